Source: an optimization exercise on an open RTL-to-GDS flow (aim: small area). Production flows keep margins and buffers that such runs may drop.
At most, simulation tests tie the RTL to the original design; equivalence was not proved.
Order is by start time. A run may have started before the one above it ended, and the first run may already hold edits.
Not every run is shown, and edits may drop behaviour that the tests do not exercise.
The RTL of run 11 was laid out without a check of its function.
In runs 9 to 16 the design's own scripts or RTL, not TritonCTS, make the clock network.
The clock port is modelled as an ideal driver, which makes a skipped or thinned clock tree look cheaper than it is; a real chip needs a root buffer or a tree.
No activity file was given, so power comes from the tool's default toggle rates.

<file path="flow/run.sh">
#!/bin/bash
# synth_recipe.tcl (not shown) runs the flow's synth.tcl, then flattens the netlist and writes it again
# the make line also repeats each setting of config.mk as NAME=value (left out here)
make -C /OpenROAD-flow-scripts/flow DESIGN_CONFIG=/design/flow/config.mk WORK_HOME=/design/flow/orfs CLKGATE_MAP_FILE= SYNTH_SCRIPT=/design/flow/synth_recipe.tcl finish
</file>
<file path="flow/config.mk">
export PLATFORM = sky130hd
export DESIGN_NAME = full_traffic_light
export DESIGN_NICKNAME = full_traffic_light
export VERILOG_FILES = /design/flow/design.v
export SDC_FILE = /design/flow/constraint.sdc
export NUM_CORES = 4
export LEC_CHECK = 0
export CAP_MARGIN = 20
export CORE_MARGIN = 2
export CORE_UTILIZATION = 40
export SLEW_MARGIN = 20
</file>
<file path="flow/constraint.sdc">
create_clock -name core_clock -period 10.0 [get_ports {clk_27}]
set_input_delay 2.0000 -clock core_clock [delete_from_list [all_inputs] [get_ports {clk_27}]]
set_output_delay 2.0000 -clock core_clock [all_outputs]
set_load 0.01 [all_outputs]
</file>
<file path="flow/design.v">
module full_traffic_light(
input clk_27,
input reset,
input de_bug,
input left_turn_request,
input [1:0]push_button,
output reg northbound_green, northbound_amber, northbound_red,
output reg southbound_green, southbound_amber, southbound_red,
output reg [1:0] southbound_arrow,
output reg eastbound_green, eastbound_amber, eastbound_red,
output reg westbound_green, westbound_amber, westbound_red,
output reg [4:0] NBnd_D, SBnd_D, EBnd_D, WBnd_D, 
output [6:1] northbound, southbound, eastbound, westbound
);
reg [4:0] WBnd_FD, NBnd_FD, SBnd_FD, EBnd_FD;
reg NBnd_W;
reg SBnd_W;
reg EBnd_W;
reg WBnd_W;
assign northbound = {NBnd_W,NBnd_FD};
assign southbound = {SBnd_W,SBnd_FD};
assign eastbound = {EBnd_W,EBnd_FD};
assign westbound = {WBnd_W,WBnd_FD};
reg clk;
reg entering_state_2s, state_2s, state_2s_d, staying_in_state_2s;
reg entering_state_1w, entering_state_1fd, entering_state_1d, entering_state_1, entering_state_2, entering_state_3, entering_state_4a, entering_state_4w, entering_state_4fd, entering_state_4d, entering_state_4, entering_state_5, entering_state_6;
reg state_1w, state_1fd, state_1d, state_1, state_2, state_3, state_4a, state_4w, state_4fd, state_4d, state_4, state_5, state_6;
reg state_1w_d, state_1fd_d, state_1d_d, state_1_d, state_2_d, state_3_d, state_4a_d, state_4w_d, state_4fd_d, state_4d_d, state_4_d, state_5_d, state_6_d;
reg staying_in_state_1w, staying_in_state_1fd, staying_in_state_1d, staying_in_state_1, staying_in_state_2, staying_in_state_3, staying_in_state_4a, staying_in_state_4w, staying_in_state_4fd, staying_in_state_4d, staying_in_state_4, staying_in_state_5, staying_in_state_6;
reg [5:0] timer;
reg clk0_5;
reg [12:0] counter0_5;
always @ (posedge clk_27 or negedge reset)
if (reset == 1'b0)
	begin
	counter0_5 <= 13'd0;
	clk0_5 <= 1'b0;
	end
else if (counter0_5 < 13'd6750)
	counter0_5 <= counter0_5 + 13'd1;
else
	begin
	counter0_5 <= 13'd0;
	clk0_5 <= ~clk0_5;
	end 
reg clk0_05;
reg [9:0] counter0_05;
always @ (posedge clk_27 or negedge reset)
if (reset == 1'b0)
	begin
	counter0_05 <= 10'd0;
	clk0_05 <= 1'b0;
	end
else if (counter0_05 < 10'd675)
	counter0_05 <= counter0_05 + 10'd1;
else
	begin
	counter0_05 <= 10'd0;
	clk0_05 <= ~clk0_05;
	end 
reg clk1;
reg [13:0] counter;
always @ (posedge clk_27 or negedge reset)
if (reset == 1'b0)
	begin
	counter <= 14'd0;
	clk1 <= 1'b0;
	end
else if (counter < 14'd13500)
	counter <= counter + 14'd1;
else
	begin
	counter <= 14'd0;
	clk1 <= ~clk1;
	end
reg clk_10;
reg [10:0] counter_10;
always @ (posedge clk_27 or negedge reset)
if (reset == 1'b0)
	begin
	counter_10 <= 11'd0;
	clk_10 <= 1'b0;
	end
else if (counter_10 < 11'd1350)
	counter_10 <= counter_10 + 11'd1;
else
	begin
	counter_10 <= 11'd0;
	clk_10 <= ~clk_10;
	end
reg clk_d;
always @ *	
if (de_bug == 1'b1)
	begin
	clk = clk_10;
	clk_d = clk0_05;
	end
else
	begin
	clk = clk1;
	clk_d = clk0_5;
	end
reg clk_q, clk_d_q;
wire clk_tick, clk_d_tick;
always @ (posedge clk_27 or negedge reset)
if (reset == 1'b0)
	begin
	clk_q <= 1'b0;
	clk_d_q <= 1'b0;
	end
else
	begin
	clk_q <= clk;
	clk_d_q <= clk_d;
	end
assign clk_tick = clk & ~clk_q;
assign clk_d_tick = clk_d & ~clk_d_q;
always @ (posedge clk_27 or negedge reset)
if (reset == 1'b0)
	timer <= 6'd60;  
else if (clk_tick == 1'b0)
	timer <= timer;
else if (entering_state_1w == 1'b1)
		timer <= 6'd10;  
else if (entering_state_1fd == 1'b1)
		timer <= 6'd20;  
else if (entering_state_1d == 1'b1)
		timer <= 6'd30;  
else if (entering_state_1 == 1'b1)
	timer <= 6'd60;  
else if (entering_state_2 == 1'b1)
	timer <= 6'd6;  
else if (entering_state_2s == 1'b1)
	timer <= 6'd20;  
else if (entering_state_3 == 1'b1)
	timer <= 6'd2;  
else if (entering_state_4a == 1'b1)
	timer <= 6'd20;  
else if (entering_state_4w == 1'b1)
		timer <= 6'd10;  
else if (entering_state_4fd == 1'b1)
		timer <= 6'd20;  
else if (entering_state_4d == 1'b1)
		timer <= 6'd30;  
else if (entering_state_4 == 1'b1)
	timer <= 6'd60;  
else if (entering_state_5 == 1'b1)
	timer <= 6'd6;  
else if (entering_state_6 == 1'b1)
	timer <= 6'd2;  
else if (timer == 6'd1)
		timer <= timer;
else 
		timer <= timer - 6'd1;
reg walk_request;
always @ (posedge clk_27 or negedge reset)
	if (reset == 1'b0)  
		walk_request <= 1'b0;
	else if ((push_button[1] == 1'b0))
		walk_request <= 1'b1;
	else if (clk_tick == 1'b0)
		walk_request <= walk_request;
	else if ((state_6 == 1'b1)&&(timer == 6'd1)&& (walk_request == 1'b1))
		walk_request <= 1'b0;
	else if ((state_4a == 1'b1)&&(timer == 6'd1)&& (walk_request == 1'b1))
		walk_request <= 1'b0;
	else if ((state_3 == 1'b1)&&(timer == 6'd1)&&(left_turn_request == 1'b1)&&(walk_request == 1'b1))
		walk_request <= 1'b0;
	else
		walk_request <= walk_request;
always @ (posedge clk_27 or negedge reset)
	if (reset == 1'b0)  
		state_1w <= 1'b0;
	else if (clk_tick == 1'b1) state_1w <= state_1w_d;
always @ *
	if( (state_6 == 1'b1) && (walk_request == 1'b1) && (timer == 6'd1) )
		entering_state_1w <= 1'b1;
	else entering_state_1w <= 1'b0;
always @ *
	if( (state_1w == 1'b1) && (timer != 6'd1) )
		staying_in_state_1w <= 1'b1;
	else staying_in_state_1w <= 1'b0;
always @ *
	if( entering_state_1w == 1'b1 )
		state_1w_d <= 1'b1;
	else if ( staying_in_state_1w == 1'b1)
		state_1w_d <= 1'b1;
	else  
		state_1w_d <= 1'b0;
always @ (posedge clk_27 or negedge reset)
	if (reset == 1'b0)  
		state_1fd <= 1'b0;
	else if (clk_tick == 1'b1) state_1fd <= state_1fd_d;
always @ *
	if( (state_1w == 1'b1) && (timer == 6'd1) )
		entering_state_1fd <= 1'b1;
	else entering_state_1fd <= 1'b0;
always @ *
	if( (state_1fd == 1'b1) && (timer != 6'd1) )
		staying_in_state_1fd <= 1'b1;
	else staying_in_state_1fd <= 1'b0;
always @ *
	if( entering_state_1fd == 1'b1 )
		state_1fd_d <= 1'b1;
	else if ( staying_in_state_1fd == 1'b1)
		state_1fd_d <= 1'b1;
	else  
		state_1fd_d <= 1'b0;		
always @ (posedge clk_27 or negedge reset)
	if (reset == 1'b0)  
		state_1d <= 1'b0;
	else if (clk_tick == 1'b1) state_1d <= state_1d_d;
always @ *
	if( (state_1fd == 1'b1) && (timer == 6'd1) )
		entering_state_1d <= 1'b1;
	else entering_state_1d <= 1'b0;
always @ *
	if( (state_1d == 1'b1) && (timer != 6'd1) )
		staying_in_state_1d <= 1'b1;
	else staying_in_state_1d <= 1'b0;
always @ *
	if( entering_state_1d == 1'b1 )
		state_1d_d <= 1'b1;
	else if ( staying_in_state_1d == 1'b1)
		state_1d_d <= 1'b1;
	else  
		state_1d_d <= 1'b0;		
always @ (posedge clk_27 or negedge reset)
	if (reset == 1'b0)  
		state_1 <= 1'b1;
	else if (clk_tick == 1'b1) state_1 <= state_1_d;
always @ *
	if( (((state_6 == 1'b1)&&(walk_request == 1'b0)) && (timer == 6'd1)) )
		entering_state_1 <= 1'b1;
	else entering_state_1 <= 1'b0;
always @ *
	if( (state_1 == 1'b1) && (timer != 6'd1) )
		staying_in_state_1 <= 1'b1;
	else staying_in_state_1 <= 1'b0;
always @ *
	if( entering_state_1 == 1'b1 )
		state_1_d <= 1'b1;
	else if ( staying_in_state_1 == 1'b1)
		state_1_d <= 1'b1;
	else  
		state_1_d <= 1'b0;
always @ (posedge clk_27 or negedge reset)
	if (reset == 1'b0)  
		state_2 <= 1'b0;
	else if (clk_tick == 1'b1) state_2 <= state_2_d;
always @ *
	if( (state_1 == 1'b1) && (timer == 6'd1) )
		entering_state_2 <= 1'b1;	
	else if (((state_1d == 1'b1))  && (timer == 6'd1) )
		entering_state_2 <= 1'b1;
	else entering_state_2 <= 1'b0;
always @ *
	if( (state_2 == 1'b1) && (timer != 6'd1) )
		staying_in_state_2 <= 1'b1;
	else staying_in_state_2 <= 1'b0;
always @ *
	if( entering_state_2 == 1'b1 )
		state_2_d <= 1'b1;
	else if ( staying_in_state_2 == 1'b1)
		state_2_d <= 1'b1;
	else  
		state_2_d <= 1'b0;
always @ (posedge clk_27 or negedge reset)
	if (reset == 1'b0)  
		state_2s <= 1'b0;
	else if (clk_tick == 1'b1) state_2s <= state_2s_d;
always @ *
	if( (state_2 == 1'b1) && (push_button[0] == 1'b0) && (timer == 6'd1) )
		entering_state_2s <= 1'b1;	
	else entering_state_2s <= 1'b0;
always @ *
	if( (state_2s == 1'b1) && (timer != 6'd1) )
		staying_in_state_2s <= 1'b1;
	else staying_in_state_2s <= 1'b0;
always @ *
	if( entering_state_2s == 1'b1 )
		state_2s_d <= 1'b1;
	else if ( staying_in_state_2s == 1'b1)
		state_2s_d <= 1'b1;
	else  
		state_2s_d <= 1'b0;
always @ (posedge clk_27 or negedge reset)
	if (reset == 1'b0)  
		state_3 <= 1'b0;
	else if (clk_tick == 1'b1) state_3 <= state_3_d;
always @ *
	if( (((state_2 == 1'b1)&&(push_button[0] == 1'b1)) || (state_2s == 1'b1)) && (timer == 6'd1) )
		entering_state_3 <= 1'b1;
	else entering_state_3 <= 1'b0;
always @ *
	if( (state_3 == 1'b1) && (timer != 6'd1) )
		staying_in_state_3 <= 1'b1;
	else staying_in_state_3 <= 1'b0;
always @ *
	if( entering_state_3 == 1'b1 )
		state_3_d <= 1'b1;
	else if ( staying_in_state_3 == 1'b1)
		state_3_d <= 1'b1;
	else  
		state_3_d <= 1'b0;		
always @ (posedge clk_27 or negedge reset)
	if (reset == 1'b0)  
		state_4a <= 1'b0;
	else if (clk_tick == 1'b1) state_4a <= state_4a_d;
always @ *
	if( (state_3 == 1'b1) && (left_turn_request == 1'b0) && (timer == 6'd1) )
		entering_state_4a <= 1'b1;
	else entering_state_4a <= 1'b0;
always @ *
	if( (state_4a == 1'b1) && (timer != 6'd1) )
		staying_in_state_4a <= 1'b1;
	else staying_in_state_4a <= 1'b0;
always @ *
	if( entering_state_4a == 1'b1 )
		state_4a_d <= 1'b1;
	else if ( staying_in_state_4a == 1'b1)
		state_4a_d <= 1'b1;
	else  
		state_4a_d <= 1'b0;	
always @ (posedge clk_27 or negedge reset)
	if (reset == 1'b0)  
		state_4w <= 1'b0;
	else if (clk_tick == 1'b1) state_4w <= state_4w_d;
always @ *
	if( (state_3 == 1'b1) && (left_turn_request == 1'b1)&&(walk_request == 1'b1) && (timer == 6'd1))
		entering_state_4w <= 1'b1;	
	else if ((state_4a == 1'b1) && (walk_request == 1'b1) && (timer == 6'd1) )
		entering_state_4w <= 1'b1;
	else entering_state_4w <= 1'b0;
always @ *
	if( (state_4w == 1'b1) && (timer != 6'd1) )
		staying_in_state_4w <= 1'b1;
	else staying_in_state_4w <= 1'b0;
always @ *
	if( entering_state_4w == 1'b1 )
		state_4w_d <= 1'b1;
	else if ( staying_in_state_4w == 1'b1)
		state_4w_d <= 1'b1;
	else  
		state_4w_d <= 1'b0;
always @ (posedge clk_27 or negedge reset)
	if (reset == 1'b0)  
		state_4fd <= 1'b0;
	else if (clk_tick == 1'b1) state_4fd <= state_4fd_d;
always @ *
	if( (state_4w == 1'b1) && (timer == 6'd1) )
		entering_state_4fd <= 1'b1;
	else entering_state_4fd <= 1'b0;
always @ *
	if( (state_4fd == 1'b1) && (timer != 6'd1) )
		staying_in_state_4fd <= 1'b1;
	else staying_in_state_4fd <= 1'b0;
always @ *
	if( entering_state_4fd == 1'b1 )
		state_4fd_d <= 1'b1;
	else if ( staying_in_state_4fd == 1'b1)
		state_4fd_d <= 1'b1;
	else  
		state_4fd_d <= 1'b0;		
always @ (posedge clk_27 or negedge reset)
	if (reset == 1'b0)  
		state_4d <= 1'b0;
	else if (clk_tick == 1'b1) state_4d <= state_4d_d;
always @ *
	if( (state_4fd == 1'b1) && (timer == 6'd1) )
		entering_state_4d <= 1'b1;
	else entering_state_4d <= 1'b0;
always @ *
	if( (state_4d == 1'b1) && (timer != 6'd1) )
		staying_in_state_4d <= 1'b1;
	else staying_in_state_4d <= 1'b0;
always @ *
	if( entering_state_4d == 1'b1 )
		state_4d_d <= 1'b1;
	else if ( staying_in_state_4d == 1'b1)
		state_4d_d <= 1'b1;
	else  
		state_4d_d <= 1'b0;	
always @ (posedge clk_27 or negedge reset)
	if (reset == 1'b0)  
		state_4 <= 1'b0;
	else if (clk_tick == 1'b1) state_4 <= state_4_d;
always @ *
	if ((state_4a == 1'b1)&&(walk_request == 1'b0)&&(timer == 6'd1))
		entering_state_4 <= 1'b1;
	else if (((state_3 == 1'b1)&&(left_turn_request == 1'b1)&&(walk_request == 1'b0)) && (timer == 6'd1))
		entering_state_4 <= 1'b1;	
	else entering_state_4 <= 1'b0;
always @ *
	if( (state_4 == 1'b1) && (timer != 6'd1) )
		staying_in_state_4 <= 1'b1;
	else staying_in_state_4 <= 1'b0;
always @ *
	if( entering_state_4 == 1'b1 )
		state_4_d <= 1'b1;
	else if ( staying_in_state_4 == 1'b1)
		state_4_d <= 1'b1;
	else  
		state_4_d <= 1'b0;
always @ (posedge clk_27 or negedge reset)
	if (reset == 1'b0)  
		state_5 <= 1'b0;
	else if (clk_tick == 1'b1) state_5 <= state_5_d;
always @ *
	if( ((state_4 == 1'b1) || (state_4d ==1'b1)) && (timer == 6'd1) )
		entering_state_5 <= 1'b1;
	else entering_state_5 <= 1'b0;
always @ *
	if( (state_5 == 1'b1) && (timer != 6'd1) )
		staying_in_state_5 <= 1'b1;
	else staying_in_state_5 <= 1'b0;
always @ *
	if( entering_state_5 == 1'b1 )
		state_5_d <= 1'b1;
	else if ( staying_in_state_5 == 1'b1)
		state_5_d <= 1'b1;
	else  
		state_5_d <= 1'b0;	
always @ (posedge clk_27 or negedge reset)
	if (reset == 1'b0)  
		state_6 <= 1'b0;
	else if (clk_tick == 1'b1) state_6 <= state_6_d;
always @ *
	if( (state_5 == 1'b1) && (timer == 6'd1) )
		entering_state_6 <= 1'b1;
	else entering_state_6 <= 1'b0;
always @ *
	if( (state_6 == 1'b1) && (timer != 6'd1) )
		staying_in_state_6 <= 1'b1;
	else staying_in_state_6 <= 1'b0;
always @ *
	if( entering_state_6 == 1'b1 )
		state_6_d <= 1'b1;
	else if ( staying_in_state_6 == 1'b1)
		state_6_d <= 1'b1;
	else  
		state_6_d <= 1'b0;	
always @ (posedge clk_27 or negedge reset)
if (reset == 1'b0)
	eastbound_red <= 1'b1;
else if (clk_d_tick == 1'b1)
if (state_2s == 1'b1)
	eastbound_red <= ~eastbound_red;
else if ((state_3 | state_4 | state_5 | state_6 | state_4a | state_4w | state_4fd | state_4d) == 1'b1) 
		eastbound_red <= 1'b0;
else
		eastbound_red <= 1'b1;
always @ *
if (state_2 == 1'b1)
	eastbound_amber = 1'b0;
else
	eastbound_amber = 1'b1;
always @ *
if ((state_1 | state_1w | state_1fd | state_1d) == 1'b1)
	eastbound_green = 1'b0;
else
	eastbound_green = 1'b1;
always @ (posedge clk_27 or negedge reset)
if (reset == 1'b0)
	northbound_red <= 1'b0;
else if (clk_d_tick == 1'b1)
	if (state_2s == 1'b1)
		northbound_red <= ~northbound_red;
else if ((state_1 | state_2 | state_3 | state_6 | state_4a | state_1w | state_1fd | state_1d) == 1'b1) 
		northbound_red <= 1'b0;
else
		northbound_red <= 1'b1;
always @ *
if (state_5 == 1'b1)
	northbound_amber = 1'b0;
else
	northbound_amber = 1'b1;
always @ *
if ((state_4 | state_4w | state_4fd | state_4d) == 1'b1)
	northbound_green = 1'b0;
else
	northbound_green = 1'b1;		
always @ (posedge clk_27 or negedge reset)
if (reset == 1'b0)
	southbound_red <= 1'b0;
else if (clk_d_tick == 1'b1)
	if (state_2s == 1'b1)
		southbound_red <= ~southbound_red;
else if ((state_1 | state_2 | state_3 | state_6 | state_1w | state_1fd | state_1d) == 1'b1) 
		southbound_red <= 1'b0;  
else
		southbound_red <= 1'b1;  
always @ *
if ((state_5 == 1'b1) | (state_4a == 1'b1))
	southbound_amber = 1'b0;
else
	southbound_amber = 1'b1;
always @ *
if ((state_4 | state_4w | state_4fd | state_4d) == 1'b1)
	southbound_green = 1'b0;
else
	southbound_green = 1'b1;
always @ *
if (state_4a == 1'b1)
	southbound_arrow = 2'b00;
else
	southbound_arrow = 2'b11;
always @ (posedge clk_27 or negedge reset)
if (reset == 1'b0)
	westbound_red <= 1'b1;
else if (clk_d_tick == 1'b1)
	if (state_2s == 1'b1)
		westbound_red <= ~westbound_red;
else if ((state_3 | state_4 | state_5 | state_6 | state_4a | state_4w | state_4fd | state_4d) == 1'b1) 
		westbound_red <= 1'b0;
else
		westbound_red <= 1'b1;
always @ *
if (state_2 == 1'b1)
	westbound_amber = 1'b0;
else
	westbound_amber = 1'b1;
always @ *
if ((state_1 | state_1w | state_1fd | state_1d) == 1'b1)
	westbound_green = 1'b0;
else
	westbound_green = 1'b1;		
always @ *
if (state_1w | state_1fd | state_1d | state_1 | state_2 | state_3 | state_4a | state_4d | state_4 | state_5 | state_6)
	NBnd_D = 5'b00000;
else 
	NBnd_D = 5'b11111;
always @ (posedge clk_27 or negedge reset)
if (reset == 1'b0)
	NBnd_W <= 1'b1;
else if (clk_d_tick == 1'b1)
if (state_4w == 1'b1)
	NBnd_W <= 1'b0;
else
	NBnd_W <= 1'b1;
always @ (posedge clk_27 or negedge reset)
if (reset == 1'b0)
	NBnd_FD <= 5'b00000;
else if (clk_d_tick == 1'b1)
if (state_4w == 1'b1)
	NBnd_FD <= 5'b11111;
else if (state_4fd == 1'b1)
	NBnd_FD <= ~NBnd_FD;	
else 
	NBnd_FD <= 5'b00000;
always @ *
if (state_1w | state_1fd | state_1d | state_1 | state_2 | state_3 | state_4a | state_4d | state_4 | state_5 | state_6)
	SBnd_D = 5'b00000;
else 
	SBnd_D = 5'b11111;
always @ (posedge clk_27 or negedge reset)
if (reset == 1'b0)
	SBnd_W <= 1'b1;
else if (clk_d_tick == 1'b1)
if (state_4w == 1'b1)
	SBnd_W <= 1'b0;
else
	SBnd_W <= 1'b1;
always @ (posedge clk_27 or negedge reset)
if (reset == 1'b0)
	SBnd_FD <= 5'b00000;
else if (clk_d_tick == 1'b1)
if (state_4w == 1'b1)
	SBnd_FD <= 5'b11111;
else if (state_4fd == 1'b1)
	SBnd_FD <= ~SBnd_FD;		
else 
	SBnd_FD <= 5'b00000;
always @ *
if (state_1d | state_1 | state_2 | state_3 | state_4a | state_4w | state_4fd | state_4d | state_4 | state_5 | state_6)
	EBnd_D = 5'b00000;
else 
	EBnd_D = 5'b11111;
always @ (posedge clk_27 or negedge reset)
if (reset == 1'b0)
	EBnd_W <= 1'b1;
else if (clk_d_tick == 1'b1)
if (state_1w == 1'b1)
	EBnd_W <= 1'b0;
else
	EBnd_W <= 1'b1;
always @ (posedge clk_27 or negedge reset)
if (reset == 1'b0)
	EBnd_FD <= 5'b00000;
else if (clk_d_tick == 1'b1)
if (state_1w == 1'b1)
	EBnd_FD <= 5'b11111;
else if (state_1fd == 1'b1)
	EBnd_FD <= ~EBnd_FD;	
else 
	EBnd_FD <= 5'b00000;	
always @ *
if (state_1d | state_1 | state_2 | state_3 | state_4a | state_4w | state_4fd | state_4d | state_4 | state_5 | state_6)
	WBnd_D = 5'b00000;
else 
	WBnd_D = 5'b11111;
always @ (posedge clk_27 or negedge reset)
if (reset == 1'b0)
	WBnd_W <= 1'b1;
else if (clk_d_tick == 1'b1)
if (state_1w == 1'b1)
	WBnd_W <= 1'b0;
else
	WBnd_W <= 1'b1;
always @ (posedge clk_27 or negedge reset)
if (reset == 1'b0)
	WBnd_FD <= 5'b00000;
else if (clk_d_tick == 1'b1)
if (state_1fd == 1'b1)
	WBnd_FD <= ~WBnd_FD;	
else if (state_1w == 1'b1)
	WBnd_FD <= 5'b11111;
else 
	WBnd_FD <= 5'b00000;
endmodule
</file>
==> impl_summary.log, run 1 <==
INFO  metric most_common_library_cell_in_the_layout_ignoring_fill_and_taps = dfrtp_1
INFO  metric endpoint_kind = output port
INFO  metric grt_pass1_wl = 17.0 mm
INFO  metric synth_cells = 544
INFO  metric critical_path_class = register to output port
INFO  metric grt_start_max_net_pins = 63
INFO  metric total_nets_after_synthesis = 556
INFO  metric utilization = 0.477
INFO  metric clock_sink_count = 101
INFO  metric synth_async_sr_flop_share = 1.00
INFO  metric area.growth.synth_to_final = 17.1%
INFO  metric remaining_antenna_violation_count_after_routing = 0
INFO  metric path_clk_slew = 70 ps
INFO  metric max_slew_margin = 0.407
INFO  metric drt_drc_violations_left = 0
INFO  metric placeableCoreArea = 12600 sq um
INFO  metric synth.yosys.seq_area_share = 0.496
INFO  metric max_freq = 0.198 GHz
INFO  metric critical_path_required = 8000 ps
INFO  metric grt_antenna_before_repair = 0
INFO  metric gr-total-overflow = 0
INFO  metric outcome = timing/DRC/antenna clean
INFO  metric drt-initial-drc-count = 209
INFO  metric yosys.area.top_type_share = 0.450
INFO  metric timing_worst_slew_pin_value = 890 ps
INFO  metric worstHoldPathType = register to register
INFO  metric wirelength = 10.3 mm
INFO  metric post_synth_main_area_contributors = dfrtp_1, nor2_1, dfstp_2
INFO  metric dp_hpwl = 7.15 mm
INFO  metric cell_taking_the_most_area_after_synthesis = dfrtp_1
INFO  metric synthDistinctLibCells = 55
INFO  metric placementRows = 41
INFO  metric grt_setup_unrepaired = false
INFO  metric reg2reg_setup_slack = 7520 ps
INFO  metric hold_buffers = 0
INFO  metric synth-edff-count = 0
INFO  metric drv_slew = 0
INFO  metric most-common-layout-cells = dfrtp_1, nor2_1, clkdlybuf4s50_1
INFO  metric drive_above_1_share = 0.0690
INFO  metric layout.nets = 587
INFO  metric skew = 12.2 ps
INFO  metric critical_path_peak_fanout = 16
INFO  metric post_route_cell_area = 5990 sq um
INFO  metric cts-buffers-inserted = 9
INFO  metric maxCapViolCount = 0
INFO  metric pin_count = 64
INFO  metric die-area = 13700 sq um
INFO  metric globalRouteTotalUtil = 0.160
INFO  metric synth-warning-count = 1
INFO  metric grt_pass1_vias = 3493
INFO  metric worst_ep_arrival_time = 3060 ps
INFO  metric routed_wire_length_per_instance = 13.7 um
INFO  metric insertion_delay = 350 ps
INFO  metric detail_route.vias_per_cell = 5.09
INFO  metric port_buffer_count = 63
INFO  metric start_util = 0.407
INFO  metric die_h = 117 um
INFO  metric seqCellArea = 2540 sq um
INFO  metric cts_resized = 0
INFO  metric synth_seq_cells = 101
INFO  metric clock_tree_from_tritoncts = built
INFO  metric post-cts-setup-buffer-count = 0
INFO  metric placement.cell_area = 5710 sq um
INFO  metric die-width = 117 um
INFO  metric num_vias = 3829
INFO  metric dominantRegCellSynth = dfrtp_1
INFO  metric avgSynthCellArea = 9.41 sq um
INFO  metric antenna-diode-count = 0
INFO  metric crit_path_start_kind = register
INFO  metric period_needed = 5060 ps
INFO  metric synthesized_area = 5120 sq um
INFO  metric max-clock-path-buffers = 2
INFO  metric htree_levels = 3
INFO  metric fillers = 1176
INFO  metric total_area_of_multi_input_combinational_cells = 2190 sq um
INFO  metric post-route-period-util = 0.506
INFO  metric drt_pre_antenna_iters = 4
INFO  metric final-hold-violation-count = 0
INFO  metric cts_root_buffer = clkbuf_16
INFO  metric setup_viol = 0
INFO  metric fin_tns_setup = 0 ps
INFO  metric place_congestion = 0.902
-- Yosys cell counts, types with 4 or more instances --
master	instances
buf_4	27
nand2_1	60
mux2i_1	5
nor2_1	68
nor4_1	6
xor2_1	26
a21oi_1	25
dfstp_2	9
o21ai_1	6
a211oi_1	8
and3_1	6
nor3_1	7
a31oi_1	4
ha_1	6
clkbuf_1	16
dfrtp_1	92
nand4_1	9
inv_1	29
o21ai_0	32
nand2b_1	4
a21o_1	9
xnor2_1	15
nor2b_1	9
nand3_1	18
-- logic make-up (layout without fill, tap and decap cells) --
logic type / Yosys count / count (layout) / share of synthesized area
buf+inv: 75 / 111 / 0.0755
fa+ha+maj: 6 / 6 / 0.0147
mux: 7 / 7 / 0.0142
compound gates: 110 / 110 / 0.139
simple gates: 204 / 204 / 0.191
flops: 101 / 101 / 0.496
xor+xnor: 41 / 41 / 0.0702
-- per-stage QoR --
| stage | hold slack, ps | setup WS, ps | std cells |
|---|---|---|---|
| 3_3_place_gp | 438 | 5430 | 736 |
| 3_5_place_dp | 447 | 5300 | 736 |
| 5_1_grt | 479 | 4650 | 752 |
| 2_1_floorplan | 420 | 5820 | 544 |
| 4_1_cts | 446 | 4910 | 752 |
| 6_report | 446 | 4940 | 752 |
-- metal layers --
| layer | track usage | wire, um | vias up |
|---|---|---|---|
| met2 | 0.247 | 4630 | 104 |
| met4 | 0.0471 | 149 | 0 |
| met3 | 0.0494 | 574 | 16 |
| met5 | 0 | 0 | - |
| met1 | 0.217 | 4930 | 1820 |
| li1 | - | - | 1889 |
-- critical path, stage by stage, from the launching register on --
cell	delay (ps)
dfrtp_1	570
nor4_1	780
nand3_1	230
nor2_1	470
clkdlybuf4s50_1	640
-- worst paths after layout --
check                          startpoint                    endpoint  cells after the start
max in group asynchronous           reset                 counter[11]                      2
max                              register                   SBnd_D[0]                      4
min in group asynchronous           reset  asynchronous set/reset pin                      1
min                        counter_10[10]               counter_10[9]                      1
max reg2reg                      timer[1]                    timer[1]                      7
min reg2reg                counter_10[10]               counter_10[9]                      1
-- area by class of cell --
| class | count | area share |
|---|---|---|
| Tap cell | 172 | 0.0359 |
| Sequential cell | 101 | 0.424 |
| Inverter | 29 | 0.0182 |
| Timing Repair Buffer | 66 | 0.109 |
| Multi-Input combinational cell | 368 | 0.366 |
| Clock inverter | 4 | 0.00543 |
| Clock buffer | 12 | 0.0428 |
Power of run 1 is not shown: the default activity estimate is doubtful for this run.
==> inputs of run 2 (changes only) <==
==> flow/design.v (replaced) <==
module full_traffic_light(
input clk_27,
input reset,
input de_bug,
input left_turn_request,
input [1:0]push_button,
output reg northbound_green, northbound_amber, northbound_red,
output reg southbound_green, southbound_amber, southbound_red,
output reg [1:0] southbound_arrow,
output reg eastbound_green, eastbound_amber, eastbound_red,
output reg westbound_green, westbound_amber, westbound_red,
output reg [4:0] NBnd_D, SBnd_D, EBnd_D, WBnd_D,
output [6:1] northbound, southbound, eastbound, westbound
);
localparam [13:0] C1_T = 14'd8524;
localparam [10:0] C10_T = 11'd1555;
localparam [12:0] C05_T = 13'd5772;
localparam [9:0] C005_T = 10'd597;
localparam C1_J = ~C1_T[8];
localparam C10_J = ~C10_T[4];
localparam C05_J = ~C05_T[3];
localparam C005_J = ~C005_T[4];
reg [13:0] c1;
reg clk1;
wire c1_end = (c1 & 14'h3F3F) == (14'd8524 & 14'h3F3F);
always @ (posedge clk_27 or negedge reset)
if (reset == 1'b0) begin
	c1 <= 14'd152;
	clk1 <= 1'b0;
end else begin
	c1 <= {c1[12:9], c1_end ? C1_J : c1[8], c1[7:0], ~(c1[13] ^ c1[0] ^ c1[2] ^ c1[3])};
	clk1 <= clk1 ^ c1_end;
end
reg [10:0] c10;
reg clk_10;
wire c10_end = (c10 & 11'h7B3) == (11'd1555 & 11'h7B3);
always @ (posedge clk_27 or negedge reset)
if (reset == 1'b0) begin
	c10 <= 11'd1030;
	clk_10 <= 1'b0;
end else begin
	c10 <= {c10[9:5], c10_end ? C10_J : c10[4], c10[3:0], ~(c10[10] ^ c10[2])};
	clk_10 <= clk_10 ^ c10_end;
end
reg [12:0] c05;
reg clk0_5;
wire c05_end = (c05 & 13'h0FDF) == (13'd5772 & 13'h0FDF);
always @ (posedge clk_27 or negedge reset)
if (reset == 1'b0) begin
	c05 <= 13'd3336;
	clk0_5 <= 1'b0;
end else begin
	c05 <= {c05[11:4], c05_end ? C05_J : c05[3], c05[2:0], c05[12] ^ c05[3]};
	clk0_5 <= clk0_5 ^ c05_end;
end
reg [9:0] c005;
reg clk0_05;
wire c005_end = (c005 & 10'h0FF) == (10'd597 & 10'h0FF);
always @ (posedge clk_27 or negedge reset)
if (reset == 1'b0) begin
	c005 <= 10'd138;
	clk0_05 <= 1'b0;
end else begin
	c005 <= {c005[8:5], c005_end ? C005_J : c005[4], c005[3:0], c005[9] ^ c005[0]};
	clk0_05 <= clk0_05 ^ c005_end;
end
wire clk = de_bug ? clk_10 : clk1;
wire clk_d = de_bug ? clk0_05 : clk0_5;
reg clk_q, clk_d_q;
always @ (posedge clk_27)
begin
	clk_q <= clk;
	clk_d_q <= clk_d;
end
wire tick = clk & ~clk_q;
wire dtick = clk_d & ~clk_d_q;
reg h, a, b;        
reg wk;             
reg walk_request;
reg [5:0] e;        
wire L60 = ~a & ~b;
wire L6  = ~a &  b;
wire L20 =  a & ~b;
wire L2  =  a &  b;
wire pend = e[0] & (L2 | (L6 & e[2]) | (e[4] & e[1] & (L20 | (L60 & e[5] & e[3]))));
wire adv = tick & pend;
wire enter60 = a & (h | (b & left_turn_request));
always @ (posedge clk_27 or negedge reset)
if (reset == 1'b0) begin
	h <= 1'b0;
	a <= 1'b0;
	b <= 1'b0;
	wk <= 1'b0;
	e <= 6'd0;
end else if (tick == 1'b1) begin
	if (pend == 1'b1) begin
		h <= h ^ (a & b);
		a <= ~a ? b : (b ? ~h & ~left_turn_request : ~h);
		b <= ~a ? (~b | h | push_button[0]) : (~b & ~h);
		wk <= walk_request;
		e <= 6'd0;
	end else
		e <= e + 6'd1;
end
always @ (posedge clk_27 or negedge reset)
if (reset == 1'b0)
	walk_request <= 1'b0;
else if (push_button[1] == 1'b0)
	walk_request <= 1'b1;
else if (adv & enter60)
	walk_request <= 1'b0;
wire ew60 = ~h & L60;             
wire ns60 =  h & L60;             
wire st2s = ~h & L20;
wire w10 = ~(e[5] | e[4] | (e[3] & (e[2] | e[1])));    
wire w30 = ~(e[5] | (e[4] & e[3] & e[2] & e[1]));      
wire ew_walk = ew60 & wk;
wire ns_walk = ns60 & wk;
always @ *
begin
	eastbound_green = ~ew60;
	westbound_green = ~ew60;
	eastbound_amber = ~(~h & L6);
	westbound_amber = ~(~h & L6);
	northbound_green = ~ns60;
	southbound_green = ~ns60;
	northbound_amber = ~(h & L6);
	southbound_amber = ~(h & (a ^ b));
	southbound_arrow = {2{~(h & L20)}};
	NBnd_D = {5{(ns_walk & w30) | st2s}};
	SBnd_D = {5{(ns_walk & w30) | st2s}};
	EBnd_D = {5{(ew_walk & w30) | st2s}};
	WBnd_D = {5{(ew_walk & w30) | st2s}};
end
reg ew_red, n_red, s_red, ns_w, ns_fd, ew_w, ew_fd;
always @ (posedge clk_27 or negedge reset)
if (reset == 1'b0) begin
	ew_red <= 1'b1;
	n_red <= 1'b0;
	s_red <= 1'b0;
	ns_w <= 1'b1;
	ns_fd <= 1'b0;
	ew_w <= 1'b1;
	ew_fd <= 1'b0;
end else if (dtick == 1'b1) begin
	ew_red <= st2s ? ~ew_red : ~h & ~a;
	n_red <= st2s ? ~n_red : h & ~a;
	s_red <= st2s ? ~s_red : h & ~(a & b);
	ns_w <= ~(ns_walk & w10);
	ns_fd <= ns_walk & (w10 | (w30 & ~ns_fd));
	ew_w <= ~(ew_walk & w10);
	ew_fd <= ew_walk & (w10 | (w30 & ~ew_fd));
end
always @ *
begin
	eastbound_red = ew_red;
	westbound_red = ew_red;
	northbound_red = n_red;
	southbound_red = s_red;
end
assign northbound = {ns_w, {5{ns_fd}}};
assign southbound = {ns_w, {5{ns_fd}}};
assign eastbound = {ew_w, {5{ew_fd}}};
assign westbound = {ew_w, {5{ew_fd}}};
endmodule
==> run 2 against run 1 <==
  * Clock skew down 3.7 ps
  * Synthesized cell count down 54%
  * Register-to-register slack better by 370 ps
  * Critical path type unchanged
==> impl_summary.log, run 2 <==
INFO  metric outcome = timing/DRC/antenna clean
INFO  metric die-area = 8200 sq um
INFO  metric grt_pass1_wl = 8.18 mm
INFO  metric gr-total-overflow = 0
INFO  metric max_slew_margin = 0.412
INFO  metric cts_resized = 0
INFO  metric antenna-diode-count = 0
INFO  metric placedCellCount = 365
INFO  metric crit_path_start_kind = register
INFO  metric cellLeakagePower = 1.51 nW
INFO  metric wirelength = 4.82 mm
INFO  metric layout.nets = 289
INFO  metric post-cts-setup-buffer-count = 0
INFO  metric synth_async_sr_flop_share = 0.972
INFO  metric endpoint_kind = output port
INFO  metric synth-edff-count = 0
INFO  metric insertion_delay = 330 ps
INFO  metric grt_start_max_net_pins = 71
INFO  metric cts_root_buffer = clkbuf_8
INFO  metric most_common_library_cell_in_the_layout_ignoring_fill_and_taps = clkdlybuf4s50_1
INFO  metric routed_wire_length_per_instance = 12.6 um
INFO  metric worst_ep_arrival_time = 2760 ps
INFO  metric area.growth.synth_to_final = 18.9%
INFO  metric placementRows = 31
INFO  metric max-clock-path-buffers = 2
INFO  metric grt_pass1_vias = 1679
INFO  metric critical_path_required = 8000 ps
INFO  metric avgSynthCellArea = 11.9 sq um
INFO  metric max_freq = 0.210 GHz
INFO  metric maxCapViolCount = 0
INFO  metric most-common-layout-cells = clkdlybuf4s50_1, dfrtp_1, nand2_1
INFO  metric vdd.ir_drop.worst = 94.2 uV
INFO  metric post-route-period-util = 0.476
INFO  metric yosys.area.top_type_share = 0.451
INFO  metric critical_path.n_buffers_inverters = 2
INFO  metric critical_path_peak_fanout = 10
INFO  metric cts-buffers-inserted = 9
INFO  metric yosysMostFrequentCell = dfrtp_1
INFO  metric critPathMaxStageDelay = 720 ps
INFO  metric layout.cells.non_filler = 381
INFO  metric drv_slew = 0
INFO  metric largest_register_ffs = 14
INFO  metric drive_above_1_share = 0.128
INFO  metric hold_buffers = 0
INFO  metric start_util = 0.413
INFO  metric dp_hpwl = 3.36 mm
INFO  metric die-width = 90.6 um
INFO  metric globalRouteTotalUtil = 0.126
INFO  metric placeableCoreArea = 7250 sq um
INFO  metric largest_register = c1
INFO  metric num_vias = 1759
INFO  metric place_congestion = 0.756
INFO  metric period_needed = 4760 ps
INFO  metric cell_taking_the_most_area_after_synthesis = dfrtp_1
INFO  metric finalWorstSetupSlack = 5240 ps
INFO  metric total_nets_after_synthesis = 264
INFO  metric biggestRegsByFlops = c1: 14 flops, c05: 13 flops, c10: 11 flops
INFO  metric timing.critical_path.cells = inv_1, ha_1, nand3_1, o21ai_0, clkdlybuf4s50_1
INFO  metric grt_antenna_before_repair = 0
INFO  metric clock_sink_count = 72
INFO  metric pin_count = 64
INFO  metric power_density = 140 nW/um^2
INFO  metric synth_cells = 252
INFO  metric fin_tns_setup = 0 ps
INFO  metric critical_path_class = register to output port
INFO  metric grt_setup_unrepaired = false
INFO  metric fillers = 657
INFO  metric die_h = 90.6 um
INFO  metric synth_seq_cells = 72
INFO  metric port_buffer_count = 63
INFO  metric worstHoldPathType = register to register
INFO  metric drt_drc_violations_left = 0
INFO  metric post_synth_main_area_contributors = dfrtp_1, dfstp_2, buf_4
INFO  metric path_delay_family = buffers and inverters
INFO  metric drt_pre_antenna_iters = 4
INFO  metric synthesized_area = 3000 sq um
INFO  metric path_clk_slew = 70 ps
INFO  metric total_area_of_multi_input_combinational_cells = 787 sq um
INFO  metric seqCellArea = 1810 sq um
INFO  metric place_ws = 5570 ps
INFO  metric dominantRegCellSynth = dfrtp_1
INFO  metric clock_tree_from_tritoncts = built
INFO  metric htree_levels = 3
INFO  metric skew = 8.45 ps
INFO  metric synth.yosys.seq_area_share = 0.604
INFO  metric synth-warning-count = 1
INFO  metric drt-initial-drc-count = 67
INFO  metric critPathSlowestCell = o21ai_0
INFO  metric final-hold-violation-count = 0
INFO  metric utilization = 0.492
INFO  metric remaining_antenna_violation_count_after_routing = 0
INFO  metric detail_route.vias_per_cell = 4.62
INFO  metric setup_viol = 0
INFO  metric synthDistinctLibCells = 43
INFO  metric netlist_top_cells_count = dfrtp_1, buf_4, nand2_1
INFO  metric totalPowerFinal = 0.000498 W
INFO  metric timing_worst_slew_pin_value = 872 ps
run 2: changes by cell type after synthesis, sizes merged, moves of 12 or more:
cell	change
a21oi	-19
buf	+18
clkbuf	-14
dfrtp	-38
inv	-20
nand2	-41
nand3	-12
nor2	-55
o21ai	-28
xor2	-24
run 2: worst paths after layout:
check                              from        end  slack, ps  cells past startpoint
worst max-delay path                  a  SBnd_D[2]       5240                      5
worst min-delay path            c005[8]    c005[9]        350                      0
worst max register to register        a         wk       7890                      6
worst min register to register  c005[8]    c005[9]        350                      0
max in group asynchronous         reset       e[3]       7610                      2
min in group asynchronous         reset       e[4]       1850                      2
run 2: routing by layer:
metal	part of all wire	wire [um]	up-vias	global-route usage
met5	0	0	-	0
met4	0.010	49	0	0.0462
met3	0.068	327	5	0.0576
met2	0.45	2180	52	0.187
met1	0.47	2260	851	0.161
li1	-	-	851	-
run 2: power breakdown:
part                       switching (W)  internal, W  leakage, nW
Combinational                 0.00000556   0.00000199        0.555
Sequential     0.00000000000000000000422     0.000291        0.865
Clock                          0.0000963     0.000103       0.0894
run 2: metrics by stage:
step | hold slack (ps) | area, sq um
2_1_floorplan | 331 | 3000
3_3_place_gp | 334 | 3390
3_5_place_dp | 338 | 3390
4_1_cts | 354 | 3570
5_1_grt | 354 | 3570
6_report | 345 | 3570
run 2: kinds of logic after synthesis:
| kind of cell | Yosys count | synth area share |
|---|---|---|
| DFF | 72 | 0.604 |
| xor gates and xnor gates | 13 | 0.0380 |
| adders and majority gates | 6 | 0.0250 |
| buffers and inverters | 59 | 0.133 |
| and+or+nand+nor | 69 | 0.121 |
| AOI/OAI and AO/OA | 29 | 0.0651 |
| muxes | 4 | 0.0138 |
run 2: layout make-up:
type / count / share of cell area
sequential: 72 / 0.508
multi-input combinational: 121 / 0.221
timing repair buffer: 64 / 0.178
clock buffer: 13 / 0.0446
tap: 99 / 0.0347
inverter: 9 / 0.00947
clock inverter: 3 / 0.00491
run 2: worst reg2reg max path: cells and delay by family, from the launching register on:
family                     cells  cell delay (ps)
buffers and inverters          1              180
adders and majority gates      1              250
AOI/OAI and AO/OA              1              330
and+or+nand+nor                2              420
muxes                          1              370
DFF                            1              460
==> inputs of run 3 (changes only) <==
==> flow/flow/run.sh (new file) <==
#!/bin/bash
# Standard layout, with the port buffers made from the smallest buffer cell.
set -euo pipefail
export BUFFER_PORTS_ARGS="-buffer_cell sky130_fd_sc_hd__buf_1"
bash standard.sh > standard.log 2>&1
==> flow/standard.sh (new file) <==
#!/bin/bash
# synth_recipe.tcl (not shown) runs the flow's synth.tcl, then flattens the netlist and writes it again
# the make line also repeats each setting of config.mk as NAME=value (left out here)
make -C /OpenROAD-flow-scripts/flow DESIGN_CONFIG=/design/flow/config.mk WORK_HOME=/design/flow/orfs CLKGATE_MAP_FILE= SYNTH_SCRIPT=/design/flow/synth_recipe.tcl "${@:-finish}"
removed: flow/run.sh
==> run 3 against run 2 <==
  * Still clean on timing, DRC and antenna
  * Clock-buffer cell count is the same
  * Via count shrank 1.0%
  * Core utilization shrank 5.1 points
  * Die area is the same
  * Clock skew is essentially flat
  * Maximum frequency grew 12%
  * Combinational power shrank 13%
  * Global-route usage shrank 0.29 points
  * Non-clock buffer count is the same
  * Largest cell class unchanged
  * Largest power group unchanged
==> impl_summary.log, run 3 <==
INFO  metric outcome = timing/DRC/antenna clean
INFO  metric period_needed = 4230 ps
INFO  metric remaining_antenna_violation_count_after_routing = 0
INFO  metric drive_above_1_share = 0.124
INFO  metric endpoint_kind = output port
INFO  metric start_util = 0.413
INFO  metric cts-buffers-inserted = 9
INFO  metric post-cts-setup-buffer-count = 0
INFO  metric drv_slew = 0
INFO  metric place_congestion = 0.815
INFO  metric clock_tree_from_tritoncts = built
INFO  metric path_clk_slew = 80 ps
INFO  metric worst_ep_arrival_time = 2230 ps
INFO  metric cell_taking_the_most_area_after_synthesis = dfrtp_1
INFO  metric detail_route.vias_per_cell = 4.57
INFO  metric most_common_library_cell_in_the_layout_ignoring_fill_and_taps = buf_1
INFO  metric avgSynthCellArea = 11.9 sq um
INFO  metric fin_tns_setup = 0 ps
INFO  metric maxCapViolCount = 0
INFO  metric max-clock-path-buffers = 2
INFO  metric synth-edff-count = 0
INFO  metric critPathMaxStageDelay = 670 ps
INFO  metric critical_path_class = register to output port
INFO  metric area.growth.synth_to_final = 6.51%
INFO  metric most-common-layout-cells = buf_1, dfrtp_1, nand2_1
INFO  metric globalRouteMet2Util = 0.179
INFO  metric netlist_top_cells_count = dfrtp_1, buf_4, nand2_1
INFO  metric synth_async_sr_flop_share = 0.972
INFO  metric drt_drc_violations_left = 0
INFO  metric skew = 8.69 ps
INFO  metric max_slew_margin = 0.441
INFO  metric synth-warning-count = 1
INFO  metric placedCellCount = 365
INFO  metric hold_buffers = 0
INFO  metric antenna-diode-count = 0
INFO  metric setup_viol = 0
INFO  metric yosysMostFrequentCell = dfrtp_1
INFO  metric synth_seq_cells = 72
INFO  metric drt-initial-drc-count = 30
INFO  metric dominantRegCellSynth = dfrtp_1
INFO  metric die-area = 8200 sq um
INFO  metric grt_antenna_before_repair = 0
INFO  metric placeableCoreArea = 7250 sq um
INFO  metric utilization = 0.440
INFO  metric post-route-period-util = 0.423
INFO  metric top_usage_layer = met2
INFO  metric critical_path_required = 8000 ps
INFO  metric wirelength = 4.56 mm
INFO  metric placementRows = 31
INFO  metric cts_resized = 0
INFO  metric final-hold-violation-count = 0
INFO  metric layout.cells.non_filler = 381
INFO  metric grt_setup_unrepaired = false
INFO  metric gr-total-overflow = 0
INFO  metric die_h = 90.6 um
INFO  metric cts_root_buffer = clkbuf_8
INFO  metric grt_pass1_vias = 1609
INFO  metric worstHoldPathType = register to register
INFO  metric power_density = 163 nW/um^2
INFO  metric synthDistinctLibCells = 43
INFO  metric clock_sink_count = 72
INFO  metric grt_start_max_net_pins = 71
INFO  metric pin_count = 64
INFO  metric timing_worst_slew_pin_value = 838 ps
INFO  metric met1_usage = 0.162
INFO  metric synthesized_area = 3000 sq um
INFO  metric num_vias = 1741
INFO  metric biggestRegsByFlops = c1: 14 flops, c05: 13 flops, c10: 11 flops
INFO  metric dp_hpwl = 3.10 mm
INFO  metric drt_pre_antenna_iters = 4
INFO  metric grt_util_met3 = 0.0501
INFO  metric crit_path_start_kind = register
INFO  metric total_nets_after_synthesis = 264
INFO  metric htree_levels = 3
INFO  metric critPathSlowestCell = o21ai_0
INFO  metric synth.yosys.seq_area_share = 0.604
INFO  metric largest_register_ffs = 14
INFO  metric critical_path_peak_fanout = 10
INFO  metric post_synth_main_area_contributors = dfrtp_1, dfstp_2, buf_4
INFO  metric grt_pass1_wl = 7.78 mm
INFO  metric layout.nets = 289
INFO  metric routed_wire_length_per_instance = 12.0 um
INFO  metric port_buffer_count = 63
INFO  metric yosys.area.top_type_share = 0.451
INFO  metric globalRouteTotalUtil = 0.123
INFO  metric vdd.ir_drop.worst = 91.5 uV
INFO  metric largest_register = c1
INFO  metric cellLeakagePower = 1.37 nW
INFO  metric insertion_delay = 340 ps
INFO  metric die-width = 90.6 um
INFO  metric max_freq = 0.236 GHz
INFO  metric timing.critical_path.cells = inv_1, ha_1, nand3_1, o21ai_0, buf_1
INFO  metric synth_cells = 252
run 3: cell counts after synthesis:
No cell type changed its count.
run 3: stage by stage:
step / power, W / hold WS, ps / cell area, sq um / worst slack, ps
detailed placement: 0.000304 / 336 / 3000 / 6110
global route: 0.000540 / 361 / 3190 / 5530
global placement: 0.000304 / 334 / 3000 / 6200
CTS: 0.000529 / 353 / 3190 / 5730
floorplan: 0.000297 / 331 / 3000 / 6090
finish: 0.000520 / 349 / 3190 / 5770
run 3: report_power, final:
group | leakage (nW) | internal [W] | switching (W)
sequential | 0.865 | 0.000291 | 0.00000000000000000000770
combinational | 0.408 | 0.000000977 | 0.00000559
clock | 0.0936 | 0.000122 | 0.000101
total | 1.37 | 0.000414 | 0.000106
run 3: worst paths after layout:
check                       start         to  slack [ps]  cells past startpoint
max                             a  NBnd_D[2]        5770                      5
min in group asynchronous   reset      c1[0]        1850                      2
min                        c10[6]     c10[7]         350                      0
min reg2reg                c10[6]     c10[7]         350                      0
max in group asynchronous   reset      s_red        7600                      2
max reg2reg                     a         wk        7920                      6
run 3: layout make-up:
cell class	instances	area (sq um)
Sequential cell	72	1810
Timing Repair Buffer	64	245
Fill cell	679	4060
Tap cell	99	124
Inverter	9	33.8
Clock buffer	13	149
Multi-Input combinational cell	121	787
Clock inverter	3	42.5
run 3: cell families (layout without fill, tap and decap cells):
group,after synthesis,count (layout),synth area share
DFF,72,72,0.604
AOI/OAI and AO/OA,29,29,0.0651
muxes,4,4,0.0138
adders and majority gates,6,6,0.0250
xor gates and xnor gates,13,13,0.0380
buffers and inverters,59,89,0.133
and+or+nand+nor,69,69,0.121
run 3: layer usage:
metal	wire length, um	part of all wire
met4	76	0.017
met3	251	0.055
met1	2190	0.48
met5	0	0
met2	2040	0.45
run 3: worst max-delay path, delay by kind of cell, from the launching register on:
kind,cells,cell delay [ps]
AND/OR/NAND/NOR,1,130
buffers and inverters,2,400
flip-flops,1,450
AO/OA/AOI/OAI,1,670
adder cells (fa/ha/maj),1,260
==> inputs of run 4 (changes only) <==
==> flow/flow/run.sh (replaced) <==
#!/bin/bash
# Standard layout, with the port buffers made from the smallest buffer cell
# and a clock tree of small clock buffers without dummy loads.
set -euo pipefail
export BUFFER_PORTS_ARGS="-buffer_cell sky130_fd_sc_hd__buf_1"
export CTS_ARGS="-sink_clustering_enable -repair_clock_nets -buf_list {sky130_fd_sc_hd__clkbuf_2 sky130_fd_sc_hd__clkbuf_4} -sink_clustering_size 30 -sink_clustering_max_diameter 100 -dont_use_dummy_load"
bash standard.sh > standard.log 2>&1
==> run 4 against run 3 <==
  * Still clean
  * Sequential cell count unchanged
  * Routed wire length decreased by 1.5%
  * First-iteration DRC count increased by 43%
  * Hold slack got worse by 3.4 ps
  * Combinational power about the same
  * Die area unchanged
  * Core utilization decreased by 1.7 points
  * Clock-buffer cell count decreased by 4
  * Register-to-register slack got worse by 40 ps
  * Clock skew increased by 12 ps
  * Critical endpoint unchanged
==> impl_summary.log, run 4 <==
INFO  metric drt_drc_violations_left = 0
INFO  metric synthDistinctLibCells = 43
INFO  metric grt_pass1_vias = 1618
INFO  metric drt_pre_antenna_iters = 4
INFO  metric cts-buffers-inserted = 9
INFO  metric worst_r2r_endpoint = wk
INFO  metric most_common_library_cell_in_the_layout_ignoring_fill_and_taps = buf_1
INFO  metric remaining_antenna_violation_count_after_routing = 0
INFO  metric synthesized_area = 3000 sq um
INFO  metric largest_register = c1
INFO  metric pin_count = 64
INFO  metric endpoint_kind = output port
INFO  metric die_h = 90.6 um
INFO  metric drv_slew = 0
INFO  metric placementRows = 31
INFO  metric whs_path_cells = 0
INFO  metric post-cts-setup-buffer-count = 0
INFO  metric reg2reg_setup_slack = 7880 ps
INFO  metric port_buffer_count = 63
INFO  metric synth.yosys.seq_area_share = 0.604
INFO  metric cellLeakagePower = 1.31 nW
INFO  metric grt_antenna_before_repair = 0
INFO  metric insertion_delay = 400 ps
INFO  metric outcome = timing/DRC/antenna clean
INFO  metric start_util = 0.413
INFO  metric layout.cells.non_filler = 374
INFO  metric routed_wire_length_per_instance = 12.0 um
INFO  metric worstHoldPathType = register to register
INFO  metric globalRouteTotalUtil = 0.122
INFO  metric reg2reg_from = a
INFO  metric synth_cells = 252
INFO  metric power_switching = 0.0000884 W
INFO  metric gr-total-overflow = 0
INFO  metric drt-initial-drc-count = 43
INFO  metric dp_hpwl = 3.10 mm
INFO  metric max-clock-path-buffers = 2
INFO  metric timing_worst_slew_pin_value = 844 ps
INFO  metric synth-edff-count = 0
INFO  metric die-width = 90.6 um
INFO  metric num_vias = 1721
INFO  metric skew = 21.1 ps
INFO  metric cts_resized = 0
INFO  metric layout.nets = 289
INFO  metric post_synth_main_area_contributors = dfrtp_1, dfstp_2, buf_4
INFO  metric total_nets_after_synthesis = 264
INFO  metric synth_async_sr_flop_share = 0.972
INFO  metric biggestRegsByFlops = c1: 14 flops, c05: 13 flops, c10: 11 flops
INFO  metric largest_register_ffs = 14
INFO  metric netlist_top_cells_count = dfrtp_1, buf_4, nand2_1
INFO  metric combPwrFrac = 0.016
INFO  metric grt_start_max_net_pins = 71
INFO  metric timing.critical_path.cells = inv_1, ha_1, nand3_1, o21ai_0, buf_1
INFO  metric die-area = 8200 sq um
INFO  metric htree_levels = 3
INFO  metric placedCellCount = 365
INFO  metric critPathMaxStageDelay = 670 ps
INFO  metric period_needed = 4310 ps
INFO  metric clock_sink_count = 72
INFO  metric pwr-share-clk = 0.295
INFO  metric clock_tree_from_tritoncts = built
INFO  metric final-hold-violation-count = 0
INFO  metric synth-warning-count = 1
INFO  metric max_slew_margin = 0.438
INFO  metric cell_taking_the_most_area_after_synthesis = dfrtp_1
INFO  metric critical_path_class = register to output port
INFO  metric cts_root_buffer = clkbuf_4
INFO  metric drive_above_1_share = 0.113
INFO  metric internal_power = 0.000334 W
INFO  metric post-route-period-util = 0.431
INFO  metric hold_buffers = 0
INFO  metric yosysMostFrequentCell = dfrtp_1
INFO  metric worst_ep_arrival_time = 2310 ps
INFO  metric path_clk_slew = 110 ps
INFO  metric area.growth.synth_to_final = 2.38%
INFO  metric crit_path_start_kind = register
INFO  metric wirelength = 4.49 mm
INFO  metric critical_path_required = 8000 ps
INFO  metric placeableCoreArea = 7250 sq um
INFO  metric grt_setup_unrepaired = false
INFO  metric fin_tns_setup = 0 ps
INFO  metric worst-r2r-cell-count = 6
INFO  metric critPathSlowestCell = o21ai_0
INFO  metric avgSynthCellArea = 11.9 sq um
INFO  metric yosys.area.top_type_share = 0.451
INFO  metric detail_route.vias_per_cell = 4.60
INFO  metric critical_path_peak_fanout = 10
INFO  metric power_density = 138 nW/um^2
INFO  metric worstHoldEndpoint = c10[7]
INFO  metric power.share.sequential = 0.689
INFO  metric antenna-diode-count = 0
INFO  metric grt_pass1_wl = 7.73 mm
INFO  metric most-common-layout-cells = buf_1, dfrtp_1, nand2_1
INFO  metric place_congestion = 0.815
INFO  metric setup_viol = 0
INFO  metric synth_seq_cells = 72
INFO  metric vdd.ir_drop.worst = 71.6 uV
INFO  metric dominantRegCellSynth = dfrtp_1
INFO  metric power.share.switching = 0.209
INFO  metric maxCapViolCount = 0
INFO  metric min-delay-start = c10[6]
INFO  metric max_freq = 0.232 GHz
[run 4: power groups by stage]
| stage | combinational [W] | clock [W] | sequential [W] |
|---|---|---|---|
| 2_1_floorplan | 0.000000302 | 0 | 0.000297 |
| 3_3_place_gp | 0.00000707 | 0 | 0.000297 |
| 3_5_place_dp | 0.00000719 | 0 | 0.000297 |
| 4_1_cts | 0.00000721 | 0.000134 | 0.000291 |
| 5_1_grt | 0.00000795 | 0.000144 | 0.000291 |
| 6_report | 0.00000660 | 0.000125 | 0.000291 |
[run 4: cell type report]
cell class	count	area, sq um
sequential	72	1810
clock buffer	9	67.6
tap	99	124
multi-input combinational	121	787
timing repair buffer	64	245
inverter	9	33.8
fill	683	4180
[run 4: cell families after synthesis]
family	after synthesis	share of synthesized area
DFF	72	0.604
and+or+nand+nor	69	0.121
buffers and inverters	59	0.133
AOI/OAI and AO/OA	29	0.0651
xor gates and xnor gates	13	0.0380
adders and majority gates	6	0.0250
muxes	4	0.0138
[run 4: worst max-delay path: cells and delay by family, from the launching register on]
family	cells	cell delay (ps)
flip-flops	1	460
AO/OA/AOI/OAI	1	670
AND/OR/NAND/NOR	1	130
adder cells (fa/ha/maj)	1	260
buffers and inverters	2	400
[run 4: per-stage QoR]
stage	utilization	setup slack (ps)	total power, W	hold WS (ps)	cell area (sq um)
2_1_floorplan	-	6090	0.000297	331	3000
3_3_place_gp	0.414	6200	0.000304	334	3000
3_5_place_dp	0.414	6110	0.000304	336	3000
4_1_cts	0.423	5640	0.000432	355	3070
5_1_grt	0.423	5430	0.000443	360	3070
6_report	0.423	5690	0.000422	345	3070
[run 4: worst max path at each step]
| stage | slack (ps) | startpoint | endpoint | cells after the start |
|---|---|---|---|---|
| finish | 5690 | a | NBnd_D[2] | 5 |
| global route | 5430 | a | NBnd_D[1] | 5 |
| floorplan | 6090 | a | NBnd_D[1] | 5 |
| global placement | 6200 | a | NBnd_D[1] | 5 |
| detailed placement | 6110 | a | NBnd_D[2] | 5 |
| CTS | 5640 | a | NBnd_D[2] | 5 |
[run 4: routing by layer]
metal | part of all wire | vias up | track usage
met2 | 0.45 | 51 | 0.181
met5 | 0 | - | 0
met4 | 0.021 | 0 | 0.0577
met1 | 0.48 | 815 | 0.158
li1 | - | 846 | -
met3 | 0.047 | 9 | 0.0451
==> inputs of run 5 (changes only) <==
==> flow/flow/run.sh (replaced) <==
#!/bin/bash
# Standard layout, with the port buffers made from the smallest buffer cell
# and a clock tree of small clock buffers without dummy loads.
set -euo pipefail
export BUFFER_PORTS_ARGS="-buffer_cell sky130_fd_sc_hd__buf_1"
export CTS_ARGS="-sink_clustering_enable -repair_clock_nets -buf_list {sky130_fd_sc_hd__clkbuf_4 sky130_fd_sc_hd__clkbuf_8} -sink_clustering_size 50 -sink_clustering_max_diameter 200 -dont_use_dummy_load"
bash standard.sh > standard.log 2>&1
==> run 5 against run 4 <==
  * Cell area is 1.8% higher
  * Combinational power hardly changed
  * Core utilization is 0.78 points higher
  * Critical path depth stayed put
  * Area after synthesis stayed put
  * Sequential share of layout area is 1.1 points lower
  * Clock power is 36% higher
  * Final cell count stayed put
  * Critical endpoint unchanged
==> impl_summary.log, run 5 <==
INFO  metric vdd.ir_drop.worst = 83.7 uV
INFO  metric synth.yosys.seq_area_share = 0.604
INFO  metric die-width = 90.6 um
INFO  metric critPathMaxStageDelay = 670 ps
INFO  metric maxCapViolCount = 0
INFO  metric power.share.sequential = 0.623
INFO  metric worstHoldEndpoint = c10[7]
INFO  metric cellLeakagePower = 1.34 nW
INFO  metric timing.critical_path.cells = inv_1, ha_1, nand3_1, o21ai_0, buf_1
INFO  metric synth_cells = 252
INFO  metric critical_path_required = 8000 ps
INFO  metric routed_wire_length_per_instance = 12.1 um
INFO  metric post-route-period-util = 0.423
INFO  metric combPwrFrac = 0.014
INFO  metric min-delay-start = c10[6]
INFO  metric grt_setup_unrepaired = false
INFO  metric synth_async_sr_flop_share = 0.972
INFO  metric layout.nets = 289
INFO  metric start_util = 0.413
INFO  metric clock_tree_from_tritoncts = built
INFO  metric drive_above_1_share = 0.113
INFO  metric grt_start_max_net_pins = 71
INFO  metric max_freq = 0.236 GHz
INFO  metric cts_resized = 0
INFO  metric max-clock-path-buffers = 2
INFO  metric wirelength = 4.53 mm
INFO  metric yosys.area.top_type_share = 0.451
INFO  metric period_needed = 4230 ps
INFO  metric post-cts-setup-buffer-count = 0
INFO  metric final-hold-violation-count = 0
INFO  metric worst_ep_arrival_time = 2230 ps
INFO  metric avgSynthCellArea = 11.9 sq um
INFO  metric dp_hpwl = 3.10 mm
INFO  metric drt_pre_antenna_iters = 4
INFO  metric antenna-diode-count = 0
INFO  metric seqCellArea = 1810 sq um
INFO  metric skew = 12.8 ps
INFO  metric max_slew_margin = 0.439
INFO  metric worst_r2r_endpoint = wk
INFO  metric yosysMostFrequentCell = dfrtp_1
INFO  metric cts-buffers-inserted = 9
INFO  metric cts_root_buffer = clkbuf_8
INFO  metric critPathSlowestCell = o21ai_0
INFO  metric total_nets_after_synthesis = 264
INFO  metric clock_sink_count = 72
INFO  metric reg2reg_from = a
INFO  metric worst-r2r-cell-count = 6
INFO  metric timing_worst_slew_pin_value = 841 ps
INFO  metric synthDistinctLibCells = 43
INFO  metric area.growth.synth_to_final = 4.26%
INFO  metric reg2reg_setup_slack = 7900 ps
INFO  metric synth_seq_cells = 72
INFO  metric outcome = timing/DRC/antenna clean
INFO  metric largest_register = c1
INFO  metric grt_antenna_before_repair = 0
INFO  metric total_area_of_multi_input_combinational_cells = 787 sq um
INFO  metric insertion_delay = 340 ps
INFO  metric hold_buffers = 0
INFO  metric crit_path_start_kind = register
INFO  metric post_synth_main_area_contributors = dfrtp_1, dfstp_2, buf_4
INFO  metric fin_tns_setup = 0 ps
INFO  metric totalPowerFinal = 0.000468 W
INFO  metric die-area = 8200 sq um
INFO  metric placeableCoreArea = 7250 sq um
INFO  metric dominantRegCellSynth = dfrtp_1
INFO  metric grt_pass1_wl = 7.76 mm
INFO  metric cell_taking_the_most_area_after_synthesis = dfrtp_1
INFO  metric place_congestion = 0.815
INFO  metric synthesized_area = 3000 sq um
INFO  metric port_buffer_count = 63
INFO  metric biggestRegsByFlops = c1: 14 flops, c05: 13 flops, c10: 11 flops
INFO  metric critical_path_class = register to output port
INFO  metric synth-warning-count = 1
INFO  metric power.share.switching = 0.203
INFO  metric fillers = 674
INFO  metric placementRows = 31
INFO  metric worstHoldPathType = register to register
INFO  metric whs_path_cells = 0
INFO  metric critical_path_peak_fanout = 10
INFO  metric drt-initial-drc-count = 42
INFO  metric internal_power = 0.000373 W
INFO  metric path_clk_slew = 70 ps
INFO  metric gr-total-overflow = 0
INFO  metric most_common_library_cell_in_the_layout_ignoring_fill_and_taps = buf_1
INFO  metric power_density = 150 nW/um^2
INFO  metric grt_pass1_vias = 1605
INFO  metric drv_slew = 0
INFO  metric power_switching = 0.0000950 W
INFO  metric synth-edff-count = 0
INFO  metric globalRouteTotalUtil = 0.122
INFO  metric remaining_antenna_violation_count_after_routing = 0
INFO  metric setup_viol = 0
INFO  metric drt_drc_violations_left = 0
INFO  metric htree_levels = 3
INFO  metric num_vias = 1713
INFO  metric detail_route.vias_per_cell = 4.58
INFO  metric most-common-layout-cells = buf_1, dfrtp_1, nand2_1
INFO  metric netlist_top_cells_count = dfrtp_1, buf_4, nand2_1
INFO  metric pwr-share-clk = 0.363
INFO  metric largest_register_ffs = 14
INFO  metric endpoint_kind = output port
INFO  metric die_h = 90.6 um
INFO  metric pin_count = 64
-- run 5: cell counts after synthesis --
Identical to the previous run, type by type.
-- run 5: cell type report --
class | instances | area share
clock buffer | 9 | 0.0396
inverter | 9 | 0.0108
multi-input combinational | 121 | 0.252
sequential | 72 | 0.580
tap | 99 | 0.0396
timing repair buffer | 64 | 0.0785
-- run 5: cells by family after synthesis --
kind of cell               count (synthesis)  share of synthesized area
adders and majority gates                  6                     0.0250
AOI/OAI and AO/OA                         29                     0.0651
muxes                                      4                     0.0138
and+or+nand+nor                           69                      0.121
buffers and inverters                     59                      0.133
DFF                                       72                      0.604
xor gates and xnor gates                  13                     0.0380
-- run 5: metal layers --
layer | track usage | part of all wire | vias to the layer above
met5 | 0 | 0 | -
met4 | 0.0500 | 0.014 | 0
met3 | 0.0501 | 0.058 | 6
met2 | 0.180 | 0.45 | 52
met1 | 0.161 | 0.48 | 812
li1 | - | - | 843
-- run 5: critical path, delay by kind of cell (launching register included) --
| kind | cells | cell delay [ps] |
|---|---|---|
| compound gates | 1 | 670 |
| flops | 1 | 450 |
| buf+inv | 2 | 400 |
| fa+ha+maj | 1 | 250 |
| simple gates | 1 | 130 |
-- run 5: power groups by stage --
stage / sequential (W) / combinational [W] / clock [W]
floorplan: 0.000297 / 0.000000302 / 0
global placement: 0.000297 / 0.00000707 / 0
detailed placement: 0.000297 / 0.00000719 / 0
CTS: 0.000291 / 0.00000721 / 0.000178
global route: 0.000291 / 0.00000798 / 0.000188
finish: 0.000291 / 0.00000658 / 0.000170
-- run 5: worst max-delay path by stage --
| stage | from | end | depth (start not counted) |
|---|---|---|---|
| final | a | NBnd_D[2] | 5 |
| after global routing | a | NBnd_D[1] | 5 |
| after floorplan | a | NBnd_D[1] | 5 |
| after detailed placement | a | NBnd_D[2] | 5 |
| after CTS | a | NBnd_D[2] | 5 |
| after global placement | a | NBnd_D[1] | 5 |
-- run 5: stage by stage --
| stage | instances | instance area, sq um | hold slack (ps) | setup WS (ps) | utilization |
|---|---|---|---|---|---|
| floorplan | 252 | 3000 | 331 | 6090 | - |
| global placement | 365 | 3000 | 334 | 6200 | 0.414 |
| detailed placement | 365 | 3000 | 336 | 6110 | 0.414 |
| CTS | 374 | 3130 | 352 | 5730 | 0.431 |
| global route | 374 | 3130 | 360 | 5530 | 0.431 |
| finish | 374 | 3130 | 346 | 5770 | 0.431 |
==> inputs of run 6 (changes only) <==
--- a/flow/design.v
+++ b/flow/design.v
@@ -134,3 +134,5 @@
 end
-reg ew_red, n_red, s_red, ns_w, ns_fd, ew_w, ew_fd;
+reg ew_red, n_red, s_red, wlk, fd, side;
+wire walk = wk & L60;
+wire fd_cur = fd & (side == h);     
 always @ (posedge clk_27 or negedge reset)
@@ -140,6 +142,5 @@
 	s_red <= 1'b0;
-	ns_w <= 1'b1;
-	ns_fd <= 1'b0;
-	ew_w <= 1'b1;
-	ew_fd <= 1'b0;
+	wlk <= 1'b0;
+	fd <= 1'b0;
+	side <= 1'b0;
 end else if (dtick == 1'b1) begin
@@ -148,6 +149,5 @@
 	s_red <= st2s ? ~s_red : h & ~(a & b);
-	ns_w <= ~(ns_walk & w10);
-	ns_fd <= ns_walk & (w10 | (w30 & ~ns_fd));
-	ew_w <= ~(ew_walk & w10);
-	ew_fd <= ew_walk & (w10 | (w30 & ~ew_fd));
+	wlk <= walk & w10;
+	fd <= walk & (w10 | (w30 & ~fd_cur));
+	side <= h;
 end
@@ -160,2 +160,6 @@
 end
+wire ns_w = ~(wlk & side);
+wire ew_w = ~(wlk & ~side);
+wire ns_fd = fd & side;
+wire ew_fd = fd & ~side;
 assign northbound = {ns_w, {5{ns_fd}}};
==> flow/flow/run.sh (replaced) <==
#!/bin/bash
# Standard layout, with the port buffers made from the smallest buffer cell
# and a clock tree of small clock buffers without dummy loads.
set -euo pipefail
export BUFFER_PORTS_ARGS="-buffer_cell sky130_fd_sc_hd__buf_1"
export CTS_ARGS="-sink_clustering_enable -repair_clock_nets -buf_list {sky130_fd_sc_hd__clkbuf_2 sky130_fd_sc_hd__clkbuf_4} -sink_clustering_size 30 -sink_clustering_max_diameter 100 -dont_use_dummy_load"
bash standard.sh > standard.log 2>&1
==> run 6 against run 5 <==
  * Non-clock buffer count increased by 1
  * Via count increased by 1.2%
  * Critical path depth increased by 1
  * Setup slack improved by 120 ps
  * Still clean on timing, DRC and antenna
  * Critical path type unchanged
  * Sequential cell count decreased by 1
  * Maximum frequency increased by 3.0%
==> impl_summary.log, run 6 <==
INFO  metric synth_cells = 253
INFO  metric drt_drc_violations_left = 0
INFO  metric grt_start_max_net_pins = 70
INFO  metric power.share.switching = 0.213
INFO  metric post_route_cell_area = 3050 sq um
INFO  metric detail_route.vias_per_cell = 4.62
INFO  metric internal_power = 0.000330 W
INFO  metric cts-buffers-inserted = 9
INFO  metric gr-total-overflow = 0
INFO  metric synth_async_sr_flop_share = 0.972
INFO  metric yosysMostFrequentCell = dfrtp_1
INFO  metric total_area_of_multi_input_combinational_cells = 787 sq um
INFO  metric fin_tns_setup = 0 ps
INFO  metric path_clk_slew = 110 ps
INFO  metric maxCapViolCount = 0
INFO  metric insertion_delay = 400 ps
INFO  metric layout.cells.non_filler = 375
INFO  metric combPwrFrac = 0.015
INFO  metric synth.yosys.seq_area_share = 0.599
INFO  metric place_ws = 6290 ps
INFO  metric max_slew_margin = 0.450
INFO  metric most_common_library_cell_in_the_layout_ignoring_fill_and_taps = buf_1
INFO  metric die_h = 90.3 um
INFO  metric synthDistinctLibCells = 40
INFO  metric crit_path_start_kind = register
INFO  metric clock_sink_count = 71
INFO  metric largest_register = c1
INFO  metric pin_count = 64
INFO  metric outcome = timing/DRC/antenna clean
INFO  metric fillers = 707
INFO  metric yosys.area.top_type_share = 0.462
INFO  metric avgSynthCellArea = 11.8 sq um
INFO  metric post-route-period-util = 0.411
INFO  metric synth-warning-count = 1
INFO  metric clock_tree_from_tritoncts = built
INFO  metric netlist_top_cells_count = dfrtp_1, buf_4, nand2_1
INFO  metric cts_root_buffer = clkbuf_4
INFO  metric synthesized_area = 2980 sq um
INFO  metric antenna-diode-count = 0
INFO  metric start_util = 0.413
INFO  metric power_density = 137 nW/um^2
INFO  metric pwr-share-clk = 0.300
INFO  metric port_buffer_count = 63
INFO  metric worstHoldPathType = register to register
INFO  metric drv_slew = 0
INFO  metric period_needed = 4110 ps
INFO  metric grt_setup_unrepaired = false
INFO  metric placementRows = 31
INFO  metric post-cts-setup-buffer-count = 0
INFO  metric cts_resized = 0
INFO  metric wirelength = 4.54 mm
INFO  metric final-hold-violation-count = 0
INFO  metric most-common-layout-cells = buf_1, dfrtp_1, nand2_1
INFO  metric hold_buffers = 0
INFO  metric drt-initial-drc-count = 39
INFO  metric area.growth.synth_to_final = 2.52%
INFO  metric grt_pass1_wl = 7.86 mm
INFO  metric htree_levels = 3
INFO  metric die-width = 90.3 um
INFO  metric placement.cell_area = 2990 sq um
INFO  metric drive_above_1_share = 0.109
INFO  metric endpoint_kind = output port
INFO  metric dominantRegCellSynth = dfrtp_1
INFO  metric finalWorstSetupSlack = 5890 ps
INFO  metric cellLeakagePower = 1.32 nW
INFO  metric synth_seq_cells = 71
INFO  metric utilization = 0.423
INFO  metric layout.nets = 290
INFO  metric skew = 27.6 ps
INFO  metric vdd.ir_drop.worst = 85.7 uV
INFO  metric biggestRegsByFlops = c1: 14 flops, c05: 13 flops, c10: 11 flops
INFO  metric remaining_antenna_violation_count_after_routing = 0
INFO  metric power_switching = 0.0000894 W
INFO  metric grt_pass1_vias = 1668
INFO  metric placeableCoreArea = 7210 sq um
INFO  metric drt_pre_antenna_iters = 5
INFO  metric critical_path_peak_fanout = 10
INFO  metric num_vias = 1734
INFO  metric power.share.sequential = 0.685
INFO  metric seqCellArea = 1780 sq um
INFO  metric max-clock-path-buffers = 2
INFO  metric synth-edff-count = 0
INFO  metric cell_taking_the_most_area_after_synthesis = dfrtp_1
INFO  metric worst_ep_arrival_time = 2110 ps
INFO  metric max_freq = 0.243 GHz
INFO  metric globalRouteTotalUtil = 0.122
INFO  metric post_synth_main_area_contributors = dfrtp_1, dfstp_2, buf_4
INFO  metric placedCellCount = 366
INFO  metric critical_path_required = 8000 ps
INFO  metric setup_viol = 0
INFO  metric total_nets_after_synthesis = 265
INFO  metric critical_path_class = register to output port
INFO  metric routed_wire_length_per_instance = 12.1 um
INFO  metric place_congestion = 0.824
INFO  metric die-area = 8150 sq um
INFO  metric grt_antenna_before_repair = 0
INFO  metric largest_register_ffs = 14
INFO  metric timing_worst_slew_pin_value = 826 ps
INFO  metric dp_hpwl = 3.12 mm
==> run 6: cell count changes in the layout (fill, tap and decap cells not counted), sizes merged, moves of 2 or more <==
cell,delta
a22o,-2
dfstp,-2
nor2,-2
nor3,-3
a31oi,+2
==> run 6: cells by family after synthesis <==
group | Yosys count | share of synthesized area
DFF | 71 | 0.599
and+or+nand+nor | 67 | 0.121
buffers and inverters | 61 | 0.137
AOI/OAI and AO/OA | 30 | 0.0618
xor gates and xnor gates | 14 | 0.0412
adders and majority gates | 6 | 0.0252
muxes | 4 | 0.0151
==> run 6: final timing paths <==
path	startpoint	endpoint	slack, ps	cells after the start
worst max-delay path	a	SBnd_D[4]	5890	6
worst max register to register	a	wk	7840	6
worst min register to register	c10[3]	c10[4]	330	0
worst min-delay path	c10[3]	c10[4]	330	0
max in group asynchronous	reset	walk_request	7670	2
min in group asynchronous	reset	c1[2]	1750	2
==> run 6: cell type report <==
type                    instances  area share
well taps                      99      0.0406
repair buffers                 65      0.0828
multi-input cells             121       0.258
inverters                      10      0.0123
flip-flops and latches         71       0.584
clock buffers                   9      0.0221
==> run 6: routing by layer <==
layer,share of wire,wire length [um],GRT usage
met4,0.013,57,0.0423
met5,0,0,0
met3,0.067,302,0.0501
met2,0.44,2010,0.178
met1,0.48,2160,0.164
==> run 6: per-stage QoR <==
step	hold WS (ps)	total power, W
finish	327	0.000419
global route	339	0.000436
CTS	336	0.000427
detailed placement	336	0.000299
global placement	332	0.000299
floorplan	331	0.000293
==> run 6: worst max-delay path: stages, from the launching register on <==
cell,delay [ps]
dfrtp_1,440
inv_1,190
ha_1,310
nand2_1,100
o41ai_1,310
buf_4,220
buf_1,160
==> run 6: power groups by stage <==
stage | logic [W] | clock network (W) | registers, W
finish | 0.00000631 | 0.000126 | 0.000287
global route | 0.00000764 | 0.000142 | 0.000287
detailed placement | 0.00000691 | 0 | 0.000293
floorplan | 0.000000212 | 0 | 0.000293
global placement | 0.00000678 | 0 | 0.000293
CTS | 0.00000691 | 0.000133 | 0.000287
==> inputs of run 7 (changes only) <==
--- a/flow/flow/run.sh
+++ b/flow/flow/run.sh
@@ -1,5 +1,9 @@
 #!/bin/bash
-# Standard layout, with the port buffers made from the smallest buffer cell
-# and a clock tree of small clock buffers without dummy loads.
+# Standard layout, except:
+#  - logic cells are set to their smallest drive strength after floorplan
+#    (flow/downsize.tcl); later repair steps upsize where needed;
+#  - the port buffers are the smallest buffer cell (buf_1);
+#  - the clock tree uses small clock buffers and no dummy loads.
 set -euo pipefail
+export POST_FLOORPLAN_TCL="$(pwd)/flow/downsize.tcl"
 export BUFFER_PORTS_ARGS="-buffer_cell sky130_fd_sc_hd__buf_1"
==> flow/flow/downsize.tcl (new file) <==
# Sourced after floorplan: every logic cell is set to the smallest drive
# strength of its own cell family (same function and pins).  Synthesis
# sizes for loads it cannot see; later resizing (repair_design,
# repair_timing) upsizes again where slew, capacitance or timing need it.
set db [ord::get_db]
set block [ord::get_db_block]
set dont_use $::env(DONT_USE_CELLS)
set families [dict create]
foreach lib [$db getLibs] {
  foreach m [$lib getMasters] {
    set n [$m getName]
    if {[lsearch -exact $dont_use $n] >= 0} { continue }
    if {![regexp {^(sky130_fd_sc_hd__[a-z0-9]+)_([0-9]+)$} $n -> fam drive]} { continue }
    set area [expr {[$m getWidth] * [$m getHeight]}]
    if {![dict exists $families $fam] || $area < [lindex [dict get $families $fam] 1]} {
      dict set families $fam [list $n $area]
    }
  }
}
set count 0
foreach inst [$block getInsts] {
  set m [$inst getMaster]
  set n [$m getName]
  if {![regexp {^(sky130_fd_sc_hd__[a-z0-9]+)_([0-9]+)$} $n -> fam drive]} { continue }
  # registers, clock cells, tie cells and physical cells keep their cell
  if {[regexp {__(df|dl|sdf|edf|clk|conb|tap|fill|decap|diode|probe|lpflow)} $n]} { continue }
  if {![dict exists $families $fam]} { continue }
  set best [lindex [dict get $families $fam] 0]
  set area [expr {[$m getWidth] * [$m getHeight]}]
  if {$best ne $n && [lindex [dict get $families $fam] 1] < $area} {
    replace_cell [$inst getName] $best
    incr count
  }
}
puts "downsize: $count cells set to their smallest drive strength"
==> run 7 against run 6 <==
  * Global-route usage grew 0.31 points
  * Critical endpoint is now NBnd_D[0]
  * Critical path type unchanged
  * Hold slack gained 19 ps
  * Core utilization shrank 0.10 points
  * Maximum frequency shrank 0.96%
  * Cell area shrank 0.25%
  * Sequential share of layout area grew 0.14 points
  * Final cell count is the same
  * Largest power group unchanged
  * Setup slack lost 40 ps
  * Sequential power is essentially flat
  * Non-clock buffer count is the same
  * Combinational power grew 1%
  * First-iteration DRC count grew 51%
  * Still clean on timing, DRC and antenna
==> impl_summary.log, run 7 <==
INFO  metric outcome = timing/DRC/antenna clean
INFO  metric pin_count = 64
INFO  metric totalPowerFinal = 0.000417 W
INFO  metric path_delay_family = buffers and inverters
INFO  metric clock_tree_from_tritoncts = built
INFO  metric power_density = 137 nW/um^2
INFO  metric cts-buffers-inserted = 9
INFO  metric wirelength = 4.58 mm
INFO  metric skew = 27.3 ps
INFO  metric cell_taking_the_most_area_after_synthesis = dfrtp_1
INFO  metric clock_sink_count = 71
INFO  metric cts_resized = 0
INFO  metric max_slew_margin = 0.445
INFO  metric avgSynthCellArea = 11.8 sq um
INFO  metric grt_setup_unrepaired = false
INFO  metric num_vias = 1755
INFO  metric placementRows = 31
INFO  metric largest_register_ffs = 14
INFO  metric crit_path_start_kind = register
INFO  metric layout.nets = 290
INFO  metric synth_top_family_by_area = buffers and inverters
INFO  metric post_route_cell_area = 3050 sq um
INFO  metric synthDistinctLibCells = 40
INFO  metric timing.critical_path.cells = inv_1, ha_1, nand2_1, o41ai_1, buf_4, buf_1
INFO  metric synth.yosys.seq_area_share = 0.599
INFO  metric synth_cells = 253
INFO  metric biggestRegsByFlops = c1: 14 flops, c05: 13 flops, c10: 11 flops
INFO  metric drt-initial-drc-count = 59
INFO  metric synth_adder_area_share = 0.0252
INFO  metric dominantRegCellSynth = dfrtp_1
INFO  metric cts_root_buffer = clkbuf_4
INFO  metric die-width = 90.3 um
INFO  metric placedCellCount = 366
INFO  metric period_needed = 4150 ps
INFO  metric netlist_top_cells_count = dfrtp_1, buf_4, nand2_1
INFO  metric post_synth_main_area_contributors = dfrtp_1, dfstp_2, buf_4
INFO  metric final-hold-violation-count = 0
INFO  metric placeableCoreArea = 7210 sq um
INFO  metric total_nets_after_synthesis = 265
INFO  metric start_util = 0.413
INFO  metric synth_simple_gate_area_frac = 0.121
INFO  metric power.share.sequential = 0.688
INFO  metric post-route-period-util = 0.415
INFO  metric most_common_library_cell_in_the_layout_ignoring_fill_and_taps = buf_1
INFO  metric drv_slew = 0
INFO  metric layout.cells.non_filler = 375
INFO  metric die-area = 8150 sq um
INFO  metric setup_viol = 0
INFO  metric gr-total-overflow = 0
INFO  metric grt_antenna_before_repair = 0
INFO  metric drive_above_1_share = 0.101
INFO  metric yosys.area_share.xor_xnor = 0.0412
INFO  metric globalRouteTotalUtil = 0.125
INFO  metric critical_path_class = register to output port
INFO  metric endpoint_kind = output port
INFO  metric timing_worst_slew_pin_value = 833 ps
INFO  metric critical_path_peak_fanout = 10
INFO  metric drt_drc_violations_left = 0
INFO  metric synthesized_area = 2980 sq um
INFO  metric worst_ep_arrival_time = 2150 ps
INFO  metric place_congestion = 0.859
INFO  metric htree_levels = 3
INFO  metric hold_buffers = 0
INFO  metric critPathMaxStageDelay = 450 ps
INFO  metric insertion_delay = 390 ps
INFO  metric drt_pre_antenna_iters = 4
INFO  metric worstHoldPathType = register to register
INFO  metric critical_path_required = 8000 ps
INFO  metric vdd.ir_drop.worst = 74.9 uV
INFO  metric largest_register = c1
INFO  metric detail_route.vias_per_cell = 4.68
INFO  metric placement.cell_area = 2980 sq um
INFO  metric power_switching = 0.0000875 W
INFO  metric synth-edff-count = 0
INFO  metric area.growth.synth_to_final = 2.27%
INFO  metric routed_wire_length_per_instance = 12.2 um
INFO  metric synth_compound_area_frac = 0.0618
INFO  metric synth-warning-count = 1
INFO  metric critPathSlowestCell = dfrtp_1
INFO  metric yosysMostFrequentCell = dfrtp_1
INFO  metric most-common-layout-cells = buf_1, dfrtp_1, nand2_1
INFO  metric combPwrFrac = 0.015
INFO  metric synth_seq_cells = 71
INFO  metric max_freq = 0.241 GHz
INFO  metric grt_pass1_wl = 7.97 mm
INFO  metric internal_power = 0.000330 W
INFO  metric remaining_antenna_violation_count_after_routing = 0
INFO  metric post_synth_mux_area_share = 0.0151
INFO  metric path_clk_slew = 90 ps
INFO  metric fin_tns_setup = 0 ps
INFO  metric maxCapViolCount = 0
INFO  metric grt_start_max_net_pins = 70
INFO  metric die_h = 90.3 um
INFO  metric pwr-share-clk = 0.297
INFO  metric synth_async_sr_flop_share = 0.972
INFO  metric grt_pass1_vias = 1617
INFO  metric max-clock-path-buffers = 2
INFO  metric antenna-diode-count = 0
INFO  metric cellLeakagePower = 1.32 nW
INFO  metric power.share.switching = 0.210
INFO  metric yosys.area.top_type_share = 0.462
INFO  metric critical_path.n_buffers_inverters = 3
INFO  metric post-cts-setup-buffer-count = 0
INFO  metric port_buffer_count = 63
INFO  metric dp_hpwl = 3.21 mm
-- run 7: cell counts after synthesis --
Identical to the previous run, type by type.
-- run 7: worst reg2reg max path: cells and delay by family, from the launching register on --
kind	cells	cell delay (ps)
AOI/OAI and AO/OA	1	510
DFF	1	450
and+or+nand+nor	2	370
muxes	1	370
adders and majority gates	1	280
buffers and inverters	1	190
-- run 7: power groups by stage --
stage | registers [W] | logic (W) | clock network, W
2_1_floorplan | 0.000293 | 0.000000212 | 0
3_3_place_gp | 0.000293 | 0.00000680 | 0
3_5_place_dp | 0.000293 | 0.00000693 | 0
4_1_cts | 0.000287 | 0.00000695 | 0.000130
5_1_grt | 0.000287 | 0.00000774 | 0.000142
6_report | 0.000287 | 0.00000639 | 0.000124
-- run 7: area by class of cell --
type,instances,area (sq um)
sequential,71,1780
multi-input combinational,121,779
clock buffer,9,67.6
inverter,10,37.5
tap,99,124
fill,694,4170
timing repair buffer,65,253
-- run 7: layer usage --
layer / GRT usage / routed length, um / part of all wire / vias up
li1: - / - / - / 847
met1: 0.171 / 2240 / 0.49 / 820
met2: 0.178 / 1940 / 0.42 / 82
met3: 0.0384 / 319 / 0.070 / 6
met4: 0.0654 / 82 / 0.018 / 0
met5: 0 / 0 / 0 / -
-- run 7: cell families after synthesis --
family / count (synthesis)
flip-flops: 71
AND/OR/NAND/NOR: 67
buffers and inverters: 61
AO/OA/AOI/OAI: 30
XOR/XNOR: 14
adder cells (fa/ha/maj): 6
multiplexers: 4
-- run 7: worst paths after layout --
| kind | end | slack, ps | startpoint | depth (start not counted) |
|---|---|---|---|---|
| worst max-delay path | NBnd_D[0] | 5850 | a | 6 |
| worst max register to register | wk | 7720 | a | 6 |
| min in group asynchronous | c1[0] | 1790 | reset | 2 |
| max in group asynchronous | e[5] | 7640 | reset | 2 |
| worst min register to register | c1[7] | 350 | c1[6] | 0 |
| worst min-delay path | c1[7] | 350 | c1[6] | 0 |
-- run 7: per-stage QoR --
| stage | hold slack (ps) | util | setup slack (ps) |
|---|---|---|---|
| floorplan | 331 | - | 5690 |
| global placement | 333 | 0.413 | 6270 |
| detailed placement | 336 | 0.413 | 6220 |
| CTS | 355 | 0.422 | 5800 |
| global route | 367 | 0.422 | 5650 |
| finish | 346 | 0.422 | 5850 |
==> inputs of run 8 (changes only) <==
==> flow/design.v (replaced) <==
module full_traffic_light(
input clk_27,
input reset,
input de_bug,
input left_turn_request,
input [1:0]push_button,
output northbound_green, northbound_amber, northbound_red,
output southbound_green, southbound_amber, southbound_red,
output [1:0] southbound_arrow,
output eastbound_green, eastbound_amber, eastbound_red,
output westbound_green, westbound_amber, westbound_red,
output [4:0] NBnd_D, SBnd_D, EBnd_D, WBnd_D,
output [6:1] northbound, southbound, eastbound, westbound
);
reg a;
reg b;
reg [9:0] c005;
reg [12:0] c05;
reg [13:0] c1;
reg [10:0] c10;
reg clk0_05;
reg clk0_5;
reg clk1;
reg clk_10;
reg clk_d_q;
reg clk_q;
reg [5:0] e;
reg ew_red;
reg fd;
reg h;
reg n_red;
reg s_red;
reg side;
reg walk_request;
reg wk;
reg wlk;
wire n8;
wire n9;
wire n10;
wire n11;
wire n13;
wire n14;
wire n15;
wire n17;
wire n18;
wire n19;
wire n20;
wire n21;
wire n22;
wire n24;
wire n27;
wire n33;
wire n35;
wire n36;
wire n37;
wire n38;
wire n41;
wire n42;
wire n43;
wire n49;
wire n50;
wire n53;
wire n56;
wire n59;
wire n62;
wire n63;
wire n64;
wire n66;
wire n69;
wire n71;
wire n76;
wire n81;
wire n82;
wire n83;
wire n84;
wire n86;
wire n89;
wire n94;
wire n97;
wire n98;
wire n99;
wire n101;
wire n105;
wire n108;
wire n111;
wire n116;
wire n118;
wire n119;
wire n120;
wire n121;
wire n122;
wire n123;
wire n125;
wire n127;
wire n128;
wire n129;
wire n130;
wire n131;
wire n132;
wire n133;
wire n134;
wire n135;
wire n137;
wire n138;
wire n139;
wire n140;
wire n141;
wire n142;
wire n143;
wire n144;
wire n145;
wire n146;
wire n147;
wire n148;
wire n149;
wire n150;
wire n151;
wire n152;
wire n153;
wire n155;
wire n156;
wire n157;
wire n158;
wire n159;
wire n160;
wire n161;
wire n162;
wire n163;
wire n164;
wire n165;
wire n166;
wire n167;
wire n168;
wire n169;
wire n170;
wire n171;
wire n172;
wire n173;
wire n174;
wire n175;
wire n176;
wire n177;
wire n178;
wire n179;
wire n180;
wire n181;
wire n182;
always @ (posedge clk_27 or negedge reset) if (reset == 1'b0) a <= 1'b0; else a <= n173;
always @ (posedge clk_27 or negedge reset) if (reset == 1'b0) b <= 1'b0; else b <= n150;
always @ (posedge clk_27 or negedge reset) if (reset == 1'b0) c005[0] <= 1'b0; else c005[0] <= n66;
always @ (posedge clk_27 or negedge reset) if (reset == 1'b0) c005[1] <= 1'b1; else c005[1] <= c005[0];
always @ (posedge clk_27 or negedge reset) if (reset == 1'b0) c005[2] <= 1'b0; else c005[2] <= c005[1];
always @ (posedge clk_27 or negedge reset) if (reset == 1'b0) c005[3] <= 1'b1; else c005[3] <= c005[2];
always @ (posedge clk_27 or negedge reset) if (reset == 1'b0) c005[4] <= 1'b0; else c005[4] <= c005[3];
always @ (posedge clk_27 or negedge reset) if (reset == 1'b0) c005[5] <= 1'b0; else c005[5] <= n64;
always @ (posedge clk_27 or negedge reset) if (reset == 1'b0) c005[6] <= 1'b0; else c005[6] <= c005[5];
always @ (posedge clk_27 or negedge reset) if (reset == 1'b0) c005[7] <= 1'b1; else c005[7] <= c005[6];
always @ (posedge clk_27 or negedge reset) if (reset == 1'b0) c005[8] <= 1'b0; else c005[8] <= c005[7];
always @ (posedge clk_27 or negedge reset) if (reset == 1'b0) c005[9] <= 1'b0; else c005[9] <= c005[8];
always @ (posedge clk_27 or negedge reset) if (reset == 1'b0) c05[0] <= 1'b0; else c05[0] <= n86;
always @ (posedge clk_27 or negedge reset) if (reset == 1'b0) c05[1] <= 1'b0; else c05[1] <= c05[0];
always @ (posedge clk_27 or negedge reset) if (reset == 1'b0) c05[2] <= 1'b0; else c05[2] <= c05[1];
always @ (posedge clk_27 or negedge reset) if (reset == 1'b0) c05[3] <= 1'b1; else c05[3] <= c05[2];
always @ (posedge clk_27 or negedge reset) if (reset == 1'b0) c05[4] <= 1'b0; else c05[4] <= n84;
always @ (posedge clk_27 or negedge reset) if (reset == 1'b0) c05[5] <= 1'b0; else c05[5] <= c05[4];
always @ (posedge clk_27 or negedge reset) if (reset == 1'b0) c05[6] <= 1'b0; else c05[6] <= c05[5];
always @ (posedge clk_27 or negedge reset) if (reset == 1'b0) c05[7] <= 1'b0; else c05[7] <= c05[6];
always @ (posedge clk_27 or negedge reset) if (reset == 1'b0) c05[8] <= 1'b1; else c05[8] <= c05[7];
always @ (posedge clk_27 or negedge reset) if (reset == 1'b0) c05[9] <= 1'b0; else c05[9] <= c05[8];
always @ (posedge clk_27 or negedge reset) if (reset == 1'b0) c05[10] <= 1'b1; else c05[10] <= c05[9];
always @ (posedge clk_27 or negedge reset) if (reset == 1'b0) c05[11] <= 1'b1; else c05[11] <= c05[10];
always @ (posedge clk_27 or negedge reset) if (reset == 1'b0) c05[12] <= 1'b0; else c05[12] <= c05[11];
always @ (posedge clk_27 or negedge reset) if (reset == 1'b0) c1[0] <= 1'b0; else c1[0] <= n123;
always @ (posedge clk_27 or negedge reset) if (reset == 1'b0) c1[1] <= 1'b0; else c1[1] <= c1[0];
always @ (posedge clk_27 or negedge reset) if (reset == 1'b0) c1[2] <= 1'b0; else c1[2] <= c1[1];
always @ (posedge clk_27 or negedge reset) if (reset == 1'b0) c1[3] <= 1'b1; else c1[3] <= c1[2];
always @ (posedge clk_27 or negedge reset) if (reset == 1'b0) c1[4] <= 1'b1; else c1[4] <= c1[3];
always @ (posedge clk_27 or negedge reset) if (reset == 1'b0) c1[5] <= 1'b0; else c1[5] <= c1[4];
always @ (posedge clk_27 or negedge reset) if (reset == 1'b0) c1[6] <= 1'b0; else c1[6] <= c1[5];
always @ (posedge clk_27 or negedge reset) if (reset == 1'b0) c1[7] <= 1'b1; else c1[7] <= c1[6];
always @ (posedge clk_27 or negedge reset) if (reset == 1'b0) c1[8] <= 1'b0; else c1[8] <= c1[7];
always @ (posedge clk_27 or negedge reset) if (reset == 1'b0) c1[9] <= 1'b0; else c1[9] <= n120;
always @ (posedge clk_27 or negedge reset) if (reset == 1'b0) c1[10] <= 1'b0; else c1[10] <= c1[9];
always @ (posedge clk_27 or negedge reset) if (reset == 1'b0) c1[11] <= 1'b0; else c1[11] <= c1[10];
always @ (posedge clk_27 or negedge reset) if (reset == 1'b0) c1[12] <= 1'b0; else c1[12] <= c1[11];
always @ (posedge clk_27 or negedge reset) if (reset == 1'b0) c1[13] <= 1'b0; else c1[13] <= c1[12];
always @ (posedge clk_27 or negedge reset) if (reset == 1'b0) c10[0] <= 1'b0; else c10[0] <= n101;
always @ (posedge clk_27 or negedge reset) if (reset == 1'b0) c10[1] <= 1'b1; else c10[1] <= c10[0];
always @ (posedge clk_27 or negedge reset) if (reset == 1'b0) c10[2] <= 1'b1; else c10[2] <= c10[1];
always @ (posedge clk_27 or negedge reset) if (reset == 1'b0) c10[3] <= 1'b0; else c10[3] <= c10[2];
always @ (posedge clk_27 or negedge reset) if (reset == 1'b0) c10[4] <= 1'b0; else c10[4] <= c10[3];
always @ (posedge clk_27 or negedge reset) if (reset == 1'b0) c10[5] <= 1'b0; else c10[5] <= n99;
always @ (posedge clk_27 or negedge reset) if (reset == 1'b0) c10[6] <= 1'b0; else c10[6] <= c10[5];
always @ (posedge clk_27 or negedge reset) if (reset == 1'b0) c10[7] <= 1'b0; else c10[7] <= c10[6];
always @ (posedge clk_27 or negedge reset) if (reset == 1'b0) c10[8] <= 1'b0; else c10[8] <= c10[7];
always @ (posedge clk_27 or negedge reset) if (reset == 1'b0) c10[9] <= 1'b0; else c10[9] <= c10[8];
always @ (posedge clk_27 or negedge reset) if (reset == 1'b0) c10[10] <= 1'b1; else c10[10] <= c10[9];
always @ (posedge clk_27 or negedge reset) if (reset == 1'b0) clk0_05 <= 1'b0; else clk0_05 <= n63;
always @ (posedge clk_27 or negedge reset) if (reset == 1'b0) clk0_5 <= 1'b0; else clk0_5 <= n83;
always @ (posedge clk_27 or negedge reset) if (reset == 1'b0) clk1 <= 1'b0; else clk1 <= n119;
always @ (posedge clk_27 or negedge reset) if (reset == 1'b0) clk_10 <= 1'b0; else clk_10 <= n98;
always @ (posedge clk_27) clk_d_q <= n50;
always @ (posedge clk_27) clk_q <= n41;
always @ (posedge clk_27 or negedge reset) if (reset == 1'b0) e[0] <= 1'b0; else e[0] <= n166;
always @ (posedge clk_27 or negedge reset) if (reset == 1'b0) e[1] <= 1'b0; else e[1] <= n164;
always @ (posedge clk_27 or negedge reset) if (reset == 1'b0) e[2] <= 1'b0; else e[2] <= n162;
always @ (posedge clk_27 or negedge reset) if (reset == 1'b0) e[3] <= 1'b0; else e[3] <= n160;
always @ (posedge clk_27 or negedge reset) if (reset == 1'b0) e[4] <= 1'b0; else e[4] <= n158;
always @ (posedge clk_27 or negedge reset) if (reset == 1'b0) e[5] <= 1'b0; else e[5] <= n135;
always @ (posedge clk_27 or negedge reset) if (reset == 1'b0) ew_red <= 1'b1; else ew_red <= n147;
always @ (posedge clk_27 or negedge reset) if (reset == 1'b0) fd <= 1'b0; else fd <= n182;
always @ (posedge clk_27 or negedge reset) if (reset == 1'b0) h <= 1'b0; else h <= n178;
always @ (posedge clk_27 or negedge reset) if (reset == 1'b0) n_red <= 1'b0; else n_red <= n139;
always @ (posedge clk_27 or negedge reset) if (reset == 1'b0) s_red <= 1'b0; else s_red <= n143;
always @ (posedge clk_27 or negedge reset) if (reset == 1'b0) side <= 1'b0; else side <= n176;
always @ (posedge clk_27 or negedge reset) if (reset == 1'b0) walk_request <= 1'b0; else walk_request <= n156;
always @ (posedge clk_27 or negedge reset) if (reset == 1'b0) wk <= 1'b0; else wk <= n174;
always @ (posedge clk_27 or negedge reset) if (reset == 1'b0) wlk <= 1'b0; else wlk <= n171;
g_clkinv_1 u0 (.A(h), .Y(n24));
g_nor2_1 u1 (.A(b), .B(a), .Y(n27));
g_nand2_1 u2 (.A(n24), .B(n27), .Y(n14));
g_a41oi_1 u3 (.A1(e[1]), .A2(e[4]), .A3(e[2]), .A4(e[3]), .B1(e[5]), .Y(n33));
g_and3_1 u4 (.A(wk), .B(n27), .C(n33), .X(n35));
g_clkinv_1 u5 (.A(n35), .Y(n36));
g_nor2_1 u6 (.A(b), .B(h), .Y(n37));
g_nand2_1 u7 (.A(a), .B(n37), .Y(n38));
g_o21ai_0 u8 (.A1(h), .A2(n36), .B1(n38), .Y(n18));
g_mux2_1 u9 (.A0(clk1), .A1(clk_10), .S(de_bug), .X(n41));
g_nand2_1 u10 (.A(h), .B(n27), .Y(n8));
g_o21ai_0 u11 (.A1(n24), .A2(n36), .B1(n38), .Y(n17));
g_clkinv_1 u12 (.A(b), .Y(n42));
g_nand3_1 u13 (.A(n42), .B(a), .C(h), .Y(n13));
g_nand2_1 u14 (.A(b), .B(a), .Y(n43));
g_nand3b_1 u15 (.A_N(n27), .B(n43), .C(h), .Y(n11));
g_or3_1 u16 (.A(n42), .B(a), .C(n24), .X(n9));
g_or3_1 u17 (.A(n42), .B(a), .C(h), .X(n15));
g_nor2b_1 u18 (.A(side), .B_N(fd), .Y(n21));
g_nand2_1 u19 (.A(side), .B(wlk), .Y(n20));
g_nand2b_1 u20 (.A_N(side), .B(wlk), .Y(n22));
g_and2_0 u21 (.A(fd), .B(side), .X(n19));
g_mux2i_1 u22 (.A0(clk0_5), .A1(clk0_05), .S(de_bug), .Y(n49));
g_clkinv_1 u23 (.A(n49), .Y(n50));
g_nor2_1 u24 (.A(c005[1]), .B(c005[3]), .Y(n53));
g_nand2_1 u25 (.A(c005[0]), .B(c005[2]), .Y(n56));
g_nor3_1 u26 (.A(c005[5]), .B(c005[7]), .C(n56), .Y(n59));
g_nand4_1 u27 (.A(c005[4]), .B(c005[6]), .C(n53), .D(n59), .Y(n62));
g_xnor2_1 u28 (.A(clk0_05), .B(n62), .Y(n63));
g_and2_0 u29 (.A(c005[4]), .B(n62), .X(n64));
g_xor2_1 u30 (.A(c005[0]), .B(c005[9]), .X(n66));
g_nand2_1 u31 (.A(c05[9]), .B(c05[10]), .Y(n69));
g_nor2_1 u32 (.A(c05[11]), .B(n69), .Y(n71));
g_nor4bb_1 u33 (.A(c05[1]), .B(c05[6]), .C_N(c05[7]), .D_N(c05[3]), .Y(n76));
g_nor4b_1 u34 (.A(c05[0]), .B(c05[4]), .C(c05[8]), .D_N(c05[2]), .Y(n81));
g_nand3_1 u35 (.A(n71), .B(n76), .C(n81), .Y(n82));
g_xnor2_1 u36 (.A(clk0_5), .B(n82), .Y(n83));
g_and2_0 u37 (.A(c05[3]), .B(n82), .X(n84));
g_xor2_1 u38 (.A(c05[3]), .B(c05[12]), .X(n86));
g_nand2_1 u39 (.A(c10[10]), .B(c10[9]), .Y(n89));
g_nand4b_1 u40 (.A_N(c10[5]), .B(c10[4]), .C(c10[0]), .D(c10[1]), .Y(n94));
g_or4_1 u41 (.A(c10[8]), .B(c10[7]), .C(n89), .D(n94), .X(n97));
g_xnor2_1 u42 (.A(clk_10), .B(n97), .Y(n98));
g_and2_0 u43 (.A(c10[4]), .B(n97), .X(n99));
g_xnor2_1 u44 (.A(c10[10]), .B(c10[2]), .Y(n101));
g_nor3_1 u45 (.A(c1[11]), .B(c1[10]), .C(c1[12]), .Y(n105));
g_nand2_1 u46 (.A(c1[2]), .B(c1[3]), .Y(n108));
g_nor3_1 u47 (.A(c1[1]), .B(c1[0]), .C(n108), .Y(n111));
g_nor4b_1 u48 (.A(c1[5]), .B(c1[4]), .C(c1[9]), .D_N(c1[8]), .Y(n116));
g_nand4_1 u49 (.A(c1[13]), .B(n105), .C(n111), .D(n116), .Y(n118));
g_xnor2_1 u50 (.A(clk1), .B(n118), .Y(n119));
g_and2_0 u51 (.A(c1[8]), .B(n118), .X(n120));
g_xnor2_1 u52 (.A(c1[2]), .B(c1[3]), .Y(n121));
g_xnor2_1 u53 (.A(c1[0]), .B(c1[13]), .Y(n122));
g_xnor2_1 u54 (.A(n121), .B(n122), .Y(n123));
g_nor2b_1 u55 (.A(clk_q), .B_N(n41), .Y(n125));
g_and3_1 u56 (.A(e[0]), .B(e[1]), .C(n125), .X(n127));
g_and3_1 u57 (.A(e[2]), .B(e[3]), .C(n127), .X(n128));
g_a21oi_1 u58 (.A1(e[4]), .A2(n128), .B1(e[5]), .Y(n129));
g_and2_0 u59 (.A(e[0]), .B(n125), .X(n130));
g_nand2_1 u60 (.A(e[1]), .B(e[4]), .Y(n131));
g_a21oi_1 u61 (.A1(e[5]), .A2(e[3]), .B1(a), .Y(n132));
g_o21ai_0 u62 (.A1(n131), .A2(n132), .B1(n42), .Y(n133));
g_o311a_1 u63 (.A1(n42), .A2(a), .A3(e[2]), .B1(n130), .C1(n133), .X(n134));
g_nor2_1 u64 (.A(n129), .B(n134), .Y(n135));
g_nor2_1 u65 (.A(clk_d_q), .B(n49), .Y(n137));
g_o221ai_1 u66 (.A1(a), .A2(n24), .B1(n38), .B2(n_red), .C1(n137), .Y(n138));
g_o21a_1 u67 (.A1(n_red), .A2(n137), .B1(n138), .X(n139));
g_nor2_1 u68 (.A(s_red), .B(n38), .Y(n140));
g_a21oi_1 u69 (.A1(h), .A2(n43), .B1(n140), .Y(n141));
g_nor2_1 u70 (.A(s_red), .B(n137), .Y(n142));
g_a21oi_1 u71 (.A1(n137), .A2(n141), .B1(n142), .Y(n143));
g_or2_0 u72 (.A(clk_d_q), .B(n49), .X(n144));
g_nor2_1 u73 (.A(h), .B(n144), .Y(n145));
g_o21ai_0 u74 (.A1(b), .A2(ew_red), .B1(a), .Y(n146));
g_a22o_1 u75 (.A1(ew_red), .A2(n144), .B1(n145), .B2(n146), .X(n147));
g_o21ai_0 u76 (.A1(b), .A2(h), .B1(a), .Y(n148));
g_o311ai_0 u77 (.A1(n42), .A2(h), .A3(push_button[0]), .B1(n134), .C1(n148), .Y(n149));
g_o21ai_0 u78 (.A1(n42), .A2(n134), .B1(n149), .Y(n150));
g_nor2_1 u79 (.A(h), .B(left_turn_request), .Y(n151));
g_nor2_1 u80 (.A(n37), .B(n151), .Y(n152));
g_nand3_1 u81 (.A(a), .B(n134), .C(n152), .Y(n153));
g_nand2_1 u82 (.A(walk_request), .B(n153), .Y(n155));
g_nand2_1 u83 (.A(push_button[1]), .B(n155), .Y(n156));
g_nor2_1 u84 (.A(e[4]), .B(n128), .Y(n157));
g_a211oi_1 u85 (.A1(e[4]), .A2(n128), .B1(n134), .C1(n157), .Y(n158));
g_a21oi_1 u86 (.A1(e[2]), .A2(n127), .B1(e[3]), .Y(n159));
g_nor3_1 u87 (.A(n128), .B(n134), .C(n159), .Y(n160));
g_nor2_1 u88 (.A(e[2]), .B(n127), .Y(n161));
g_a211oi_1 u89 (.A1(e[2]), .A2(n127), .B1(n134), .C1(n161), .Y(n162));
g_nor2_1 u90 (.A(e[1]), .B(n130), .Y(n163));
g_nor3_1 u91 (.A(n127), .B(n134), .C(n163), .Y(n164));
g_nor2_1 u92 (.A(e[0]), .B(n125), .Y(n165));
g_nor2_1 u93 (.A(n130), .B(n165), .Y(n166));
g_nand2_1 u94 (.A(wlk), .B(n144), .Y(n167));
g_o21a_1 u95 (.A1(e[1]), .A2(e[2]), .B1(e[3]), .X(n168));
g_nor3_1 u96 (.A(e[4]), .B(e[5]), .C(n168), .Y(n169));
g_nand4_1 u97 (.A(wk), .B(n27), .C(n137), .D(n169), .Y(n170));
g_nand2_1 u98 (.A(n167), .B(n170), .Y(n171));
g_a21oi_1 u99 (.A1(b), .A2(n134), .B1(a), .Y(n172));
g_a31oi_1 u100 (.A1(a), .A2(n134), .A3(n152), .B1(n172), .Y(n173));
g_mux2_1 u101 (.A0(wk), .A1(walk_request), .S(n134), .X(n174));
g_nor2_1 u102 (.A(side), .B(n137), .Y(n175));
g_nor2_1 u103 (.A(n145), .B(n175), .Y(n176));
g_nand3_1 u104 (.A(b), .B(a), .C(n130), .Y(n177));
g_xnor2_1 u105 (.A(h), .B(n177), .Y(n178));
g_mux2i_1 u106 (.A0(n21), .A1(n19), .S(h), .Y(n179));
g_nand3_1 u107 (.A(n35), .B(n137), .C(n179), .Y(n180));
g_nand2_1 u108 (.A(fd), .B(n144), .Y(n181));
g_nand3_1 u109 (.A(n170), .B(n180), .C(n181), .Y(n182));
assign northbound_green = n8;
assign northbound_amber = n9;
assign northbound_red = n_red;
assign southbound_green = n8;
assign southbound_amber = n11;
assign southbound_red = s_red;
assign southbound_arrow[0] = n13;
assign southbound_arrow[1] = n13;
assign eastbound_green = n14;
assign eastbound_amber = n15;
assign eastbound_red = ew_red;
assign westbound_green = n14;
assign westbound_amber = n15;
assign westbound_red = ew_red;
assign NBnd_D[0] = n17;
assign NBnd_D[1] = n17;
assign NBnd_D[2] = n17;
assign NBnd_D[3] = n17;
assign NBnd_D[4] = n17;
assign SBnd_D[0] = n17;
assign SBnd_D[1] = n17;
assign SBnd_D[2] = n17;
assign SBnd_D[3] = n17;
assign SBnd_D[4] = n17;
assign EBnd_D[0] = n18;
assign EBnd_D[1] = n18;
assign EBnd_D[2] = n18;
assign EBnd_D[3] = n18;
assign EBnd_D[4] = n18;
assign WBnd_D[0] = n18;
assign WBnd_D[1] = n18;
assign WBnd_D[2] = n18;
assign WBnd_D[3] = n18;
assign WBnd_D[4] = n18;
assign northbound[1] = n19;
assign northbound[2] = n19;
assign northbound[3] = n19;
assign northbound[4] = n19;
assign northbound[5] = n19;
assign northbound[6] = n20;
assign southbound[1] = n19;
assign southbound[2] = n19;
assign southbound[3] = n19;
assign southbound[4] = n19;
assign southbound[5] = n19;
assign southbound[6] = n20;
assign eastbound[1] = n21;
assign eastbound[2] = n21;
assign eastbound[3] = n21;
assign eastbound[4] = n21;
assign eastbound[5] = n21;
assign eastbound[6] = n22;
assign westbound[1] = n21;
assign westbound[2] = n21;
assign westbound[3] = n21;
assign westbound[4] = n21;
assign westbound[5] = n21;
assign westbound[6] = n22;
endmodule
module g_a211oi_1(input A1, input A2, input B1, input C1, output Y);
assign Y = (~A1&~B1&~C1) | (~A2&~B1&~C1);
endmodule
module g_a21oi_1(input A1, input A2, input B1, output Y);
assign Y = (~A1&~B1) | (~A2&~B1);
endmodule
module g_a22o_1(input A1, input A2, input B1, input B2, output X);
assign X = (B1&B2) | (A1&A2);
endmodule
module g_a31oi_1(input A1, input A2, input A3, input B1, output Y);
assign Y = (~A1&~B1) | (~A2&~B1) | (~A3&~B1);
endmodule
module g_a41oi_1(input A1, input A2, input A3, input A4, input B1, output Y);
assign Y = (~A1&~B1) | (~A2&~B1) | (~A3&~B1) | (~A4&~B1);
endmodule
module g_and2_0(input A, input B, output X);
assign X = (A&B);
endmodule
module g_and3_1(input A, input B, input C, output X);
assign X = (A&B&C);
endmodule
module g_clkinv_1(input A, output Y);
assign Y = (~A);
endmodule
module g_mux2_1(input A0, input A1, input S, output X);
assign X = (A0&~S) | (A1&S);
endmodule
module g_mux2i_1(input A0, input A1, input S, output Y);
assign Y = (~A0&~S) | (~A1&S);
endmodule
module g_nand2_1(input A, input B, output Y);
assign Y = (~A) | (~B);
endmodule
module g_nand2b_1(input A_N, input B, output Y);
assign Y = (A_N) | (~B);
endmodule
module g_nand3_1(input A, input B, input C, output Y);
assign Y = (~A) | (~B) | (~C);
endmodule
module g_nand3b_1(input A_N, input B, input C, output Y);
assign Y = (A_N) | (~B) | (~C);
endmodule
module g_nand4_1(input A, input B, input C, input D, output Y);
assign Y = (~A) | (~B) | (~C) | (~D);
endmodule
module g_nand4b_1(input A_N, input B, input C, input D, output Y);
assign Y = (A_N) | (~B) | (~C) | (~D);
endmodule
module g_nor2_1(input A, input B, output Y);
assign Y = (~A&~B);
endmodule
module g_nor2b_1(input A, input B_N, output Y);
assign Y = (~A&B_N);
endmodule
module g_nor3_1(input A, input B, input C, output Y);
assign Y = (~A&~B&~C);
endmodule
module g_nor4b_1(input A, input B, input C, input D_N, output Y);
assign Y = (~A&~B&~C&D_N);
endmodule
module g_nor4bb_1(input A, input B, input C_N, input D_N, output Y);
assign Y = (~A&~B&C_N&D_N);
endmodule
module g_o21a_1(input A1, input A2, input B1, output X);
assign X = (A1&B1) | (A2&B1);
endmodule
module g_o21ai_0(input A1, input A2, input B1, output Y);
assign Y = (~A1&~A2) | (~B1);
endmodule
module g_o221ai_1(input A1, input A2, input B1, input B2, input C1, output Y);
assign Y = (~B1&~B2) | (~A1&~A2) | (~C1);
endmodule
module g_o311a_1(input A1, input A2, input A3, input B1, input C1, output X);
assign X = (A1&B1&C1) | (A2&B1&C1) | (A3&B1&C1);
endmodule
module g_o311ai_0(input A1, input A2, input A3, input B1, input C1, output Y);
assign Y = (~A1&~A2&~A3) | (~B1) | (~C1);
endmodule
module g_or2_0(input A, input B, output X);
assign X = (A) | (B);
endmodule
module g_or3_1(input A, input B, input C, output X);
assign X = (A) | (B) | (C);
endmodule
module g_or4_1(input A, input B, input C, input D, output X);
assign X = (A) | (B) | (C) | (D);
endmodule
module g_xnor2_1(input A, input B, output Y);
assign Y = (~A&~B) | (A&B);
endmodule
module g_xor2_1(input A, input B, output X);
assign X = (A&~B) | (~A&B);
endmodule
--- a/flow/config.mk
+++ b/flow/config.mk
@@ -11 +11,3 @@
 export SLEW_MARGIN = 20
+export SYNTH_HIERARCHICAL = 1
+export SYNTH_MINIMUM_KEEP_SIZE = 0
==> run 8 against run 7 <==
  * Routed wire length is 8.9% lower
  * Area after synthesis is 2.1% lower
  * Hold slack better by 7.9 ps
  * Die area is 2.0% lower
  * Via count is 7.4% lower
  * Cell area is 5.9% lower
  * Maximum frequency hardly changed
  * Register-to-register slack better by 460 ps
  * First-iteration DRC count is 36% lower
  * Critical path depth is 1 lower
  * Non-clock buffer count is 1 lower
  * Still clean
  * Sequential power hardly changed
==> impl_summary.log, run 8 <==
INFO  metric crit_path_start_kind = register
INFO  metric worstHoldPathType = register to register
INFO  metric placeableCoreArea = 7140 sq um
INFO  metric synth.yosys.seq_area_share = 0.612
INFO  metric netlist_top_cells_count = dfrtp_1, buf_4, nor2_1
INFO  metric critical_path_peak_fanout = 15
INFO  metric synth_seq_cells = 71
INFO  metric largest_register_ffs = 14
INFO  metric cts_root_buffer = clkbuf_4
INFO  metric hold-worst-slack = 354 ps
INFO  metric maxCapViolCount = 0
INFO  metric clock_sink_count = 71
INFO  metric grt_pass1_vias = 1392
INFO  metric total_area_of_multi_input_combinational_cells = 631 sq um
INFO  metric area.growth.synth_to_final = -1.72%
INFO  metric num_vias = 1625
INFO  metric timing_worst_slew_pin_value = 847 ps
INFO  metric timing.critical_path.cells = nor2_1, and3_1, inv_1, o21ai_1, buf_1
INFO  metric yosysMostFrequentCell = dfrtp_1
INFO  metric grt_start_max_net_pins = 70
INFO  metric grt_setup_unrepaired = false
INFO  metric worst_r2r_endpoint = wk
INFO  metric max_freq = 0.241 GHz
INFO  metric biggestRegsByFlops = c1: 14 flops, c05: 13 flops, c10: 11 flops
INFO  metric critical_path_required = 8000 ps
INFO  metric worst_ep_arrival_time = 2150 ps
INFO  metric drive_above_1_share = 0.102
INFO  metric critPathMaxStageDelay = 540 ps
INFO  metric layout.nets = 262
INFO  metric die-area = 7990 sq um
INFO  metric period_needed = 4150 ps
INFO  metric total_nets_after_synthesis = 237
INFO  metric drt_pre_antenna_iters = 4
INFO  metric most_common_library_cell_in_the_layout_ignoring_fill_and_taps = buf_1
INFO  metric insertion_delay = 390 ps
INFO  metric clock_tree_from_tritoncts = built
INFO  metric drv_slew = 0
INFO  metric endpoint_kind = output port
INFO  metric cell_taking_the_most_area_after_synthesis = dfrtp_1
INFO  metric die_h = 89.4 um
INFO  metric cts_resized = 0
INFO  metric skew = 25.2 ps
INFO  metric max-clock-path-buffers = 2
INFO  metric yosys.area.top_type_share = 0.472
INFO  metric vdd.ir_drop.worst = 96.0 uV
INFO  metric most-common-layout-cells = buf_1, dfrtp_1, nor2_1
INFO  metric pin_count = 64
INFO  metric synthesized_area = 2920 sq um
INFO  metric fin_tns_setup = 0 ps
INFO  metric synth_cells = 231
INFO  metric die-width = 89.4 um
INFO  metric worstHoldEndpoint = c10[4]
INFO  metric post_synth_main_area_contributors = dfrtp_1, buf_4, dfstp_2
INFO  metric critical_path_class = register to output port
INFO  metric synth-warning-count = 7
INFO  metric grt_pass1_wl = 6.62 mm
INFO  metric gr-total-overflow = 0
INFO  metric power_density = 146 nW/um^2
INFO  metric dominantRegCellSynth = dfrtp_1
INFO  metric detail_route.vias_per_cell = 4.60
INFO  metric critPathSlowestCell = dfrtp_1
INFO  metric grt_antenna_before_repair = 0
INFO  metric totalPowerFinal = 0.000418 W
INFO  metric synth_async_sr_flop_share = 0.972
INFO  metric worst-r2r-cell-count = 5
INFO  metric avgSynthCellArea = 12.6 sq um
INFO  metric placementRows = 31
INFO  metric final-hold-violation-count = 0
INFO  metric fillers = 687
INFO  metric drt_drc_violations_left = 0
INFO  metric start_util = 0.409
INFO  metric wirelength = 4.17 mm
INFO  metric outcome = timing/DRC/antenna clean
INFO  metric routed_wire_length_per_instance = 11.8 um
INFO  metric post-cts-setup-buffer-count = 0
INFO  metric antenna-diode-count = 0
INFO  metric synthDistinctLibCells = 35
INFO  metric post-route-period-util = 0.415
INFO  metric drt-initial-drc-count = 38
INFO  metric place_congestion = 0.733
INFO  metric largest_register = c1
INFO  metric htree_levels = 3
INFO  metric hold_buffers = 0
INFO  metric synth-edff-count = 0
INFO  metric remaining_antenna_violation_count_after_routing = 0
INFO  metric path_clk_slew = 90 ps
INFO  metric reg2reg_setup_slack = 8180 ps
INFO  metric cts-buffers-inserted = 9
INFO  metric min-delay-start = c10[3]
INFO  metric setup_viol = 0
INFO  metric reg2reg_from = clk_10
INFO  metric whs_path_cells = 0
INFO  metric max_slew_margin = 0.435
INFO  metric seqCellArea = 1780 sq um
INFO  metric globalRouteTotalUtil = 0.114
INFO  metric dp_hpwl = 2.79 mm
INFO  metric cellLeakagePower = 1.24 nW
INFO  metric port_buffer_count = 63
-- run 8: worst max path at each step --
stage,from,to,slack (ps),depth (start not counted)
after detailed placement,a,EBnd_D[0],6230,5
after global routing,a,EBnd_D[4],5460,5
final,a,EBnd_D[0],5850,5
after CTS,a,EBnd_D[0],5780,5
after floorplan,a,NBnd_D[0],6420,5
after global placement,a,EBnd_D[0],6320,5
-- run 8: Yosys stat by module, one instance, submodules excluded, excerpt --
module / times used / flops+latches / area, sq um / cells inside
g_nand3b_1: 1 / 0 / 7.51 / 1
g_xnor2_1: 9 / 0 / 8.76 / 1
g_or4_1: 1 / 0 / 7.51 / 1
g_a41oi_1: 1 / 0 / 16.3 / 1
g_nor2b_1: 2 / 0 / 13.8 / 1
g_or3_1: 2 / 0 / 6.26 / 1
g_a211oi_1: 2 / 0 / 12.5 / 1
g_nand3_1: 6 / 0 / 5.00 / 1
g_xor2_1: 2 / 0 / 8.76 / 1
g_and2_0: 6 / 0 / 6.26 / 1
-- run 8: routing by layer --
metal  wire length, um  global-route usage
met1              2140               0.158
met4                26              0.0326
met3               266              0.0554
met2              1740               0.158
met5                 0                   0
-- run 8: final cells by class --
type	instances	share of cell area
flip-flops and latches	71	0.622
multi-input cells	106	0.220
well taps	99	0.0432
inverters	4	0.00524
repair buffers	64	0.0856
clock buffers	9	0.0236
-- run 8: critical path: cells and delay by family, from the launching register on --
kind                   cells  cell delay, ps
DFF                        1             540
AOI/OAI and AO/OA          1             450
and+or+nand+nor            2             520
buffers and inverters      2             270
-- run 8: logic make-up (layout without fill, tap and decap cells) --
group           count (synthesis)  count (layout)  share of synthesized area
mux                             4               4                     0.0172
simple gates                   69              69                      0.140
xor+xnor                       11              11                     0.0330
buf+inv                        54              77                      0.134
compound gates                 22              22                     0.0644
flops                          71              71                      0.612
-- run 8: power breakdown --
part | switching, W | internal (W)
clock network | 0.0000826 | 0.0000419
logic | 0.00000571 | 0.000000954
registers | 0.00000000000000000000552 | 0.000287
-- run 8: metrics by stage --
stage	std cells	utilization	cell area, sq um	setup slack [ps]
after floorplan	231	-	2920	6420
final	353	0.402	2870	5850
after global placement	344	0.392	2800	6320
after global routing	353	0.402	2870	5460
after CTS	353	0.402	2870	5780
after detailed placement	344	0.392	2800	6230
==> inputs of run 9 (changes only) <==
==> flow/flow/run.sh (replaced) <==
#!/bin/bash
# Standard layout, except:
#  - logic cells are set to their smallest drive strength after floorplan
#    (flow/downsize.tcl); later repair steps upsize where needed;
#  - the port buffers are the smallest buffer cell (buf_1);
#  - the clock tree is a few clock buffers, one per cluster of flip-flops,
#    each driven by the clock port (flow/cts.tcl).
set -euo pipefail
export POST_FLOORPLAN_TCL="$(pwd)/flow/downsize.tcl"
export BUFFER_PORTS_ARGS="-buffer_cell sky130_fd_sc_hd__buf_1"
export PRE_CTS_TCL="$(pwd)/flow/cts.tcl"
export MY_CLOCK_CLUSTERS="${MY_CLOCK_CLUSTERS:-4}"
export MY_CLOCK_BUFFER="${MY_CLOCK_BUFFER:-sky130_fd_sc_hd__clkbuf_8}"
bash standard.sh > standard.log 2>&1
==> flow/flow/cts.tcl (new file) <==
# Replaces clock_tree_synthesis (sourced before CTS): the flip-flops are
# split into MY_CLOCK_CLUSTERS groups by k-means on their placement, and
# each group gets one MY_CLOCK_BUFFER at its centre, driven by the clock
# port.  Every flip-flop clock pin is driven by exactly one buffer.
rename clock_tree_synthesis __orig_clock_tree_synthesis
proc clock_tree_synthesis {args} {
  set k $::env(MY_CLOCK_CLUSTERS)
  set buf $::env(MY_CLOCK_BUFFER)
  set block [ord::get_db_block]
  set dbu [$block getDbUnitsPerMicron]
  set pins [get_pins -of_objects [get_nets clk_27]]
  set pts {}
  foreach p $pins {
    set box [[[sta::sta_to_db_pin $p] getInst] getBBox]
    lappend pts [list $p [expr {([$box xMin] + [$box xMax]) / 2.0 / $dbu}] \
      [expr {([$box yMin] + [$box yMax]) / 2.0 / $dbu}]]
  }
  set n [llength $pts]
  # initial centres: sinks spread along x + y
  set sorted [lsort -real -index 1 [lmap q $pts {list [lindex $q 0] [expr {[lindex $q 1] + [lindex $q 2]}]}]]
  set cx {}
  set cy {}
  for {set c 0} {$c < $k} {incr c} {
    set q [lindex $pts [lsearch -exact -index 0 $pts [lindex [lindex $sorted [expr {int(($c + 0.5) * $n / $k)}]] 0]]]
    lappend cx [lindex $q 1]
    lappend cy [lindex $q 2]
  }
  for {set it 0} {$it < 50} {incr it} {
    set groups [lrepeat $k {}]
    foreach q $pts {
      set best 0
      set bd 1e30
      for {set c 0} {$c < $k} {incr c} {
        set d [expr {abs([lindex $q 1] - [lindex $cx $c]) + abs([lindex $q 2] - [lindex $cy $c])}]
        if {$d < $bd} { set bd $d; set best $c }
      }
      lset groups $best [concat [lindex $groups $best] [list $q]]
    }
    for {set c 0} {$c < $k} {incr c} {
      set g [lindex $groups $c]
      if {[llength $g] == 0} { continue }
      set sx 0.0
      set sy 0.0
      foreach q $g { set sx [expr {$sx + [lindex $q 1]}]; set sy [expr {$sy + [lindex $q 2]}] }
      lset cx $c [expr {$sx / [llength $g]}]
      lset cy $c [expr {$sy / [llength $g]}]
    }
  }
  for {set c 0} {$c < $k} {incr c} {
    set g [lindex $groups $c]
    if {[llength $g] == 0} { continue }
    puts "clock buffer $c: [llength $g] sinks at [lindex $cx $c] [lindex $cy $c]"
    insert_buffer -buffer_cell $buf -net clk_27 -load_pins [lmap q $g {lindex $q 0}] \
      -location [list [lindex $cx $c] [lindex $cy $c]] \
      -buffer_name clkbuf_$c -net_name clknet_$c
  }
  foreach it [[[$block findBTerm clk_27] getNet] getITerms] {
    set inst [$it getInst]
    foreach o [$inst getITerms] {
      if {[$o isOutputSignal]} { [$o getNet] setSigType CLOCK }
    }
  }
  set_propagated_clock [all_clocks]
}
==> run 9 against run 8 <==
  * Core utilization down 0.18 points
  * Global-route usage shrank 1.5 points
  * Critical path depth stayed put
  * Sequential power about the same
  * Final cell count down 1.4%
  * Hold slack better by 3.1 ps
  * Sequential share of layout area up 0.27 points
  * Routed wire length down 3.9%
==> impl_summary.log, run 9 <==
INFO  metric outcome = timing/DRC/antenna clean
INFO  metric place_ws = 6230 ps
INFO  metric most-common-layout-cells = buf_1, dfrtp_1, nor2_1
INFO  metric layout.nets = 257
INFO  metric dominantRegCellSynth = dfrtp_1
INFO  metric die-width = 89.4 um
INFO  metric whs_path_cells = 0
INFO  metric antenna-diode-count = 0
INFO  metric worst-r2r-cell-count = 5
INFO  metric worstHoldPathType = register to register
INFO  metric critical_path_class = register to output port
INFO  metric totalPowerFinal = 0.000397 W
INFO  metric remaining_antenna_violation_count_after_routing = 0
INFO  metric grt_setup_unrepaired = false
INFO  metric wirelength = 4.01 mm
INFO  metric finalWorstSetupSlack = 6050 ps
INFO  metric period_needed = 3950 ps
INFO  metric synth_adder_area_share = 0
INFO  metric detail_route.vias_per_cell = 4.57
INFO  metric pwr-share-clk = 0.260
INFO  metric routed_wire_length_per_instance = 11.5 um
INFO  metric drt-initial-drc-count = 53
INFO  metric placement.cell_area = 2800 sq um
INFO  metric yosysMostFrequentCell = dfrtp_1
INFO  metric die_h = 89.4 um
INFO  metric dp_hpwl = 2.79 mm
INFO  metric area.growth.synth_to_final = -2.14%
INFO  metric endpoint_kind = output port
INFO  metric worst_ep_arrival_time = 1950 ps
INFO  metric start_util = 0.409
INFO  metric combPwrFrac = 0.017
INFO  metric max_freq = 0.253 GHz
INFO  metric setup_viol = 0
INFO  metric pin_count = 64
INFO  metric grt_antenna_before_repair = 0
INFO  metric gr-total-overflow = 0
INFO  metric synth_async_sr_flop_share = 0.972
INFO  metric yosys.area.top_type_share = 0.472
INFO  metric cts_resized = 0
INFO  metric crit_path_start_kind = register
INFO  metric skew = 18.3 ps
INFO  metric placementRows = 31
INFO  metric port_buffer_count = 63
INFO  metric timing_worst_slew_pin_value = 835 ps
INFO  metric post_synth_mux_area_share = 0.0172
INFO  metric synth-warning-count = 7
INFO  metric drive_above_1_share = 0.0843
INFO  metric internal_power = 0.000325 W
INFO  metric path_clk_slew = 110 ps
INFO  metric grt_pass1_wl = 6.36 mm
INFO  metric cell_taking_the_most_area_after_synthesis = dfrtp_1
INFO  metric power_switching = 0.0000716 W
INFO  metric synth_compound_area_frac = 0.0644
INFO  metric largest_register = c1
INFO  metric synth_seq_cells = 71
INFO  metric grt_start_max_net_pins = 70
INFO  metric hold_buffers = 0
INFO  metric avgSynthCellArea = 12.6 sq um
INFO  metric post-cts-setup-buffer-count = 0
INFO  metric synth.yosys.seq_area_share = 0.612
INFO  metric layout.cells.non_filler = 348
INFO  metric final-hold-violation-count = 0
INFO  metric synth-edff-count = 0
INFO  metric synthDistinctLibCells = 35
INFO  metric vdd.ir_drop.worst = 61.7 uV
INFO  metric insertion_delay = 170 ps
INFO  metric synth_top_family_by_area = simple AND/OR/NAND/NOR gates
INFO  metric placedCellCount = 344
INFO  metric drv_slew = 0
INFO  metric synthesized_area = 2920 sq um
INFO  metric yosys.area_share.xor_xnor = 0.0330
INFO  metric placeableCoreArea = 7140 sq um
INFO  metric die-area = 7990 sq um
INFO  metric place_congestion = 0.733
INFO  metric critical_path_required = 8000 ps
INFO  metric most_common_library_cell_in_the_layout_ignoring_fill_and_taps = buf_1
INFO  metric cellLeakagePower = 1.23 nW
INFO  metric critical_path_peak_fanout = 15
INFO  metric biggestRegsByFlops = c1: 14 flops, c05: 13 flops, c10: 11 flops
INFO  metric post_route_cell_area = 2850 sq um
INFO  metric maxCapViolCount = 0
INFO  metric post_synth_main_area_contributors = dfrtp_1, buf_4, dfstp_2
INFO  metric power.share.switching = 0.180
INFO  metric max_slew_margin = 0.443
INFO  metric grt_pass1_vias = 1340
INFO  metric num_vias = 1592
INFO  metric drt_drc_violations_left = 0
INFO  metric drt_pre_antenna_iters = 4
INFO  metric globalRouteTotalUtil = 0.0982
INFO  metric power.share.sequential = 0.723
INFO  metric synth_simple_gate_area_frac = 0.140
INFO  metric power_density = 139 nW/um^2
INFO  metric netlist_top_cells_count = dfrtp_1, buf_4, nor2_1
INFO  metric fin_tns_setup = 0 ps
INFO  metric largest_register_ffs = 14
INFO  metric synth_cells = 231
INFO  metric total_nets_after_synthesis = 237
INFO  metric post-route-period-util = 0.395
[run 9: cell types whose count changed in the layout (fill, tap and decap cells not counted), sizes merged]
cell    before  now
clkbuf      10    5
[run 9: logic make-up after synthesis]
family,after synthesis
xor gates and xnor gates,11
muxes,4
and+or+nand+nor,69
AOI/OAI and AO/OA,22
DFF,71
buffers and inverters,54
[run 9: worst max-delay path, cell delays in order (launching register included)]
cell and delay (ps):
dfrtp_1 540, nor2_1 300, and3_1 230, inv_1 60, o21ai_1 450, buf_1 210
[run 9: metal layers]
metal | track usage | share of wire
met1 | 0.155 | 0.51
met2 | 0.153 | 0.42
met3 | 0.0111 | 0.057
met4 | 0.00814 | 0.0085
met5 | 0 | 0
[run 9: path summary, 6_finish.rpt]
check | start | end | slack [ps]
worst max-delay path | a | EBnd_D[0] | 6050
worst min-delay path | c10[3] | c10[4] | 360
worst max register to register | clk1 | wk | 8180
worst min register to register | c10[3] | c10[4] | 360
max in group asynchronous | reset | c10[0] | 7440
min in group asynchronous | reset | c10[5] | 2020
[run 9: power groups by stage]
| stage | Sequential [W] | Clock [W] | Combinational [W] |
|---|---|---|---|
| global route | 0.000287 | 0.000118 | 0.00000787 |
| detailed placement | 0.000293 | 0 | 0.00000714 |
| global placement | 0.000293 | 0 | 0.00000705 |
| floorplan | 0.000293 | 0 | 0.000000380 |
| finish | 0.000287 | 0.000103 | 0.00000661 |
| CTS | 0.000287 | 0.000107 | 0.00000710 |
[run 9: modules after synthesis, one instance, submodules excluded, excerpt]
module | flops+latches | cells
g_and2_0 | 0 | 1
g_nand3_1 | 0 | 1
g_nor4bb_1 | 0 | 1
g_o311ai_0 | 0 | 1
g_mux2_1 | 0 | 1
g_o21ai_0 | 0 | 1
g_o21a_1 | 0 | 1
g_nor2_1 | 0 | 1
g_a31oi_1 | 0 | 1
full_traffic_light | 71 | 121
g_mux2i_1 | 0 | 1
g_clkinv_1 | 0 | 1
[run 9: metrics by stage]
step | util | hold WS (ps)
4_1_cts | 0.400 | 359
5_1_grt | 0.400 | 371
3_5_place_dp | 0.392 | 338
2_1_floorplan | - | 331
6_report | 0.400 | 357
3_3_place_gp | 0.392 | 332
[run 9: cell type report, without the clock buffers]
type	instances	area, sq um
tap	99	124
inverter	4	15.0
sequential	71	1780
multi-input combinational	106	631
timing repair buffer	64	245
fill	683	4280
==> inputs of run 10 (changes only) <==
==> flow/design.v (replaced) <==
module full_traffic_light(
input clk_27,
input reset,
input de_bug,
input left_turn_request,
input [1:0]push_button,
output northbound_green, northbound_amber, northbound_red,
output southbound_green, southbound_amber, southbound_red,
output [1:0] southbound_arrow,
output eastbound_green, eastbound_amber, eastbound_red,
output westbound_green, westbound_amber, westbound_red,
output [4:0] NBnd_D, SBnd_D, EBnd_D, WBnd_D,
output [6:1] northbound, southbound, eastbound, westbound
);
reg a;
reg b;
reg [9:0] c005;
reg [12:0] c05;
reg [13:0] c1;
reg [10:0] c10;
reg clk0_05;
reg clk0_5;
reg clk1;
reg clk_10;
reg clk_d_q;
reg clk_q;
reg [5:0] e;
reg ew_red;
reg fd;
reg h;
reg n_red;
reg s_red;
reg side;
reg walk_request;
reg wk;
reg wlk;
wire n8;
wire n9;
wire n10;
wire n11;
wire n13;
wire n14;
wire n15;
wire n17;
wire n18;
wire n19;
wire n20;
wire n21;
wire n22;
wire n25;
wire n34;
wire n36;
wire n37;
wire n38;
wire n39;
wire n40;
wire n41;
wire n42;
wire n48;
wire n49;
wire n51;
wire n52;
wire n55;
wire n58;
wire n61;
wire n64;
wire n65;
wire n66;
wire n68;
wire n71;
wire n76;
wire n79;
wire n82;
wire n84;
wire n85;
wire n86;
wire n88;
wire n91;
wire n96;
wire n99;
wire n100;
wire n101;
wire n103;
wire n108;
wire n113;
wire n118;
wire n119;
wire n120;
wire n121;
wire n122;
wire n123;
wire n124;
wire n125;
wire n126;
wire n127;
wire n129;
wire n130;
wire n132;
wire n133;
wire n134;
wire n135;
wire n136;
wire n137;
wire n138;
wire n139;
wire n140;
wire n141;
wire n142;
wire n143;
wire n145;
wire n146;
wire n147;
wire n148;
wire n149;
wire n150;
wire n151;
wire n152;
wire n153;
wire n154;
wire n155;
wire n156;
wire n157;
wire n158;
wire n159;
wire n160;
wire n161;
wire n162;
wire n163;
wire n164;
wire n165;
wire n166;
wire n167;
wire n168;
wire n169;
wire n170;
wire n171;
wire n172;
wire n173;
wire n174;
wire n175;
wire n176;
wire n177;
wire n178;
always @ (posedge clk_27 or negedge reset) if (reset == 1'b0) a <= 1'b0; else a <= n143;
always @ (posedge clk_27 or negedge reset) if (reset == 1'b0) b <= 1'b0; else b <= n176;
always @ (posedge clk_27 or negedge reset) if (reset == 1'b0) c005[0] <= 1'b0; else c005[0] <= n68;
always @ (posedge clk_27 or negedge reset) if (reset == 1'b0) c005[1] <= 1'b1; else c005[1] <= c005[0];
always @ (posedge clk_27 or negedge reset) if (reset == 1'b0) c005[2] <= 1'b0; else c005[2] <= c005[1];
always @ (posedge clk_27 or negedge reset) if (reset == 1'b0) c005[3] <= 1'b1; else c005[3] <= c005[2];
always @ (posedge clk_27 or negedge reset) if (reset == 1'b0) c005[4] <= 1'b0; else c005[4] <= c005[3];
always @ (posedge clk_27 or negedge reset) if (reset == 1'b0) c005[5] <= 1'b0; else c005[5] <= n66;
always @ (posedge clk_27 or negedge reset) if (reset == 1'b0) c005[6] <= 1'b0; else c005[6] <= c005[5];
always @ (posedge clk_27 or negedge reset) if (reset == 1'b0) c005[7] <= 1'b1; else c005[7] <= c005[6];
always @ (posedge clk_27 or negedge reset) if (reset == 1'b0) c005[8] <= 1'b0; else c005[8] <= c005[7];
always @ (posedge clk_27 or negedge reset) if (reset == 1'b0) c005[9] <= 1'b0; else c005[9] <= c005[8];
always @ (posedge clk_27 or negedge reset) if (reset == 1'b0) c05[0] <= 1'b0; else c05[0] <= n88;
always @ (posedge clk_27 or negedge reset) if (reset == 1'b0) c05[1] <= 1'b0; else c05[1] <= c05[0];
always @ (posedge clk_27 or negedge reset) if (reset == 1'b0) c05[2] <= 1'b0; else c05[2] <= c05[1];
always @ (posedge clk_27 or negedge reset) if (reset == 1'b0) c05[3] <= 1'b1; else c05[3] <= c05[2];
always @ (posedge clk_27 or negedge reset) if (reset == 1'b0) c05[4] <= 1'b0; else c05[4] <= n86;
always @ (posedge clk_27 or negedge reset) if (reset == 1'b0) c05[5] <= 1'b0; else c05[5] <= c05[4];
always @ (posedge clk_27 or negedge reset) if (reset == 1'b0) c05[6] <= 1'b0; else c05[6] <= c05[5];
always @ (posedge clk_27 or negedge reset) if (reset == 1'b0) c05[7] <= 1'b0; else c05[7] <= c05[6];
always @ (posedge clk_27 or negedge reset) if (reset == 1'b0) c05[8] <= 1'b1; else c05[8] <= c05[7];
always @ (posedge clk_27 or negedge reset) if (reset == 1'b0) c05[9] <= 1'b0; else c05[9] <= c05[8];
always @ (posedge clk_27 or negedge reset) if (reset == 1'b0) c05[10] <= 1'b1; else c05[10] <= c05[9];
always @ (posedge clk_27 or negedge reset) if (reset == 1'b0) c05[11] <= 1'b1; else c05[11] <= c05[10];
always @ (posedge clk_27 or negedge reset) if (reset == 1'b0) c05[12] <= 1'b0; else c05[12] <= c05[11];
always @ (posedge clk_27 or negedge reset) if (reset == 1'b0) c1[0] <= 1'b0; else c1[0] <= n123;
always @ (posedge clk_27 or negedge reset) if (reset == 1'b0) c1[1] <= 1'b0; else c1[1] <= c1[0];
always @ (posedge clk_27 or negedge reset) if (reset == 1'b0) c1[2] <= 1'b1; else c1[2] <= c1[1];
always @ (posedge clk_27 or negedge reset) if (reset == 1'b0) c1[3] <= 1'b1; else c1[3] <= c1[2];
always @ (posedge clk_27 or negedge reset) if (reset == 1'b0) c1[4] <= 1'b0; else c1[4] <= c1[3];
always @ (posedge clk_27 or negedge reset) if (reset == 1'b0) c1[5] <= 1'b0; else c1[5] <= c1[4];
always @ (posedge clk_27 or negedge reset) if (reset == 1'b0) c1[6] <= 1'b0; else c1[6] <= c1[5];
always @ (posedge clk_27 or negedge reset) if (reset == 1'b0) c1[7] <= 1'b0; else c1[7] <= n121;
always @ (posedge clk_27 or negedge reset) if (reset == 1'b0) c1[8] <= 1'b1; else c1[8] <= c1[7];
always @ (posedge clk_27 or negedge reset) if (reset == 1'b0) c1[9] <= 1'b0; else c1[9] <= c1[8];
always @ (posedge clk_27 or negedge reset) if (reset == 1'b0) c1[10] <= 1'b0; else c1[10] <= c1[9];
always @ (posedge clk_27 or negedge reset) if (reset == 1'b0) c1[11] <= 1'b0; else c1[11] <= c1[10];
always @ (posedge clk_27 or negedge reset) if (reset == 1'b0) c1[12] <= 1'b0; else c1[12] <= c1[11];
always @ (posedge clk_27 or negedge reset) if (reset == 1'b0) c1[13] <= 1'b1; else c1[13] <= c1[12];
always @ (posedge clk_27 or negedge reset) if (reset == 1'b0) c10[0] <= 1'b0; else c10[0] <= n103;
always @ (posedge clk_27 or negedge reset) if (reset == 1'b0) c10[1] <= 1'b1; else c10[1] <= c10[0];
always @ (posedge clk_27 or negedge reset) if (reset == 1'b0) c10[2] <= 1'b1; else c10[2] <= c10[1];
always @ (posedge clk_27 or negedge reset) if (reset == 1'b0) c10[3] <= 1'b0; else c10[3] <= c10[2];
always @ (posedge clk_27 or negedge reset) if (reset == 1'b0) c10[4] <= 1'b0; else c10[4] <= c10[3];
always @ (posedge clk_27 or negedge reset) if (reset == 1'b0) c10[5] <= 1'b0; else c10[5] <= n101;
always @ (posedge clk_27 or negedge reset) if (reset == 1'b0) c10[6] <= 1'b0; else c10[6] <= c10[5];
always @ (posedge clk_27 or negedge reset) if (reset == 1'b0) c10[7] <= 1'b0; else c10[7] <= c10[6];
always @ (posedge clk_27 or negedge reset) if (reset == 1'b0) c10[8] <= 1'b0; else c10[8] <= c10[7];
always @ (posedge clk_27 or negedge reset) if (reset == 1'b0) c10[9] <= 1'b0; else c10[9] <= c10[8];
always @ (posedge clk_27 or negedge reset) if (reset == 1'b0) c10[10] <= 1'b1; else c10[10] <= c10[9];
always @ (posedge clk_27 or negedge reset) if (reset == 1'b0) clk0_05 <= 1'b0; else clk0_05 <= n65;
always @ (posedge clk_27 or negedge reset) if (reset == 1'b0) clk0_5 <= 1'b0; else clk0_5 <= n85;
always @ (posedge clk_27 or negedge reset) if (reset == 1'b0) clk1 <= 1'b0; else clk1 <= n120;
always @ (posedge clk_27 or negedge reset) if (reset == 1'b0) clk_10 <= 1'b0; else clk_10 <= n100;
always @ (posedge clk_27) clk_d_q <= n49;
always @ (posedge clk_27) clk_q <= n25;
always @ (posedge clk_27 or negedge reset) if (reset == 1'b0) e[0] <= 1'b0; else e[0] <= n165;
always @ (posedge clk_27 or negedge reset) if (reset == 1'b0) e[1] <= 1'b0; else e[1] <= n163;
always @ (posedge clk_27 or negedge reset) if (reset == 1'b0) e[2] <= 1'b1; else e[2] <= n161;
always @ (posedge clk_27 or negedge reset) if (reset == 1'b0) e[3] <= 1'b0; else e[3] <= n158;
always @ (posedge clk_27 or negedge reset) if (reset == 1'b0) e[4] <= 1'b0; else e[4] <= n155;
always @ (posedge clk_27 or negedge reset) if (reset == 1'b0) e[5] <= 1'b0; else e[5] <= n138;
always @ (posedge clk_27 or negedge reset) if (reset == 1'b0) ew_red <= 1'b1; else ew_red <= n141;
always @ (posedge clk_27 or negedge reset) if (reset == 1'b0) fd <= 1'b0; else fd <= n174;
always @ (posedge clk_27 or negedge reset) if (reset == 1'b0) h <= 1'b0; else h <= n167;
always @ (posedge clk_27 or negedge reset) if (reset == 1'b0) n_red <= 1'b0; else n_red <= n127;
always @ (posedge clk_27 or negedge reset) if (reset == 1'b0) s_red <= 1'b0; else s_red <= n152;
always @ (posedge clk_27) if (n52) side <= h;
always @ (posedge clk_27 or negedge reset) if (reset == 1'b0) walk_request <= 1'b0; else walk_request <= n178;
always @ (posedge clk_27 or negedge reset) if (reset == 1'b0) wk <= 1'b0; else wk <= n148;
always @ (posedge clk_27 or negedge reset) if (reset == 1'b0) wlk <= 1'b0; else wlk <= n170;
g_mux2_1 u0 (.A0(clk1), .A1(clk_10), .S(de_bug), .X(n25));
g_or3_1 u1 (.A(a), .B(h), .C(b), .X(n14));
g_o41ai_1 u2 (.A1(e[4]), .A2(e[1]), .A3(e[3]), .A4(e[2]), .B1(e[5]), .Y(n34));
g_nand2_1 u3 (.A(wk), .B(n34), .Y(n36));
g_nor2_1 u4 (.A(h), .B(b), .Y(n37));
g_nand2_1 u5 (.A(a), .B(n37), .Y(n38));
g_o31ai_1 u6 (.A1(h), .A2(b), .A3(n36), .B1(n38), .Y(n18));
g_nor2_1 u7 (.A(a), .B(b), .Y(n39));
g_nand2_1 u8 (.A(h), .B(n39), .Y(n8));
g_o21ai_0 u9 (.A1(n36), .A2(n8), .B1(n38), .Y(n17));
g_o21ai_0 u10 (.A1(h), .A2(b), .B1(a), .Y(n40));
g_or2_0 u11 (.A(b), .B(n40), .X(n13));
g_nor2b_1 u12 (.A(a), .B_N(h), .Y(n41));
g_nand2_1 u13 (.A(b), .B(n41), .Y(n9));
g_and2_0 u14 (.A(n13), .B(n9), .X(n11));
g_nor2_1 u15 (.A(a), .B(h), .Y(n42));
g_nand2_1 u16 (.A(b), .B(n42), .Y(n15));
g_nand2_1 u17 (.A(wlk), .B(side), .Y(n20));
g_nor2b_1 u18 (.A(side), .B_N(fd), .Y(n21));
g_and2_0 u19 (.A(side), .B(fd), .X(n19));
g_nand2b_1 u20 (.A_N(side), .B(wlk), .Y(n22));
g_mux2i_1 u21 (.A0(clk0_5), .A1(clk0_05), .S(de_bug), .Y(n48));
g_clkinv_1 u22 (.A(n48), .Y(n49));
g_or2_0 u23 (.A(clk_d_q), .B(n48), .X(n51));
g_clkinv_1 u24 (.A(n51), .Y(n52));
g_nor2_1 u25 (.A(c005[1]), .B(c005[3]), .Y(n55));
g_nand2_1 u26 (.A(c005[0]), .B(c005[2]), .Y(n58));
g_nor3_1 u27 (.A(c005[5]), .B(c005[7]), .C(n58), .Y(n61));
g_nand4_1 u28 (.A(c005[4]), .B(c005[6]), .C(n55), .D(n61), .Y(n64));
g_xnor2_1 u29 (.A(clk0_05), .B(n64), .Y(n65));
g_and2_0 u30 (.A(c005[4]), .B(n64), .X(n66));
g_xor2_1 u31 (.A(c005[0]), .B(c005[9]), .X(n68));
g_nand2_1 u32 (.A(c05[9]), .B(c05[10]), .Y(n71));
g_nor4b_1 u33 (.A(c05[6]), .B(c05[4]), .C(c05[8]), .D_N(c05[7]), .Y(n76));
g_nor2_1 u34 (.A(c05[1]), .B(c05[0]), .Y(n79));
g_nand4_1 u35 (.A(c05[2]), .B(c05[3]), .C(n76), .D(n79), .Y(n82));
g_or3_1 u36 (.A(c05[11]), .B(n71), .C(n82), .X(n84));
g_xnor2_1 u37 (.A(clk0_5), .B(n84), .Y(n85));
g_and2_0 u38 (.A(c05[3]), .B(n84), .X(n86));
g_xor2_1 u39 (.A(c05[3]), .B(c05[12]), .X(n88));
g_nand2_1 u40 (.A(c10[10]), .B(c10[9]), .Y(n91));
g_nand4b_1 u41 (.A_N(c10[5]), .B(c10[4]), .C(c10[0]), .D(c10[1]), .Y(n96));
g_or4_1 u42 (.A(c10[8]), .B(c10[7]), .C(n91), .D(n96), .X(n99));
g_xnor2_1 u43 (.A(clk_10), .B(n99), .Y(n100));
g_and2_0 u44 (.A(c10[4]), .B(n99), .X(n101));
g_xnor2_1 u45 (.A(c10[10]), .B(c10[2]), .Y(n103));
g_nor4b_1 u46 (.A(c1[10]), .B(c1[9]), .C(c1[11]), .D_N(c1[13]), .Y(n108));
g_nor4b_1 u47 (.A(c1[0]), .B(c1[3]), .C(c1[4]), .D_N(c1[6]), .Y(n113));
g_and4b_1 u48 (.A_N(c1[5]), .B(c1[7]), .C(c1[1]), .D(c1[2]), .X(n118));
g_nand3_1 u49 (.A(n108), .B(n113), .C(n118), .Y(n119));
g_xnor2_1 u50 (.A(clk1), .B(n119), .Y(n120));
g_and2_0 u51 (.A(c1[6]), .B(n119), .X(n121));
g_xor2_1 u52 (.A(c1[3]), .B(c1[13]), .X(n122));
g_xnor2_1 u53 (.A(c1[0]), .B(n122), .Y(n123));
g_nor2_1 u54 (.A(n_red), .B(n52), .Y(n124));
g_nor2_1 u55 (.A(n_red), .B(n38), .Y(n125));
g_nor3_1 u56 (.A(n41), .B(n51), .C(n125), .Y(n126));
g_nor2_1 u57 (.A(n124), .B(n126), .Y(n127));
g_nor2b_1 u58 (.A(clk_q), .B_N(n25), .Y(n129));
g_and3_1 u59 (.A(e[1]), .B(e[3]), .C(e[2]), .X(n130));
g_and3_1 u60 (.A(e[0]), .B(n129), .C(n130), .X(n132));
g_and2_0 u61 (.A(e[4]), .B(n132), .X(n133));
g_and3_1 u62 (.A(e[5]), .B(e[4]), .C(n132), .X(n134));
g_nor2_1 u63 (.A(h), .B(left_turn_request), .Y(n135));
g_nor2_1 u64 (.A(n40), .B(n135), .Y(n136));
g_nand2_1 u65 (.A(n134), .B(n136), .Y(n137));
g_o21a_1 u66 (.A1(e[5]), .A2(n133), .B1(n137), .X(n138));
g_o21ai_0 u67 (.A1(a), .A2(h), .B1(n52), .Y(n139));
g_nor3_1 u68 (.A(h), .B(b), .C(ew_red), .Y(n140));
g_o22a_1 u69 (.A1(ew_red), .A2(n52), .B1(n139), .B2(n140), .X(n141));
g_a21oi_1 u70 (.A1(b), .A2(n134), .B1(a), .Y(n142));
g_a21oi_1 u71 (.A1(n134), .A2(n136), .B1(n142), .Y(n143));
g_nand2_1 u72 (.A(walk_request), .B(n134), .Y(n145));
g_nand2_1 u73 (.A(e[5]), .B(n133), .Y(n146));
g_nand2_1 u74 (.A(wk), .B(n146), .Y(n147));
g_nand2_1 u75 (.A(n145), .B(n147), .Y(n148));
g_clkinv_1 u76 (.A(s_red), .Y(n149));
g_nand2_1 u77 (.A(a), .B(b), .Y(n150));
g_o21ai_0 u78 (.A1(h), .A2(n149), .B1(n150), .Y(n151));
g_a22oi_1 u79 (.A1(n149), .A2(n139), .B1(n151), .B2(n52), .Y(n152));
g_nor2_1 u80 (.A(e[4]), .B(n132), .Y(n153));
g_o211ai_1 u81 (.A1(push_button[0]), .A2(n15), .B1(n134), .C1(n40), .Y(n154));
g_o21ai_0 u82 (.A1(n133), .A2(n153), .B1(n154), .Y(n155));
g_and2_0 u83 (.A(e[0]), .B(n129), .X(n156));
g_a31oi_1 u84 (.A1(e[1]), .A2(e[2]), .A3(n156), .B1(e[3]), .Y(n157));
g_o22ai_1 u85 (.A1(n146), .A2(n136), .B1(n157), .B2(n132), .Y(n158));
g_nand2_1 u86 (.A(e[1]), .B(n156), .Y(n159));
g_xor2_1 u87 (.A(e[2]), .B(n159), .X(n160));
g_o21ai_0 u88 (.A1(n39), .A2(n146), .B1(n160), .Y(n161));
g_xnor2_1 u89 (.A(e[1]), .B(n156), .Y(n162));
g_nand2_1 u90 (.A(n154), .B(n162), .Y(n163));
g_nor2_1 u91 (.A(e[0]), .B(n129), .Y(n164));
g_nor2_1 u92 (.A(n156), .B(n164), .Y(n165));
g_nor2_1 u93 (.A(n146), .B(n150), .Y(n166));
g_xor2_1 u94 (.A(h), .B(n166), .X(n167));
g_nand3_1 u95 (.A(wk), .B(n39), .C(n52), .Y(n168));
g_nor4_1 u96 (.A(e[5]), .B(e[4]), .C(n130), .D(n168), .Y(n169));
g_a21o_1 u97 (.A1(wlk), .A2(n51), .B1(n169), .X(n170));
g_mux2i_1 u98 (.A0(n21), .A1(n19), .S(h), .Y(n171));
g_nand2_1 u99 (.A(n34), .B(n171), .Y(n172));
g_a21oi_1 u100 (.A1(fd), .A2(n51), .B1(n169), .Y(n173));
g_o21ai_0 u101 (.A1(n168), .A2(n172), .B1(n173), .Y(n174));
g_nand2_1 u102 (.A(b), .B(n146), .Y(n175));
g_nand2_1 u103 (.A(n154), .B(n175), .Y(n176));
g_nand2_1 u104 (.A(walk_request), .B(n137), .Y(n177));
g_nand2_1 u105 (.A(push_button[1]), .B(n177), .Y(n178));
assign northbound_green = n8;
assign northbound_amber = n9;
assign northbound_red = n_red;
assign southbound_green = n8;
assign southbound_amber = n11;
assign southbound_red = s_red;
assign southbound_arrow[0] = n13;
assign southbound_arrow[1] = n13;
assign eastbound_green = n14;
assign eastbound_amber = n15;
assign eastbound_red = ew_red;
assign westbound_green = n14;
assign westbound_amber = n15;
assign westbound_red = ew_red;
assign NBnd_D[0] = n17;
assign NBnd_D[1] = n17;
assign NBnd_D[2] = n17;
assign NBnd_D[3] = n17;
assign NBnd_D[4] = n17;
assign SBnd_D[0] = n17;
assign SBnd_D[1] = n17;
assign SBnd_D[2] = n17;
assign SBnd_D[3] = n17;
assign SBnd_D[4] = n17;
assign EBnd_D[0] = n18;
assign EBnd_D[1] = n18;
assign EBnd_D[2] = n18;
assign EBnd_D[3] = n18;
assign EBnd_D[4] = n18;
assign WBnd_D[0] = n18;
assign WBnd_D[1] = n18;
assign WBnd_D[2] = n18;
assign WBnd_D[3] = n18;
assign WBnd_D[4] = n18;
assign northbound[1] = n19;
assign northbound[2] = n19;
assign northbound[3] = n19;
assign northbound[4] = n19;
assign northbound[5] = n19;
assign northbound[6] = n20;
assign southbound[1] = n19;
assign southbound[2] = n19;
assign southbound[3] = n19;
assign southbound[4] = n19;
assign southbound[5] = n19;
assign southbound[6] = n20;
assign eastbound[1] = n21;
assign eastbound[2] = n21;
assign eastbound[3] = n21;
assign eastbound[4] = n21;
assign eastbound[5] = n21;
assign eastbound[6] = n22;
assign westbound[1] = n21;
assign westbound[2] = n21;
assign westbound[3] = n21;
assign westbound[4] = n21;
assign westbound[5] = n21;
assign westbound[6] = n22;
endmodule
module g_a21o_1(input A1, input A2, input B1, output X);
assign X = (A1&A2) | (B1);
endmodule
module g_a21oi_1(input A1, input A2, input B1, output Y);
assign Y = (~A1&~B1) | (~A2&~B1);
endmodule
module g_a22oi_1(input A1, input A2, input B1, input B2, output Y);
assign Y = (~A1&~B1) | (~A1&~B2) | (~A2&~B1) | (~A2&~B2);
endmodule
module g_a31oi_1(input A1, input A2, input A3, input B1, output Y);
assign Y = (~A1&~B1) | (~A2&~B1) | (~A3&~B1);
endmodule
module g_and2_0(input A, input B, output X);
assign X = (A&B);
endmodule
module g_and3_1(input A, input B, input C, output X);
assign X = (A&B&C);
endmodule
module g_and4b_1(input A_N, input B, input C, input D, output X);
assign X = (~A_N&B&C&D);
endmodule
module g_clkinv_1(input A, output Y);
assign Y = (~A);
endmodule
module g_mux2_1(input A0, input A1, input S, output X);
assign X = (A0&~S) | (A1&S);
endmodule
module g_mux2i_1(input A0, input A1, input S, output Y);
assign Y = (~A0&~S) | (~A1&S);
endmodule
module g_nand2_1(input A, input B, output Y);
assign Y = (~A) | (~B);
endmodule
module g_nand2b_1(input A_N, input B, output Y);
assign Y = (A_N) | (~B);
endmodule
module g_nand3_1(input A, input B, input C, output Y);
assign Y = (~A) | (~B) | (~C);
endmodule
module g_nand4_1(input A, input B, input C, input D, output Y);
assign Y = (~A) | (~B) | (~C) | (~D);
endmodule
module g_nand4b_1(input A_N, input B, input C, input D, output Y);
assign Y = (A_N) | (~B) | (~C) | (~D);
endmodule
module g_nor2_1(input A, input B, output Y);
assign Y = (~A&~B);
endmodule
module g_nor2b_1(input A, input B_N, output Y);
assign Y = (~A&B_N);
endmodule
module g_nor3_1(input A, input B, input C, output Y);
assign Y = (~A&~B&~C);
endmodule
module g_nor4_1(input A, input B, input C, input D, output Y);
assign Y = (~A&~B&~C&~D);
endmodule
module g_nor4b_1(input A, input B, input C, input D_N, output Y);
assign Y = (~A&~B&~C&D_N);
endmodule
module g_o211ai_1(input A1, input A2, input B1, input C1, output Y);
assign Y = (~A1&~A2) | (~B1) | (~C1);
endmodule
module g_o21a_1(input A1, input A2, input B1, output X);
assign X = (A1&B1) | (A2&B1);
endmodule
module g_o21ai_0(input A1, input A2, input B1, output Y);
assign Y = (~A1&~A2) | (~B1);
endmodule
module g_o22a_1(input A1, input A2, input B1, input B2, output X);
assign X = (A1&B1) | (A2&B1) | (A1&B2) | (A2&B2);
endmodule
module g_o22ai_1(input A1, input A2, input B1, input B2, output Y);
assign Y = (~B1&~B2) | (~A1&~A2);
endmodule
module g_o31ai_1(input A1, input A2, input A3, input B1, output Y);
assign Y = (~A1&~A2&~A3) | (~B1);
endmodule
module g_o41ai_1(input A1, input A2, input A3, input A4, input B1, output Y);
assign Y = (~A1&~A2&~A3&~A4) | (~B1);
endmodule
module g_or2_0(input A, input B, output X);
assign X = (A) | (B);
endmodule
module g_or3_1(input A, input B, input C, output X);
assign X = (A) | (B) | (C);
endmodule
module g_or4_1(input A, input B, input C, input D, output X);
assign X = (A) | (B) | (C) | (D);
endmodule
module g_xnor2_1(input A, input B, output Y);
assign Y = (~A&~B) | (A&B);
endmodule
module g_xor2_1(input A, input B, output X);
assign X = (A&~B) | (~A&B);
endmodule
==> run 10 against run 9 <==
  * Maximum frequency is 6.4% lower
  * Clock skew grew 12 ps
  * Cell area shrank 0.92%
  * Via count is 4.6% lower
  * Critical path depth down 1
  * Register-to-register slack improved by 80 ps
  * First-iteration DRC count increased by 60%
  * Total power is essentially flat
  * Synthesized cell count fell by 1.7%
  * Critical path type unchanged
  * Critical endpoint unchanged
  * Highest routed layer unchanged
==> impl_summary.log, run 10 <==
INFO  metric outcome = timing/DRC/antenna clean
INFO  metric grt_antenna_before_repair = 0
INFO  metric wirelength = 3.88 mm
INFO  metric routed_wire_length_per_instance = 11.4 um
INFO  metric placementRows = 30
INFO  metric cts_resized = 0
INFO  metric pin_count = 64
INFO  metric post-cts-setup-buffer-count = 0
INFO  metric max_slew_margin = 0.377
INFO  metric start_util = 0.420
INFO  metric grt_start_max_net_pins = 69
INFO  metric synth_async_sr_flop_share = 0.958
INFO  metric power.share.sequential = 0.724
INFO  metric die-width = 88.9 um
INFO  metric remaining_antenna_violation_count_after_routing = 0
INFO  metric maxCapViolCount = 0
INFO  metric num_vias = 1518
INFO  metric drt-initial-drc-count = 85
INFO  metric drt_pre_antenna_iters = 4
INFO  metric cell_taking_the_most_area_after_synthesis = dfrtp_1
INFO  metric crit_path_start_kind = register
INFO  metric power_switching = 0.0000714 W
INFO  metric power_density = 140 nW/um^2
INFO  metric most-common-layout-cells = buf_1, dfrtp_1, nand2_1
INFO  metric grt_pass1_wl = 6.30 mm
INFO  metric fillers = 663
INFO  metric netlist_top_cells_count = dfrtp_1, buf_4, nand2_1
INFO  metric place_congestion = 0.741
INFO  metric hold_buffers = 0
INFO  metric layout.nets = 253
INFO  metric synthesized_area = 2880 sq um
INFO  metric worst_ep_arrival_time = 2220 ps
INFO  metric insertion_delay = 170 ps
INFO  metric globalRouteTotalUtil = 0.0977
INFO  metric total_nets_after_synthesis = 233
INFO  metric port_buffer_count = 63
INFO  metric synth-warning-count = 7
INFO  metric timing_worst_slew_pin_value = 926 ps
INFO  metric synth_cells = 227
INFO  metric cellLeakagePower = 1.25 nW
INFO  metric synth_seq_cells = 71
INFO  metric largest_register = c1
INFO  metric post-route-period-util = 0.422
INFO  metric pwr-share-clk = 0.260
INFO  metric post_synth_main_area_contributors = dfrtp_1, dfstp_2, buf_4
INFO  metric avgSynthCellArea = 12.7 sq um
INFO  metric setup_viol = 0
INFO  metric grt_pass1_vias = 1315
INFO  metric grt_setup_unrepaired = false
INFO  metric dp_hpwl = 2.73 mm
INFO  metric path_clk_slew = 100 ps
INFO  metric drv_slew = 0
INFO  metric gr-total-overflow = 0
INFO  metric worstHoldPathType = register to register
INFO  metric yosysMostFrequentCell = dfrtp_1
INFO  metric layout.cells.non_filler = 341
INFO  metric placedCellCount = 337
INFO  metric yosys.area.top_type_share = 0.451
INFO  metric largest_register_ffs = 14
INFO  metric placeableCoreArea = 6870 sq um
INFO  metric critical_path_required = 8000 ps
INFO  metric area.growth.synth_to_final = -1.91%
INFO  metric combPwrFrac = 0.016
INFO  metric vdd.ir_drop.worst = 92.9 uV
INFO  metric synthDistinctLibCells = 37
INFO  metric internal_power = 0.000326 W
INFO  metric die_h = 88.9 um
INFO  metric synth-edff-count = 1
INFO  metric endpoint_kind = output port
INFO  metric most_common_library_cell_in_the_layout_ignoring_fill_and_taps = buf_1
INFO  metric antenna-diode-count = 0
INFO  metric drt_drc_violations_left = 0
INFO  metric drive_above_1_share = 0.0898
INFO  metric placement.cell_area = 2770 sq um
INFO  metric critical_path_peak_fanout = 10
INFO  metric period_needed = 4220 ps
INFO  metric synth.yosys.seq_area_share = 0.622
INFO  metric skew = 30.3 ps
INFO  metric die-area = 7900 sq um
INFO  metric critical_path_class = register to output port
INFO  metric biggestRegsByFlops = c1: 14 flops, c05: 13 flops, c10: 11 flops
INFO  metric post_route_cell_area = 2830 sq um
INFO  metric max_freq = 0.237 GHz
INFO  metric power.share.switching = 0.180
INFO  metric detail_route.vias_per_cell = 4.45
INFO  metric dominantRegCellSynth = dfrtp_1
INFO  metric fin_tns_setup = 0 ps
INFO  metric final-hold-violation-count = 0
-- run 10: cell type report, without the clock buffers --
class                           instances  area [sq um]  area share
Inverter                                3          11.3     0.00398
Tap cell                               96           120      0.0425
Multi-Input combinational cell        103           604       0.214
Timing Repair Buffer                   64           245      0.0867
Sequential cell                        71          1790       0.634
-- run 10: cells by family (layout without fill, tap and decap cells) --
group	Yosys count	in the layout	share of synthesized area
AO/OA/AOI/OAI	19	19	0.0525
XOR/XNOR	12	12	0.0365
buffers and inverters	53	71	0.134
flip-flops	71	71	0.622
multiplexers	3	3	0.0122
AND/OR/NAND/NOR	69	69	0.143
-- run 10: path summary, 6_finish.rpt --
path | startpoint | endpoint | slack, ps | depth (start not counted)
max reg2reg | clk1 | h | 8260 | 7
min in group asynchronous | reset | c1[5] | 1980 | 2
min reg2reg | c10[3] | c10[4] | 360 | 0
max | e[1] | EBnd_D[0] | 5780 | 4
max in group asynchronous | reset | fd | 7450 | 2
min | c10[3] | c10[4] | 360 | 0
-- run 10: Yosys stat by module, one instance, submodules excluded, a selection --
module / times used / cells / area (sq um)
g_nand2_1: 22 / 1 / 3.75
g_o211ai_1: 1 / 1 / 12.5
g_a22oi_1: 1 / 1 / 12.5
g_nand4b_1: 1 / 1 / 8.76
g_xor2_1: 5 / 1 / 8.76
g_nand3_1: 2 / 1 / 5.00
g_o22ai_1: 1 / 1 / 6.26
g_xnor2_1: 7 / 1 / 8.76
g_or2_0: 2 / 1 / 6.26
g_a31oi_1: 1 / 1 / 6.26
g_a21oi_1: 3 / 1 / 8.76
g_nor4_1: 1 / 1 / 12.5
g_nor3_1: 3 / 1 / 10.0
-- run 10: layer usage --
layer	track usage	vias to the layer above	share of wire
met5	0	-	0
met4	0.00826	0	0.0093
met3	0.0175	5	0.076
met2	0.151	55	0.42
met1	0.152	722	0.50
li1	-	736	-
-- run 10: power groups by stage --
stage	Clock, W	Sequential, W	Combinational, W
6_report	0.000103	0.000288	0.00000623
3_5_place_dp	0	0.000293	0.00000674
2_1_floorplan	0	0.000293	0.000000245
3_3_place_gp	0	0.000293	0.00000669
4_1_cts	0.000107	0.000288	0.00000671
5_1_grt	0.000117	0.000288	0.00000753
-- run 10: worst max-delay path, stage by stage (launching register included) --
cell and delay (ps):
dfrtp_1 440, o41ai_1 500, nand2_1 130, o31ai_1 770, buf_1 220
-- run 10: through the flow --
step	hold WS [ps]	util	worst slack, ps	power, W
global placement	334	0.404	6050	0.000300
detailed placement	337	0.404	5990	0.000300
finish	357	0.412	5780	0.000397
CTS	361	0.412	5780	0.000401
global route	365	0.412	5470	0.000412
floorplan	331	-	6450	0.000293
==> inputs of run 11 (changes only) <==
--- a/flow/design.v
+++ b/flow/design.v
@@ -50,6 +50,6 @@
 wire n25;
-wire n34;
-wire n36;
+wire n26;
+wire n28;
+wire n31;
 wire n37;
-wire n38;
 wire n39;
@@ -58,5 +58,5 @@
 wire n42;
-wire n48;
+wire n43;
 wire n49;
-wire n51;
+wire n50;
 wire n52;
@@ -69,19 +69,19 @@
 wire n68;
-wire n71;
+wire n72;
 wire n76;
 wire n79;
-wire n82;
+wire n83;
 wire n84;
 wire n85;
-wire n86;
-wire n88;
-wire n91;
-wire n96;
+wire n87;
+wire n90;
+wire n95;
+wire n98;
 wire n99;
 wire n100;
-wire n101;
-wire n103;
-wire n108;
-wire n113;
-wire n118;
+wire n102;
+wire n107;
+wire n111;
+wire n115;
+wire n117;
 wire n119;
@@ -94,5 +94,5 @@
 wire n126;
-wire n127;
-wire n129;
+wire n128;
 wire n130;
+wire n131;
 wire n132;
@@ -109,5 +109,5 @@
 wire n143;
+wire n144;
 wire n145;
 wire n146;
-wire n147;
 wire n148;
@@ -142,5 +142,4 @@
 wire n177;
-wire n178;
-always @ (posedge clk_27 or negedge reset) if (reset == 1'b0) a <= 1'b0; else a <= n143;
-always @ (posedge clk_27 or negedge reset) if (reset == 1'b0) b <= 1'b0; else b <= n176;
+always @ (posedge clk_27 or negedge reset) if (reset == 1'b0) a <= 1'b0; else a <= n146;
+always @ (posedge clk_27 or negedge reset) if (reset == 1'b0) b <= 1'b0; else b <= n175;
 always @ (posedge clk_27 or negedge reset) if (reset == 1'b0) c005[0] <= 1'b0; else c005[0] <= n68;
@@ -155,3 +154,3 @@
 always @ (posedge clk_27 or negedge reset) if (reset == 1'b0) c005[9] <= 1'b0; else c005[9] <= c005[8];
-always @ (posedge clk_27 or negedge reset) if (reset == 1'b0) c05[0] <= 1'b0; else c05[0] <= n88;
+always @ (posedge clk_27 or negedge reset) if (reset == 1'b0) c05[0] <= 1'b0; else c05[0] <= n87;
 always @ (posedge clk_27 or negedge reset) if (reset == 1'b0) c05[1] <= 1'b0; else c05[1] <= c05[0];
@@ -159,3 +158,3 @@
 always @ (posedge clk_27 or negedge reset) if (reset == 1'b0) c05[3] <= 1'b1; else c05[3] <= c05[2];
-always @ (posedge clk_27 or negedge reset) if (reset == 1'b0) c05[4] <= 1'b0; else c05[4] <= n86;
+always @ (posedge clk_27 or negedge reset) if (reset == 1'b0) c05[4] <= 1'b0; else c05[4] <= n85;
 always @ (posedge clk_27 or negedge reset) if (reset == 1'b0) c05[5] <= 1'b0; else c05[5] <= c05[4];
@@ -182,3 +181,3 @@
 always @ (posedge clk_27 or negedge reset) if (reset == 1'b0) c1[13] <= 1'b1; else c1[13] <= c1[12];
-always @ (posedge clk_27 or negedge reset) if (reset == 1'b0) c10[0] <= 1'b0; else c10[0] <= n103;
+always @ (posedge clk_27 or negedge reset) if (reset == 1'b0) c10[0] <= 1'b0; else c10[0] <= n102;
 always @ (posedge clk_27 or negedge reset) if (reset == 1'b0) c10[1] <= 1'b1; else c10[1] <= c10[0];
@@ -187,3 +186,3 @@
 always @ (posedge clk_27 or negedge reset) if (reset == 1'b0) c10[4] <= 1'b0; else c10[4] <= c10[3];
-always @ (posedge clk_27 or negedge reset) if (reset == 1'b0) c10[5] <= 1'b0; else c10[5] <= n101;
+always @ (posedge clk_27 or negedge reset) if (reset == 1'b0) c10[5] <= 1'b0; else c10[5] <= n100;
 always @ (posedge clk_27 or negedge reset) if (reset == 1'b0) c10[6] <= 1'b0; else c10[6] <= c10[5];
@@ -194,47 +193,47 @@
 always @ (posedge clk_27 or negedge reset) if (reset == 1'b0) clk0_05 <= 1'b0; else clk0_05 <= n65;
-always @ (posedge clk_27 or negedge reset) if (reset == 1'b0) clk0_5 <= 1'b0; else clk0_5 <= n85;
+always @ (posedge clk_27 or negedge reset) if (reset == 1'b0) clk0_5 <= 1'b0; else clk0_5 <= n84;
 always @ (posedge clk_27 or negedge reset) if (reset == 1'b0) clk1 <= 1'b0; else clk1 <= n120;
-always @ (posedge clk_27 or negedge reset) if (reset == 1'b0) clk_10 <= 1'b0; else clk_10 <= n100;
-always @ (posedge clk_27) clk_d_q <= n49;
-always @ (posedge clk_27) clk_q <= n25;
-always @ (posedge clk_27 or negedge reset) if (reset == 1'b0) e[0] <= 1'b0; else e[0] <= n165;
-always @ (posedge clk_27 or negedge reset) if (reset == 1'b0) e[1] <= 1'b0; else e[1] <= n163;
-always @ (posedge clk_27 or negedge reset) if (reset == 1'b0) e[2] <= 1'b1; else e[2] <= n161;
+always @ (posedge clk_27 or negedge reset) if (reset == 1'b0) clk_10 <= 1'b0; else clk_10 <= n99;
+always @ (posedge clk_27) clk_d_q <= n50;
+always @ (posedge clk_27) clk_q <= n26;
+always @ (posedge clk_27 or negedge reset) if (reset == 1'b0) e[0] <= 1'b0; else e[0] <= n163;
+always @ (posedge clk_27 or negedge reset) if (reset == 1'b0) e[1] <= 1'b0; else e[1] <= n162;
+always @ (posedge clk_27 or negedge reset) if (reset == 1'b0) e[2] <= 1'b1; else e[2] <= n160;
 always @ (posedge clk_27 or negedge reset) if (reset == 1'b0) e[3] <= 1'b0; else e[3] <= n158;
-always @ (posedge clk_27 or negedge reset) if (reset == 1'b0) e[4] <= 1'b0; else e[4] <= n155;
-always @ (posedge clk_27 or negedge reset) if (reset == 1'b0) e[5] <= 1'b0; else e[5] <= n138;
-always @ (posedge clk_27 or negedge reset) if (reset == 1'b0) ew_red <= 1'b1; else ew_red <= n141;
-always @ (posedge clk_27 or negedge reset) if (reset == 1'b0) fd <= 1'b0; else fd <= n174;
-always @ (posedge clk_27 or negedge reset) if (reset == 1'b0) h <= 1'b0; else h <= n167;
-always @ (posedge clk_27 or negedge reset) if (reset == 1'b0) n_red <= 1'b0; else n_red <= n127;
-always @ (posedge clk_27 or negedge reset) if (reset == 1'b0) s_red <= 1'b0; else s_red <= n152;
+always @ (posedge clk_27 or negedge reset) if (reset == 1'b0) e[4] <= 1'b0; else e[4] <= n156;
+always @ (posedge clk_27 or negedge reset) if (reset == 1'b0) e[5] <= 1'b0; else e[5] <= n143;
+always @ (posedge clk_27 or negedge reset) if (reset == 1'b0) ew_red <= 1'b1; else ew_red <= n145;
+always @ (posedge clk_27 or negedge reset) if (reset == 1'b0) fd <= 1'b0; else fd <= n173;
+always @ (posedge clk_27 or negedge reset) if (reset == 1'b0) h <= 1'b0; else h <= n165;
+always @ (posedge clk_27 or negedge reset) if (reset == 1'b0) n_red <= 1'b0; else n_red <= n125;
+always @ (posedge clk_27 or negedge reset) if (reset == 1'b0) s_red <= 1'b0; else s_red <= n154;
 always @ (posedge clk_27) if (n52) side <= h;
-always @ (posedge clk_27 or negedge reset) if (reset == 1'b0) walk_request <= 1'b0; else walk_request <= n178;
-always @ (posedge clk_27 or negedge reset) if (reset == 1'b0) wk <= 1'b0; else wk <= n148;
+always @ (posedge clk_27 or negedge reset) if (reset == 1'b0) walk_request <= 1'b0; else walk_request <= n177;
+always @ (posedge clk_27 or negedge reset) if (reset == 1'b0) wk <= 1'b0; else wk <= n150;
 always @ (posedge clk_27 or negedge reset) if (reset == 1'b0) wlk <= 1'b0; else wlk <= n170;
-g_mux2_1 u0 (.A0(clk1), .A1(clk_10), .S(de_bug), .X(n25));
-g_or3_1 u1 (.A(a), .B(h), .C(b), .X(n14));
-g_o41ai_1 u2 (.A1(e[4]), .A2(e[1]), .A3(e[3]), .A4(e[2]), .B1(e[5]), .Y(n34));
-g_nand2_1 u3 (.A(wk), .B(n34), .Y(n36));
-g_nor2_1 u4 (.A(h), .B(b), .Y(n37));
-g_nand2_1 u5 (.A(a), .B(n37), .Y(n38));
-g_o31ai_1 u6 (.A1(h), .A2(b), .A3(n36), .B1(n38), .Y(n18));
-g_nor2_1 u7 (.A(a), .B(b), .Y(n39));
-g_nand2_1 u8 (.A(h), .B(n39), .Y(n8));
-g_o21ai_0 u9 (.A1(n36), .A2(n8), .B1(n38), .Y(n17));
-g_o21ai_0 u10 (.A1(h), .A2(b), .B1(a), .Y(n40));
-g_or2_0 u11 (.A(b), .B(n40), .X(n13));
-g_nor2b_1 u12 (.A(a), .B_N(h), .Y(n41));
-g_nand2_1 u13 (.A(b), .B(n41), .Y(n9));
-g_and2_0 u14 (.A(n13), .B(n9), .X(n11));
-g_nor2_1 u15 (.A(a), .B(h), .Y(n42));
-g_nand2_1 u16 (.A(b), .B(n42), .Y(n15));
-g_nand2_1 u17 (.A(wlk), .B(side), .Y(n20));
-g_nor2b_1 u18 (.A(side), .B_N(fd), .Y(n21));
-g_and2_0 u19 (.A(side), .B(fd), .X(n19));
-g_nand2b_1 u20 (.A_N(side), .B(wlk), .Y(n22));
-g_mux2i_1 u21 (.A0(clk0_5), .A1(clk0_05), .S(de_bug), .Y(n48));
-g_clkinv_1 u22 (.A(n48), .Y(n49));
-g_or2_0 u23 (.A(clk_d_q), .B(n48), .X(n51));
-g_clkinv_1 u24 (.A(n51), .Y(n52));
+g_mux2i_1 u0 (.A0(clk1), .A1(clk_10), .S(de_bug), .Y(n25));
+g_clkinv_1 u1 (.A(n25), .Y(n26));
+g_clkinv_1 u2 (.A(h), .Y(n28));
+g_nor2_1 u3 (.A(a), .B(b), .Y(n31));
+g_nand2_1 u4 (.A(n28), .B(n31), .Y(n14));
+g_o41ai_1 u5 (.A1(e[4]), .A2(e[1]), .A3(e[3]), .A4(e[2]), .B1(e[5]), .Y(n37));
+g_nand3_1 u6 (.A(wk), .B(n31), .C(n37), .Y(n39));
+g_nor2_1 u7 (.A(h), .B(b), .Y(n40));
+g_nand2_1 u8 (.A(a), .B(n40), .Y(n41));
+g_o21ai_0 u9 (.A1(h), .A2(n39), .B1(n41), .Y(n18));
+g_nand2_1 u10 (.A(h), .B(n31), .Y(n8));
+g_o21ai_0 u11 (.A1(n28), .A2(n39), .B1(n41), .Y(n17));
+g_nand3b_1 u12 (.A_N(b), .B(h), .C(a), .Y(n13));
+g_nand2_1 u13 (.A(a), .B(b), .Y(n42));
+g_nand3b_1 u14 (.A_N(n31), .B(n42), .C(h), .Y(n11));
+g_nand3b_1 u15 (.A_N(a), .B(h), .C(b), .Y(n9));
+g_nor2_1 u16 (.A(a), .B(h), .Y(n43));
+g_nand2_1 u17 (.A(b), .B(n43), .Y(n15));
+g_nand2_1 u18 (.A(wlk), .B(side), .Y(n20));
+g_nor2b_1 u19 (.A(side), .B_N(fd), .Y(n21));
+g_and2_0 u20 (.A(side), .B(fd), .X(n19));
+g_nand2b_1 u21 (.A_N(side), .B(wlk), .Y(n22));
+g_mux2i_1 u22 (.A0(clk0_5), .A1(clk0_05), .S(de_bug), .Y(n49));
+g_clkinv_1 u23 (.A(n49), .Y(n50));
+g_nor2_1 u24 (.A(clk_d_q), .B(n49), .Y(n52));
 g_nor2_1 u25 (.A(c005[1]), .B(c005[3]), .Y(n55));
@@ -246,20 +245,20 @@
 g_xor2_1 u31 (.A(c005[0]), .B(c005[9]), .X(n68));
-g_nand2_1 u32 (.A(c05[9]), .B(c05[10]), .Y(n71));
-g_nor4b_1 u33 (.A(c05[6]), .B(c05[4]), .C(c05[8]), .D_N(c05[7]), .Y(n76));
-g_nor2_1 u34 (.A(c05[1]), .B(c05[0]), .Y(n79));
-g_nand4_1 u35 (.A(c05[2]), .B(c05[3]), .C(n76), .D(n79), .Y(n82));
-g_or3_1 u36 (.A(c05[11]), .B(n71), .C(n82), .X(n84));
-g_xnor2_1 u37 (.A(clk0_5), .B(n84), .Y(n85));
-g_and2_0 u38 (.A(c05[3]), .B(n84), .X(n86));
-g_xor2_1 u39 (.A(c05[3]), .B(c05[12]), .X(n88));
-g_nand2_1 u40 (.A(c10[10]), .B(c10[9]), .Y(n91));
-g_nand4b_1 u41 (.A_N(c10[5]), .B(c10[4]), .C(c10[0]), .D(c10[1]), .Y(n96));
-g_or4_1 u42 (.A(c10[8]), .B(c10[7]), .C(n91), .D(n96), .X(n99));
-g_xnor2_1 u43 (.A(clk_10), .B(n99), .Y(n100));
-g_and2_0 u44 (.A(c10[4]), .B(n99), .X(n101));
-g_xnor2_1 u45 (.A(c10[10]), .B(c10[2]), .Y(n103));
-g_nor4b_1 u46 (.A(c1[10]), .B(c1[9]), .C(c1[11]), .D_N(c1[13]), .Y(n108));
-g_nor4b_1 u47 (.A(c1[0]), .B(c1[3]), .C(c1[4]), .D_N(c1[6]), .Y(n113));
-g_and4b_1 u48 (.A_N(c1[5]), .B(c1[7]), .C(c1[1]), .D(c1[2]), .X(n118));
-g_nand3_1 u49 (.A(n108), .B(n113), .C(n118), .Y(n119));
+g_nor3_1 u32 (.A(c05[6]), .B(c05[4]), .C(c05[8]), .Y(n72));
+g_nand4_1 u33 (.A(c05[2]), .B(c05[3]), .C(c05[7]), .D(n72), .Y(n76));
+g_nor3_1 u34 (.A(c05[1]), .B(c05[0]), .C(n76), .Y(n79));
+g_nand4b_1 u35 (.A_N(c05[11]), .B(n79), .C(c05[9]), .D(c05[10]), .Y(n83));
+g_xnor2_1 u36 (.A(clk0_5), .B(n83), .Y(n84));
+g_and2_0 u37 (.A(c05[3]), .B(n83), .X(n85));
+g_xor2_1 u38 (.A(c05[3]), .B(c05[12]), .X(n87));
+g_nand2_1 u39 (.A(c10[10]), .B(c10[9]), .Y(n90));
+g_nand4b_1 u40 (.A_N(c10[5]), .B(c10[4]), .C(c10[0]), .D(c10[1]), .Y(n95));
+g_nor4_1 u41 (.A(c10[8]), .B(c10[7]), .C(n90), .D(n95), .Y(n98));
+g_xor2_1 u42 (.A(clk_10), .B(n98), .X(n99));
+g_nor2b_1 u43 (.A(n98), .B_N(c10[4]), .Y(n100));
+g_xnor2_1 u44 (.A(c10[10]), .B(c10[2]), .Y(n102));
+g_nor4b_1 u45 (.A(c1[10]), .B(c1[9]), .C(c1[11]), .D_N(c1[13]), .Y(n107));
+g_nor3_1 u46 (.A(c1[0]), .B(c1[3]), .C(c1[4]), .Y(n111));
+g_nand3_1 u47 (.A(c1[7]), .B(c1[1]), .C(c1[2]), .Y(n115));
+g_nor2_1 u48 (.A(n115), .B(c1[5]), .Y(n117));
+g_nand4_1 u49 (.A(c1[6]), .B(n107), .C(n111), .D(n117), .Y(n119));
 g_xnor2_1 u50 (.A(clk1), .B(n119), .Y(n120));
@@ -268,54 +267,53 @@
 g_xnor2_1 u53 (.A(c1[0]), .B(n122), .Y(n123));
-g_nor2_1 u54 (.A(n_red), .B(n52), .Y(n124));
-g_nor2_1 u55 (.A(n_red), .B(n38), .Y(n125));
-g_nor3_1 u56 (.A(n41), .B(n51), .C(n125), .Y(n126));
-g_nor2_1 u57 (.A(n124), .B(n126), .Y(n127));
-g_nor2b_1 u58 (.A(clk_q), .B_N(n25), .Y(n129));
-g_and3_1 u59 (.A(e[1]), .B(e[3]), .C(e[2]), .X(n130));
-g_and3_1 u60 (.A(e[0]), .B(n129), .C(n130), .X(n132));
-g_and2_0 u61 (.A(e[4]), .B(n132), .X(n133));
-g_and3_1 u62 (.A(e[5]), .B(e[4]), .C(n132), .X(n134));
-g_nor2_1 u63 (.A(h), .B(left_turn_request), .Y(n135));
-g_nor2_1 u64 (.A(n40), .B(n135), .Y(n136));
-g_nand2_1 u65 (.A(n134), .B(n136), .Y(n137));
-g_o21a_1 u66 (.A1(e[5]), .A2(n133), .B1(n137), .X(n138));
-g_o21ai_0 u67 (.A1(a), .A2(h), .B1(n52), .Y(n139));
-g_nor3_1 u68 (.A(h), .B(b), .C(ew_red), .Y(n140));
-g_o22a_1 u69 (.A1(ew_red), .A2(n52), .B1(n139), .B2(n140), .X(n141));
-g_a21oi_1 u70 (.A1(b), .A2(n134), .B1(a), .Y(n142));
-g_a21oi_1 u71 (.A1(n134), .A2(n136), .B1(n142), .Y(n143));
-g_nand2_1 u72 (.A(walk_request), .B(n134), .Y(n145));
-g_nand2_1 u73 (.A(e[5]), .B(n133), .Y(n146));
-g_nand2_1 u74 (.A(wk), .B(n146), .Y(n147));
-g_nand2_1 u75 (.A(n145), .B(n147), .Y(n148));
-g_clkinv_1 u76 (.A(s_red), .Y(n149));
-g_nand2_1 u77 (.A(a), .B(b), .Y(n150));
-g_o21ai_0 u78 (.A1(h), .A2(n149), .B1(n150), .Y(n151));
-g_a22oi_1 u79 (.A1(n149), .A2(n139), .B1(n151), .B2(n52), .Y(n152));
-g_nor2_1 u80 (.A(e[4]), .B(n132), .Y(n153));
-g_o211ai_1 u81 (.A1(push_button[0]), .A2(n15), .B1(n134), .C1(n40), .Y(n154));
-g_o21ai_0 u82 (.A1(n133), .A2(n153), .B1(n154), .Y(n155));
-g_and2_0 u83 (.A(e[0]), .B(n129), .X(n156));
-g_a31oi_1 u84 (.A1(e[1]), .A2(e[2]), .A3(n156), .B1(e[3]), .Y(n157));
-g_o22ai_1 u85 (.A1(n146), .A2(n136), .B1(n157), .B2(n132), .Y(n158));
-g_nand2_1 u86 (.A(e[1]), .B(n156), .Y(n159));
-g_xor2_1 u87 (.A(e[2]), .B(n159), .X(n160));
-g_o21ai_0 u88 (.A1(n39), .A2(n146), .B1(n160), .Y(n161));
-g_xnor2_1 u89 (.A(e[1]), .B(n156), .Y(n162));
-g_nand2_1 u90 (.A(n154), .B(n162), .Y(n163));
-g_nor2_1 u91 (.A(e[0]), .B(n129), .Y(n164));
-g_nor2_1 u92 (.A(n156), .B(n164), .Y(n165));
-g_nor2_1 u93 (.A(n146), .B(n150), .Y(n166));
-g_xor2_1 u94 (.A(h), .B(n166), .X(n167));
-g_nand3_1 u95 (.A(wk), .B(n39), .C(n52), .Y(n168));
-g_nor4_1 u96 (.A(e[5]), .B(e[4]), .C(n130), .D(n168), .Y(n169));
-g_a21o_1 u97 (.A1(wlk), .A2(n51), .B1(n169), .X(n170));
-g_mux2i_1 u98 (.A0(n21), .A1(n19), .S(h), .Y(n171));
-g_nand2_1 u99 (.A(n34), .B(n171), .Y(n172));
-g_a21oi_1 u100 (.A1(fd), .A2(n51), .B1(n169), .Y(n173));
-g_o21ai_0 u101 (.A1(n168), .A2(n172), .B1(n173), .Y(n174));
-g_nand2_1 u102 (.A(b), .B(n146), .Y(n175));
-g_nand2_1 u103 (.A(n154), .B(n175), .Y(n176));
-g_nand2_1 u104 (.A(walk_request), .B(n137), .Y(n177));
-g_nand2_1 u105 (.A(push_button[1]), .B(n177), .Y(n178));
+g_o221ai_1 u54 (.A1(a), .A2(n28), .B1(n_red), .B2(n41), .C1(n52), .Y(n124));
+g_o21a_1 u55 (.A1(n_red), .A2(n52), .B1(n124), .X(n125));
+g_nand2_1 u56 (.A(e[1]), .B(e[2]), .Y(n126));
+g_nor2_1 u57 (.A(clk_q), .B(n25), .Y(n128));
+g_nand2_1 u58 (.A(e[0]), .B(n128), .Y(n130));
+g_nor2_1 u59 (.A(n126), .B(n130), .Y(n131));
+g_nand2_1 u60 (.A(e[3]), .B(n131), .Y(n132));
+g_xor2_1 u61 (.A(e[4]), .B(n132), .X(n133));
+g_nand3_1 u62 (.A(e[5]), .B(e[4]), .C(n133), .Y(n134));
+g_clkinv_1 u63 (.A(n134), .Y(n135));
+g_a31oi_1 u64 (.A1(e[4]), .A2(e[3]), .A3(n131), .B1(e[5]), .Y(n136));
+g_nor2_1 u65 (.A(h), .B(push_button[0]), .Y(n137));
+g_o21bai_1 u66 (.A1(n137), .A2(a), .B1_N(n40), .Y(n138));
+g_o21ai_0 u67 (.A1(h), .A2(left_turn_request), .B1(a), .Y(n139));
+g_nor2_1 u68 (.A(n40), .B(n139), .Y(n140));
+g_nor3_1 u69 (.A(n31), .B(n134), .C(n140), .Y(n141));
+g_a21oi_1 u70 (.A1(n135), .A2(n138), .B1(n141), .Y(n142));
+g_o21ai_0 u71 (.A1(n135), .A2(n136), .B1(n142), .Y(n143));
+g_o221ai_1 u72 (.A1(a), .A2(h), .B1(ew_red), .B2(n41), .C1(n52), .Y(n144));
+g_o21a_1 u73 (.A1(ew_red), .A2(n52), .B1(n144), .X(n145));
+g_a21o_1 u74 (.A1(a), .A2(n134), .B1(n141), .X(n146));
+g_nand2_1 u75 (.A(walk_request), .B(n135), .Y(n148));
+g_nand2_1 u76 (.A(wk), .B(n134), .Y(n149));
+g_nand2_1 u77 (.A(n148), .B(n149), .Y(n150));
+g_nor2_1 u78 (.A(s_red), .B(n41), .Y(n151));
+g_a21oi_1 u79 (.A1(h), .A2(n42), .B1(n151), .Y(n152));
+g_nor2_1 u80 (.A(s_red), .B(n52), .Y(n153));
+g_a21oi_1 u81 (.A1(n52), .A2(n152), .B1(n153), .Y(n154));
+g_nand2_1 u82 (.A(n135), .B(n138), .Y(n155));
+g_nand2_1 u83 (.A(n155), .B(n133), .Y(n156));
+g_o21ai_0 u84 (.A1(e[3]), .A2(n131), .B1(n132), .Y(n157));
+g_nand2_1 u85 (.A(n142), .B(n157), .Y(n158));
+g_a31oi_1 u86 (.A1(e[1]), .A2(e[0]), .A3(n128), .B1(e[2]), .Y(n159));
+g_o22ai_1 u87 (.A1(n31), .A2(n134), .B1(n159), .B2(n131), .Y(n160));
+g_xor2_1 u88 (.A(e[1]), .B(n130), .X(n161));
+g_nand2_1 u89 (.A(n155), .B(n161), .Y(n162));
+g_xor2_1 u90 (.A(e[0]), .B(n128), .X(n163));
+g_nor2_1 u91 (.A(n42), .B(n134), .Y(n164));
+g_xnor2_1 u92 (.A(n28), .B(n164), .Y(n165));
+g_clkinv_1 u93 (.A(n52), .Y(n166));
+g_and3_1 u94 (.A(e[1]), .B(e[3]), .C(e[2]), .X(n167));
+g_nand3_1 u95 (.A(wk), .B(n31), .C(n52), .Y(n168));
+g_nor4_1 u96 (.A(e[5]), .B(e[4]), .C(n167), .D(n168), .Y(n169));
+g_a21o_1 u97 (.A1(wlk), .A2(n166), .B1(n169), .X(n170));
+g_xnor2_1 u98 (.A(side), .B(h), .Y(n171));
+g_a21oi_1 u99 (.A1(n171), .A2(fd), .B1(n168), .Y(n172));
+g_a221o_1 u100 (.A1(fd), .A2(n166), .B1(n172), .B2(n37), .C1(n169), .X(n173));
+g_nand2_1 u101 (.A(b), .B(n134), .Y(n174));
+g_nand2_1 u102 (.A(n155), .B(n174), .Y(n175));
+g_o31ai_1 u103 (.A1(n40), .A2(n134), .A3(n139), .B1(walk_request), .Y(n176));
+g_nand2_1 u104 (.A(push_button[1]), .B(n176), .Y(n177));
 assign northbound_green = n8;
@@ -385,4 +383,4 @@
 endmodule
-module g_a22oi_1(input A1, input A2, input B1, input B2, output Y);
-assign Y = (~A1&~B1) | (~A1&~B2) | (~A2&~B1) | (~A2&~B2);
+module g_a221o_1(input A1, input A2, input B1, input B2, input C1, output X);
+assign X = (B1&B2) | (A1&A2) | (C1);
 endmodule
@@ -397,5 +395,2 @@
 endmodule
-module g_and4b_1(input A_N, input B, input C, input D, output X);
-assign X = (~A_N&B&C&D);
-endmodule
 module g_clkinv_1(input A, output Y);
@@ -403,5 +398,2 @@
 endmodule
-module g_mux2_1(input A0, input A1, input S, output X);
-assign X = (A0&~S) | (A1&S);
-endmodule
 module g_mux2i_1(input A0, input A1, input S, output Y);
@@ -418,2 +410,5 @@
 endmodule
+module g_nand3b_1(input A_N, input B, input C, output Y);
+assign Y = (A_N) | (~B) | (~C);
+endmodule
 module g_nand4_1(input A, input B, input C, input D, output Y);
@@ -439,5 +434,2 @@
 endmodule
-module g_o211ai_1(input A1, input A2, input B1, input C1, output Y);
-assign Y = (~A1&~A2) | (~B1) | (~C1);
-endmodule
 module g_o21a_1(input A1, input A2, input B1, output X);
@@ -448,4 +440,7 @@
 endmodule
-module g_o22a_1(input A1, input A2, input B1, input B2, output X);
-assign X = (A1&B1) | (A2&B1) | (A1&B2) | (A2&B2);
+module g_o21bai_1(input A1, input A2, input B1_N, output Y);
+assign Y = (~A1&~A2) | (B1_N);
+endmodule
+module g_o221ai_1(input A1, input A2, input B1, input B2, input C1, output Y);
+assign Y = (~B1&~B2) | (~A1&~A2) | (~C1);
 endmodule
@@ -460,11 +455,2 @@
 endmodule
-module g_or2_0(input A, input B, output X);
-assign X = (A) | (B);
-endmodule
-module g_or3_1(input A, input B, input C, output X);
-assign X = (A) | (B) | (C);
-endmodule
-module g_or4_1(input A, input B, input C, input D, output X);
-assign X = (A) | (B) | (C) | (D);
-endmodule
 module g_xnor2_1(input A, input B, output Y);
==> run 11 against run 10 <==
  * Cell area shrank 0.22%
  * Combinational power shrank 1%
  * Hold slack gained 6.9 ps
  * Critical path type unchanged
  * Critical endpoint is now EBnd_D[4]
  * Still clean on timing, DRC and antenna
==> impl_summary.log, run 11 <==
INFO  metric critical_path_class = register to output port
INFO  metric grt_pass1_vias = 1324
INFO  metric globalRouteTotalUtil = 0.0968
INFO  metric min-delay-start = c10[3]
INFO  metric routed_wire_length_per_instance = 11.5 um
INFO  metric critical_path_peak_fanout = 10
INFO  metric synth-warning-count = 7
INFO  metric grt_pass1_wl = 6.26 mm
INFO  metric reg2reg_from = clk_10
INFO  metric total_nets_after_synthesis = 232
INFO  metric outcome = timing/DRC/antenna clean
INFO  metric timing_worst_slew_pin_value = 805 ps
INFO  metric skew = 35.8 ps
INFO  metric insertion_delay = 170 ps
INFO  metric die-area = 7880 sq um
INFO  metric dp_hpwl = 2.71 mm
INFO  metric gr-total-overflow = 0
INFO  metric detail_route.vias_per_cell = 4.46
INFO  metric place_ws = 6050 ps
INFO  metric vdd.ir_drop.worst = 82.3 uV
INFO  metric cts_resized = 0
INFO  metric path_clk_slew = 100 ps
INFO  metric yosysMostFrequentCell = dfrtp_1
INFO  metric worst-r2r-cell-count = 10
INFO  metric worstHoldPathType = register to register
INFO  metric synth.yosys.seq_area_share = 0.623
INFO  metric die_h = 88.8 um
INFO  metric yosys.area.top_type_share = 0.453
INFO  metric biggestRegsByFlops = c1: 14 flops, c05: 13 flops, c10: 11 flops
INFO  metric period_needed = 3950 ps
INFO  metric whs_path_cells = 0
INFO  metric synth_seq_cells = 71
INFO  metric synthesized_area = 2880 sq um
INFO  metric crit_path_start_kind = register
INFO  metric port_buffer_count = 63
INFO  metric area.growth.synth_to_final = -1.87%
INFO  metric drt_pre_antenna_iters = 3
INFO  metric maxCapViolCount = 0
INFO  metric critPathSlowestCell = o41ai_1
INFO  metric hold_buffers = 0
INFO  metric layout.nets = 252
INFO  metric largest_register_ffs = 14
INFO  metric post_synth_main_area_contributors = dfrtp_1, dfstp_2, buf_4
INFO  metric drt_drc_violations_left = 0
INFO  metric pin_count = 64
INFO  metric drt-initial-drc-count = 90
INFO  metric antenna-diode-count = 0
INFO  metric post-cts-setup-buffer-count = 0
INFO  metric grt_start_max_net_pins = 69
INFO  metric synthDistinctLibCells = 33
INFO  metric power_density = 141 nW/um^2
INFO  metric place_congestion = 0.757
INFO  metric most_common_library_cell_in_the_layout_ignoring_fill_and_taps = buf_1
INFO  metric critical_path_required = 8000 ps
INFO  metric netlist_top_cells_count = dfrtp_1, buf_4, nand2_1
INFO  metric setup.worst_path.start = e[1]
INFO  metric setup_viol = 0
INFO  metric placedCellCount = 336
INFO  metric fin_tns_setup = 0 ps
INFO  metric placementRows = 30
INFO  metric final-hold-violation-count = 0
INFO  metric wirelength = 3.90 mm
INFO  metric largest_register = c1
INFO  metric grt_setup_unrepaired = false
INFO  metric placeableCoreArea = 6870 sq um
INFO  metric utilization = 0.411
INFO  metric critPathMaxStageDelay = 520 ps
INFO  metric post-route-period-util = 0.395
INFO  metric avgSynthCellArea = 12.7 sq um
INFO  metric max_slew_margin = 0.463
INFO  metric layout.cells.non_filler = 340
INFO  metric cell_taking_the_most_area_after_synthesis = dfrtp_1
INFO  metric cellLeakagePower = 1.26 nW
INFO  metric most-common-layout-cells = buf_1, dfrtp_1, nand2_1
INFO  metric remaining_antenna_violation_count_after_routing = 0
INFO  metric timing.critical_path.cells = o41ai_1, nand3_1, o21ai_1, buf_1
INFO  metric grt_antenna_before_repair = 0
INFO  metric synth-edff-count = 1
INFO  metric synth_async_sr_flop_share = 0.958
INFO  metric drive_above_1_share = 0.0902
INFO  metric max_freq = 0.253 GHz
INFO  metric worst_ep_arrival_time = 1950 ps
INFO  metric dominantRegCellSynth = dfrtp_1
INFO  metric endpoint_kind = output port
INFO  metric synth_cells = 226
INFO  metric die-width = 88.8 um
INFO  metric drv_slew = 0
INFO  metric finalWorstSetupSlack = 6050 ps
INFO  metric start_util = 0.419
INFO  metric num_vias = 1515
## run 11: per-layer routing
metal	part of all wire	global-route usage	up-vias
met5	0	0	-
met3	0.056	0.0131	4
li1	-	-	738
met4	0.010	0.00964	0
met1	0.49	0.154	730
met2	0.45	0.147	43
## run 11: layout make-up, without the clock buffers
type | instances | area [sq um]
inverters | 5 | 18.8
fillers | 661 | 4050
well taps | 96 | 120
multi-input cells | 100 | 591
repair buffers | 64 | 245
flip-flops and latches | 71 | 1790
## run 11: power by group
part / leakage [nW] / switching (W) / internal [W]
clock: 0.0288 / 0.0000657 / 0.0000372
combinational: 0.358 / 0.00000527 / 0.000000876
sequential: 0.868 / 0.00000000000000000000547 / 0.000288
## run 11: Yosys stat by module, one instance, submodules excluded, excerpt
module	cell area [sq um]	times used	flip-flops and latches
g_a21o_1	7.51	2	0
g_a221o_1	10.0	1	0
g_and3_1	6.26	1	0
g_clkinv_1	3.75	5	0
g_nand2b_1	6.26	1	0
g_nand3_1	5.00	4	0
g_nor2_1	3.75	13	0
g_nor2b_1	13.8	2	0
g_nor3_1	10.0	5	0
g_o22ai_1	6.26	1	0
g_o31ai_1	12.5	1	0
## run 11: metrics by stage
stage / total power (W) / area (sq um) / hold WS [ps]
floorplan: 0.000293 / 2880 / 331
global placement: 0.000300 / 2770 / 333
detailed placement: 0.000300 / 2770 / 338
CTS: 0.000402 / 2820 / 370
global route: 0.000412 / 2820 / 371
finish: 0.000397 / 2820 / 364
## run 11: path summary, 6_finish.rpt
check / endpoint / slack, ps
max: EBnd_D[4] / 6050
min: c10[4] / 360
max reg2reg: e[5] / 7830
min reg2reg: c10[4] / 360
max in group asynchronous: fd / 7450
min in group asynchronous: c05[4] / 1980
## run 11: logic make-up after synthesis
logic type | after synthesis | share of synthesized area
AO/OA/AOI/OAI | 22 | 0.0644
flip-flops | 71 | 0.623
multiplexers | 2 | 0.00696
XOR/XNOR | 14 | 0.0426
buffers and inverters | 55 | 0.137
AND/OR/NAND/NOR | 62 | 0.126
## run 11: worst max-delay path, delay by kind of cell, from the launching register on
family          cells  cell delay [ps]
simple gates        1              170
compound gates      2             1010
flops               1              440
buf+inv             1              210
==> inputs of run 12 (changes only) <==
==> flow/design.v: back to that of run 10 <==
--- a/flow/config.mk
+++ b/flow/config.mk
@@ -9,3 +9,3 @@
 export CORE_MARGIN = 2
-export CORE_UTILIZATION = 40
+export CORE_UTILIZATION = 65
 export SLEW_MARGIN = 20
==> run 12 against run 11 <==
  * Still clean
  * Routed wire length is 1.2% higher
  * Sequential power is essentially flat
  * Combinational power hardly changed
  * Synthesized cell count grew 0.44%
  * Total power hardly changed
  * Clock skew shrank 14 ps
  * First-iteration DRC count shrank 41%
  * Register-to-register slack better by 420 ps
  * Largest power group unchanged
  * Highest routed layer unchanged
==> impl_summary.log, run 12 <==
INFO  metric gr-total-overflow = 0
INFO  metric grt_pass1_vias = 1421
INFO  metric outcome = timing/DRC/antenna clean
INFO  metric grt_pass1_wl = 6.53 mm
INFO  metric largest_register_ffs = 14
INFO  metric grt_util_met3 = 0.0142
INFO  metric area.growth.synth_to_final = -3.82%
INFO  metric die_h = 70.6 um
INFO  metric largest_register = c1
INFO  metric critPathMaxStageDelay = 710 ps
INFO  metric drv_slew = 0
INFO  metric combPwrFrac = 0.016
INFO  metric critical_path_required = 8000 ps
INFO  metric detail_route.vias_per_cell = 5.21
INFO  metric critPathSlowestCell = o31ai_1
INFO  metric critical_path_class = register to output port
INFO  metric hold_buffers = 0
INFO  metric routed_wire_length_per_instance = 13.3 um
INFO  metric drive_above_1_share = 0.0898
INFO  metric worstHoldPathType = register to register
INFO  metric cell_taking_the_most_area_after_synthesis = dfrtp_1
INFO  metric remaining_antenna_violation_count_after_routing = 0
INFO  metric setup_viol = 0
INFO  metric path_clk_slew = 110 ps
INFO  metric synth_cells = 227
INFO  metric dp_hpwl = 2.76 mm
INFO  metric drt_pre_antenna_iters = 6
INFO  metric top_usage_layer = met2
INFO  metric dominantRegCellSynth = dfrtp_1
INFO  metric grt_antenna_before_repair = 0
INFO  metric wirelength = 3.95 mm
INFO  metric most-common-layout-cells = buf_1, dfrtp_1, nand2_1
INFO  metric die-width = 70.6 um
INFO  metric total_nets_after_synthesis = 233
INFO  metric start_util = 0.667
INFO  metric post_synth_main_area_contributors = dfrtp_1, dfstp_2, buf_4
INFO  metric synth_async_sr_flop_share = 0.958
INFO  metric pin_count = 64
INFO  metric grt_start_max_net_pins = 69
INFO  metric max_freq = 0.240 GHz
INFO  metric netlist_top_cells_count = dfrtp_1, buf_4, nand2_1
INFO  metric synthesized_area = 2880 sq um
INFO  metric power.share.switching = 0.179
INFO  metric synth_seq_cells = 71
INFO  metric yosys.area.top_type_share = 0.451
INFO  metric fin_tns_setup = 0 ps
INFO  metric power_switching = 0.0000709 W
INFO  metric globalRouteMet2Util = 0.267
INFO  metric internal_power = 0.000326 W
INFO  metric critical_path_peak_fanout = 10
INFO  metric insertion_delay = 170 ps
INFO  metric antenna-diode-count = 0
INFO  metric maxCapViolCount = 0
INFO  metric biggestRegsByFlops = c1: 14 flops, c05: 13 flops, c10: 11 flops
INFO  metric drt-initial-drc-count = 53
INFO  metric critical_path.n_buffers_inverters = 1
INFO  metric path_delay_family = compound AO/OA/AOI/OAI gates
INFO  metric met1_usage = 0.228
INFO  metric grt_setup_unrepaired = false
INFO  metric synth-warning-count = 7
INFO  metric yosysMostFrequentCell = dfrtp_1
INFO  metric placeableCoreArea = 4320 sq um
INFO  metric power.share.sequential = 0.725
INFO  metric power_density = 143 nW/um^2
INFO  metric finalWorstSetupSlack = 5830 ps
INFO  metric synth-edff-count = 1
INFO  metric post-cts-setup-buffer-count = 0
INFO  metric skew = 21.7 ps
INFO  metric drt_drc_violations_left = 0
INFO  metric period_needed = 4170 ps
INFO  metric synth.yosys.seq_area_share = 0.622
INFO  metric crit_path_start_kind = register
INFO  metric timing.critical_path.cells = o41ai_1, nand2_1, o31ai_1, buf_1
INFO  metric cts_resized = 0
INFO  metric final-hold-violation-count = 0
INFO  metric globalRouteTotalUtil = 0.156
INFO  metric hold-worst-slack = 348 ps
INFO  metric vdd.ir_drop.worst = 113 uV
INFO  metric worst_ep_arrival_time = 2170 ps
INFO  metric post-route-period-util = 0.417
INFO  metric cellLeakagePower = 1.25 nW
INFO  metric timing_worst_slew_pin_value = 841 ps
INFO  metric num_vias = 1547
INFO  metric max_slew_margin = 0.435
INFO  metric place_congestion = 0.786
INFO  metric place_ws = 6040 ps
INFO  metric utilization = 0.641
INFO  metric most_common_library_cell_in_the_layout_ignoring_fill_and_taps = buf_1
INFO  metric pwr-share-clk = 0.259
INFO  metric synthDistinctLibCells = 37
INFO  metric layout.nets = 253
INFO  metric port_buffer_count = 63
INFO  metric die-area = 4980 sq um
INFO  metric avgSynthCellArea = 12.7 sq um
INFO  metric placementRows = 24
INFO  metric endpoint_kind = output port
-- run 12: power groups by stage --
stage                     Clock (W)  Sequential, W  Combinational [W]
after floorplan                   0       0.000293        0.000000245
after global placement            0       0.000293         0.00000624
final                      0.000103       0.000288         0.00000616
after detailed placement          0       0.000293         0.00000664
after CTS                  0.000105       0.000288         0.00000663
after global routing       0.000116       0.000288         0.00000738
-- run 12: final cells by class, without the clock buffers --
| cell class | instances | area, sq um |
|---|---|---|
| sequential | 71 | 1790 |
| fill | 350 | 1550 |
| multi-input combinational | 103 | 604 |
| timing repair buffer | 64 | 245 |
| tap | 52 | 65.1 |
| inverter | 3 | 11.3 |
-- run 12: per-layer routing --
layer | share of wire | routed length [um] | vias up
li1 | - | - | 728
met1 | 0.44 | 1750 | 753
met2 | 0.48 | 1890 | 60
met3 | 0.060 | 237 | 6
met4 | 0.016 | 63 | 0
met5 | 0 | 0 | -
-- run 12: cells by family after synthesis --
family / synth area share
multiplexers: 0.0122
AND/OR/NAND/NOR: 0.143
AO/OA/AOI/OAI: 0.0525
XOR/XNOR: 0.0365
flip-flops: 0.622
buffers and inverters: 0.134
-- run 12: worst paths after layout --
check / startpoint / slack [ps] / endpoint / cells after the start
worst max register to register: clk0_5 / 8250 / fd / 7
worst max-delay path: e[1] / 5830 / WBnd_D[2] / 4
min in group asynchronous: reset / 2000 / c005[0] / 2
worst min-delay path: c005[8] / 350 / c005[9] / 0
worst min register to register: c005[8] / 350 / c005[9] / 0
max in group asynchronous: reset / 7470 / e[4] / 2
-- run 12: modules after synthesis, one instance, submodules excluded, a selection --
module / flip-flops and latches / copies in the design / cells / area [sq um]
g_a21o_1: 0 / 1 / 1 / 7.51
g_a21oi_1: 0 / 3 / 1 / 8.76
g_a31oi_1: 0 / 1 / 1 / 6.26
g_and4b_1: 0 / 1 / 1 / 10.0
g_mux2_1: 0 / 1 / 1 / 15.0
g_nand2_1: 0 / 22 / 1 / 3.75
g_nand4_1: 0 / 2 / 1 / 6.26
g_nor4_1: 0 / 1 / 1 / 12.5
g_nor4b_1: 0 / 3 / 1 / 15.0
g_o211ai_1: 0 / 1 / 1 / 12.5
g_o21ai_0: 0 / 7 / 1 / 5.00
g_o22ai_1: 0 / 1 / 1 / 6.26
g_xnor2_1: 0 / 7 / 1 / 8.76
g_xor2_1: 0 / 5 / 1 / 8.76
-- run 12: through the flow --
stage | instances | instance area (sq um) | power, W
2_1_floorplan | 227 | 2880 | 0.000293
3_3_place_gp | 293 | 2720 | 0.000299
3_5_place_dp | 293 | 2720 | 0.000300
4_1_cts | 297 | 2770 | 0.000400
5_1_grt | 297 | 2770 | 0.000411
6_report | 297 | 2770 | 0.000397
==> inputs of run 13 (changes only) <==
==> flow/design.v (replaced) <==
module full_traffic_light(
input clk_27,
input reset,
input de_bug,
input left_turn_request,
input [1:0]push_button,
output northbound_green, northbound_amber, northbound_red,
output southbound_green, southbound_amber, southbound_red,
output [1:0] southbound_arrow,
output eastbound_green, eastbound_amber, eastbound_red,
output westbound_green, westbound_amber, westbound_red,
output [4:0] NBnd_D, SBnd_D, EBnd_D, WBnd_D,
output [6:1] northbound, southbound, eastbound, westbound
);
reg a;
reg b;
reg [9:0] c005;
reg [12:0] c05;
reg [13:0] c1;
reg [10:0] c10;
reg clk0_05;
reg clk0_5;
reg clk1;
reg clk_10;
reg clk_d_q;
reg clk_q;
reg [5:0] e;
reg ew_red;
reg fd;
reg h;
reg n_red;
reg s_red;
reg walk_request;
reg wk;
reg wlk;
wire n8;
wire n9;
wire n10;
wire n11;
wire n13;
wire n14;
wire n15;
wire n17;
wire n18;
wire n19;
wire n20;
wire n21;
wire n22;
wire n25;
wire n26;
wire n28;
wire n31;
wire n37;
wire n39;
wire n40;
wire n41;
wire n43;
wire n44;
wire n48;
wire n51;
wire n54;
wire n57;
wire n60;
wire n61;
wire n62;
wire n64;
wire n68;
wire n72;
wire n75;
wire n79;
wire n80;
wire n81;
wire n83;
wire n86;
wire n91;
wire n94;
wire n95;
wire n96;
wire n98;
wire n103;
wire n107;
wire n111;
wire n113;
wire n115;
wire n116;
wire n117;
wire n118;
wire n119;
wire n120;
wire n122;
wire n124;
wire n125;
wire n126;
wire n127;
wire n129;
wire n130;
wire n131;
wire n132;
wire n133;
wire n134;
wire n135;
wire n136;
wire n138;
wire n139;
wire n140;
wire n141;
wire n142;
wire n143;
wire n144;
wire n145;
wire n146;
wire n147;
wire n148;
wire n149;
wire n150;
wire n151;
wire n152;
wire n153;
wire n154;
wire n155;
wire n156;
wire n157;
wire n158;
wire n159;
wire n160;
wire n161;
wire n162;
wire n163;
wire n164;
wire n165;
wire n166;
wire n167;
wire n168;
wire n169;
wire n170;
wire n171;
wire n172;
wire n173;
wire n174;
always @ (posedge clk_27 or negedge reset) if (reset == 1'b0) a <= 1'b0; else a <= n168;
always @ (posedge clk_27 or negedge reset) if (reset == 1'b0) b <= 1'b0; else b <= n167;
always @ (posedge clk_27 or negedge reset) if (reset == 1'b0) c005[0] <= 1'b0; else c005[0] <= n64;
always @ (posedge clk_27 or negedge reset) if (reset == 1'b0) c005[1] <= 1'b1; else c005[1] <= c005[0];
always @ (posedge clk_27 or negedge reset) if (reset == 1'b0) c005[2] <= 1'b0; else c005[2] <= c005[1];
always @ (posedge clk_27 or negedge reset) if (reset == 1'b0) c005[3] <= 1'b1; else c005[3] <= c005[2];
always @ (posedge clk_27 or negedge reset) if (reset == 1'b0) c005[4] <= 1'b0; else c005[4] <= c005[3];
always @ (posedge clk_27 or negedge reset) if (reset == 1'b0) c005[5] <= 1'b0; else c005[5] <= n62;
always @ (posedge clk_27 or negedge reset) if (reset == 1'b0) c005[6] <= 1'b0; else c005[6] <= c005[5];
always @ (posedge clk_27 or negedge reset) if (reset == 1'b0) c005[7] <= 1'b1; else c005[7] <= c005[6];
always @ (posedge clk_27 or negedge reset) if (reset == 1'b0) c005[8] <= 1'b0; else c005[8] <= c005[7];
always @ (posedge clk_27 or negedge reset) if (reset == 1'b0) c005[9] <= 1'b0; else c005[9] <= c005[8];
always @ (posedge clk_27 or negedge reset) if (reset == 1'b0) c05[0] <= 1'b0; else c05[0] <= n83;
always @ (posedge clk_27 or negedge reset) if (reset == 1'b0) c05[1] <= 1'b0; else c05[1] <= c05[0];
always @ (posedge clk_27 or negedge reset) if (reset == 1'b0) c05[2] <= 1'b0; else c05[2] <= c05[1];
always @ (posedge clk_27 or negedge reset) if (reset == 1'b0) c05[3] <= 1'b1; else c05[3] <= c05[2];
always @ (posedge clk_27 or negedge reset) if (reset == 1'b0) c05[4] <= 1'b0; else c05[4] <= n81;
always @ (posedge clk_27 or negedge reset) if (reset == 1'b0) c05[5] <= 1'b0; else c05[5] <= c05[4];
always @ (posedge clk_27 or negedge reset) if (reset == 1'b0) c05[6] <= 1'b0; else c05[6] <= c05[5];
always @ (posedge clk_27 or negedge reset) if (reset == 1'b0) c05[7] <= 1'b0; else c05[7] <= c05[6];
always @ (posedge clk_27 or negedge reset) if (reset == 1'b0) c05[8] <= 1'b1; else c05[8] <= c05[7];
always @ (posedge clk_27 or negedge reset) if (reset == 1'b0) c05[9] <= 1'b0; else c05[9] <= c05[8];
always @ (posedge clk_27 or negedge reset) if (reset == 1'b0) c05[10] <= 1'b1; else c05[10] <= c05[9];
always @ (posedge clk_27 or negedge reset) if (reset == 1'b0) c05[11] <= 1'b1; else c05[11] <= c05[10];
always @ (posedge clk_27 or negedge reset) if (reset == 1'b0) c05[12] <= 1'b0; else c05[12] <= c05[11];
always @ (posedge clk_27 or negedge reset) if (reset == 1'b0) c1[0] <= 1'b0; else c1[0] <= n119;
always @ (posedge clk_27 or negedge reset) if (reset == 1'b0) c1[1] <= 1'b0; else c1[1] <= c1[0];
always @ (posedge clk_27 or negedge reset) if (reset == 1'b0) c1[2] <= 1'b1; else c1[2] <= c1[1];
always @ (posedge clk_27 or negedge reset) if (reset == 1'b0) c1[3] <= 1'b1; else c1[3] <= c1[2];
always @ (posedge clk_27 or negedge reset) if (reset == 1'b0) c1[4] <= 1'b0; else c1[4] <= c1[3];
always @ (posedge clk_27 or negedge reset) if (reset == 1'b0) c1[5] <= 1'b0; else c1[5] <= c1[4];
always @ (posedge clk_27 or negedge reset) if (reset == 1'b0) c1[6] <= 1'b0; else c1[6] <= c1[5];
always @ (posedge clk_27 or negedge reset) if (reset == 1'b0) c1[7] <= 1'b0; else c1[7] <= n117;
always @ (posedge clk_27 or negedge reset) if (reset == 1'b0) c1[8] <= 1'b1; else c1[8] <= c1[7];
always @ (posedge clk_27 or negedge reset) if (reset == 1'b0) c1[9] <= 1'b0; else c1[9] <= c1[8];
always @ (posedge clk_27 or negedge reset) if (reset == 1'b0) c1[10] <= 1'b0; else c1[10] <= c1[9];
always @ (posedge clk_27 or negedge reset) if (reset == 1'b0) c1[11] <= 1'b0; else c1[11] <= c1[10];
always @ (posedge clk_27 or negedge reset) if (reset == 1'b0) c1[12] <= 1'b0; else c1[12] <= c1[11];
always @ (posedge clk_27 or negedge reset) if (reset == 1'b0) c1[13] <= 1'b1; else c1[13] <= c1[12];
always @ (posedge clk_27 or negedge reset) if (reset == 1'b0) c10[0] <= 1'b0; else c10[0] <= n98;
always @ (posedge clk_27 or negedge reset) if (reset == 1'b0) c10[1] <= 1'b1; else c10[1] <= c10[0];
always @ (posedge clk_27 or negedge reset) if (reset == 1'b0) c10[2] <= 1'b1; else c10[2] <= c10[1];
always @ (posedge clk_27 or negedge reset) if (reset == 1'b0) c10[3] <= 1'b0; else c10[3] <= c10[2];
always @ (posedge clk_27 or negedge reset) if (reset == 1'b0) c10[4] <= 1'b0; else c10[4] <= c10[3];
always @ (posedge clk_27 or negedge reset) if (reset == 1'b0) c10[5] <= 1'b0; else c10[5] <= n96;
always @ (posedge clk_27 or negedge reset) if (reset == 1'b0) c10[6] <= 1'b0; else c10[6] <= c10[5];
always @ (posedge clk_27 or negedge reset) if (reset == 1'b0) c10[7] <= 1'b0; else c10[7] <= c10[6];
always @ (posedge clk_27 or negedge reset) if (reset == 1'b0) c10[8] <= 1'b0; else c10[8] <= c10[7];
always @ (posedge clk_27 or negedge reset) if (reset == 1'b0) c10[9] <= 1'b0; else c10[9] <= c10[8];
always @ (posedge clk_27 or negedge reset) if (reset == 1'b0) c10[10] <= 1'b1; else c10[10] <= c10[9];
always @ (posedge clk_27 or negedge reset) if (reset == 1'b0) clk0_05 <= 1'b0; else clk0_05 <= n61;
always @ (posedge clk_27 or negedge reset) if (reset == 1'b0) clk0_5 <= 1'b0; else clk0_5 <= n80;
always @ (posedge clk_27 or negedge reset) if (reset == 1'b0) clk1 <= 1'b0; else clk1 <= n116;
always @ (posedge clk_27 or negedge reset) if (reset == 1'b0) clk_10 <= 1'b0; else clk_10 <= n95;
always @ (posedge clk_27) clk_d_q <= n48;
always @ (posedge clk_27) clk_q <= n26;
always @ (posedge clk_27 or negedge reset) if (reset == 1'b0) e[0] <= 1'b0; else e[0] <= n157;
always @ (posedge clk_27 or negedge reset) if (reset == 1'b0) e[1] <= 1'b0; else e[1] <= n156;
always @ (posedge clk_27 or negedge reset) if (reset == 1'b0) e[2] <= 1'b1; else e[2] <= n152;
always @ (posedge clk_27 or negedge reset) if (reset == 1'b0) e[3] <= 1'b0; else e[3] <= n149;
always @ (posedge clk_27 or negedge reset) if (reset == 1'b0) e[4] <= 1'b0; else e[4] <= n145;
always @ (posedge clk_27 or negedge reset) if (reset == 1'b0) e[5] <= 1'b0; else e[5] <= n165;
always @ (posedge clk_27 or negedge reset) if (reset == 1'b0) ew_red <= 1'b1; else ew_red <= n154;
always @ (posedge clk_27 or negedge reset) if (reset == 1'b0) fd <= 1'b0; else fd <= n174;
always @ (posedge clk_27 or negedge reset) if (reset == 1'b0) h <= 1'b0; else h <= n127;
always @ (posedge clk_27 or negedge reset) if (reset == 1'b0) n_red <= 1'b0; else n_red <= n170;
always @ (posedge clk_27 or negedge reset) if (reset == 1'b0) s_red <= 1'b0; else s_red <= n134;
always @ (posedge clk_27 or negedge reset) if (reset == 1'b0) walk_request <= 1'b0; else walk_request <= n139;
always @ (posedge clk_27 or negedge reset) if (reset == 1'b0) wk <= 1'b0; else wk <= n160;
always @ (posedge clk_27 or negedge reset) if (reset == 1'b0) wlk <= 1'b0; else wlk <= n163;
g_mux2i_1 u0 (.A0(clk1), .A1(clk_10), .S(de_bug), .Y(n25));
g_clkinv_1 u1 (.A(n25), .Y(n26));
g_clkinv_1 u2 (.A(h), .Y(n28));
g_nor2_1 u3 (.A(a), .B(b), .Y(n31));
g_nand2_1 u4 (.A(n28), .B(n31), .Y(n14));
g_o41ai_1 u5 (.A1(e[4]), .A2(e[1]), .A3(e[3]), .A4(e[2]), .B1(e[5]), .Y(n37));
g_nand3_1 u6 (.A(wk), .B(n31), .C(n37), .Y(n39));
g_nor2_1 u7 (.A(h), .B(b), .Y(n40));
g_nand2_1 u8 (.A(a), .B(n40), .Y(n41));
g_o21ai_0 u9 (.A1(h), .A2(n39), .B1(n41), .Y(n18));
g_nand2_1 u10 (.A(wlk), .B(n_red), .Y(n20));
g_nand2_1 u11 (.A(h), .B(n31), .Y(n8));
g_o21ai_0 u12 (.A1(n28), .A2(n39), .B1(n41), .Y(n17));
g_nand3b_1 u13 (.A_N(b), .B(h), .C(a), .Y(n13));
g_nand2_1 u14 (.A(a), .B(b), .Y(n43));
g_nand3b_1 u15 (.A_N(n31), .B(n43), .C(h), .Y(n11));
g_nand3b_1 u16 (.A_N(a), .B(h), .C(b), .Y(n9));
g_nor2_1 u17 (.A(a), .B(h), .Y(n44));
g_nand2_1 u18 (.A(b), .B(n44), .Y(n15));
g_nor2b_1 u19 (.A(n_red), .B_N(fd), .Y(n21));
g_and2_0 u20 (.A(n_red), .B(fd), .X(n19));
g_nand2b_1 u21 (.A_N(n_red), .B(wlk), .Y(n22));
g_mux2_1 u22 (.A0(clk0_5), .A1(clk0_05), .S(de_bug), .X(n48));
g_nand2_1 u23 (.A(c005[6]), .B(c005[4]), .Y(n51));
g_nor3_1 u24 (.A(n51), .B(c005[5]), .C(c005[7]), .Y(n54));
g_nor2_1 u25 (.A(c005[1]), .B(c005[3]), .Y(n57));
g_nand4_1 u26 (.A(c005[0]), .B(c005[2]), .C(n54), .D(n57), .Y(n60));
g_xnor2_1 u27 (.A(clk0_05), .B(n60), .Y(n61));
g_and2_0 u28 (.A(c005[4]), .B(n60), .X(n62));
g_xor2_1 u29 (.A(c005[0]), .B(c005[9]), .X(n64));
g_nor3_1 u30 (.A(c05[6]), .B(c05[4]), .C(c05[8]), .Y(n68));
g_nand4_1 u31 (.A(c05[2]), .B(c05[3]), .C(c05[7]), .D(n68), .Y(n72));
g_nor3_1 u32 (.A(c05[1]), .B(c05[0]), .C(n72), .Y(n75));
g_nand4b_1 u33 (.A_N(c05[11]), .B(n75), .C(c05[9]), .D(c05[10]), .Y(n79));
g_xnor2_1 u34 (.A(clk0_5), .B(n79), .Y(n80));
g_and2_0 u35 (.A(c05[3]), .B(n79), .X(n81));
g_xor2_1 u36 (.A(c05[3]), .B(c05[12]), .X(n83));
g_nand2_1 u37 (.A(c10[10]), .B(c10[9]), .Y(n86));
g_nand4b_1 u38 (.A_N(c10[5]), .B(c10[4]), .C(c10[0]), .D(c10[1]), .Y(n91));
g_nor4_1 u39 (.A(c10[8]), .B(c10[7]), .C(n86), .D(n91), .Y(n94));
g_xor2_1 u40 (.A(clk_10), .B(n94), .X(n95));
g_nor2b_1 u41 (.A(n94), .B_N(c10[4]), .Y(n96));
g_xnor2_1 u42 (.A(c10[10]), .B(c10[2]), .Y(n98));
g_nor4b_1 u43 (.A(c1[10]), .B(c1[9]), .C(c1[11]), .D_N(c1[13]), .Y(n103));
g_nor3_1 u44 (.A(c1[0]), .B(c1[3]), .C(c1[4]), .Y(n107));
g_nand3_1 u45 (.A(c1[7]), .B(c1[1]), .C(c1[2]), .Y(n111));
g_nor2_1 u46 (.A(n111), .B(c1[5]), .Y(n113));
g_nand4_1 u47 (.A(c1[6]), .B(n103), .C(n107), .D(n113), .Y(n115));
g_xnor2_1 u48 (.A(clk1), .B(n115), .Y(n116));
g_and2_0 u49 (.A(c1[6]), .B(n115), .X(n117));
g_xor2_1 u50 (.A(c1[0]), .B(c1[13]), .X(n118));
g_xnor2_1 u51 (.A(c1[3]), .B(n118), .Y(n119));
g_and3_1 u52 (.A(e[1]), .B(e[3]), .C(e[2]), .X(n120));
g_nor2_1 u53 (.A(clk_q), .B(n25), .Y(n122));
g_and3_1 u54 (.A(e[0]), .B(n120), .C(n122), .X(n124));
g_nand3_1 u55 (.A(e[5]), .B(e[4]), .C(n124), .Y(n125));
g_nor2_1 u56 (.A(n43), .B(n125), .Y(n126));
g_xnor2_1 u57 (.A(n28), .B(n126), .Y(n127));
g_nand2b_1 u58 (.A_N(clk_d_q), .B(n48), .Y(n129));
g_clkinv_1 u59 (.A(n129), .Y(n130));
g_nor2_1 u60 (.A(s_red), .B(n41), .Y(n131));
g_a21oi_1 u61 (.A1(h), .A2(n43), .B1(n131), .Y(n132));
g_nor2_1 u62 (.A(s_red), .B(n130), .Y(n133));
g_a21oi_1 u63 (.A1(n130), .A2(n132), .B1(n133), .Y(n134));
g_o21ai_0 u64 (.A1(h), .A2(left_turn_request), .B1(a), .Y(n135));
g_or2_0 u65 (.A(n40), .B(n135), .X(n136));
g_o21ai_0 u66 (.A1(n125), .A2(n136), .B1(walk_request), .Y(n138));
g_nand2_1 u67 (.A(push_button[1]), .B(n138), .Y(n139));
g_xnor2_1 u68 (.A(e[4]), .B(n124), .Y(n140));
g_nor2_1 u69 (.A(h), .B(push_button[0]), .Y(n141));
g_nor2_1 u70 (.A(a), .B(n141), .Y(n142));
g_clkinv_1 u71 (.A(n125), .Y(n143));
g_o21ai_0 u72 (.A1(n40), .A2(n142), .B1(n143), .Y(n144));
g_nand2_1 u73 (.A(n140), .B(n144), .Y(n145));
g_and3_1 u74 (.A(e[1]), .B(e[0]), .C(n122), .X(n146));
g_a21oi_1 u75 (.A1(e[2]), .A2(n146), .B1(e[3]), .Y(n147));
g_nand2b_1 u76 (.A_N(n125), .B(n136), .Y(n148));
g_o21ai_0 u77 (.A1(n124), .A2(n147), .B1(n148), .Y(n149));
g_nor2_1 u78 (.A(n31), .B(n125), .Y(n150));
g_nand2b_1 u79 (.A_N(n150), .B(e[2]), .Y(n151));
g_xnor2_1 u80 (.A(n146), .B(n151), .Y(n152));
g_o221ai_1 u81 (.A1(a), .A2(h), .B1(ew_red), .B2(n41), .C1(n130), .Y(n153));
g_o21a_1 u82 (.A1(ew_red), .A2(n130), .B1(n153), .X(n154));
g_a21oi_1 u83 (.A1(e[0]), .A2(n122), .B1(e[1]), .Y(n155));
g_o21ai_0 u84 (.A1(n146), .A2(n155), .B1(n144), .Y(n156));
g_xor2_1 u85 (.A(e[0]), .B(n122), .X(n157));
g_nand2_1 u86 (.A(walk_request), .B(n143), .Y(n158));
g_nand2_1 u87 (.A(wk), .B(n125), .Y(n159));
g_nand2_1 u88 (.A(n158), .B(n159), .Y(n160));
g_nand3_1 u89 (.A(wk), .B(n31), .C(n130), .Y(n161));
g_nor4_1 u90 (.A(e[5]), .B(e[4]), .C(n120), .D(n161), .Y(n162));
g_a21o_1 u91 (.A1(wlk), .A2(n129), .B1(n162), .X(n163));
g_a21oi_1 u92 (.A1(e[4]), .A2(n124), .B1(e[5]), .Y(n164));
g_o21ai_0 u93 (.A1(n143), .A2(n164), .B1(n148), .Y(n165));
g_nand2_1 u94 (.A(b), .B(n125), .Y(n166));
g_nand2_1 u95 (.A(n144), .B(n166), .Y(n167));
g_a22o_1 u96 (.A1(a), .A2(n125), .B1(n136), .B2(n150), .X(n168));
g_o221ai_1 u97 (.A1(a), .A2(n28), .B1(n_red), .B2(n41), .C1(n130), .Y(n169));
g_o21a_1 u98 (.A1(n_red), .A2(n130), .B1(n169), .X(n170));
g_mux2i_1 u99 (.A0(n21), .A1(n19), .S(h), .Y(n171));
g_nand2_1 u100 (.A(n37), .B(n171), .Y(n172));
g_a21oi_1 u101 (.A1(fd), .A2(n129), .B1(n162), .Y(n173));
g_o21ai_0 u102 (.A1(n161), .A2(n172), .B1(n173), .Y(n174));
assign northbound_green = n8;
assign northbound_amber = n9;
assign northbound_red = n_red;
assign southbound_green = n8;
assign southbound_amber = n11;
assign southbound_red = s_red;
assign southbound_arrow[0] = n13;
assign southbound_arrow[1] = n13;
assign eastbound_green = n14;
assign eastbound_amber = n15;
assign eastbound_red = ew_red;
assign westbound_green = n14;
assign westbound_amber = n15;
assign westbound_red = ew_red;
assign NBnd_D[0] = n17;
assign NBnd_D[1] = n17;
assign NBnd_D[2] = n17;
assign NBnd_D[3] = n17;
assign NBnd_D[4] = n17;
assign SBnd_D[0] = n17;
assign SBnd_D[1] = n17;
assign SBnd_D[2] = n17;
assign SBnd_D[3] = n17;
assign SBnd_D[4] = n17;
assign EBnd_D[0] = n18;
assign EBnd_D[1] = n18;
assign EBnd_D[2] = n18;
assign EBnd_D[3] = n18;
assign EBnd_D[4] = n18;
assign WBnd_D[0] = n18;
assign WBnd_D[1] = n18;
assign WBnd_D[2] = n18;
assign WBnd_D[3] = n18;
assign WBnd_D[4] = n18;
assign northbound[1] = n19;
assign northbound[2] = n19;
assign northbound[3] = n19;
assign northbound[4] = n19;
assign northbound[5] = n19;
assign northbound[6] = n20;
assign southbound[1] = n19;
assign southbound[2] = n19;
assign southbound[3] = n19;
assign southbound[4] = n19;
assign southbound[5] = n19;
assign southbound[6] = n20;
assign eastbound[1] = n21;
assign eastbound[2] = n21;
assign eastbound[3] = n21;
assign eastbound[4] = n21;
assign eastbound[5] = n21;
assign eastbound[6] = n22;
assign westbound[1] = n21;
assign westbound[2] = n21;
assign westbound[3] = n21;
assign westbound[4] = n21;
assign westbound[5] = n21;
assign westbound[6] = n22;
endmodule
module g_a21o_1(input A1, input A2, input B1, output X);
assign X = (A1&A2) | (B1);
endmodule
module g_a21oi_1(input A1, input A2, input B1, output Y);
assign Y = (~A1&~B1) | (~A2&~B1);
endmodule
module g_a22o_1(input A1, input A2, input B1, input B2, output X);
assign X = (B1&B2) | (A1&A2);
endmodule
module g_and2_0(input A, input B, output X);
assign X = (A&B);
endmodule
module g_and3_1(input A, input B, input C, output X);
assign X = (A&B&C);
endmodule
module g_clkinv_1(input A, output Y);
assign Y = (~A);
endmodule
module g_mux2_1(input A0, input A1, input S, output X);
assign X = (A0&~S) | (A1&S);
endmodule
module g_mux2i_1(input A0, input A1, input S, output Y);
assign Y = (~A0&~S) | (~A1&S);
endmodule
module g_nand2_1(input A, input B, output Y);
assign Y = (~A) | (~B);
endmodule
module g_nand2b_1(input A_N, input B, output Y);
assign Y = (A_N) | (~B);
endmodule
module g_nand3_1(input A, input B, input C, output Y);
assign Y = (~A) | (~B) | (~C);
endmodule
module g_nand3b_1(input A_N, input B, input C, output Y);
assign Y = (A_N) | (~B) | (~C);
endmodule
module g_nand4_1(input A, input B, input C, input D, output Y);
assign Y = (~A) | (~B) | (~C) | (~D);
endmodule
module g_nand4b_1(input A_N, input B, input C, input D, output Y);
assign Y = (A_N) | (~B) | (~C) | (~D);
endmodule
module g_nor2_1(input A, input B, output Y);
assign Y = (~A&~B);
endmodule
module g_nor2b_1(input A, input B_N, output Y);
assign Y = (~A&B_N);
endmodule
module g_nor3_1(input A, input B, input C, output Y);
assign Y = (~A&~B&~C);
endmodule
module g_nor4_1(input A, input B, input C, input D, output Y);
assign Y = (~A&~B&~C&~D);
endmodule
module g_nor4b_1(input A, input B, input C, input D_N, output Y);
assign Y = (~A&~B&~C&D_N);
endmodule
module g_o21a_1(input A1, input A2, input B1, output X);
assign X = (A1&B1) | (A2&B1);
endmodule
module g_o21ai_0(input A1, input A2, input B1, output Y);
assign Y = (~A1&~A2) | (~B1);
endmodule
module g_o221ai_1(input A1, input A2, input B1, input B2, input C1, output Y);
assign Y = (~B1&~B2) | (~A1&~A2) | (~C1);
endmodule
module g_o41ai_1(input A1, input A2, input A3, input A4, input B1, output Y);
assign Y = (~A1&~A2&~A3&~A4) | (~B1);
endmodule
module g_or2_0(input A, input B, output X);
assign X = (A) | (B);
endmodule
module g_xnor2_1(input A, input B, output Y);
assign Y = (~A&~B) | (A&B);
endmodule
module g_xor2_1(input A, input B, output X);
assign X = (A&~B) | (~A&B);
endmodule
==> run 13 against run 12 <==
  * Core utilization fell by 0.48 points
  * Area after synthesis fell by 1.4%
  * Sequential power fell by 2%
  * Combinational power fell by 3.7%
  * Sequential cell count fell by 1
  * Total power fell by 2.1%
  * Hold slack improved by 19 ps
  * Setup slack improved by 260 ps
  * Via count fell by 2.5%
  * Synthesized cell count fell by 1.8%
  * Clock skew rose by 7.5 ps
==> impl_summary.log, run 13 <==
INFO  metric gr-total-overflow = 0
INFO  metric worst_r2r_endpoint = e[2]
INFO  metric worst_ep_arrival_time = 1900 ps
INFO  metric biggestRegsByFlops = c1: 14 flops, c05: 13 flops, c10: 11 flops
INFO  metric whs_path_cells = 0
INFO  metric area.growth.synth_to_final = -3.87%
INFO  metric grt_start_max_net_pins = 69
INFO  metric grt_pass1_wl = 6.24 mm
INFO  metric critPathMaxStageDelay = 480 ps
INFO  metric critical_path_class = register to output port
INFO  metric post_synth_mux_area_share = 0.0123
INFO  metric power_density = 142 nW/um^2
INFO  metric critical_path.n_buffers_inverters = 1
INFO  metric synth_cells = 223
INFO  metric num_vias = 1509
INFO  metric grt_antenna_before_repair = 0
INFO  metric synth_simple_gate_area_frac = 0.129
INFO  metric path_delay_family = compound AO/OA/AOI/OAI gates
INFO  metric vdd.ir_drop.worst = 127 uV
INFO  metric worstHoldEndpoint = c10[4]
INFO  metric timing_worst_slew_pin_value = 787 ps
INFO  metric setup_viol = 0
INFO  metric final-hold-violation-count = 0
INFO  metric largest_register = c1
INFO  metric post_route_cell_area = 2730 sq um
INFO  metric yosysMostFrequentCell = dfrtp_1
INFO  metric cellLeakagePower = 1.25 nW
INFO  metric globalRouteTotalUtil = 0.150
INFO  metric post_synth_main_area_contributors = dfrtp_1, dfstp_2, buf_4
INFO  metric placementRows = 24
INFO  metric die-area = 4920 sq um
INFO  metric drive_above_1_share = 0.0913
INFO  metric min-delay-start = c10[3]
INFO  metric yosys.area.top_type_share = 0.458
INFO  metric post-route-period-util = 0.390
INFO  metric layout.cells.non_filler = 293
INFO  metric drv_slew = 0
INFO  metric maxCapViolCount = 0
INFO  metric die-width = 70.1 um
INFO  metric post-cts-setup-buffer-count = 0
INFO  metric drt_drc_violations_left = 0
INFO  metric crit_path_start_kind = register
INFO  metric pin_count = 64
INFO  metric critPathSlowestCell = o21ai_1
INFO  metric total_nets_after_synthesis = 229
INFO  metric start_util = 0.662
INFO  metric synthDistinctLibCells = 30
INFO  metric place_congestion = 0.772
INFO  metric avgSynthCellArea = 12.7 sq um
INFO  metric netlist_top_cells_count = dfrtp_1, buf_4, dfstp_2, nand2_1, nor2_1
INFO  metric routed_wire_length_per_instance = 12.6 um
INFO  metric endpoint_kind = output port
INFO  metric placedCellCount = 289
INFO  metric max_freq = 0.256 GHz
INFO  metric dominantRegCellSynth = dfrtp_1
INFO  metric synth.yosys.seq_area_share = 0.620
INFO  metric fin_tns_setup = 0 ps
INFO  metric antenna-diode-count = 0
INFO  metric cell_taking_the_most_area_after_synthesis = dfrtp_1
INFO  metric synth-edff-count = 0
INFO  metric synth_compound_area_frac = 0.0616
INFO  metric worst-r2r-cell-count = 7
INFO  metric largest_register_ffs = 14
INFO  metric detail_route.vias_per_cell = 5.15
INFO  metric drt_pre_antenna_iters = 4
INFO  metric drt-initial-drc-count = 39
INFO  metric reg2reg_from = clk_10
INFO  metric timing.critical_path.cells = o41ai_1, nand3_1, o21ai_1, buf_1
INFO  metric synth_adder_area_share = 0
INFO  metric skew = 29.2 ps
INFO  metric synth-warning-count = 7
INFO  metric synthesized_area = 2840 sq um
INFO  metric worstHoldPathType = register to register
INFO  metric port_buffer_count = 63
INFO  metric setup.worst_path.start = e[4]
INFO  metric outcome = timing/DRC/antenna clean
INFO  metric grt_setup_unrepaired = false
INFO  metric hold_buffers = 0
INFO  metric critical_path_peak_fanout = 10
INFO  metric critical_path_required = 8000 ps
INFO  metric remaining_antenna_violation_count_after_routing = 0
INFO  metric utilization = 0.636
INFO  metric cts_resized = 0
INFO  metric period_needed = 3900 ps
INFO  metric placeableCoreArea = 4290 sq um
INFO  metric layout.nets = 249
INFO  metric path_clk_slew = 110 ps
INFO  metric wirelength = 3.68 mm
INFO  metric placement.cell_area = 2680 sq um
INFO  metric most-common-layout-cells = buf_1, dfrtp_1, nand2_1, dfstp_2, nor2_1
INFO  metric synth_seq_cells = 70
INFO  metric most_common_library_cell_in_the_layout_ignoring_fill_and_taps = buf_1
INFO  metric synth_async_sr_flop_share = 0.971
INFO  metric dp_hpwl = 2.61 mm
INFO  metric insertion_delay = 160 ps
INFO  metric grt_pass1_vias = 1333
INFO  metric max_slew_margin = 0.475
INFO  metric yosys.area_share.xor_xnor = 0.0401
INFO  metric totalPowerFinal = 0.000388 W
INFO  metric synth_top_family_by_area = buffers and inverters
INFO  metric reg2reg_setup_slack = 8170 ps
INFO  metric die_h = 70.1 um
==> run 13: cell count changes after synthesis, sizes merged, moves of 2 or more <==
cell    change
o21ai       +2
and2        -4
or3         -2
o221ai      +2
a21oi       +3
nor2        -2
nand3       +2
nor4b       -2
nand2       -6
nand3b      +3
nand2b      +3
==> run 13: cell families (layout without fill, tap and decap cells) <==
kind of cell | Yosys count | in the layout
compound gates | 22 | 22
xor+xnor | 13 | 13
buf+inv | 54 | 72
flops | 70 | 70
mux | 3 | 3
simple gates | 61 | 61
==> run 13: where the power goes <==
| part | internal, W | switching [W] | leakage [nW] |
|---|---|---|---|
| sequential | 0.000283 | 0.00000000000000000000474 | 0.863 |
| combinational | 0.000000848 | 0.00000508 | 0.361 |
| clock | 0.0000371 | 0.0000623 | 0.0288 |
==> run 13: worst max path at each step <==
stage,endpoint,slack (ps),depth (start not counted)
floorplan,NBnd_D[0],6460,4
global placement,WBnd_D[4],6330,4
detailed placement,EBnd_D[0],6270,4
CTS,EBnd_D[0],6060,4
global route,EBnd_D[3],5860,4
finish,EBnd_D[0],6100,4
==> run 13: area by class of cell, without the clock buffers <==
type | instances | area (sq um)
flip-flops and latches | 70 | 1760
inverters | 4 | 15.0
multi-input cells | 99 | 591
fillers | 333 | 1560
repair buffers | 64 | 245
well taps | 52 | 65.1
==> run 13: Yosys stat by module (local to each module, per instance), a selection <==
module | flops+latches | area [sq um] | copies in the design
g_a21oi_1 | 0 | 8.76 | 6
g_nand3_1 | 0 | 5.00 | 4
g_a22o_1 | 0 | 8.76 | 1
g_mux2_1 | 0 | 15.0 | 1
full_traffic_light | 70 | 2140 | 1
g_o21a_1 | 0 | 7.51 | 2
g_mux2i_1 | 0 | 10.0 | 2
g_nor3_1 | 0 | 10.0 | 4
g_or2_0 | 0 | 6.26 | 1
g_nand2b_1 | 0 | 6.26 | 4
g_nand4b_1 | 0 | 8.76 | 2
g_o21ai_0 | 0 | 5.00 | 9
g_nor2_1 | 0 | 3.75 | 12
==> run 13: worst register-to-register path: stages (launching register included) <==
cell	delay (ps)
dfrtp_1	380
mux2i_1	110
nor2_1	230
and3_1	270
nand3_1	260
nor2_1	220
nand2b_1	140
xnor2_1	120
==> run 13: routing by layer <==
| metal | vias to the layer above | GRT usage | routed length (um) |
|---|---|---|---|
| li1 | 729 | - | - |
| met1 | 716 | 0.225 | 1730 |
| met2 | 58 | 0.254 | 1690 |
| met3 | 6 | 0.0101 | 198 |
| met4 | 0 | 0.0192 | 59 |
| met5 | - | 0 | 0 |
==> run 13: per-stage QoR <==
step	setup slack [ps]	hold slack, ps
2_1_floorplan	6460	331
3_3_place_gp	6330	334
3_5_place_dp	6270	343
4_1_cts	6060	368
5_1_grt	5860	373
6_report	6100	367
==> inputs of run 14 (changes only) <==
--- a/flow/flow/run.sh
+++ b/flow/flow/run.sh
@@ -5,2 +5,4 @@
 #  - the port buffers are the smallest buffer cell (buf_1);
+#  - an input port buffer feeding one more buffer takes that buffer's
+#    cell instead (flow/resize.tcl);
 #  - the clock tree is a few clock buffers, one per cluster of flip-flops,
@@ -10,2 +12,3 @@
 export BUFFER_PORTS_ARGS="-buffer_cell sky130_fd_sc_hd__buf_1"
+export PRE_RESIZE_TCL="$(pwd)/flow/resize.tcl"
 export PRE_CTS_TCL="$(pwd)/flow/cts.tcl"
==> flow/flow/resize.tcl (new file) <==
# Sourced before the resize step: an input port whose buffer drives a
# single buffer (added by placement's repair for a large fanout, as for the
# reset) gets that buffer's cell as its port buffer instead of the chain.
set block [ord::get_db_block]
foreach bterm [$block getBTerms] {
  if {[$bterm getIoType] ne "INPUT"} { continue }
  set net [$bterm getNet]
  if {$net eq "NULL" || [$net getSigType] eq "CLOCK"} { continue }
  set its [$net getITerms]
  if {[llength $its] != 1} { continue }
  set pbuf [[lindex $its 0] getInst]
  if {![regexp {__buf_|__clkbuf_} [[$pbuf getMaster] getName]]} { continue }
  set onet ""
  foreach it [$pbuf getITerms] { if {[$it isOutputSignal]} { set onet [$it getNet] } }
  if {$onet eq "" || $onet eq "NULL"} { continue }
  set loads {}
  foreach it [$onet getITerms] { if {[$it getInst] ne $pbuf} { lappend loads $it } }
  if {[llength $loads] != 1 || [llength [$onet getBTerms]] != 0} { continue }
  set b2 [[lindex $loads 0] getInst]
  set cell [[$b2 getMaster] getName]
  if {![regexp {__buf_|__clkbuf_} $cell]} { continue }
  puts "port [$bterm getName]: buffer [$pbuf getName] -> [$b2 getName] ($cell) merged"
  remove_buffers [get_cells [$b2 getName]]
  replace_cell [$pbuf getName] $cell
}
==> run 14 against run 13 <==
  * Still clean on timing, DRC and antenna
  * Total power is 0.18% higher
  * Critical path depth stayed put
  * Final cell count is 0.34% lower
  * Sequential power hardly changed
  * Setup slack worse by 83 ps
  * Die area stayed put
  * Clock skew is 7.0 ps higher
  * Register-to-register slack hardly changed
  * Synthesized cell count stayed put
  * Maximum frequency is 2.1% lower
==> impl_summary.log, run 14 <==
INFO  metric largest_register_ffs = 14
INFO  metric place_congestion = 0.772
INFO  metric maxCapViolCount = 0
INFO  metric fin_tns_setup = 0 ps
INFO  metric critPathMaxStageDelay = 540 ps
INFO  metric finalWorstSetupSlack = 6010 ps
INFO  metric dp_hpwl = 2.61 mm
INFO  metric wirelength = 3.70 mm
INFO  metric critical_path_class = register to output port
INFO  metric timing.critical_path.cells = o41ai_1, nand3_1, o21ai_1, buf_1
INFO  metric combPwrFrac = 0.015
INFO  metric grt_start_max_net_pins = 69
INFO  metric synth_async_sr_flop_share = 0.971
INFO  metric biggestRegsByFlops = c1: 14 flops, c05: 13 flops, c10: 11 flops
INFO  metric fillers = 357
INFO  metric die_h = 70.1 um
INFO  metric critPathSlowestCell = o41ai_1
INFO  metric reg2reg_from = clk1
INFO  metric vdd.ir_drop.worst = 124 uV
INFO  metric cell_taking_the_most_area_after_synthesis = dfrtp_1
INFO  metric post-cts-setup-buffer-count = 0
INFO  metric max_slew_margin = 0.481
INFO  metric reg2reg_setup_slack = 8180 ps
INFO  metric synth_cells = 223
INFO  metric critical_path_required = 8000 ps
INFO  metric setup_viol = 0
INFO  metric die-width = 70.1 um
INFO  metric layout.cells.non_filler = 292
INFO  metric yosysMostFrequentCell = dfrtp_1
INFO  metric post_synth_main_area_contributors = dfrtp_1, dfstp_2, buf_4
INFO  metric skew = 36.2 ps
INFO  metric dominantRegCellSynth = dfrtp_1
INFO  metric post-route-period-util = 0.399
INFO  metric seqCellArea = 1760 sq um
INFO  metric die-area = 4920 sq um
INFO  metric synthesized_area = 2840 sq um
INFO  metric globalRouteTotalUtil = 0.155
INFO  metric num_vias = 1509
INFO  metric outcome = timing/DRC/antenna clean
INFO  metric avgSynthCellArea = 12.7 sq um
INFO  metric placedCellCount = 288
INFO  metric total_area_of_multi_input_combinational_cells = 591 sq um
INFO  metric power_density = 143 nW/um^2
INFO  metric placeableCoreArea = 4290 sq um
INFO  metric critPathCapture = EBnd_D[1]
INFO  metric period_needed = 3990 ps
INFO  metric cts_resized = 0
INFO  metric path_clk_slew = 100 ps
INFO  metric drt-initial-drc-count = 68
INFO  metric port_buffer_count = 63
INFO  metric start_util = 0.662
INFO  metric cellLeakagePower = 1.25 nW
INFO  metric drv_slew = 0
INFO  metric synth_seq_cells = 70
INFO  metric worst_r2r_endpoint = e[2]
INFO  metric hold_buffers = 0
INFO  metric worst-r2r-cell-count = 7
INFO  metric final-hold-violation-count = 0
INFO  metric power_switching = 0.0000681 W
INFO  metric gr-total-overflow = 0
INFO  metric worst_ep_arrival_time = 1990 ps
INFO  metric endpoint_kind = output port
INFO  metric synth.yosys.seq_area_share = 0.620
INFO  metric drive_above_1_share = 0.0875
INFO  metric pwr-share-clk = 0.258
INFO  metric most_common_library_cell_in_the_layout_ignoring_fill_and_taps = buf_1
INFO  metric insertion_delay = 170 ps
INFO  metric synthDistinctLibCells = 30
INFO  metric worstHoldPathType = register to register
INFO  metric total_nets_after_synthesis = 229
INFO  metric timing_worst_slew_pin_value = 778 ps
INFO  metric power.share.sequential = 0.728
INFO  metric synth-edff-count = 0
INFO  metric drt_drc_violations_left = 0
INFO  metric crit_path_start_kind = register
INFO  metric antenna-diode-count = 0
INFO  metric synth-warning-count = 7
INFO  metric drt_pre_antenna_iters = 4
INFO  metric largest_register = c1
INFO  metric pin_count = 64
INFO  metric grt_pass1_wl = 6.42 mm
INFO  metric most-common-layout-cells = buf_1, dfrtp_1, nand2_1, dfstp_2, nor2_1
INFO  metric routed_wire_length_per_instance = 12.7 um
INFO  metric layout.nets = 248
INFO  metric grt_pass1_vias = 1346
INFO  metric internal_power = 0.000321 W
INFO  metric remaining_antenna_violation_count_after_routing = 0
INFO  metric placementRows = 24
INFO  metric grt_antenna_before_repair = 0
INFO  metric max_freq = 0.251 GHz
INFO  metric place_ws = 6230 ps
INFO  metric setup.worst_path.start = e[4]
INFO  metric detail_route.vias_per_cell = 5.17
INFO  metric yosys.area.top_type_share = 0.458
INFO  metric netlist_top_cells_count = dfrtp_1, buf_4, dfstp_2, nand2_1, nor2_1
INFO  metric critical_path_peak_fanout = 10
INFO  metric grt_setup_unrepaired = false
INFO  metric power.share.switching = 0.175
INFO  metric area.growth.synth_to_final = -4.05%
run 14: cell counts after synthesis:
No cell type changed its count.
run 14: final cells by class, without the clock buffers:
| class | count | area share |
|---|---|---|
| Tap cell | 52 | 0.0239 |
| Inverter | 4 | 0.00550 |
| Sequential cell | 70 | 0.646 |
| Timing Repair Buffer | 63 | 0.0881 |
| Multi-Input combinational cell | 99 | 0.217 |
run 14: metrics by stage:
| stage | hold slack (ps) | cell area (sq um) | utilization | power [W] |
|---|---|---|---|---|
| after CTS | 367 | 2730 | 0.635 | 0.000393 |
| after detailed placement | 338 | 2670 | 0.622 | 0.000295 |
| after floorplan | 331 | 2840 | - | 0.000289 |
| after global placement | 334 | 2680 | 0.624 | 0.000295 |
| final | 366 | 2730 | 0.635 | 0.000389 |
| after global routing | 371 | 2730 | 0.635 | 0.000406 |
run 14: how the worst min path moves through the flow:
stage                       start  endpoint  slack (ps)  cells after the start
after floorplan           c005[8]   c005[9]         330                      0
after global placement     c10[6]    c10[7]         330                      0
after CTS                  c10[3]    c10[4]         370                      0
after detailed placement   c05[5]    c05[6]         340                      0
final                      c10[3]    c10[4]         370                      0
after global routing       c10[3]    c10[4]         370                      0
run 14: critical path, delay by kind of cell, from the launching register on:
| kind | cells | cell delay [ps] |
|---|---|---|
| buffers and inverters | 1 | 210 |
| AOI/OAI and AO/OA | 2 | 1010 |
| and+or+nand+nor | 1 | 160 |
| DFF | 1 | 450 |
run 14: power groups by stage:
| stage | logic (W) | clock network (W) | registers (W) |
|---|---|---|---|
| after floorplan | 0.000000150 | 0 | 0.000288 |
| after global placement | 0.00000619 | 0 | 0.000288 |
| after detailed placement | 0.00000624 | 0 | 0.000288 |
| after CTS | 0.00000625 | 0.000104 | 0.000283 |
| after global routing | 0.00000693 | 0.000116 | 0.000283 |
| final | 0.00000573 | 0.000100 | 0.000283 |
run 14: per-module statistics from Yosys (local to each module, per instance), excerpt:
module              times used  flip-flops and latches
g_nor2b_1                    2                       0
g_nand4b_1                   2                       0
full_traffic_light           1                      70
g_o41ai_1                    1                       0
g_and3_1                     3                       0
g_nand3b_1                   3                       0
g_o21a_1                     2                       0
g_nand4_1                    3                       0
run 14: layer usage:
metal / up-vias / GRT usage / part of all wire / wire, um
met5: - / 0 / 0 / 0
met4: 0 / 0.0128 / 0.017 / 62
met3: 5 / 0.0159 / 0.053 / 196
met2: 52 / 0.257 / 0.46 / 1690
met1: 732 / 0.235 / 0.47 / 1750
li1: 720 / - / - / -
run 14: cells by family after synthesis:
logic type | Yosys count | synth area share
buffers and inverters | 54 | 0.137
xor gates and xnor gates | 13 | 0.0401
AOI/OAI and AO/OA | 22 | 0.0616
muxes | 3 | 0.0123
DFF | 70 | 0.620
and+or+nand+nor | 61 | 0.129
==> inputs of run 15 (changes only) <==
==> flow/design.v (replaced) <==
module full_traffic_light(
input clk_27,
input reset,
input de_bug,
input left_turn_request,
input [1:0]push_button,
output northbound_green, northbound_amber, northbound_red,
output southbound_green, southbound_amber, southbound_red,
output [1:0] southbound_arrow,
output eastbound_green, eastbound_amber, eastbound_red,
output westbound_green, westbound_amber, westbound_red,
output [4:0] NBnd_D, SBnd_D, EBnd_D, WBnd_D,
output [6:1] northbound, southbound, eastbound, westbound
);
reg a;
reg b;
reg [9:0] c005;
reg [12:0] c05;
reg [13:0] c1;
reg [10:0] c10;
reg clk0_05;
reg clk0_5;
reg clk1;
reg clk_10;
reg clk_d_q;
reg clk_q;
reg [5:0] e;
reg ew_red;
reg fd;
reg h;
reg n_red;
reg s_red;
reg walk;
reg walk_request;
reg wlk;
wire n8;
wire n9;
wire n10;
wire n11;
wire n13;
wire n14;
wire n15;
wire n17;
wire n18;
wire n19;
wire n20;
wire n21;
wire n22;
wire n25;
wire n31;
wire n33;
wire n36;
wire n38;
wire n39;
wire n40;
wire n41;
wire n42;
wire n43;
wire n48;
wire n49;
wire n52;
wire n55;
wire n58;
wire n61;
wire n62;
wire n63;
wire n65;
wire n68;
wire n73;
wire n76;
wire n79;
wire n81;
wire n82;
wire n83;
wire n85;
wire n88;
wire n93;
wire n96;
wire n97;
wire n98;
wire n100;
wire n105;
wire n110;
wire n115;
wire n116;
wire n117;
wire n118;
wire n119;
wire n120;
wire n122;
wire n124;
wire n125;
wire n126;
wire n127;
wire n128;
wire n130;
wire n131;
wire n132;
wire n133;
wire n135;
wire n136;
wire n137;
wire n138;
wire n139;
wire n140;
wire n141;
wire n142;
wire n143;
wire n144;
wire n145;
wire n146;
wire n147;
wire n148;
wire n149;
wire n150;
wire n151;
wire n152;
wire n153;
wire n154;
wire n155;
wire n156;
wire n157;
wire n158;
wire n159;
wire n160;
wire n161;
wire n162;
wire n163;
wire n164;
wire n165;
wire n166;
wire n167;
wire n168;
wire n169;
wire n170;
wire n171;
wire n172;
wire n173;
always @ (posedge clk_27 or negedge reset) if (reset == 1'b0) a <= 1'b0; else a <= n168;
always @ (posedge clk_27 or negedge reset) if (reset == 1'b0) b <= 1'b0; else b <= n167;
always @ (posedge clk_27 or negedge reset) if (reset == 1'b0) c005[0] <= 1'b0; else c005[0] <= n65;
always @ (posedge clk_27 or negedge reset) if (reset == 1'b0) c005[1] <= 1'b1; else c005[1] <= c005[0];
always @ (posedge clk_27 or negedge reset) if (reset == 1'b0) c005[2] <= 1'b0; else c005[2] <= c005[1];
always @ (posedge clk_27 or negedge reset) if (reset == 1'b0) c005[3] <= 1'b1; else c005[3] <= c005[2];
always @ (posedge clk_27 or negedge reset) if (reset == 1'b0) c005[4] <= 1'b0; else c005[4] <= c005[3];
always @ (posedge clk_27 or negedge reset) if (reset == 1'b0) c005[5] <= 1'b0; else c005[5] <= n63;
always @ (posedge clk_27 or negedge reset) if (reset == 1'b0) c005[6] <= 1'b0; else c005[6] <= c005[5];
always @ (posedge clk_27 or negedge reset) if (reset == 1'b0) c005[7] <= 1'b1; else c005[7] <= c005[6];
always @ (posedge clk_27 or negedge reset) if (reset == 1'b0) c005[8] <= 1'b0; else c005[8] <= c005[7];
always @ (posedge clk_27 or negedge reset) if (reset == 1'b0) c005[9] <= 1'b0; else c005[9] <= c005[8];
always @ (posedge clk_27 or negedge reset) if (reset == 1'b0) c05[0] <= 1'b0; else c05[0] <= n85;
always @ (posedge clk_27 or negedge reset) if (reset == 1'b0) c05[1] <= 1'b0; else c05[1] <= c05[0];
always @ (posedge clk_27 or negedge reset) if (reset == 1'b0) c05[2] <= 1'b0; else c05[2] <= c05[1];
always @ (posedge clk_27 or negedge reset) if (reset == 1'b0) c05[3] <= 1'b1; else c05[3] <= c05[2];
always @ (posedge clk_27 or negedge reset) if (reset == 1'b0) c05[4] <= 1'b0; else c05[4] <= n83;
always @ (posedge clk_27 or negedge reset) if (reset == 1'b0) c05[5] <= 1'b0; else c05[5] <= c05[4];
always @ (posedge clk_27 or negedge reset) if (reset == 1'b0) c05[6] <= 1'b0; else c05[6] <= c05[5];
always @ (posedge clk_27 or negedge reset) if (reset == 1'b0) c05[7] <= 1'b0; else c05[7] <= c05[6];
always @ (posedge clk_27 or negedge reset) if (reset == 1'b0) c05[8] <= 1'b1; else c05[8] <= c05[7];
always @ (posedge clk_27 or negedge reset) if (reset == 1'b0) c05[9] <= 1'b0; else c05[9] <= c05[8];
always @ (posedge clk_27 or negedge reset) if (reset == 1'b0) c05[10] <= 1'b1; else c05[10] <= c05[9];
always @ (posedge clk_27 or negedge reset) if (reset == 1'b0) c05[11] <= 1'b1; else c05[11] <= c05[10];
always @ (posedge clk_27 or negedge reset) if (reset == 1'b0) c05[12] <= 1'b0; else c05[12] <= c05[11];
always @ (posedge clk_27 or negedge reset) if (reset == 1'b0) c1[0] <= 1'b0; else c1[0] <= n120;
always @ (posedge clk_27 or negedge reset) if (reset == 1'b0) c1[1] <= 1'b0; else c1[1] <= c1[0];
always @ (posedge clk_27 or negedge reset) if (reset == 1'b0) c1[2] <= 1'b1; else c1[2] <= c1[1];
always @ (posedge clk_27 or negedge reset) if (reset == 1'b0) c1[3] <= 1'b1; else c1[3] <= c1[2];
always @ (posedge clk_27 or negedge reset) if (reset == 1'b0) c1[4] <= 1'b0; else c1[4] <= c1[3];
always @ (posedge clk_27 or negedge reset) if (reset == 1'b0) c1[5] <= 1'b0; else c1[5] <= c1[4];
always @ (posedge clk_27 or negedge reset) if (reset == 1'b0) c1[6] <= 1'b0; else c1[6] <= c1[5];
always @ (posedge clk_27 or negedge reset) if (reset == 1'b0) c1[7] <= 1'b0; else c1[7] <= n118;
always @ (posedge clk_27 or negedge reset) if (reset == 1'b0) c1[8] <= 1'b1; else c1[8] <= c1[7];
always @ (posedge clk_27 or negedge reset) if (reset == 1'b0) c1[9] <= 1'b0; else c1[9] <= c1[8];
always @ (posedge clk_27 or negedge reset) if (reset == 1'b0) c1[10] <= 1'b0; else c1[10] <= c1[9];
always @ (posedge clk_27 or negedge reset) if (reset == 1'b0) c1[11] <= 1'b0; else c1[11] <= c1[10];
always @ (posedge clk_27 or negedge reset) if (reset == 1'b0) c1[12] <= 1'b0; else c1[12] <= c1[11];
always @ (posedge clk_27 or negedge reset) if (reset == 1'b0) c1[13] <= 1'b1; else c1[13] <= c1[12];
always @ (posedge clk_27 or negedge reset) if (reset == 1'b0) c10[0] <= 1'b0; else c10[0] <= n100;
always @ (posedge clk_27 or negedge reset) if (reset == 1'b0) c10[1] <= 1'b1; else c10[1] <= c10[0];
always @ (posedge clk_27 or negedge reset) if (reset == 1'b0) c10[2] <= 1'b1; else c10[2] <= c10[1];
always @ (posedge clk_27 or negedge reset) if (reset == 1'b0) c10[3] <= 1'b0; else c10[3] <= c10[2];
always @ (posedge clk_27 or negedge reset) if (reset == 1'b0) c10[4] <= 1'b0; else c10[4] <= c10[3];
always @ (posedge clk_27 or negedge reset) if (reset == 1'b0) c10[5] <= 1'b0; else c10[5] <= n98;
always @ (posedge clk_27 or negedge reset) if (reset == 1'b0) c10[6] <= 1'b0; else c10[6] <= c10[5];
always @ (posedge clk_27 or negedge reset) if (reset == 1'b0) c10[7] <= 1'b0; else c10[7] <= c10[6];
always @ (posedge clk_27 or negedge reset) if (reset == 1'b0) c10[8] <= 1'b0; else c10[8] <= c10[7];
always @ (posedge clk_27 or negedge reset) if (reset == 1'b0) c10[9] <= 1'b0; else c10[9] <= c10[8];
always @ (posedge clk_27 or negedge reset) if (reset == 1'b0) c10[10] <= 1'b1; else c10[10] <= c10[9];
always @ (posedge clk_27 or negedge reset) if (reset == 1'b0) clk0_05 <= 1'b0; else clk0_05 <= n62;
always @ (posedge clk_27 or negedge reset) if (reset == 1'b0) clk0_5 <= 1'b0; else clk0_5 <= n82;
always @ (posedge clk_27 or negedge reset) if (reset == 1'b0) clk1 <= 1'b0; else clk1 <= n117;
always @ (posedge clk_27 or negedge reset) if (reset == 1'b0) clk_10 <= 1'b0; else clk_10 <= n97;
always @ (posedge clk_27) clk_d_q <= n49;
always @ (posedge clk_27) clk_q <= n25;
always @ (posedge clk_27 or negedge reset) if (reset == 1'b0) e[0] <= 1'b0; else e[0] <= n158;
always @ (posedge clk_27 or negedge reset) if (reset == 1'b0) e[1] <= 1'b0; else e[1] <= n156;
always @ (posedge clk_27 or negedge reset) if (reset == 1'b0) e[2] <= 1'b1; else e[2] <= n154;
always @ (posedge clk_27 or negedge reset) if (reset == 1'b0) e[3] <= 1'b0; else e[3] <= n146;
always @ (posedge clk_27 or negedge reset) if (reset == 1'b0) e[4] <= 1'b0; else e[4] <= n143;
always @ (posedge clk_27 or negedge reset) if (reset == 1'b0) e[5] <= 1'b0; else e[5] <= n165;
always @ (posedge clk_27 or negedge reset) if (reset == 1'b0) ew_red <= 1'b1; else ew_red <= n150;
always @ (posedge clk_27 or negedge reset) if (reset == 1'b0) fd <= 1'b0; else fd <= n173;
always @ (posedge clk_27 or negedge reset) if (reset == 1'b0) h <= 1'b0; else h <= n128;
always @ (posedge clk_27 or negedge reset) if (reset == 1'b0) n_red <= 1'b0; else n_red <= n170;
always @ (posedge clk_27 or negedge reset) if (reset == 1'b0) s_red <= 1'b0; else s_red <= n133;
always @ (posedge clk_27 or negedge reset) if (reset == 1'b0) walk <= 1'b0; else walk <= n159;
always @ (posedge clk_27 or negedge reset) if (reset == 1'b0) walk_request <= 1'b0; else walk_request <= n140;
always @ (posedge clk_27 or negedge reset) if (reset == 1'b0) wlk <= 1'b0; else wlk <= n163;
g_mux2_1 u0 (.A0(clk1), .A1(clk_10), .S(de_bug), .X(n25));
g_o41ai_1 u1 (.A1(e[4]), .A2(e[1]), .A3(e[3]), .A4(e[2]), .B1(e[5]), .Y(n31));
g_nand2_1 u2 (.A(walk), .B(n31), .Y(n33));
g_nor2_1 u3 (.A(h), .B(b), .Y(n36));
g_nand2_1 u4 (.A(a), .B(n36), .Y(n38));
g_o21ai_0 u5 (.A1(h), .A2(n33), .B1(n38), .Y(n18));
g_nand3_1 u6 (.A(h), .B(walk), .C(n31), .Y(n39));
g_nand2_1 u7 (.A(n38), .B(n39), .Y(n17));
g_o21ai_0 u8 (.A1(h), .A2(b), .B1(a), .Y(n40));
g_nor2_1 u9 (.A(b), .B(n40), .Y(n41));
g_clkinv_1 u10 (.A(n41), .Y(n13));
g_nor2b_1 u11 (.A(a), .B_N(h), .Y(n42));
g_a21oi_1 u12 (.A1(b), .A2(n42), .B1(n41), .Y(n11));
g_nand2_1 u13 (.A(b), .B(n42), .Y(n9));
g_nand2b_1 u14 (.A_N(b), .B(n42), .Y(n8));
g_nor2_1 u15 (.A(a), .B(h), .Y(n43));
g_nand2_1 u16 (.A(b), .B(n43), .Y(n15));
g_or3_1 u17 (.A(a), .B(h), .C(b), .X(n14));
g_nor2b_1 u18 (.A(n_red), .B_N(fd), .Y(n21));
g_and2_0 u19 (.A(n_red), .B(fd), .X(n19));
g_nand2b_1 u20 (.A_N(n_red), .B(wlk), .Y(n22));
g_nand2_1 u21 (.A(n_red), .B(wlk), .Y(n20));
g_mux2i_1 u22 (.A0(clk0_5), .A1(clk0_05), .S(de_bug), .Y(n48));
g_clkinv_1 u23 (.A(n48), .Y(n49));
g_nor2_1 u24 (.A(c005[1]), .B(c005[3]), .Y(n52));
g_nand2_1 u25 (.A(c005[0]), .B(c005[2]), .Y(n55));
g_nor3_1 u26 (.A(c005[5]), .B(c005[7]), .C(n55), .Y(n58));
g_nand4_1 u27 (.A(c005[4]), .B(c005[6]), .C(n52), .D(n58), .Y(n61));
g_xnor2_1 u28 (.A(clk0_05), .B(n61), .Y(n62));
g_and2_0 u29 (.A(c005[4]), .B(n61), .X(n63));
g_xor2_1 u30 (.A(c005[0]), .B(c005[9]), .X(n65));
g_nand2_1 u31 (.A(c05[9]), .B(c05[10]), .Y(n68));
g_nor4b_1 u32 (.A(c05[6]), .B(c05[4]), .C(c05[8]), .D_N(c05[7]), .Y(n73));
g_nor2_1 u33 (.A(c05[1]), .B(c05[0]), .Y(n76));
g_nand4_1 u34 (.A(c05[2]), .B(c05[3]), .C(n73), .D(n76), .Y(n79));
g_or3_1 u35 (.A(c05[11]), .B(n68), .C(n79), .X(n81));
g_xnor2_1 u36 (.A(clk0_5), .B(n81), .Y(n82));
g_and2_0 u37 (.A(c05[3]), .B(n81), .X(n83));
g_xor2_1 u38 (.A(c05[3]), .B(c05[12]), .X(n85));
g_nand2_1 u39 (.A(c10[10]), .B(c10[9]), .Y(n88));
g_nand4b_1 u40 (.A_N(c10[5]), .B(c10[4]), .C(c10[0]), .D(c10[1]), .Y(n93));
g_or4_1 u41 (.A(c10[8]), .B(c10[7]), .C(n88), .D(n93), .X(n96));
g_xnor2_1 u42 (.A(clk_10), .B(n96), .Y(n97));
g_and2_0 u43 (.A(c10[4]), .B(n96), .X(n98));
g_xnor2_1 u44 (.A(c10[10]), .B(c10[2]), .Y(n100));
g_nor4b_1 u45 (.A(c1[10]), .B(c1[9]), .C(c1[11]), .D_N(c1[13]), .Y(n105));
g_nor4b_1 u46 (.A(c1[0]), .B(c1[3]), .C(c1[4]), .D_N(c1[6]), .Y(n110));
g_and4b_1 u47 (.A_N(c1[5]), .B(c1[7]), .C(c1[1]), .D(c1[2]), .X(n115));
g_nand3_1 u48 (.A(n105), .B(n110), .C(n115), .Y(n116));
g_xnor2_1 u49 (.A(clk1), .B(n116), .Y(n117));
g_and2_0 u50 (.A(c1[6]), .B(n116), .X(n118));
g_xor2_1 u51 (.A(c1[3]), .B(c1[13]), .X(n119));
g_xnor2_1 u52 (.A(c1[0]), .B(n119), .Y(n120));
g_nor2b_1 u53 (.A(clk_q), .B_N(n25), .Y(n122));
g_and2_0 u54 (.A(e[0]), .B(n122), .X(n124));
g_and4_1 u55 (.A(e[1]), .B(e[3]), .C(e[2]), .D(n124), .X(n125));
g_and3_1 u56 (.A(e[5]), .B(e[4]), .C(n125), .X(n126));
g_nand3_1 u57 (.A(a), .B(b), .C(n126), .Y(n127));
g_xnor2_1 u58 (.A(h), .B(n127), .Y(n128));
g_or3_1 u59 (.A(clk_d_q), .B(n42), .C(n48), .X(n130));
g_nor2_1 u60 (.A(s_red), .B(n38), .Y(n131));
g_nor2_1 u61 (.A(clk_d_q), .B(n48), .Y(n132));
g_o32a_1 u62 (.A1(n41), .A2(n130), .A3(n131), .B1(n132), .B2(s_red), .X(n133));
g_clkinv_1 u63 (.A(walk_request), .Y(n135));
g_and2_0 u64 (.A(e[4]), .B(n125), .X(n136));
g_nand2_1 u65 (.A(e[5]), .B(n136), .Y(n137));
g_nor2_1 u66 (.A(h), .B(left_turn_request), .Y(n138));
g_nor3_1 u67 (.A(n40), .B(n137), .C(n138), .Y(n139));
g_o21ai_0 u68 (.A1(n135), .A2(n139), .B1(push_button[1]), .Y(n140));
g_nor2_1 u69 (.A(e[4]), .B(n125), .Y(n141));
g_o211ai_1 u70 (.A1(push_button[0]), .A2(n15), .B1(n126), .C1(n40), .Y(n142));
g_o21ai_0 u71 (.A1(n136), .A2(n141), .B1(n142), .Y(n143));
g_a31oi_1 u72 (.A1(e[1]), .A2(e[2]), .A3(n124), .B1(e[3]), .Y(n144));
g_o21ai_0 u73 (.A1(n40), .A2(n138), .B1(n126), .Y(n145));
g_o21ai_0 u74 (.A1(n125), .A2(n144), .B1(n145), .Y(n146));
g_nor3_1 u75 (.A(h), .B(b), .C(ew_red), .Y(n147));
g_nor2_1 u76 (.A(n43), .B(n147), .Y(n148));
g_nor2_1 u77 (.A(ew_red), .B(n132), .Y(n149));
g_a21oi_1 u78 (.A1(n132), .A2(n148), .B1(n149), .Y(n150));
g_a21oi_1 u79 (.A1(b), .A2(n126), .B1(a), .Y(n151));
g_nand2_1 u80 (.A(e[1]), .B(n124), .Y(n152));
g_xor2_1 u81 (.A(e[2]), .B(n152), .X(n153));
g_o21ai_0 u82 (.A1(n137), .A2(n151), .B1(n153), .Y(n154));
g_xnor2_1 u83 (.A(e[1]), .B(n124), .Y(n155));
g_nand2_1 u84 (.A(n142), .B(n155), .Y(n156));
g_nor2_1 u85 (.A(e[0]), .B(n122), .Y(n157));
g_nor2_1 u86 (.A(n124), .B(n157), .Y(n158));
g_a22o_1 u87 (.A1(walk), .A2(n137), .B1(n139), .B2(walk_request), .X(n159));
g_nor2_1 u88 (.A(wlk), .B(n132), .Y(n160));
g_a311oi_1 u89 (.A1(e[1]), .A2(e[3]), .A3(e[2]), .B1(e[4]), .C1(e[5]), .Y(n161));
g_a211oi_1 u90 (.A1(walk), .A2(n161), .B1(n48), .C1(clk_d_q), .Y(n162));
g_nor2_1 u91 (.A(n160), .B(n162), .Y(n163));
g_nor2_1 u92 (.A(e[5]), .B(n136), .Y(n164));
g_nor2_1 u93 (.A(n139), .B(n164), .Y(n165));
g_nand2_1 u94 (.A(b), .B(n137), .Y(n166));
g_nand2_1 u95 (.A(n142), .B(n166), .Y(n167));
g_nor2_1 u96 (.A(n139), .B(n151), .Y(n168));
g_nor2_1 u97 (.A(n_red), .B(n38), .Y(n169));
g_o22a_1 u98 (.A1(n_red), .A2(n132), .B1(n130), .B2(n169), .X(n170));
g_nor2_1 u99 (.A(n39), .B(n19), .Y(n171));
g_o31ai_1 u100 (.A1(h), .A2(n33), .A3(n21), .B1(n162), .Y(n172));
g_o22a_1 u101 (.A1(fd), .A2(n132), .B1(n171), .B2(n172), .X(n173));
assign northbound_green = n8;
assign northbound_amber = n9;
assign northbound_red = n_red;
assign southbound_green = n8;
assign southbound_amber = n11;
assign southbound_red = s_red;
assign southbound_arrow[0] = n13;
assign southbound_arrow[1] = n13;
assign eastbound_green = n14;
assign eastbound_amber = n15;
assign eastbound_red = ew_red;
assign westbound_green = n14;
assign westbound_amber = n15;
assign westbound_red = ew_red;
assign NBnd_D[0] = n17;
assign NBnd_D[1] = n17;
assign NBnd_D[2] = n17;
assign NBnd_D[3] = n17;
assign NBnd_D[4] = n17;
assign SBnd_D[0] = n17;
assign SBnd_D[1] = n17;
assign SBnd_D[2] = n17;
assign SBnd_D[3] = n17;
assign SBnd_D[4] = n17;
assign EBnd_D[0] = n18;
assign EBnd_D[1] = n18;
assign EBnd_D[2] = n18;
assign EBnd_D[3] = n18;
assign EBnd_D[4] = n18;
assign WBnd_D[0] = n18;
assign WBnd_D[1] = n18;
assign WBnd_D[2] = n18;
assign WBnd_D[3] = n18;
assign WBnd_D[4] = n18;
assign northbound[1] = n19;
assign northbound[2] = n19;
assign northbound[3] = n19;
assign northbound[4] = n19;
assign northbound[5] = n19;
assign northbound[6] = n20;
assign southbound[1] = n19;
assign southbound[2] = n19;
assign southbound[3] = n19;
assign southbound[4] = n19;
assign southbound[5] = n19;
assign southbound[6] = n20;
assign eastbound[1] = n21;
assign eastbound[2] = n21;
assign eastbound[3] = n21;
assign eastbound[4] = n21;
assign eastbound[5] = n21;
assign eastbound[6] = n22;
assign westbound[1] = n21;
assign westbound[2] = n21;
assign westbound[3] = n21;
assign westbound[4] = n21;
assign westbound[5] = n21;
assign westbound[6] = n22;
endmodule
module g_a211oi_1(input A1, input A2, input B1, input C1, output Y);
assign Y = (~A1&~B1&~C1) | (~A2&~B1&~C1);
endmodule
module g_a21oi_1(input A1, input A2, input B1, output Y);
assign Y = (~A1&~B1) | (~A2&~B1);
endmodule
module g_a22o_1(input A1, input A2, input B1, input B2, output X);
assign X = (B1&B2) | (A1&A2);
endmodule
module g_a311oi_1(input A1, input A2, input A3, input B1, input C1, output Y);
assign Y = (~A1&~B1&~C1) | (~A2&~B1&~C1) | (~A3&~B1&~C1);
endmodule
module g_a31oi_1(input A1, input A2, input A3, input B1, output Y);
assign Y = (~A1&~B1) | (~A2&~B1) | (~A3&~B1);
endmodule
module g_and2_0(input A, input B, output X);
assign X = (A&B);
endmodule
module g_and3_1(input A, input B, input C, output X);
assign X = (A&B&C);
endmodule
module g_and4_1(input A, input B, input C, input D, output X);
assign X = (A&B&C&D);
endmodule
module g_and4b_1(input A_N, input B, input C, input D, output X);
assign X = (~A_N&B&C&D);
endmodule
module g_clkinv_1(input A, output Y);
assign Y = (~A);
endmodule
module g_mux2_1(input A0, input A1, input S, output X);
assign X = (A0&~S) | (A1&S);
endmodule
module g_mux2i_1(input A0, input A1, input S, output Y);
assign Y = (~A0&~S) | (~A1&S);
endmodule
module g_nand2_1(input A, input B, output Y);
assign Y = (~A) | (~B);
endmodule
module g_nand2b_1(input A_N, input B, output Y);
assign Y = (A_N) | (~B);
endmodule
module g_nand3_1(input A, input B, input C, output Y);
assign Y = (~A) | (~B) | (~C);
endmodule
module g_nand4_1(input A, input B, input C, input D, output Y);
assign Y = (~A) | (~B) | (~C) | (~D);
endmodule
module g_nand4b_1(input A_N, input B, input C, input D, output Y);
assign Y = (A_N) | (~B) | (~C) | (~D);
endmodule
module g_nor2_1(input A, input B, output Y);
assign Y = (~A&~B);
endmodule
module g_nor2b_1(input A, input B_N, output Y);
assign Y = (~A&B_N);
endmodule
module g_nor3_1(input A, input B, input C, output Y);
assign Y = (~A&~B&~C);
endmodule
module g_nor4b_1(input A, input B, input C, input D_N, output Y);
assign Y = (~A&~B&~C&D_N);
endmodule
module g_o211ai_1(input A1, input A2, input B1, input C1, output Y);
assign Y = (~A1&~A2) | (~B1) | (~C1);
endmodule
module g_o21ai_0(input A1, input A2, input B1, output Y);
assign Y = (~A1&~A2) | (~B1);
endmodule
module g_o22a_1(input A1, input A2, input B1, input B2, output X);
assign X = (A1&B1) | (A2&B1) | (A1&B2) | (A2&B2);
endmodule
module g_o31ai_1(input A1, input A2, input A3, input B1, output Y);
assign Y = (~A1&~A2&~A3) | (~B1);
endmodule
module g_o32a_1(input A1, input A2, input A3, input B1, input B2, output X);
assign X = (A1&B1) | (A1&B2) | (A2&B1) | (A3&B1) | (A2&B2) | (A3&B2);
endmodule
module g_o41ai_1(input A1, input A2, input A3, input A4, input B1, output Y);
assign Y = (~A1&~A2&~A3&~A4) | (~B1);
endmodule
module g_or3_1(input A, input B, input C, output X);
assign X = (A) | (B) | (C);
endmodule
module g_or4_1(input A, input B, input C, input D, output X);
assign X = (A) | (B) | (C) | (D);
endmodule
module g_xnor2_1(input A, input B, output Y);
assign Y = (~A&~B) | (A&B);
endmodule
module g_xor2_1(input A, input B, output X);
assign X = (A&~B) | (~A&B);
endmodule
==> run 15 against run 14 <==
  * Cell area shrank 0.14%
  * Still clean on timing, DRC and antenna
  * Via count grew 1.9%
  * Routed wire length grew 12%
  * Sequential power is essentially flat
  * Combinational power grew 6.5%
  * Final cell count shrank 0.34%
==> impl_summary.log, run 15 <==
INFO  metric outcome = timing/DRC/antenna clean
INFO  metric placedCellCount = 287
INFO  metric biggestRegsByFlops = c1: 14 flops, c05: 13 flops, c10: 11 flops
INFO  metric pin_count = 64
INFO  metric final-hold-violation-count = 0
INFO  metric synth_async_sr_flop_share = 0.971
INFO  metric die-area = 4900 sq um
INFO  metric post-cts-setup-buffer-count = 0
INFO  metric grt_pass1_wl = 7.04 mm
INFO  metric largest_register = c1
INFO  metric whs_path_cells = 0
INFO  metric yosys.area.top_type_share = 0.459
INFO  metric timing_worst_slew_pin_value = 809 ps
INFO  metric yosysMostFrequentCell = dfrtp_1
INFO  metric critical_path_peak_fanout = 10
INFO  metric hold-worst-slack = 355 ps
INFO  metric grt_setup_unrepaired = false
INFO  metric dominantRegCellSynth = dfrtp_1
INFO  metric grt_antenna_before_repair = 0
INFO  metric path_clk_slew = 120 ps
INFO  metric maxCapViolCount = 0
INFO  metric finalWorstSetupSlack = 6030 ps
INFO  metric hold_buffers = 0
INFO  metric post-route-period-util = 0.397
INFO  metric critical_path_required = 8000 ps
INFO  metric period_needed = 3970 ps
INFO  metric max_slew_margin = 0.461
INFO  metric post_synth_main_area_contributors = dfrtp_1, dfstp_2, buf_4
INFO  metric grt_pass1_vias = 1469
INFO  metric cellLeakagePower = 1.20 nW
INFO  metric antenna-diode-count = 0
INFO  metric drt-initial-drc-count = 60
INFO  metric layout.cells.non_filler = 291
INFO  metric grt_start_max_net_pins = 69
INFO  metric timing.critical_path.cells = o41ai_1, nand2_1, o21ai_1, buf_1
INFO  metric worst_ep_arrival_time = 1970 ps
INFO  metric avgSynthCellArea = 12.8 sq um
INFO  metric netlist_top_cells_count = dfrtp_1, buf_4, nor2_1
INFO  metric synth_cells = 222
INFO  metric num_vias = 1538
INFO  metric critPathMaxStageDelay = 530 ps
INFO  metric power_density = 144 nW/um^2
INFO  metric port_buffer_count = 63
INFO  metric layout.nets = 247
INFO  metric crit_path_start_kind = register
INFO  metric vdd.ir_drop.worst = 87.0 uV
INFO  metric cts_resized = 0
INFO  metric cell_taking_the_most_area_after_synthesis = dfrtp_1
INFO  metric drt_pre_antenna_iters = 4
INFO  metric dp_hpwl = 2.99 mm
INFO  metric most_common_library_cell_in_the_layout_ignoring_fill_and_taps = buf_1
INFO  metric insertion_delay = 170 ps
INFO  metric largest_register_ffs = 14
INFO  metric setup_viol = 0
INFO  metric endpoint_kind = output port
INFO  metric most-common-layout-cells = buf_1, dfrtp_1, nor2_1
INFO  metric drv_slew = 0
INFO  metric start_util = 0.664
INFO  metric placeableCoreArea = 4260 sq um
INFO  metric synth_seq_cells = 70
INFO  metric fillers = 353
INFO  metric critPathSlowestCell = o41ai_1
INFO  metric wirelength = 4.16 mm
INFO  metric die-width = 70.0 um
INFO  metric max_freq = 0.252 GHz
INFO  metric globalRouteTotalUtil = 0.173
INFO  metric die_h = 70.0 um
INFO  metric fin_tns_setup = 0 ps
INFO  metric synth-warning-count = 7
INFO  metric post_route_cell_area = 2720 sq um
INFO  metric placement.cell_area = 2670 sq um
INFO  metric place_ws = 6120 ps
INFO  metric critical_path.n_buffers_inverters = 1
INFO  metric placementRows = 24
INFO  metric total_nets_after_synthesis = 228
INFO  metric detail_route.vias_per_cell = 5.29
INFO  metric synthesized_area = 2830 sq um
INFO  metric synth-edff-count = 0
INFO  metric remaining_antenna_violation_count_after_routing = 0
INFO  metric worst-r2r-cell-count = 8
INFO  metric synthDistinctLibCells = 35
INFO  metric drive_above_1_share = 0.0879
INFO  metric path_delay_family = compound AO/OA/AOI/OAI gates
INFO  metric critical_path_class = register to output port
INFO  metric drt_drc_violations_left = 0
INFO  metric place_congestion = 0.833
INFO  metric area.growth.synth_to_final = -3.84%
INFO  metric path_depth = 4
INFO  metric synth.yosys.seq_area_share = 0.622
INFO  metric skew = 25.1 ps
INFO  metric routed_wire_length_per_instance = 14.3 um
INFO  metric worstHoldPathType = register to register
INFO  metric gr-total-overflow = 0
-- run 15: cell count changes in the layout (fill, tap and decap cells not counted), sizes merged, moves of 3 or more --
cell    before  now
a21oi        6    3
and2         4    7
nand3b       3    0
nor2        12   20
or3          0    3
-- run 15: per-module statistics from Yosys, one instance, submodules excluded, a selection --
| module | times used | area (sq um) | flip-flops and latches |
|---|---|---|---|
| g_xnor2_1 | 8 | 8.76 | 0 |
| full_traffic_light | 1 | 2140 | 70 |
| g_mux2_1 | 1 | 15.0 | 0 |
| g_nor4b_1 | 3 | 15.0 | 0 |
| g_nand4_1 | 2 | 6.26 | 0 |
| g_a211oi_1 | 1 | 12.5 | 0 |
| g_nand3_1 | 3 | 5.00 | 0 |
-- run 15: cells by family after synthesis --
logic type | after synthesis | synth area share
AOI/OAI and AO/OA | 20 | 0.0587
DFF | 70 | 0.622
xor gates and xnor gates | 12 | 0.0371
muxes | 2 | 0.00883
buffers and inverters | 53 | 0.136
and+or+nand+nor | 65 | 0.137
-- run 15: layout make-up, without the clock buffers --
class                           count  area, sq um  share of cell area
Timing Repair Buffer               63          240              0.0882
Inverter                            3         11.3             0.00413
Multi-Input combinational cell     99          591               0.217
Tap cell                           52         65.1              0.0239
Sequential cell                    70         1760               0.647
-- run 15: power by group --
group / internal (W) / switching, W
registers: 0.000283 / 0
clock network: 0.0000372 / 0.0000652
logic: 0.000000769 / 0.00000533
total: 0.000321 / 0.0000705
-- run 15: final timing paths --
kind,start,to,slack [ps]
setup reg to reg,clk_10,walk,7900
min in group asynchronous,reset,clk0_05,1910
hold reg to reg,c05[6],c05[7],350
hold / removal,c05[6],c05[7],350
max in group asynchronous,reset,c1[12],7540
setup / recovery,e[1],EBnd_D[1],6030
-- run 15: layer usage --
metal  share of wire  wire length [um]  track usage
met2            0.48              2010        0.305
met5               0                 0            0
met1            0.45              1870        0.249
met3           0.053               222       0.0101
met4           0.014                57       0.0214
-- run 15: stage by stage --
stage,total power (W),utilization
6_report,0.000392,0.639
5_1_grt,0.000405,0.639
4_1_cts,0.000394,0.639
3_5_place_dp,0.000295,0.626
3_3_place_gp,0.000295,0.627
2_1_floorplan,0.000289,-
==> inputs of run 16 (changes only) <==
==> flow/design.v (replaced) <==
module full_traffic_light(
input clk_27,
input reset,
input de_bug,
input left_turn_request,
input [1:0]push_button,
output northbound_green, northbound_amber, northbound_red,
output southbound_green, southbound_amber, southbound_red,
output [1:0] southbound_arrow,
output eastbound_green, eastbound_amber, eastbound_red,
output westbound_green, westbound_amber, westbound_red,
output [4:0] NBnd_D, SBnd_D, EBnd_D, WBnd_D,
output [6:1] northbound, southbound, eastbound, westbound
);
reg a;
reg b;
reg [9:0] c005;
reg [12:0] c05;
reg [13:0] c1;
reg [10:0] c10;
reg clk0_05;
reg clk0_5;
reg clk1;
reg clk_10;
reg clk_d_q;
reg clk_q;
reg [5:0] e;
reg ew_red;
reg fd;
reg h;
reg n_red;
reg s_red;
reg walk;
reg walk_request;
reg wlk;
wire n8;
wire n9;
wire n10;
wire n11;
wire n13;
wire n14;
wire n15;
wire n17;
wire n18;
wire n19;
wire n20;
wire n21;
wire n22;
wire n25;
wire n26;
wire n33;
wire n35;
wire n38;
wire n40;
wire n41;
wire n42;
wire n43;
wire n44;
wire n48;
wire n49;
wire n52;
wire n55;
wire n58;
wire n61;
wire n62;
wire n63;
wire n65;
wire n68;
wire n70;
wire n73;
wire n76;
wire n81;
wire n82;
wire n83;
wire n84;
wire n86;
wire n89;
wire n94;
wire n97;
wire n98;
wire n99;
wire n101;
wire n106;
wire n110;
wire n114;
wire n116;
wire n118;
wire n119;
wire n120;
wire n121;
wire n122;
wire n123;
wire n125;
wire n127;
wire n128;
wire n129;
wire n130;
wire n131;
wire n132;
wire n134;
wire n135;
wire n136;
wire n137;
wire n138;
wire n139;
wire n141;
wire n142;
wire n143;
wire n144;
wire n145;
wire n146;
wire n147;
wire n148;
wire n149;
wire n150;
wire n151;
wire n152;
wire n153;
wire n154;
wire n155;
wire n156;
wire n157;
wire n158;
wire n159;
wire n160;
wire n161;
wire n162;
wire n163;
wire n164;
wire n165;
wire n166;
wire n167;
wire n168;
wire n169;
wire n170;
wire n171;
wire n172;
wire n173;
always @ (posedge clk_27 or negedge reset) if (reset == 1'b0) a <= 1'b1; else a <= n173;
always @ (posedge clk_27 or negedge reset) if (reset == 1'b0) b <= 1'b0; else b <= n172;
always @ (posedge clk_27 or negedge reset) if (reset == 1'b0) c005[0] <= 1'b0; else c005[0] <= n65;
always @ (posedge clk_27 or negedge reset) if (reset == 1'b0) c005[1] <= 1'b1; else c005[1] <= c005[0];
always @ (posedge clk_27 or negedge reset) if (reset == 1'b0) c005[2] <= 1'b0; else c005[2] <= c005[1];
always @ (posedge clk_27 or negedge reset) if (reset == 1'b0) c005[3] <= 1'b1; else c005[3] <= c005[2];
always @ (posedge clk_27 or negedge reset) if (reset == 1'b0) c005[4] <= 1'b0; else c005[4] <= c005[3];
always @ (posedge clk_27 or negedge reset) if (reset == 1'b0) c005[5] <= 1'b0; else c005[5] <= n63;
always @ (posedge clk_27 or negedge reset) if (reset == 1'b0) c005[6] <= 1'b0; else c005[6] <= c005[5];
always @ (posedge clk_27 or negedge reset) if (reset == 1'b0) c005[7] <= 1'b1; else c005[7] <= c005[6];
always @ (posedge clk_27 or negedge reset) if (reset == 1'b0) c005[8] <= 1'b0; else c005[8] <= c005[7];
always @ (posedge clk_27 or negedge reset) if (reset == 1'b0) c005[9] <= 1'b0; else c005[9] <= c005[8];
always @ (posedge clk_27 or negedge reset) if (reset == 1'b0) c05[0] <= 1'b0; else c05[0] <= n86;
always @ (posedge clk_27 or negedge reset) if (reset == 1'b0) c05[1] <= 1'b0; else c05[1] <= c05[0];
always @ (posedge clk_27 or negedge reset) if (reset == 1'b0) c05[2] <= 1'b0; else c05[2] <= c05[1];
always @ (posedge clk_27 or negedge reset) if (reset == 1'b0) c05[3] <= 1'b1; else c05[3] <= c05[2];
always @ (posedge clk_27 or negedge reset) if (reset == 1'b0) c05[4] <= 1'b0; else c05[4] <= n84;
always @ (posedge clk_27 or negedge reset) if (reset == 1'b0) c05[5] <= 1'b0; else c05[5] <= c05[4];
always @ (posedge clk_27 or negedge reset) if (reset == 1'b0) c05[6] <= 1'b0; else c05[6] <= c05[5];
always @ (posedge clk_27 or negedge reset) if (reset == 1'b0) c05[7] <= 1'b0; else c05[7] <= c05[6];
always @ (posedge clk_27 or negedge reset) if (reset == 1'b0) c05[8] <= 1'b1; else c05[8] <= c05[7];
always @ (posedge clk_27 or negedge reset) if (reset == 1'b0) c05[9] <= 1'b0; else c05[9] <= c05[8];
always @ (posedge clk_27 or negedge reset) if (reset == 1'b0) c05[10] <= 1'b1; else c05[10] <= c05[9];
always @ (posedge clk_27 or negedge reset) if (reset == 1'b0) c05[11] <= 1'b1; else c05[11] <= c05[10];
always @ (posedge clk_27 or negedge reset) if (reset == 1'b0) c05[12] <= 1'b0; else c05[12] <= c05[11];
always @ (posedge clk_27 or negedge reset) if (reset == 1'b0) c1[0] <= 1'b0; else c1[0] <= n122;
always @ (posedge clk_27 or negedge reset) if (reset == 1'b0) c1[1] <= 1'b0; else c1[1] <= c1[0];
always @ (posedge clk_27 or negedge reset) if (reset == 1'b0) c1[2] <= 1'b1; else c1[2] <= c1[1];
always @ (posedge clk_27 or negedge reset) if (reset == 1'b0) c1[3] <= 1'b1; else c1[3] <= c1[2];
always @ (posedge clk_27 or negedge reset) if (reset == 1'b0) c1[4] <= 1'b0; else c1[4] <= c1[3];
always @ (posedge clk_27 or negedge reset) if (reset == 1'b0) c1[5] <= 1'b0; else c1[5] <= c1[4];
always @ (posedge clk_27 or negedge reset) if (reset == 1'b0) c1[6] <= 1'b0; else c1[6] <= c1[5];
always @ (posedge clk_27 or negedge reset) if (reset == 1'b0) c1[7] <= 1'b0; else c1[7] <= n120;
always @ (posedge clk_27 or negedge reset) if (reset == 1'b0) c1[8] <= 1'b1; else c1[8] <= c1[7];
always @ (posedge clk_27 or negedge reset) if (reset == 1'b0) c1[9] <= 1'b0; else c1[9] <= c1[8];
always @ (posedge clk_27 or negedge reset) if (reset == 1'b0) c1[10] <= 1'b0; else c1[10] <= c1[9];
always @ (posedge clk_27 or negedge reset) if (reset == 1'b0) c1[11] <= 1'b0; else c1[11] <= c1[10];
always @ (posedge clk_27 or negedge reset) if (reset == 1'b0) c1[12] <= 1'b0; else c1[12] <= c1[11];
always @ (posedge clk_27 or negedge reset) if (reset == 1'b0) c1[13] <= 1'b1; else c1[13] <= c1[12];
always @ (posedge clk_27 or negedge reset) if (reset == 1'b0) c10[0] <= 1'b0; else c10[0] <= n101;
always @ (posedge clk_27 or negedge reset) if (reset == 1'b0) c10[1] <= 1'b1; else c10[1] <= c10[0];
always @ (posedge clk_27 or negedge reset) if (reset == 1'b0) c10[2] <= 1'b1; else c10[2] <= c10[1];
always @ (posedge clk_27 or negedge reset) if (reset == 1'b0) c10[3] <= 1'b0; else c10[3] <= c10[2];
always @ (posedge clk_27 or negedge reset) if (reset == 1'b0) c10[4] <= 1'b0; else c10[4] <= c10[3];
always @ (posedge clk_27 or negedge reset) if (reset == 1'b0) c10[5] <= 1'b0; else c10[5] <= n99;
always @ (posedge clk_27 or negedge reset) if (reset == 1'b0) c10[6] <= 1'b0; else c10[6] <= c10[5];
always @ (posedge clk_27 or negedge reset) if (reset == 1'b0) c10[7] <= 1'b0; else c10[7] <= c10[6];
always @ (posedge clk_27 or negedge reset) if (reset == 1'b0) c10[8] <= 1'b0; else c10[8] <= c10[7];
always @ (posedge clk_27 or negedge reset) if (reset == 1'b0) c10[9] <= 1'b0; else c10[9] <= c10[8];
always @ (posedge clk_27 or negedge reset) if (reset == 1'b0) c10[10] <= 1'b1; else c10[10] <= c10[9];
always @ (posedge clk_27 or negedge reset) if (reset == 1'b0) clk0_05 <= 1'b0; else clk0_05 <= n62;
always @ (posedge clk_27 or negedge reset) if (reset == 1'b0) clk0_5 <= 1'b0; else clk0_5 <= n83;
always @ (posedge clk_27 or negedge reset) if (reset == 1'b0) clk1 <= 1'b0; else clk1 <= n119;
always @ (posedge clk_27 or negedge reset) if (reset == 1'b0) clk_10 <= 1'b0; else clk_10 <= n98;
always @ (posedge clk_27) clk_d_q <= n49;
always @ (posedge clk_27) clk_q <= n26;
always @ (posedge clk_27 or negedge reset) if (reset == 1'b0) e[0] <= 1'b0; else e[0] <= n165;
always @ (posedge clk_27 or negedge reset) if (reset == 1'b0) e[1] <= 1'b0; else e[1] <= n164;
always @ (posedge clk_27 or negedge reset) if (reset == 1'b0) e[2] <= 1'b1; else e[2] <= n162;
always @ (posedge clk_27 or negedge reset) if (reset == 1'b0) e[3] <= 1'b0; else e[3] <= n161;
always @ (posedge clk_27 or negedge reset) if (reset == 1'b0) e[4] <= 1'b0; else e[4] <= n159;
always @ (posedge clk_27 or negedge reset) if (reset == 1'b0) e[5] <= 1'b0; else e[5] <= n170;
always @ (posedge clk_27 or negedge reset) if (reset == 1'b0) ew_red <= 1'b1; else ew_red <= n139;
always @ (posedge clk_27 or negedge reset) if (reset == 1'b0) fd <= 1'b0; else fd <= n153;
always @ (posedge clk_27 or negedge reset) if (reset == 1'b0) h <= 1'b0; else h <= n132;
always @ (posedge clk_27 or negedge reset) if (reset == 1'b0) n_red <= 1'b0; else n_red <= n147;
always @ (posedge clk_27 or negedge reset) if (reset == 1'b0) s_red <= 1'b0; else s_red <= n137;
always @ (posedge clk_27 or negedge reset) if (reset == 1'b0) walk <= 1'b0; else walk <= n166;
always @ (posedge clk_27 or negedge reset) if (reset == 1'b0) walk_request <= 1'b0; else walk_request <= n145;
always @ (posedge clk_27 or negedge reset) if (reset == 1'b0) wlk <= 1'b0; else wlk <= n168;
g_mux2i_1 u0 (.A0(clk1), .A1(clk_10), .S(de_bug), .Y(n25));
g_clkinv_1 u1 (.A(n25), .Y(n26));
g_nand2_1 u2 (.A(wlk), .B(n_red), .Y(n20));
g_o41ai_1 u3 (.A1(e[4]), .A2(e[1]), .A3(e[2]), .A4(e[3]), .B1(e[5]), .Y(n33));
g_nand2_1 u4 (.A(walk), .B(n33), .Y(n35));
g_nor2_1 u5 (.A(h), .B(a), .Y(n38));
g_nand2_1 u6 (.A(b), .B(n38), .Y(n40));
g_o21ai_0 u7 (.A1(h), .A2(n35), .B1(n40), .Y(n18));
g_clkinv_1 u8 (.A(h), .Y(n41));
g_o21ai_0 u9 (.A1(n41), .A2(n35), .B1(n40), .Y(n17));
g_nor2_1 u10 (.A(n41), .B(a), .Y(n42));
g_nand2_1 u11 (.A(b), .B(n42), .Y(n13));
g_clkinv_1 u12 (.A(n42), .Y(n11));
g_nor2_1 u13 (.A(b), .B(a), .Y(n43));
g_nand2_1 u14 (.A(h), .B(n43), .Y(n9));
g_nor2b_1 u15 (.A(b), .B_N(a), .Y(n44));
g_nand2_1 u16 (.A(h), .B(n44), .Y(n8));
g_nand2_1 u17 (.A(n41), .B(n43), .Y(n15));
g_nor2b_1 u18 (.A(n_red), .B_N(fd), .Y(n21));
g_nand2_1 u19 (.A(n41), .B(n44), .Y(n14));
g_and2_0 u20 (.A(n_red), .B(fd), .X(n19));
g_nand2b_1 u21 (.A_N(n_red), .B(wlk), .Y(n22));
g_mux2i_1 u22 (.A0(clk0_5), .A1(clk0_05), .S(de_bug), .Y(n48));
g_clkinv_1 u23 (.A(n48), .Y(n49));
g_nor2_1 u24 (.A(c005[1]), .B(c005[3]), .Y(n52));
g_nand2_1 u25 (.A(c005[0]), .B(c005[2]), .Y(n55));
g_nor3_1 u26 (.A(c005[5]), .B(c005[7]), .C(n55), .Y(n58));
g_nand4_1 u27 (.A(c005[4]), .B(c005[6]), .C(n52), .D(n58), .Y(n61));
g_xnor2_1 u28 (.A(clk0_05), .B(n61), .Y(n62));
g_and2_0 u29 (.A(c005[4]), .B(n61), .X(n63));
g_xor2_1 u30 (.A(c005[0]), .B(c005[9]), .X(n65));
g_nand2_1 u31 (.A(c05[9]), .B(c05[10]), .Y(n68));
g_nor2_1 u32 (.A(c05[11]), .B(n68), .Y(n70));
g_nand2_1 u33 (.A(c05[7]), .B(c05[3]), .Y(n73));
g_nor3_1 u34 (.A(n73), .B(c05[1]), .C(c05[6]), .Y(n76));
g_nor4b_1 u35 (.A(c05[0]), .B(c05[4]), .C(c05[8]), .D_N(c05[2]), .Y(n81));
g_nand3_1 u36 (.A(n70), .B(n76), .C(n81), .Y(n82));
g_xnor2_1 u37 (.A(clk0_5), .B(n82), .Y(n83));
g_and2_0 u38 (.A(c05[3]), .B(n82), .X(n84));
g_xor2_1 u39 (.A(c05[3]), .B(c05[12]), .X(n86));
g_nand2_1 u40 (.A(c10[10]), .B(c10[9]), .Y(n89));
g_nand4b_1 u41 (.A_N(c10[5]), .B(c10[4]), .C(c10[0]), .D(c10[1]), .Y(n94));
g_nor4_1 u42 (.A(c10[8]), .B(c10[7]), .C(n89), .D(n94), .Y(n97));
g_xor2_1 u43 (.A(clk_10), .B(n97), .X(n98));
g_nor2b_1 u44 (.A(n97), .B_N(c10[4]), .Y(n99));
g_xnor2_1 u45 (.A(c10[10]), .B(c10[2]), .Y(n101));
g_nor4b_1 u46 (.A(c1[10]), .B(c1[9]), .C(c1[11]), .D_N(c1[13]), .Y(n106));
g_nor3_1 u47 (.A(c1[0]), .B(c1[3]), .C(c1[4]), .Y(n110));
g_nand3_1 u48 (.A(c1[7]), .B(c1[1]), .C(c1[2]), .Y(n114));
g_nor2_1 u49 (.A(n114), .B(c1[5]), .Y(n116));
g_nand4_1 u50 (.A(c1[6]), .B(n106), .C(n110), .D(n116), .Y(n118));
g_xnor2_1 u51 (.A(clk1), .B(n118), .Y(n119));
g_and2_0 u52 (.A(c1[6]), .B(n118), .X(n120));
g_xor2_1 u53 (.A(c1[3]), .B(c1[13]), .X(n121));
g_xnor2_1 u54 (.A(c1[0]), .B(n121), .Y(n122));
g_nand2_1 u55 (.A(b), .B(a), .Y(n123));
g_nor2_1 u56 (.A(clk_q), .B(n25), .Y(n125));
g_and3_1 u57 (.A(e[0]), .B(e[1]), .C(n125), .X(n127));
g_xnor2_1 u58 (.A(e[2]), .B(n127), .Y(n128));
g_and3_1 u59 (.A(e[2]), .B(e[3]), .C(n128), .X(n129));
g_nand3_1 u60 (.A(e[5]), .B(e[4]), .C(n129), .Y(n130));
g_nor2_1 u61 (.A(n123), .B(n130), .Y(n131));
g_xnor2_1 u62 (.A(n41), .B(n131), .Y(n132));
g_nor2_1 u63 (.A(clk_d_q), .B(n48), .Y(n134));
g_o21ai_0 u64 (.A1(n41), .A2(b), .B1(n134), .Y(n135));
g_nor2_1 u65 (.A(s_red), .B(n40), .Y(n136));
g_o32a_1 u66 (.A1(n42), .A2(n135), .A3(n136), .B1(n134), .B2(s_red), .X(n137));
g_o221ai_1 u67 (.A1(h), .A2(b), .B1(ew_red), .B2(n40), .C1(n134), .Y(n138));
g_o21a_1 u68 (.A1(ew_red), .A2(n134), .B1(n138), .X(n139));
g_clkinv_1 u69 (.A(walk_request), .Y(n141));
g_o21ai_0 u70 (.A1(h), .A2(left_turn_request), .B1(b), .Y(n142));
g_nand2b_1 u71 (.A_N(n142), .B(n40), .Y(n143));
g_nor2_1 u72 (.A(n130), .B(n143), .Y(n144));
g_o21ai_0 u73 (.A1(n141), .A2(n144), .B1(push_button[1]), .Y(n145));
g_nor2_1 u74 (.A(n_red), .B(n40), .Y(n146));
g_o22a_1 u75 (.A1(n_red), .A2(n134), .B1(n135), .B2(n146), .X(n147));
g_mux2i_1 u76 (.A0(n21), .A1(n19), .S(h), .Y(n148));
g_nand2_1 u77 (.A(n134), .B(n148), .Y(n149));
g_a311oi_1 u78 (.A1(e[1]), .A2(e[2]), .A3(e[3]), .B1(e[4]), .C1(e[5]), .Y(n150));
g_nand3_1 u79 (.A(walk), .B(n134), .C(n150), .Y(n151));
g_o21ai_0 u80 (.A1(clk_d_q), .A2(n48), .B1(fd), .Y(n152));
g_o211ai_1 u81 (.A1(n35), .A2(n149), .B1(n151), .C1(n152), .Y(n153));
g_nor2_1 u82 (.A(push_button[0]), .B(n15), .Y(n154));
g_o21ai_0 u83 (.A1(n154), .A2(a), .B1(n142), .Y(n155));
g_nor2_1 u84 (.A(n44), .B(n155), .Y(n156));
g_nand2b_1 u85 (.A_N(n130), .B(n143), .Y(n157));
g_xnor2_1 u86 (.A(e[4]), .B(n129), .Y(n158));
g_o21ai_0 u87 (.A1(n156), .A2(n157), .B1(n158), .Y(n159));
g_a21oi_1 u88 (.A1(e[2]), .A2(n127), .B1(e[3]), .Y(n160));
g_o21ai_0 u89 (.A1(n129), .A2(n160), .B1(n157), .Y(n161));
g_o21ai_0 u90 (.A1(n44), .A2(n130), .B1(n128), .Y(n162));
g_a21oi_1 u91 (.A1(e[0]), .A2(n125), .B1(e[1]), .Y(n163));
g_o22ai_1 u92 (.A1(n156), .A2(n157), .B1(n127), .B2(n163), .Y(n164));
g_xor2_1 u93 (.A(e[0]), .B(n125), .X(n165));
g_a22o_1 u94 (.A1(walk), .A2(n130), .B1(n144), .B2(walk_request), .X(n166));
g_o21ai_0 u95 (.A1(clk_d_q), .A2(n48), .B1(wlk), .Y(n167));
g_nand2_1 u96 (.A(n151), .B(n167), .Y(n168));
g_a21oi_1 u97 (.A1(e[4]), .A2(n129), .B1(e[5]), .Y(n169));
g_nor2_1 u98 (.A(n144), .B(n169), .Y(n170));
g_nand2_1 u99 (.A(b), .B(n130), .Y(n171));
g_a21oi_1 u100 (.A1(n157), .A2(n171), .B1(n44), .Y(n172));
g_mux2_1 u101 (.A0(n155), .A1(a), .S(n130), .X(n173));
assign northbound_green = n8;
assign northbound_amber = n9;
assign northbound_red = n_red;
assign southbound_green = n8;
assign southbound_amber = n11;
assign southbound_red = s_red;
assign southbound_arrow[0] = n13;
assign southbound_arrow[1] = n13;
assign eastbound_green = n14;
assign eastbound_amber = n15;
assign eastbound_red = ew_red;
assign westbound_green = n14;
assign westbound_amber = n15;
assign westbound_red = ew_red;
assign NBnd_D[0] = n17;
assign NBnd_D[1] = n17;
assign NBnd_D[2] = n17;
assign NBnd_D[3] = n17;
assign NBnd_D[4] = n17;
assign SBnd_D[0] = n17;
assign SBnd_D[1] = n17;
assign SBnd_D[2] = n17;
assign SBnd_D[3] = n17;
assign SBnd_D[4] = n17;
assign EBnd_D[0] = n18;
assign EBnd_D[1] = n18;
assign EBnd_D[2] = n18;
assign EBnd_D[3] = n18;
assign EBnd_D[4] = n18;
assign WBnd_D[0] = n18;
assign WBnd_D[1] = n18;
assign WBnd_D[2] = n18;
assign WBnd_D[3] = n18;
assign WBnd_D[4] = n18;
assign northbound[1] = n19;
assign northbound[2] = n19;
assign northbound[3] = n19;
assign northbound[4] = n19;
assign northbound[5] = n19;
assign northbound[6] = n20;
assign southbound[1] = n19;
assign southbound[2] = n19;
assign southbound[3] = n19;
assign southbound[4] = n19;
assign southbound[5] = n19;
assign southbound[6] = n20;
assign eastbound[1] = n21;
assign eastbound[2] = n21;
assign eastbound[3] = n21;
assign eastbound[4] = n21;
assign eastbound[5] = n21;
assign eastbound[6] = n22;
assign westbound[1] = n21;
assign westbound[2] = n21;
assign westbound[3] = n21;
assign westbound[4] = n21;
assign westbound[5] = n21;
assign westbound[6] = n22;
endmodule
module g_a21oi_1(input A1, input A2, input B1, output Y);
assign Y = (~A1&~B1) | (~A2&~B1);
endmodule
module g_a22o_1(input A1, input A2, input B1, input B2, output X);
assign X = (B1&B2) | (A1&A2);
endmodule
module g_a311oi_1(input A1, input A2, input A3, input B1, input C1, output Y);
assign Y = (~A1&~B1&~C1) | (~A2&~B1&~C1) | (~A3&~B1&~C1);
endmodule
module g_and2_0(input A, input B, output X);
assign X = (A&B);
endmodule
module g_and3_1(input A, input B, input C, output X);
assign X = (A&B&C);
endmodule
module g_clkinv_1(input A, output Y);
assign Y = (~A);
endmodule
module g_mux2_1(input A0, input A1, input S, output X);
assign X = (A0&~S) | (A1&S);
endmodule
module g_mux2i_1(input A0, input A1, input S, output Y);
assign Y = (~A0&~S) | (~A1&S);
endmodule
module g_nand2_1(input A, input B, output Y);
assign Y = (~A) | (~B);
endmodule
module g_nand2b_1(input A_N, input B, output Y);
assign Y = (A_N) | (~B);
endmodule
module g_nand3_1(input A, input B, input C, output Y);
assign Y = (~A) | (~B) | (~C);
endmodule
module g_nand4_1(input A, input B, input C, input D, output Y);
assign Y = (~A) | (~B) | (~C) | (~D);
endmodule
module g_nand4b_1(input A_N, input B, input C, input D, output Y);
assign Y = (A_N) | (~B) | (~C) | (~D);
endmodule
module g_nor2_1(input A, input B, output Y);
assign Y = (~A&~B);
endmodule
module g_nor2b_1(input A, input B_N, output Y);
assign Y = (~A&B_N);
endmodule
module g_nor3_1(input A, input B, input C, output Y);
assign Y = (~A&~B&~C);
endmodule
module g_nor4_1(input A, input B, input C, input D, output Y);
assign Y = (~A&~B&~C&~D);
endmodule
module g_nor4b_1(input A, input B, input C, input D_N, output Y);
assign Y = (~A&~B&~C&D_N);
endmodule
module g_o211ai_1(input A1, input A2, input B1, input C1, output Y);
assign Y = (~A1&~A2) | (~B1) | (~C1);
endmodule
module g_o21a_1(input A1, input A2, input B1, output X);
assign X = (A1&B1) | (A2&B1);
endmodule
module g_o21ai_0(input A1, input A2, input B1, output Y);
assign Y = (~A1&~A2) | (~B1);
endmodule
module g_o221ai_1(input A1, input A2, input B1, input B2, input C1, output Y);
assign Y = (~B1&~B2) | (~A1&~A2) | (~C1);
endmodule
module g_o22a_1(input A1, input A2, input B1, input B2, output X);
assign X = (A1&B1) | (A2&B1) | (A1&B2) | (A2&B2);
endmodule
module g_o22ai_1(input A1, input A2, input B1, input B2, output Y);
assign Y = (~B1&~B2) | (~A1&~A2);
endmodule
module g_o32a_1(input A1, input A2, input A3, input B1, input B2, output X);
assign X = (A1&B1) | (A1&B2) | (A2&B1) | (A3&B1) | (A2&B2) | (A3&B2);
endmodule
module g_o41ai_1(input A1, input A2, input A3, input A4, input B1, output Y);
assign Y = (~A1&~A2&~A3&~A4) | (~B1);
endmodule
module g_xnor2_1(input A, input B, output Y);
assign Y = (~A&~B) | (A&B);
endmodule
module g_xor2_1(input A, input B, output X);
assign X = (A&~B) | (~A&B);
endmodule
==> run 16 against run 15 <==
  * Global-route usage is 0.98 points lower
  * Final cell count is 0.69% lower
  * Clock skew is 7.6 ps lower
  * Die area is 0.17% lower
  * Area after synthesis is 0.18% lower
  * Core utilization is 2.6 points higher
  * Sequential share of layout area is 0.22 points higher
  * Routed wire length is 5.5% lower
  * Synthesized cell count stayed put
  * Critical path type unchanged
==> impl_summary.log, run 16 <==
INFO  metric outcome = timing/DRC/antenna clean
INFO  metric num_vias = 1528
INFO  metric fillers = 305
INFO  metric cts_resized = 0
INFO  metric critical_path_class = register to output port
INFO  metric grt_start_max_net_pins = 69
INFO  metric avgSynthCellArea = 12.7 sq um
INFO  metric antenna-diode-count = 0
INFO  metric max_freq = 0.258 GHz
INFO  metric grt_antenna_before_repair = 0
INFO  metric synth-warning-count = 7
INFO  metric port_buffer_count = 63
INFO  metric period_needed = 3870 ps
INFO  metric synthDistinctLibCells = 32
INFO  metric finalWorstSetupSlack = 6130 ps
INFO  metric post_synth_main_area_contributors = dfrtp_1, dfstp_2, buf_4
INFO  metric grt_setup_unrepaired = false
INFO  metric drt_pre_antenna_iters = 4
INFO  metric most_common_library_cell_in_the_layout_ignoring_fill_and_taps = buf_1
INFO  metric max_slew_margin = 0.474
INFO  metric gr-total-overflow = 0
INFO  metric globalRouteTotalUtil = 0.163
INFO  metric netlist_top_cells_count = dfrtp_1, buf_4, dfstp_2
INFO  metric die-area = 4890 sq um
INFO  metric synth_compound_area_frac = 0.0650
INFO  metric yosysMostFrequentCell = dfrtp_1
INFO  metric place_congestion = 0.852
INFO  metric layout.nets = 247
INFO  metric crit_path_start_kind = register
INFO  metric worst_ep_arrival_time = 1870 ps
INFO  metric maxCapViolCount = 0
INFO  metric post-route-period-util = 0.387
INFO  metric most-common-layout-cells = buf_1, dfrtp_1, dfstp_2
INFO  metric cellLeakagePower = 1.23 nW
INFO  metric dp_hpwl = 2.82 mm
INFO  metric endpoint_kind = output port
INFO  metric remaining_antenna_violation_count_after_routing = 0
INFO  metric place_ws = 6050 ps
INFO  metric drt_drc_violations_left = 0
INFO  metric detail_route.vias_per_cell = 5.29
INFO  metric grt_pass1_wl = 6.78 mm
INFO  metric timing_worst_slew_pin_value = 789 ps
INFO  metric worstHoldPathType = register to register
INFO  metric yosys.area.top_type_share = 0.451
INFO  metric area.growth.synth_to_final = -3.94%
INFO  metric drv_slew = 0
INFO  metric path_clk_slew = 110 ps
INFO  metric synth_adder_area_share = 0
INFO  metric dominantRegCellSynth = dfrtp_1
INFO  metric drt-initial-drc-count = 66
INFO  metric drive_above_1_share = 0.0921
INFO  metric skew = 17.6 ps
INFO  metric synth_seq_cells = 70
INFO  metric hold_buffers = 0
INFO  metric insertion_delay = 160 ps
INFO  metric post-cts-setup-buffer-count = 0
INFO  metric pin_count = 64
INFO  metric placementRows = 23
INFO  metric biggestRegsByFlops = c1: 14 flops, c05: 13 flops, c10: 11 flops
INFO  metric largest_register = c1
INFO  metric critical_path_required = 8000 ps
INFO  metric path_delay_family = compound AO/OA/AOI/OAI gates
INFO  metric critPathSlowestCell = o21ai_1
INFO  metric total_nets_after_synthesis = 228
INFO  metric start_util = 0.692
INFO  metric critical_path.n_buffers_inverters = 1
INFO  metric critPathMaxStageDelay = 500 ps
INFO  metric synth_top_family_by_area = buffers and inverters
INFO  metric routed_wire_length_per_instance = 13.6 um
INFO  metric synth_async_sr_flop_share = 0.971
INFO  metric seqCellArea = 1760 sq um
INFO  metric yosys.area_share.xor_xnor = 0.0403
INFO  metric synth.yosys.seq_area_share = 0.623
INFO  metric setup_viol = 0
INFO  metric largest_register_ffs = 14
INFO  metric total_area_of_multi_input_combinational_cells = 577 sq um
INFO  metric die_h = 70.0 um
INFO  metric synthesized_area = 2830 sq um
INFO  metric placeableCoreArea = 4090 sq um
INFO  metric die-width = 70.0 um
INFO  metric fin_tns_setup = 0 ps
INFO  metric timing.critical_path.cells = o41ai_1, nand2_1, o21ai_1, buf_1
INFO  metric critical_path_peak_fanout = 10
INFO  metric synth-edff-count = 0
INFO  metric post_synth_mux_area_share = 0.0159
INFO  metric synth_simple_gate_area_frac = 0.116
INFO  metric vdd.ir_drop.worst = 105 uV
INFO  metric grt_pass1_vias = 1451
INFO  metric final-hold-violation-count = 0
INFO  metric power_density = 143 nW/um^2
INFO  metric wirelength = 3.93 mm
INFO  metric cell_taking_the_most_area_after_synthesis = dfrtp_1
INFO  metric synth_cells = 222
[run 16: changes by cell type after synthesis, sizes merged, moves of 2 or more]
cell	change
inv	+2
o21ai	+4
or3	-3
nor2	-5
nand2	+2
mux2i	+2
and2	-3
[run 16: metal layers]
layer	GRT usage	routed length (um)
met5	0	0
met4	0.0150	26
met3	0.0144	209
met2	0.289	1930
met1	0.231	1770
[run 16: Yosys stat by module (local to each module, per instance), excerpt]
| module | copies in the design | area (sq um) |
|---|---|---|
| g_nor3_1 | 3 | 10.0 |
| g_nor4b_1 | 2 | 15.0 |
| g_a22o_1 | 1 | 8.76 |
| g_nor4_1 | 1 | 12.5 |
| g_o21a_1 | 1 | 7.51 |
| g_nor2_1 | 15 | 3.75 |
| g_clkinv_1 | 5 | 3.75 |
| g_nand4_1 | 2 | 6.26 |
[run 16: per-stage QoR]
| step | total power (W) | area (sq um) | hold slack, ps | std cells | util |
|---|---|---|---|---|---|
| global route | 0.000405 | 2720 | 370 | 289 | 0.665 |
| floorplan | 0.000289 | 2830 | 331 | 222 | - |
| CTS | 0.000393 | 2720 | 364 | 289 | 0.665 |
| detailed placement | 0.000295 | 2660 | 344 | 285 | 0.651 |
| finish | 0.000389 | 2720 | 360 | 289 | 0.665 |
| global placement | 0.000295 | 2670 | 335 | 286 | 0.652 |
[run 16: worst register-to-register path, stage by stage, from the launching register on]
cell	delay, ps
dfrtp_1	410
mux2i_1	190
nor2_1	110
and3_1	220
xnor2_1	210
and3_1	260
nand3_1	240
nand2b_1	270
a21oi_1	160
[run 16: where the power goes]
group	total [W]	switching (W)	internal, W
Combinational	0.00000582	0.00000508	0.000000742
Sequential	0.000283	0	0.000283
Clock	0.000100	0.0000630	0.0000371
[run 16: cell families (layout without fill, tap and decap cells)]
group                  count (synthesis)  count (layout)
AO/OA/AOI/OAI                         24              24
flip-flops                            70              70
multiplexers                           4               4
AND/OR/NAND/NOR                       56              56
XOR/XNOR                              13              13
buffers and inverters                 55              72
[run 16: layout make-up, without the clock buffers]
| type | instances | area share |
|---|---|---|
| repair buffers | 63 | 0.0884 |
| inverters | 5 | 0.00691 |
| well taps | 50 | 0.0230 |
| flip-flops and latches | 70 | 0.649 |
| multi-input cells | 97 | 0.212 |
[run 16: final timing paths]
check / startpoint / to / slack, ps / depth (start not counted)
setup / recovery: e[4] / WBnd_D[1] / 6130 / 4
hold reg to reg: c1[12] / c1[13] / 360 / 0
setup reg to reg: clk_10 / b / 7840 / 8
min in group asynchronous: reset / c005[8] / 1900 / 1
max in group asynchronous: reset / c1[11] / 7560 / 1
hold / removal: c1[12] / c1[13] / 360 / 0

[separate check: timing with driven ports]
No port has a modelled driver above. Below, the same layouts with a new extraction and two added sets of constraints. Step 1 (the two cells are an assumption about what drives the block):
set clk [get_ports {clk_27}]
set_driving_cell -lib_cell sky130_fd_sc_hd__clkbuf_16 $clk
set_driving_cell -lib_cell sky130_fd_sc_hd__buf_2 [delete_from_list [all_inputs] $clk]
Step 2, shift: input delay + t, output delay - t, t = (earliest + latest rising clock arrival at the registers) / 2. This alone moves slack from input paths to output paths. Three values: ideal ports, drivers, drivers and shift; two values: the first two.
run | shift t [ns] | slack for setup (ns) | clock arrival spread, ns
run 1 | 0.382 | 4.943 / 4.906 / 5.287 | 0.012 / 0.013
run 2 | 0.356 | 5.244 / 5.217 / 5.573 | 0.008 / 0.008
run 3 | 0.364 | 5.767 / 5.736 / 6.100 | 0.008 / 0.008
run 4 | 0.412 | 5.688 / 5.661 / 6.073 | 0.021 / 0.022
run 5 | 0.359 | 5.767 / 5.735 / 6.095 | 0.013 / 0.013
run 6 | 0.413 | 5.889 / 5.865 / 6.279 | 0.027 / 0.027
run 7 | 0.407 | 5.849 / 5.823 / 6.231 | 0.039 / 0.039
run 8 | 0.401 | 5.848 / 5.825 / 6.227 | 0.025 / 0.025
run 9 | 0.210 | 6.052 / 5.999 / 6.209 | 0.019 / 0.019
run 10 | 0.212 | 5.781 / 5.726 / 5.938 | 0.032 / 0.033
run 11 | 0.210 | 6.046 / 5.989 / 6.009 | 0.036 / 0.036
run 12 | 0.210 | 5.833 / 5.779 / 5.988 | 0.023 / 0.023
run 13 | 0.203 | 6.095 / 6.042 / 6.244 | 0.029 / 0.029
run 14 | 0.203 | 6.012 / 5.957 / 6.160 | 0.036 / 0.036
run 15 | 0.211 | 6.029 / 5.977 / 6.080 | 0.026 / 0.026
run 16 | 0.204 | 6.130 / 6.078 / 6.032 | 0.019 / 0.018
After both steps every run listed still meets setup and hold. The setup slack of run 16, which loses most, moves by -0.052 ns with the drivers and by -0.098 ns with both steps.
